Source: an optimization exercise on an open RTL-to-GDS flow (aim: small area and a short achievable clock period). Production flows keep margins and buffers that such runs may drop. Where RTL was checked, it was by simulation tests only, not by an equivalence proof against the original. Runs are listed by start time; runs that overlapped did not see each other's results, and the first one shown may already differ from the original design. The series may have gaps, and a smaller design here may also do less where the tests do not look. Only the layout flow was run in runs 2, 3, 8, 9, 18, 19 and 22 to 25; the RTL was not checked for function there. No activity file was given, so power comes from the tool's default toggle rates.

**flow/design.v**
```verilog
module ELM_Mitchw4_v2(
    input [15:0] x,
    input [15:0] y,
    output [31:0] p
    );
    wire [1:0] sign_factor;
    wire [16:0] PP_2;
    wire [14:0] PP_1;
    wire [27:0] PP_0;
    PP_2_gen High(
        .x1(x[15:13]),
        .y(y),
        .sign_factor(sign_factor[1]),
        .PP(PP_2)
        );
    PP_1_gen Middle(
        .x(x[13:0]),
        .y1(y[15:13]),
        .sign_factor(sign_factor[0]),
        .PP(PP_1)
        );
    PP_0_gen Low(
        .x0(x[13:0]),
        .y0(y[13:0]),
        .PP(PP_0)
        );
    PP_add Final(
        .sign_factor(sign_factor),
        .PP_2(PP_2),
        .PP_1(PP_1),
        .PP_0(PP_0),
        .p(p)
        );
endmodule
module PP_2_gen(
    input [2:0] x1,
    input [15:0] y,
    output sign_factor,
    output [16:0] PP
    );
    wire one, two, sign;
    code encode_block(
        .one(one),
        .two(two),
        .sign(sign),
        .y2(x1[2]),
        .y1(x1[1]),
        .y0(x1[0])
        );
    wire [16:0] tmp1_pp; 
    assign tmp1_pp = {y[15],y};  
    wire [17:0] out1;
    assign out1[0] = sign;
    genvar i;
    generate
        for ( i = 0; i < 17; i = i+1 )
            begin : pp_rad4_first 
            product pp_pr(tmp1_pp[i],out1[i],one,two,sign,PP[i],out1[i+1]);
            end
    endgenerate
    sgn_gen sign_gen(one,two,sign,sign_factor);
endmodule
module PP_1_gen(
    input [13:0] x,
    input [2:0] y1,
    output sign_factor,
    output [14:0] PP
    );
    wire one, two, sign;
    code encode_block(
        .one(one),
        .two(two),
        .sign(sign),
        .y2(y1[2]),
        .y1(y1[1]),
        .y0(y1[0])
        );
    wire [14:0] tmp1_pp; 
    assign tmp1_pp = {x[13],x};  
    wire [15:0] out1;
    assign out1[0] = sign;
    genvar i;
    generate
        for ( i = 0; i < 15; i = i+1 )
            begin : pp_rad4_first 
            product pp_pr(tmp1_pp[i],out1[i],one,two,sign,PP[i],out1[i+1]);
            end
    endgenerate
    sgn_gen sign_gen(one,two,sign,sign_factor);
endmodule   
module code(one,two,sign,y2,y1,y0);  
	input y2,y1,y0;                     
	output one,two,sign;                
	wire [1:0]k;                        
	xor x1(one,y0,y1);                  
	xor x2(k[1],y2,y1);                 
	not n1(k[0],one);                   
	and a1(two,k[0],k[1]);              
	assign sign=y2;                     
endmodule       
module product(x1,x0,one,two,sign,p,i);
	input x1,x0,sign,one,two;
	output p,i;
	wire [1:0] k;
	xor xo1(i,x1,sign);
	and a1(k[1],i,one);
	and a0(k[0],x0,two);
	or o1(p,k[1],k[0]);
endmodule
module sgn_gen(one,two,sign,sign_factor);
    input sign,one,two;
    output sign_factor;
    wire k;
    or o1(k,one,two);
    and a1(sign_factor,sign,k);
endmodule
module PP_0_gen(
    input signed [13:0] x0,
    input signed [13:0] y0,
    output signed [27:0] PP
    );
    wire [13:0] x0_abs;
    assign x0_abs = x0 ^ {14{x0[13]}};
    wire [13:0] k_x0;
    wire zero_x0;
    wire [13:0] x0_abs2;
	assign x0_abs2 = x0_abs;
    LOD14 lod_x0(
        .data_i(x0_abs),
        .zero_o(zero_x0),
        .data_o(k_x0));
    wire [3:0] k_x0_enc;
    PriorityEncoder_14v2 PE_x0(
        .data_i(k_x0),
        .code_o(k_x0_enc));
    wire [2:0] x_shift;
    LBarrel Lshift_x0(
        .data_i(x0_abs2),
        .shift_i(k_x0),
        .data_o(x_shift));
    wire [13:0] y0_abs;
    assign y0_abs = y0 ^ {14{y0[13]}};
    wire [13:0] k_y0;
    wire zero_y0;
    LOD14 lod_y0(
        .data_i(y0_abs),
        .zero_o(zero_y0),
        .data_o(k_y0));
	wire [13:0] y0_abs2;
	assign y0_abs2 = y0_abs;  
    wire [3:0] k_y0_enc;
    PriorityEncoder_14v2 PE_y0(
        .data_i(k_y0),
        .code_o(k_y0_enc));
    wire [2:0] y_shift;
    LBarrel Lshift_y0(
        .data_i(y0_abs2),
        .shift_i(k_y0),
        .data_o(y_shift));
    wire [7:0] x_log;
    wire [7:0] y_log;
    wire [7:0] p_log;
    assign x_log = {1'b0,k_x0_enc,x_shift};
    assign y_log = {1'b0,k_y0_enc,y_shift};
    assign p_log = x_log + y_log;
    wire [19:0] p_l1b;
    wire [3:0] l1_input;
    assign l1_input = {1'b1,p_log[2:0]};
    L1Barrel L1shift_plog(
        .data_i(l1_input),
        .shift_i(p_log[6:3]),
        .data_o(p_l1b));
    wire [12:0] p_low;
    wire not_k_l5 = ~p_log[7];
    assign p_low = p_l1b[15:3] & {13{not_k_l5}};
    wire [3:0] p_med;
    assign p_med = p_log[7] ? p_l1b[3:0] : p_l1b[19:16];
    wire [10:0] p_high;
    assign p_high = p_l1b[14:4] & {11{p_log[7]}};
    wire [27:0] PP_abs;
    assign PP_abs = {p_high,p_med,p_low};
    wire p_sign;
    wire [27:0] PP_temp;
    assign p_sign = x0[13] ^ y0[13];
    assign PP_temp = PP_abs ^ {28{p_sign}};
    wire notZeroA, notZeroB, notZeroD;
    assign notZeroA = ~zero_x0 | x0[13] | x0[0];
    assign notZeroB = ~zero_y0 | y0[13] | y0[0];
    assign notZeroD = notZeroA & notZeroB;
    assign PP = notZeroD? PP_temp : 28'b0;
endmodule
module LOD14(
    input [13:0] data_i,
    output zero_o,
    output [13:0] data_o
    );
	 wire [13:0] z;
	 wire [3:0] zdet;
	 wire [3:0] select;
	 assign zdet[3] = |(data_i[13:12]);
	 assign zdet[2] = |(data_i[11:8]);
	 assign zdet[1] = |(data_i[7:4]);
	 assign zdet[0] = |(data_i[3:0]);
	 assign zero_o = ~( zdet[0]  | zdet[1] );
	 LOD4 lod4_1 (
		.data_i(data_i[3:0]), 
		.data_o(z[3:0])
	 );
	  LOD4 lod4_2 (
            .data_i(data_i[7:4]), 
            .data_o(z[7:4])
         );
      LOD4 lod4_3 (
           .data_i(data_i[11:8]), 
           .data_o(z[11:8])
        );
	 LOD2 lod2_4 (
                .data_i(data_i[13:12]), 
                .data_o(z[13:12])
             );
	 	LOD4 lod4_5 (
                .data_i(zdet), 
                .data_o(select)
             );
	Muxes2in1Array2 Inst_MUX214_3 (
         .data_i(z[13:12]), 
         .select_i(select[3]), 
         .data_o(data_o[13:12])
     );
	Muxes2in1Array4 Inst_MUX214_2 (
        .data_i(z[11:8]), 
        .select_i(select[2]), 
        .data_o(data_o[11:8])
    );
	 Muxes2in1Array4 Inst_MUX214_1 (
        .data_i(z[7:4]), 
        .select_i(select[1]), 
        .data_o(data_o[7:4])
    );
	 Muxes2in1Array4 Inst_MUX214_0 (
		.data_i(z[3:0]), 
		.select_i(select[0]), 
		.data_o(data_o[3:0])
    );
endmodule
module LOD4(
    input [3:0] data_i,
    output [3:0] data_o
    );
	 wire mux0;
	 wire mux1;
	 wire mux2;
	 assign mux2 = (data_i[3]==1) ? 1'b0 : 1'b1;
	 assign mux1 = (data_i[2]==1) ? 1'b0 : mux2;
	 assign mux0 = (data_i[1]==1) ? 1'b0 : mux1;
	 assign data_o[3] = data_i[3];
	 assign data_o[2] =(mux2 & data_i[2]);
	 assign data_o[1] =(mux1 & data_i[1]);
	 assign data_o[0] =(mux0 & data_i[0]);
endmodule
module LOD2(
    input [1:0] data_i,
    output [1:0] data_o
    );
	 assign data_o[1] = data_i[1];
	 assign data_o[0] =(~data_i[1] & data_i[0]);
endmodule
module Muxes2in1Array4(
    input [3:0] data_i,
    input select_i,
    output [3:0] data_o
    );
	assign data_o[3] = select_i ? data_i[3] : 1'b0;
	assign data_o[2] = select_i ? data_i[2] : 1'b0;
	assign data_o[1] = select_i ? data_i[1] : 1'b0;
	assign data_o[0] = select_i ? data_i[0] : 1'b0;
endmodule
module Muxes2in1Array2(
    input [1:0] data_i,
    input select_i,
    output [1:0] data_o
    );
	assign data_o[1] = select_i ? data_i[1] : 1'b0;
	assign data_o[0] = select_i ? data_i[0] : 1'b0;
endmodule
module PriorityEncoder_14(
    input [13:0] data_i,
    output reg [3:0] code_o
    );
	  always @*
		case (data_i)
	     14'b00000000000001 : code_o = 4'b0000;
         14'b00000000000010 : code_o = 4'b0001;
         14'b00000000000100 : code_o = 4'b0010;
         14'b00000000001000 : code_o = 4'b0011;
         14'b00000000010000 : code_o = 4'b0100;
         14'b00000000100000 : code_o = 4'b0101;
         14'b00000001000000 : code_o = 4'b0110;
         14'b00000010000000 : code_o = 4'b0111;
         14'b00000100000000 : code_o = 4'b1000;
         14'b00001000000000 : code_o = 4'b1001;
         14'b00010000000000 : code_o = 4'b1010;
         14'b00100000000000 : code_o = 4'b1011;
		 default  : code_o = 4'b1100;
		endcase		
endmodule
module PriorityEncoder_14v2(
    input [13:0] data_i,
    output [3:0] code_o
    );
	wire tmp10, tmp20,tmp30,tmp40;
	assign tmp10 = ~(~(data_i[1] | data_i[3]) & ~data_i[5]);
	assign tmp20 = ~(~(data_i[7] | data_i[9]) & ~data_i[11]);
	assign code_o[0] = tmp10 | tmp20;
	assign tmp30 = ~(~(data_i[2] | data_i[3]) & ~data_i[6]);
	assign tmp40 = ~(~(data_i[7] | data_i[10]) & ~data_i[11]);
	assign code_o[1] = tmp30 | tmp40;
	wire [1:0] tmp50, tmp60;
	wire tmp70, tmp80;
	assign tmp50 = ~ (data_i[5:4] | data_i[7:6]);
	assign tmp70 = ~&(tmp50);
	assign code_o[2] = tmp70 | data_i[12];
	assign tmp60 = ~ (data_i[9:8] | data_i[11:10]);
	assign tmp80 = ~&(tmp60);
	assign code_o[3] = tmp80 | data_i[12];
endmodule
module LBarrel(
    input [13:0] data_i,
    input [13:0] shift_i,
    output [2:0] data_o);
	wire [11:0] tmp1_l;  
	wire [5:0] tmp2_l;	 
	wire [2:0] tmp3_l;	 
	assign tmp1_l = ~(data_i[11:0] & shift_i[12:1]);
	assign tmp2_l = ~(tmp1_l[11:6] & tmp1_l[5:0]);	
    assign tmp3_l = ~(tmp2_l[5:3] | tmp2_l[2:0]);
	assign data_o[2] = 	~&tmp3_l;
	wire [11:0] tmp1_r;
	wire [5:0] tmp2_r;
	wire [2:0] tmp3_r;
	assign tmp1_r[11] = 1'b1;
	assign tmp1_r[10:0] = ~(data_i[10:0] & shift_i[12:2]);
	assign tmp2_r = ~(tmp1_r[11:6] & tmp1_r[5:0]);	
    assign tmp3_r = ~(tmp2_r[5:3] | tmp2_r[2:0]);
	assign data_o[1] = 	~&tmp3_r;
	wire [11:0] tmp1_u;
	wire [5:0] tmp2_u;
	wire [2:0] tmp3_u;
	assign tmp1_u[11] = 1'b1;
	assign tmp1_u[10] = 1'b1;
	assign tmp1_u[9:0] = ~(data_i[9:0] & shift_i[12:3]);
	assign tmp2_u = ~(tmp1_u[11:6] & tmp1_u[5:0]);	
    assign tmp3_u = ~(tmp2_u[5:3] | tmp2_u[2:0]);
	assign data_o[0] = 	~&tmp3_u;
endmodule
module L1Barrel(
    input [3:0] data_i,
    input [3:0] shift_i,
    output reg [19:0] data_o);
    always @*
        case (shift_i)
           4'b0000: data_o = data_i;
           4'b0001: data_o = data_i << 1;
           4'b0010: data_o = data_i << 2;
           4'b0011: data_o = data_i << 3;
           4'b0100: data_o = data_i << 4;
           4'b0101: data_o = data_i << 5;
           4'b0110: data_o = data_i << 6;
           4'b0111: data_o = data_i << 7;
           4'b1000: data_o = data_i << 8;
           4'b1001: data_o = data_i << 9;
           4'b1010: data_o = data_i << 10;
           4'b1011: data_o = data_i << 11;
           4'b1100: data_o = data_i << 12;
           4'b1101: data_o = data_i << 13;
           4'b1110: data_o = data_i << 14;
           default: data_o = data_i << 15;
        endcase
endmodule
module RBarell(
    input data_i,
    input shift_i,
    output [1:0] data_o);
    assign data_o[1] = ~shift_i;
    assign data_o[0] = shift_i | data_i;
endmodule
module PP_add(
    input [1:0] sign_factor,
    input [16:0] PP_2,
    input [14:0] PP_1,
    input [27:0] PP_0,
    output [31:0] p
    );
    wire [2:0] E_MSB;
    assign E_MSB[0] = ~ PP_0[27];
    assign E_MSB[1] = ~ PP_1[14];
    assign E_MSB[2] = ~ PP_2[16];
    wire [15:0] sum00_FA;
    wire [15:0] carry00_FA;
    wire [15:0] tmp001_FA;
    wire [15:0] tmp002_FA;
    wire [15:0] tmp003_FA;
    assign tmp001_FA = {E_MSB[0],PP_0[27],PP_0[27:14]};
    assign tmp002_FA = {E_MSB[1],PP_1};
    assign tmp003_FA = {PP_2[15:0]};
    genvar i001;
    generate
        for (i001 = 0; i001 < 16; i001 = i001 + 1)
            begin : pp_fad00
            FAd pp_fad(tmp001_FA[i001],tmp002_FA[i001], tmp003_FA[i001], carry00_FA[i001],sum00_FA[i001]);
            end
    endgenerate
    wire sum00_HA, carry00_HA;
    assign carry00_HA = PP_2[16];  
    assign sum00_HA = E_MSB[2];  
    wire [31:0] tmp1_add;
    wire [31:0] tmp2_add;
    assign tmp1_add = {E_MSB[2],sum00_HA,sum00_FA,PP_0[13:0]};
    assign tmp2_add = {carry00_HA,carry00_FA,sign_factor[1],{14{sign_factor[0]}}};
    assign p = tmp1_add + tmp2_add;
endmodule
module FAd(a,b,c,cy,sm);
	input a,b,c;
	output cy,sm;
	wire x,y,z;
	xor x1(x,a,b);
	xor x2(sm,x,c);
	and a1(y,a,b);
	and a2(z,x,c);
	or o1(cy,y,z);
endmodule 
module mult_top(
    input clk,
    input  [15:0] x,
    input  [15:0] y,
    output reg [31:0] p_out
    );
    wire [31:0] P_vec;
    reg [15:0] X_vec;
    reg [15:0] Y_vec;
    ELM_Mitchw4_v2 mult(X_vec,Y_vec,P_vec); 
    always @(posedge clk) 
    begin
        p_out = P_vec;
        X_vec = x;
        Y_vec = y;
    end
endmodule 
```
**flow/run.sh**
```bash
#!/bin/bash
# synth_recipe.tcl (not shown) runs the flow's synth.tcl, then flattens the netlist and writes it again
# the make line also repeats each setting of config.mk as NAME=value (left out here)
make -C /OpenROAD-flow-scripts/flow DESIGN_CONFIG=/design/flow/config.mk WORK_HOME=/design/flow/orfs CLKGATE_MAP_FILE= SYNTH_SCRIPT=/design/flow/synth_recipe.tcl finish
```
**flow/config.mk**
```make
export PLATFORM = sky130hd
export DESIGN_NAME = mult_top
export DESIGN_NICKNAME = mult_top
export VERILOG_FILES = /design/flow/design.v
export SDC_FILE = /design/flow/constraint.sdc
export NUM_CORES = 4
export LEC_CHECK = 0
export CAP_MARGIN = 20
export CORE_MARGIN = 2
export CORE_UTILIZATION = 40
export SLEW_MARGIN = 20
```
**flow/constraint.sdc**
```tcl
create_clock -name core_clock -period 7.0 [get_ports {clk}]
set_input_delay 1.4000 -clock core_clock [delete_from_list [all_inputs] [get_ports {clk}]]
set_output_delay 1.4000 -clock core_clock [all_outputs]
set_load 0.01 [all_outputs]
```
==> flow_summary.yaml, run 1 <==
status:
  status: "no timing/DRC/antenna violations"
setup_path:
  start_kind: "flop"
  cp.required_ns: 7.23
  crit_top_cell: "a31oi_1"
  cp_slowest_cell: "or3b_2"
  slowest_delay_ns: 0.46
  cp-end-kind: "flop"
  arrival_ns: 6.84
  crit_type: "reg2reg"
  cp_top_family: "compound AO/OA/AOI/OAI gates"
  crit_buf_inv: 2
  crit_fanout: 8
detailed_routing:
  drc: 0
  via_count: 6934
  routedWlPerCell_um: 15.8
  wl_um: 19800
  viasPerCell: 5.54
  drt_pass1_iterations: 7
  ant_nets: 0
  drt_iter0_drc: 524
finish:
  final_cell_area_um2: 8640
  final_cell_mix: "buf_4, nor2_1, nand2_1"
  area_delta_synth_final_pct: 27.5
  num-nets-final: 1116
  layout_commonest_cell: "buf_4"
  antenna_cells: 0
  drive_above_1_share: 0.154
floorplan:
  rows: 47
  io_pins: 65
  die_y_um: 134
  dieArea_um2: 18000
  start_util: 0.409
  core_um2: 16600
  die_x_um: 134
sta:
  hold_violations: 0
  min_period_ns: 6.62
  max_freq_mhz: 151
  skew_ns: 0.00857
  setup_violations: 0
  post-route-period-util: 0.945
  timing.hold.ws_ns: 0.919
  finalSetupTns_ns: 0
  max_slew_margin: 0.267
  finalMaxSlewViolations: 0
  tightest_slew_ns: 1.10
synthesis:
  synth.avg_cell_area_um2: 7.37
  netlist_area_um2: 6780
  ys_seq_area_frac: 0.189
  netlist.area_leader.share: 0.189
  async_flop_share: 0
  ys_ff_latch: 64
  synth_nets: 1009
  ys.warnings.count: 2
  synth_top_flop_cell: "dfxtp_1"
  ys_types: 70
  synth_edf_count: 0
  synth_cells: 920
  synth.area.top_cells: "dfxtp_1, ha_1, xnor2_1"
  synth_top_area_cell: "dfxtp_1"
place:
  dpl.hpwl_um: 15600
  place_area_um2: 8160
  place_congestion: 0.942
  io_buffers: 64
power:
  vdd_drop_max_v: 0.000207
  pwr_density_cell_nw_per_um2: 311
  p_leak_nw: 3.66
  power_mw: 2.69
grt:
  top_usage_layer: "met2"
  grt_pass1_wl_um: 32000
  use_met2: 0.367
  use_met1: 0.300
  grt_pass1_vias: 6349
  grt-ovfl-total: 0
  met3_usage: 0.0276
  grtUsageTotal: 0.222
  antenna_found_initial: 0
  grt_start_max_net_pins: 25
clock_network:
  cts.sinks: 64
  cts_hold_buffers: 0
  cts_buffer_depth: 2
  clk_latency_ns: 0.35
  cts_buffers: 9
  root_buffer: "clkbuf_16"
  clkTransAtPathRegs_ns: 0.06
  htree_levels: 3
  cts_tree: "built"
flow_run:
  drv_cap: 0
min_path:
  hold_path_class: "reg2reg"
[sequential cells by signal, indices dropped and copies added (netlist names)]
| register | flops |
|---|---|
| Y_vec | 16 |
| p_out | 32 |
| X_vec | 16 |
[kinds of logic (layout without fill, tap and decap cells)]
kind of cell    Yosys count  after routing  share of synthesized area
fa+ha+maj                56             56                      0.123
flops                    64             64                      0.189
buf+inv                 125            237                     0.0716
compound gates          301            301                      0.294
simple gates            282            282                      0.198
xor+xnor                 82             82                      0.108
mux                      10             10                     0.0155
[power by group]
part,switching (mW),total (mW),internal [mW]
registers,0.0330,0.507,0.474
logic,0.874,1.72,0.845
clock network,0.169,0.464,0.295
[synth_stat cells, types with 14 or more instances]
cell / number
o211ai_1: 14
a21oi_1: 65
o21ai_0: 60
a21o_1: 16
a211oi_1: 22
fa_1: 18
a31oi_1: 18
nor3_1: 32
nand3_1: 25
clkbuf_1: 53
xor2_1: 35
inv_1: 59
xnor2_1: 45
dfxtp_1: 64
nand2_1: 70
a221oi_1: 16
and3_1: 14
nor2_1: 80
ha_1: 38
[worst register-to-register path, delay by kind of cell (launching register included)]
kind | cells | cell delay [ns]
AO/OA/AOI/OAI | 12 | 2.41
XOR/XNOR | 1 | 0.17
adder cells (fa/ha/maj) | 3 | 0.98
buffers and inverters | 2 | 0.25
flip-flops | 1 | 0.34
multiplexers | 1 | 0.33
AND/OR/NAND/NOR | 11 | 2.05
[layer usage]
metal	wire length, µm	part of all wire
met4	379	0.019
met1	9460	0.48
met5	0	0
met2	9230	0.47
met3	757	0.038
[what timing repair did]
action                     4_1_cts  5_1_grt
resized for setup                0       46
buffers inserted                 0        2
setup endpoints to repair        0       16
[metrics by stage]
| step | cells | worst slack (ns) | util |
|---|---|---|---|
| 2_1_floorplan | 920 | 0.336 | - |
| 3_3_place_gp | 1234 | 0.0906 | 0.492 |
| 3_5_place_dp | 1234 | 0.0790 | 0.492 |
| 4_1_cts | 1250 | 0.0400 | 0.510 |
| 5_1_grt | 1252 | -0.0449 | 0.521 |
| 6_report | 1252 | 0.383 | 0.521 |
[path summary, 6_finish.rpt]
check / from / endpoint / slack (ns) / cells past startpoint
worst max-delay path: Y_vec[11] / p_out[31] / 0.38 / 30
worst min-delay path: X_vec[14] / p_out[31] / 0.92 / 5
worst max register to register: Y_vec[11] / p_out[31] / 0.38 / 30
worst min register to register: X_vec[14] / p_out[31] / 0.92 / 5
[cell type report]
cell class	count	area, µm²
multi-input combinational	731	5180
clock inverter	2	37.5
timing repair buffer	161	1370
sequential	64	1280
clock buffer	14	264
tap	220	275
inverter	60	225
fill	1680	7940
==> run 2, diff against run 1 <==
==> flow/design.v (replaced) <==
module elm_log13(
    input  [12:0] a,
    output [3:0]  n,
    output [2:0]  f
    );
    wire [12:0] oh;
    genvar i;
    generate
        for (i = 0; i < 13; i = i + 1) begin : g_oh
            if (i == 12) begin : g_top
                assign oh[i] = a[i];
            end else begin : g_rest
                assign oh[i] = a[i] & ~|a[12:i+1];
            end
        end
    endgenerate
    assign n[0] = oh[1] | oh[3] | oh[5] | oh[7] | oh[9] | oh[11];
    assign n[1] = oh[2] | oh[3] | oh[6] | oh[7] | oh[10] | oh[11];
    assign n[2] = oh[4] | oh[5] | oh[6] | oh[7] | oh[12];
    assign n[3] = oh[8] | oh[9] | oh[10] | oh[11] | oh[12];
    assign f[2] = |(oh[12:1] & a[11:0]);
    assign f[1] = |(oh[12:2] & a[10:0]);
    assign f[0] = |(oh[12:3] & a[9:0]);
endmodule
module elm_stage1(
    input  [15:0] x,
    input  [15:0] y,
    output [17:0] e,
    output        sf0,
    output [7:0]  l,
    output        ps,
    output        nz
    );
    wire x_one = x[13] ^ x[14];
    wire x_two = ~x_one & (x[15] ^ x[14]);
    wire x_neg = x[15] & (x_one | x_two);
    wire y_one = y[13] ^ y[14];
    wire y_two = ~y_one & (y[15] ^ y[14]);
    wire y_neg = y[15] & (y_one | y_two);
    wire [17:0] ys = {{2{y[15]}}, y};
    wire [17:0] xs = {{4{x[13]}}, x[13:0]};
    wire [17:0] pa = (x_one ? ys : x_two ? {ys[16:0], 1'b0} : 18'd0) ^ {18{x_neg}};
    wire [17:0] pb = (y_one ? xs : y_two ? {xs[16:0], 1'b0} : 18'd0) ^ {18{y_neg}};
    assign e = pa + pb + {17'd0, x_neg} + {17'd0, y_neg};
    assign sf0 = y_neg;
    wire [3:0] nx, ny;
    wire [2:0] fx, fy;
    elm_log13 lx(.a(x[12:0] ^ {13{x[13]}}), .n(nx), .f(fx));
    elm_log13 ly(.a(y[12:0] ^ {13{y[13]}}), .n(ny), .f(fy));
    assign l = {1'b0, nx, fx} + {1'b0, ny, fy};
    assign ps = x[13] ^ y[13];
    assign nz = (x[13] | (|x[7:0])) & (y[13] | (|y[7:0]));
endmodule
module elm_stage2(
    input  [17:0] e,
    input         sf0,
    input  [7:0]  l,
    input         ps,
    input         nz,
    output [31:0] p
    );
    wire [28:0] sh = {25'd0, 1'b1, l[2:0]} << l[7:3];
    wire [25:0] a  = sh[28:3];
    wire [27:0] m  = nz ? ({2'b00, a} ^ {28{ps}}) : 28'd0;
    assign p = {e, 14'd0} + {{4{m[27]}}, m} - {31'd0, sf0};
endmodule
module mult_top(
    input clk,
    input  [15:0] x,
    input  [15:0] y,
    output reg [31:0] p_out
    );
    wire [17:0] e;
    wire        sf0;
    wire [7:0]  l;
    wire        ps, nz;
    elm_stage1 s1(.x(x), .y(y), .e(e), .sf0(sf0), .l(l), .ps(ps), .nz(nz));
    reg [17:0] e_r;
    reg        sf0_r;
    reg [7:0]  l_r;
    reg        ps_r, nz_r;
    always @(posedge clk) begin
        e_r   <= e;
        sf0_r <= sf0;
        l_r   <= l;
        ps_r  <= ps;
        nz_r  <= nz;
    end
    wire [31:0] p;
    elm_stage2 s2(.e(e_r), .sf0(sf0_r), .l(l_r), .ps(ps_r), .nz(nz_r), .p(p));
    always @(posedge clk)
        p_out <= p;
endmodule
--- a/flow/config.mk
+++ b/flow/config.mk
@@ -5,6 +5,7 @@
 export SDC_FILE = /design/flow/constraint.sdc
 export NUM_CORES = 4
 export LEC_CHECK = 0
+export ABC_AREA = 1
 export CAP_MARGIN = 20
 export CORE_MARGIN = 2
 export CORE_UTILIZATION = 40
==> run 2 against run 1 <==
Still clean. Core utilization fell by 5.0 points. Non-clock buffer count fell by 93. Clock skew fell by 0.0024 ns. Clock power fell by 5.2%. Global-route usage fell by 3.2 points. Worst hold slack got worse by 0.38 ns. Combinational power rose by 54%. Clock-buffer cell count fell by 3. Critical path type is now in2reg.
==> flow_summary.yaml, run 2 <==
floorplan:
  die_y_um: 139
  io_pins: 65
  dieArea_um2: 19200
  rows: 49
  start_util: 0.406
  core_um2: 17800
  die_x_um: 139
setup_path:
  cp_slowest_cell: "nand2_1"
  cp.required_ns: 7.22
  crit_fanout: 20
  start_kind: "input port"
  crit_type: "in2reg"
  crit_buf_inv: 3
  cp_top_family: "simple AND/OR/NAND/NOR gates"
  slowest_delay_ns: 0.49
  path_cells: "clkdlybuf4s50_1, buf_4, nor2_1, nor2_1, clkinv_1, nand2_1, o22ai_1, xor2_1, ha_1, ha_1, a21oi_1, o21ai_0, nor2_1, o21ai_0, nand3_1, nand2_1, a21oi_1, nor2_1, nor2_1, xor2_1"
  crit_top_cell: "nor2_1"
  arrival_ns: 5.59
  cp-end-kind: "flop"
synthesis:
  synth_cells: 1139
  synth.avg_cell_area_um2: 6.35
  ys_seq_area_frac: 0.169
  netlist.area_leader.share: 0.169
  synth.area.top_cells: "dfxtp_1, ha_1, nand2_1"
  netlist_area_um2: 7240
  synth_nets: 1261
  ys_types: 48
  ys_ff_latch: 61
  ys.warnings.count: 1
  ys_top_cells_by_count: "nand2_1, inv_1, nor2_1"
  synth_top_flop_cell: "dfxtp_1"
  synth.most_common_cell: "nand2_1"
  synth_top_area_cell: "dfxtp_1"
  synth_edf_count: 0
  async_flop_share: 0
detailed_routing:
  viasPerCell: 4.99
  drt_iter0_drc: 397
  routedWlPerCell_um: 12.7
  via_count: 7147
  drc: 0
  drt_pass1_iterations: 8
  wl_um: 18200
  ant_nets: 0
finish:
  num-nets-final: 1321
  largest_reg_flops: 32
  drive_above_1_share: 0.0416
  area_delta_synth_final_pct: 16.1
  antenna_cells: 0
  layout_commonest_cell: "nand2_1"
  final_cell_mix: "nand2_1, inv_1, nor2_1"
power:
  pwr_density_cell_nw_per_um2: 440
  vdd_drop_max_v: 0.000234
  p_leak_nw: 4.31
  power_mw: 3.70
sta:
  max_slew_margin: 0.452
  rsz0062_at_grt: "false"
  max_freq_mhz: 186
  skew_ns: 0.00615
  setup_violations: 0
  min_period_ns: 5.37
  tightest_slew_ns: 0.817
  finalSetupTns_ns: 0
  timing.hold.ws_ns: 0.537
  post-route-period-util: 0.767
  hold_violations: 0
  finalMaxSlewViolations: 0
place:
  dpl.hpwl_um: 15500
  place_congestion: 0.959
  io_buffers: 64
clock_network:
  post_cts_buffers: 0
  htree_levels: 3
  cts_tree: "built"
  cts_resized: 0
  clk_latency_ns: 0.33
  cts_buffer_depth: 2
  clkTransAtPathRegs_ns: 0.05
  root_buffer: "clkbuf_16"
  cts_hold_buffers: 0
  cts_buffers: 9
  cts.sinks: 61
grt:
  grt-ovfl-total: 0
  antenna_found_initial: 0
  grt_pass1_vias: 6662
  grtUsageTotal: 0.190
  grt_start_max_net_pins: 36
  grt_pass1_wl_um: 30600
flow_run:
  drv_cap: 0
min_path:
  hold_path_class: "reg2reg"
status:
  status: "no timing/DRC/antenna violations"
[run 2: worst paths after layout]
check | cells past startpoint | endpoint | from | slack, ns
worst max-delay path | 20 | e_r[17] | x[13] | 1.63
worst min-delay path | 2 | p_out[0] | sf0_r | 0.54
worst max register to register | 14 | p_out[27] | ps_r | 2.91
worst min register to register | 2 | p_out[0] | sf0_r | 0.54
[run 2: worst register-to-register path, cell delays in order (launching register included)]
cell and delay [ns]:
dfxtp_1 0.71, clkinv_1 0.86, a21oi_1 0.33, o21ai_0 0.13, ha_1 0.32, inv_1 0.04
ha_1 0.36, a21oi_1 0.20, o21a_1 0.15, a21boi_0 0.33, o21ai_0 0.15, a21oi_1 0.20
nand2_1 0.08, nand2_1 0.06, nand2_1 0.05
[run 2: layout make-up]
type | count | area, µm²
clock inverters | 4 | 47.5
clock buffers | 11 | 253
flip-flops and latches | 61 | 1220
multi-input cells | 845 | 5120
inverters | 214 | 803
well taps | 229 | 287
repair buffers | 68 | 671
fillers | 1915 | 9440
[run 2: layer usage]
layer  up-vias  part of all wire  track usage
li1       3844                 -            -
met1      3048              0.46        0.246
met2       210              0.46        0.322
met3        45             0.040       0.0163
met4         0             0.036       0.0886
met5         -                 0            0
[run 2: cells by family (layout without fill, tap and decap cells)]
group	after synthesis	in the layout	synth area share
and+or+nand+nor	454	454	0.271
buffers and inverters	233	297	0.124
AOI/OAI and AO/OA	208	208	0.165
xor gates and xnor gates	94	94	0.115
adders and majority gates	89	89	0.157
DFF	61	61	0.169
[run 2: report_power, final]
part           switching, mW  total [mW]  internal [mW]  leakage (nW)
logic                   1.62        2.65           1.03          3.65
registers             0.0671       0.607          0.540         0.514
clock network          0.149       0.440          0.291         0.147
[run 2: through the flow]
| stage | setup WS [ns] | utilization | area (µm²) | cells |
|---|---|---|---|---|
| floorplan | 2.33 | - | 7240 | 1139 |
| global placement | 1.44 | 0.454 | 8100 | 1417 |
| detailed placement | 1.34 | 0.454 | 8100 | 1417 |
| CTS | 1.67 | 0.471 | 8400 | 1432 |
| global route | 1.17 | 0.471 | 8400 | 1432 |
| finish | 1.63 | 0.471 | 8400 | 1432 |
==> run 3, diff against run 2 <==
--- a/flow/config.mk
+++ b/flow/config.mk
@@ -5,7 +5,6 @@
 export SDC_FILE = /design/flow/constraint.sdc
 export NUM_CORES = 4
 export LEC_CHECK = 0
-export ABC_AREA = 1
 export CAP_MARGIN = 20
 export CORE_MARGIN = 2
 export CORE_UTILIZATION = 40
==> run 3 against run 2 <==
Global-route usage fell by 0.31 points. Total power fell by 3.4%. Synthesized area up 12%. Synthesized cell count decreased by 1.9%. Combinational power decreased by 3%. Worst hold slack better by 0.0018 ns. Critical endpoint unchanged. Sequential cell count unchanged.
==> flow_summary.yaml, run 3 <==
detailed_routing:
  ant_nets: 0
  via_count: 7714
  wl_um: 20300
  drt_iter0_drc: 548
  drc: 0
  drt_pass1_iterations: 6
  routedWlPerCell_um: 14.5
  viasPerCell: 5.50
finish:
  num-fill-cells: 2054
  fin_cells: 1402
  area_delta_synth_final_pct: 12.5
  fin_util: 0.462
  antenna_cells: 0
  multi_input_area_um2: 6180
  num-nets-final: 1254
  final_cell_mix: "nand2_1, inv_1, ha_1"
  final_cell_area_um2: 9080
  register_area_um2: 1220
  largest_reg_flops: 32
  drive_above_1_share: 0.0484
  layout_commonest_cell: "nand2_1"
setup_path:
  crit_end: "e_r[17]"
  cp-end-kind: "flop"
  crit_fanout: 18
  r2r_start: "l_r[3]"
  cp.required_ns: 7.24
  start_kind: "input port"
  r2r_cells: 17
  arrival_ns: 5.95
  crit_start: "y[13]"
  reg2reg_to: "p_out[26]"
  r2r_slack_ns: 2.67
  crit_type: "in2reg"
floorplan:
  core_um2: 19700
  start_util: 0.411
  die_x_um: 146
  io_pins: 65
  die_y_um: 146
  dieArea_um2: 21300
  rows: 51
place:
  io_buffers: 64
  dpl.hpwl_um: 16100
  pre_cts_ws_ns: 0.992
  place_congestion: 0.889
  place_inst: 1386
  place_area_um2: 8810
clock_network:
  cts_buffer_depth: 2
  clkTransAtPathRegs_ns: 0.05
  cts.sinks: 61
  cts_tree: "built"
  root_buffer: "clkbuf_16"
  post_cts_buffers: 0
  cts_resized: 0
  cts_buffers: 9
  cts_hold_buffers: 0
  htree_levels: 3
  clk_latency_ns: 0.33
sta:
  tightest_slew_ns: 0.892
  rsz0062_at_grt: "false"
  max_slew_margin: 0.403
  finalMaxSlewViolations: 0
  min_period_ns: 5.72
  skew_ns: 0.00641
  max_freq_mhz: 175
  hold_violations: 0
  post-route-period-util: 0.817
  finalSetupTns_ns: 0
  setup_violations: 0
  setup_ws_ns: 1.28
  timing.hold.ws_ns: 0.539
synthesis:
  ys_seq_area_frac: 0.151
  async_flop_share: 0
  synth_edf_count: 0
  synth_top_area_cell: "dfxtp_1"
  ys_top_cells_by_count: "nand2_1, inv_1, ha_1"
  netlist.area_leader.share: 0.151
  synth.most_common_cell: "nand2_1"
  netlist_area_um2: 8070
  synth.avg_cell_area_um2: 7.23
  ys.warnings.count: 1
  ys_ff_latch: 61
  synth.area.top_cells: "dfxtp_1, ha_1, xnor2_1"
  synth_nets: 1239
  synth_cells: 1117
  synth_top_flop_cell: "dfxtp_1"
  ys_types: 88
power:
  pwr_density_cell_nw_per_um2: 393
  power_mw: 3.57
  p_leak_nw: 3.98
  vdd_drop_max_v: 0.000252
grt:
  grt_start_max_net_pins: 36
  grt_pass1_wl_um: 33700
  grtUsageTotal: 0.187
  grt_pass1_vias: 6944
  antenna_found_initial: 0
  grt-ovfl-total: 0
min_path:
  hold_path_class: "reg2reg"
status:
  status: "no timing/DRC/antenna violations"
flow_run:
  drv_cap: 0
-- run 3: changes by cell type after synthesis, moves of 27 or more --
cell,delta
clkbuf_1,+37
xor2_1,-27
nand3_1,-35
inv_1,-105
nand2b_1,+29
nand2_1,-108
xnor2_1,+46
nor2_1,-33
a21o_1,+29
-- run 3: worst max-delay path, stage by stage --
cell             delay, ns
clkdlybuf4s50_1       0.85
buf_4                 0.28
nand2_1               0.12
nor2_1                0.57
a22oi_1               0.19
o21ai_0               0.12
ha_1                  0.27
ha_1                  0.34
a21o_1                0.19
a21oi_1               0.17
o21ai_0               0.14
a41oi_1               0.31
o21bai_1              0.13
o41ai_1               0.53
nor3_1                0.10
a311oi_1              0.22
-- run 3: how the worst min path moves through the flow --
stage | start | endpoint | slack (ns) | cells after the start
global route | sf0_r | p_out[0] | 0.57 | 2
finish | sf0_r | p_out[0] | 0.54 | 2
CTS | sf0_r | p_out[0] | 0.56 | 2
floorplan | sf0_r | p_out[0] | 0.47 | 2
global placement | sf0_r | p_out[0] | 0.55 | 2
detailed placement | sf0_r | p_out[0] | 0.55 | 2
-- run 3: cell type report --
cell class	count	area share
Multi-Input combinational cell	884	0.680
Sequential cell	61	0.134
Timing Repair Buffer	72	0.0772
Inverter	104	0.0430
Tap cell	265	0.0365
Clock buffer	11	0.0256
Clock inverter	5	0.00303
-- run 3: power by group --
group | internal (mW) | leakage, nW | switching, mW
Sequential | 0.533 | 0.514 | 0.0738
Combinational | 1.16 | 3.34 | 1.42
Clock | 0.236 | 0.129 | 0.148
Total | 1.93 | 3.98 | 1.65
-- run 3: cell families after synthesis --
family                     after synthesis  share of synthesized area
AOI/OAI and AO/OA                      336                      0.289
xor gates and xnor gates               112                      0.121
adders and majority gates               89                      0.141
buffers and inverters                  172                     0.0848
DFF                                     61                      0.151
muxes                                    7                    0.00930
and+or+nand+nor                        340                      0.204
-- run 3: per-layer routing --
layer / track usage / share of wire
met1: 0.259 / 0.47
met2: 0.304 / 0.46
met3: 0.0172 / 0.046
met4: 0.0650 / 0.021
met5: 0 / 0
==> run 4, diff against run 3 <==
==> flow/design.v (replaced) <==
module elm_log13(
    input  [12:0] a,
    output [3:0]  n,
    output [2:0]  f
    );
    wire        z3 = ~|a[12:5];
    wire [12:0] a1 = z3 ? {a[4:0], 8'd0} : a;
    wire        z2 = ~|a1[12:9];
    wire [12:0] a2 = z2 ? {a1[8:0], 4'd0} : a1;
    wire        z1 = ~|a2[12:11];
    wire [12:0] a3 = z1 ? {a2[10:0], 2'd0} : a2;
    wire        z0 = ~a3[12];
    wire [11:0] a4 = z0 ? {a3[10:0], 1'b0} : a3[11:0];
    wire        az = ~a3[12] & ~a3[11];
    assign n = az ? 4'd0 : 4'd12 - {z3, z2, z1, z0};
    assign f = a4[11:9];
endmodule
module elm_stage1(
    input  [15:0] x,
    input  [15:0] y,
    output [17:0] e,
    output        sf0,
    output [3:0]  nx,
    output [2:0]  fx,
    output [3:0]  ny,
    output [2:0]  fy,
    output        s
    );
    wire x_one = x[13] ^ x[14];
    wire x_two = ~x_one & (x[15] ^ x[14]);
    wire x_neg = x[15] & ~(x[14] & x[13]);
    wire y_one = y[13] ^ y[14];
    wire y_two = ~y_one & (y[15] ^ y[14]);
    wire y_neg = y[15] & ~(y[14] & y[13]);
    wire [17:0] ys = {{2{y[15]}}, y};
    wire [17:0] xs = {{4{x[13]}}, x[13:0]};
    wire [17:0] pa = (({18{x_one}} & ys) | ({18{x_two}} & {ys[16:0], 1'b0})) ^ {18{x_neg}};
    wire [17:0] pb = (({18{y_one}} & xs) | ({18{y_two}} & {xs[16:0], 1'b0})) ^ {18{y_neg}};
    assign e = pa + pb + {17'd0, x_neg};
    assign sf0 = y_neg;
    elm_log13 lx(.a(x[12:0] ^ {13{x[13]}}), .n(nx), .f(fx));
    elm_log13 ly(.a(y[12:0] ^ {13{y[13]}}), .n(ny), .f(fy));
    wire nz = (x[13] | (|x[7:0])) & (y[13] | (|y[7:0]));
    assign s = nz & (x[13] ^ y[13]);
endmodule
module elm_stage2(
    input  [17:0] e,
    input         sf0,
    input  [7:0]  l,
    input         s,
    input         z,
    output [31:0] p
    );
    wire [4:0] k = l[7:3];
    wire [2:0] f = l[2:0];
    wire [28:0] d = {28'd0, ~z} << k;
    wire [25:0] a = d[25:0] | ({26{f[2]}} & d[26:1])
                            | ({26{f[1]}} & d[27:2])
                            | ({26{f[0]}} & d[28:3]);
    wire [27:0] m = {s, s, a ^ {26{s}}};
    wire        c14 = sf0 & (|m[13:0]);
    assign p[13:0]  = m[13:0] - {13'd0, sf0};
    assign p[31:14] = e + {{4{m[27]}}, m[27:14]} + {17'd0, c14};
endmodule
module mult_top(
    input clk,
    input  [15:0] x,
    input  [15:0] y,
    output reg [31:0] p_out
    );
    wire [17:0] e;
    wire        sf0, s;
    wire [3:0]  nx, ny;
    wire [2:0]  fx, fy;
    elm_stage1 s1(.x(x), .y(y), .e(e), .sf0(sf0),
                  .nx(nx), .fx(fx), .ny(ny), .fy(fy), .s(s));
    reg [17:0] e_r;
    reg        sf0_r, s_r, z_r;
    reg [6:0]  lx_r, ly_r;
    always @(posedge clk) begin
        e_r   <= e;
        sf0_r <= sf0;
        s_r   <= s;
        z_r   <= ~((x[13] | (|x[7:0])) & (y[13] | (|y[7:0])));
        lx_r  <= {nx, fx};
        ly_r  <= {ny, fy};
    end
    wire [7:0]  l = {1'b0, lx_r} + {1'b0, ly_r};
    wire [31:0] p;
    elm_stage2 s2(.e(e_r), .sf0(sf0_r), .l(l), .s(s_r), .z(z_r), .p(p));
    always @(posedge clk)
        p_out <= p;
endmodule
==> run 4 against run 3 <==
Register-to-register slack got worse by 1.7 ns. First-iteration DRC count fell by 11%. Sequential share of layout area rose by 3.4 points. Total power fell by 25%. Routed wire length fell by 16%. Critical path type is now reg2reg. Core utilization rose by 1.4 points. Sequential cell count rose by 6. Synthesized area fell by 15%. Critical path depth rose by 5. Clock skew rose by 0.0023 ns. Clock power rose by 14%.
==> flow_summary.yaml, run 4 <==
power:
  pwr_density_cell_nw_per_um2: 337
  vdd_drop_max_v: 0.000201
  p_leak_nw: 2.99
grt:
  grt-ovfl-total: 0
  antenna_found_initial: 0
  grtUsageTotal: 0.185
  grt_pass1_vias: 5632
  grt_pass1_wl_um: 27800
  grt_start_max_net_pins: 35
synthesis:
  synth_edf_count: 0
  ys_ff_latch: 67
  ys_seq_area_frac: 0.195
  ys_types: 99
  netlist.area_leader.share: 0.195
  synth_top_flop_cell: "dfxtp_1"
  async_flop_share: 0
  netlist_area_um2: 6890
  ys_top_cells_by_count: "nand2_1, xnor2_1, dfxtp_1"
  synth_top_area_cell: "dfxtp_1"
  synth_cells: 875
  synth.avg_cell_area_um2: 7.87
  synth.area.top_cells: "dfxtp_1, xnor2_1, ha_1"
  ys.warnings.count: 1
  synth_nets: 955
  synth.most_common_cell: "nand2_1"
finish:
  final_cell_mix: "nand2_1, xnor2_1, dfxtp_1"
  antenna_cells: 0
  num-fill-cells: 1706
  layout_commonest_cell: "nand2_1"
  multi_input_area_um2: 5200
  register_area_um2: 1340
  area_delta_synth_final_pct: 15.3
  num-nets-final: 987
  drive_above_1_share: 0.0866
  largest_reg_flops: 32
clock_network:
  cts_buffers: 9
  root_buffer: "clkbuf_16"
  post_cts_buffers: 0
  clkTransAtPathRegs_ns: 0.05
  htree_levels: 3
  clk_latency_ns: 0.33
  cts_tree: "built"
  cts_buffer_depth: 2
  cts_hold_buffers: 0
  cts.sinks: 67
  cts_resized: 0
floorplan:
  io_pins: 65
  die_x_um: 135
  rows: 47
  die_y_um: 135
  start_util: 0.412
  core_um2: 16700
  dieArea_um2: 18300
setup_path:
  crit_type: "reg2reg"
  cp_slowest_cell: "o41ai_1"
  crit_fanout: 8
  r2r_slack_ns: 1.01
  cp-end-kind: "flop"
  cp_top_family: "compound AO/OA/AOI/OAI gates"
  path_cells: "ha_1, fa_1, a211o_4, a21o_1, and4_1, nand4_1, o311a_1, nand4b_1, nor2b_1, nand2_1, o41ai_2, fa_1, nor2b_1, o21ai_0, a21oi_1, o41ai_1, o21ai_0, o41a_1, a211oi_1, a21oi_1, xnor2_1"
  cp.required_ns: 7.22
  start_kind: "flop"
  slowest_delay_ns: 0.52
  arrival_ns: 6.20
  crit_buf_inv: 0
flow_run:
  drv_cap: 0
sta:
  finalSetupTns_ns: 0
  hold_violations: 0
  skew_ns: 0.00869
  setup_ws_ns: 1.01
  rsz0062_at_grt: "false"
  min_period_ns: 5.99
  max_slew_margin: 0.590
  max_freq_mhz: 167
  tightest_slew_ns: 0.607
  setup_violations: 0
  finalMaxSlewViolations: 0
  post-route-period-util: 0.855
detailed_routing:
  ant_nets: 0
  drc: 0
  viasPerCell: 5.57
  routedWlPerCell_um: 15.1
  drt_iter0_drc: 489
  drt_pass1_iterations: 5
  wl_um: 17100
  via_count: 6308
status:
  status: "no timing/DRC/antenna violations"
place:
  io_buffers: 64
  dpl.hpwl_um: 13200
  place_congestion: 0.879
  pre_cts_ws_ns: 1.08
min_path:
  hold_path_class: "reg2reg"
==> run 4: worst register-to-register path, stage by stage, from the launching register on <==
cell      delay [ns]
dfxtp_1         0.30
ha_1            0.26
fa_1            0.48
a211o_4         0.44
a21o_1          0.29
and4_1          0.29
nand4_1         0.11
o311a_1         0.33
nand4b_1        0.20
nor2b_1         0.23
nand2_1         0.11
o41ai_2         0.38
fa_1            0.28
nor2b_1         0.05
o21ai_0         0.21
a21oi_1         0.12
o41ai_1         0.52
o21ai_0         0.28
o41a_1          0.39
a211oi_1        0.32
a21oi_1         0.13
xnor2_1         0.13
==> run 4: where the power goes <==
group          switching (mW)  internal, mW  leakage [nW]
sequential             0.0393         0.535         0.564
combinational           0.917         0.749          2.29
clock                   0.157         0.283         0.145
==> run 4: logic make-up (layout without fill, tap and decap cells) <==
| kind of cell | after synthesis | after routing | synth area share |
|---|---|---|---|
| AOI/OAI and AO/OA | 284 | 284 | 0.310 |
| and+or+nand+nor | 282 | 282 | 0.207 |
| xor gates and xnor gates | 105 | 105 | 0.137 |
| buffers and inverters | 82 | 119 | 0.0505 |
| DFF | 67 | 67 | 0.195 |
| adders and majority gates | 47 | 47 | 0.0897 |
| muxes | 8 | 8 | 0.0116 |
==> run 4: area by class of cell <==
class                      instances  area share
clock inverter                     5     0.00662
multi-input combinational        726       0.655
timing repair buffer              76      0.0920
tap                              220      0.0347
inverter                          27      0.0128
clock buffer                      11      0.0306
sequential                        67       0.169
==> run 4: final timing paths <==
check              endpoint  cells after the start  startpoint
setup reg to reg  p_out[31]                     21     lx_r[0]
hold reg to reg   p_out[31]                      2     e_r[17]
hold / removal    p_out[31]                      2     e_r[17]
setup / recovery  p_out[31]                     21     lx_r[0]
==> run 4: metal layers <==
layer	vias to the layer above	part of all wire	track usage
li1	3272	-	-
met1	2859	0.49	0.257
met2	157	0.45	0.297
met3	20	0.040	0.0243
met4	0	0.019	0.0613
met5	-	0	0
==> run 4: through the flow <==
stage	std cells	hold WS, ns	area [µm²]	utilization	power [mW]
after floorplan	875	0.509	6890	-	1.84
final	1132	0.549	7940	0.476	2.68
after CTS	1132	0.559	7940	0.476	2.70
after global placement	1116	0.554	7650	0.458	2.24
after detailed placement	1116	0.547	7650	0.458	2.24
after global routing	1132	0.588	7940	0.476	2.90
==> run 5, diff against run 4 <==
--- a/flow/config.mk
+++ b/flow/config.mk
@@ -5,6 +5,7 @@
 export SDC_FILE = /design/flow/constraint.sdc
 export NUM_CORES = 4
 export LEC_CHECK = 0
+export ABC_AREA = 1
 export CAP_MARGIN = 20
 export CORE_MARGIN = 2
 export CORE_UTILIZATION = 40
==> run 5 against run 4 <==
Global-route usage down 0.54 points. Clock power increased by 5.0%. Cell area shrank 3.9%. Still clean on timing, DRC and antenna. Total power is 4.2% higher. Sequential cell count unchanged. Routed wire length shrank 8.9%. Highest routed layer unchanged. Largest cell class unchanged. First-iteration DRC count shrank 26%.
==> flow_summary.yaml, run 5 <==
clock_network:
  cts_tree: "built"
  root_buffer: "clkbuf_16"
  clkTransAtPathRegs_ns: 0.05
  clk_latency_ns: 0.34
  post_cts_buffers: 0
  cts.sinks: 67
  htree_levels: 3
  cts_buffer_depth: 2
  cts_resized: 0
  cts_hold_buffers: 0
  cts_buffers: 9
synthesis:
  ys_types: 52
  synth_top_area_cell: "dfxtp_1"
  async_flop_share: 0
  synth_cells: 975
  netlist.area_leader.share: 0.205
  synth.most_common_cell: "nand2_1"
  synth_nets: 1055
  netlist_area_um2: 6540
  ys.warnings.count: 1
  synth_top_flop_cell: "dfxtp_1"
  synth_edf_count: 0
  ys_ff_latch: 67
  synth.avg_cell_area_um2: 6.70
  ys_top_cells_by_count: "nand2_1, inv_1, xor2_1"
  synth.area.top_cells: "dfxtp_1, nand2_1, xor2_1"
  ys_seq_area_frac: 0.205
grt:
  antenna_found_initial: 0
  grtUsageTotal: 0.180
  grt_pass1_vias: 5582
  grt-ovfl-total: 0
  grt_start_max_net_pins: 38
  grt_pass1_wl_um: 26400
setup_path:
  cp-end-kind: "flop"
  crit_fanout: 18
  slowest_delay_ns: 0.53
  crit_top_cell: "o21ai_0"
  cp_slowest_cell: "nand3_1"
  start_kind: "input port"
  cp_top_family: "compound AO/OA/AOI/OAI gates"
  arrival_ns: 5.78
  crit_type: "in2reg"
  path_cells: "clkdlybuf4s50_1, buf_4, ha_1, inv_1, nand3_1, o22ai_1, xor2_1, fa_1, a21o_1, a21oi_1, o21ai_0, a31oi_1, o21ai_0, a21boi_0, o21ai_0, xor2_1"
  cp.required_ns: 7.22
  crit_buf_inv: 3
finish:
  area_delta_synth_final_pct: 16.9
  num-nets-final: 1105
  antenna_cells: 0
  drive_above_1_share: 0.0680
  final_cell_area_um2: 7640
  largest_reg_flops: 32
  layout_commonest_cell: "nand2_1"
  final_cell_mix: "nand2_1, inv_1, xor2_1"
sta:
  setup_ws_ns: 1.44
  setup_violations: 0
  post-route-period-util: 0.794
  skew_ns: 0.00434
  min_period_ns: 5.56
  hold_violations: 0
  tightest_slew_ns: 0.923
  finalSetupTns_ns: 0
  rsz0062_at_grt: "false"
  finalMaxSlewViolations: 0
  max_freq_mhz: 180
  max_slew_margin: 0.383
place:
  io_buffers: 64
  place_congestion: 0.929
  dpl.hpwl_um: 12600
  place_area_um2: 7320
  pre_cts_ws_ns: 1.11
power:
  p_leak_nw: 3.62
  vdd_drop_max_v: 0.000152
  pwr_density_cell_nw_per_um2: 365
detailed_routing:
  wl_um: 15500
  drt_pass1_iterations: 5
  drc: 0
  viasPerCell: 5.02
  via_count: 6257
  routedWlPerCell_um: 12.5
  ant_nets: 0
  drt_iter0_drc: 363
min_path:
  hold_path_class: "reg2reg"
floorplan:
  die_x_um: 132
  dieArea_um2: 17400
  start_util: 0.410
  rows: 46
  io_pins: 65
  core_um2: 15900
  die_y_um: 132
status:
  status: "no timing/DRC/antenna violations"
flow_run:
  drv_cap: 0
[run 5: cell count changes after synthesis, moves of 14 or more]
cell	previous run	this run
nand2b_1	21	0
xor2_1	31	82
o22ai_1	9	33
o21a_1	14	0
inv_1	26	116
nand2_1	76	200
clkbuf_1	34	12
a22oi_1	30	0
xnor2_1	71	24
nand3_1	30	66
nand4_1	11	38
[run 5: cell families (layout without fill, tap and decap cells)]
family,count (synthesis),in the layout,share of synthesized area
compound gates,178,178,0.161
flops,67,67,0.205
simple gates,421,421,0.298
fa+ha+maj,47,47,0.0946
buf+inv,156,211,0.0992
xor+xnor,106,106,0.142
[run 5: layout make-up]
type | instances | area, µm²
clock buffer | 13 | 270
tap | 216 | 270
multi-input combinational | 752 | 4550
sequential | 67 | 1340
fill | 1662 | 8310
clock inverter | 3 | 45.0
timing repair buffer | 70 | 686
inverter | 125 | 472
[run 5: power breakdown]
group | leakage (nW) | switching (mW) | internal [mW]
registers | 0.564 | 0.0469 | 0.540
logic | 2.91 | 1.06 | 0.680
clock network | 0.148 | 0.157 | 0.304
[run 5: path summary, 6_finish.rpt]
path	start	to	slack, ns	depth (start not counted)
max reg2reg	lx_r[4]	p_out[28]	1.56	25
max	x[13]	e_r[14]	1.44	16
min reg2reg	sf0_r	p_out[0]	0.60	2
min	sf0_r	p_out[0]	0.60	2
[run 5: through the flow]
| step | cells | power [mW] | hold slack, ns | utilization |
|---|---|---|---|---|
| 2_1_floorplan | 975 | 1.89 | 0.493 | - |
| 3_3_place_gp | 1230 | 2.33 | 0.588 | 0.459 |
| 3_5_place_dp | 1230 | 2.34 | 0.579 | 0.459 |
| 4_1_cts | 1246 | 2.81 | 0.592 | 0.479 |
| 5_1_grt | 1246 | 3.05 | 0.641 | 0.479 |
| 6_report | 1246 | 2.79 | 0.595 | 0.479 |
[run 5: layer usage]
layer	up-vias	share of wire	wire, µm	global-route usage
li1	3368	-	-	-
met1	2669	0.50	7700	0.254
met2	194	0.44	6770	0.278
met3	26	0.051	788	0.0265
met4	0	0.018	277	0.0664
met5	-	0	0	0
[run 5: worst register-to-register path, delay by kind of cell (launching register included)]
family / cells / cell delay (ns)
flops: 1 / 0.31
fa+ha+maj: 3 / 1.22
buf+inv: 2 / 0.43
compound gates: 7 / 1.85
xor+xnor: 1 / 0.15
simple gates: 12 / 1.37
==> run 6, diff against run 5 <==
--- a/flow/config.mk
+++ b/flow/config.mk
@@ -5,8 +5,9 @@
 export SDC_FILE = /design/flow/constraint.sdc
 export NUM_CORES = 4
 export LEC_CHECK = 0
-export ABC_AREA = 1
+export ABC_AREA = 0
 export CAP_MARGIN = 20
 export CORE_MARGIN = 2
 export CORE_UTILIZATION = 40
+export SETUP_SLACK_MARGIN = 3.5
 export SLEW_MARGIN = 20
==> run 6 against run 5 <==
Critical path depth is 6 higher. Maximum frequency is 8.8% higher. Register-to-register slack better by 0.33 ns. Worst setup slack better by 0.45 ns. Still clean. Clock power is 12% higher. Combinational power is 37% higher.
==> flow_summary.yaml, run 6 <==
status:
  status: "no timing/DRC/antenna violations"
floorplan:
  die_x_um: 135
  die_y_um: 135
  dieArea_um2: 18300
  core_um2: 16700
  io_pins: 65
  start_util: 0.412
  rows: 47
clock_network:
  cts_buffers: 9
  root_buffer: "clkbuf_16"
  clk_latency_ns: 0.34
  cts_hold_buffers: 0
  htree_levels: 3
  cts_tree: "built"
  cts_buffer_depth: 2
  clkTransAtPathRegs_ns: 0.06
  cts.sinks: 67
synthesis:
  ys_top_cells_by_count: "nand2_1, xnor2_1, dfxtp_1"
  synth.most_common_cell: "nand2_1"
  synth_edf_count: 0
  synth_top_flop_cell: "dfxtp_1"
  synth.area.top_cells: "dfxtp_1, xnor2_1, ha_1"
  netlist.area_leader.share: 0.195
  async_flop_share: 0
  ys.warnings.count: 1
  synth_top_area_cell: "dfxtp_1"
  ys_ff_latch: 67
  synth_cells: 875
  ys_seq_area_frac: 0.195
  synth.avg_cell_area_um2: 7.87
  ys_types: 99
  netlist_area_um2: 6890
  synth_nets: 955
sta:
  tightest_slew_ns: 0.614
  skew_ns: 0.00689
  rsz0062_at_grt: "true"
  setup_violations: 0
  min_period_ns: 5.11
  finalSetupTns_ns: 0
  max_slew_margin: 0.590
  finalMaxSlewViolations: 0
  max_freq_mhz: 196
  post-route-period-util: 0.730
  hold_violations: 0
power:
  p_int_mw: 2.06
  net-switching-power_mw: 1.42
  pwr_density_cell_nw_per_um2: 349
  power_mw: 3.48
  p_leak_nw: 3.92
  vdd_drop_max_v: 0.000231
  switching_share: 0.408
  clockPowerShare: 0.149
  power_frac_comb: 0.685
  seq_power_share: 0.166
setup_path:
  arrival_ns: 5.33
  path_cells: "ha_4, fa_2, a211o_4, a31oi_4, buf_12, xnor2_4, nand3_2, a21oi_2, nor2_2, or3_1, a21o_1, o41ai_4, fa_2, nor2b_2, o21ai_2, a21oi_2, o41ai_2, o21ai_1, o41a_1, a211oi_2, buf_4, xnor2_2"
  cp-end-kind: "flop"
  crit_fanout: 8
  crit_buf_inv: 2
  cp_slowest_cell: "a211o_4"
  cp.required_ns: 7.22
  crit_type: "reg2reg"
  slowest_delay_ns: 0.43
  start_kind: "flop"
  cp_top_family: "compound AO/OA/AOI/OAI gates"
detailed_routing:
  drt_iter0_drc: 534
  drt_pass1_iterations: 5
  via_count: 7079
  drc: 0
  ant_nets: 0
  viasPerCell: 5.66
  routedWlPerCell_um: 16.5
  wl_um: 20600
finish:
  num-nets-final: 1105
  drive_above_1_share: 0.333
  area_delta_synth_final_pct: 44.8
  final_cell_mix: "buf_4, nand2_1, xnor2_1, dfxtp_1, nor2_1"
  largest_reg_flops: 32
  layout_commonest_cell: "buf_4"
  num-fill-cells: 1454
grt:
  met3_usage: 0.0307
  use_met2: 0.372
  antenna_found_initial: 1
  grt_pass1_wl_um: 33200
  grt_start_max_net_pins: 34
  grtUsageTotal: 0.222
  grt-ovfl-total: 0
  top_usage_layer: "met2"
  grt_pass1_vias: 6592
  use_met1: 0.297
place:
  io_buffers: 64
  place_congestion: 0.879
  dpl.hpwl_um: 13400
min_path:
  hold_path_class: "reg2reg"
flow_run:
  drv_cap: 0
==> run 6: worst paths after layout <==
check,startpoint,endpoint,slack [ns],depth (start not counted)
max,lx_r[0],p_out[29],1.89,22
max reg2reg,lx_r[0],p_out[29],1.89,22
min,e_r[17],p_out[31],0.57,2
min reg2reg,e_r[17],p_out[31],0.57,2
==> run 6: cell type report <==
class                   instances  area [µm²]  share of cell area
inverters                      27         101              0.0102
flip-flops and latches         67        1340               0.135
clock inverters                 4        97.6             0.00979
well taps                     220         275              0.0276
clock buffers                  12         246              0.0247
diodes                          1        2.50            0.000251
multi-input cells             726        6170               0.619
repair buffers                194        1740               0.174
==> run 6: cell families (layout without fill, tap and decap cells) <==
logic type,count (synthesis),count (layout),synth area share
compound gates,284,284,0.310
simple gates,282,282,0.207
xor+xnor,105,105,0.137
buf+inv,82,237,0.0505
flops,67,67,0.195
fa+ha+maj,47,47,0.0897
mux,8,8,0.0116
other cells,0,1,0
==> run 6: metal layers <==
metal	wire, µm	up-vias	part of all wire
met4	411	0	0.020
met1	9340	3285	0.45
met3	973	39	0.047
li1	-	3515	-
met5	0	-	0
met2	9870	240	0.48
==> run 6: tightest hold or removal path, stage by stage, from the launching register on <==
cell	delay, ns
dfxtp_1	0.32
xnor2_1	0.08
xnor2_1	0.12
==> run 6: repair_timing <==
item                       in CTS  in global routing
setup endpoints to repair      60                 51
gates resized for setup       157                 84
cloned                          3                  0
buffers inserted               96                 26
pin swaps                      69                 59
==> run 6: through the flow <==
| step | util | cell area, µm² | setup WS, ns | hold slack [ns] | cells |
|---|---|---|---|---|---|
| after global placement | 0.468 | 7810 | 1.58 | 0.549 | 1109 |
| final | 0.597 | 9970 | 1.89 | 0.569 | 1251 |
| after floorplan | - | 7180 | 2.15 | 0.509 | 875 |
| after detailed placement | 0.468 | 7810 | 1.55 | 0.553 | 1109 |
| after global routing | 0.597 | 9970 | 1.69 | 0.621 | 1251 |
| after CTS | 0.563 | 9400 | 2.00 | 0.568 | 1224 |
==> run 6: power groups by stage <==
stage / Sequential (mW) / Clock [mW] / Combinational [mW]
finish: 0.576 / 0.519 / 2.38
global route: 0.590 / 0.546 / 2.57
CTS: 0.578 / 0.528 / 2.12
detailed placement: 0.583 / 0 / 1.74
global placement: 0.583 / 0 / 1.75
floorplan: 0.616 / 0 / 1.30
==> run 7, diff against run 6 <==
--- a/flow/config.mk
+++ b/flow/config.mk
@@ -5,7 +5,7 @@
 export SDC_FILE = /design/flow/constraint.sdc
 export NUM_CORES = 4
 export LEC_CHECK = 0
-export ABC_AREA = 0
+export ABC_AREA = 1
 export CAP_MARGIN = 20
 export CORE_MARGIN = 2
 export CORE_UTILIZATION = 40
==> run 7 against run 6 <==
Core utilization rose by 4.8 points. Global-route usage is 0.23 points higher. Clock power decreased by 13%. First-iteration DRC count shrank 12%. Sequential share of layout area shrank 0.42 points. Die area decreased by 5.0%. Maximum frequency up 14%. Cell count is 12% higher. Synthesized cell count rose by 11%. Register-to-register slack improved by 0.64 ns. Critical path depth grew 9. Total power rose by 13%. Critical path type unchanged.
==> flow_summary.yaml, run 7 <==
detailed_routing:
  drt_iter0_drc: 469
  ant_nets: 0
  drt_pass1_iterations: 5
  wl_um: 21800
  drc: 0
  routedWlPerCell_um: 15.5
  via_count: 7564
  viasPerCell: 5.38
setup_path:
  crit_type: "reg2reg"
  crit_top_cell: "buf_4"
  start_kind: "flop"
  slowest_delay_ns: 0.38
  r2r_cells: 31
  cp-end-kind: "flop"
  crit_fanout: 6
  cp.required_ns: 7.24
  arrival_ns: 4.70
  cp_slowest_cell: "fa_2"
synthesis:
  ys_ff_latch: 67
  synth_top_flop_cell: "dfxtp_1"
  synth_cells: 975
  synth_top_area_cell: "dfxtp_1"
  async_flop_share: 0
  synth_nets: 1055
  synth.avg_cell_area_um2: 6.70
  synth_edf_count: 0
  ys_seq_area_frac: 0.205
  netlist_area_um2: 6540
  ys.warnings.count: 1
  ys_top_cells_by_count: "nand2_1, inv_1, xor2_1"
  synth.area.top_cells: "dfxtp_1, nand2_1, xor2_1"
  synth.most_common_cell: "nand2_1"
  ys_types: 52
  netlist.area_leader.share: 0.205
floorplan:
  die_x_um: 132
  dieArea_um2: 17400
  start_util: 0.410
  die_y_um: 132
  io_pins: 65
  core_um2: 15900
  rows: 46
sta:
  max_freq_mhz: 224
  finalSetupTns_ns: 0
  min_period_ns: 4.47
  setup_violations: 0
  finalMaxSlewViolations: 0
  post-route-period-util: 0.638
  timing.hold.ws_ns: 0.654
  tightest_slew_ns: 0.969
  rsz0062_at_grt: "true"
  skew_ns: 0.00490
  hold_violations: 0
  max_slew_margin: 0.353
min_path:
  holdPathStages: 2
  hold_path_class: "reg2reg"
clock_network:
  cts_buffers: 9
  root_buffer: "clkbuf_16"
  cts_tree: "built"
  cts.sinks: 67
  htree_levels: 3
  clk_latency_ns: 0.35
  clkTransAtPathRegs_ns: 0.05
  cts_buffer_depth: 2
  cts_hold_buffers: 0
finish:
  antenna_cells: 0
  layout_commonest_cell: "nand2_1"
  drive_above_1_share: 0.363
  fin_util: 0.645
  num-nets-final: 1265
  largest_reg_flops: 32
  final_cell_mix: "nand2_1, buf_4, inv_1"
  area_delta_synth_final_pct: 57.3
status:
  status: "no timing/DRC/antenna violations"
grt:
  antenna_found_initial: 0
  grt_pass1_vias: 7038
  grt-ovfl-total: 0
  grt_pass1_wl_um: 32700
  grtUsageTotal: 0.225
  grt_start_max_net_pins: 26
power:
  pwr_density_cell_nw_per_um2: 384
  p_leak_nw: 4.72
  vdd_drop_max_v: 0.000206
  power_mw: 3.94
place:
  io_buffers: 64
  place_congestion: 0.911
  dpl.hpwl_um: 13100
flow_run:
  drv_cap: 0
-- run 7: changes by cell type after synthesis, moves of 21 or more --
cell,change
clkbuf_1,-22
o22ai_1,+24
inv_1,+90
nand3_1,+36
xor2_1,+51
nand4_1,+27
nand2_1,+124
nand2b_1,-21
xnor2_1,-47
a22oi_1,-30
-- run 7: per-stage QoR --
stage	std cells	setup slack (ns)	instance area (µm²)
global route	1406	2.34	10300
finish	1406	2.53	10300
floorplan	975	3.01	6830
CTS	1365	2.82	9340
global placement	1226	1.73	7530
detailed placement	1226	1.64	7530
-- run 7: cell type report --
cell class,count,area [µm²]
Fill cell,1364,5660
Clock buffer,10,239
Sequential cell,67,1340
Clock inverter,6,63.8
Timing Repair Buffer,223,2030
Tap cell,216,270
Inverter,125,495
Multi-Input combinational cell,759,5840
-- run 7: what timing repair did --
| item | in CTS | in global routing |
|---|---|---|
| endpoints found under the setup margin | 50 | 44 |
| cloned | 6 | 1 |
| buffers inserted | 117 | 40 |
| pin swaps | 90 | 75 |
| gates resized for setup | 164 | 134 |
-- run 7: worst paths after layout --
| path | start | to | slack [ns] |
|---|---|---|---|
| worst max-delay path | lx_r[0] | p_out[8] | 2.53 |
| worst max register to register | lx_r[0] | p_out[8] | 2.53 |
| worst min-delay path | sf0_r | p_out[0] | 0.65 |
| worst min register to register | sf0_r | p_out[0] | 0.65 |
-- run 7: logic make-up after synthesis --
group | share of synthesized area
AOI/OAI and AO/OA | 0.161
xor gates and xnor gates | 0.142
adders and majority gates | 0.0946
and+or+nand+nor | 0.298
buffers and inverters | 0.0992
DFF | 0.205
-- run 7: per-layer routing --
metal  part of all wire  track usage  wire length, µm
met3              0.059       0.0400             1280
met1               0.41        0.274             8870
met2               0.50        0.388            10900
met5                  0            0                0
met4              0.035       0.0990              754
-- run 7: worst max-delay path: cells and delay by family (launching register included) --
kind	cells	cell delay (ns)
flops	1	0.33
buf+inv	15	1.88
simple gates	13	1.46
compound gates	1	0.14
fa+ha+maj	2	0.54
-- run 7: where the power goes --
part | internal, mW | switching (mW) | total (mW) | leakage, nW
clock | 0.285 | 0.167 | 0.452 | 0.145
sequential | 0.541 | 0.0576 | 0.599 | 0.564
combinational | 1.31 | 1.58 | 2.89 | 4.01
total | 2.14 | 1.80 | 3.94 | 4.72
==> run 8, diff against run 7 <==
--- a/flow/design.v
+++ b/flow/design.v
@@ -36,7 +36,7 @@
     wire [17:0] xs = {{4{x[13]}}, x[13:0]};
     wire [17:0] pa = (({18{x_one}} & ys) | ({18{x_two}} & {ys[16:0], 1'b0})) ^ {18{x_neg}};
     wire [17:0] pb = (({18{y_one}} & xs) | ({18{y_two}} & {xs[16:0], 1'b0})) ^ {18{y_neg}};
-    assign e = pa + pb + {17'd0, x_neg};
+    elm_add #(.W(18), .LV(5)) add_e(.a(pa), .b(pb), .ci(x_neg), .s(e));
     assign sf0 = y_neg;
     elm_log13 lx(.a(x[12:0] ^ {13{x[13]}}), .n(nx), .f(fx));
     elm_log13 ly(.a(y[12:0] ^ {13{y[13]}}), .n(ny), .f(fy));
@@ -60,7 +60,34 @@
     wire [27:0] m = {s, s, a ^ {26{s}}};
     wire        c14 = sf0 & (|m[13:0]);
     assign p[13:0]  = m[13:0] - {13'd0, sf0};
-    assign p[31:14] = e + {{4{m[27]}}, m[27:14]} + {17'd0, c14};
+    elm_add #(.W(18), .LV(5)) add_p(.a(e), .b({{4{m[27]}}, m[27:14]}), .ci(c14), .s(p[31:14]));
+endmodule
+module elm_add #(parameter W = 18, parameter LV = 5) (
+    input  [W-1:0] a,
+    input  [W-1:0] b,
+    input          ci,
+    output [W-1:0] s
+    );
+    wire [W-1:0] g [0:LV];
+    wire [W-1:0] p [0:LV];
+    wire [W-1:0] h = a ^ b;
+    assign g[0] = (a & b) | {{(W-1){1'b0}}, h[0] & ci};
+    assign p[0] = h;
+    genvar l, i;
+    generate
+        for (l = 0; l < LV; l = l + 1) begin : g_lv
+            for (i = 0; i < W; i = i + 1) begin : g_bit
+                if ((i >> l) & 1) begin : g_op
+                    assign g[l+1][i] = g[l][i] | (p[l][i] & g[l][((i >> l) << l) - 1]);
+                    assign p[l+1][i] = p[l][i] & p[l][((i >> l) << l) - 1];
+                end else begin : g_pass
+                    assign g[l+1][i] = g[l][i];
+                    assign p[l+1][i] = p[l][i];
+                end
+            end
+        end
+    endgenerate
+    assign s = h ^ {g[LV][W-2:0], ci};
 endmodule
 module mult_top(
     input clk,
@@ -85,7 +112,8 @@
         lx_r  <= {nx, fx};
         ly_r  <= {ny, fy};
     end
-    wire [7:0]  l = {1'b0, lx_r} + {1'b0, ly_r};
+    wire [7:0]  l;
+    elm_add #(.W(8), .LV(3)) add_l(.a({1'b0, lx_r}), .b({1'b0, ly_r}), .ci(1'b0), .s(l));
     wire [31:0] p;
     elm_stage2 s2(.e(e_r), .sf0(sf0_r), .l(l), .s(s_r), .z(z_r), .p(p));
     always @(posedge clk)
--- a/flow/config.mk
+++ b/flow/config.mk
@@ -5,9 +5,8 @@
 export SDC_FILE = /design/flow/constraint.sdc
 export NUM_CORES = 4
 export LEC_CHECK = 0
-export ABC_AREA = 1
+export ABC_AREA = 0
 export CAP_MARGIN = 20
 export CORE_MARGIN = 2
 export CORE_UTILIZATION = 40
-export SETUP_SLACK_MARGIN = 3.5
 export SLEW_MARGIN = 20
==> run 8 against run 7 <==
Still clean on timing, DRC and antenna. Total power fell by 35%. Critical path depth shrank 7. Synthesized cell count shrank 25%. Sequential cell count unchanged. Global-route usage shrank 4.1 points. Cell area shrank 31%.
==> flow_summary.yaml, run 8 <==
clock_network:
  cts_tree: "built"
  clk_latency_ns: 0.33
  cts_buffer_depth: 2
  clkTransAtPathRegs_ns: 0.05
  root_buffer: "clkbuf_16"
  htree_levels: 3
  cts.sinks: 67
  cts_hold_buffers: 0
  cts_buffers: 9
grt:
  grt-ovfl-total: 0
  antenna_found_initial: 0
  grt_pass1_wl_um: 24300
  grt_start_max_net_pins: 38
  grt_pass1_vias: 5015
  grtUsageTotal: 0.184
setup_path:
  slowest_delay_ns: 0.49
  crit_start: "ly_r[0]"
  crit_type: "reg2reg"
  path_cells: "ha_1, inv_1, fa_1, fa_1, xnor2_2, mux2i_1, o211ai_1, nor2_1, and4_1, mux2_2, inv_2, o41ai_2, fa_1, fa_1, nor2b_1, o21ai_0, a21oi_1, o31ai_1, a21oi_1, a211o_1, a21oi_1, o21bai_1, fa_1, xnor2_1"
  cp_top_family: "compound AO/OA/AOI/OAI gates"
  start_kind: "flop"
  cp.required_ns: 7.22
  r2r_start: "ly_r[0]"
  crit_buf_inv: 2
  cp_slowest_cell: "mux2i_1"
  cp-end-kind: "flop"
  crit_fanout: 10
  arrival_ns: 6.78
  crit_top_cell: "fa_1"
floorplan:
  io_pins: 65
  start_util: 0.410
  die_y_um: 126
  rows: 44
  die_x_um: 126
  dieArea_um2: 15900
  core_um2: 14500
synthesis:
  ys_seq_area_frac: 0.225
  ys.warnings.count: 3
  synth.area.top_cells: "dfxtp_1, xnor2_1, ha_1"
  synth_edf_count: 0
  synth_cells: 733
  ys_top_cells_by_count: "dfxtp_1, xnor2_1, nor2_1"
  ys_ff_latch: 67
  synth_nets: 818
  synth_top_area_cell: "dfxtp_1"
  ys_types: 76
  async_flop_share: 0
  netlist.area_leader.share: 0.225
  netlist_area_um2: 5950
  synth.avg_cell_area_um2: 8.12
  synth_top_flop_cell: "dfxtp_1"
place:
  io_buffers: 64
  dpl.hpwl_um: 11600
  place_congestion: 0.888
finish:
  fin_util: 0.490
  final_cell_mix: "xnor2_1, dfxtp_1, clkdlybuf4s50_1"
  antenna_cells: 0
  largest_reg_flops: 32
  num-nets-final: 859
  drive_above_1_share: 0.0809
  area_delta_synth_final_pct: 19.6
sta:
  max_slew_margin: 0.580
  rsz0062_at_grt: "false"
  min_period_ns: 6.56
  tightest_slew_ns: 0.613
  skew_ns: 0.00710
  max_freq_mhz: 152
  post-route-period-util: 0.937
  finalMaxSlewViolations: 0
  finalSetupTns_ns: 0
  setup_violations: 0
  hold_violations: 0
flow_run:
  drv_cap: 0
min_path:
  min_from: "e_r[16]"
  hold_path_class: "reg2reg"
detailed_routing:
  drt_pass1_iterations: 5
  routedWlPerCell_um: 15.4
  drt_iter0_drc: 547
  wl_um: 14800
  via_count: 5490
  viasPerCell: 5.70
  ant_nets: 0
  drc: 0
power:
  p_leak_nw: 2.79
  vdd_drop_max_v: 0.000149
  pwr_density_cell_nw_per_um2: 361
status:
  status: "no timing/DRC/antenna violations"
==> run 8: what timing repair did <==
item | CTS | global route
buffers inserted | 0 | 1
setup endpoints to repair | 0 | 2
hold endpoints to repair | 0 | 0
resized for setup | 0 | 10
==> run 8: logic make-up (layout without fill, tap and decap cells) <==
group / Yosys count / after routing / share of synthesized area
AOI/OAI and AO/OA: 222 / 222 / 0.259
xor gates and xnor gates: 97 / 97 / 0.144
adders and majority gates: 52 / 52 / 0.127
buffers and inverters: 96 / 142 / 0.0639
DFF: 67 / 67 / 0.225
muxes: 18 / 18 / 0.0320
and+or+nand+nor: 181 / 181 / 0.148
==> run 8: final timing paths <==
check | end | slack, ns | cells past startpoint
max reg2reg | p_out[31] | 0.44 | 24
max | p_out[31] | 0.44 | 24
min reg2reg | p_out[30] | 0.55 | 1
min | p_out[30] | 0.55 | 1
==> run 8: layer usage <==
metal,vias to the layer above,share of wire,global-route usage
met3,14,0.043,0.0229
met5,-,0,0
met4,0,0.011,0.0485
li1,2745,-,-
met2,143,0.48,0.310
met1,2588,0.47,0.249
==> run 8: report_power, final <==
part / internal [mW] / total [mW] / switching (mW)
logic: 0.692 / 1.50 / 0.813
clock network: 0.321 / 0.486 / 0.165
registers: 0.535 / 0.578 / 0.0430
==> run 8: area by class of cell <==
class	instances	area, µm²
sequential	67	1340
inverter	44	165
fill	1407	7410
tap	184	230
clock inverter	6	88.8
clock buffer	10	239
multi-input combinational	570	4280
timing repair buffer	82	776
==> run 8: metrics by stage <==
step	cell area (µm²)	hold WS (ns)	setup slack, ns	power (mW)	instances
finish	7120	0.550	0.441	2.57	963
global route	7120	0.560	0.0563	2.78	963
CTS	7060	0.558	0.0326	2.56	962
detailed placement	6740	0.545	0.0467	2.07	946
global placement	6740	0.509	0.316	2.03	946
floorplan	5950	0.493	0.905	1.65	733
==> run 9, diff against run 8 <==
--- a/flow/config.mk
+++ b/flow/config.mk
@@ -5,7 +5,7 @@
 export SDC_FILE = /design/flow/constraint.sdc
 export NUM_CORES = 4
 export LEC_CHECK = 0
-export ABC_AREA = 0
+export ABC_AREA = 1
 export CAP_MARGIN = 20
 export CORE_MARGIN = 2
 export CORE_UTILIZATION = 40
==> run 9 against run 8 <==
Register-to-register slack better by 0.35 ns. Clock skew hardly changed. Clock-buffer cell count stayed put. First-iteration DRC count is 49% lower. Worst hold slack worse by 0.0079 ns. Total power is 0.90% higher. Synthesized cell count is 26% higher. Cell area is 6.0% higher. Via count is 3.5% higher. Maximum frequency is 5.6% higher. Largest cell class unchanged. Die area is 8.3% higher.
==> flow_summary.yaml, run 9 <==
status:
  status: "no timing/DRC/antenna violations"
detailed_routing:
  viasPerCell: 4.74
  drt_pass1_iterations: 5
  ant_nets: 0
  wl_um: 14600
  drt_iter0_drc: 278
  via_count: 5681
  drc: 0
  routedWlPerCell_um: 12.2
synthesis:
  ys_top_cells_by_count: "nand2_1, inv_1, xor2_1"
  synth.area.top_cells: "dfxtp_1, nand2_1, xor2_1"
  synth.most_common_cell: "nand2_1"
  synth_nets: 1005
  synth.avg_cell_area_um2: 7.02
  netlist_area_um2: 6460
  ys_seq_area_frac: 0.208
  synth_top_flop_cell: "dfxtp_1"
  ys.warnings.count: 3
  ys_ff_latch: 67
  synth_edf_count: 0
  synth_cells: 920
  ys_types: 51
  async_flop_share: 0
  netlist.area_leader.share: 0.208
  synth_top_area_cell: "dfxtp_1"
floorplan:
  start_util: 0.408
  io_pins: 65
  die_y_um: 131
  rows: 46
  core_um2: 15800
  dieArea_um2: 17200
  die_x_um: 131
sta:
  skew_ns: 0.00706
  hold_violations: 0
  tightest_slew_ns: 0.832
  finalMaxSlewViolations: 0
  min_period_ns: 6.21
  max_slew_margin: 0.442
  setup_violations: 0
  post-route-period-util: 0.888
  setup_ws_ns: 0.787
  rsz0062_at_grt: "false"
  finalSetupTns_ns: 0
  max_freq_mhz: 161
place:
  place_area_um2: 7270
  place_congestion: 0.906
  pre_cts_ws_ns: 0.787
  dpl.hpwl_um: 11900
  io_buffers: 64
power:
  pwr_density_cell_nw_per_um2: 344
  vdd_drop_max_v: 0.000176
  p_leak_nw: 3.68
clock_network:
  cts_buffers: 9
  cts_resized: 0
  post_cts_buffers: 0
  cts_hold_buffers: 0
  cts_tree: "built"
  clkTransAtPathRegs_ns: 0.06
  cts.sinks: 67
  clk_latency_ns: 0.35
  cts_buffer_depth: 2
  htree_levels: 3
  root_buffer: "clkbuf_16"
finish:
  final_cell_area_um2: 7540
  area_delta_synth_final_pct: 16.8
  drive_above_1_share: 0.115
  layout_commonest_cell: "nand2_1"
  largest_reg_flops: 32
  antenna_cells: 0
  multi_input_area_um2: 4450
  fin_util: 0.477
  final_cell_mix: "nand2_1, inv_1, xor2_1"
  register_area_um2: 1340
  num-nets-final: 1062
  num-fill-cells: 1620
setup_path:
  slowest_delay_ns: 0.54
  cp.required_ns: 7.24
  crit_type: "reg2reg"
  start_kind: "flop"
  crit_fanout: 7
  cp-end-kind: "flop"
  crit_top_cell: "nand2_1"
  arrival_ns: 6.45
  cp_slowest_cell: "fa_1"
grt:
  grtUsageTotal: 0.185
  grt-ovfl-total: 0
  grt_start_max_net_pins: 32
  antenna_found_initial: 0
  grt_pass1_vias: 5340
  grt_pass1_wl_um: 25200
flow_run:
  drv_cap: 0
min_path:
  hold_path_class: "reg2reg"
-- run 9: cell count changes after synthesis, sizes merged, moves of 22 or more --
cell and change:
a22oi -22, xnor2 -43, nor2 +34, nand2 +189
clkbuf -28, nand3 +45, inv +94, xor2 +43
-- run 9: final timing paths --
check | from | endpoint | slack (ns) | depth (start not counted)
worst max-delay path | lx_r[0] | p_out[31] | 0.79 | 38
worst min-delay path | e_r[16] | p_out[30] | 0.54 | 1
worst max register to register | lx_r[0] | p_out[31] | 0.79 | 38
worst min register to register | e_r[16] | p_out[30] | 0.54 | 1
-- run 9: area by class of cell --
class,count,share of cell area
multi-input cells,689,0.590
flip-flops and latches,67,0.178
repair buffers,69,0.0899
inverters,141,0.0708
well taps,216,0.0358
clock buffers,10,0.0304
clock inverters,6,0.00564
-- run 9: power breakdown --
group          switching [mW]  leakage, nW  internal (mW)  total, mW
registers              0.0487        0.564          0.541      0.589
logic                   0.956         2.98          0.638       1.59
clock network           0.169        0.128          0.239      0.408
-- run 9: kinds of logic (layout without fill, tap and decap cells) --
group	count (synthesis)	count (layout)	synth area share
compound gates	108	108	0.102
fa+ha+maj	52	52	0.117
mux	1	1	0.00174
simple gates	431	431	0.332
buf+inv	164	226	0.104
flops	67	67	0.208
xor+xnor	97	97	0.136
-- run 9: per-layer routing --
layer / vias to the layer above / track usage / wire length, µm
li1: 3068 / - / -
met1: 2468 / 0.258 / 7370
met2: 120 / 0.288 / 6390
met3: 25 / 0.0288 / 545
met4: 0 / 0.0695 / 342
met5: - / 0 / 0
-- run 9: worst max-delay path, delay by kind of cell (launching register included) --
kind / cells / cell delay (ns)
buf+inv: 6 / 0.50
flops: 1 / 0.32
fa+ha+maj: 6 / 1.93
xor+xnor: 1 / 0.13
compound gates: 3 / 0.74
simple gates: 22 / 2.49
-- run 9: through the flow --
step	hold WS (ns)	std cells	total power, mW
floorplan	0.493	920	1.77
global placement	0.534	1182	2.18
detailed placement	0.535	1182	2.20
CTS	0.549	1198	2.62
global route	0.569	1198	2.86
finish	0.542	1198	2.59
==> run 10, diff against run 9 <==
--- a/flow/design.v
+++ b/flow/design.v
@@ -36,7 +36,7 @@
     wire [17:0] xs = {{4{x[13]}}, x[13:0]};
     wire [17:0] pa = (({18{x_one}} & ys) | ({18{x_two}} & {ys[16:0], 1'b0})) ^ {18{x_neg}};
     wire [17:0] pb = (({18{y_one}} & xs) | ({18{y_two}} & {xs[16:0], 1'b0})) ^ {18{y_neg}};
-    elm_add #(.W(18), .LV(5)) add_e(.a(pa), .b(pb), .ci(x_neg), .s(e));
+    assign e = pa + pb + {17'd0, x_neg};
     assign sf0 = y_neg;
     elm_log13 lx(.a(x[12:0] ^ {13{x[13]}}), .n(nx), .f(fx));
     elm_log13 ly(.a(y[12:0] ^ {13{y[13]}}), .n(ny), .f(fy));
@@ -60,34 +60,7 @@
     wire [27:0] m = {s, s, a ^ {26{s}}};
     wire        c14 = sf0 & (|m[13:0]);
     assign p[13:0]  = m[13:0] - {13'd0, sf0};
-    elm_add #(.W(18), .LV(5)) add_p(.a(e), .b({{4{m[27]}}, m[27:14]}), .ci(c14), .s(p[31:14]));
-endmodule
-module elm_add #(parameter W = 18, parameter LV = 5) (
-    input  [W-1:0] a,
-    input  [W-1:0] b,
-    input          ci,
-    output [W-1:0] s
-    );
-    wire [W-1:0] g [0:LV];
-    wire [W-1:0] p [0:LV];
-    wire [W-1:0] h = a ^ b;
-    assign g[0] = (a & b) | {{(W-1){1'b0}}, h[0] & ci};
-    assign p[0] = h;
-    genvar l, i;
-    generate
-        for (l = 0; l < LV; l = l + 1) begin : g_lv
-            for (i = 0; i < W; i = i + 1) begin : g_bit
-                if ((i >> l) & 1) begin : g_op
-                    assign g[l+1][i] = g[l][i] | (p[l][i] & g[l][((i >> l) << l) - 1]);
-                    assign p[l+1][i] = p[l][i] & p[l][((i >> l) << l) - 1];
-                end else begin : g_pass
-                    assign g[l+1][i] = g[l][i];
-                    assign p[l+1][i] = p[l][i];
-                end
-            end
-        end
-    endgenerate
-    assign s = h ^ {g[LV][W-2:0], ci};
+    assign p[31:14] = e + {{4{m[27]}}, m[27:14]} + {17'd0, c14};
 endmodule
 module mult_top(
     input clk,
@@ -112,8 +85,7 @@
         lx_r  <= {nx, fx};
         ly_r  <= {ny, fy};
     end
-    wire [7:0]  l;
-    elm_add #(.W(8), .LV(3)) add_l(.a({1'b0, lx_r}), .b({1'b0, ly_r}), .ci(1'b0), .s(l));
+    wire [7:0]  l = {1'b0, lx_r} + {1'b0, ly_r};
     wire [31:0] p;
     elm_stage2 s2(.e(e_r), .sf0(sf0_r), .l(l), .s(s_r), .z(z_r), .p(p));
     always @(posedge clk)
==> flow/flow/run.sh (new file) <==
#!/bin/bash
# Layout flow: the standard ORFS flow (standard.sh) with Yosys's full/half
# adder extraction turned off (ADDER_MAP_FILE empty), so that ABC maps the
# adders itself. Everything else, including the synthesis script, is standard.
set -euo pipefail
cd "$(dirname "$0")/.."
bash standard.sh ADDER_MAP_FILE= finish > flow_make.log 2>&1
==> flow/standard.sh (new file) <==
#!/bin/bash
# synth_recipe.tcl (not shown) runs the flow's synth.tcl, then flattens the netlist and writes it again
# the make line also repeats each setting of config.mk as NAME=value (left out here)
make -C /OpenROAD-flow-scripts/flow DESIGN_CONFIG=/design/flow/config.mk WORK_HOME=/design/flow/orfs CLKGATE_MAP_FILE= SYNTH_SCRIPT=/design/flow/synth_recipe.tcl "${@:-finish}"
removed: flow/run.sh
==> run 10 against run 9 <==
Critical path depth fell by 23. Sequential power fell by 3%. Routed wire length rose by 4.1%. Total power rose by 3.6%. Cell count rose by 14%. Clock-buffer cell count rose by 1. Critical path type is now in2reg. Register-to-register slack improved by 2.7 ns. Worst setup slack improved by 1.2 ns. Largest cell class unchanged. Clock power rose by 8.3%. Sequential share of layout area rose by 0.16 points. Highest routed layer unchanged.
==> flow_summary.yaml, run 10 <==
sta:
  tightest_slew_ns: 0.821
  max_slew_margin: 0.451
  finalMaxSlewViolations: 0
  max_freq_mhz: 198
  setup_violations: 0
  rsz0062_at_grt: "false"
  post-route-period-util: 0.721
  skew_ns: 0.00840
  min_period_ns: 5.05
  hold_violations: 0
  finalSetupTns_ns: 0
grt:
  antenna_found_initial: 0
  grt_pass1_vias: 5595
  grt_pass1_wl_um: 25500
  grt-ovfl-total: 0
  grt_start_max_net_pins: 36
  grtUsageTotal: 0.185
setup_path:
  r2r_start: "lx_r[0]"
  start_kind: "input port"
  crit_type: "in2reg"
  arrival_ns: 5.27
  r2r_cells: 27
  r2r_slack_ns: 3.50
  cp-end-kind: "flop"
  crit_fanout: 17
  cp.required_ns: 7.22
  path_cells: "clkdlybuf4s50_1, nor2_1, o21ai_1, o22ai_1, xor2_1, or2_2, nand2_1, o21ai_0, a21oi_1, o21ai_1, a21oi_1, o21ai_1, a21oi_1, o31ai_1, xnor2_1"
  cp_slowest_cell: "clkdlybuf4s50_1"
  reg2reg_to: "p_out[31]"
  slowest_delay_ns: 1.00
finish:
  num-nets-final: 1179
  area_delta_synth_final_pct: 17.3
  final_cell_mix: "nand2_1, inv_1, nor2_1"
  fin_util: 0.476
  largest_reg_flops: 32
  layout_commonest_cell: "nand2_1"
  drive_above_1_share: 0.0634
  antenna_cells: 0
  num-fill-cells: 1735
synthesis:
  ys_types: 47
  ys_ff_latch: 67
  synth_top_flop_cell: "dfxtp_1"
  synth_cells: 1090
  synth.most_common_cell: "nand2_1"
  netlist_area_um2: 6370
  synth_nets: 1123
  ys_seq_area_frac: 0.210
  async_flop_share: 0
  synth.avg_cell_area_um2: 5.85
  ys.warnings.count: 1
  synth_top_area_cell: "dfxtp_1"
  synth.area.top_cells: "dfxtp_1, nand2_1, xor2_1"
  netlist.area_leader.share: 0.210
  ys_top_cells_by_count: "nand2_1, inv_1, nor2_1"
  synth_edf_count: 0
clock_network:
  post_cts_buffers: 0
  clk_latency_ns: 0.33
  htree_levels: 3
  root_buffer: "clkbuf_16"
  cts_buffer_depth: 2
  cts.sinks: 67
  clkTransAtPathRegs_ns: 0.06
  cts_resized: 0
  cts_hold_buffers: 0
  cts_tree: "built"
  cts_buffers: 9
power:
  vdd_drop_max_v: 0.000166
  p_leak_nw: 3.80
  pwr_density_cell_nw_per_um2: 359
place:
  place_congestion: 0.908
  io_buffers: 64
  dpl.hpwl_um: 12500
detailed_routing:
  viasPerCell: 4.66
  ant_nets: 0
  routedWlPerCell_um: 11.1
  wl_um: 15200
  drc: 0
  drt_iter0_drc: 392
  via_count: 6365
  drt_pass1_iterations: 5
floorplan:
  io_pins: 65
  rows: 46
  core_um2: 15700
  die_y_um: 130
  dieArea_um2: 17000
  start_util: 0.406
  die_x_um: 130
min_path:
  min_from: "e_r[17]"
  hold_path_class: "reg2reg"
  hold_end: "p_out[31]"
  holdPathStages: 3
status:
  status: "no timing/DRC/antenna violations"
flow_run:
  drv_cap: 0
run 10: cell type report:
class | instances | area, µm² | area share
Multi-Input combinational cell | 833 | 4280 | 0.572
Tap cell | 216 | 270 | 0.0362
Inverter | 169 | 634 | 0.0849
Sequential cell | 67 | 1340 | 0.179
Timing Repair Buffer | 66 | 656 | 0.0877
Clock inverter | 5 | 52.6 | 0.00703
Clock buffer | 11 | 243 | 0.0325
run 10: worst max-delay path by stage:
stage / end / from / cells past startpoint
after floorplan: e_r[16] / x[13] / 17
after global placement: e_r[14] / y[13] / 15
after detailed placement: e_r[14] / y[13] / 15
after CTS: e_r[14] / y[13] / 15
after global routing: e_r[13] / y[13] / 17
final: e_r[14] / y[13] / 15
run 10: per-layer routing:
layer	track usage	wire length [µm]
met1	0.250	7570
met2	0.292	6510
met3	0.0258	745
met4	0.0867	420
met5	0	0
run 10: worst max-delay path, delay by kind of cell:
| family | cells | cell delay, ns |
|---|---|---|
| buffers and inverters | 1 | 1.00 |
| XOR/XNOR | 2 | 0.34 |
| AO/OA/AOI/OAI | 9 | 1.91 |
| AND/OR/NAND/NOR | 3 | 0.59 |
run 10: power by group:
| part | total (mW) | switching (mW) | internal (mW) |
|---|---|---|---|
| logic | 1.67 | 1.06 | 0.613 |
| registers | 0.573 | 0.0449 | 0.528 |
| clock network | 0.442 | 0.159 | 0.283 |
run 10: cell families after synthesis:
kind of cell,count (synthesis),synth area share
simple gates,581,0.390
xor+xnor,105,0.144
compound gates,144,0.131
flops,67,0.210
mux,3,0.00471
buf+inv,190,0.120
run 10: stage by stage:
step	hold WS (ns)	area [µm²]	cells	setup WS (ns)	power [mW]
2_1_floorplan	0.492	6370	1090	3.22	1.83
3_3_place_gp	0.553	7170	1351	1.75	2.24
3_5_place_dp	0.558	7170	1351	1.67	2.25
4_1_cts	0.566	7470	1367	2.02	2.70
5_1_grt	0.603	7470	1367	1.61	2.97
6_report	0.572	7470	1367	1.95	2.69
==> run 11, diff against run 10 <==
--- a/flow/config.mk
+++ b/flow/config.mk
@@ -9,4 +9,5 @@
 export CAP_MARGIN = 20
 export CORE_MARGIN = 2
 export CORE_UTILIZATION = 40
+export SETUP_SLACK_MARGIN = 4.0
 export SLEW_MARGIN = 20
==> run 11 against run 10 <==
Worst hold slack worse by 0.028 ns. Via count rose by 24%. Global-route usage is 4.8 points higher. Core utilization is 23 points higher. Clock-buffer cell count is the same. Critical path type unchanged. Synthesized area unchanged.
==> flow_summary.yaml, run 11 <==
status:
  status: "no timing/DRC/antenna violations"
sta:
  tightest_slew_ns: 0.664
  max_freq_mhz: 286
  skew_ns: 0.00639
  setup_violations: 0
  finalSetupTns_ns: 0
  hold_violations: 0
  post-route-period-util: 0.499
  setup_ws_ns: 3.50
  finalMaxSlewViolations: 0
  max_slew_margin: 0.557
  rsz0062_at_grt: "true"
  min_period_ns: 3.50
setup_path:
  cp.required_ns: 7.27
  cp-end-kind: "flop"
  cp_slowest_cell: "nor3b_2"
  r2r_cells: 30
  arrival_ns: 3.76
  crit_start: "x[13]"
  slowest_delay_ns: 0.23
  crit_top_cell: "o21ai_1"
  r2r_start: "ly_r[2]"
  cp_top_family: "simple AND/OR/NAND/NOR gates"
  start_kind: "input port"
  r2r_slack_ns: 3.70
  reg2reg_to: "p_out[31]"
  crit_buf_inv: 7
  path_cells: "buf_6, buf_12, buf_12, buf_8, xor2_4, nor3b_2, nand2_2, inv_4, o21ai_1, nand2_1, nor2_1, nand2_2, inv_4, o21ai_4, inv_2, nor2_4, o21ai_1, o22ai_1, nand2_1, o21ai_1"
  crit_type: "in2reg"
  crit_fanout: 6
  path_depth: 20
detailed_routing:
  ant_nets: 0
  routedWlPerCell_um: 14.6
  drt_pass1_iterations: 5
  viasPerCell: 5.05
  drt_iter0_drc: 535
  via_count: 7881
  drc: 0
  wl_um: 22800
finish:
  antenna_cells: 0
  final_cell_mix: "nand2_1, buf_4, inv_1"
  layout_commonest_cell: "nand2_1"
  area_delta_synth_final_pct: 73.7
  drive_above_1_share: 0.444
  final_cell_area_um2: 11100
  num-nets-final: 1372
  largest_reg_flops: 32
  fin_cells: 1560
power:
  pwr_density_cell_nw_per_um2: 336
  seq_power_share: 0.157
  p_int_mw: 1.95
  p_leak_nw: 5.27
  vdd_drop_max_v: 0.000188
  switching_share: 0.476
  power_mw: 3.72
  clockPowerShare: 0.118
  net-switching-power_mw: 1.77
  power_frac_comb: 0.725
synthesis:
  netlist_area_um2: 6370
  synth_top_area_cell: "dfxtp_1"
  ys_ff_latch: 67
  synth_cells: 1090
  synth.most_common_cell: "nand2_1"
  synth.area.top_cells: "dfxtp_1, nand2_1, xor2_1"
  ys_top_cells_by_count: "nand2_1, inv_1, nor2_1"
  netlist.area_leader.share: 0.210
  synth_top_flop_cell: "dfxtp_1"
  async_flop_share: 0
  ys.warnings.count: 1
  ys_types: 47
  ys_seq_area_frac: 0.210
  synth_edf_count: 0
  synth.avg_cell_area_um2: 5.85
  synth_nets: 1123
floorplan:
  die_y_um: 130
  dieArea_um2: 17000
  die_x_um: 130
  start_util: 0.406
  rows: 46
  core_um2: 15700
  io_pins: 65
clock_network:
  cts_buffers: 9
  cts.sinks: 67
  clkTransAtPathRegs_ns: 0.06
  cts_buffer_depth: 2
  clk_latency_ns: 0.34
  cts_hold_buffers: 0
  root_buffer: "clkbuf_16"
  cts_tree: "built"
  htree_levels: 3
grt:
  grt_start_max_net_pins: 36
  grtUsageTotal: 0.233
  grt-ovfl-total: 0
  grt_pass1_wl_um: 32100
  antenna_found_initial: 0
  grt_pass1_vias: 6968
min_path:
  min_from: "e_r[17]"
  hold_path_class: "reg2reg"
  hold_end: "p_out[31]"
  holdPathStages: 3
place:
  place_area_um2: 7450
  place_inst: 1351
  pre_cts_ws_ns: 1.98
  io_buffers: 64
  place_congestion: 0.947
  dpl.hpwl_um: 13000
flow_run:
  drv_cap: 0
[run 11: worst max-delay path by stage]
stage | to | slack (ns)
after global placement | e_r[13] | 2.05
after floorplan | e_r[14] | 3.49
after detailed placement | e_r[14] | 1.98
after global routing | e_r[13] | 3.37
after CTS | e_r[13] | 3.69
final | lx_r[0] | 3.50
[run 11: worst reg2reg max path, delay by kind of cell, from the launching register on]
family        cells  cell delay [ns]
simple gates     28             2.59
buf+inv           2             0.26
flops             1             0.36
[run 11: repair_timing]
action,4_1_cts,5_1_grt
cloned,3,1
resized for setup,327,223
endpoints found under the setup margin,61,56
hold endpoints to repair,0,0
setup buffers,138,51
pin swaps,139,116
[run 11: per-layer routing]
layer  vias to the layer above  track usage  part of all wire
li1                       3919            -                 -
met3                        64       0.0312             0.045
met4                         0        0.102             0.034
met5                         -            0                 0
met2                       296        0.403              0.53
met1                      3602        0.291              0.39
[run 11: cells by family after synthesis]
logic type                synth area share
xor gates and xnor gates             0.144
buffers and inverters                0.120
AOI/OAI and AO/OA                    0.131
muxes                              0.00471
and+or+nand+nor                      0.390
DFF                                  0.210
[run 11: area by class of cell]
class                   instances  area (µm²)
flip-flops and latches         67        1360
well taps                     216         270
clock buffers                  11         233
fillers                      1200        4640
repair inverters                2        7.51
repair buffers                255        2350
clock inverters                 5        53.8
multi-input cells             835        6130
inverters                     169         669
[run 11: stage by stage]
step,hold slack [ns],util
finish,0.544,0.705
floorplan,0.492,-
global placement,0.538,0.474
detailed placement,0.539,0.474
CTS,0.549,0.621
global route,0.596,0.705
[run 11: power by group through the flow]
stage                     clock network, mW  registers (mW)  logic (mW)
final                                 0.438           0.585        2.70
after floorplan                           0           0.611        1.27
after CTS                             0.446           0.580        2.17
after global placement                    0           0.580        1.70
after global routing                  0.461           0.599        2.91
after detailed placement                  0           0.582        1.71
==> run 12, diff against run 11 <==
--- a/flow/config.mk
+++ b/flow/config.mk
@@ -9,5 +9,5 @@
 export CAP_MARGIN = 20
 export CORE_MARGIN = 2
 export CORE_UTILIZATION = 40
-export SETUP_SLACK_MARGIN = 4.0
+export SETUP_SLACK_MARGIN = 3.0
 export SLEW_MARGIN = 20
==> run 12 against run 11 <==
Routed wire length is 31% lower. Highest routed layer unchanged. Synthesized area is the same. Global-route usage is 4.7 points lower. Critical path depth down 3. Core utilization shrank 21 points. Clock-buffer cell count did not move. Maximum frequency down 9.9%. Cell area decreased by 30%. Sequential share of layout area increased by 5.0 points.
==> flow_summary.yaml, run 12 <==
status:
  status: "no timing/DRC/antenna violations"
sta:
  setup_violations: 0
  rsz0062_at_grt: "true"
  setup_ws_ns: 3.12
  skew_ns: 0.00832
  max_freq_mhz: 258
  finalSetupTns_ns: 0
  min_period_ns: 3.88
  max_slew_margin: 0.532
  hold_violations: 0
  finalMaxSlewViolations: 0
  tightest_slew_ns: 0.701
  post-route-period-util: 0.554
detailed_routing:
  wl_um: 15700
  routedWlPerCell_um: 11.4
  drt_pass1_iterations: 5
  via_count: 6463
  viasPerCell: 4.68
  drc: 0
  ant_nets: 0
  drt_iter0_drc: 384
grt:
  grtUsageTotal: 0.187
  grt_pass1_vias: 5654
  grt_pass1_wl_um: 25800
  grt_start_max_net_pins: 36
  antenna_found_initial: 0
  grt-ovfl-total: 0
place:
  io_buffers: 64
  dpl.hpwl_um: 12500
  pre_cts_ws_ns: 1.67
  place_area_um2: 7170
  place_congestion: 0.908
finish:
  drive_above_1_share: 0.108
  final_cell_area_um2: 7770
  largest_reg_flops: 32
  fin_util: 0.495
  area_delta_synth_final_pct: 21.9
  multi_input_area_um2: 4440
  antenna_cells: 0
  register_area_um2: 1340
  num-fill-cells: 1708
  final_cell_mix: "nand2_1, inv_1, nor2_1"
  layout_commonest_cell: "nand2_1"
  num-nets-final: 1194
power:
  p_leak_nw: 3.95
  clockPowerShare: 0.162
  pwr_density_cell_nw_per_um2: 351
  switching_share: 0.470
  p_int_mw: 1.45
  net-switching-power_mw: 1.28
  seq_power_share: 0.210
  vdd_drop_max_v: 0.000166
  power_frac_comb: 0.628
  power_mw: 2.73
synthesis:
  ys_ff_latch: 67
  synth_top_area_cell: "dfxtp_1"
  netlist.area_leader.share: 0.210
  synth.avg_cell_area_um2: 5.85
  synth_edf_count: 0
  synth_nets: 1123
  synth_cells: 1090
  synth_top_flop_cell: "dfxtp_1"
  synth.area.top_cells: "dfxtp_1, nand2_1, xor2_1"
  netlist_area_um2: 6370
  synth.most_common_cell: "nand2_1"
  async_flop_share: 0
  ys_top_cells_by_count: "nand2_1, inv_1, nor2_1"
  ys_types: 47
  ys.warnings.count: 1
  ys_seq_area_frac: 0.210
setup_path:
  cp_top_family: "compound AO/OA/AOI/OAI gates"
  arrival_ns: 4.10
  crit_buf_inv: 2
  crit_type: "in2reg"
  start_kind: "input port"
  cp_slowest_cell: "clkdlybuf4s50_1"
  cp-end-kind: "flop"
  crit_fanout: 11
  crit_top_cell: "a21oi_2"
  cp.required_ns: 7.22
  slowest_delay_ns: 0.51
  path_cells: "clkdlybuf4s50_1, inv_1, nand2_2, nand2_2, nand2_4, o22ai_1, xor2_1, or2_2, nand2_1, o21ai_0, a21oi_2, o21ai_2, a21oi_2, o21ai_2, a21oi_2, o31ai_1, xnor2_1"
floorplan:
  die_x_um: 130
  rows: 46
  core_um2: 15700
  io_pins: 65
  die_y_um: 130
  start_util: 0.406
  dieArea_um2: 17000
clock_network:
  cts.sinks: 67
  cts_tree: "built"
  clkTransAtPathRegs_ns: 0.06
  cts_hold_buffers: 0
  root_buffer: "clkbuf_16"
  cts_buffers: 9
  cts_buffer_depth: 2
  clk_latency_ns: 0.33
  htree_levels: 3
min_path:
  hold_path_class: "reg2reg"
flow_run:
  drv_cap: 0
run 12: cell type report:
class / instances / share of cell area
inverters: 169 / 0.0829
well taps: 216 / 0.0348
repair buffers: 81 / 0.101
multi-input cells: 833 / 0.571
clock inverters: 5 / 0.00676
flip-flops and latches: 67 / 0.173
clock buffers: 11 / 0.0312
run 12: stage by stage:
stage               instances  hold WS, ns
floorplan                1090        0.492
global placement         1351        0.553
detailed placement       1351        0.558
CTS                      1368        0.566
global route             1382        0.603
finish                   1382        0.572
run 12: repair_timing:
action	in CTS	in global routing
setup buffers	1	14
endpoints found under the setup margin	24	23
pin swaps	1	7
hold endpoints to repair	0	0
gates resized for setup	28	39
run 12: worst paths after layout:
path,from,end,slack [ns],cells past startpoint
worst min-delay path,e_r[17],p_out[31],0.57,3
worst max-delay path,x[14],e_r[14],3.12,17
worst max register to register,lx_r[0],p_out[31],3.58,27
worst min register to register,e_r[17],p_out[31],0.57,3
run 12: cell families (layout without fill, tap and decap cells):
logic type      count (synthesis)  after routing  share of synthesized area
flops                          67             67                      0.210
xor+xnor                      105            105                      0.144
mux                             3              3                    0.00471
buf+inv                       190            266                      0.120
compound gates                144            144                      0.131
simple gates                  581            581                      0.390
run 12: per-layer routing:
metal | track usage | vias to the layer above | wire length, µm | part of all wire
met5 | 0 | - | 0 | 0
met4 | 0.0879 | 0 | 432 | 0.028
met3 | 0.0267 | 34 | 770 | 0.049
met2 | 0.297 | 171 | 6820 | 0.43
met1 | 0.250 | 2696 | 7670 | 0.49
li1 | - | 3562 | - | -
run 12: power by group through the flow:
stage	clock network (mW)	logic, mW	registers [mW]
floorplan	0	1.22	0.611
global placement	0	1.66	0.580
detailed placement	0	1.66	0.582
CTS	0.454	1.68	0.574
global route	0.469	1.95	0.589
finish	0.441	1.71	0.573
run 12: worst min-delay path: stages (launching register included):
cell	delay [ns]
dfxtp_1	0.34
xnor2_1	0.08
nand2_1	0.06
nand2_1	0.04
==> run 13, diff against run 12 <==
==> flow/flow/run.sh (replaced) <==
#!/bin/bash
# Layout flow: the standard ORFS flow (standard.sh) with two changes:
#  - Yosys's full/half adder extraction is off (ADDER_MAP_FILE empty), so ABC
#    maps the adders itself;
#  - the port buffers are sky130_fd_sc_hd__buf_2 instead of the delay buffer
#    buffer_ports picks by default.
# make's full output goes to flow_make.log; each tool's log is under orfs/logs/.
set -euo pipefail
cd "$(dirname "$0")/.."
bash standard.sh ADDER_MAP_FILE= "BUFFER_PORTS_ARGS=-buffer_cell sky130_fd_sc_hd__buf_2"  finish > flow_make.log 2>&1
--- a/flow/config.mk
+++ b/flow/config.mk
@@ -9,5 +9,5 @@
 export CAP_MARGIN = 20
 export CORE_MARGIN = 2
 export CORE_UTILIZATION = 40
-export SETUP_SLACK_MARGIN = 3.0
+export SETUP_SLACK_MARGIN = 2.5
 export SLEW_MARGIN = 20
==> run 13 against run 12 <==
Worst hold slack got worse by 0.029 ns. Cell area fell by 7.2%. Still clean on timing, DRC and antenna. Via count fell by 1.8%. Worst setup slack got worse by 0.24 ns. Clock skew fell by 0.0018 ns. First-iteration DRC count fell by 4.2%. Global-route usage fell by 0.24 points. Highest routed layer unchanged. Synthesized cell count did not move.
==> flow_summary.yaml, run 13 <==
sta:
  finalSetupTns_ns: 0
  setup_ws_ns: 2.89
  finalMaxSlewViolations: 0
  skew_ns: 0.00648
  hold_violations: 0
  post-route-period-util: 0.588
  rsz0062_at_grt: "false"
  max_freq_mhz: 243
  setup_violations: 0
  max_slew_margin: 0.625
  tightest_slew_ns: 0.556
  min_period_ns: 4.11
place:
  io_buffers: 64
  dpl.hpwl_um: 12500
  pre_cts_ws_ns: 2.39
  place_congestion: 0.951
grt:
  use_met2: 0.290
  top_usage_layer: "met2"
  grt-ovfl-total: 0
  grt_pass1_wl_um: 25500
  grt_start_max_net_pins: 36
  grt_pass1_vias: 5582
  met3_usage: 0.0312
  antenna_found_initial: 0
  grtUsageTotal: 0.184
  use_met1: 0.253
finish:
  drive_above_1_share: 0.120
  largest_reg_flops: 32
  layout_commonest_cell: "nand2_1"
  fin_util: 0.459
  final_cell_mix: "nand2_1, inv_1, nor2_1"
  num-fill-cells: 1759
  antenna_cells: 0
  num-nets-final: 1180
  area_delta_synth_final_pct: 13.1
setup_path:
  r2r_cells: 23
  cp-end-kind: "flop"
  crit_buf_inv: 2
  slowest_delay_ns: 0.36
  crit_top_cell: "nand2_1"
  arrival_ns: 4.34
  start_kind: "input port"
  reg2reg_to: "p_out[31]"
  crit_fanout: 19
  cp_slowest_cell: "nand2_1"
  crit_type: "in2reg"
  path_cells: "clkbuf_4, inv_1, nand2_1, nand2_1, nand2_1, o22ai_1, xor2_1, or2_2, nand2_1, nor2_1, a21oi_1, o21ai_1, a21oi_1, o21ai_1, a21oi_1, o31ai_1, xnor2_1"
  r2r_slack_ns: 3.57
  crit_start: "x[13]"
  cp_top_family: "compound AO/OA/AOI/OAI gates"
  cp.required_ns: 7.22
  r2r_start: "lx_r[2]"
power:
  p_int_mw: 1.42
  pwr_density_cell_nw_per_um2: 373
  vdd_drop_max_v: 0.000152
  power_frac_comb: 0.597
  seq_power_share: 0.212
  clockPowerShare: 0.191
  switching_share: 0.471
  p_leak_nw: 3.84
  net-switching-power_mw: 1.26
flow_run:
  drv_cap: 0
synthesis:
  ys.warnings.count: 1
  netlist_area_um2: 6370
  ys_seq_area_frac: 0.210
  synth_cells: 1090
  synth_top_flop_cell: "dfxtp_1"
  async_flop_share: 0
  ys_top_cells_by_count: "nand2_1, inv_1, nor2_1"
  synth_edf_count: 0
  ys_types: 47
  netlist.area_leader.share: 0.210
  synth.most_common_cell: "nand2_1"
  synth.avg_cell_area_um2: 5.85
  ys_ff_latch: 67
  synth_nets: 1123
  synth.area.top_cells: "dfxtp_1, nand2_1, xor2_1"
  synth_top_area_cell: "dfxtp_1"
clock_network:
  htree_levels: 3
  root_buffer: "clkbuf_16"
  cts.sinks: 67
  cts_hold_buffers: 0
  clk_latency_ns: 0.34
  cts_buffers: 9
  cts_buffer_depth: 2
  cts_tree: "built"
  clkTransAtPathRegs_ns: 0.06
status:
  status: "no timing/DRC/antenna violations"
detailed_routing:
  ant_nets: 0
  drt_pass1_iterations: 5
  drt_iter0_drc: 368
  routedWlPerCell_um: 11.2
  drc: 0
  via_count: 6348
  wl_um: 15300
  viasPerCell: 4.64
floorplan:
  rows: 46
  dieArea_um2: 17000
  die_x_um: 130
  io_pins: 65
  core_um2: 15700
  die_y_um: 130
  start_util: 0.406
min_path:
  hold_path_class: "reg2reg"
  holdPathStages: 3
  hold_end: "p_out[31]"
  min_from: "e_r[17]"
==> run 13: cell type report <==
type	instances	area, µm²	area share
Tap cell	216	270	0.0375
Sequential cell	67	1340	0.186
Inverter	169	634	0.0880
Multi-Input combinational cell	833	4270	0.593
Timing Repair Buffer	67	345	0.0479
Clock inverter	6	113	0.0156
Clock buffer	10	229	0.0318
==> run 13: worst min-delay path, delay by kind of cell, from the launching register on <==
family | cells | cell delay [ns]
flip-flops | 1 | 0.32
AND/OR/NAND/NOR | 2 | 0.10
XOR/XNOR | 1 | 0.07
==> run 13: worst max-delay path by stage <==
stage               to  slack (ns)  cells after the start
2_1_floorplan  e_r[16]        3.22                     17
6_report       e_r[14]        2.89                     17
4_1_cts        e_r[14]        2.76                     15
3_5_place_dp   e_r[14]        2.39                     15
3_3_place_gp   e_r[14]        2.43                     15
5_1_grt        e_r[13]        2.53                     18
==> run 13: kinds of logic after synthesis <==
family / share of synthesized area
flip-flops: 0.210
buffers and inverters: 0.120
AO/OA/AOI/OAI: 0.131
AND/OR/NAND/NOR: 0.390
multiplexers: 0.00471
XOR/XNOR: 0.144
==> run 13: through the flow <==
stage	hold slack [ns]	total power [mW]	cells	instance area, µm²
6_report	0.543	2.69	1368	7210
5_1_grt	0.582	2.95	1368	7210
4_1_cts	0.550	2.70	1367	7190
3_5_place_dp	0.542	2.17	1351	6850
3_3_place_gp	0.542	2.16	1351	6850
2_1_floorplan	0.492	1.83	1090	6370
==> run 13: power groups by stage <==
stage | Sequential [mW] | Combinational [mW] | Clock, mW
2_1_floorplan | 0.611 | 1.22 | 0
5_1_grt | 0.585 | 1.82 | 0.545
3_3_place_gp | 0.577 | 1.58 | 0
4_1_cts | 0.570 | 1.60 | 0.526
6_report | 0.569 | 1.60 | 0.513
3_5_place_dp | 0.578 | 1.59 | 0
==> run 13: routing by layer <==
layer	wire, µm	up-vias
met5	0	-
met4	356	0
met3	746	28
met2	6530	164
met1	7690	2627
li1	-	3529
==> run 13: timing repair <==
| action | in CTS | in global routing |
|---|---|---|
| buffers inserted | 0 | 0 |
| gates resized for setup | 0 | 2 |
| setup endpoints to repair | 0 | 5 |
==> run 14, diff against run 13 <==
--- a/flow/config.mk
+++ b/flow/config.mk
@@ -9,5 +9,5 @@
 export CAP_MARGIN = 20
 export CORE_MARGIN = 2
 export CORE_UTILIZATION = 40
-export SETUP_SLACK_MARGIN = 2.5
+export SETUP_SLACK_MARGIN = 3.5
 export SLEW_MARGIN = 20
==> run 14 against run 13 <==
Global-route usage increased by 0.72 points. Via count increased by 6.8%. Worst hold slack got worse by 0.0053 ns. Still clean on timing, DRC and antenna. Critical path depth decreased by 1. Highest routed layer unchanged. Clock power decreased by 21%. Critical endpoint is now e_r[12]. Non-clock buffer count increased by 42. Sequential power increased by 1%. Core utilization increased by 7.4 points. Cell count increased by 3.3%. Sequential cell count unchanged. Synthesized cell count unchanged. Clock-buffer cell count increased by 1.
==> flow_summary.yaml, run 14 <==
status:
  status: "no timing/DRC/antenna violations"
synthesis:
  ys_top_cells_by_count: "nand2_1, inv_1, nor2_1"
  ys.warnings.count: 1
  ys_ff_latch: 67
  synth.most_common_cell: "nand2_1"
  synth_top_area_cell: "dfxtp_1"
  synth_edf_count: 0
  ys_types: 47
  synth_nets: 1123
  netlist.area_leader.share: 0.210
  synth_cells: 1090
  synth.area.top_cells: "dfxtp_1, nand2_1, xor2_1"
  synth.avg_cell_area_um2: 5.85
  synth_top_flop_cell: "dfxtp_1"
  ys_seq_area_frac: 0.210
  netlist_area_um2: 6370
  async_flop_share: 0
power:
  p_leak_nw: 4.26
  power_mw: 2.86
  pwr_density_cell_nw_per_um2: 342
  vdd_drop_max_v: 0.000184
finish:
  register_area_um2: 1350
  num-nets-final: 1225
  num-fill-cells: 1589
  layout_commonest_cell: "nand2_1"
  drive_above_1_share: 0.266
  final_cell_mix: "nand2_1, inv_1, nor2_1"
  antenna_cells: 0
  area_delta_synth_final_pct: 31.3
  multi_input_area_um2: 5090
  largest_reg_flops: 32
sta:
  finalSetupTns_ns: 0
  min_period_ns: 3.39
  skew_ns: 0.00537
  max_slew_margin: 0.590
  max_freq_mhz: 295
  post-route-period-util: 0.484
  tightest_slew_ns: 0.606
  rsz0062_at_grt: "true"
  timing.hold.ws_ns: 0.538
  setup_violations: 0
  finalMaxSlewViolations: 0
  hold_violations: 0
detailed_routing:
  routedWlPerCell_um: 12.1
  via_count: 6779
  ant_nets: 0
  wl_met2_um: 7760
  drt_iter0_drc: 407
  wl_met1_um: 8090
  top_layer: "met4"
  drc: 0
  drt_pass1_iterations: 5
  wl_um: 17200
  viasPerCell: 4.80
  wl_met3_um: 951
floorplan:
  die_y_um: 130
  io_pins: 65
  rows: 46
  dieArea_um2: 17000
  start_util: 0.406
  die_x_um: 130
  core_um2: 15700
min_path:
  holdPathStages: 3
  hold_path_class: "reg2reg"
  min_from: "e_r[17]"
  hold_end: "p_out[31]"
flow_run:
  drv_cap: 0
clock_network:
  clkTransAtPathRegs_ns: 0.05
  cts_tree: "built"
  cts.sinks: 67
  cts_buffer_depth: 2
  clk_latency_ns: 0.34
  htree_levels: 3
  cts_buffers: 9
  root_buffer: "clkbuf_16"
setup_path:
  start_kind: "input port"
  reg2reg_to: "p_out[30]"
  cp-end-kind: "flop"
  r2r_slack_ns: 3.78
  arrival_ns: 3.66
  r2r_cells: 17
  crit_fanout: 7
  crit_type: "in2reg"
  cp.required_ns: 7.27
  r2r_start: "ly_r[1]"
place:
  io_buffers: 64
  place_congestion: 0.971
  dpl.hpwl_um: 12800
grt:
  antenna_found_initial: 0
  grt_pass1_wl_um: 26600
  grt-ovfl-total: 0
  grtUsageTotal: 0.192
  grt_start_max_net_pins: 36
  grt_pass1_vias: 5814
==> run 14: cell types whose count changed in the layout (fill, tap and decap cells not counted), moves of 11 or more <==
cell     delta
buf_4      +40
nor2_2     +12
nand2_4    +14
nor2_1     -30
nand2_2    +20
o21ai_0    -12
inv_1      -11
nor2_4     +20
nand2_1    -36
==> run 14: what timing repair did <==
action	in CTS	in global routing
gates resized for setup	12	176
hold endpoints to repair	0	0
hold buffers	0	0
cloned	0	4
setup buffers	2	39
endpoints found under the setup margin	17	34
pin swaps	2	56
==> run 14: per-stage QoR <==
| stage | area [µm²] | setup slack [ns] | cells | util |
|---|---|---|---|---|
| after floorplan | 6530 | 3.49 | 1090 | - |
| after global placement | 6980 | 2.88 | 1352 | 0.444 |
| after detailed placement | 6980 | 2.80 | 1352 | 0.444 |
| after CTS | 7320 | 3.50 | 1370 | 0.466 |
| after global routing | 8370 | 3.46 | 1413 | 0.533 |
| final | 8370 | 3.61 | 1413 | 0.533 |
==> run 14: how the worst max path moves through the flow <==
stage	start	to	slack, ns	cells after the start
after floorplan	x[13]	lx_r[1]	3.49	14
after global placement	y[13]	e_r[13]	2.88	17
after detailed placement	x[13]	e_r[13]	2.80	18
after CTS	y[13]	e_r[13]	3.50	18
after global routing	x[13]	e_r[17]	3.46	16
final	y[14]	e_r[12]	3.61	16
==> run 14: kinds of logic (layout without fill, tap and decap cells) <==
group           Yosys count  count (layout)  share of synthesized area
simple gates            581             584                      0.390
buf+inv                 190             294                      0.120
compound gates          144             144                      0.131
xor+xnor                105             105                      0.144
flops                    67              67                      0.210
mux                       3               3                    0.00471
==> run 14: power by group <==
part | internal (mW) | switching [mW]
clock network | 0.247 | 0.160
logic | 0.675 | 1.20
registers | 0.529 | 0.0458
==> run 14: area by class of cell <==
class / count / area share
inverters: 169 / 0.0791
well taps: 216 / 0.0323
clock inverters: 5 / 0.00344
repair buffers: 109 / 0.0873
flip-flops and latches: 67 / 0.161
multi-input cells: 836 / 0.608
clock buffers: 11 / 0.0290
==> run 14: worst max-delay path, cell delays in order <==
cell     delay (ns)
buf_4          0.15
nor2_4         0.07
o21ai_4        0.25
buf_6          0.15
o22ai_2        0.06
xor2_1         0.18
or2_1          0.27
nand2_1        0.12
nor2_1         0.06
a21oi_2        0.17
o21ai_2        0.09
a21oi_2        0.16
o21ai_2        0.09
a21oi_2        0.17
buf_4          0.13
xor2_1         0.13
==> run 14: per-layer routing <==
metal,GRT usage,up-vias
met3,0.0308,24
met5,0,-
met4,0.0753,0
met1,0.263,2919
li1,-,3627
met2,0.300,209
==> run 15, diff against run 14 <==
--- a/flow/config.mk
+++ b/flow/config.mk
@@ -8,6 +8,7 @@
 export ABC_AREA = 1
 export CAP_MARGIN = 20
 export CORE_MARGIN = 2
-export CORE_UTILIZATION = 40
-export SETUP_SLACK_MARGIN = 3.5
+export CORE_UTILIZATION = 65
+export PLACE_DENSITY = 0.75
+export SETUP_SLACK_MARGIN = 3.0
 export SLEW_MARGIN = 20
==> run 15 against run 14 <==
First-iteration DRC count shrank 32%. Synthesized area unchanged. Total power is 13% lower. Clock-buffer cell count shrank 2. Clock power is 24% lower. Combinational power fell by 14%. Register-to-register slack lost 0.27 ns. Critical endpoint is now e_r[14]. Largest power group unchanged. Sequential power hardly changed. Critical path depth grew 1. Clock skew grew 0.0015 ns. Global-route usage rose by 10 points.
==> flow_summary.yaml, run 15 <==
status:
  status: "no timing/DRC/antenna violations"
synthesis:
  synth_nets: 1123
  synth_cells: 1090
  synth_top_flop_cell: "dfxtp_1"
  synth_edf_count: 0
  ys_top_cells_by_count: "nand2_1, inv_1, nor2_1"
  ys.warnings.count: 1
  synth.avg_cell_area_um2: 5.85
  synth.most_common_cell: "nand2_1"
  synth_top_area_cell: "dfxtp_1"
  netlist_area_um2: 6370
  ys_seq_area_frac: 0.210
  netlist.area_leader.share: 0.210
  ys_ff_latch: 67
  async_flop_share: 0
  ys_types: 47
  synth.area.top_cells: "dfxtp_1, nand2_1, xor2_1"
sta:
  hold_violations: 0
  post-route-period-util: 0.538
  rsz0062_at_grt: "false"
  min_period_ns: 3.77
  tightest_slew_ns: 0.713
  setup_ws_ns: 3.23
  max_freq_mhz: 265
  finalMaxSlewViolations: 0
  setup_violations: 0
  max_slew_margin: 0.524
  timing.hold.ws_ns: 0.565
  finalSetupTns_ns: 0
  skew_ns: 0.00684
place:
  place_congestion: 0.956
  place_inst: 1267
  dpl.hpwl_um: 12300
  place_area_um2: 6740
  pre_cts_ws_ns: 2.37
  io_buffers: 64
grt:
  grt_start_max_net_pins: 36
  grtUsageTotal: 0.292
  grt_pass1_vias: 5663
  grt_pass1_wl_um: 24800
  grt-ovfl-total: 0
  antenna_found_initial: 0
detailed_routing:
  ant_nets: 0
  routedWlPerCell_um: 11.9
  drt_iter0_drc: 278
  via_count: 6555
  drc: 0
  drt_pass1_iterations: 5
  viasPerCell: 5.11
  wl_um: 15300
setup_path:
  slowest_delay_ns: 0.34
  r2r_cells: 27
  crit_end: "e_r[14]"
  crit_type: "in2reg"
  cp_top_family: "compound AO/OA/AOI/OAI gates"
  start_kind: "input port"
  path_cells: "buf_6, inv_1, nand2_1, nand2_1, nand2_4, o22ai_1, xor2_1, or2_2, nand2_1, nor2_1, a21oi_1, o21ai_1, a21oi_2, o21ai_2, a21oi_2, o31ai_1, xnor2_1"
  crit_start: "x[13]"
  cp-end-kind: "flop"
  crit_buf_inv: 2
  cp_slowest_cell: "or2_2"
  crit_fanout: 19
  reg2reg_to: "p_out[31]"
  cp.required_ns: 7.25
  r2r_start: "ly_r[0]"
  r2r_slack_ns: 3.51
  crit_top_cell: "nand2_1"
  path_depth: 17
  arrival_ns: 4.02
finish:
  largest_reg_flops: 32
  antenna_cells: 0
  area_delta_synth_final_pct: 10.1
  final_cell_area_um2: 7020
  num-fill-cells: 882
  fin_cells: 1284
  drive_above_1_share: 0.130
  final_cell_mix: "nand2_1, inv_1, nor2_1"
  layout_commonest_cell: "nand2_1"
  num-nets-final: 1179
  fin_util: 0.728
min_path:
  holdPathStages: 2
  hold_path_class: "reg2reg"
clock_network:
  cts_tree: "built"
  clk_latency_ns: 0.35
  root_buffer: "clkbuf_8"
  cts_buffers: 9
  htree_levels: 3
  cts_buffer_depth: 2
  clkTransAtPathRegs_ns: 0.08
  cts_hold_buffers: 0
  post_cts_buffers: 0
  cts.sinks: 67
power:
  pwr_density_cell_nw_per_um2: 357
  p_leak_nw: 3.78
  vdd_drop_max_v: 0.000187
  power_mw: 2.50
floorplan:
  dieArea_um2: 10600
  core_um2: 9640
  io_pins: 65
  die_y_um: 103
  start_util: 0.661
  die_x_um: 103
  rows: 36
flow_run:
  drv_cap: 0
==> run 15: area by class of cell <==
cell class              instances  area, µm²  area share
flip-flops and latches         67       1340       0.191
clock inverters                 7       68.8     0.00980
inverters                     169        637      0.0907
repair buffers                 66        344      0.0490
multi-input cells             833       4340       0.618
well taps                     133        166      0.0237
clock buffers                   9        124      0.0176
==> run 15: how the worst min path moves through the flow <==
stage                     startpoint   endpoint  slack [ns]
after floorplan                sf0_r   p_out[0]        0.49
after global placement         sf0_r   p_out[0]        0.54
after detailed placement       sf0_r  p_out[14]        0.56
after CTS                      sf0_r  p_out[14]        0.57
after global routing           sf0_r  p_out[14]        0.59
final                          sf0_r  p_out[14]        0.57
==> run 15: cells by family (layout without fill, tap and decap cells) <==
| family | count (synthesis) | in the layout | share of synthesized area |
|---|---|---|---|
| muxes | 3 | 3 | 0.00471 |
| and+or+nand+nor | 581 | 581 | 0.390 |
| buffers and inverters | 190 | 251 | 0.120 |
| DFF | 67 | 67 | 0.210 |
| AOI/OAI and AO/OA | 144 | 144 | 0.131 |
| xor gates and xnor gates | 105 | 105 | 0.144 |
==> run 15: power breakdown <==
part | total (mW) | internal [mW] | switching (mW)
Sequential | 0.573 | 0.527 | 0.0452
Clock | 0.310 | 0.163 | 0.147
Combinational | 1.62 | 0.544 | 1.08
==> run 15: tightest hold or removal path, stage by stage (launching register included) <==
cell and delay (ns):
dfxtp_1 0.37, nand2_1 0.10, xnor2_1 0.05
==> run 15: layer usage <==
metal	global-route usage	vias to the layer above	wire length, µm
met1	0.373	2804	7100
met5	0	-	0
li1	-	3534	-
met3	0.0536	30	726
met4	0.103	0	301
met2	0.494	187	7150
==> run 15: repair_timing <==
action,4_1_cts,5_1_grt
gates cloned,0,0
endpoints found under the setup margin,7,15
resized for setup,4,20
==> run 16, diff against run 15 <==
--- a/flow/config.mk
+++ b/flow/config.mk
@@ -8,7 +8,7 @@
 export ABC_AREA = 1
 export CAP_MARGIN = 20
 export CORE_MARGIN = 2
-export CORE_UTILIZATION = 65
-export PLACE_DENSITY = 0.75
+export CORE_UTILIZATION = 40
+export CTS_BUF_LIST = sky130_fd_sc_hd__clkbuf_4
 export SETUP_SLACK_MARGIN = 3.0
 export SLEW_MARGIN = 20
==> run 16 against run 15 <==
Clock-buffer cell count grew 1. Largest power group unchanged. Critical path type unchanged. Total power fell by 0.15%. Combinational power is essentially flat. Via count decreased by 3.0%. Routed wire length shrank 0.11%. Synthesized cell count is the same. Highest routed layer unchanged. Core utilization decreased by 28 points. Die area grew 60%. Cell count increased by 6.6%. Sequential power shrank 1%.
==> flow_summary.yaml, run 16 <==
sta:
  hold_violations: 0
  tightest_slew_ns: 0.558
  finalMaxSlewViolations: 0
  finalSetupTns_ns: 0
  rsz0062_at_grt: "false"
  max_slew_margin: 0.628
  max_freq_mhz: 264
  setup_violations: 0
  post-route-period-util: 0.540
  min_period_ns: 3.78
  skew_ns: 0.0136
min_path:
  holdPathStages: 3
  hold_path_class: "reg2reg"
setup_path:
  cp-end-kind: "flop"
  start_kind: "input port"
  cp.required_ns: 7.33
  slowest_delay_ns: 0.32
  r2r_cells: 23
  cp_slowest_cell: "or2_2"
  crit_type: "in2reg"
  arrival_ns: 4.11
  path_cells: "clkbuf_4, nor2_1, inv_1, nand2_2, o22ai_1, xor2_1, or2_2, nand2_1, nor2_1, a21oi_1, o21ai_1, a21oi_2, o21ai_1, a21oi_1, o31ai_1, xnor2_1"
  crit_fanout: 17
floorplan:
  io_pins: 65
  core_um2: 15700
  rows: 46
  die_x_um: 130
  die_y_um: 130
  dieArea_um2: 17000
  start_util: 0.406
synthesis:
  synth.most_common_cell: "nand2_1"
  synth_top_area_cell: "dfxtp_1"
  async_flop_share: 0
  netlist.area_leader.share: 0.210
  ys_types: 47
  synth_nets: 1123
  synth_top_flop_cell: "dfxtp_1"
  synth_edf_count: 0
  ys_top_cells_by_count: "nand2_1, inv_1, nor2_1"
  ys.warnings.count: 1
  netlist_area_um2: 6370
  synth.avg_cell_area_um2: 5.85
  synth.area.top_cells: "dfxtp_1, nand2_1, xor2_1"
  ys_seq_area_frac: 0.210
  synth_cells: 1090
  ys_ff_latch: 67
finish:
  num-nets-final: 1180
  largest_reg_flops: 32
  drive_above_1_share: 0.128
  layout_commonest_cell: "nand2_1"
  fin_util: 0.452
  final_cell_mix: "nand2_1, inv_1, nor2_1"
  area_delta_synth_final_pct: 11.5
clock_network:
  clk_latency_ns: 0.43
  root_buffer: "clkbuf_4"
  clkTransAtPathRegs_ns: 0.12
  cts.sinks: 67
  cts_tree: "built"
  cts_buffers: 9
  cts_buffer_depth: 2
  htree_levels: 3
power:
  net-switching-power_mw: 1.24
  vdd_drop_max_v: 0.000142
  p_int_mw: 1.26
  power_frac_comb: 0.642
  pwr_density_cell_nw_per_um2: 352
  clockPowerShare: 0.131
  switching_share: 0.496
  p_leak_nw: 3.79
  seq_power_share: 0.227
detailed_routing:
  ant_nets: 0
  via_count: 6361
  routedWlPerCell_um: 11.1
  viasPerCell: 4.65
  wl_um: 15300
  drt_pass1_iterations: 5
  drc: 0
  drt_iter0_drc: 303
grt:
  grt_pass1_wl_um: 25400
  grt_start_max_net_pins: 36
  antenna_found_initial: 1
  grt_pass1_vias: 5580
  grt-ovfl-total: 0
  grtUsageTotal: 0.183
place:
  io_buffers: 64
  dpl.hpwl_um: 12500
  place_congestion: 0.951
status:
  status: "no timing/DRC/antenna violations"
flow_run:
  drv_cap: 0
-- run 16: what timing repair did --
item,4_1_cts,5_1_grt
hold buffers,0,0
hold endpoints to repair,0,0
resized for setup,3,14
endpoints found under the setup margin,3,12
buffers inserted,0,0
pin swaps,0,0
-- run 16: worst paths after layout --
path                               from         to  slack (ns)
worst max-delay path              y[13]    e_r[14]        3.22
worst min-delay path            e_r[17]  p_out[31]        0.56
worst max register to register  lx_r[1]  p_out[31]        3.56
worst min register to register  e_r[17]  p_out[31]        0.56
-- run 16: cell type report --
| type | count | area [µm²] |
|---|---|---|
| diodes | 1 | 2.50 |
| repair buffers | 67 | 348 |
| clock inverters | 6 | 113 |
| multi-input cells | 833 | 4320 |
| fillers | 1783 | 8610 |
| clock buffers | 10 | 75.1 |
| flip-flops and latches | 67 | 1340 |
| inverters | 169 | 637 |
| well taps | 216 | 270 |
-- run 16: cell families (layout without fill, tap and decap cells) --
logic type | Yosys count | in the layout | share of synthesized area
AOI/OAI and AO/OA | 144 | 144 | 0.131
xor gates and xnor gates | 105 | 105 | 0.144
buffers and inverters | 190 | 252 | 0.120
other | 0 | 1 | 0
and+or+nand+nor | 581 | 581 | 0.390
DFF | 67 | 67 | 0.210
muxes | 3 | 3 | 0.00471
-- run 16: per-layer routing --
layer / GRT usage / routed length (µm)
met5: 0 / 0
met4: 0.0626 / 322
met3: 0.0287 / 680
met2: 0.289 / 6530
met1: 0.254 / 7730
-- run 16: worst max-delay path: cells and delay by family --
family,cells,cell delay [ns]
compound gates,7,1.08
xor+xnor,2,0.30
buf+inv,2,0.35
simple gates,5,0.95
-- run 16: stage by stage --
step / area (µm²) / hold slack [ns] / total power, mW / std cells / worst slack [ns]
after global placement: 6850 / 0.542 / 2.16 / 1351 / 2.43
after CTS: 7050 / 0.559 / 2.51 / 1367 / 3.12
final: 7110 / 0.557 / 2.50 / 1369 / 3.22
after detailed placement: 6850 / 0.542 / 2.17 / 1351 / 2.39
after global routing: 7110 / 0.592 / 2.77 / 1369 / 3.00
after floorplan: 6370 / 0.492 / 1.83 / 1090 / 3.22
-- run 16: power groups by stage --
stage	Sequential [mW]	Clock (mW)	Combinational, mW
after CTS	0.568	0.341	1.60
after detailed placement	0.578	0	1.59
after global routing	0.583	0.358	1.83
final	0.567	0.328	1.60
after global placement	0.577	0	1.58
after floorplan	0.611	0	1.22
==> run 17, diff against run 16 <==
==> flow/flow/run.sh (replaced) <==
#!/bin/bash
# Layout flow: the standard ORFS flow (standard.sh) with these changes:
#  - synthesis runs flow/synth.tcl: synth_recipe.tcl with ABC using flow/abc.script;
#  - Yosys's full/half adder extraction is off (ADDER_MAP_FILE empty), so ABC
#    maps the adders itself;
#  - the port buffers are sky130_fd_sc_hd__buf_2 instead of the delay buffer
#    buffer_ports picks by default.
# make's full output goes to flow_make.log; each tool's log is under orfs/logs/.
set -euo pipefail
cd "$(dirname "$0")/.."
export FLOW_ABC_SCRIPT="$PWD/flow/abc.script"
sed "s#synth_recipe.tcl#flow/synth.tcl#" standard.sh > flow_standard.sh
bash flow_standard.sh ADDER_MAP_FILE= "BUFFER_PORTS_ARGS=-buffer_cell sky130_fd_sc_hd__buf_2" finish > flow_make.log 2>&1
==> flow/flow/abc.script (new file) <==
strash
dch
map -D 5000
topo
stime -c
buffer -c
upsize -c
dnsize -c
==> flow/flow/synth.tcl (new file) <==
# synth_recipe.tcl (the standard synthesis) with one change: the abc call uses
# flow/abc.script in place of ORFS's ABC script.
proc synth {args} { yosys synth -nofsm -noshare {*}$args }
proc abc {args} {
  set i [lsearch -exact $args -script]
  lset args [expr {$i + 1}] $::env(FLOW_ABC_SCRIPT)
  yosys abc {*}$args
}
source $::env(SCRIPTS_DIR)/synth.tcl
# left out here: clear keep_hierarchy, flatten, clean up, hide names made inside functions, write 1_2_yosys.v
--- a/flow/config.mk
+++ b/flow/config.mk
@@ -9,6 +9,5 @@
 export CAP_MARGIN = 20
 export CORE_MARGIN = 2
 export CORE_UTILIZATION = 40
-export CTS_BUF_LIST = sky130_fd_sc_hd__clkbuf_4
 export SETUP_SLACK_MARGIN = 3.0
 export SLEW_MARGIN = 20
==> run 17 against run 16 <==
Still clean. Clock skew fell by 0.0088 ns. Core utilization rose by 14 points. Sequential share of layout area fell by 2.7 points. Cell count fell by 9.6%. Combinational power rose by 38%. Die area fell by 10%. First-iteration DRC count rose by 2.0%. Maximum frequency fell by 11%. Critical path type unchanged.
==> flow_summary.yaml, run 17 <==
status:
  status: "no timing/DRC/antenna violations"
synthesis:
  ys_seq_area_frac: 0.235
  netlist.area_leader.share: 0.235
  synth.area.top_cells: "dfxtp_1, xor2_1, nor2_1"
  synth_nets: 918
  synth_top_area_cell: "dfxtp_1"
  ys_top_cells_by_count: "nor2_1, inv_1, nand2_1"
  synth.most_common_cell: "nor2_1"
  ys.warnings.count: 1
  synth_top_flop_cell: "dfxtp_1"
  synth.avg_cell_area_um2: 6.46
  ys_types: 51
  netlist_area_um2: 5720
  ys_ff_latch: 67
  synth_cells: 885
  synth_edf_count: 0
  async_flop_share: 0
setup_path:
  crit_fanout: 8
  r2r_slack_ns: 2.75
  slowest_delay_ns: 0.29
  arrival_ns: 4.48
  start_kind: "input port"
  cp_slowest_cell: "o31ai_4"
  cp.required_ns: 7.23
  cp-end-kind: "flop"
  crit_buf_inv: 4
  crit_type: "in2reg"
  cp_top_family: "compound AO/OA/AOI/OAI gates"
clock_network:
  htree_levels: 3
  cts_tree: "built"
  cts_buffers: 9
  clk_latency_ns: 0.34
  cts_buffer_depth: 2
  clkTransAtPathRegs_ns: 0.06
  cts.sinks: 67
  cts_hold_buffers: 0
  root_buffer: "clkbuf_16"
sta:
  post-route-period-util: 0.608
  setup_ws_ns: 2.75
  finalSetupTns_ns: 0
  tightest_slew_ns: 0.772
  min_period_ns: 4.25
  setup_violations: 0
  finalMaxSlewViolations: 0
  rsz0062_at_grt: "true"
  skew_ns: 0.00487
  max_slew_margin: 0.479
  hold_violations: 0
  timing.hold.ws_ns: 0.575
  max_freq_mhz: 235
grt:
  grt_pass1_vias: 5558
  antenna_found_initial: 0
  grt-ovfl-total: 0
  grt_pass1_wl_um: 24600
  grtUsageTotal: 0.202
  grt_start_max_net_pins: 22
detailed_routing:
  wl_um: 16200
  viasPerCell: 4.91
  drc: 0
  wl_met1_um: 7210
  routedWlPerCell_um: 13.0
  drt_pass1_iterations: 5
  wl_met2_um: 7870
  top_layer: "met4"
  via_count: 6080
  wl_met3_um: 617
  ant_nets: 0
  drt_iter0_drc: 309
finish:
  num-fill-cells: 1258
  drive_above_1_share: 0.357
  largest_reg_flops: 32
  final_cell_mix: "inv_1, nor2_1, nand2_1"
  final_cell_area_um2: 8290
  fin_cells: 1238
  fin_util: 0.595
  layout_commonest_cell: "inv_1"
  num-nets-final: 1086
  antenna_cells: 0
  area_delta_synth_final_pct: 45.1
floorplan:
  start_util: 0.410
  dieArea_um2: 15300
  io_pins: 65
  core_um2: 13900
  die_y_um: 124
  die_x_um: 124
  rows: 43
min_path:
  hold_path_class: "reg2reg"
power:
  power_mw: 3.25
  vdd_drop_max_v: 0.000214
  p_leak_nw: 3.87
  pwr_density_cell_nw_per_um2: 391
place:
  dpl.hpwl_um: 10800
  place_inst: 1117
  place_congestion: 0.918
  io_buffers: 64
  place_area_um2: 6330
  pre_cts_ws_ns: 1.67
flow_run:
  drv_cap: 0
==> run 17: cell types whose count changed in the layout (fill, tap and decap cells not counted), moves of 10 or more <==
cell	previous run	this run
a21oi_2	3	13
a21oi_1	27	51
o21ai_0	51	25
xor2_2	0	13
nand2_1	304	96
clkbuf_4	11	0
nand3_1	64	12
inv_2	6	24
buf_4	4	82
nor2_1	131	118
nor2_4	3	23
buf_6	0	26
inv_1	162	125
==> run 17: cell families (layout without fill, tap and decap cells) <==
logic type	Yosys count	count (layout)	share of synthesized area
simple gates	335	335	0.255
compound gates	180	180	0.196
buf+inv	174	347	0.116
xor+xnor	128	128	0.197
flops	67	67	0.235
mux	1	1	0.00175
==> run 17: report_power, final <==
group          switching (mW)  internal, mW
clock                   0.174         0.277
combinational            1.29         0.926
sequential             0.0510         0.532
==> run 17: layer usage <==
metal / up-vias / track usage
met5: - / 0
met4: 0 / 0.0767
met3: 38 / 0.0300
met2: 159 / 0.347
met1: 2722 / 0.255
li1: 3161 / -
==> run 17: timing repair <==
item,CTS,global route
setup endpoints to repair,27,32
pin swaps,33,62
resized for setup,90,123
gates cloned,0,0
setup buffers,71,34
==> run 17: final timing paths <==
path | from | to | cells past startpoint
setup / recovery | y[13] | e_r[17] | 25
setup reg to reg | lx_r[2] | p_out[23] | 32
hold / removal | e_r[17] | p_out[31] | 2
hold reg to reg | e_r[17] | p_out[31] | 2
==> run 17: tightest hold or removal path: stages, from the launching register on <==
cell,delay (ns)
dfxtp_1,0.33
xor2_1,0.07
xor2_1,0.13
==> run 17: layout make-up <==
type / instances / area, µm² / area share
Clock buffer: 9 / 225 / 0.0272
Inverter: 158 / 626 / 0.0754
Multi-Input combinational cell: 644 / 4490 / 0.542
Sequential cell: 67 / 1340 / 0.162
Clock inverter: 7 / 77.6 / 0.00935
Timing Repair Buffer: 173 / 1300 / 0.157
Tap cell: 180 / 225 / 0.0272
==> run 18, diff against run 17 <==
--- a/flow/design.v
+++ b/flow/design.v
@@ -3,17 +3,24 @@
     output [3:0]  n,
     output [2:0]  f
     );
-    wire        z3 = ~|a[12:5];
-    wire [12:0] a1 = z3 ? {a[4:0], 8'd0} : a;
-    wire        z2 = ~|a1[12:9];
-    wire [12:0] a2 = z2 ? {a1[8:0], 4'd0} : a1;
-    wire        z1 = ~|a2[12:11];
-    wire [12:0] a3 = z1 ? {a2[10:0], 2'd0} : a2;
-    wire        z0 = ~a3[12];
-    wire [11:0] a4 = z0 ? {a3[10:0], 1'b0} : a3[11:0];
-    wire        az = ~a3[12] & ~a3[11];
-    assign n = az ? 4'd0 : 4'd12 - {z3, z2, z1, z0};
-    assign f = a4[11:9];
+    wire [12:0] oh;
+    genvar i;
+    generate
+        for (i = 0; i < 13; i = i + 1) begin : g_oh
+            if (i == 12) begin : g_top
+                assign oh[i] = a[i];
+            end else begin : g_rest
+                assign oh[i] = a[i] & ~|a[12:i+1];
+            end
+        end
+    endgenerate
+    assign n[0] = oh[1] | oh[3] | oh[5] | oh[7] | oh[9] | oh[11];
+    assign n[1] = oh[2] | oh[3] | oh[6] | oh[7] | oh[10] | oh[11];
+    assign n[2] = oh[4] | oh[5] | oh[6] | oh[7] | oh[12];
+    assign n[3] = oh[8] | oh[9] | oh[10] | oh[11] | oh[12];
+    assign f[2] = |(oh[12:1] & a[11:0]);
+    assign f[1] = |(oh[12:2] & a[10:0]);
+    assign f[0] = |(oh[12:3] & a[9:0]);
 endmodule
 module elm_stage1(
     input  [15:0] x,
==> flow/flow/run.sh (replaced) <==
#!/bin/bash
# Layout flow: the standard ORFS flow (standard.sh) with two changes:
#  - Yosys's full/half adder extraction is off (ADDER_MAP_FILE empty), so ABC
#    maps the adders itself;
#  - the port buffers are sky130_fd_sc_hd__buf_2 instead of the delay buffer
#    buffer_ports picks by default.
# make's full output goes to flow_make.log; each tool's log is under orfs/logs/.
set -euo pipefail
cd "$(dirname "$0")/.."
bash standard.sh ADDER_MAP_FILE= "BUFFER_PORTS_ARGS=-buffer_cell sky130_fd_sc_hd__buf_2"  finish > flow_make.log 2>&1
removed: flow/flow/abc.script
removed: flow/flow/synth.tcl
==> run 18 against run 17 <==
Still clean. Worst hold slack got worse by 0.029 ns. Non-clock buffer count fell by 108. Register-to-register slack gained 0.81 ns. Die area is 13% higher. Critical endpoint is now e_r[16].
==> flow_summary.yaml, run 18 <==
status:
  status: "no timing/DRC/antenna violations"
sta:
  finalMaxSlewViolations: 0
  skew_ns: 0.00663
  finalSetupTns_ns: 0
  rsz0062_at_grt: "false"
  max_slew_margin: 0.391
  tightest_slew_ns: 0.910
  setup_violations: 0
  max_freq_mhz: 267
  hold_violations: 0
  setup_ws_ns: 3.25
  post-route-period-util: 0.535
  min_period_ns: 3.75
detailed_routing:
  routedWlPerCell_um: 11.6
  drt_iter0_drc: 422
  top_layer: "met4"
  wl_um: 16200
  wl_met2_um: 6880
  via_count: 6583
  ant_nets: 0
  drc: 0
  drt_pass1_iterations: 5
  wl_met3_um: 842
  wl_met1_um: 8150
  viasPerCell: 4.71
synthesis:
  netlist.area_leader.share: 0.207
  synth_nets: 1156
  synth_cells: 1123
  ys_types: 46
  ys_ff_latch: 67
  synth.most_common_cell: "nand2_1"
  ys_seq_area_frac: 0.207
  netlist_area_um2: 6490
  async_flop_share: 0
  synth_top_area_cell: "dfxtp_1"
  ys_top_cells_by_count: "nand2_1, inv_1, nor2_1"
  synth_edf_count: 0
  synth.avg_cell_area_um2: 5.78
  synth_top_flop_cell: "dfxtp_1"
  synth.area.top_cells: "dfxtp_1, nand2_1, xor2_1"
  ys.warnings.count: 1
clock_network:
  clkTransAtPathRegs_ns: 0.06
  cts.sinks: 67
  htree_levels: 3
  cts_hold_buffers: 0
  cts_buffers: 9
  root_buffer: "clkbuf_16"
  cts_tree: "built"
  cts_buffer_depth: 2
  clk_latency_ns: 0.33
power:
  clockPowerShare: 0.193
  p_leak_nw: 3.90
  switching_share: 0.466
  power_frac_comb: 0.580
  p_int_mw: 1.32
  pwr_density_cell_nw_per_um2: 334
  seq_power_share: 0.227
  power_mw: 2.47
  vdd_drop_max_v: 0.000162
  net-switching-power_mw: 1.15
flow_run:
  drv_cap: 0
setup_path:
  slowest_delay_ns: 0.31
  path_cells: "buf_6, nand2_1, inv_1, nor2_2, inv_4, xor2_1, or2_2, nand2_1, inv_1, nand3_1, o21ai_1, nand3_1, nand2_1, nand3_1, nand2_1, a21boi_2, o21ai_2, a21oi_2, nor2_1, o21ai_0"
  cp-end-kind: "flop"
  start_kind: "input port"
  cp_top_family: "simple AND/OR/NAND/NOR gates"
  arrival_ns: 4.01
  crit_fanout: 19
  crit_type: "in2reg"
  crit_top_cell: "nand2_1"
  cp.required_ns: 7.26
  crit_buf_inv: 4
  cp_slowest_cell: "or2_2"
finish:
  num-nets-final: 1211
  num-fill-cells: 1744
  largest_reg_flops: 32
  antenna_cells: 0
  layout_commonest_cell: "nand2_1"
  area_delta_synth_final_pct: 14.0
  drive_above_1_share: 0.132
  final_cell_mix: "nand2_1, inv_1, nor2_1"
grt:
  grt_pass1_vias: 5724
  grt-ovfl-total: 0
  antenna_found_initial: 0
  grt_start_max_net_pins: 37
  grt_pass1_wl_um: 26600
  grtUsageTotal: 0.184
floorplan:
  core_um2: 15900
  die_y_um: 131
  io_pins: 65
  rows: 46
  dieArea_um2: 17300
  start_util: 0.408
  die_x_um: 131
place:
  place_congestion: 0.959
  io_buffers: 64
  dpl.hpwl_um: 13200
  pre_cts_ws_ns: 2.39
min_path:
  hold_path_class: "reg2reg"
## run 18: cell types whose count changed after synthesis, moves of 8 or more
| cell | delta |
|---|---|
| a22oi_1 | -8 |
| nand3_1 | +55 |
| nand2_2 | +16 |
| nand2_1 | +199 |
| xnor2_1 | -14 |
| inv_1 | +23 |
| o21ai_1 | +11 |
| a21oi_1 | -35 |
| and2_1 | -8 |
## run 18: worst paths after layout
path	from	to	slack, ns	cells past startpoint
hold reg to reg	e_r[17]	p_out[31]	0.55	3
setup / recovery	x[13]	e_r[16]	3.25	20
setup reg to reg	ly_r[2]	p_out[31]	3.56	30
hold / removal	e_r[17]	p_out[31]	0.55	3
## run 18: layout make-up
| type | count | area [µm²] | share of cell area |
|---|---|---|---|
| Tap cell | 216 | 270 | 0.0365 |
| Multi-Input combinational cell | 852 | 4430 | 0.599 |
| Clock inverter | 6 | 90.1 | 0.0122 |
| Inverter | 183 | 692 | 0.0936 |
| Timing Repair Buffer | 65 | 340 | 0.0460 |
| Clock buffer | 10 | 229 | 0.0310 |
| Sequential cell | 67 | 1340 | 0.181 |
## run 18: metrics by stage
stage               area, µm²  hold WS (ns)  instances   util
floorplan                6490         0.471       1123      -
global placement         6970         0.535       1383  0.439
detailed placement       6970         0.539       1383  0.439
CTS                      7310         0.550       1399  0.460
global route             7400         0.582       1399  0.466
finish                   7400         0.545       1399  0.466
## run 18: power by group through the flow
stage	logic [mW]	clock network [mW]	registers [mW]
CTS	1.42	0.488	0.562
floorplan	1.07	0	0.601
global route	1.62	0.507	0.574
global placement	1.40	0	0.569
finish	1.43	0.477	0.561
detailed placement	1.41	0	0.570
## run 18: worst min-delay path, delay by kind of cell (launching register included)
family	cells	cell delay, ns
xor gates and xnor gates	1	0.08
DFF	1	0.32
and+or+nand+nor	2	0.10
## run 18: layer usage
| layer | GRT usage | vias up |
|---|---|---|
| met5 | 0 | - |
| met4 | 0.0707 | 0 |
| met3 | 0.0197 | 23 |
| met2 | 0.288 | 207 |
| met1 | 0.261 | 2721 |
| li1 | - | 3632 |
## run 18: cell families (layout without fill, tap and decap cells)
logic type             after synthesis  count (layout)  synth area share
multiplexers                         1               1           0.00154
AND/OR/NAND/NOR                    598             598             0.389
buffers and inverters              204             264             0.123
XOR/XNOR                           107             107             0.144
flip-flops                          67              67             0.207
AO/OA/AOI/OAI                      146             146             0.135
## run 18: timing repair
action	4_1_cts	5_1_grt
setup buffers	0	0
resized for setup	7	21
endpoints found under the hold margin	0	0
gates cloned	0	0
setup endpoints to repair	6	6
pin swaps	0	0
==> run 19, diff against run 18 <==
--- a/flow/design.v
+++ b/flow/design.v
@@ -25,7 +25,10 @@
 module elm_stage1(
     input  [15:0] x,
     input  [15:0] y,
-    output [17:0] e,
+    output [9:0]  el,
+    output        ec,
+    output [6:0]  pah,
+    output [4:0]  pbh,
     output        sf0,
     output [3:0]  nx,
     output [2:0]  fx,
@@ -43,7 +46,9 @@
     wire [17:0] xs = {{4{x[13]}}, x[13:0]};
     wire [17:0] pa = (({18{x_one}} & ys) | ({18{x_two}} & {ys[16:0], 1'b0})) ^ {18{x_neg}};
     wire [17:0] pb = (({18{y_one}} & xs) | ({18{y_two}} & {xs[16:0], 1'b0})) ^ {18{y_neg}};
-    assign e = pa + pb + {17'd0, x_neg};
+    assign {ec, el} = {1'b0, pa[9:0]} + {1'b0, pb[9:0]} + {10'd0, x_neg};
+    assign pah = pa[16:10];
+    assign pbh = pb[14:10];
     assign sf0 = y_neg;
     elm_log13 lx(.a(x[12:0] ^ {13{x[13]}}), .n(nx), .f(fx));
     elm_log13 ly(.a(y[12:0] ^ {13{y[13]}}), .n(ny), .f(fy));
@@ -51,13 +56,18 @@
     assign s = nz & (x[13] ^ y[13]);
 endmodule
 module elm_stage2(
-    input  [17:0] e,
+    input  [9:0]  el,
+    input         ec,
+    input  [6:0]  pah,
+    input  [4:0]  pbh,
     input         sf0,
     input  [7:0]  l,
     input         s,
     input         z,
     output [31:0] p
     );
+    wire [7:0] eh = {pah[6], pah} + {{3{pbh[4]}}, pbh} + {7'd0, ec};
+    wire [17:0] e = {eh, el};
     wire [4:0] k = l[7:3];
     wire [2:0] f = l[2:0];
     wire [28:0] d = {28'd0, ~z} << k;
@@ -75,17 +85,26 @@
     input  [15:0] y,
     output reg [31:0] p_out
     );
-    wire [17:0] e;
+    wire [9:0]  el;
+    wire        ec;
+    wire [6:0]  pah;
+    wire [4:0]  pbh;
     wire        sf0, s;
     wire [3:0]  nx, ny;
     wire [2:0]  fx, fy;
-    elm_stage1 s1(.x(x), .y(y), .e(e), .sf0(sf0),
+    elm_stage1 s1(.x(x), .y(y), .el(el), .ec(ec), .pah(pah), .pbh(pbh), .sf0(sf0),
                   .nx(nx), .fx(fx), .ny(ny), .fy(fy), .s(s));
-    reg [17:0] e_r;
+    reg [9:0]  el_r;
+    reg        ec_r;
+    reg [6:0]  pah_r;
+    reg [4:0]  pbh_r;
     reg        sf0_r, s_r, z_r;
     reg [6:0]  lx_r, ly_r;
     always @(posedge clk) begin
-        e_r   <= e;
+        el_r  <= el;
+        ec_r  <= ec;
+        pah_r <= pah;
+        pbh_r <= pbh;
         sf0_r <= sf0;
         s_r   <= s;
         z_r   <= ~((x[13] | (|x[7:0])) & (y[13] | (|y[7:0])));
@@ -94,7 +113,7 @@
     end
     wire [7:0]  l = {1'b0, lx_r} + {1'b0, ly_r};
     wire [31:0] p;
-    elm_stage2 s2(.e(e_r), .sf0(sf0_r), .l(l), .s(s_r), .z(z_r), .p(p));
+    elm_stage2 s2(.el(el_r), .ec(ec_r), .pah(pah_r), .pbh(pbh_r), .sf0(sf0_r), .l(l), .s(s_r), .z(z_r), .p(p));
     always @(posedge clk)
         p_out <= p;
 endmodule
==> run 19 against run 18 <==
Synthesized area increased by 1.7%. Maximum frequency is 0.33% higher. Critical endpoint is now ec_r. First-iteration DRC count fell by 11%.
==> flow_summary.yaml, run 19 <==
finish:
  register_area_um2: 1440
  drive_above_1_share: 0.151
  largest_reg_flops: 32
  area_delta_synth_final_pct: 13.6
  multi_input_area_um2: 4410
  layout_commonest_cell: "nand2_1"
  num-fill-cells: 1736
  final_cell_mix: "nand2_1, inv_1, nor2_1"
  num-nets-final: 1203
  antenna_cells: 0
sta:
  post-route-period-util: 0.533
  finalMaxSlewViolations: 0
  max_slew_margin: 0.291
  timing.hold.ws_ns: 0.607
  rsz0062_at_grt: "false"
  skew_ns: 0.00879
  finalSetupTns_ns: 0
  max_freq_mhz: 268
  min_period_ns: 3.73
  hold_violations: 0
  setup_violations: 0
  tightest_slew_ns: 1.06
detailed_routing:
  drc: 0
  wl_um: 16200
  viasPerCell: 4.72
  drt_iter0_drc: 375
  drt_pass1_iterations: 5
  routedWlPerCell_um: 11.6
  ant_nets: 0
  via_count: 6570
setup_path:
  start_kind: "input port"
  cp-end-kind: "flop"
  crit_fanout: 18
  arrival_ns: 3.96
  slowest_delay_ns: 0.29
  crit_type: "in2reg"
  r2r_start: "lx_r[4]"
  cp_top_family: "simple AND/OR/NAND/NOR gates"
  r2r_slack_ns: 3.69
  cp_slowest_cell: "nor2_1"
  reg2reg_to: "p_out[28]"
  crit_buf_inv: 4
  path_cells: "buf_4, nor2_1, nor2_2, inv_2, o22ai_1, xor2_1, or2_1, nand3_1, nand2_1, nand2_1, nand2_1, a21oi_2, inv_2, a21oi_2, inv_1, a21oi_1, o21ai_1, nand3_1, a31oi_1"
  r2r_cells: 20
  crit_top_cell: "nand2_1"
  cp.required_ns: 7.23
place:
  io_buffers: 64
  dpl.hpwl_um: 13100
  place_congestion: 0.939
synthesis:
  synth.most_common_cell: "nand2_1"
  synth.area.top_cells: "dfxtp_1, nand2_1, xor2_1"
  synth_top_area_cell: "dfxtp_1"
  ys_top_cells_by_count: "nand2_1, inv_1, nor2_1"
  synth_edf_count: 0
  ys_ff_latch: 72
  synth_cells: 1113
  ys_seq_area_frac: 0.219
  ys_types: 48
  netlist.area_leader.share: 0.219
  netlist_area_um2: 6600
  synth_nets: 1146
  ys.warnings.count: 1
  synth.avg_cell_area_um2: 5.93
  synth_top_flop_cell: "dfxtp_1"
  async_flop_share: 0
floorplan:
  die_y_um: 132
  die_x_um: 132
  rows: 46
  dieArea_um2: 17500
  core_um2: 16000
  io_pins: 65
  start_util: 0.412
clock_network:
  cts_tree: "built"
  htree_levels: 3
  cts_hold_buffers: 0
  clkTransAtPathRegs_ns: 0.06
  cts_buffers: 9
  root_buffer: "clkbuf_16"
  cts_buffer_depth: 2
  clk_latency_ns: 0.34
  cts.sinks: 72
grt:
  grt_pass1_vias: 5839
  grt_start_max_net_pins: 31
  antenna_found_initial: 0
  grtUsageTotal: 0.185
  grt_pass1_wl_um: 27200
  grt-ovfl-total: 0
power:
  switching_share: 0.455
  net-switching-power_mw: 1.20
  p_leak_nw: 3.90
  power_mw: 2.64
  p_int_mw: 1.44
  pwr_density_cell_nw_per_um2: 352
  seq_power_share: 0.221
  clockPowerShare: 0.204
  vdd_drop_max_v: 0.000255
  power_frac_comb: 0.575
flow_run:
  drv_cap: 0
min_path:
  hold_path_class: "reg2reg"
  hold_end: "p_out[14]"
  holdPathStages: 2
  min_from: "sf0_r"
status:
  status: "no timing/DRC/antenna violations"
## run 19: cell types whose count changed after synthesis, moves of 5 or more
cell     before  now
nand4_1       3    9
nor3_1        7   14
nand2_2      21   28
nor2_1      151  136
inv_1       171  156
inv_2        11   20
a21oi_1      29   13
dfxtp_1      67   72
o21ai_0      37   27
## run 19: how the worst max path moves through the flow
stage / startpoint / to / slack (ns) / cells past startpoint
2_1_floorplan: x[13] / ec_r / 3.26 / 18
3_3_place_gp: y[13] / ec_r / 2.21 / 18
3_5_place_dp: y[13] / ec_r / 2.15 / 18
4_1_cts: x[13] / ec_r / 3.03 / 19
5_1_grt: y[13] / ec_r / 3.03 / 20
6_report: y[13] / ec_r / 3.27 / 19
## run 19: repair_timing
| action | CTS | global route |
|---|---|---|
| buffers inserted | 0 | 0 |
| resized for setup | 6 | 8 |
| setup endpoints to repair | 6 | 4 |
## run 19: area by class of cell
type	count	area share
multi-input cells	844	0.589
flip-flops and latches	72	0.192
inverters	177	0.0887
repair buffers	66	0.0459
well taps	216	0.0361
clock buffers	11	0.0337
clock inverters	5	0.0137
## run 19: metal layers
metal  wire length, µm  track usage  up-vias
met5                 0            0        -
met4               361       0.0657        0
met3               646       0.0277       26
met2              7060        0.297      152
met1              8120        0.253     2788
li1                  -            -     3604
## run 19: kinds of logic after synthesis
kind of cell / after synthesis / share of synthesized area
AOI/OAI and AO/OA: 119 / 0.113
and+or+nand+nor: 623 / 0.415
buffers and inverters: 197 / 0.118
xor gates and xnor gates: 102 / 0.135
DFF: 72 / 0.219
## run 19: worst reg2reg max path: stages (launching register included)
cell and delay [ns]:
dfxtp_1 0.36, nand2_1 0.11, nand2_2 0.12, o21ai_1 0.10
nor2_2 0.16, nand2_1 0.10, nand2_1 0.07, nand2_1 0.18
nor2_1 0.32, nand2_1 0.12, o2111ai_1 0.26, xor2_1 0.13
or2_1 0.27, nand2_1 0.13, nor2_1 0.09, a21oi_2 0.19
nor2_1 0.07, nor3_1 0.23, nand2_1 0.09, nand2_1 0.06
nand2_1 0.05
## run 19: metrics by stage
stage | instance area, µm² | std cells | setup slack, ns | utilization
after floorplan | 6600 | 1113 | 3.26 | -
after global placement | 7090 | 1375 | 2.21 | 0.443
after detailed placement | 7090 | 1375 | 2.15 | 0.443
after CTS | 7460 | 1391 | 3.03 | 0.467
after global routing | 7490 | 1391 | 3.03 | 0.468
final | 7490 | 1391 | 3.27 | 0.468
## run 19: power by group through the flow
stage | logic (mW) | clock network, mW | registers, mW
finish | 1.52 | 0.537 | 0.583
global route | 1.73 | 0.566 | 0.596
CTS | 1.52 | 0.548 | 0.584
detailed placement | 1.51 | 0 | 0.593
global placement | 1.50 | 0 | 0.590
floorplan | 1.16 | 0 | 0.627
==> run 20, diff against run 19 <==
==> flow/design.v: back to that of run 4 <==
==> flow/flow/run.sh (replaced) <==
#!/bin/bash
# Layout flow: the standard ORFS flow (standard.sh) with two changes:
#  - Yosys's full/half adder extraction is off (ADDER_MAP_FILE empty), so ABC
#    maps the adders itself;
#  - the port buffers are sky130_fd_sc_hd__buf_2 instead of the delay buffer
#    buffer_ports picks by default.
set -euo pipefail
cd "$(dirname "$0")/.."
bash standard.sh ADDER_MAP_FILE= "BUFFER_PORTS_ARGS=-buffer_cell sky130_fd_sc_hd__buf_2" finish > flow_make.log 2>&1
==> run 20 against run 19 <==
Synthesized area fell by 3.3%. Sequential power fell by 2%. Maximum frequency up 0.52%. Routed wire length fell by 5.1%. Critical path type unchanged. Critical endpoint is now e_r[14]. Largest cell class unchanged.
==> flow_summary.yaml, run 20 <==
synthesis:
  ys_ff_latch: 67
  async_flop_share: 0
  synth.avg_cell_area_um2: 5.85
  synth_edf_count: 0
  netlist_area_um2: 6370
  ys.warnings.count: 1
  synth_nets: 1123
  ys_types: 47
  synth.area.top_cells: "dfxtp_1, nand2_1, xor2_1"
  ys_top_cells_by_count: "nand2_1, inv_1, nor2_1"
  synth_top_area_cell: "dfxtp_1"
  ys_seq_area_frac: 0.210
  netlist.area_leader.share: 0.210
  synth_cells: 1090
  synth_top_flop_cell: "dfxtp_1"
  synth.most_common_cell: "nand2_1"
flow_run:
  drv_cap: 0
clock_network:
  cts_buffer_depth: 2
  clkTransAtPathRegs_ns: 0.06
  cts_hold_buffers: 0
  root_buffer: "clkbuf_16"
  cts_resized: 7
  cts_tree: "built"
  clk_latency_ns: 0.34
  htree_levels: 3
  cts.sinks: 67
  post_cts_buffers: 0
  cts_buffers: 9
setup_path:
  start_kind: "input port"
  crit_type: "in2reg"
  crit_top_cell: "nand2_1"
  cp_top_family: "compound AO/OA/AOI/OAI gates"
  path_cells: "buf_6, inv_1, nand2_1, nand2_1, nand2_4, o22ai_1, xor2_1, or2_2, nand2_1, nor2_1, a21oi_1, o21ai_2, a21oi_2, o21ai_1, a21oi_2, o31ai_1, xnor2_1"
  r2r_start: "lx_r[1]"
  cp-end-kind: "flop"
  reg2reg_to: "p_out[31]"
  crit_buf_inv: 2
  cp_slowest_cell: "or2_2"
  arrival_ns: 3.94
  cp.required_ns: 7.22
  r2r_cells: 23
  slowest_delay_ns: 0.34
  crit_fanout: 19
  r2r_slack_ns: 3.59
finish:
  layout_commonest_cell: "nand2_1"
  fin_util: 0.463
  num-nets-final: 1180
  antenna_cells: 0
  num-fill-cells: 1758
  drive_above_1_share: 0.129
  largest_reg_flops: 32
  area_delta_synth_final_pct: 14.2
  final_cell_mix: "nand2_1, inv_1, nor2_1"
grt:
  grt_pass1_vias: 5587
  grtUsageTotal: 0.185
  grt_start_max_net_pins: 36
  grt_pass1_wl_um: 25500
  antenna_found_initial: 0
  grt-ovfl-total: 0
sta:
  hold_violations: 0
  post-route-period-util: 0.531
  rsz0062_at_grt: "true"
  skew_ns: 0.00681
  max_freq_mhz: 269
  setup_violations: 0
  max_slew_margin: 0.617
  finalSetupTns_ns: 0
  finalMaxSlewViolations: 0
  min_period_ns: 3.71
  tightest_slew_ns: 0.573
status:
  status: "no timing/DRC/antenna violations"
power:
  p_int_mw: 1.43
  p_leak_nw: 3.86
  power_frac_comb: 0.599
  seq_power_share: 0.211
  switching_share: 0.471
  net-switching-power_mw: 1.27
  vdd_drop_max_v: 0.000152
  pwr_density_cell_nw_per_um2: 370
  clockPowerShare: 0.190
place:
  io_buffers: 64
  place_congestion: 0.951
  dpl.hpwl_um: 12500
floorplan:
  start_util: 0.406
  rows: 46
  dieArea_um2: 17000
  die_y_um: 130
  die_x_um: 130
  core_um2: 15700
  io_pins: 65
detailed_routing:
  drc: 0
  routedWlPerCell_um: 11.2
  wl_um: 15400
  via_count: 6380
  viasPerCell: 4.66
  ant_nets: 0
  drt_iter0_drc: 333
  drt_pass1_iterations: 6
min_path:
  hold_path_class: "reg2reg"
  min_from: "e_r[17]"
  holdPathStages: 3
  hold_end: "p_out[31]"
[run 20: how the worst max path moves through the flow]
| stage | start | endpoint | slack, ns | cells after the start |
|---|---|---|---|---|
| after floorplan | x[13] | e_r[16] | 3.22 | 17 |
| after global placement | y[13] | e_r[14] | 2.43 | 15 |
| after detailed placement | y[13] | e_r[14] | 2.39 | 15 |
| after CTS | y[13] | e_r[14] | 3.06 | 16 |
| after global routing | y[13] | e_r[13] | 2.96 | 18 |
| final | x[13] | e_r[14] | 3.29 | 17 |
[run 20: kinds of logic after synthesis]
family                 share of synthesized area
buffers and inverters                      0.120
AO/OA/AOI/OAI                              0.131
XOR/XNOR                                   0.144
flip-flops                                 0.210
AND/OR/NAND/NOR                            0.390
multiplexers                             0.00471
[run 20: power by group through the flow]
stage	combinational, mW	sequential [mW]	clock (mW)
finish	1.61	0.569	0.512
floorplan	1.22	0.611	0
global placement	1.58	0.577	0
CTS	1.60	0.570	0.526
detailed placement	1.59	0.578	0
global route	1.83	0.585	0.545
[run 20: area by class of cell]
type                       instances  area [µm²]  share of cell area
multi-input combinational        833        4330               0.595
sequential                        67        1340               0.184
inverter                         169         639              0.0878
timing repair buffer              67         352              0.0483
tap                              216         270              0.0371
clock buffer                      10         229              0.0315
clock inverter                     6         113              0.0155
[run 20: metrics by stage]
step	power [mW]	cell area (µm²)	hold slack [ns]	instances	setup WS [ns]
2_1_floorplan	1.83	6370	0.492	1090	3.22
3_3_place_gp	2.16	6850	0.542	1351	2.43
3_5_place_dp	2.17	6850	0.542	1351	2.39
4_1_cts	2.70	7220	0.550	1367	3.06
5_1_grt	2.96	7280	0.582	1368	2.96
6_report	2.69	7280	0.548	1368	3.29
[run 20: worst reg2reg max path, cell delays in order (launching register included)]
cell,delay [ns]
dfxtp_1,0.34
nand2_1,0.13
nor2_1,0.07
nor2_2,0.17
nor2_2,0.05
nor2_2,0.11
nand2_1,0.08
nand2_1,0.11
nand2_4,0.13
nor2_1,0.39
nand2_1,0.21
o2111ai_2,0.24
xor2_1,0.23
nor2_1,0.10
nor2_2,0.21
inv_2,0.09
nor2_4,0.11
inv_1,0.05
nor2_1,0.09
nand2_1,0.08
nand2_2,0.10
nand2_1,0.09
nand3_1,0.07
nand2_1,0.06
[run 20: layer usage]
metal / share of wire / vias to the layer above / GRT usage
met5: 0 / - / 0
met4: 0.021 / 0 / 0.0664
met3: 0.044 / 24 / 0.0312
met2: 0.43 / 179 / 0.291
met1: 0.50 / 2642 / 0.254
li1: - / 3535 / -
==> run 21, diff against run 20 <==
==> flow/flow/run.sh (replaced) <==
#!/bin/bash
# Layout flow: the standard ORFS flow (standard.sh) with these changes:
#  - synthesis runs flow/synth.tcl: synth_recipe.tcl with ABC using flow/abc.script;
#  - Yosys's full/half adder extraction is off (ADDER_MAP_FILE empty), so ABC
#    maps the adders itself;
#  - the port buffers are sky130_fd_sc_hd__buf_2 instead of the delay buffer
#    buffer_ports picks by default.
# make's full output goes to flow_make.log; each tool's log is under orfs/logs/.
set -euo pipefail
cd "$(dirname "$0")/.."
export FLOW_ABC_SCRIPT="$PWD/flow/abc.script"
sed "s#synth_recipe.tcl#flow/synth.tcl#" standard.sh > flow_standard.sh
bash flow_standard.sh ADDER_MAP_FILE= "BUFFER_PORTS_ARGS=-buffer_cell sky130_fd_sc_hd__buf_2" finish > flow_make.log 2>&1
==> flow/flow/abc.script (new file) <==
strash
dch
map -B 0.9
topo
==> flow/flow/synth.tcl (new file) <==
# synth_recipe.tcl (the standard synthesis) with one change: the abc call uses
# flow/abc.script in place of ORFS's ABC script.
proc synth {args} { yosys synth -nofsm -noshare {*}$args }
proc abc {args} {
  set i [lsearch -exact $args -script]
  lset args [expr {$i + 1}] $::env(FLOW_ABC_SCRIPT)
  yosys abc {*}$args
}
source $::env(SCRIPTS_DIR)/synth.tcl
# left out here: clear keep_hierarchy, flatten, clean up, hide names made inside functions, write 1_2_yosys.v
==> run 21 against run 20 <==
Sequential cell count is the same. First-iteration DRC count shrank 6.6%. Critical path type unchanged. Die area shrank 4.2%. Largest power group unchanged. Total power shrank 3.6%. Routed wire length shrank 0.18%. Synthesized area shrank 4.3%. Cell area grew 0.62%. Worst hold slack is essentially flat. Maximum frequency shrank 0.65%. Core utilization grew 2.4 points.
==> flow_summary.yaml, run 21 <==
status:
  status: "no timing/DRC/antenna violations"
synthesis:
  synth_top_flop_cell: "dfxtp_1"
  async_flop_share: 0
  netlist.area_leader.share: 0.220
  synth_cells: 1069
  ys_top_cells_by_count: "nand2_1, clkinv_1, nor2_1"
  synth_nets: 1102
  synth.area.top_cells: "dfxtp_1, nand2_1, xor2_1"
  ys.warnings.count: 1
  netlist_area_um2: 6100
  synth.avg_cell_area_um2: 5.71
  synth_top_area_cell: "dfxtp_1"
  ys_types: 30
  synth_edf_count: 0
  synth.most_common_cell: "nand2_1"
  ys_seq_area_frac: 0.220
  ys_ff_latch: 67
finish:
  largest_reg_flops: 32
  antenna_cells: 0
  drive_above_1_share: 0.137
  final_cell_mix: "nand2_1, clkinv_1, nor2_1"
  num-nets-final: 1192
  final_cell_area_um2: 7320
  fin_util: 0.487
  num-fill-cells: 1637
  area_delta_synth_final_pct: 20.0
  layout_commonest_cell: "nand2_1"
grt:
  grt_pass1_vias: 5740
  grt-ovfl-total: 0
  antenna_found_initial: 0
  grt_start_max_net_pins: 36
  grt_pass1_wl_um: 25600
  grtUsageTotal: 0.191
min_path:
  hold_path_class: "reg2reg"
  hold_end: "p_out[31]"
  min_from: "e_r[17]"
  holdPathStages: 3
clock_network:
  clk_latency_ns: 0.34
  clkTransAtPathRegs_ns: 0.05
  cts_buffers: 9
  htree_levels: 3
  cts_buffer_depth: 2
  root_buffer: "clkbuf_16"
  cts.sinks: 67
  cts_tree: "built"
  cts_hold_buffers: 0
sta:
  min_period_ns: 3.74
  skew_ns: 0.00716
  post-route-period-util: 0.534
  setup_violations: 0
  finalSetupTns_ns: 0
  rsz0062_at_grt: "false"
  finalMaxSlewViolations: 0
  tightest_slew_ns: 0.630
  max_slew_margin: 0.575
  hold_violations: 0
  max_freq_mhz: 267
detailed_routing:
  top_layer: "met4"
  wl_met2_um: 6600
  ant_nets: 0
  viasPerCell: 4.79
  via_count: 6479
  drc: 0
  drt_pass1_iterations: 5
  wl_um: 15300
  drt_iter0_drc: 311
  wl_met1_um: 7580
  wl_met3_um: 697
  routedWlPerCell_um: 11.3
setup_path:
  crit_type: "in2reg"
  arrival_ns: 4.00
  r2r_start: "lx_r[2]"
  r2r_slack_ns: 3.46
  cp-end-kind: "flop"
  r2r_cells: 23
  cp.required_ns: 7.26
  start_kind: "input port"
  crit_fanout: 19
  reg2reg_to: "p_out[31]"
place:
  place_congestion: 0.988
  dpl.hpwl_um: 12400
  place_area_um2: 6690
  io_buffers: 64
floorplan:
  die_x_um: 128
  io_pins: 65
  start_util: 0.406
  core_um2: 15000
  die_y_um: 128
  dieArea_um2: 16300
  rows: 45
power:
  vdd_drop_max_v: 0.000143
  pwr_density_cell_nw_per_um2: 355
  p_leak_nw: 3.31
flow_run:
  drv_cap: 0
run 21: cell count changes in the layout (fill, tap and decap cells not counted), moves of 5 or more:
cell | before | now
or2_2 | 6 | 11
buf_4 | 4 | 14
clkinv_1 | 0 | 161
nand2_2 | 15 | 5
inv_1 | 162 | 0
nand2_1 | 304 | 314
o21ai_1 | 10 | 3
run 21: worst max path at each step:
stage | to | startpoint | depth (start not counted) | slack (ns)
6_report | lx_r[0] | x[13] | 16 | 3.26
5_1_grt | p_out[31] | lx_r[2] | 30 | 2.98
4_1_cts | e_r[14] | x[13] | 17 | 3.00
3_5_place_dp | e_r[14] | x[13] | 16 | 2.17
3_3_place_gp | e_r[14] | x[13] | 16 | 2.31
2_1_floorplan | e_r[14] | y[14] | 14 | 3.05
run 21: routing by layer:
layer | track usage | up-vias
li1 | - | 3591
met1 | 0.254 | 2681
met2 | 0.305 | 174
met3 | 0.0281 | 33
met4 | 0.0905 | 0
met5 | 0 | -
run 21: critical path, stage by stage:
cell      delay [ns]
buf_8           0.15
xnor2_1         0.23
nand2_1         0.09
nor3b_1         0.20
nand2_1         0.18
o21ai_0         0.37
nor2_1          0.10
nand2_1         0.19
clkinv_1        0.16
o21ai_1         0.29
inv_2           0.10
nor2_2          0.17
o21ai_0         0.11
o22ai_1         0.11
nand2_1         0.06
o21ai_0         0.08
run 21: cell families after synthesis:
kind of cell / after synthesis / synth area share
flip-flops: 67 / 0.220
AND/OR/NAND/NOR: 581 / 0.386
multiplexers: 3 / 0.00492
XOR/XNOR: 105 / 0.151
buffers and inverters: 169 / 0.104
AO/OA/AOI/OAI: 144 / 0.134
run 21: layout make-up:
cell class | count | area (µm²) | share of cell area
well taps | 188 | 235 | 0.0321
clock buffers | 12 | 246 | 0.0337
inverters | 169 | 671 | 0.0916
clock inverters | 4 | 26.3 | 0.00359
multi-input cells | 833 | 4340 | 0.593
flip-flops and latches | 67 | 1340 | 0.183
repair buffers | 79 | 462 | 0.0630
run 21: per-stage QoR:
stage          setup slack (ns)  cells  power, mW  hold slack [ns]
3_3_place_gp               2.31   1324       2.10            0.541
4_1_cts                    3.00   1340       2.54            0.557
5_1_grt                    2.98   1352       2.88            0.584
3_5_place_dp               2.17   1324       2.11            0.547
2_1_floorplan              3.05   1069       1.75            0.475
6_report                   3.26   1352       2.60            0.548
run 21: power breakdown:
group	internal [mW]	switching (mW)
Combinational	0.564	1.05
Clock	0.248	0.158
Sequential	0.528	0.0465
Total	1.34	1.26
run 21: timing repair:
item,in CTS,in global routing
hold endpoints to repair,0,0
pin swaps,0,4
resized for setup,20,61
endpoints found under the setup margin,29,34
buffers inserted,0,12
==> run 22, diff against run 21 <==
==> flow/design.v (replaced) <==
module elm_log13(
    input  [12:0] a,
    output [3:0]  n,
    output [2:0]  f
    );
    wire [12:0] oh;
    genvar i;
    generate
        for (i = 0; i < 13; i = i + 1) begin : g_oh
            if (i == 12) begin : g_top
                assign oh[i] = a[i];
            end else begin : g_rest
                assign oh[i] = a[i] & ~|a[12:i+1];
            end
        end
    endgenerate
    assign n[0] = oh[1] | oh[3] | oh[5] | oh[7] | oh[9] | oh[11];
    assign n[1] = oh[2] | oh[3] | oh[6] | oh[7] | oh[10] | oh[11];
    assign n[2] = oh[4] | oh[5] | oh[6] | oh[7] | oh[12];
    assign n[3] = oh[8] | oh[9] | oh[10] | oh[11] | oh[12];
    assign f[2] = |(oh[12:1] & a[11:0]);
    assign f[1] = |(oh[12:2] & a[10:0]);
    assign f[0] = |(oh[12:3] & a[9:0]);
endmodule
module elm_stage1(
    input  [15:0] x,
    input  [15:0] y,
    output [16:0] pa,
    output [14:0] pb,
    output        xn,
    output        sf0,
    output [3:0]  nx,
    output [2:0]  fx,
    output [3:0]  ny,
    output [2:0]  fy,
    output        s
    );
    wire x_one = x[13] ^ x[14];
    wire x_two = ~x_one & (x[15] ^ x[14]);
    wire x_neg = x[15] & ~(x[14] & x[13]);
    wire y_one = y[13] ^ y[14];
    wire y_two = ~y_one & (y[15] ^ y[14]);
    wire y_neg = y[15] & ~(y[14] & y[13]);
    wire [16:0] ys = {y[15], y};
    wire [14:0] xs = {x[13], x[13:0]};
    assign pa = (({17{x_one}} & ys) | ({17{x_two}} & {ys[15:0], 1'b0})) ^ {17{x_neg}};
    assign pb = (({15{y_one}} & xs) | ({15{y_two}} & {xs[13:0], 1'b0})) ^ {15{y_neg}};
    assign xn = x_neg;
    assign sf0 = y_neg;
    elm_log13 lx(.a(x[12:0] ^ {13{x[13]}}), .n(nx), .f(fx));
    elm_log13 ly(.a(y[12:0] ^ {13{y[13]}}), .n(ny), .f(fy));
    wire nz = (x[13] | (|x[7:0])) & (y[13] | (|y[7:0]));
    assign s = nz & (x[13] ^ y[13]);
endmodule
module elm_stage2(
    input  [16:0] pa,
    input  [14:0] pb,
    input         xn,
    input         sf0,
    input  [7:0]  l,
    input         s,
    input         z,
    output [17:0] e,
    output [11:0] mh,
    output        c14,
    output [13:0] pl
    );
    assign e = {pa[16], pa} + {{3{pb[14]}}, pb} + {17'd0, xn};
    wire [4:0] k = l[7:3];
    wire [2:0] f = l[2:0];
    wire [28:0] d = {28'd0, ~z} << k;
    wire [25:0] a = d[25:0] | ({26{f[2]}} & d[26:1])
                            | ({26{f[1]}} & d[27:2])
                            | ({26{f[0]}} & d[28:3]);
    wire [25:0] m = a ^ {26{s}};
    assign c14 = sf0 & (|m[13:0]);
    assign pl  = m[13:0] - {13'd0, sf0};
    assign mh  = m[25:14];
endmodule
module elm_stage3(
    input  [17:0] e,
    input  [11:0] mh,
    input         s,
    input         c14,
    output [17:0] ph
    );
    assign ph = e + {{6{s}}, mh} + {17'd0, c14};
endmodule
module mult_top(
    input clk,
    input  [15:0] x,
    input  [15:0] y,
    output [31:0] p_out
    );
    wire [16:0] pa;
    wire [14:0] pb;
    wire        xn, sf0, s;
    wire [3:0]  nx, ny;
    wire [2:0]  fx, fy;
    elm_stage1 s1(.x(x), .y(y), .pa(pa), .pb(pb), .xn(xn), .sf0(sf0),
                  .nx(nx), .fx(fx), .ny(ny), .fy(fy), .s(s));
    reg [16:0] pa_r;
    reg [14:0] pb_r;
    reg        xn_r, sf0_r, s_r, z_r;
    reg [6:0]  lx_r, ly_r;
    always @(posedge clk) begin
        pa_r  <= pa;
        pb_r  <= pb;
        xn_r  <= xn;
        sf0_r <= sf0;
        s_r   <= s;
        z_r   <= ~((x[13] | (|x[7:0])) & (y[13] | (|y[7:0])));
        lx_r  <= {nx, fx};
        ly_r  <= {ny, fy};
    end
    wire [7:0]  l = {1'b0, lx_r} + {1'b0, ly_r};
    wire [17:0] e;
    wire [11:0] mh;
    wire        c14;
    wire [13:0] pl;
    elm_stage2 s2(.pa(pa_r), .pb(pb_r), .xn(xn_r), .sf0(sf0_r), .l(l), .s(s_r), .z(z_r),
                  .e(e), .mh(mh), .c14(c14), .pl(pl));
    reg [17:0] e_q;
    reg [11:0] mh_q;
    reg        s_q, c14_q;
    reg [13:0] pl_q;
    always @(posedge clk) begin
        e_q   <= e;
        mh_q  <= mh;
        s_q   <= s_r;
        c14_q <= c14;
        pl_q  <= pl;
    end
    wire [17:0] ph;
    elm_stage3 s3(.e(e_q), .mh(mh_q), .s(s_q), .c14(c14_q), .ph(ph));
    assign p_out = {ph, pl_q};
endmodule
==> flow/flow/run.sh (replaced) <==
#!/bin/bash
# Layout flow: the standard ORFS flow (standard.sh) with two changes:
#  - Yosys's full/half adder extraction is off (ADDER_MAP_FILE empty), so ABC
#    maps the adders itself;
#  - the port buffers are sky130_fd_sc_hd__buf_2 instead of the delay buffer
#    buffer_ports picks by default.
# make's full output goes to flow_make.log; each tool's log is under orfs/logs/.
set -euo pipefail
cd "$(dirname "$0")/.."
bash standard.sh ADDER_MAP_FILE= "BUFFER_PORTS_ARGS=-buffer_cell sky130_fd_sc_hd__buf_2"  finish > flow_make.log 2>&1
removed: flow/flow/abc.script
removed: flow/flow/synth.tcl
==> run 22 against run 21 <==
Clock-buffer cell count down 2. Worst setup slack worse by 0.054 ns. Maximum frequency down 1.4%. Core utilization down 3.9 points. Largest power group unchanged.
==> flow_summary.yaml, run 22 <==
finish:
  layout_commonest_cell: "nand2_1"
  antenna_cells: 0
  largest_reg_flops: 18
  final_cell_mix: "nand2_1, inv_1, nor2_1"
  num-nets-final: 1243
  fin_cells: 1449
  final_cell_area_um2: 8300
  num-fill-cells: 1957
  area_delta_synth_final_pct: 11.0
  drive_above_1_share: 0.142
setup_path:
  r2r_start: "ly_r[2]"
  r2r_cells: 21
  crit_type: "reg2out"
  path_cells: "nand2_1, inv_1, nor2_1, a21oi_1, nor2_1, o21ai_0, nand3_1, a21oi_2, nor2_2, a21boi_2, o21ai_2, nand3_1, nand2_1, xor2_1, buf_2"
  arrival_ns: 2.39
  slowest_delay_ns: 0.34
  cp.required_ns: 5.60
  reg2reg_to: "c14_q"
  crit_fanout: 3
  cp_slowest_cell: "dfxtp_1"
  cp-end-kind: "output port"
  r2r_slack_ns: 4.05
  start_kind: "flop"
power:
  p_leak_nw: 4.27
  vdd_drop_max_v: 0.000164
  power_mw: 2.83
  pwr_density_cell_nw_per_um2: 341
clock_network:
  cts.sinks: 96
  cts_hold_buffers: 0
  cts_buffers: 9
  root_buffer: "clkbuf_16"
  cts_buffer_depth: 2
  clkTransAtPathRegs_ns: 0.07
  clk_latency_ns: 0.35
  cts_tree: "built"
  htree_levels: 3
synthesis:
  synth_edf_count: 0
  synth.most_common_cell: "nand2_1"
  synth.avg_cell_area_um2: 6.44
  async_flop_share: 0
  synth.area.top_cells: "dfxtp_1, nand2_1, xor2_1"
  synth_cells: 1161
  ys.warnings.count: 1
  ys_seq_area_frac: 0.257
  netlist.area_leader.share: 0.257
  synth_top_family_by_area: "simple AND/OR/NAND/NOR gates"
  ys_ff_latch: 96
  synth-adder-area-share: 0.00134
  ys_types: 47
  synth_nets: 1194
  synthMuxAreaShare: 0
  synth_top_flop_cell: "dfxtp_1"
  ys_top_cells_by_count: "nand2_1, inv_1, nor2_1"
  synth-simple-area-share: 0.367
  synth_compound_area_frac: 0.133
  synthXorXnorAreaFrac: 0.133
  netlist_area_um2: 7480
  synth_top_area_cell: "dfxtp_1"
place:
  place_congestion: 0.895
  io_buffers: 64
  dpl.hpwl_um: 14400
  place_inst: 1431
  place_area_um2: 7940
sta:
  skew_ns: 0.0116
  min_period_ns: 3.79
  hold_violations: 0
  tightest_slew_ns: 0.983
  post-route-period-util: 0.542
  finalSetupTns_ns: 0
  rsz0062_at_grt: "false"
  finalMaxSlewViolations: 0
  setup_violations: 0
  max_slew_margin: 0.340
  max_freq_mhz: 264
floorplan:
  io_pins: 65
  die_y_um: 141
  dieArea_um2: 19800
  start_util: 0.404
  core_um2: 18500
  die_x_um: 141
  rows: 50
detailed_routing:
  drc: 0
  drt_iter0_drc: 471
  via_count: 7186
  wl_um: 18000
  routedWlPerCell_um: 12.4
  drt_pass1_iterations: 5
  ant_nets: 0
  viasPerCell: 4.96
min_path:
  hold_path_class: "reg2reg"
  hold_end: "e_q[0]"
  holdPathStages: 2
  min_from: "xn_r"
grt:
  grt_start_max_net_pins: 61
  grt_pass1_wl_um: 29700
  grt-ovfl-total: 0
  antenna_found_initial: 0
  grtUsageTotal: 0.179
  grt_pass1_vias: 6294
flow_run:
  drv_cap: 0
status:
  status: "no timing/DRC/antenna violations"
[run 22: changes by cell type after synthesis, sizes merged, moves of 23 or more]
cell	change
xor2	+24
inv	+165
buf	+23
nand4	+33
clkinv	-169
nand2	-32
dfxtp	+29
[run 22: cells by family after synthesis]
| logic type | after synthesis |
|---|---|
| compound gates | 161 |
| xor+xnor | 113 |
| simple gates | 592 |
| fa+ha+maj | 1 |
| buf+inv | 198 |
| flops | 96 |
[run 22: stage by stage]
step / util / worst slack, ns / hold WS, ns
floorplan: - / 3.62 / 0.361
global placement: 0.429 / 3.34 / 0.536
detailed placement: 0.429 / 3.26 / 0.527
CTS: 0.444 / 3.04 / 0.547
global route: 0.448 / 2.99 / 0.584
finish: 0.448 / 3.21 / 0.561
[run 22: worst max path at each step]
stage,endpoint,slack (ns),from
after detailed placement,p_out[31],3.26,e_q[6]
after floorplan,p_out[31],3.62,e_q[1]
after CTS,p_out[31],3.04,e_q[6]
after global placement,p_out[31],3.34,e_q[1]
after global routing,p_out[31],2.99,mh_q[5]
final,p_out[31],3.21,e_q[2]
[run 22: cell type report]
| cell class | count | area, µm² | share of cell area |
|---|---|---|---|
| multi-input cells | 867 | 4810 | 0.579 |
| flip-flops and latches | 96 | 1920 | 0.231 |
| inverters | 165 | 619 | 0.0746 |
| repair buffers | 71 | 373 | 0.0449 |
| well taps | 234 | 293 | 0.0353 |
| clock buffers | 10 | 229 | 0.0276 |
| clock inverters | 6 | 61.3 | 0.00738 |
[run 22: critical path, delay by kind of cell, from the launching register on]
kind                      cells  cell delay (ns)
buffers and inverters         2             0.24
DFF                           1             0.34
and+or+nand+nor               7             0.52
xor gates and xnor gates      1             0.13
AOI/OAI and AO/OA             5             0.81
[run 22: what timing repair did]
action                     4_1_cts  5_1_grt
setup endpoints to repair        2        3
buffers inserted                 0        2
gates cloned                     0        0
gates resized for setup          4       18
pin swaps                        0        5
[run 22: routing by layer]
| layer | track usage | wire length, µm |
|---|---|---|
| met4 | 0.0684 | 482 |
| met1 | 0.255 | 9050 |
| met3 | 0.0275 | 779 |
| met5 | 0 | 0 |
| met2 | 0.273 | 7670 |
[run 22: power by group]
| group | switching [mW] | total, mW | internal [mW] |
|---|---|---|---|
| Combinational | 1.02 | 1.59 | 0.571 |
| Sequential | 0.0773 | 0.770 | 0.693 |
| Clock | 0.222 | 0.471 | 0.250 |
==> run 23, diff against run 22 <==
--- a/flow/config.mk
+++ b/flow/config.mk
@@ -9,5 +9,5 @@
 export CAP_MARGIN = 20
 export CORE_MARGIN = 2
 export CORE_UTILIZATION = 40
-export SETUP_SLACK_MARGIN = 3.0
+export SETUP_SLACK_MARGIN = 3.5
 export SLEW_MARGIN = 20
==> run 23 against run 22 <==
Critical path type unchanged. Highest routed layer unchanged. Cell count up 0.97%. Total power is 7.7% higher. Sequential cell count did not move. Clock power about the same. Sequential share of layout area shrank 0.52 points. First-iteration DRC count shrank 2.5%. Register-to-register slack hardly changed.
==> flow_summary.yaml, run 23 <==
synthesis:
  synth.most_common_cell: "nand2_1"
  synth_cells: 1161
  async_flop_share: 0
  synth_edf_count: 0
  synthMuxAreaShare: 0
  synthXorXnorAreaFrac: 0.133
  ys_top_cells_by_count: "nand2_1, inv_1, nor2_1"
  ys_ff_latch: 96
  netlist.area_leader.share: 0.257
  synth_nets: 1194
  ys_types: 47
  synth-adder-area-share: 0.00134
  synth_compound_area_frac: 0.133
  synth-simple-area-share: 0.367
  ys_seq_area_frac: 0.257
  synth.area.top_cells: "dfxtp_1, nand2_1, xor2_1"
  synth_top_family_by_area: "simple AND/OR/NAND/NOR gates"
  synth.avg_cell_area_um2: 6.44
  netlist_area_um2: 7480
  ys.warnings.count: 1
  synth_top_area_cell: "dfxtp_1"
  synth_top_flop_cell: "dfxtp_1"
finish:
  largest_reg_flops: 18
  final_cell_area_um2: 8550
  register_area_um2: 1930
  final_cell_mix: "nand2_1, inv_1, nor2_1"
  area_delta_synth_final_pct: 14.4
  multi_input_area_um2: 4930
  antenna_cells: 0
  drive_above_1_share: 0.184
  num-nets-final: 1257
  num-fill-cells: 1945
  layout_commonest_cell: "nand2_1"
clock_network:
  cts_hold_buffers: 0
  cts.sinks: 96
  cts_buffers: 9
  cts_buffer_depth: 2
  clk_latency_ns: 0.35
  htree_levels: 3
  clkTransAtPathRegs_ns: 0.07
  root_buffer: "clkbuf_16"
  cts_tree: "built"
grt:
  grt_pass1_wl_um: 30200
  grtUsageTotal: 0.182
  grt_pass1_vias: 6457
  grt_start_max_net_pins: 61
  antenna_found_initial: 0
  grt-ovfl-total: 0
sta:
  post-route-period-util: 0.530
  min_period_ns: 3.71
  max_freq_mhz: 270
  skew_ns: 0.0111
  hold_violations: 0
  finalSetupTns_ns: 0
  finalMaxSlewViolations: 0
  max_slew_margin: 0.336
  tightest_slew_ns: 0.989
  rsz0062_at_grt: "true"
  setup_violations: 0
power:
  seq_power_share: 0.258
  p_int_mw: 1.63
  switching_share: 0.463
  vdd_drop_max_v: 0.000176
  clockPowerShare: 0.155
  power_frac_comb: 0.587
  p_leak_nw: 4.35
  pwr_density_cell_nw_per_um2: 356
  net-switching-power_mw: 1.41
detailed_routing:
  wl_um: 18400
  viasPerCell: 4.98
  ant_nets: 0
  via_count: 7284
  drt_pass1_iterations: 6
  drt_iter0_drc: 459
  drc: 0
  routedWlPerCell_um: 12.5
flow_run:
  drv_cap: 0
place:
  place_area_um2: 7940
  place_congestion: 0.895
  dpl.hpwl_um: 14400
  io_buffers: 64
status:
  status: "no timing/DRC/antenna violations"
floorplan:
  die_x_um: 141
  io_pins: 65
  die_y_um: 141
  rows: 50
  dieArea_um2: 19800
  start_util: 0.404
  core_um2: 18500
setup_path:
  start_kind: "flop"
  cp-end-kind: "output port"
  r2r_slack_ns: 4.05
  crit_fanout: 4
  arrival_ns: 2.31
  crit_type: "reg2out"
  cp.required_ns: 5.60
min_path:
  hold_path_class: "reg2reg"
run 23: cell counts after synthesis:
Identical to the previous run, type by type.
run 23: path summary, 6_finish.rpt:
check,from,cells after the start,to
min,xn_r,2,e_q[0]
min reg2reg,xn_r,2,e_q[0]
max,e_q[8],14,p_out[31]
max reg2reg,ly_r[2],21,c14_q
run 23: layer usage:
layer	routed length, µm	part of all wire	GRT usage
met1	9090	0.50	0.255
met2	7970	0.43	0.284
met3	762	0.042	0.0275
met4	524	0.029	0.0684
met5	0	0	0
run 23: layout make-up:
cell class	instances	share of cell area
clock inverters	6	0.00717
repair buffers	85	0.0568
inverters	165	0.0727
clock buffers	10	0.0268
well taps	234	0.0342
flip-flops and latches	96	0.226
multi-input cells	867	0.576
run 23: power by group through the flow:
stage	clock, mW	sequential [mW]	combinational, mW
after detailed placement	0	0.780	1.53
after global placement	0	0.776	1.52
after CTS	0.483	0.776	1.69
after floorplan	0	0.768	1.14
after global routing	0.505	0.804	1.98
final	0.472	0.786	1.79
run 23: metrics by stage:
stage                     instances   util  total power [mW]  setup slack, ns  hold WS (ns)
after floorplan                1161      -              1.91             3.62         0.361
after global placement         1431  0.429              2.30             3.34         0.536
after detailed placement       1431  0.429              2.31             3.26         0.527
after CTS                      1460  0.455              2.95             3.19         0.547
after global routing           1463  0.462              3.29             3.11         0.584
final                          1463  0.462              3.05             3.29         0.558
run 23: logic make-up (layout without fill, tap and decap cells):
logic type	count (synthesis)	after routing
AOI/OAI and AO/OA	161	161
DFF	96	96
adders and majority gates	1	1
buffers and inverters	198	266
and+or+nand+nor	592	592
xor gates and xnor gates	113	113
run 23: worst max-delay path: stages, from the launching register on:
cell and delay [ns]:
dfxtp_1 0.32, nand2_1 0.08, inv_1 0.06, nor2_2 0.18, nand2_1 0.11, nor2_2 0.11, and3_1 0.18, a21oi_2 0.08
nor2_2 0.15, a21boi_2 0.09, o21ai_2 0.14, nand3_1 0.08, nand2_1 0.10, xor2_1 0.14, buf_2 0.14
run 23: repair_timing:
action | in CTS | in global routing
endpoints found under the setup margin | 10 | 13
buffers inserted | 13 | 3
cloned | 0 | 0
hold endpoints to repair | 0 | 0
pin swaps | 15 | 19
resized for setup | 38 | 36
==> run 24, diff against run 23 <==
==> flow/design.v (replaced) <==
module elm_log13(
    input  [12:0] a,
    output [3:0]  n,
    output [2:0]  f
    );
    wire        z3 = ~|a[12:5];
    wire [12:0] a1 = z3 ? {a[4:0], 8'd0} : a;
    wire        z2 = ~|a1[12:9];
    wire [12:0] a2 = z2 ? {a1[8:0], 4'd0} : a1;
    wire        z1 = ~|a2[12:11];
    wire [12:0] a3 = z1 ? {a2[10:0], 2'd0} : a2;
    wire        z0 = ~a3[12];
    wire [11:0] a4 = z0 ? {a3[10:0], 1'b0} : a3[11:0];
    wire        az = ~a3[12] & ~a3[11];
    assign n = az ? 4'd0 : 4'd12 - {z3, z2, z1, z0};
    assign f = a4[11:9];
endmodule
module elm_stage1(
    input  [15:0] x,
    input  [15:0] y,
    output [8:0]  el,
    output        ec,
    output [8:0]  eh,
    output        sf0,
    output [3:0]  nx,
    output [2:0]  fx,
    output [3:0]  ny,
    output [2:0]  fy,
    output        s
    );
    wire x_one = x[13] ^ x[14];
    wire x_two = ~x_one & (x[15] ^ x[14]);
    wire x_neg = x[15] & ~(x[14] & x[13]);
    wire y_one = y[13] ^ y[14];
    wire y_two = ~y_one & (y[15] ^ y[14]);
    wire y_neg = y[15] & ~(y[14] & y[13]);
    wire [17:0] ys = {{2{y[15]}}, y};
    wire [17:0] xs = {{4{x[13]}}, x[13:0]};
    wire [17:0] pa = (({18{x_one}} & ys) | ({18{x_two}} & {ys[16:0], 1'b0})) ^ {18{x_neg}};
    wire [17:0] pb = (({18{y_one}} & xs) | ({18{y_two}} & {xs[16:0], 1'b0})) ^ {18{y_neg}};
    assign {ec, el} = {1'b0, pa[8:0]} + {1'b0, pb[8:0]} + {9'd0, x_neg};
    assign eh = pa[17:9] + pb[17:9];
    assign sf0 = y_neg;
    elm_log13 lx(.a(x[12:0] ^ {13{x[13]}}), .n(nx), .f(fx));
    elm_log13 ly(.a(y[12:0] ^ {13{y[13]}}), .n(ny), .f(fy));
    wire nz = (x[13] | (|x[7:0])) & (y[13] | (|y[7:0]));
    assign s = nz & (x[13] ^ y[13]);
endmodule
module elm_stage2(
    input  [8:0]  el,
    input         ec,
    input  [8:0]  eh,
    input         sf0,
    input  [7:0]  l,
    input         s,
    input         z,
    output [13:0] pl,
    output [8:0]  ql,
    output        qc,
    output [8:0]  qh
    );
    wire [4:0] k = l[7:3];
    wire [2:0] f = l[2:0];
    wire [28:0] d = {28'd0, ~z} << k;
    wire [25:0] a = d[25:0] | ({26{f[2]}} & d[26:1])
                            | ({26{f[1]}} & d[27:2])
                            | ({26{f[0]}} & d[28:3]);
    wire [27:0] m = {s, s, a ^ {26{s}}};
    wire        c14 = sf0 & (|m[13:0]);
    assign pl = m[13:0] - {13'd0, sf0};
    assign {qc, ql} = {1'b0, el} + {1'b0, m[22:14]} + {9'd0, c14};
    assign qh = eh + {{4{m[27]}}, m[27:23]} + {8'd0, ec};
endmodule
module mult_top(
    input clk,
    input  [15:0] x,
    input  [15:0] y,
    output [31:0] p_out
    );
    wire [8:0]  el, eh;
    wire        ec, sf0, s;
    wire [3:0]  nx, ny;
    wire [2:0]  fx, fy;
    elm_stage1 s1(.x(x), .y(y), .el(el), .ec(ec), .eh(eh), .sf0(sf0),
                  .nx(nx), .fx(fx), .ny(ny), .fy(fy), .s(s));
    reg [8:0]  el_r, eh_r;
    reg        ec_r, sf0_r, s_r, z_r;
    reg [6:0]  lx_r, ly_r;
    always @(posedge clk) begin
        el_r  <= el;
        ec_r  <= ec;
        eh_r  <= eh;
        sf0_r <= sf0;
        s_r   <= s;
        z_r   <= ~((x[13] | (|x[7:0])) & (y[13] | (|y[7:0])));
        lx_r  <= {nx, fx};
        ly_r  <= {ny, fy};
    end
    wire [7:0]  l = {1'b0, lx_r} + {1'b0, ly_r};
    wire [13:0] pl;
    wire [8:0]  ql, qh;
    wire        qc;
    elm_stage2 s2(.el(el_r), .ec(ec_r), .eh(eh_r), .sf0(sf0_r), .l(l), .s(s_r), .z(z_r),
                  .pl(pl), .ql(ql), .qc(qc), .qh(qh));
    reg [13:0] pl_q;
    reg [8:0]  ql_q, qh_q;
    reg        qc_q;
    always @(posedge clk) begin
        pl_q <= pl;
        ql_q <= ql;
        qc_q <= qc;
        qh_q <= qh;
    end
    assign p_out = {qh_q + {8'd0, qc_q}, ql_q, pl_q};
endmodule
--- a/flow/config.mk
+++ b/flow/config.mk
@@ -9,5 +9,5 @@
 export CAP_MARGIN = 20
 export CORE_MARGIN = 2
 export CORE_UTILIZATION = 40
-export SETUP_SLACK_MARGIN = 3.5
+export SETUP_SLACK_MARGIN = 3.0
 export SLEW_MARGIN = 20
==> run 24 against run 23 <==
Sequential share of layout area shrank 3.5 points. Core utilization is 0.11 points lower. Clock skew decreased by 0.0036 ns. Clock power is 7.4% higher. Synthesized cell count is 11% lower. Sequential power down 24%. Worst setup slack better by 0.011 ns. Worst hold slack worse by 0.086 ns. Synthesized area down 15%. Via count down 17%. Combinational power fell by 18%. Critical path type is now in2reg. Largest power group unchanged.
==> flow_summary.yaml, run 24 <==
status:
  status: "no timing/DRC/antenna violations"
synthesis:
  ys.warnings.count: 1
  synth_edf_count: 0
  synth_top_area_cell: "dfxtp_1"
  synth_cells: 1039
  netlist_area_um2: 6370
  ys_types: 48
  synth_nets: 1072
  synth.most_common_cell: "nand2_1"
  ys_ff_latch: 69
  netlist.area_leader.share: 0.217
  synth.avg_cell_area_um2: 6.13
  synth_top_flop_cell: "dfxtp_1"
  ys_seq_area_frac: 0.217
  async_flop_share: 0
  ys_top_cells_by_count: "nand2_1, inv_1, nor2_1"
  synth.area.top_cells: "dfxtp_1, nand2_1, xor2_1"
sta:
  post-route-period-util: 0.528
  setup_violations: 0
  max_freq_mhz: 271
  max_slew_margin: 0.600
  finalMaxSlewViolations: 0
  skew_ns: 0.00752
  min_period_ns: 3.70
  finalSetupTns_ns: 0
  rsz0062_at_grt: "true"
  tightest_slew_ns: 0.597
  hold_violations: 0
floorplan:
  rows: 46
  core_um2: 15700
  start_util: 0.405
  die_x_um: 130
  die_y_um: 130
  dieArea_um2: 16900
  io_pins: 65
setup_path:
  r2r_cells: 26
  slowest_delay_ns: 0.26
  cp-end-kind: "flop"
  r2r_slack_ns: 3.74
  cp.required_ns: 7.23
  r2r_start: "lx_r[2]"
  crit_top_cell: "nand2_1"
  crit_buf_inv: 2
  reg2reg_to: "ql_q[8]"
  crit_type: "in2reg"
  cp_top_family: "simple AND/OR/NAND/NOR gates"
  cp_slowest_cell: "nor2_1"
  arrival_ns: 3.92
  crit_fanout: 20
  path_cells: "clkbuf_4, nor2_1, nor2_1, inv_2, o22ai_1, xor2_1, or2_1, nand2_1, o21ai_1, nand2_1, nand2_1, nand2_1, nand2_1, o21ai_1, o21ai_1, nand2_1, nand2_1, nand2_1, nand2_1, xnor2_1"
  start_kind: "input port"
clock_network:
  cts_buffers: 9
  cts.sinks: 69
  root_buffer: "clkbuf_16"
  htree_levels: 3
  cts_tree: "built"
  clkTransAtPathRegs_ns: 0.06
  clk_latency_ns: 0.34
  cts_buffer_depth: 2
place:
  place_congestion: 0.931
  io_buffers: 64
  dpl.hpwl_um: 11700
detailed_routing:
  drt_iter0_drc: 311
  drc: 0
  routedWlPerCell_um: 10.9
  drt_pass1_iterations: 5
  wl_um: 14400
  ant_nets: 0
  viasPerCell: 4.59
  via_count: 6048
finish:
  layout_commonest_cell: "nand2_1"
  drive_above_1_share: 0.166
  num-fill-cells: 1668
  fin_util: 0.461
  multi_input_area_um2: 4280
  area_delta_synth_final_pct: 13.7
  antenna_cells: 0
  final_cell_mix: "nand2_1, inv_1, nor2_1"
  largest_reg_flops: 14
  register_area_um2: 1380
  num-nets-final: 1129
power:
  switching_share: 0.455
  clockPowerShare: 0.197
  p_leak_nw: 3.81
  net-switching-power_mw: 1.17
  pwr_density_cell_nw_per_um2: 355
  power_frac_comb: 0.570
  vdd_drop_max_v: 0.000145
  p_int_mw: 1.40
  seq_power_share: 0.233
grt:
  antenna_found_initial: 0
  grt_pass1_vias: 5135
  grtUsageTotal: 0.174
  grt-ovfl-total: 0
  grt_start_max_net_pins: 36
  grt_pass1_wl_um: 24000
min_path:
  min_from: "ec_r"
  holdPathStages: 1
  hold_path_class: "reg2reg"
  hold_end: "qh_q[0]"
flow_run:
  drv_cap: 0
[run 24: cell types whose count changed after synthesis, moves of 7 or more]
cell / previous run / this run
nor2_1: 149 / 108
nand4_1: 42 / 4
dfxtp_1: 96 / 69
xor2_1: 96 / 73
xnor2_1: 16 / 38
nand2_1: 265 / 284
a21oi_1: 36 / 20
a221oi_1: 11 / 0
inv_1: 159 / 150
nor3_1: 15 / 6
o21ai_0: 35 / 44
inv_2: 6 / 13
or2_2: 3 / 10
[run 24: worst max path at each step]
stage / startpoint / end / slack [ns] / depth (start not counted)
after floorplan: x[13] / eh_r[7] / 3.32 / 19
after global placement: x[13] / el_r[8] / 2.53 / 19
after detailed placement: x[13] / eh_r[7] / 2.46 / 19
after CTS: x[13] / eh_r[7] / 3.09 / 19
after global routing: x[13] / lx_r[0] / 2.98 / 20
final: x[13] / el_r[8] / 3.30 / 20
[run 24: final cells by class]
class	count	share of cell area
inverters	165	0.0857
clock inverters	5	0.0112
clock buffers	11	0.0349
well taps	216	0.0373
flip-flops and latches	69	0.191
repair buffers	68	0.0491
multi-input cells	783	0.591
[run 24: per-stage QoR]
stage               area (µm²)  cells  hold WS (ns)  worst slack [ns]  total power [mW]
floorplan                 6370   1039         0.434              3.32              1.77
global placement          6860   1301         0.463              2.53              2.06
detailed placement        6860   1301         0.462              2.46              2.07
CTS                       7200   1317         0.473              3.09              2.58
global route              7240   1317         0.495              2.98              2.83
finish                    7240   1317         0.472              3.30              2.57
[run 24: timing repair]
action,4_1_cts,5_1_grt
endpoints found under the setup margin,5,14
hold buffers,0,0
gates resized for setup,2,12
buffers inserted,0,0
[run 24: power by group through the flow]
| stage | clock network [mW] | registers (mW) | logic (mW) |
|---|---|---|---|
| 2_1_floorplan | 0 | 0.620 | 1.15 |
| 3_3_place_gp | 0 | 0.607 | 1.45 |
| 3_5_place_dp | 0 | 0.608 | 1.46 |
| 4_1_cts | 0.516 | 0.599 | 1.47 |
| 5_1_grt | 0.534 | 0.616 | 1.68 |
| 6_report | 0.507 | 0.598 | 1.46 |
[run 24: worst register-to-register path: stages (launching register included)]
cell and delay, ns:
dfxtp_1 0.31, nand2_1 0.12, inv_1 0.08, nand2_1 0.06
nand2_1 0.08, a21oi_2 0.20, nand2_1 0.11, nand2_2 0.09
nand2_4 0.08, nor2_2 0.41, nand2_1 0.19, o21ai_1 0.15
nor2_1 0.07, xor2_1 0.24, nand2_1 0.13, nor2_1 0.14
nand2_2 0.08, nand3_2 0.08, nand2_4 0.06, nand2_2 0.06
nand2_2 0.06, nand2_2 0.06, nand2_2 0.06, nand2_1 0.08
nand2_1 0.05, nand2_1 0.06, nand2_1 0.04
[run 24: kinds of logic after synthesis]
family,share of synthesized area
buf+inv,0.117
flops,0.217
xor+xnor,0.156
compound gates,0.122
simple gates,0.381
mux,0.00629
[run 24: metal layers]
layer | global-route usage | up-vias | wire length (µm)
met4 | 0.0620 | 0 | 208
met1 | 0.252 | 2553 | 7470
met3 | 0.0197 | 16 | 587
met2 | 0.268 | 139 | 6100
li1 | - | 3340 | -
met5 | 0 | - | 0
==> run 25, diff against run 24 <==
--- a/flow/config.mk
+++ b/flow/config.mk
@@ -9,5 +9,5 @@
 export CAP_MARGIN = 20
 export CORE_MARGIN = 2
 export CORE_UTILIZATION = 40
-export SETUP_SLACK_MARGIN = 3.0
+export SETUP_SLACK_MARGIN = 3.5
 export SLEW_MARGIN = 20
==> run 25 against run 24 <==
Routed wire length increased by 9.3%. Register-to-register slack improved by 0.13 ns. Global-route usage increased by 0.72 points. Non-clock buffer count increased by 26. First-iteration DRC count increased by 11%. Sequential power about the same. Critical path type unchanged.
==> flow_summary.yaml, run 25 <==
sta:
  rsz0062_at_grt: "false"
  setup_violations: 0
  finalMaxSlewViolations: 0
  min_period_ns: 3.47
  max_freq_mhz: 288
  finalSetupTns_ns: 0
  hold_violations: 0
  skew_ns: 0.00989
  timing.hold.ws_ns: 0.474
  max_slew_margin: 0.590
  tightest_slew_ns: 0.608
  post-route-period-util: 0.496
finish:
  largest_reg_flops: 14
  area_delta_synth_final_pct: 22.3
  antenna_cells: 0
  fin_util: 0.496
  final_cell_mix: "nand2_1, inv_1, nor2_1"
  num-nets-final: 1157
  num-fill-cells: 1676
  layout_commonest_cell: "nand2_1"
  drive_above_1_share: 0.233
power:
  clockPowerShare: 0.197
  power_frac_comb: 0.579
  seq_power_share: 0.224
  switching_share: 0.455
  vdd_drop_max_v: 0.000158
  net-switching-power_mw: 1.22
  pwr_density_cell_nw_per_um2: 343
  p_int_mw: 1.46
  p_leak_nw: 4.03
synthesis:
  synth_nets: 1072
  synth_top_flop_cell: "dfxtp_1"
  ys_ff_latch: 69
  synth_top_area_cell: "dfxtp_1"
  netlist.area_leader.share: 0.217
  async_flop_share: 0
  ys_top_cells_by_count: "nand2_1, inv_1, nor2_1"
  ys_seq_area_frac: 0.217
  synth.most_common_cell: "nand2_1"
  ys.warnings.count: 1
  synth.avg_cell_area_um2: 6.13
  netlist_area_um2: 6370
  synth.area.top_cells: "dfxtp_1, nand2_1, xor2_1"
  synth_cells: 1039
  synth_edf_count: 0
  ys_types: 48
clock_network:
  cts_hold_buffers: 0
  clkTransAtPathRegs_ns: 0.06
  cts_buffer_depth: 2
  cts_tree: "built"
  htree_levels: 3
  root_buffer: "clkbuf_16"
  cts_buffers: 9
  cts.sinks: 69
  clk_latency_ns: 0.34
detailed_routing:
  routedWlPerCell_um: 11.7
  drt_pass1_iterations: 5
  via_count: 6317
  ant_nets: 0
  viasPerCell: 4.70
  drc: 0
  drt_iter0_drc: 344
  wl_um: 15700
setup_path:
  cp.required_ns: 7.23
  start_kind: "input port"
  crit_fanout: 5
  crit_type: "in2reg"
  cp-end-kind: "flop"
  arrival_ns: 3.70
grt:
  grt_pass1_wl_um: 25000
  grtUsageTotal: 0.182
  grt_start_max_net_pins: 36
  grt-ovfl-total: 0
  antenna_found_initial: 0
  grt_pass1_vias: 5446
floorplan:
  die_y_um: 130
  start_util: 0.405
  die_x_um: 130
  core_um2: 15700
  io_pins: 65
  rows: 46
  dieArea_um2: 16900
place:
  place_congestion: 0.946
  io_buffers: 64
  dpl.hpwl_um: 12000
min_path:
  hold_path_class: "reg2reg"
status:
  status: "no timing/DRC/antenna violations"
flow_run:
  drv_cap: 0
-- run 25: cell count changes in the layout (fill, tap and decap cells not counted), sizes merged --
cell,before,now
buf,66,94
inv,164,163
clkinv,3,5
nor2,127,128
o21ai,55,56
bufinv,2,3
clkbuf,13,9
-- run 25: kinds of logic (layout without fill, tap and decap cells) --
kind of cell | after synthesis | after routing | synth area share
multiplexers | 4 | 4 | 0.00629
flip-flops | 69 | 69 | 0.217
buffers and inverters | 187 | 275 | 0.117
AO/OA/AOI/OAI | 131 | 132 | 0.122
XOR/XNOR | 112 | 112 | 0.156
AND/OR/NAND/NOR | 536 | 537 | 0.381
-- run 25: final timing paths --
kind	start	cells past startpoint	slack, ns	endpoint
min reg2reg	ec_r	1	0.47	qh_q[0]
max	y[15]	18	3.53	el_r[7]
max reg2reg	lx_r[1]	20	3.87	ql_q[7]
min	ec_r	1	0.47	qh_q[0]
-- run 25: worst max-delay path, cell delays in order --
cell	delay (ns)
buf_4	0.11
clkinvlp_4	0.18
o21ai_4	0.28
o22ai_2	0.13
xor2_1	0.18
or2_1	0.27
nand2_2	0.12
o21ai_4	0.07
nand2_2	0.10
nand2_2	0.06
nand2_1	0.07
nand2_2	0.07
o21ai_2	0.18
o21ai_2	0.09
nand2_1	0.08
nand2_2	0.07
buf_4	0.13
xor2_1	0.13
-- run 25: area by class of cell --
cell class	instances	area, µm²	area share
timing repair buffer	94	573	0.0736
clock inverter	7	121	0.0156
clock buffer	9	225	0.0289
inverter	165	636	0.0816
multi-input combinational	785	4580	0.588
sequential	69	1380	0.177
tap	216	270	0.0347
-- run 25: per-stage QoR --
| step | std cells | setup slack (ns) | power [mW] | instance area, µm² |
|---|---|---|---|---|
| floorplan | 1039 | 3.49 | 1.78 | 6450 |
| global placement | 1300 | 2.64 | 2.07 | 6910 |
| detailed placement | 1300 | 2.57 | 2.08 | 6910 |
| CTS | 1320 | 3.49 | 2.63 | 7340 |
| global route | 1345 | 3.42 | 2.94 | 7790 |
| finish | 1345 | 3.53 | 2.67 | 7790 |
-- run 25: layer usage --
metal | share of wire | up-vias | global-route usage
met2 | 0.44 | 179 | 0.281
li1 | - | 3427 | -
met3 | 0.044 | 24 | 0.0303
met4 | 0.019 | 0 | 0.0651
met1 | 0.49 | 2687 | 0.255
met5 | 0 | - | 0
-- run 25: what timing repair did --
action                                  CTS  global route
gates resized for setup                  16            66
pin swaps                                 1            25
gates cloned                              0             2
buffers inserted                          4            23
endpoints found under the setup margin   19            21
hold endpoints to repair                  0             0
-- run 25: power by group through the flow --
stage                     Clock, mW  Sequential, mW  Combinational, mW
after floorplan                   0           0.620               1.16
after global placement            0           0.607               1.46
after detailed placement          0           0.610               1.47
after CTS                     0.536           0.601               1.49
after global routing          0.558           0.617               1.76
final                         0.526           0.600               1.55
==> run 26, diff against run 25 <==
--- a/flow/design.v
+++ b/flow/design.v
@@ -61,12 +61,16 @@
     );
     wire [4:0] k = l[7:3];
     wire [2:0] f = l[2:0];
-    wire [28:0] d = {28'd0, ~z} << k;
-    wire [25:0] a = d[25:0] | ({26{f[2]}} & d[26:1])
-                            | ({26{f[1]}} & d[27:2])
-                            | ({26{f[0]}} & d[28:3]);
-    wire [27:0] m = {s, s, a ^ {26{s}}};
-    wire        c14 = sf0 & (|m[13:0]);
+    wire [3:0]  mm = z ? 4'd0 : ({1'b1, f} ^ {4{s}});
+    wire [4:0]  x1 = k[0] ? {mm, s} : {s, mm};
+    wire [6:0]  x2 = k[1] ? {x1, {2{s}}} : {{2{s}}, x1};
+    wire [10:0] x3 = k[2] ? {x2, {4{s}}} : {{4{s}}, x2};
+    wire [18:0] x4 = k[3] ? {x3, {8{s}}} : {{8{s}}, x3};
+    wire [28:3] x5 = k[4] ? {x4[12:0], {13{s}}} : {{10{s}}, x4[18:3]};
+    wire [27:0] m  = {s, s, x5};
+    wire        lo = (k <= 5'd13) | ((k == 5'd14) & (|f))
+                   | ((k == 5'd15) & (f[1] | f[0])) | ((k == 5'd16) & f[0]);
+    wire        c14 = sf0 & ~z & (s | lo);
     assign pl = m[13:0] - {13'd0, sf0};
     assign {qc, ql} = {1'b0, el} + {1'b0, m[22:14]} + {9'd0, c14};
     assign qh = eh + {{4{m[27]}}, m[27:23]} + {8'd0, ec};
--- a/flow/config.mk
+++ b/flow/config.mk
@@ -9,5 +9,5 @@
 export CAP_MARGIN = 20
 export CORE_MARGIN = 2
 export CORE_UTILIZATION = 40
-export SETUP_SLACK_MARGIN = 3.5
+export SETUP_SLACK_MARGIN = 3.0
 export SLEW_MARGIN = 20
==> run 26 against run 25 <==
Still clean on timing, DRC and antenna. Maximum frequency is 4.1% lower. Register-to-register slack lost 0.06 ns. Sequential cell count unchanged. Routed wire length shrank 19%. First-iteration DRC count fell by 29%. Clock-buffer cell count grew 4. Via count shrank 13%. Die area is 8.1% lower. Worst hold slack worse by 0.0072 ns. Cell area down 16%. Combinational power is 3% lower. Largest cell class unchanged.
==> flow_summary.yaml, run 26 <==
clock_network:
  root_buffer: "clkbuf_16"
  clkTransAtPathRegs_ns: 0.05
  cts_buffer_depth: 2
  cts_buffers: 9
  cts_hold_buffers: 0
  clk_latency_ns: 0.33
  htree_levels: 3
  cts_tree: "built"
  cts.sinks: 69
setup_path:
  cp-end-kind: "flop"
  crit_type: "in2reg"
  crit_start: "x[13]"
  r2r_start: "s_r"
  crit_top_cell: "inv_2"
  start_kind: "input port"
  cp.required_ns: 7.26
  cp_slowest_cell: "buf_2"
  crit_fanout: 20
  arrival_ns: 3.88
  r2r_cells: 18
  slowest_delay_ns: 0.36
  reg2reg_to: "pl_q[10]"
  r2r_slack_ns: 3.81
  path_cells: "buf_2, nor2_1, nor2_1, inv_2, nand2_1, nor3b_2, nand2_2, inv_2, a21oi_1, nand3_1, nor2_1, inv_2, o21ai_2, inv_2, nor2_2, nand2_1, nand2_2, mux2i_1"
synthesis:
  synth_nets: 977
  ys_top_cells_by_count: "nand2_1, inv_1, nor2_1"
  synth.avg_cell_area_um2: 6.18
  netlist_area_um2: 5840
  synth.most_common_cell: "nand2_1"
  netlist.area_leader.share: 0.237
  ys_types: 51
  ys.warnings.count: 1
  synth_top_flop_cell: "dfxtp_1"
  synth_edf_count: 0
  ys_seq_area_frac: 0.237
  async_flop_share: 0
  synth.area.top_cells: "dfxtp_1, nand2_1, xor2_1"
  synth_cells: 944
  ys_ff_latch: 69
  synth_top_area_cell: "dfxtp_1"
place:
  io_buffers: 64
  dpl.hpwl_um: 10700
  place_area_um2: 6270
  place_congestion: 0.939
sta:
  finalMaxSlewViolations: 0
  tightest_slew_ns: 0.980
  skew_ns: 0.00911
  setup_violations: 0
  min_period_ns: 3.62
  hold_violations: 0
  finalSetupTns_ns: 0
  max_freq_mhz: 276
  max_slew_margin: 0.346
  rsz0062_at_grt: "false"
  post-route-period-util: 0.517
detailed_routing:
  drt_iter0_drc: 243
  drt_pass1_iterations: 5
  routedWlPerCell_um: 10.7
  wl_um: 12700
  viasPerCell: 4.60
  ant_nets: 0
  drc: 0
  via_count: 5471
grt:
  grtUsageTotal: 0.167
  grt-ovfl-total: 0
  grt_start_max_net_pins: 25
  antenna_found_initial: 0
  grt_pass1_wl_um: 22000
  grt_pass1_vias: 4835
finish:
  final_cell_mix: "nand2_1, inv_1, nor2_1"
  area_delta_synth_final_pct: 12.4
  layout_commonest_cell: "nand2_1"
  final_cell_area_um2: 6560
  drive_above_1_share: 0.159
  num-nets-final: 1036
  largest_reg_flops: 14
  antenna_cells: 0
status:
  status: "no timing/DRC/antenna violations"
floorplan:
  die_x_um: 125
  core_um2: 14400
  die_y_um: 125
  rows: 44
  dieArea_um2: 15600
  start_util: 0.406
  io_pins: 65
min_path:
  hold_path_class: "reg2reg"
  holdPathStages: 2
  min_from: "ec_r"
  hold_end: "qh_q[0]"
flow_run:
  drv_cap: 0
power:
  pwr_density_cell_nw_per_um2: 387
  vdd_drop_max_v: 0.000165
  p_leak_nw: 3.57
run 26: area by class of cell:
cell class,instances,area (µm²)
timing repair buffer,64,323
clock inverter,1,5.00
tap,184,230
inverter,148,558
sequential,69,1380
clock buffer,13,280
multi-input combinational,711,3780
fill,1561,7810
run 26: cell families after synthesis:
group,share of synthesized area
AO/OA/AOI/OAI,0.135
multiplexers,0.00343
AND/OR/NAND/NOR,0.363
buffers and inverters,0.116
flip-flops,0.237
XOR/XNOR,0.147
run 26: layer usage:
layer | wire length, µm | vias up | GRT usage
li1 | - | 3070 | -
met3 | 634 | 12 | 0.0326
met2 | 5400 | 118 | 0.257
met5 | 0 | - | 0
met1 | 6510 | 2271 | 0.235
met4 | 163 | 0 | 0.0476
run 26: worst max path at each step:
stage	endpoint	slack [ns]
finish	lx_r[1]	3.38
global route	lx_r[2]	3.04
CTS	el_r[8]	3.26
detailed placement	el_r[8]	2.91
global placement	eh_r[8]	2.97
floorplan	eh_r[7]	3.53
run 26: where the power goes:
| group | switching, mW | leakage [nW] | internal, mW | total, mW |
|---|---|---|---|---|
| clock | 0.156 | 0.144 | 0.274 | 0.429 |
| combinational | 0.945 | 2.85 | 0.559 | 1.50 |
| sequential | 0.0620 | 0.581 | 0.548 | 0.610 |
| total | 1.16 | 3.57 | 1.38 | 2.54 |
run 26: per-stage QoR:
stage	setup WS [ns]	util	total power, mW	cells	hold slack [ns]
6_report	3.38	0.457	2.54	1190	0.467
5_1_grt	3.04	0.457	2.82	1190	0.502
3_3_place_gp	2.97	0.436	2.12	1176	0.464
4_1_cts	3.26	0.456	2.57	1190	0.472
3_5_place_dp	2.91	0.436	2.13	1176	0.457
2_1_floorplan	3.53	-	1.82	944	0.438
run 26: critical path, delay by kind of cell:
family	cells	cell delay, ns
AO/OA/AOI/OAI	2	0.35
multiplexers	1	0.19
buffers and inverters	5	0.63
AND/OR/NAND/NOR	10	1.29
run 26: what timing repair did:
item	in CTS	in global routing
gates resized for setup	0	2
setup buffers	0	0
endpoints found under the setup margin	0	4
==> run 27, diff against run 26 <==
--- a/flow/config.mk
+++ b/flow/config.mk
@@ -9,5 +9,5 @@
 export CAP_MARGIN = 20
 export CORE_MARGIN = 2
 export CORE_UTILIZATION = 40
-export SETUP_SLACK_MARGIN = 3.0
+export SETUP_SLACK_MARGIN = 3.6
 export SLEW_MARGIN = 20
==> run 27 against run 26 <==
Still clean. Core utilization up 4.0 points. Maximum frequency up 10%. Total power is 3.1% higher. Critical path type unchanged. Critical endpoint is now ec_r.
==> flow_summary.yaml, run 27 <==
status:
  status: "no timing/DRC/antenna violations"
power:
  pwr_density_cell_nw_per_um2: 367
  vdd_drop_max_v: 0.000146
  p_leak_nw: 3.81
  power_mw: 2.62
sta:
  finalSetupTns_ns: 0
  min_period_ns: 3.28
  max_slew_margin: 0.641
  post-route-period-util: 0.468
  setup_violations: 0
  finalMaxSlewViolations: 0
  tightest_slew_ns: 0.539
  hold_violations: 0
  rsz0062_at_grt: "true"
  max_freq_mhz: 305
  skew_ns: 0.00800
setup_path:
  crit_end: "ec_r"
  cp.required_ns: 7.21
  r2r_start: "s_r"
  arrival_ns: 3.49
  reg2reg_to: "pl_q[10]"
  crit_fanout: 17
  r2r_slack_ns: 4.11
  cp-end-kind: "flop"
  r2r_cells: 18
  crit_start: "y[13]"
  crit_type: "in2reg"
  start_kind: "input port"
clock_network:
  root_buffer: "clkbuf_16"
  htree_levels: 3
  cts_buffer_depth: 2
  cts.sinks: 69
  cts_tree: "built"
  clk_latency_ns: 0.33
  cts_hold_buffers: 0
  cts_buffers: 9
  clkTransAtPathRegs_ns: 0.06
synthesis:
  synth.area.top_cells: "dfxtp_1, nand2_1, xor2_1"
  synth_edf_count: 0
  async_flop_share: 0
  synth_nets: 977
  ys_types: 51
  ys_ff_latch: 69
  synth_top_flop_cell: "dfxtp_1"
  synth.most_common_cell: "nand2_1"
  ys.warnings.count: 1
  synth_top_area_cell: "dfxtp_1"
  netlist_area_um2: 5840
  synth.avg_cell_area_um2: 6.18
  ys_seq_area_frac: 0.237
  ys_top_cells_by_count: "nand2_1, inv_1, nor2_1"
  netlist.area_leader.share: 0.237
  synth_cells: 944
floorplan:
  die_y_um: 125
  start_util: 0.406
  die_x_um: 125
  dieArea_um2: 15600
  core_um2: 14400
  io_pins: 65
  rows: 44
detailed_routing:
  drc: 0
  drt_pass1_iterations: 5
  routedWlPerCell_um: 11.2
  via_count: 5733
  wl_um: 13700
  drt_iter0_drc: 267
  viasPerCell: 4.69
  ant_nets: 0
finish:
  fin_util: 0.497
  num-nets-final: 1066
  layout_commonest_cell: "nand2_1"
  antenna_cells: 0
  largest_reg_flops: 14
  drive_above_1_share: 0.226
  final_cell_area_um2: 7130
  area_delta_synth_final_pct: 22.2
  final_cell_mix: "nand2_1, inv_1, nor2_1"
grt:
  antenna_found_initial: 0
  grt_start_max_net_pins: 25
  grt_pass1_vias: 4847
  grt_pass1_wl_um: 21800
  grtUsageTotal: 0.166
  grt-ovfl-total: 0
place:
  place_area_um2: 6300
  dpl.hpwl_um: 10800
  io_buffers: 64
  place_congestion: 0.944
min_path:
  hold_path_class: "reg2reg"
  min_from: "ec_r"
flow_run:
  drv_cap: 0
==> run 27: cell type report <==
| class | instances | area (µm²) |
|---|---|---|
| multi-input combinational | 713 | 4110 |
| clock buffer | 11 | 243 |
| timing repair buffer | 92 | 558 |
| inverter | 148 | 566 |
| clock inverter | 5 | 50.0 |
| tap | 184 | 230 |
| fill | 1510 | 7230 |
| sequential | 69 | 1380 |
==> run 27: power by group <==
part | switching [mW] | internal (mW)
registers | 0.0619 | 0.548
logic | 0.977 | 0.591
clock network | 0.162 | 0.283
total | 1.20 | 1.42
==> run 27: repair_timing <==
| item | in CTS | in global routing |
|---|---|---|
| setup buffers | 0 | 28 |
| setup endpoints to repair | 18 | 37 |
| pin swaps | 0 | 12 |
| cloned | 0 | 2 |
| resized for setup | 8 | 72 |
==> run 27: critical path, cell delays in order <==
cell and delay (ns):
buf_12 0.14, nand2_4 0.09, inv_2 0.07, nor2_4 0.19, clkinv_4 0.11, buf_4 0.17, xor2_1 0.17, or2_1 0.23
nand2_1 0.06, inv_1 0.05, nand2_1 0.06, nand2_1 0.07, nand2_1 0.08, nand2_2 0.08, a21oi_4 0.16, o21ai_2 0.08
a21oi_2 0.17, o21ai_0 0.10
==> run 27: through the flow <==
stage	hold slack (ns)	instances	worst slack (ns)
3_3_place_gp	0.468	1176	3.05
3_5_place_dp	0.468	1176	2.95
4_1_cts	0.485	1192	3.60
6_report	0.479	1222	3.72
5_1_grt	0.526	1222	3.54
2_1_floorplan	0.438	944	3.60
==> run 27: cells by family after synthesis <==
group                  synth area share
XOR/XNOR                          0.147
AND/OR/NAND/NOR                   0.363
buffers and inverters             0.116
AO/OA/AOI/OAI                     0.135
flip-flops                        0.237
multiplexers                    0.00343
==> run 27: how the worst min path moves through the flow <==
stage | endpoint | slack, ns | cells after the start
after global placement | qh_q[0] | 0.47 | 2
final | qh_q[0] | 0.48 | 2
after CTS | qh_q[0] | 0.48 | 2
after detailed placement | qh_q[0] | 0.47 | 2
after global routing | qh_q[0] | 0.53 | 2
after floorplan | qh_q[0] | 0.44 | 2
==> run 27: metal layers <==
metal,track usage,up-vias,part of all wire
met5,0,-,0
li1,-,3141,-
met2,0.257,140,0.45
met3,0.0223,14,0.042
met4,0.0628,0,0.014
met1,0.236,2438,0.49
==> run 28, diff against run 27 <==
--- a/flow/config.mk
+++ b/flow/config.mk
@@ -9,5 +9,5 @@
 export CAP_MARGIN = 20
 export CORE_MARGIN = 2
 export CORE_UTILIZATION = 40
-export SETUP_SLACK_MARGIN = 3.6
+export SETUP_SLACK_MARGIN = 3.9
 export SLEW_MARGIN = 20
==> run 28 against run 27 <==
Critical path depth shrank 2. Maximum frequency grew 1.8%. Synthesized area is the same. Cell count grew 3.1%. Worst setup slack gained 0.057 ns. Still clean. Critical endpoint is now el_r[8]. Non-clock buffer count grew 39. Largest power group unchanged. Critical path type unchanged. Core utilization grew 6.1 points.
==> flow_summary.yaml, run 28 <==
floorplan:
  core_um2: 14400
  io_pins: 65
  rows: 44
  start_util: 0.406
  die_y_um: 125
  die_x_um: 125
  dieArea_um2: 15600
grt:
  grtUsageTotal: 0.183
  grt_start_max_net_pins: 25
  grt-ovfl-total: 0
  grt_pass1_vias: 5213
  grt_pass1_wl_um: 23800
  antenna_found_initial: 0
sta:
  finalMaxSlewViolations: 0
  finalSetupTns_ns: 0
  setup_ws_ns: 3.78
  setup_violations: 0
  rsz0062_at_grt: "true"
  hold_violations: 0
  max_freq_mhz: 310
  skew_ns: 0.00706
  min_period_ns: 3.22
  timing.hold.ws_ns: 0.468
  tightest_slew_ns: 0.526
  max_slew_margin: 0.645
  post-route-period-util: 0.460
clock_network:
  htree_levels: 3
  cts_buffers: 9
  clkTransAtPathRegs_ns: 0.05
  root_buffer: "clkbuf_16"
  clk_latency_ns: 0.33
  cts.sinks: 69
  cts_tree: "built"
  cts_buffer_depth: 2
detailed_routing:
  wl_um: 15300
  viasPerCell: 4.74
  drt_pass1_iterations: 6
  routedWlPerCell_um: 12.1
  ant_nets: 0
  drt_iter0_drc: 304
  via_count: 5972
  drc: 0
place:
  place_congestion: 0.891
  place_area_um2: 6410
  place_inst: 1176
  pre_cts_ws_ns: 2.95
  dpl.hpwl_um: 11000
  io_buffers: 64
synthesis:
  synthXorXnorAreaFrac: 0.147
  synth_top_flop_cell: "dfxtp_1"
  synth.area.top_cells: "dfxtp_1, nand2_1, xor2_1"
  synth-adder-area-share: 0
  synth_top_area_cell: "dfxtp_1"
  async_flop_share: 0
  synth_cells: 944
  synth_compound_area_frac: 0.135
  ys_types: 51
  netlist.area_leader.share: 0.237
  ys.warnings.count: 1
  synth.avg_cell_area_um2: 6.18
  synth.most_common_cell: "nand2_1"
  netlist_area_um2: 5840
  synth_edf_count: 0
  synthMuxAreaShare: 0.00343
  ys_ff_latch: 69
  synth-simple-area-share: 0.363
  ys_top_cells_by_count: "nand2_1, inv_1, nor2_1"
  ys_seq_area_frac: 0.237
  synth_nets: 977
  synth_top_family_by_area: "simple AND/OR/NAND/NOR gates"
setup_path:
  path_cells: "buf_16, nand2_8, inv_6, o21ai_4, o22ai_2, xor2_1, or2_1, buf_4, buf_6, nand2_4, nand2_2, nand2_2, a21oi_4, o21ai_2, a21oi_2, xor2_1"
  cp-end-kind: "flop"
  crit_type: "in2reg"
  cp_slowest_cell: "o21ai_4"
  start_kind: "input port"
  cp.required_ns: 7.22
  slowest_delay_ns: 0.32
  crit_fanout: 8
  cp_top_family: "compound AO/OA/AOI/OAI gates"
  arrival_ns: 3.44
  crit_buf_inv: 4
power:
  vdd_drop_max_v: 0.000164
  power_mw: 2.81
  p_leak_nw: 4.16
  pwr_density_cell_nw_per_um2: 351
flow_run:
  drv_cap: 0
min_path:
  hold_path_class: "reg2reg"
finish:
  fin_cells: 1260
  antenna_cells: 0
  num-fill-cells: 1338
  fin_util: 0.558
  drive_above_1_share: 0.312
  area_delta_synth_final_pct: 37.3
  final_cell_area_um2: 8010
  layout_commonest_cell: "nand2_1"
  final_cell_mix: "nand2_1, inv_1, nor2_1, dfxtp_1, buf_4"
  largest_reg_flops: 14
  num-nets-final: 1104
status:
  status: "no timing/DRC/antenna violations"
-- run 28: worst min-delay path, cell delays in order (launching register included) --
cell and delay [ns]:
dfxtp_1 0.32, a21oi_1 0.04, nor2_1 0.07
-- run 28: area by class of cell --
class / count / area (µm²) / area share
tap: 184 / 230 / 0.0287
inverter: 148 / 578 / 0.0722
clock buffer: 12 / 246 / 0.0308
sequential: 69 / 1390 / 0.174
clock inverter: 4 / 47.5 / 0.00593
timing repair buffer: 131 / 1010 / 0.126
multi-input combinational: 712 / 4510 / 0.563
-- run 28: kinds of logic after synthesis --
| group | count (synthesis) |
|---|---|
| xor gates and xnor gates | 94 |
| buffers and inverters | 164 |
| muxes | 2 |
| AOI/OAI and AO/OA | 130 |
| DFF | 69 |
| and+or+nand+nor | 485 |
-- run 28: final timing paths --
kind	from	endpoint	slack [ns]	cells past startpoint
worst max-delay path	y[13]	el_r[8]	3.78	16
worst min-delay path	ec_r	qh_q[0]	0.47	2
worst max register to register	ly_r[0]	pl_q[10]	4.24	20
worst min register to register	ec_r	qh_q[0]	0.47	2
-- run 28: timing repair --
item | in CTS | in global routing
gates resized for setup | 55 | 113
cloned | 3 | 1
hold buffers | 0 | 0
pin swaps | 35 | 53
buffers inserted | 30 | 34
endpoints found under the setup margin | 45 | 38
-- run 28: layer usage --
metal	vias to the layer above	routed length, µm	GRT usage
met3	22	546	0.0331
met2	135	7300	0.305
met1	2598	7190	0.243
met4	0	229	0.0522
met5	-	0	0
li1	3217	-	-
-- run 28: power by group --
part	internal (mW)	switching, mW	leakage (nW)
clock	0.284	0.162	0.143
sequential	0.551	0.0709	0.581
combinational	0.698	1.05	3.44
total	1.53	1.28	4.16
==> run 29, diff against run 28 <==
--- a/flow/config.mk
+++ b/flow/config.mk
@@ -9,5 +9,5 @@
 export CAP_MARGIN = 20
 export CORE_MARGIN = 2
 export CORE_UTILIZATION = 40
-export SETUP_SLACK_MARGIN = 3.9
+export SETUP_SLACK_MARGIN = 3.3
 export SLEW_MARGIN = 20
==> run 29 against run 28 <==
Still clean. Die area unchanged. Global-route usage decreased by 1.7 points. Sequential power decreased by 2%. First-iteration DRC count decreased by 17%. Via count decreased by 8.4%. Total power decreased by 9.3%. Cell count decreased by 5.6%. Critical path depth increased by 1.
==> flow_summary.yaml, run 29 <==
min_path:
  hold_end: "qh_q[0]"
  min_from: "ec_r"
  holdPathStages: 2
  hold_path_class: "reg2reg"
finish:
  largest_reg_flops: 14
  num-fill-cells: 1557
  num-nets-final: 1036
  layout_commonest_cell: "nand2_1"
  antenna_cells: 0
  fin_cells: 1190
  area_delta_synth_final_pct: 13.2
  drive_above_1_share: 0.163
  final_cell_area_um2: 6610
  final_cell_mix: "nand2_1, inv_1, nor2_1"
grt:
  grt_pass1_vias: 4835
  grtUsageTotal: 0.167
  grt_start_max_net_pins: 25
  grt_pass1_wl_um: 22000
  antenna_found_initial: 0
  grt-ovfl-total: 0
synthesis:
  async_flop_share: 0
  synth_cells: 944
  ys_seq_area_frac: 0.237
  netlist_area_um2: 5840
  synth_compound_area_frac: 0.135
  synth-simple-area-share: 0.363
  ys_types: 51
  ys.warnings.count: 1
  ys_top_cells_by_count: "nand2_1, inv_1, nor2_1"
  netlist.area_leader.share: 0.237
  synth_edf_count: 0
  synth_nets: 977
  synth_top_flop_cell: "dfxtp_1"
  synthXorXnorAreaFrac: 0.147
  synth_top_family_by_area: "simple AND/OR/NAND/NOR gates"
  synth.area.top_cells: "dfxtp_1, nand2_1, xor2_1"
  synth_top_area_cell: "dfxtp_1"
  synthMuxAreaShare: 0.00343
  synth.most_common_cell: "nand2_1"
  ys_ff_latch: 69
  synth.avg_cell_area_um2: 6.18
  synth-adder-area-share: 0
clock_network:
  clkTransAtPathRegs_ns: 0.06
  cts_buffer_depth: 2
  root_buffer: "clkbuf_16"
  cts_tree: "built"
  post_cts_buffers: 0
  htree_levels: 3
  cts_buffers: 9
  cts_hold_buffers: 0
  cts.sinks: 69
  clk_latency_ns: 0.33
setup_path:
  r2r_slack_ns: 3.82
  arrival_ns: 3.66
  cp.required_ns: 7.26
  crit_type: "in2reg"
  r2r_cells: 18
  r2r_start: "s_r"
  crit_fanout: 20
  reg2reg_to: "pl_q[10]"
  cp-end-kind: "flop"
  start_kind: "input port"
sta:
  finalMaxSlewViolations: 0
  skew_ns: 0.00957
  rsz0062_at_grt: "false"
  min_period_ns: 3.40
  hold_violations: 0
  finalSetupTns_ns: 0
  post-route-period-util: 0.486
  max_freq_mhz: 294
  setup_violations: 0
  setup_ws_ns: 3.60
  tightest_slew_ns: 0.961
  max_slew_margin: 0.359
place:
  place_area_um2: 6270
  pre_cts_ws_ns: 2.91
  io_buffers: 64
  place_inst: 1176
  place_congestion: 0.939
  dpl.hpwl_um: 10700
floorplan:
  start_util: 0.406
  die_y_um: 125
  io_pins: 65
  rows: 44
  dieArea_um2: 15600
  die_x_um: 125
  core_um2: 14400
detailed_routing:
  wl_um: 12800
  drt_pass1_iterations: 5
  viasPerCell: 4.59
  drt_iter0_drc: 253
  drc: 0
  via_count: 5468
  routedWlPerCell_um: 10.7
  ant_nets: 0
status:
  status: "no timing/DRC/antenna violations"
power:
  pwr_density_cell_nw_per_um2: 386
  p_leak_nw: 3.59
  power_frac_comb: 0.593
  clockPowerShare: 0.168
  net-switching-power_mw: 1.17
  vdd_drop_max_v: 0.000165
  switching_share: 0.458
  seq_power_share: 0.239
  p_int_mw: 1.38
flow_run:
  drv_cap: 0
## run 29: cell counts after synthesis
No cell type changed its count.
## run 29: cells by family (layout without fill, tap and decap cells)
logic type / count (synthesis) / after routing
muxes: 2 / 2
buffers and inverters: 164 / 226
DFF: 69 / 69
and+or+nand+nor: 485 / 485
AOI/OAI and AO/OA: 130 / 130
xor gates and xnor gates: 94 / 94
## run 29: metrics by stage
stage / utilization / hold WS, ns / power [mW]
2_1_floorplan: - / 0.438 / 1.82
3_3_place_gp: 0.436 / 0.464 / 2.12
3_5_place_dp: 0.436 / 0.457 / 2.13
4_1_cts: 0.456 / 0.472 / 2.57
5_1_grt: 0.460 / 0.502 / 2.83
6_report: 0.460 / 0.467 / 2.55
## run 29: how the worst max path moves through the flow
stage	start	endpoint	slack (ns)	depth (start not counted)
2_1_floorplan	x[13]	eh_r[7]	3.53	20
3_3_place_gp	x[13]	eh_r[8]	2.97	20
3_5_place_dp	x[13]	el_r[8]	2.91	17
4_1_cts	y[13]	el_r[8]	3.31	17
5_1_grt	x[13]	lx_r[2]	3.34	19
6_report	x[13]	el_r[8]	3.60	17
## run 29: timing repair
item / 4_1_cts / 5_1_grt
endpoints found under the setup margin: 4 / 18
resized for setup: 1 / 18
cloned: 0 / 0
## run 29: routing by layer
metal	global-route usage	routed length [µm]	share of wire	vias to the layer above
met4	0.0476	105	0.0082	0
met3	0.0326	621	0.049	7
met5	0	0	0	-
li1	-	-	-	3075
met2	0.257	5490	0.43	117
met1	0.235	6570	0.51	2269
## run 29: worst max-delay path, cell delays in order
cell     delay [ns]
buf_6          0.15
or2_1          0.26
nand2_1        0.09
nand2_2        0.17
o22ai_1        0.23
xor2_1         0.11
or2_1          0.25
nand2_1        0.06
inv_1          0.05
nand2_1        0.06
nand2_1        0.07
nand2_1        0.06
nand2_1        0.08
a21oi_2        0.21
o21ai_2        0.09
a21oi_2        0.16
xor2_1         0.15
## run 29: area by class of cell
cell class,count,area [µm²],area share
multi-input cells,711,3820,0.578
flip-flops and latches,69,1380,0.209
inverters,148,563,0.0852
repair buffers,64,333,0.0504
clock buffers,13,280,0.0424
well taps,184,230,0.0348
clock inverters,1,5.00,0.000757
## run 29: power by group through the flow
stage                     registers [mW]  clock network (mW)  logic, mW
after floorplan                    0.631                   0       1.19
after CTS                          0.611               0.443       1.52
final                              0.610               0.429       1.51
after global routing               0.626               0.461       1.74
after detailed placement           0.619                   0       1.52
after global placement             0.616                   0       1.51
==> run 30, diff against run 29 <==
==> flow/flow/run.sh (replaced) <==
#!/bin/bash
# Layout flow: the standard ORFS flow (standard.sh) with two changes:
#  - Yosys's full/half adder extraction is off (ADDER_MAP_FILE empty), so ABC
#    maps the adders itself;
#  - the port buffers are sky130_fd_sc_hd__buf_1 instead of the delay buffer
#    buffer_ports picks by default.
# make's full output goes to flow_make.log; each tool's log is under orfs/logs/.
set -euo pipefail
cd "$(dirname "$0")/.."
bash standard.sh ADDER_MAP_FILE= "BUFFER_PORTS_ARGS=-buffer_cell sky130_fd_sc_hd__buf_1"  finish > flow_make.log 2>&1
--- a/flow/config.mk
+++ b/flow/config.mk
@@ -9,5 +9,5 @@
 export CAP_MARGIN = 20
 export CORE_MARGIN = 2
 export CORE_UTILIZATION = 40
-export SETUP_SLACK_MARGIN = 3.3
+export SETUP_SLACK_MARGIN = 3.4
 export SLEW_MARGIN = 20
==> run 30 against run 29 <==
Register-to-register slack improved by 0.33 ns. Largest cell class unchanged. Largest power group unchanged. Clock power decreased by 2%. Via count increased by 0.80%. Still clean on timing, DRC and antenna.
==> flow_summary.yaml, run 30 <==
synthesis:
  synth.most_common_cell: "nand2_1"
  ys_ff_latch: 69
  netlist.area_leader.share: 0.237
  synth_nets: 977
  ys_types: 51
  async_flop_share: 0
  synth_cells: 944
  ys.warnings.count: 1
  synth_top_area_cell: "dfxtp_1"
  synth.avg_cell_area_um2: 6.18
  synth.area.top_cells: "dfxtp_1, nand2_1, xor2_1"
  ys_top_cells_by_count: "nand2_1, inv_1, nor2_1"
  netlist_area_um2: 5840
  ys_seq_area_frac: 0.237
  synth_top_flop_cell: "dfxtp_1"
  synth_edf_count: 0
place:
  dpl.hpwl_um: 10600
  io_buffers: 64
  pre_cts_ws_ns: 2.49
  place_congestion: 0.912
detailed_routing:
  drc: 0
  drt_pass1_iterations: 4
  wl_um: 13000
  routedWlPerCell_um: 10.9
  viasPerCell: 4.61
  drt_iter0_drc: 270
  via_count: 5512
  ant_nets: 0
grt:
  use_met1: 0.242
  antenna_found_initial: 0
  top_usage_layer: "met2"
  use_met2: 0.259
  grtUsageTotal: 0.168
  grt_start_max_net_pins: 25
  grt_pass1_vias: 4962
  met3_usage: 0.0296
  grt-ovfl-total: 0
  grt_pass1_wl_um: 22300
floorplan:
  io_pins: 65
  core_um2: 14400
  rows: 44
  dieArea_um2: 15600
  start_util: 0.406
  die_y_um: 125
  die_x_um: 125
clock_network:
  htree_levels: 3
  cts.sinks: 69
  cts_tree: "built"
  cts_buffer_depth: 2
  clkTransAtPathRegs_ns: 0.05
  root_buffer: "clkbuf_16"
  cts_buffers: 9
  clk_latency_ns: 0.32
flow_run:
  drv_cap: 0
setup_path:
  cp_slowest_cell: "o21ai_0"
  r2r_slack_ns: 4.15
  path_cells: "buf_6, xor2_1, inv_1, nand2_1, nor2_1, nand2_1, or2_1, nand2_1, nor2_1, nand2_1, o21ai_0, inv_1, a21oi_2, inv_1, o22ai_1, inv_1"
  r2r_cells: 23
  slowest_delay_ns: 0.39
  cp-end-kind: "flop"
  arrival_ns: 3.60
  reg2reg_to: "ql_q[8]"
  r2r_start: "lx_r[3]"
  crit_type: "in2reg"
  start_kind: "input port"
  crit_fanout: 17
  cp.required_ns: 7.21
status:
  status: "no timing/DRC/antenna violations"
sta:
  setup_violations: 0
  post-route-period-util: 0.483
  max_slew_margin: 0.641
  hold_violations: 0
  tightest_slew_ns: 0.539
  finalSetupTns_ns: 0
  setup_ws_ns: 3.62
  rsz0062_at_grt: "false"
  finalMaxSlewViolations: 0
  skew_ns: 0.00310
  max_freq_mhz: 296
  min_period_ns: 3.38
finish:
  fin_util: 0.461
  area_delta_synth_final_pct: 13.5
  layout_commonest_cell: "nand2_1"
  drive_above_1_share: 0.113
  num-nets-final: 1040
  final_cell_mix: "nand2_1, inv_1, nor2_1"
  antenna_cells: 0
  num-fill-cells: 1546
  largest_reg_flops: 14
power:
  vdd_drop_max_v: 0.000136
  switching_share: 0.465
  p_leak_nw: 3.45
  seq_power_share: 0.241
  p_int_mw: 1.36
  pwr_density_cell_nw_per_um2: 383
  power_frac_comb: 0.593
  net-switching-power_mw: 1.18
  clockPowerShare: 0.166
min_path:
  hold_end: "qh_q[0]"
  holdPathStages: 2
  min_from: "ec_r"
  hold_path_class: "reg2reg"
-- run 30: layout make-up --
cell class	count	area (µm²)	share of cell area
clock inverter	1	5.00	0.000755
timing repair buffer	68	287	0.0432
clock buffer	14	274	0.0414
inverter	148	563	0.0850
multi-input combinational	711	3880	0.586
tap	184	230	0.0347
sequential	69	1380	0.209
-- run 30: worst max path at each step --
stage	startpoint	slack [ns]	depth (start not counted)	end
2_1_floorplan	x[13]	3.53	20	eh_r[7]
3_3_place_gp	x[13]	2.55	20	eh_r[8]
3_5_place_dp	x[13]	2.49	20	eh_r[8]
4_1_cts	x[13]	3.39	20	eh_r[8]
5_1_grt	y[13]	3.38	20	eh_r[8]
6_report	y[13]	3.62	16	ly_r[5]
-- run 30: repair_timing --
action | 4_1_cts | 5_1_grt
endpoints found under the setup margin | 24 | 24
gates resized for setup | 10 | 32
pin swaps | 0 | 1
hold buffers | 0 | 0
buffers inserted | 0 | 4
-- run 30: routing by layer --
| metal | up-vias | wire [µm] |
|---|---|---|
| met2 | 123 | 5510 |
| met4 | 0 | 151 |
| li1 | 3091 | - |
| met5 | - | 0 |
| met3 | 10 | 587 |
| met1 | 2288 | 6770 |
-- run 30: power by group through the flow --
stage                     Clock (mW)  Combinational (mW)  Sequential (mW)
after floorplan                    0                1.19            0.631
after global placement             0                1.48            0.618
after detailed placement           0                1.49            0.621
after CTS                      0.436                1.50            0.612
after global routing           0.457                1.73            0.630
final                          0.421                1.50            0.611
-- run 30: stage by stage --
stage                     hold WS [ns]  power, mW  std cells  cell area (µm²)
after floorplan                  0.438       1.82        944             5840
after global placement           0.461       2.10       1176             6190
after detailed placement         0.462       2.11       1176             6190
after CTS                        0.475       2.55       1191             6480
after global routing             0.505       2.82       1195             6630
final                            0.472       2.54       1195             6630
-- run 30: cell families after synthesis --
family,Yosys count,share of synthesized area
simple gates,485,0.363
buf+inv,164,0.116
compound gates,130,0.135
xor+xnor,94,0.147
flops,69,0.237
mux,2,0.00343
-- run 30: worst max-delay path: cells and delay by family --
family | cells | cell delay (ns)
AOI/OAI and AO/OA | 3 | 0.73
and+or+nand+nor | 7 | 0.69
buffers and inverters | 5 | 0.61
xor gates and xnor gates | 1 | 0.16
==> run 31, diff against run 30 <==
==> flow/flow/run.sh (replaced) <==
#!/bin/bash
# Layout flow: the standard ORFS flow (standard.sh) with two changes:
#  - Yosys's full/half adder extraction is off (ADDER_MAP_FILE empty), so ABC
#    maps the adders itself;
#  - the port buffers are sky130_fd_sc_hd__buf_2 instead of the delay buffer
#    buffer_ports picks by default.
# make's full output goes to flow_make.log; each tool's log is under orfs/logs/.
set -euo pipefail
cd "$(dirname "$0")/.."
bash standard.sh ADDER_MAP_FILE= "BUFFER_PORTS_ARGS=-buffer_cell sky130_fd_sc_hd__buf_2"  finish > flow_make.log 2>&1
==> run 31 against run 30 <==
Global-route usage decreased by 0.20 points. Sequential cell count did not move. Critical path depth is 1 higher. Clock-buffer cell count fell by 1. Synthesized area is the same. Clock power is 2% higher. Cell count decreased by 0.17%. Via count increased by 0.45%. Combinational power barely moved. Cell area up 0.66%. Non-clock buffer count down 1. Critical endpoint is now el_r[8]. Largest cell class unchanged. Highest routed layer unchanged.
==> flow_summary.yaml, run 31 <==
status:
  status: "no timing/DRC/antenna violations"
floorplan:
  start_util: 0.406
  core_um2: 14400
  rows: 44
  dieArea_um2: 15600
  die_x_um: 125
  io_pins: 65
  die_y_um: 125
synthesis:
  synth-simple-area-share: 0.363
  synth_top_area_cell: "dfxtp_1"
  synth_nets: 977
  synth.area.top_cells: "dfxtp_1, nand2_1, xor2_1"
  synthMuxAreaShare: 0.00343
  ys_seq_area_frac: 0.237
  synth_cells: 944
  netlist_area_um2: 5840
  ys_types: 51
  synth_top_family_by_area: "simple AND/OR/NAND/NOR gates"
  synth_top_flop_cell: "dfxtp_1"
  synthXorXnorAreaFrac: 0.147
  netlist.area_leader.share: 0.237
  async_flop_share: 0
  ys.warnings.count: 1
  synth_edf_count: 0
  ys_top_cells_by_count: "nand2_1, inv_1, nor2_1"
  synth-adder-area-share: 0
  synth.avg_cell_area_um2: 6.18
  synth.most_common_cell: "nand2_1"
  ys_ff_latch: 69
  synth_compound_area_frac: 0.135
sta:
  post-route-period-util: 0.483
  rsz0062_at_grt: "true"
  max_freq_mhz: 296
  skew_ns: 0.00894
  min_period_ns: 3.38
  finalSetupTns_ns: 0
  finalMaxSlewViolations: 0
  setup_violations: 0
  tightest_slew_ns: 0.990
  max_slew_margin: 0.339
  hold_violations: 0
finish:
  num-fill-cells: 1561
  final_cell_mix: "nand2_1, inv_1, nor2_1"
  drive_above_1_share: 0.167
  antenna_cells: 0
  multi_input_area_um2: 3850
  largest_reg_flops: 14
  area_delta_synth_final_pct: 14.3
  layout_commonest_cell: "nand2_1"
  num-nets-final: 1039
  final_cell_area_um2: 6670
  fin_util: 0.464
  register_area_um2: 1380
detailed_routing:
  drt_pass1_iterations: 5
  ant_nets: 0
  routedWlPerCell_um: 10.8
  viasPerCell: 4.64
  wl_um: 12900
  drt_iter0_drc: 239
  drc: 0
  via_count: 5537
place:
  dpl.hpwl_um: 10700
  io_buffers: 64
  place_congestion: 0.939
  place_area_um2: 6270
power:
  power_mw: 2.55
  pwr_density_cell_nw_per_um2: 383
  vdd_drop_max_v: 0.000165
  p_leak_nw: 3.61
setup_path:
  cp.required_ns: 7.26
  cp-end-kind: "flop"
  crit_type: "in2reg"
  r2r_slack_ns: 3.79
  crit_top_cell: "nand2_1"
  arrival_ns: 3.64
  crit_fanout: 20
  crit_buf_inv: 2
  path_cells: "buf_6, or2_1, nand2_1, nand2_4, o22ai_1, xor2_1, or2_1, nand2_1, inv_1, nand2_1, nand2_1, nand2_1, nand2_1, a21oi_2, o21ai_2, a21oi_2, xor2_1"
  start_kind: "input port"
  slowest_delay_ns: 0.28
  cp_slowest_cell: "or2_1"
  cp_top_family: "simple AND/OR/NAND/NOR gates"
clock_network:
  clkTransAtPathRegs_ns: 0.06
  clk_latency_ns: 0.33
  cts.sinks: 69
  cts_buffers: 9
  cts_buffer_depth: 2
  htree_levels: 3
  root_buffer: "clkbuf_16"
  cts_tree: "built"
min_path:
  hold_path_class: "reg2reg"
grt:
  grt_pass1_wl_um: 22000
  grt_pass1_vias: 4835
  antenna_found_initial: 0
  grtUsageTotal: 0.167
  grt_start_max_net_pins: 25
  grt-ovfl-total: 0
flow_run:
  drv_cap: 0
run 31: cell counts after synthesis:
Identical to the previous run, type by type.
run 31: power breakdown:
group / leakage (nW) / internal [mW] / switching, mW
clock network: 0.144 / 0.274 / 0.156
registers: 0.581 / 0.548 / 0.0620
logic: 2.89 / 0.564 / 0.951
run 31: final timing paths:
check,startpoint,end,cells after the start
max,x[13],el_r[8],17
min,ec_r,qh_q[0],2
max reg2reg,s_r,pl_q[10],18
min reg2reg,ec_r,qh_q[0],2
run 31: metal layers:
metal  GRT usage  share of wire
met4      0.0476          0.011
met2       0.257           0.43
met5           0              0
met3      0.0326          0.050
met1       0.235           0.51
run 31: cells by family (layout without fill, tap and decap cells):
logic type / count (synthesis) / in the layout
simple gates: 485 / 485
xor+xnor: 94 / 94
buf+inv: 164 / 229
compound gates: 130 / 130
mux: 2 / 2
flops: 69 / 69
run 31: final cells by class:
cell class	instances	share of cell area
inverter	148	0.0844
multi-input combinational	711	0.578
clock inverter	1	0.000750
sequential	69	0.207
clock buffer	13	0.0420
tap	184	0.0345
timing repair buffer	67	0.0533
run 31: repair_timing:
| action | 4_1_cts | 5_1_grt |
|---|---|---|
| resized for setup | 4 | 20 |
| hold buffers | 0 | 0 |
| setup endpoints to repair | 10 | 17 |
| gates cloned | 0 | 0 |
| buffers inserted | 0 | 3 |
run 31: worst min-delay path, delay by kind of cell, from the launching register on:
kind / cells / cell delay [ns]
flip-flops: 1 / 0.32
AO/OA/AOI/OAI: 1 / 0.04
AND/OR/NAND/NOR: 1 / 0.07
run 31: stage by stage:
step                worst slack (ns)  hold WS (ns)  std cells
floorplan                       3.53         0.438        944
global placement                2.97         0.464       1176
detailed placement              2.91         0.457       1176
CTS                             3.45         0.472       1190
global route                    3.34         0.502       1193
finish                          3.62         0.467       1193
==> run 32, diff against run 31 <==
--- a/flow/config.mk
+++ b/flow/config.mk
@@ -9,5 +9,6 @@
 export CAP_MARGIN = 20
 export CORE_MARGIN = 2
 export CORE_UTILIZATION = 40
+export CTS_BUF_LIST = sky130_fd_sc_hd__clkbuf_8
 export SETUP_SLACK_MARGIN = 3.4
 export SLEW_MARGIN = 20
==> run 32 against run 31 <==
Total power shrank 4.9%. Die area stayed put. Combinational power hardly changed. Largest power group unchanged. Maximum frequency fell by 0.66%. Critical path depth is the same. Non-clock buffer count stayed put. Synthesized area unchanged. Clock skew rose by 0.0029 ns. Sequential cell count unchanged. Clock power fell by 29%.
==> flow_summary.yaml, run 32 <==
status:
  status: "no timing/DRC/antenna violations"
setup_path:
  crit_buf_inv: 2
  r2r_slack_ns: 3.77
  path_cells: "buf_6, or2_1, nand2_1, nand2_2, o22ai_1, xor2_1, or2_1, nand2_1, inv_1, nand2_1, nand2_1, nand2_1, nand2_1, a21oi_2, o21ai_2, a21oi_2, xor2_1"
  arrival_ns: 3.69
  crit_fanout: 20
  cp_slowest_cell: "or2_1"
  crit_type: "in2reg"
  slowest_delay_ns: 0.26
  cp.required_ns: 7.29
  cp-end-kind: "flop"
  cp_top_family: "simple AND/OR/NAND/NOR gates"
  crit_top_cell: "nand2_1"
  start_kind: "input port"
finish:
  num-fill-cells: 1571
  num-nets-final: 1039
  final_cell_mix: "nand2_1, inv_1, nor2_1"
  final_cell_area_um2: 6570
  largest_reg_flops: 14
  area_delta_synth_final_pct: 12.5
  drive_above_1_share: 0.169
  antenna_cells: 0
  layout_commonest_cell: "nand2_1"
synthesis:
  netlist.area_leader.share: 0.237
  synth_nets: 977
  synth_top_flop_cell: "dfxtp_1"
  synth.area.top_cells: "dfxtp_1, nand2_1, xor2_1"
  netlist_area_um2: 5840
  synth_edf_count: 0
  async_flop_share: 0
  synth.avg_cell_area_um2: 6.18
  synth_cells: 944
  synth_top_area_cell: "dfxtp_1"
  ys_ff_latch: 69
  ys_types: 51
  synth.most_common_cell: "nand2_1"
  ys_top_cells_by_count: "nand2_1, inv_1, nor2_1"
  ys.warnings.count: 1
  ys_seq_area_frac: 0.237
power:
  p_leak_nw: 3.56
  power_mw: 2.43
  pwr_density_cell_nw_per_um2: 370
  vdd_drop_max_v: 0.000114
sta:
  skew_ns: 0.0118
  timing.hold.ws_ns: 0.473
  max_freq_mhz: 294
  tightest_slew_ns: 1.01
  rsz0062_at_grt: "true"
  min_period_ns: 3.40
  setup_violations: 0
  finalMaxSlewViolations: 0
  finalSetupTns_ns: 0
  post-route-period-util: 0.486
  hold_violations: 0
  max_slew_margin: 0.322
clock_network:
  clkTransAtPathRegs_ns: 0.08
  htree_levels: 3
  cts_buffers: 9
  cts.sinks: 69
  cts_tree: "built"
  cts_buffer_depth: 2
  clk_latency_ns: 0.35
  root_buffer: "clkbuf_8"
place:
  io_buffers: 64
  place_area_um2: 6270
  dpl.hpwl_um: 10700
  place_congestion: 0.939
detailed_routing:
  ant_nets: 0
  drc: 0
  drt_iter0_drc: 232
  via_count: 5519
  wl_um: 12900
  routedWlPerCell_um: 10.8
  viasPerCell: 4.63
  drt_pass1_iterations: 5
floorplan:
  io_pins: 65
  start_util: 0.406
  die_y_um: 125
  dieArea_um2: 15600
  rows: 44
  core_um2: 14400
  die_x_um: 125
grt:
  grt_pass1_vias: 4844
  grtUsageTotal: 0.166
  grt-ovfl-total: 0
  grt_start_max_net_pins: 25
  antenna_found_initial: 0
  grt_pass1_wl_um: 21900
flow_run:
  drv_cap: 0
min_path:
  hold_path_class: "reg2reg"
run 32: cell counts after synthesis:
Identical to the previous run, type by type.
run 32: metal layers:
| layer | global-route usage | wire, µm | up-vias | share of wire |
|---|---|---|---|---|
| met2 | 0.257 | 5540 | 117 | 0.43 |
| met5 | 0 | 0 | - | 0 |
| met3 | 0.0301 | 612 | 9 | 0.047 |
| li1 | - | - | 3080 | - |
| met1 | 0.235 | 6640 | 2313 | 0.51 |
| met4 | 0.0496 | 113 | 0 | 0.0088 |
run 32: path summary, 6_finish.rpt:
kind,end,start,cells after the start
min,qh_q[0],ec_r,2
max reg2reg,pl_q[10],s_r,16
max,el_r[8],x[13],17
min reg2reg,qh_q[0],ec_r,2
run 32: timing repair:
action,in CTS,in global routing
hold buffers,0,0
endpoints found under the setup margin,4,18
pin swaps,0,2
setup buffers,0,3
gates resized for setup,2,24
run 32: power breakdown:
group	leakage, nW	switching, mW	internal (mW)
clock network	0.0974	0.142	0.163
registers	0.581	0.0621	0.547
logic	2.89	0.951	0.565
run 32: worst reg2reg max path, delay by kind of cell (launching register included):
kind                   cells  cell delay, ns
AOI/OAI and AO/OA          3            0.63
buffers and inverters      1            0.27
DFF                        1            0.99
and+or+nand+nor           12            1.23
run 32: cell families (layout without fill, tap and decap cells):
kind of cell              count (synthesis)  count (layout)  share of synthesized area
and+or+nand+nor                         485             485                      0.363
AOI/OAI and AO/OA                       130             130                      0.135
buffers and inverters                   164             229                      0.116
xor gates and xnor gates                 94              94                      0.147
muxes                                     2               2                    0.00343
DFF                                      69              69                      0.237
run 32: stage by stage:
stage	utilization	worst slack [ns]	cells
floorplan	-	3.53	944
global placement	0.436	2.97	1176
detailed placement	0.436	2.91	1176
CTS	0.450	3.41	1190
global route	0.457	3.38	1193
finish	0.457	3.60	1193
run 32: final cells by class:
class | instances | area (µm²) | area share
multi-input combinational | 711 | 3850 | 0.587
clock buffer | 13 | 179 | 0.0273
inverter | 148 | 563 | 0.0858
tap | 184 | 230 | 0.0351
timing repair buffer | 67 | 355 | 0.0541
sequential | 69 | 1380 | 0.210
clock inverter | 1 | 5.00 | 0.000762
==> run 33, diff against run 32 <==
==> flow/flow/run.sh (replaced) <==
#!/bin/bash
# Layout flow: the standard ORFS flow (standard.sh) with these changes:
#  - synthesis runs flow/synth.tcl: synth_recipe.tcl with ABC using flow/abc.script;
#  - Yosys's full/half adder extraction is off (ADDER_MAP_FILE empty), so ABC
#    maps the adders itself;
#  - the port buffers are sky130_fd_sc_hd__buf_2 instead of the delay buffer
#    buffer_ports picks by default.
# make's full output goes to flow_make.log; each tool's log is under orfs/logs/.
set -euo pipefail
cd "$(dirname "$0")/.."
export FLOW_ABC_SCRIPT="$PWD/flow/abc.script"
sed "s#synth_recipe.tcl#flow/synth.tcl#" standard.sh > flow_standard.sh
bash flow_standard.sh ADDER_MAP_FILE= "BUFFER_PORTS_ARGS=-buffer_cell sky130_fd_sc_hd__buf_2" finish > flow_make.log 2>&1
==> flow/flow/abc.script (new file) <==
strash
dch
map -B 0.5
topo
stime -c
buffer -c
upsize -c
dnsize -c
==> flow/flow/synth.tcl (new file) <==
# synth_recipe.tcl (the standard synthesis) with one change: the abc call uses
# flow/abc.script in place of ORFS's ABC script.
proc synth {args} { yosys synth -nofsm -noshare {*}$args }
proc abc {args} {
  set i [lsearch -exact $args -script]
  lset args [expr {$i + 1}] $::env(FLOW_ABC_SCRIPT)
  yosys abc {*}$args
}
source $::env(SCRIPTS_DIR)/synth.tcl
# left out here: clear keep_hierarchy, flatten, clean up, hide names made inside functions, write 1_2_yosys.v
--- a/flow/config.mk
+++ b/flow/config.mk
@@ -10,5 +10,5 @@
 export CORE_MARGIN = 2
 export CORE_UTILIZATION = 40
 export CTS_BUF_LIST = sky130_fd_sc_hd__clkbuf_8
-export SETUP_SLACK_MARGIN = 3.4
+export SETUP_SLACK_MARGIN = 3.3
 export SLEW_MARGIN = 20
==> run 33 against run 32 <==
Cell count down 2.3%. Highest routed layer unchanged. Die area fell by 0.78%. Non-clock buffer count did not move. Sequential cell count unchanged. Via count is 1.7% higher. Clock skew rose by 0.0036 ns. Total power decreased by 6.1%. Largest power group unchanged. Clock-buffer cell count shrank 2.
==> flow_summary.yaml, run 33 <==
status:
  status: "no timing/DRC/antenna violations"
clock_network:
  cts.sinks: 69
  clk_latency_ns: 0.35
  cts_tree: "built"
  cts_buffers: 9
  clkTransAtPathRegs_ns: 0.07
  root_buffer: "clkbuf_8"
  cts_buffer_depth: 2
  cts_hold_buffers: 0
  htree_levels: 3
synthesis:
  synth_edf_count: 0
  synth_nets: 955
  ys.warnings.count: 1
  synth.area.top_cells: "dfxtp_1, nand2_1, xor2_1"
  ys_top_cells_by_count: "nand2_1, inv_1, nor2_1"
  synth.most_common_cell: "nand2_1"
  ys_seq_area_frac: 0.239
  synth_cells: 922
  netlist.area_leader.share: 0.239
  async_flop_share: 0
  synth_top_flop_cell: "dfxtp_1"
  ys_types: 51
  synth.avg_cell_area_um2: 6.28
  ys_ff_latch: 69
  netlist_area_um2: 5790
  synth_top_area_cell: "dfxtp_1"
flow_run:
  drv_cap: 0
power:
  p_leak_nw: 3.42
  pwr_density_cell_nw_per_um2: 353
  vdd_drop_max_v: 0.000105
  power_mw: 2.28
sta:
  max_slew_margin: 0.585
  max_freq_mhz: 282
  skew_ns: 0.0154
  hold_violations: 0
  post-route-period-util: 0.507
  finalSetupTns_ns: 0
  min_period_ns: 3.55
  setup_violations: 0
  tightest_slew_ns: 0.623
  rsz0062_at_grt: "true"
  timing.hold.ws_ns: 0.474
  finalMaxSlewViolations: 0
finish:
  final_cell_mix: "nand2_1, inv_1, nor2_1"
  layout_commonest_cell: "nand2_1"
  num-nets-final: 1014
  antenna_cells: 0
  area_delta_synth_final_pct: 11.4
  drive_above_1_share: 0.152
  largest_reg_flops: 14
floorplan:
  rows: 43
  start_util: 0.414
  dieArea_um2: 15500
  core_um2: 14000
  die_x_um: 124
  io_pins: 65
  die_y_um: 124
setup_path:
  crit_fanout: 18
  crit_buf_inv: 5
  r2r_start: "s_r"
  path_cells: "buf_4, xnor2_1, inv_1, nor3_1, nand2_2, inv_2, o21ai_1, nand2_1, nor4_4, a21oi_2, inv_1, o21ai_2, inv_2, nand3_1, o21ai_1"
  reg2reg_to: "pl_q[13]"
  cp_top_family: "simple AND/OR/NAND/NOR gates"
  r2r_cells: 16
  slowest_delay_ns: 0.46
  arrival_ns: 3.79
  crit_type: "in2reg"
  start_kind: "input port"
  cp-end-kind: "flop"
  r2r_slack_ns: 3.96
  cp_slowest_cell: "xnor2_1"
  cp.required_ns: 7.24
grt:
  grt-ovfl-total: 0
  grtUsageTotal: 0.174
  grt_pass1_wl_um: 22700
  grt_start_max_net_pins: 25
  antenna_found_initial: 0
  grt_pass1_vias: 5078
detailed_routing:
  wl_um: 13400
  drt_pass1_iterations: 5
  via_count: 5613
  drc: 0
  ant_nets: 0
  routedWlPerCell_um: 11.5
  drt_iter0_drc: 275
  viasPerCell: 4.81
min_path:
  min_from: "ec_r"
  holdPathStages: 1
  hold_end: "qh_q[0]"
  hold_path_class: "reg2reg"
place:
  io_buffers: 64
  place_congestion: 0.963
  dpl.hpwl_um: 11000
-- run 33: cell type report --
cell class                 instances  area, µm²
timing repair buffer              67        348
clock buffer                      11        151
sequential                        69       1380
clock inverter                     5       26.3
fill                            1516       7540
multi-input combinational        711       3860
inverter                         123        462
tap                              180        225
-- run 33: report_power, final --
| part | switching, mW | internal (mW) |
|---|---|---|
| combinational | 0.863 | 0.508 |
| sequential | 0.0733 | 0.544 |
| clock | 0.147 | 0.145 |
| total | 1.08 | 1.20 |
-- run 33: timing repair --
item                       in CTS  in global routing
setup endpoints to repair       6                 24
buffers inserted                0                  3
pin swaps                       0                  3
gates resized for setup         3                 11
-- run 33: how the worst max path moves through the flow --
stage          start       to  slack [ns]  cells past startpoint
2_1_floorplan  x[13]  eh_r[7]        3.53                     22
3_3_place_gp   y[13]  el_r[7]        2.81                     18
3_5_place_dp   x[13]  eh_r[7]        2.73                     20
4_1_cts        x[13]  eh_r[7]        3.32                     21
5_1_grt        y[13]  el_r[7]        3.25                     19
6_report       x[13]  lx_r[0]        3.45                     15
-- run 33: logic make-up (layout without fill, tap and decap cells) --
family                    count (synthesis)  in the layout  share of synthesized area
xor gates and xnor gates                 99             99                      0.151
DFF                                      69             69                      0.239
buffers and inverters                   142            206                      0.102
and+or+nand+nor                         465            465                      0.346
AOI/OAI and AO/OA                       147            147                      0.162
-- run 33: worst register-to-register path, cell delays in order, from the launching register on --
cell and delay, ns:
dfxtp_2 0.63, inv_1 0.37, nand2_1 0.16, a21oi_1 0.11, nand2_1 0.08, o21ai_1 0.08
o21ai_0 0.30, o211ai_1 0.16, nand2_1 0.10, nand2_1 0.06, nand2_1 0.10, nand2_1 0.10
nor2_2 0.17, nand2_2 0.10, nor2_4 0.15, nand3_2 0.10, xor2_1 0.16
-- run 33: per-layer routing --
layer / vias up / wire, µm / GRT usage
met5: - / 0 / 0
met4: 0 / 257 / 0.0502
met3: 20 / 602 / 0.0288
met2: 143 / 5840 / 0.284
met1: 2385 / 6670 / 0.237
li1: 3065 / - / -
-- run 33: stage by stage --
| step | setup WS (ns) | cell area (µm²) | std cells | utilization |
|---|---|---|---|---|
| after floorplan | 3.53 | 5790 | 922 | - |
| after detailed placement | 2.73 | 6210 | 1147 | 0.444 |
| after global routing | 3.25 | 6450 | 1166 | 0.461 |
| after CTS | 3.32 | 6390 | 1163 | 0.457 |
| after global placement | 2.81 | 6210 | 1147 | 0.444 |
| final | 3.45 | 6450 | 1166 | 0.461 |
==> run 34, diff against run 33 <==
==> flow/flow/run.sh (replaced) <==
#!/bin/bash
# Layout flow: the standard ORFS flow (standard.sh) with two changes:
#  - Yosys's full/half adder extraction is off (ADDER_MAP_FILE empty), so ABC
#    maps the adders itself;
#  - the port buffers are sky130_fd_sc_hd__buf_2 instead of the delay buffer
#    buffer_ports picks by default.
# make's full output goes to flow_make.log; each tool's log is under orfs/logs/.
set -euo pipefail
cd "$(dirname "$0")/.."
bash standard.sh ADDER_MAP_FILE= "BUFFER_PORTS_ARGS=-buffer_cell sky130_fd_sc_hd__buf_2"  finish > flow_make.log 2>&1
--- a/flow/config.mk
+++ b/flow/config.mk
@@ -8,7 +8,7 @@
 export ABC_AREA = 1
 export CAP_MARGIN = 20
 export CORE_MARGIN = 2
-export CORE_UTILIZATION = 40
+export CORE_UTILIZATION = 60
 export CTS_BUF_LIST = sky130_fd_sc_hd__clkbuf_8
 export SETUP_SLACK_MARGIN = 3.3
 export SLEW_MARGIN = 20
removed: flow/flow/abc.script
removed: flow/flow/synth.tcl
==> run 34 against run 33 <==
Still clean. Sequential share of layout area down 0.22 points. Worst setup slack better by 0.092 ns. Non-clock buffer count down 1. Clock-buffer cell count down 2. Cell area up 0.93%. Maximum frequency up 2.7%. Synthesized cell count up 2.4%. Synthesized area up 0.82%. Worst hold slack better by 0.010 ns. Clock power up 31%. First-iteration DRC count down 23%. Global-route usage up 10 points. Critical path type unchanged. Highest routed layer unchanged.
==> flow_summary.yaml, run 34 <==
synthesis:
  netlist_area_um2: 5840
  synth_cells: 944
  async_flop_share: 0
  synth_edf_count: 0
  synth_top_flop_cell: "dfxtp_1"
  ys_types: 51
  synth.most_common_cell: "nand2_1"
  ys_top_cells_by_count: "nand2_1, inv_1, nor2_1"
  synth_top_area_cell: "dfxtp_1"
  ys.warnings.count: 1
  ys_seq_area_frac: 0.237
  synth.avg_cell_area_um2: 6.18
  synth.area.top_cells: "dfxtp_1, nand2_1, xor2_1"
  netlist.area_leader.share: 0.237
  ys_ff_latch: 69
  synth_nets: 977
clock_network:
  htree_levels: 3
  cts.sinks: 69
  clk_latency_ns: 0.35
  root_buffer: "clkbuf_8"
  cts_hold_buffers: 0
  cts_buffers: 9
  clkTransAtPathRegs_ns: 0.09
  cts_tree: "built"
  cts_buffer_depth: 2
place:
  place_inst: 1122
  dpl.hpwl_um: 11200
  place_congestion: 0.931
  io_buffers: 64
  pre_cts_ws_ns: 2.88
sta:
  finalMaxSlewViolations: 0
  tightest_slew_ns: 0.515
  setup_violations: 0
  max_slew_margin: 0.652
  rsz0062_at_grt: "false"
  post-route-period-util: 0.494
  setup_ws_ns: 3.54
  min_period_ns: 3.46
  skew_ns: 0.00945
  timing.hold.ws_ns: 0.484
  hold_violations: 0
  finalSetupTns_ns: 0
  max_freq_mhz: 289
setup_path:
  cp.required_ns: 7.28
  cp-end-kind: "flop"
  crit_type: "in2reg"
  crit_fanout: 20
  start_kind: "input port"
  arrival_ns: 3.74
  r2r_slack_ns: 4.14
floorplan:
  die_x_um: 103
  io_pins: 65
  rows: 35
  core_um2: 9330
  start_util: 0.626
  die_y_um: 103
  dieArea_um2: 10500
finish:
  antenna_cells: 0
  area_delta_synth_final_pct: 11.6
  layout_commonest_cell: "nand2_1"
  register_area_um2: 1380
  num-nets-final: 1038
  multi_input_area_um2: 3830
  final_cell_mix: "nand2_1, inv_1, nor2_1"
  num-fill-cells: 867
  largest_reg_flops: 14
  fin_cells: 1139
  fin_util: 0.698
  drive_above_1_share: 0.169
min_path:
  hold_path_class: "reg2reg"
detailed_routing:
  wl_um: 13800
  drt_pass1_iterations: 5
  via_count: 5966
  viasPerCell: 5.24
  drt_iter0_drc: 212
  drc: 0
  ant_nets: 0
  routedWlPerCell_um: 12.1
grt:
  grt_pass1_wl_um: 23500
  grt-ovfl-total: 0
  grt_pass1_vias: 5657
  grtUsageTotal: 0.276
  antenna_found_initial: 0
  grt_start_max_net_pins: 21
flow_run:
  drv_cap: 0
power:
  pwr_density_cell_nw_per_um2: 389
  vdd_drop_max_v: 0.000170
  p_leak_nw: 3.57
status:
  status: "no timing/DRC/antenna violations"
run 34: cell count changes after synthesis, sizes merged, moves of 4 or more:
cell    delta
inv       +26
nand3      +4
a21oi     -18
o211ai     -4
nand2     +18
nor2       +4
xor2       -7
nand4      -4
o21ai      +7
a31oi      -4
run 34: report_power, final:
| part | switching [mW] | internal [mW] | leakage, nW |
|---|---|---|---|
| clock network | 0.176 | 0.207 | 0.113 |
| logic | 0.979 | 0.563 | 2.88 |
| registers | 0.0633 | 0.546 | 0.581 |
| total | 1.22 | 1.32 | 3.57 |
run 34: worst paths after layout:
kind	from	to	cells after the start
setup / recovery	x[13]	lx_r[2]	20
hold / removal	ec_r	qh_q[0]	2
setup reg to reg	ly_r[1]	ql_q[8]	26
hold reg to reg	ec_r	qh_q[0]	2
run 34: final cells by class:
type,instances,share of cell area
flip-flops and latches,69,0.212
multi-input cells,711,0.588
clock inverters,7,0.0161
well taps,129,0.0248
clock buffers,9,0.0190
repair buffers,66,0.0534
inverters,148,0.0861
run 34: per-stage QoR:
stage	area (µm²)	total power, mW
floorplan	5840	1.82
global placement	6210	2.10
detailed placement	6210	2.14
CTS	6440	2.53
global route	6510	2.80
finish	6510	2.53
run 34: layer usage:
| metal | GRT usage | share of wire | vias to the layer above |
|---|---|---|---|
| met1 | 0.311 | 0.43 | 2679 |
| met2 | 0.521 | 0.51 | 180 |
| met5 | 0 | 0 | - |
| met3 | 0.0468 | 0.050 | 31 |
| li1 | - | - | 3076 |
| met4 | 0.0923 | 0.019 | 0 |
run 34: logic make-up after synthesis:
| family | Yosys count | share of synthesized area |
|---|---|---|
| AOI/OAI and AO/OA | 130 | 0.135 |
| muxes | 2 | 0.00343 |
| buffers and inverters | 164 | 0.116 |
| and+or+nand+nor | 485 | 0.363 |
| xor gates and xnor gates | 94 | 0.147 |
| DFF | 69 | 0.237 |
run 34: worst max-delay path, cell delays in order:
cell     delay [ns]
buf_6          0.19
nor2_1         0.09
nor2_1         0.13
inv_2          0.07
nand2_1        0.07
nor3b_2        0.05
nand2_2        0.12
inv_2          0.08
o21ai_1        0.08
nand2_1        0.10
nor2_1         0.18
nand3_2        0.18
nor2_2         0.17
inv_2          0.06
o21ai_2        0.11
inv_2          0.09
nor2_4         0.14
nand2_1        0.10
nand2_2        0.13
mux2i_1        0.20
run 34: what timing repair did:
| action | CTS | global route |
|---|---|---|
| pin swaps | 0 | 1 |
| gates resized for setup | 2 | 18 |
| setup endpoints to repair | 6 | 16 |
| setup buffers | 0 | 1 |
| gates cloned | 0 | 0 |
==> run 35, diff against run 34 <==
--- a/flow/config.mk
+++ b/flow/config.mk
@@ -8,7 +8,7 @@
 export ABC_AREA = 1
 export CAP_MARGIN = 20
 export CORE_MARGIN = 2
-export CORE_UTILIZATION = 60
+export CORE_UTILIZATION = 40
 export CTS_BUF_LIST = sky130_fd_sc_hd__clkbuf_8
 export SETUP_SLACK_MARGIN = 3.3
 export SLEW_MARGIN = 20
==> run 35 against run 34 <==
Critical path depth is 2 lower. Still clean on timing, DRC and antenna. Synthesized area is the same. Combinational power is essentially flat. Cell count rose by 4.5%. Cell area hardly changed. First-iteration DRC count grew 7.1%. Sequential power barely moved. Maximum frequency rose by 2.2%. Largest cell class unchanged. Worst hold slack lost 0.0098 ns. Clock skew rose by 0.0041 ns. Sequential share of layout area about the same. Worst setup slack gained 0.073 ns.
==> flow_summary.yaml, run 35 <==
finish:
  num-nets-final: 1036
  final_cell_area_um2: 6510
  layout_commonest_cell: "nand2_1"
  largest_reg_flops: 14
  area_delta_synth_final_pct: 11.5
  drive_above_1_share: 0.163
  antenna_cells: 0
  final_cell_mix: "nand2_1, inv_1, nor2_1"
  num-fill-cells: 1566
  fin_cells: 1190
power:
  p_int_mw: 1.27
  p_leak_nw: 3.54
  pwr_density_cell_nw_per_um2: 372
  vdd_drop_max_v: 0.000113
  clockPowerShare: 0.126
  net-switching-power_mw: 1.15
  switching_share: 0.475
  seq_power_share: 0.251
  power_frac_comb: 0.623
floorplan:
  die_x_um: 125
  io_pins: 65
  start_util: 0.406
  die_y_um: 125
  core_um2: 14400
  rows: 44
  dieArea_um2: 15600
synthesis:
  synth.avg_cell_area_um2: 6.18
  async_flop_share: 0
  ys_ff_latch: 69
  netlist_area_um2: 5840
  netlist.area_leader.share: 0.237
  ys_seq_area_frac: 0.237
  ys_top_cells_by_count: "nand2_1, inv_1, nor2_1"
  synth_cells: 944
  ys.warnings.count: 1
  ys_types: 51
  synth_nets: 977
  synth_top_flop_cell: "dfxtp_1"
  synth_top_area_cell: "dfxtp_1"
  synth.area.top_cells: "dfxtp_1, nand2_1, xor2_1"
  synth_edf_count: 0
  synth.most_common_cell: "nand2_1"
grt:
  grt_pass1_wl_um: 22000
  grt_start_max_net_pins: 25
  grt_pass1_vias: 4844
  grt-ovfl-total: 0
  antenna_found_initial: 0
  grtUsageTotal: 0.166
place:
  place_congestion: 0.939
  dpl.hpwl_um: 10700
  io_buffers: 64
  place_area_um2: 6270
  place_inst: 1176
min_path:
  hold_path_class: "reg2reg"
  hold_end: "qh_q[0]"
  min_from: "ec_r"
  holdPathStages: 2
sta:
  skew_ns: 0.0136
  tightest_slew_ns: 0.971
  rsz0062_at_grt: "false"
  post-route-period-util: 0.484
  setup_violations: 0
  finalMaxSlewViolations: 0
  hold_violations: 0
  finalSetupTns_ns: 0
  max_freq_mhz: 295
  max_slew_margin: 0.352
  min_period_ns: 3.39
detailed_routing:
  drt_iter0_drc: 227
  drt_pass1_iterations: 5
  via_count: 5466
  viasPerCell: 4.59
  wl_um: 12800
  drc: 0
  routedWlPerCell_um: 10.7
  ant_nets: 0
setup_path:
  crit_fanout: 17
  r2r_start: "s_r"
  r2r_slack_ns: 3.80
  cp-end-kind: "flop"
  r2r_cells: 16
  reg2reg_to: "pl_q[10]"
  arrival_ns: 3.67
  cp.required_ns: 7.28
  start_kind: "input port"
  crit_type: "in2reg"
clock_network:
  cts.sinks: 69
  root_buffer: "clkbuf_8"
  clk_latency_ns: 0.35
  cts_tree: "built"
  post_cts_buffers: 0
  cts_buffer_depth: 2
  htree_levels: 3
  cts_buffers: 9
  clkTransAtPathRegs_ns: 0.08
flow_run:
  drv_cap: 0
status:
  status: "no timing/DRC/antenna violations"
[run 35: through the flow]
stage | setup WS (ns) | total power, mW | util | hold WS [ns]
3_3_place_gp | 2.97 | 2.12 | 0.436 | 0.464
6_report | 3.61 | 2.42 | 0.453 | 0.474
3_5_place_dp | 2.91 | 2.13 | 0.436 | 0.457
4_1_cts | 3.34 | 2.45 | 0.449 | 0.476
2_1_floorplan | 3.53 | 1.82 | - | 0.438
5_1_grt | 3.36 | 2.70 | 0.453 | 0.505
[run 35: worst max-delay path by stage]
stage	slack [ns]	endpoint	start
6_report	3.61	el_r[8]	y[13]
3_3_place_gp	2.97	eh_r[8]	x[13]
2_1_floorplan	3.53	eh_r[7]	x[13]
5_1_grt	3.36	lx_r[2]	x[13]
4_1_cts	3.34	el_r[8]	y[13]
3_5_place_dp	2.91	el_r[8]	x[13]
[run 35: critical path: stages]
cell and delay (ns):
buf_6 0.18, inv_2 0.09, nand2_1 0.15, nand2_1 0.12
o21ai_4 0.16, o22ai_1 0.16, xor2_1 0.18, or2_1 0.24
nand2_1 0.06, inv_1 0.05, nand2_1 0.06, nand2_1 0.07
nand2_1 0.06, nand2_1 0.08, a21oi_2 0.21, o21ai_2 0.09
a21oi_2 0.16, xor2_1 0.15
[run 35: layer usage]
| layer | track usage | part of all wire | vias to the layer above |
|---|---|---|---|
| li1 | - | - | 3075 |
| met3 | 0.0301 | 0.044 | 8 |
| met4 | 0.0496 | 0.0088 | 0 |
| met1 | 0.235 | 0.52 | 2284 |
| met2 | 0.257 | 0.43 | 99 |
| met5 | 0 | 0 | - |
[run 35: cell families after synthesis]
| group | share of synthesized area |
|---|---|
| AND/OR/NAND/NOR | 0.363 |
| buffers and inverters | 0.116 |
| AO/OA/AOI/OAI | 0.135 |
| XOR/XNOR | 0.147 |
| flip-flops | 0.237 |
| multiplexers | 0.00343 |
[run 35: area by class of cell]
cell class                 count  area, µm²  area share
sequential                    69       1380       0.212
clock inverter                 1       5.00    0.000769
multi-input combinational    711       3820       0.587
timing repair buffer          64        333      0.0511
inverter                     148        563      0.0865
tap                          184        230      0.0354
clock buffer                  13        179      0.0275
[run 35: repair_timing]
action,CTS,global route
resized for setup,1,18
hold buffers,0,0
setup endpoints to repair,3,17
[run 35: power groups by stage]
stage               clock [mW]  combinational [mW]  sequential (mW)
floorplan                    0                1.19            0.631
detailed placement           0                1.52            0.619
finish                   0.305                1.51            0.609
CTS                      0.318                1.52            0.610
global route             0.333                1.74            0.625
global placement             0                1.51            0.616
==> run 36, diff against run 35 <==
--- a/flow/config.mk
+++ b/flow/config.mk
@@ -10,5 +10,7 @@
 export CORE_MARGIN = 2
 export CORE_UTILIZATION = 40
 export CTS_BUF_LIST = sky130_fd_sc_hd__clkbuf_8
+export CTS_CLUSTER_DIAMETER = 100
+export CTS_CLUSTER_SIZE = 30
 export SETUP_SLACK_MARGIN = 3.3
 export SLEW_MARGIN = 20
==> run 36 against run 35 <==
Clock skew unchanged. Register-to-register slack about the same. Sequential power about the same. Synthesized cell count unchanged. Die area unchanged. Combinational power about the same. Via count unchanged. Core utilization unchanged. Worst hold slack unchanged. Clock power about the same. Clock-buffer cell count unchanged. Global-route usage unchanged. Critical path type unchanged.
==> flow_summary.yaml, run 36 <==
setup_path:
  crit_top_cell: "nand2_1"
  path_cells: "buf_6, inv_2, nand2_1, nand2_1, o21ai_4, o22ai_1, xor2_1, or2_1, nand2_1, inv_1, nand2_1, nand2_1, nand2_1, nand2_1, a21oi_2, o21ai_2, a21oi_2, xor2_1"
  crit_buf_inv: 3
  path_depth: 18
  crit_type: "in2reg"
  cp_slowest_cell: "or2_1"
  arrival_ns: 3.67
  cp-end-kind: "flop"
  start_kind: "input port"
  r2r_slack_ns: 3.80
  reg2reg_to: "pl_q[10]"
  crit_start: "y[13]"
  slowest_delay_ns: 0.24
  cp_top_family: "simple AND/OR/NAND/NOR gates"
  crit_fanout: 17
  r2r_cells: 16
  r2r_start: "s_r"
  crit_end: "el_r[8]"
  cp.required_ns: 7.28
finish:
  final_cell_area_um2: 6510
  final_cell_mix: "nand2_1, inv_1, nor2_1"
  drive_above_1_share: 0.163
  largest_reg_flops: 14
  num-nets-final: 1036
  layout_commonest_cell: "nand2_1"
  register_area_um2: 1380
  antenna_cells: 0
  multi_input_area_um2: 3820
  area_delta_synth_final_pct: 11.5
  num-fill-cells: 1566
  fin_util: 0.453
place:
  place_congestion: 0.939
  place_area_um2: 6270
  dpl.hpwl_um: 10700
  io_buffers: 64
sta:
  max_freq_mhz: 295
  rsz0062_at_grt: "false"
  hold_violations: 0
  tightest_slew_ns: 0.971
  max_slew_margin: 0.352
  finalSetupTns_ns: 0
  timing.hold.ws_ns: 0.474
  skew_ns: 0.0136
  finalMaxSlewViolations: 0
  post-route-period-util: 0.484
  min_period_ns: 3.39
  setup_violations: 0
synthesis:
  synth_compound_area_frac: 0.135
  synth-simple-area-share: 0.363
  synth.most_common_cell: "nand2_1"
  ys_seq_area_frac: 0.237
  netlist_area_um2: 5840
  synth-adder-area-share: 0
  ys_top_cells_by_count: "nand2_1, inv_1, nor2_1"
  synth.avg_cell_area_um2: 6.18
  synth_edf_count: 0
  synth.area.top_cells: "dfxtp_1, nand2_1, xor2_1"
  synth_nets: 977
  ys_types: 51
  ys_ff_latch: 69
  synth_cells: 944
  synthMuxAreaShare: 0.00343
  async_flop_share: 0
  synthXorXnorAreaFrac: 0.147
  synth_top_flop_cell: "dfxtp_1"
  netlist.area_leader.share: 0.237
  synth_top_area_cell: "dfxtp_1"
  synth_top_family_by_area: "simple AND/OR/NAND/NOR gates"
  ys.warnings.count: 1
power:
  net-switching-power_mw: 1.15
  power_mw: 2.42
  seq_power_share: 0.251
  vdd_drop_max_v: 0.000113
  pwr_density_cell_nw_per_um2: 372
  switching_share: 0.475
  p_leak_nw: 3.54
  p_int_mw: 1.27
  clockPowerShare: 0.126
  power_frac_comb: 0.623
detailed_routing:
  wl_um: 12800
  drt_pass1_iterations: 5
  drt_iter0_drc: 227
  drc: 0
  ant_nets: 0
  routedWlPerCell_um: 10.7
  viasPerCell: 4.59
  via_count: 5466
grt:
  grt_pass1_vias: 4844
  grt_pass1_wl_um: 22000
  grt-ovfl-total: 0
  grt_start_max_net_pins: 25
  grtUsageTotal: 0.166
  antenna_found_initial: 0
floorplan:
  io_pins: 65
  start_util: 0.406
  die_x_um: 125
  die_y_um: 125
  core_um2: 14400
  rows: 44
  dieArea_um2: 15600
min_path:
  min_from: "ec_r"
  hold_path_class: "reg2reg"
clock_network:
  htree_levels: 3
  cts_buffer_depth: 2
  post_cts_buffers: 0
  clkTransAtPathRegs_ns: 0.08
  clk_latency_ns: 0.35
  cts_tree: "built"
  cts_hold_buffers: 0
  cts_buffers: 9
  cts.sinks: 69
  root_buffer: "clkbuf_8"
flow_run:
  drv_cap: 0
status:
  status: "no timing/DRC/antenna violations"
==> run 36: cell counts in the layout (fill, tap and decap cells not counted) <==
Identical to the previous run, type by type.
==> run 36: logic make-up (layout without fill, tap and decap cells) <==
kind of cell    after synthesis  in the layout
xor+xnor                     94             94
simple gates                485            485
compound gates              130            130
buf+inv                     164            226
flops                        69             69
mux                           2              2
==> run 36: cell type report <==
cell class / count / area share
Multi-Input combinational cell: 711 / 0.587
Sequential cell: 69 / 0.212
Inverter: 148 / 0.0865
Timing Repair Buffer: 64 / 0.0511
Tap cell: 184 / 0.0354
Clock buffer: 13 / 0.0275
Clock inverter: 1 / 0.000769
==> run 36: power groups by stage <==
stage	combinational, mW	sequential [mW]	clock (mW)
detailed placement	1.52	0.619	0
floorplan	1.19	0.631	0
global placement	1.51	0.616	0
global route	1.74	0.625	0.333
CTS	1.52	0.610	0.318
finish	1.51	0.609	0.305
==> run 36: worst min path at each step <==
stage | to | slack, ns | cells past startpoint
2_1_floorplan | qh_q[0] | 0.44 | 2
3_3_place_gp | qh_q[0] | 0.46 | 2
3_5_place_dp | qh_q[0] | 0.46 | 2
4_1_cts | qh_q[0] | 0.48 | 2
5_1_grt | qh_q[0] | 0.51 | 2
6_report | qh_q[0] | 0.47 | 2
==> run 36: layer usage <==
metal | vias up | wire [µm] | GRT usage
li1 | 3075 | - | -
met1 | 2284 | 6650 | 0.235
met2 | 99 | 5450 | 0.257
met3 | 8 | 568 | 0.0301
met4 | 0 | 112 | 0.0496
met5 | - | 0 | 0
==> run 36: worst reg2reg max path, stage by stage (launching register included) <==
cell and delay [ns]:
dfxtp_1 0.96, inv_2 0.27, o21ai_0 0.30, nor2_1 0.06, nand2_1 0.08, nand3_1 0.08, nand2_1 0.09, nand2_1 0.06
nand2_1 0.08, o21ai_1 0.09, o21ai_1 0.24, nand2_1 0.12, nor2_1 0.19, nand3_2 0.12, or2_1 0.23, nand2_1 0.07
nand2_1 0.05
==> run 36: stage by stage <==
step                setup slack (ns)  instances
CTS                             3.34       1190
floorplan                       3.53        944
finish                          3.61       1190
global route                    3.36       1190
global placement                2.97       1176
detailed placement              2.91       1176
==> run 36: what timing repair did <==
action	in CTS	in global routing
resized for setup	1	18
pin swaps	0	0
setup endpoints to repair	3	17
==> run 37, diff against run 36 <==
--- a/flow/config.mk
+++ b/flow/config.mk
@@ -10,7 +10,6 @@
 export CORE_MARGIN = 2
 export CORE_UTILIZATION = 40
 export CTS_BUF_LIST = sky130_fd_sc_hd__clkbuf_8
-export CTS_CLUSTER_DIAMETER = 100
-export CTS_CLUSTER_SIZE = 30
+export GPL_ROUTABILITY_DRIVEN = 0
 export SETUP_SLACK_MARGIN = 3.3
 export SLEW_MARGIN = 20
==> run 37 against run 36 <==
Still clean. Sequential cell count unchanged. Combinational power about the same. Via count increased by 1.2%. Total power increased by 4.3%. Maximum frequency about the same. Global-route usage increased by 0.14 points. Critical endpoint unchanged. Highest routed layer unchanged.
==> flow_summary.yaml, run 37 <==
finish:
  antenna_cells: 0
  fin_util: 0.461
  num-nets-final: 1036
  num-fill-cells: 1574
  layout_commonest_cell: "nand2_1"
  area_delta_synth_final_pct: 13.4
  final_cell_mix: "nand2_1, inv_1, nor2_1"
  drive_above_1_share: 0.169
  largest_reg_flops: 14
detailed_routing:
  drt_pass1_iterations: 5
  via_count: 5530
  routedWlPerCell_um: 10.7
  drc: 0
  viasPerCell: 4.64
  ant_nets: 0
  drt_iter0_drc: 261
  wl_um: 12800
setup_path:
  crit_type: "in2reg"
  cp-end-kind: "flop"
  crit_start: "y[13]"
  r2r_start: "s_r"
  crit_fanout: 17
  start_kind: "input port"
  r2r_cells: 18
  r2r_slack_ns: 3.78
  cp.required_ns: 7.29
  reg2reg_to: "pl_q[10]"
  arrival_ns: 3.67
clock_network:
  cts_buffers: 9
  cts_tree: "built"
  root_buffer: "clkbuf_8"
  clk_latency_ns: 0.35
  htree_levels: 3
  post_cts_buffers: 0
  clkTransAtPathRegs_ns: 0.08
  cts.sinks: 69
  cts_buffer_depth: 2
sta:
  tightest_slew_ns: 0.996
  finalMaxSlewViolations: 0
  finalSetupTns_ns: 0
  rsz0062_at_grt: "false"
  max_slew_margin: 0.335
  max_freq_mhz: 295
  min_period_ns: 3.38
  hold_violations: 0
  setup_violations: 0
  skew_ns: 0.00823
  post-route-period-util: 0.483
synthesis:
  synth_top_area_cell: "dfxtp_1"
  async_flop_share: 0
  synth.area.top_cells: "dfxtp_1, nand2_1, xor2_1"
  synth_cells: 944
  netlist_area_um2: 5840
  ys_top_cells_by_count: "nand2_1, inv_1, nor2_1"
  ys_types: 51
  ys_seq_area_frac: 0.237
  netlist.area_leader.share: 0.237
  synth.avg_cell_area_um2: 6.18
  ys_ff_latch: 69
  synth_top_flop_cell: "dfxtp_1"
  ys.warnings.count: 1
  synth_edf_count: 0
  synth.most_common_cell: "nand2_1"
  synth_nets: 977
floorplan:
  die_x_um: 125
  dieArea_um2: 15600
  die_y_um: 125
  rows: 44
  io_pins: 65
  core_um2: 14400
  start_util: 0.406
min_path:
  hold_end: "qh_q[0]"
  min_from: "ec_r"
  holdPathStages: 2
  hold_path_class: "reg2reg"
grt:
  grtUsageTotal: 0.168
  grt-ovfl-total: 0
  grt_start_max_net_pins: 25
  grt_pass1_vias: 5002
  grt_pass1_wl_um: 22200
  antenna_found_initial: 0
power:
  pwr_density_cell_nw_per_um2: 382
  vdd_drop_max_v: 0.000133
  p_leak_nw: 3.58
place:
  dpl.hpwl_um: 10600
  io_buffers: 64
status:
  status: "no timing/DRC/antenna violations"
flow_run:
  drv_cap: 0
run 37: cell counts after synthesis:
Identical to the previous run, type by type.
run 37: report_power, final:
group / switching, mW / total, mW / internal (mW)
Clock: 0.152 / 0.398 / 0.246
Combinational: 0.956 / 1.52 / 0.563
Sequential: 0.0625 / 0.609 / 0.547
run 37: what timing repair did:
item / CTS / global route
setup endpoints to repair: 0 / 19
hold buffers: 0 / 0
gates resized for setup: 0 / 26
run 37: per-layer routing:
layer  global-route usage  vias to the layer above  wire, µm
li1                     -                     3077         -
met1                0.237                     2312      6580
met2                0.260                      125      5400
met3               0.0284                       16       621
met4               0.0502                        0       197
met5                    0                        -         0
run 37: metrics by stage:
step / hold WS (ns) / instances / worst slack (ns) / area, µm² / total power [mW]
after detailed placement: 0.461 / 1176 / 2.95 / 6270 / 2.13
after global placement: 0.470 / 1176 / 2.99 / 6270 / 2.12
after CTS: 0.488 / 1192 / 3.32 / 6520 / 2.54
after global routing: 0.524 / 1192 / 3.32 / 6620 / 2.81
after floorplan: 0.438 / 944 / 3.53 / 5840 / 1.82
final: 0.485 / 1192 / 3.62 / 6620 / 2.53
run 37: layout make-up:
class,instances,area (µm²),area share
flip-flops and latches,69,1380,0.209
well taps,184,230,0.0348
inverters,148,563,0.0851
repair buffers,64,333,0.0503
clock buffers,10,138,0.0208
clock inverters,6,110,0.0166
multi-input cells,711,3860,0.584
run 37: logic make-up after synthesis:
kind of cell	synth area share
muxes	0.00343
AOI/OAI and AO/OA	0.135
and+or+nand+nor	0.363
xor gates and xnor gates	0.147
DFF	0.237
buffers and inverters	0.116
run 37: worst max-delay path, cell delays in order:
cell	delay (ns)
buf_6	0.16
nand2_2	0.10
inv_1	0.08
nor2_2	0.30
inv_4	0.18
xor2_1	0.21
or2_1	0.24
nand2_1	0.06
inv_1	0.05
nand2_1	0.06
nand2_1	0.08
nand2_1	0.06
nand2_1	0.08
a21oi_2	0.21
o21ai_2	0.10
a21oi_2	0.17
xor2_1	0.15
run 37: worst max path at each step:
stage | end | cells past startpoint
after floorplan | eh_r[7] | 20
after global placement | eh_r[8] | 20
after detailed placement | eh_r[7] | 20
after CTS | el_r[8] | 17
after global routing | el_r[8] | 18
final | el_r[8] | 17
==> run 38, diff against run 37 <==
--- a/flow/flow/run.sh
+++ b/flow/flow/run.sh
@@ -7,4 +7,4 @@
 # make's full output goes to flow_make.log; each tool's log is under orfs/logs/.
 set -euo pipefail
 cd "$(dirname "$0")/.."
-bash standard.sh ADDER_MAP_FILE= "BUFFER_PORTS_ARGS=-buffer_cell sky130_fd_sc_hd__buf_2"  finish > flow_make.log 2>&1
+bash standard.sh ADDER_MAP_FILE= "BUFFER_PORTS_ARGS=-buffer_cell sky130_fd_sc_hd__buf_2" RECOVER_POWER=100 finish > flow_make.log 2>&1
--- a/flow/config.mk
+++ b/flow/config.mk
@@ -10,6 +10,5 @@
 export CORE_MARGIN = 2
 export CORE_UTILIZATION = 40
 export CTS_BUF_LIST = sky130_fd_sc_hd__clkbuf_8
-export GPL_ROUTABILITY_DRIVEN = 0
 export SETUP_SLACK_MARGIN = 3.3
 export SLEW_MARGIN = 20
==> run 38 against run 37 <==
Combinational power is 5% lower. Non-clock buffer count stayed put. Sequential power hardly changed. Register-to-register slack worse by 0.84 ns. Critical path type unchanged. Critical endpoint is now ec_r. Largest cell class unchanged.
==> flow_summary.yaml, run 38 <==
synthesis:
  synth_top_flop_cell: "dfxtp_1"
  ys_top_cells_by_count: "nand2_1, inv_1, nor2_1"
  ys_ff_latch: 69
  synth_nets: 977
  synth_edf_count: 0
  synth.avg_cell_area_um2: 6.18
  async_flop_share: 0
  ys.warnings.count: 1
  synth.area.top_cells: "dfxtp_1, nand2_1, xor2_1"
  synth.most_common_cell: "nand2_1"
  netlist.area_leader.share: 0.237
  synth_cells: 944
  netlist_area_um2: 5840
  ys_types: 51
  ys_seq_area_frac: 0.237
  synth_top_area_cell: "dfxtp_1"
status:
  status: "no timing/DRC/antenna violations"
setup_path:
  arrival_ns: 5.01
  crit_fanout: 17
  reg2reg_to: "pl_q[12]"
  cp-end-kind: "flop"
  start_kind: "input port"
  cp_top_family: "buffers and inverters"
  crit_type: "in2reg"
  crit_buf_inv: 4
  crit_top_cell: "nand2_1"
  slowest_delay_ns: 0.73
  r2r_cells: 19
  r2r_start: "s_r"
  path_cells: "clkbuf_1, nand2_1, inv_1, nor2_1, clkinvlp_2, xor2_1, or2_1, nand2_1, inv_1, nand2_1, nand2_1, nand2_1, nand2_1, a21oi_1, o21ai_2, a21oi_1, o21ai_0"
  cp.required_ns: 7.23
  crit_start: "y[13]"
  cp_slowest_cell: "clkinvlp_2"
  r2r_slack_ns: 2.94
grt:
  grt_pass1_vias: 4844
  grt_pass1_wl_um: 22000
  grt_start_max_net_pins: 25
  antenna_found_initial: 0
  grt-ovfl-total: 0
  grtUsageTotal: 0.166
floorplan:
  rows: 44
  die_y_um: 125
  dieArea_um2: 15600
  die_x_um: 125
  start_util: 0.406
  core_um2: 14400
  io_pins: 65
finish:
  num-fill-cells: 1608
  drive_above_1_share: 0.105
  final_cell_area_um2: 6350
  antenna_cells: 0
  num-nets-final: 1036
  area_delta_synth_final_pct: 8.87
  fin_cells: 1190
  largest_reg_flops: 14
  layout_commonest_cell: "nand2_1"
  final_cell_mix: "nand2_1, inv_1, nor2_1"
clock_network:
  cts_tree: "built"
  cts.sinks: 69
  cts_resized: 1
  clkTransAtPathRegs_ns: 0.07
  post_cts_buffers: 0
  cts_hold_buffers: 0
  root_buffer: "clkbuf_8"
  clk_latency_ns: 0.35
  cts_buffers: 9
  cts_buffer_depth: 2
  htree_levels: 3
place:
  place_inst: 1176
  place_area_um2: 6270
  dpl.hpwl_um: 10700
  io_buffers: 64
  place_congestion: 0.939
detailed_routing:
  wl_um: 12900
  viasPerCell: 4.58
  drt_pass1_iterations: 4
  routedWlPerCell_um: 10.8
  ant_nets: 0
  drt_iter0_drc: 240
  drc: 0
  via_count: 5450
sta:
  hold_violations: 0
  max_slew_margin: 0.315
  max_freq_mhz: 209
  tightest_slew_ns: 1.03
  post-route-period-util: 0.683
  finalMaxSlewViolations: 0
  finalSetupTns_ns: 0
  skew_ns: 0.0147
  rsz0062_at_grt: "false"
  setup_violations: 0
  min_period_ns: 4.78
  timing.hold.ws_ns: 0.474
power:
  vdd_drop_max_v: 0.000116
  p_leak_nw: 3.40
  pwr_density_cell_nw_per_um2: 372
  power_mw: 2.37
min_path:
  hold_path_class: "reg2reg"
  min_from: "ec_r"
  hold_end: "qh_q[0]"
  holdPathStages: 2
flow_run:
  drv_cap: 0
[run 38: logic make-up after synthesis]
group	count (synthesis)	synth area share
multiplexers	2	0.00343
flip-flops	69	0.237
buffers and inverters	164	0.116
AND/OR/NAND/NOR	485	0.363
AO/OA/AOI/OAI	130	0.135
XOR/XNOR	94	0.147
[run 38: stage by stage]
stage | util | setup slack [ns]
2_1_floorplan | - | 3.53
3_3_place_gp | 0.436 | 2.97
3_5_place_dp | 0.436 | 2.91
4_1_cts | 0.449 | 3.34
5_1_grt | 0.442 | 1.79
6_report | 0.442 | 2.22
[run 38: worst max-delay path by stage]
stage                    to  depth (start not counted)
CTS                 el_r[8]                         17
detailed placement  el_r[8]                         17
global route           ec_r                         17
finish                 ec_r                         17
floorplan           eh_r[7]                         20
global placement    eh_r[8]                         20
[run 38: cell type report]
type	instances	area (µm²)	area share
Multi-Input combinational cell	711	3720	0.585
Inverter	148	561	0.0882
Clock inverter	1	5.00	0.000788
Clock buffer	13	179	0.0282
Sequential cell	69	1380	0.217
Timing Repair Buffer	64	279	0.0439
Tap cell	184	230	0.0362
[run 38: where the power goes]
part | leakage (nW) | total [mW] | switching [mW] | internal, mW
logic | 2.72 | 1.45 | 0.927 | 0.525
registers | 0.581 | 0.611 | 0.0636 | 0.547
clock network | 0.0974 | 0.304 | 0.141 | 0.163
total | 3.40 | 2.37 | 1.13 | 1.24
[run 38: per-layer routing]
| metal | part of all wire | wire length [µm] | track usage | vias to the layer above |
|---|---|---|---|---|
| met3 | 0.044 | 570 | 0.0301 | 6 |
| met4 | 0.0075 | 97 | 0.0496 | 0 |
| met1 | 0.53 | 6750 | 0.235 | 2277 |
| met5 | 0 | 0 | 0 | - |
| li1 | - | - | - | 3070 |
| met2 | 0.42 | 5440 | 0.257 | 97 |
[run 38: worst register-to-register path, delay by kind of cell, from the launching register on]
kind                   cells  cell delay (ns)
buffers and inverters      3             0.73
and+or+nand+nor           13             1.61
DFF                        1             0.95
AOI/OAI and AO/OA          3             0.67
==> run 39, diff against run 38 <==
--- a/flow/flow/run.sh
+++ b/flow/flow/run.sh
@@ -7,4 +7,4 @@
 # make's full output goes to flow_make.log; each tool's log is under orfs/logs/.
 set -euo pipefail
 cd "$(dirname "$0")/.."
-bash standard.sh ADDER_MAP_FILE= "BUFFER_PORTS_ARGS=-buffer_cell sky130_fd_sc_hd__buf_2" RECOVER_POWER=100 finish > flow_make.log 2>&1
+bash standard.sh ADDER_MAP_FILE= "BUFFER_PORTS_ARGS=-buffer_cell sky130_fd_sc_hd__buf_2"  finish > flow_make.log 2>&1
--- a/flow/config.mk
+++ b/flow/config.mk
@@ -10,5 +10,6 @@
 export CORE_MARGIN = 2
 export CORE_UTILIZATION = 40
 export CTS_BUF_LIST = sky130_fd_sc_hd__clkbuf_8
+export GPL_TIMING_DRIVEN = 0
 export SETUP_SLACK_MARGIN = 3.3
 export SLEW_MARGIN = 20
==> run 39 against run 38 <==
Non-clock buffer count grew 15. Largest power group unchanged. Critical endpoint is now ly_r[5]. Clock power is essentially flat. Register-to-register slack gained 1.3 ns.
==> flow_summary.yaml, run 39 <==
synthesis:
  synth_top_area_cell: "dfxtp_1"
  synth.avg_cell_area_um2: 6.18
  netlist_area_um2: 5840
  synth.most_common_cell: "nand2_1"
  synth_nets: 977
  synth.area.top_cells: "dfxtp_1, nand2_1, xor2_1"
  ys_top_cells_by_count: "nand2_1, inv_1, nor2_1"
  synth_top_flop_cell: "dfxtp_1"
  ys_ff_latch: 69
  ys_types: 51
  ys_seq_area_frac: 0.237
  synth_edf_count: 0
  ys.warnings.count: 1
  synth_cells: 944
  netlist.area_leader.share: 0.237
  async_flop_share: 0
power:
  pwr_density_cell_nw_per_um2: 371
  power_frac_comb: 0.628
  vdd_drop_max_v: 0.000130
  p_leak_nw: 3.59
  switching_share: 0.474
  seq_power_share: 0.248
  p_int_mw: 1.28
  clockPowerShare: 0.124
  net-switching-power_mw: 1.16
finish:
  fin_cells: 1205
  area_delta_synth_final_pct: 12.8
  antenna_cells: 0
  largest_reg_flops: 14
  final_cell_mix: "nand2_1, inv_1, nor2_1"
  num-nets-final: 1051
  drive_above_1_share: 0.169
  layout_commonest_cell: "nand2_1"
status:
  status: "no timing/DRC/antenna violations"
grt:
  grt-ovfl-total: 0
  grt_pass1_vias: 4960
  grt_pass1_wl_um: 22100
  grt_start_max_net_pins: 11
  antenna_found_initial: 0
  grtUsageTotal: 0.170
min_path:
  min_from: "ec_r"
  hold_path_class: "reg2reg"
sta:
  finalSetupTns_ns: 0
  rsz0062_at_grt: "false"
  timing.hold.ws_ns: 0.484
  setup_violations: 0
  finalMaxSlewViolations: 0
  post-route-period-util: 0.485
  max_slew_margin: 0.599
  skew_ns: 0.00638
  tightest_slew_ns: 0.602
  min_period_ns: 3.39
  max_freq_mhz: 295
  hold_violations: 0
floorplan:
  start_util: 0.406
  io_pins: 65
  die_y_um: 125
  die_x_um: 125
  rows: 44
  core_um2: 14400
  dieArea_um2: 15600
setup_path:
  cp.required_ns: 7.24
  crit_buf_inv: 7
  crit_type: "in2reg"
  r2r_start: "ly_r[3]"
  crit_top_cell: "inv_1"
  slowest_delay_ns: 0.26
  arrival_ns: 3.63
  start_kind: "input port"
  crit_start: "y[13]"
  path_cells: "buf_6, buf_6, nor2_1, inv_1, a211oi_1, nand2_1, or2_1, nand2_1, nor2_1, nand2_1, inv_2, a21oi_1, inv_1, a21oi_2, inv_1, o22ai_1, inv_1"
  crit_fanout: 10
  cp_slowest_cell: "a211oi_1"
  cp-end-kind: "flop"
  cp_top_family: "compound AO/OA/AOI/OAI gates"
clock_network:
  htree_levels: 3
  clkTransAtPathRegs_ns: 0.07
  cts_hold_buffers: 0
  cts_buffers: 9
  cts_tree: "built"
  cts.sinks: 69
  clk_latency_ns: 0.35
  cts_buffer_depth: 2
  root_buffer: "clkbuf_8"
detailed_routing:
  via_count: 5551
  drc: 0
  drt_iter0_drc: 217
  viasPerCell: 4.61
  ant_nets: 0
  drt_pass1_iterations: 4
  routedWlPerCell_um: 10.8
  wl_um: 13100
place:
  place_congestion: 0.993
  io_buffers: 62
  place_inst: 1190
  dpl.hpwl_um: 11100
flow_run:
  drv_cap: 0
==> run 39: cell families after synthesis <==
group | after synthesis | share of synthesized area
AND/OR/NAND/NOR | 485 | 0.363
buffers and inverters | 164 | 0.116
flip-flops | 69 | 0.237
multiplexers | 2 | 0.00343
AO/OA/AOI/OAI | 130 | 0.135
XOR/XNOR | 94 | 0.147
==> run 39: final cells by class <==
cell class | count | area, µm²
Clock buffer | 13 | 179
Sequential cell | 69 | 1380
Buffer | 16 | 116
Multi-Input combinational cell | 711 | 3790
Timing Repair Buffer | 63 | 318
Tap cell | 184 | 230
Clock inverter | 1 | 5.00
Fill cell | 1572 | 7790
Inverter | 148 | 558
==> run 39: path summary, 6_finish.rpt <==
kind / endpoint / slack, ns / cells past startpoint
worst min register to register: qh_q[0] / 0.48 / 2
worst min-delay path: qh_q[0] / 0.48 / 2
worst max-delay path: ly_r[5] / 3.61 / 17
worst max register to register: ql_q[8] / 4.25 / 24
==> run 39: worst min-delay path, delay by kind of cell, from the launching register on <==
kind | cells | cell delay, ns
AND/OR/NAND/NOR | 1 | 0.07
AO/OA/AOI/OAI | 1 | 0.04
flip-flops | 1 | 0.33
==> run 39: power groups by stage <==
stage	clock, mW	sequential (mW)	combinational (mW)
after global placement	0	0.614	1.53
after CTS	0.315	0.607	1.54
final	0.302	0.606	1.53
after detailed placement	0	0.616	1.54
after floorplan	0	0.631	1.19
after global routing	0.330	0.622	1.76
==> run 39: stage by stage <==
stage | instance area (µm²) | setup slack [ns] | power, mW | util
after floorplan | 5840 | 3.53 | 1.82 | -
after global placement | 6380 | 3.19 | 2.14 | 0.444
after detailed placement | 6380 | 3.18 | 2.15 | 0.444
after CTS | 6560 | 3.55 | 2.46 | 0.457
after global routing | 6580 | 3.28 | 2.72 | 0.458
final | 6580 | 3.61 | 2.44 | 0.458
==> run 39: what timing repair did <==
item                                    in CTS  in global routing
endpoints found under the setup margin       0                  4
endpoints found under the hold margin        0                  0
setup buffers                                0                  1
resized for setup                            0                  6
==> run 39: routing by layer <==
metal	vias up	track usage	share of wire
li1	3096	-	-
met1	2316	0.234	0.50
met2	121	0.269	0.43
met3	18	0.0301	0.050
met4	0	0.0555	0.020
met5	-	0	0
==> run 40, diff against run 39 <==
--- a/flow/config.mk
+++ b/flow/config.mk
@@ -10,6 +10,6 @@
 export CORE_MARGIN = 2
 export CORE_UTILIZATION = 40
 export CTS_BUF_LIST = sky130_fd_sc_hd__clkbuf_8
-export GPL_TIMING_DRIVEN = 0
+export PLACE_DENSITY = 0.7
 export SETUP_SLACK_MARGIN = 3.3
 export SLEW_MARGIN = 20
==> run 40 against run 39 <==
Critical path type unchanged. Synthesized cell count did not move. Still clean on timing, DRC and antenna. Cell area is 0.46% lower. Die area stayed put. Critical endpoint is now lx_r[2].
==> flow_summary.yaml, run 40 <==
finish:
  drive_above_1_share: 0.166
  fin_util: 0.456
  num-nets-final: 1036
  area_delta_synth_final_pct: 12.2
  layout_commonest_cell: "nand2_1"
  largest_reg_flops: 14
  fin_cells: 1192
  final_cell_mix: "nand2_1, inv_1, nor2_1"
  antenna_cells: 0
clock_network:
  cts.sinks: 69
  htree_levels: 3
  cts_hold_buffers: 0
  cts_buffer_depth: 2
  cts_buffers: 9
  clkTransAtPathRegs_ns: 0.07
  clk_latency_ns: 0.34
  root_buffer: "clkbuf_8"
  cts_tree: "built"
synthesis:
  ys_top_cells_by_count: "nand2_1, inv_1, nor2_1"
  ys.warnings.count: 1
  synth_top_area_cell: "dfxtp_1"
  ys_ff_latch: 69
  async_flop_share: 0
  synth.most_common_cell: "nand2_1"
  synth_edf_count: 0
  netlist_area_um2: 5840
  synth_cells: 944
  ys_seq_area_frac: 0.237
  synth.avg_cell_area_um2: 6.18
  synth_nets: 977
  synth.area.top_cells: "dfxtp_1, nand2_1, xor2_1"
  synth_top_flop_cell: "dfxtp_1"
  ys_types: 51
  netlist.area_leader.share: 0.237
setup_path:
  cp-end-kind: "flop"
  path_cells: "buf_6, nor2_1, nor2_1, inv_2, nand2_1, nor3b_2, nand2_2, inv_2, o21ai_1, nand2_1, nor2_1, nand3_1, inv_1, o21ai_4, inv_2, nor2_2, nand2_1, nand2_2, mux2i_1"
  cp_top_family: "simple AND/OR/NAND/NOR gates"
  r2r_cells: 18
  crit_fanout: 20
  cp.required_ns: 7.27
  path_depth: 19
  cp_slowest_cell: "o21ai_4"
  start_kind: "input port"
  r2r_start: "s_r"
  slowest_delay_ns: 0.21
  crit_type: "in2reg"
  crit_start: "x[13]"
  reg2reg_to: "pl_q[10]"
  r2r_slack_ns: 3.83
  arrival_ns: 3.73
  crit_buf_inv: 5
grt:
  grtUsageTotal: 0.169
  grt_start_max_net_pins: 25
  grt_pass1_wl_um: 22200
  grt-ovfl-total: 0
  antenna_found_initial: 0
  grt_pass1_vias: 4991
power:
  net-switching-power_mw: 1.16
  power_frac_comb: 0.617
  switching_share: 0.472
  clockPowerShare: 0.136
  vdd_drop_max_v: 0.000134
  p_leak_nw: 3.56
  seq_power_share: 0.247
  p_int_mw: 1.30
  pwr_density_cell_nw_per_um2: 376
  power_mw: 2.46
min_path:
  hold_end: "qh_q[0]"
  holdPathStages: 2
  min_from: "ec_r"
  hold_path_class: "reg2reg"
sta:
  post-route-period-util: 0.495
  min_period_ns: 3.46
  tightest_slew_ns: 0.945
  finalMaxSlewViolations: 0
  skew_ns: 0.0103
  max_freq_mhz: 289
  finalSetupTns_ns: 0
  hold_violations: 0
  rsz0062_at_grt: "false"
  setup_violations: 0
  max_slew_margin: 0.369
place:
  io_buffers: 64
  dpl.hpwl_um: 10600
  place_congestion: 0.963
  place_inst: 1176
floorplan:
  rows: 44
  start_util: 0.406
  io_pins: 65
  core_um2: 14400
  die_x_um: 125
  dieArea_um2: 15600
  die_y_um: 125
detailed_routing:
  drt_pass1_iterations: 5
  routedWlPerCell_um: 10.8
  viasPerCell: 4.68
  drc: 0
  ant_nets: 0
  via_count: 5581
  drt_iter0_drc: 307
  wl_um: 12900
flow_run:
  drv_cap: 0
status:
  status: "no timing/DRC/antenna violations"
-- run 40: cell count changes in the layout (fill, tap and decap cells not counted), sizes merged --
cell	delta
clkinvlp	+1
buf	-14
clkbuf	-2
inv	+1
bufinv	+1
-- run 40: kinds of logic (layout without fill, tap and decap cells) --
| group | count (synthesis) | count (layout) | share of synthesized area |
|---|---|---|---|
| AND/OR/NAND/NOR | 485 | 485 | 0.363 |
| buffers and inverters | 164 | 228 | 0.116 |
| AO/OA/AOI/OAI | 130 | 130 | 0.135 |
| XOR/XNOR | 94 | 94 | 0.147 |
| flip-flops | 69 | 69 | 0.237 |
| multiplexers | 2 | 2 | 0.00343 |
-- run 40: timing repair --
item | CTS | global route
endpoints found under the hold margin | 0 | 0
setup buffers | 0 | 0
resized for setup | 0 | 20
endpoints found under the setup margin | 0 | 18
-- run 40: metrics by stage --
step	area, µm²	worst slack [ns]	hold slack, ns
floorplan	5840	3.53	0.438
global placement	6270	2.95	0.459
detailed placement	6270	2.93	0.457
CTS	6480	3.30	0.466
global route	6550	3.28	0.516
finish	6550	3.54	0.465
-- run 40: worst max-delay path by stage --
stage,end,slack (ns)
floorplan,eh_r[7],3.53
global placement,eh_r[8],2.95
detailed placement,eh_r[8],2.93
CTS,ec_r,3.30
global route,lx_r[2],3.28
finish,lx_r[2],3.54
-- run 40: layout make-up --
type	instances	area (µm²)
Inverter	148	563
Multi-Input combinational cell	711	3830
Fill cell	1495	7820
Timing Repair Buffer	64	333
Tap cell	184	230
Sequential cell	69	1380
Clock inverter	4	46.3
Clock buffer	12	165
-- run 40: worst reg2reg max path, stage by stage (launching register included) --
cell     delay [ns]
dfxtp_1        0.94
inv_2          0.27
o21ai_0        0.29
inv_1          0.06
nand2_1        0.06
nand2_1        0.06
nand2_1        0.06
nand2_1        0.06
nand3_1        0.07
nand2_1        0.14
o21ai_1        0.20
a21oi_1        0.12
inv_2          0.07
nand2_2        0.09
nor2_8         0.15
nand3_2        0.09
or2_1          0.23
nand2_1        0.07
nand2_1        0.04
-- run 40: power groups by stage --
stage	Clock, mW	Sequential, mW	Combinational, mW
6_report	0.334	0.609	1.52
2_1_floorplan	0	0.631	1.19
3_3_place_gp	0	0.616	1.49
4_1_cts	0.348	0.610	1.52
5_1_grt	0.366	0.627	1.76
3_5_place_dp	0	0.619	1.51
-- run 40: per-layer routing --
layer  GRT usage  routed length (µm)
met5           0                   0
met3      0.0331                 740
met1       0.232                6460
met4      0.0542                 218
met2       0.266                5500
==> run 41, diff against run 40 <==
--- a/flow/config.mk
+++ b/flow/config.mk
@@ -10,6 +10,5 @@
 export CORE_MARGIN = 2
 export CORE_UTILIZATION = 40
 export CTS_BUF_LIST = sky130_fd_sc_hd__clkbuf_8
-export PLACE_DENSITY = 0.7
-export SETUP_SLACK_MARGIN = 3.3
+export SETUP_SLACK_MARGIN = 3.1
 export SLEW_MARGIN = 20
==> run 41 against run 40 <==
Worst setup slack lost 0.089 ns. Cell area shrank 1.3%. Via count shrank 1.8%. Largest power group unchanged.
==> flow_summary.yaml, run 41 <==
sta:
  rsz0062_at_grt: "false"
  setup_violations: 0
  finalMaxSlewViolations: 0
  max_freq_mhz: 282
  skew_ns: 0.0136
  hold_violations: 0
  finalSetupTns_ns: 0
  post-route-period-util: 0.507
  min_period_ns: 3.55
  tightest_slew_ns: 0.978
  max_slew_margin: 0.347
setup_path:
  r2r_start: "s_r"
  crit_buf_inv: 5
  cp.required_ns: 7.23
  cp_top_family: "compound AO/OA/AOI/OAI gates"
  reg2reg_to: "pl_q[10]"
  start_kind: "input port"
  path_cells: "clkbuf_4, xnor2_1, nand2_1, a211oi_1, nand2_1, o21ai_0, nor2_1, nand2_1, inv_2, a21oi_1, inv_1, a21oi_2, inv_1, o22ai_1, inv_1"
  crit_fanout: 17
  cp_slowest_cell: "o21ai_0"
  r2r_slack_ns: 3.80
  arrival_ns: 3.78
  r2r_cells: 16
  cp-end-kind: "flop"
  crit_type: "in2reg"
  slowest_delay_ns: 0.34
synthesis:
  synth_cells: 944
  synth_nets: 977
  synth-adder-area-share: 0
  synthMuxAreaShare: 0.00343
  synth_top_family_by_area: "simple AND/OR/NAND/NOR gates"
  async_flop_share: 0
  synth-simple-area-share: 0.363
  synth_top_flop_cell: "dfxtp_1"
  netlist_area_um2: 5840
  synth.avg_cell_area_um2: 6.18
  ys_types: 51
  ys_ff_latch: 69
  netlist.area_leader.share: 0.237
  synth_compound_area_frac: 0.135
  synth.most_common_cell: "nand2_1"
  ys_seq_area_frac: 0.237
  ys.warnings.count: 1
  synthXorXnorAreaFrac: 0.147
  synth_top_area_cell: "dfxtp_1"
  synth_edf_count: 0
  ys_top_cells_by_count: "nand2_1, inv_1, nor2_1"
  synth.area.top_cells: "dfxtp_1, nand2_1, xor2_1"
min_path:
  hold_end: "qh_q[0]"
  min_from: "ec_r"
  holdPathStages: 2
  hold_path_class: "reg2reg"
power:
  power_frac_comb: 0.622
  p_leak_nw: 3.53
  seq_power_share: 0.252
  net-switching-power_mw: 1.15
  p_int_mw: 1.27
  pwr_density_cell_nw_per_um2: 374
  vdd_drop_max_v: 0.000114
  switching_share: 0.475
  clockPowerShare: 0.126
detailed_routing:
  viasPerCell: 4.61
  drc: 0
  routedWlPerCell_um: 10.7
  drt_iter0_drc: 232
  via_count: 5480
  ant_nets: 0
  wl_um: 12800
  drt_pass1_iterations: 5
finish:
  layout_commonest_cell: "nand2_1"
  multi_input_area_um2: 3790
  register_area_um2: 1380
  largest_reg_flops: 14
  final_cell_mix: "nand2_1, inv_1, nor2_1"
  drive_above_1_share: 0.160
  area_delta_synth_final_pct: 10.8
  antenna_cells: 0
  num-nets-final: 1036
  num-fill-cells: 1570
  fin_cells: 1190
floorplan:
  dieArea_um2: 15600
  io_pins: 65
  rows: 44
  start_util: 0.406
  die_x_um: 125
  die_y_um: 125
  core_um2: 14400
grt:
  grt_start_max_net_pins: 25
  grt_pass1_wl_um: 22000
  grtUsageTotal: 0.166
  grt-ovfl-total: 0
  antenna_found_initial: 0
  grt_pass1_vias: 4844
clock_network:
  clk_latency_ns: 0.35
  clkTransAtPathRegs_ns: 0.07
  cts_buffer_depth: 2
  htree_levels: 3
  cts.sinks: 69
  root_buffer: "clkbuf_8"
  cts_buffers: 9
  cts_tree: "built"
flow_run:
  drv_cap: 0
place:
  dpl.hpwl_um: 10700
  io_buffers: 64
  place_congestion: 0.939
  place_inst: 1176
status:
  status: "no timing/DRC/antenna violations"
[run 41: cell counts after synthesis]
Identical to the previous run, type by type.
[run 41: cell families after synthesis]
| kind of cell | after synthesis |
|---|---|
| simple gates | 485 |
| buf+inv | 164 |
| compound gates | 130 |
| xor+xnor | 94 |
| flops | 69 |
| mux | 2 |
[run 41: worst min-delay path, delay by kind of cell (launching register included)]
family | cells | cell delay [ns]
AO/OA/AOI/OAI | 1 | 0.04
flip-flops | 1 | 0.33
AND/OR/NAND/NOR | 1 | 0.07
[run 41: worst max-delay path by stage]
| stage | startpoint | to | slack [ns] | cells past startpoint |
|---|---|---|---|---|
| after floorplan | x[13] | eh_r[7] | 3.53 | 20 |
| after global placement | x[13] | eh_r[8] | 2.97 | 20 |
| after detailed placement | x[13] | el_r[8] | 2.91 | 17 |
| after CTS | x[13] | el_r[8] | 3.29 | 17 |
| after global routing | y[13] | ec_r | 3.13 | 17 |
| final | y[13] | ly_r[5] | 3.45 | 15 |
[run 41: repair_timing]
item | CTS | global route
hold endpoints to repair | 0 | 0
setup endpoints to repair | 0 | 8
hold buffers | 0 | 0
buffers inserted | 0 | 0
resized for setup | 0 | 4
[run 41: through the flow]
step | power (mW) | cell area (µm²) | setup WS (ns) | hold WS [ns] | utilization
finish | 2.42 | 6470 | 3.45 | 0.473 | 0.450
global route | 2.69 | 6470 | 3.13 | 0.505 | 0.450
CTS | 2.45 | 6450 | 3.29 | 0.476 | 0.449
detailed placement | 2.13 | 6270 | 2.91 | 0.457 | 0.436
global placement | 2.12 | 6270 | 2.97 | 0.464 | 0.436
floorplan | 1.82 | 5840 | 3.53 | 0.438 | -
[run 41: layout make-up]
class,count,area share
multi-input combinational,711,0.586
sequential,69,0.214
inverter,148,0.0863
timing repair buffer,64,0.0503
tap,184,0.0356
clock buffer,13,0.0277
clock inverter,1,0.000774
[run 41: per-layer routing]
| layer | global-route usage | part of all wire | up-vias |
|---|---|---|---|
| li1 | - | - | 3066 |
| met1 | 0.235 | 0.52 | 2298 |
| met2 | 0.257 | 0.42 | 105 |
| met3 | 0.0301 | 0.046 | 11 |
| met4 | 0.0496 | 0.011 | 0 |
| met5 | 0 | 0 | - |
[run 41: power groups by stage]
stage | Sequential [mW] | Clock [mW] | Combinational [mW]
global route | 0.625 | 0.333 | 1.74
global placement | 0.616 | 0 | 1.51
floorplan | 0.631 | 0 | 1.19
finish | 0.609 | 0.304 | 1.51
detailed placement | 0.619 | 0 | 1.52
CTS | 0.610 | 0.318 | 1.52
==> run 42, diff against run 41 <==
--- a/flow/config.mk
+++ b/flow/config.mk
@@ -10,5 +10,5 @@
 export CORE_MARGIN = 2
 export CORE_UTILIZATION = 40
 export CTS_BUF_LIST = sky130_fd_sc_hd__clkbuf_8
-export SETUP_SLACK_MARGIN = 3.1
+export SETUP_SLACK_MARGIN = 3.2
 export SLEW_MARGIN = 20
==> run 42 against run 41 <==
Synthesized cell count did not move. Maximum frequency is 0.55% higher. Core utilization up 0.087 points. Routed wire length is essentially flat. Global-route usage unchanged. Clock power about the same. Critical endpoint unchanged. Critical path type unchanged. Sequential share of layout area about the same. Total power barely moved. Register-to-register slack about the same. Sequential cell count stayed put. Worst setup slack better by 0.020 ns.
==> flow_summary.yaml, run 42 <==
synthesis:
  netlist.area_leader.share: 0.237
  synth.area.top_cells: "dfxtp_1, nand2_1, xor2_1"
  synth_nets: 977
  ys_top_cells_by_count: "nand2_1, inv_1, nor2_1"
  synth_edf_count: 0
  synth.most_common_cell: "nand2_1"
  synth.avg_cell_area_um2: 6.18
  synth_top_area_cell: "dfxtp_1"
  synth_cells: 944
  ys_seq_area_frac: 0.237
  ys.warnings.count: 1
  ys_ff_latch: 69
  netlist_area_um2: 5840
  synth_top_flop_cell: "dfxtp_1"
  async_flop_share: 0
  ys_types: 51
grt:
  grt-ovfl-total: 0
  grt_pass1_vias: 4844
  grt_start_max_net_pins: 25
  antenna_found_initial: 0
  grt_pass1_wl_um: 22000
  grtUsageTotal: 0.166
setup_path:
  cp.required_ns: 7.23
  start_kind: "input port"
  crit_fanout: 17
  crit_end: "ly_r[5]"
  reg2reg_to: "pl_q[10]"
  cp-end-kind: "flop"
  crit_type: "in2reg"
  crit_start: "y[13]"
  r2r_slack_ns: 3.81
  arrival_ns: 3.77
  r2r_cells: 16
  r2r_start: "s_r"
clock_network:
  cts_buffer_depth: 2
  clk_latency_ns: 0.35
  clkTransAtPathRegs_ns: 0.07
  htree_levels: 3
  root_buffer: "clkbuf_8"
  cts_tree: "built"
  cts_buffers: 9
  cts.sinks: 69
place:
  dpl.hpwl_um: 10700
  place_congestion: 0.939
  pre_cts_ws_ns: 2.91
  place_area_um2: 6270
  place_inst: 1176
  io_buffers: 64
detailed_routing:
  ant_nets: 0
  drt_pass1_iterations: 5
  routedWlPerCell_um: 10.7
  wl_um: 12800
  drc: 0
  drt_iter0_drc: 191
  viasPerCell: 4.62
  via_count: 5495
floorplan:
  rows: 44
  dieArea_um2: 15600
  core_um2: 14400
  die_x_um: 125
  start_util: 0.406
  io_pins: 65
  die_y_um: 125
finish:
  fin_cells: 1190
  area_delta_synth_final_pct: 11.0
  final_cell_mix: "nand2_1, inv_1, nor2_1"
  drive_above_1_share: 0.161
  fin_util: 0.451
  largest_reg_flops: 14
  antenna_cells: 0
  layout_commonest_cell: "nand2_1"
  final_cell_area_um2: 6480
  num-nets-final: 1036
sta:
  finalSetupTns_ns: 0
  skew_ns: 0.0130
  setup_ws_ns: 3.47
  max_freq_mhz: 283
  tightest_slew_ns: 0.975
  rsz0062_at_grt: "false"
  timing.hold.ws_ns: 0.473
  min_period_ns: 3.53
  setup_violations: 0
  max_slew_margin: 0.349
  finalMaxSlewViolations: 0
  post-route-period-util: 0.505
  hold_violations: 0
power:
  switching_share: 0.475
  vdd_drop_max_v: 0.000113
  p_int_mw: 1.27
  p_leak_nw: 3.53
  power_mw: 2.42
  seq_power_share: 0.252
  clockPowerShare: 0.126
  pwr_density_cell_nw_per_um2: 373
  power_frac_comb: 0.623
  net-switching-power_mw: 1.15
flow_run:
  drv_cap: 0
min_path:
  hold_path_class: "reg2reg"
status:
  status: "no timing/DRC/antenna violations"
==> run 42: cell counts after synthesis <==
No cell type changed its count.
==> run 42: worst min path at each step <==
stage | from | slack, ns | to | depth (start not counted)
CTS | ec_r | 0.48 | qh_q[0] | 2
finish | ec_r | 0.47 | qh_q[0] | 2
detailed placement | ec_r | 0.46 | qh_q[0] | 2
floorplan | ec_r | 0.44 | qh_q[0] | 2
global placement | ec_r | 0.46 | qh_q[0] | 2
global route | ec_r | 0.51 | qh_q[0] | 2
==> run 42: logic make-up (layout without fill, tap and decap cells) <==
group           Yosys count  after routing  synth area share
buf+inv                 164            226             0.116
xor+xnor                 94             94             0.147
compound gates          130            130             0.135
flops                    69             69             0.237
simple gates            485            485             0.363
mux                       2              2           0.00343
==> run 42: what timing repair did <==
item,4_1_cts,5_1_grt
endpoints found under the hold margin,0,0
gates resized for setup,0,10
endpoints found under the setup margin,0,14
buffers inserted,0,0
hold buffers,0,0
==> run 42: power groups by stage <==
stage                     Sequential, mW  Clock, mW  Combinational, mW
after global routing               0.625      0.333               1.74
after CTS                          0.610      0.318               1.52
after detailed placement           0.619          0               1.52
after global placement             0.616          0               1.51
final                              0.609      0.304               1.51
after floorplan                    0.631          0               1.19
==> run 42: area by class of cell <==
| cell class | instances | area [µm²] |
|---|---|---|
| multi-input cells | 711 | 3800 |
| well taps | 184 | 230 |
| inverters | 148 | 561 |
| repair buffers | 64 | 325 |
| flip-flops and latches | 69 | 1380 |
| fillers | 1565 | 7890 |
| clock buffers | 13 | 179 |
| clock inverters | 1 | 5.00 |
==> run 42: critical path, cell delays in order <==
cell	delay [ns]
clkbuf_4	0.23
xnor2_1	0.31
nand2_1	0.08
a211oi_1	0.18
nand2_1	0.17
o21ai_0	0.31
nor2_1	0.09
nand2_1	0.13
inv_2	0.09
a21oi_1	0.20
inv_1	0.09
a21oi_2	0.19
inv_1	0.12
o22ai_1	0.14
inv_1	0.06
==> run 42: per-layer routing <==
metal	GRT usage	up-vias	part of all wire
li1	-	3068	-
met1	0.235	2295	0.52
met2	0.257	118	0.42
met3	0.0301	14	0.046
met4	0.0496	0	0.013
met5	0	-	0

==> afterwards: timing with drivers on the ports <==
In the flow no input, the clock included, has a driving cell. The finished layouts below were timed again as built, in two steps. Step 1: set_driving_cell puts a clkbuf_16 on clk and a buf_2 on each other input, an assumption about the parent block. Step 2, shift: input delay + t, output delay - t, t = (earliest + latest rising clock arrival at the registers) / 2. This alone moves slack from input paths to output paths. Three values: ideal, step 1, step 2; two values: the first two.
run	t, ns	slack for setup (ns)	worst setup path at the end	worst data-port slew with drivers (ns)	cell pins on the clock port's net
run 1	0.389	0.383 / 0.383 / 0.383	register to register	0.04	1
run 2	0.369	1.629 / 1.645 / 1.276	input to register	0.04	1
run 3	0.364	1.282 / 1.290 / 0.926	input to register	0.03	1
run 4	0.368	1.014 / 1.014 / 1.014	register to register	0.05	1
run 5	0.374	1.443 / 1.459 / 1.085	input to register	0.03	1
run 6	0.378	1.893 / 1.893 / 1.893	register to register	0.06	1
run 7	0.383	2.534 / 2.534 / 2.534	register to register	0.09	1
run 8	0.368	0.441 / 0.441 / 0.441	register to register	0.04	1
run 9	0.380	0.787 / 0.787 / 0.787	register to register	0.03	1
run 10	0.367	1.951 / 1.964 / 1.597	input to register	0.04	1
run 11	0.376	3.505 / 3.513 / 3.137	input to register	0.08	1
run 12	0.369	3.122 / 3.139 / 2.770	input to register	0.04	1
run 13	0.373	2.885 / 2.902 / 2.528	input to register	0.03	1
run 14	0.373	3.611 / 3.536 / 3.162	input to register	0.13	1
run 15	0.388	3.231 / 3.224 / 2.837	input to register	0.04	1
run 16	0.456	3.217 / 3.232 / 2.776	input to register	0.03	1
run 17	0.376	2.746 / 2.724 / 2.348	input to register	0.08	1
run 18	0.370	3.254 / 3.265 / 2.895	input to register	0.04	1
run 19	0.376	3.266 / 3.285 / 2.909	input to register	0.04	1
run 20	0.373	3.286 / 3.289 / 2.916	input to register	0.04	1
run 21	0.376	3.261 / 3.263 / 2.888	input to register	0.05	1
run 22	0.387	3.207 / 3.163 / 3.428	input to register	0.04	1
run 23	0.389	3.292 / 3.248 / 3.480	input to register	0.03	1
run 24	0.371	3.304 / 3.322 / 2.951	input to register	0.03	1
run 25	0.378	3.525 / 3.539 / 3.161	input to register	0.06	1
run 26	0.364	3.378 / 3.394 / 3.030	input to register	0.03	1
run 27	0.363	3.722 / 3.712 / 3.349	input to register	0.06	1
run 28	0.370	3.779 / 3.695 / 3.325	input to register	0.26	1
run 29	0.364	3.601 / 3.608 / 3.244	input to register	0.04	1
run 30	0.359	3.616 / 3.617 / 3.258	input to register	0.04	1
run 31	0.364	3.622 / 3.629 / 3.264	input to register	0.04	1
run 32	0.379	3.599 / 3.602 / 3.224	input to register	0.04	1
run 33	0.381	3.448 / 3.462 / 3.081	input to register	0.03	1
run 34	0.384	3.540 / 3.533 / 3.149	input to register	0.04	1
run 35	0.378	3.613 / 3.608 / 3.231	input to register	0.04	1
run 36	0.378	3.613 / 3.608 / 3.231	input to register	0.04	1
run 37	0.379	3.616 / 3.615 / 3.237	input to register	0.04	1
run 38	0.376	2.218 / 2.232 / 1.856	input to register	0.03	1
run 39	0.379	3.608 / 3.610 / 3.231	input to register	0.04	1
run 40	0.369	3.538 / 3.541 / 3.172	input to register	0.04	1
run 41	0.378	3.449 / 3.461 / 3.083	input to register	0.03	1
run 42	0.378	3.468 / 3.481 / 3.103	input to register	0.03	1
After both steps setup and hold are still met in every run listed. The setup slack of run 28, which loses most, moves by -0.084 ns with the drivers and by -0.454 ns with both steps.
